Context: an optimization exercise on an open-source flow, tuned for small area, a short achievable clock period and few clock cycles per item. The choices shown serve that exercise and are no tape-out recipe. RTL that was checked went through simulation tests only; none was proved equivalent to the original. Order is by start time. A run may have started before the one above it ended, and the first run may already hold edits. Some runs may be left out. An edit can pass the tests and still lose a function that they never use. Only the layout flow was run in runs 2 to 15, 19, 21, 22, 27 to 29, 31, 32 and 37; the RTL was not checked for function there. No driver is modelled on the clock port, so clocking that relies on it looks cheaper here than on a real chip. No activity file was given, so power comes from the tool's default toggle rates.

**flow/design.v**
```verilog
module Convolution(
        clk,
        rst_n,
        in_valid,
        weight_valid,
        In_IFM_1,
        In_IFM_2,
        In_IFM_3,
        In_IFM_4,
        In_IFM_5,
        In_IFM_6,
        In_IFM_7,
        In_IFM_8,
        In_IFM_9,
        In_Weight_1,
        In_Weight_2,
        In_Weight_3,
        In_Weight_4,
        In_Weight_5,
        In_Weight_6,
        In_Weight_7,
        In_Weight_8,
        In_Weight_9,
        out_valid, 
        Out_OFM
);
input clk, rst_n, in_valid, weight_valid;
input [7:0]In_IFM_1;
input [7:0]In_IFM_2;
input [7:0]In_IFM_3;
input [7:0]In_IFM_4;
input [7:0]In_IFM_5;
input [7:0]In_IFM_6;
input [7:0]In_IFM_7;
input [7:0]In_IFM_8;
input [7:0]In_IFM_9;
input [7:0]In_Weight_1;
input [7:0]In_Weight_2;
input [7:0]In_Weight_3;
input [7:0]In_Weight_4;
input [7:0]In_Weight_5;
input [7:0]In_Weight_6;
input [7:0]In_Weight_7;
input [7:0]In_Weight_8;
input [7:0]In_Weight_9;
output reg out_valid;
output reg [20:0] Out_OFM;
reg EXE;
reg [7:0]IFM_1;
reg [7:0]IFM_2;
reg [7:0]IFM_3;
reg [7:0]IFM_4;
reg [7:0]IFM_5;
reg [7:0]IFM_6;
reg [7:0]IFM_7;
reg [7:0]IFM_8;
reg [7:0]IFM_9;
reg [7:0]Weight_1;
reg [7:0]Weight_2;
reg [7:0]Weight_3;
reg [7:0]Weight_4;
reg [7:0]Weight_5;
reg [7:0]Weight_6;
reg [7:0]Weight_7;
reg [7:0]Weight_8;
reg [7:0]Weight_9;
always @(posedge clk or negedge rst_n) begin
    if (!rst_n) begin
        Weight_1 <= 0;
        Weight_2 <= 0;
        Weight_3 <= 0;
        Weight_4 <= 0;
        Weight_5 <= 0;
        Weight_6 <= 0;
        Weight_7 <= 0;
        Weight_8 <= 0;
        Weight_9 <= 0;
        IFM_1 <= 0;
        IFM_2 <= 0;
        IFM_3 <= 0;
        IFM_4 <= 0;
        IFM_5 <= 0;
        IFM_6 <= 0;
        IFM_7 <= 0;
        IFM_8 <= 0;
        IFM_9 <= 0;
    end 
	else begin
        if (weight_valid) begin
            Weight_1 <= In_Weight_1;
            Weight_2 <= In_Weight_2;
            Weight_3 <= In_Weight_3;
            Weight_4 <= In_Weight_4;
            Weight_5 <= In_Weight_5;
            Weight_6 <= In_Weight_6;
            Weight_7 <= In_Weight_7;
            Weight_8 <= In_Weight_8;
            Weight_9 <= In_Weight_9;
        end
        if (in_valid) begin
            IFM_1 <= In_IFM_1;
            IFM_2 <= In_IFM_2;
            IFM_3 <= In_IFM_3;
            IFM_4 <= In_IFM_4;
            IFM_5 <= In_IFM_5;
            IFM_6 <= In_IFM_6;
            IFM_7 <= In_IFM_7;
            IFM_8 <= In_IFM_8;
            IFM_9 <= In_IFM_9;
        end
    end
end
always@(posedge clk or negedge rst_n) begin
        if(!rst_n)
                EXE <= 0;
        else if(in_valid)
                EXE <= 1;
        else
                EXE <= 0;
end
always@(posedge clk or negedge rst_n) begin
        if(!rst_n)
                out_valid <= 0;
        else if(EXE)
                out_valid <= 1;
        else
                out_valid <= 0;
end
always@(posedge clk or negedge rst_n) begin
        if(!rst_n)
                Out_OFM <= 0;
        else if(EXE) begin
                Out_OFM <= IFM_1*Weight_1
                          +IFM_2*Weight_2
                          +IFM_3*Weight_3
                          +IFM_4*Weight_4
                          +IFM_5*Weight_5
                          +IFM_6*Weight_6
                          +IFM_7*Weight_7
                          +IFM_8*Weight_8
                          +IFM_9*Weight_9;
        end
        else 
                Out_OFM <= 0;
end
endmodule
```
**flow/run.sh**
```bash
#!/bin/bash
# synth_recipe.tcl (not shown) runs the flow's synth.tcl, then flattens the netlist and writes it again
# the make line also repeats each setting of config.mk as NAME=value (left out here)
make -C /OpenROAD-flow-scripts/flow DESIGN_CONFIG=/design/flow/config.mk WORK_HOME=/design/flow/orfs CLKGATE_MAP_FILE= SYNTH_SCRIPT=/design/flow/synth_recipe.tcl finish
```
**flow/config.mk**
```make
export PLATFORM = sky130hd
export DESIGN_NAME = Convolution
export DESIGN_NICKNAME = Convolution
export VERILOG_FILES = /design/flow/design.v
export SDC_FILE = /design/flow/constraint.sdc
export NUM_CORES = 8
export LEC_CHECK = 0
export CAP_MARGIN = 20
export CORE_MARGIN = 2
export CORE_UTILIZATION = 40
export SLEW_MARGIN = 20
```
**flow/constraint.sdc**
```tcl
create_clock -name core_clock -period 8.0 [get_ports {clk}]
set_input_delay 1.6000 -clock core_clock [delete_from_list [all_inputs] [get_ports {clk}]]
set_output_delay 1.6000 -clock core_clock [all_outputs]
set_load 0.01 [all_outputs]
```
==> results.py, run 1 <==
metrics = {
    "place": {
        "placer_congestion": 0.901,
        "postPlaceCellArea_sq_um": 29300,
        "hpwl_reported_at_the_end_of_detailed_placement_mm": 59.0,
        "buffer_ports.inserted": 169,
    },
    "detailed_routing": {
        "antenna_left": 0,
        "met3_wirelength_mm": 2.49,
        "drt_wirelength_mm": 68.2,
        "routed_via_density": 4.72,
        "detail_route.first_pass.iterations": 5,
        "top_routing_layer_in_use": "met4",
        "initialDrtViolationCount": 861,
        "routed_wire_length_per_instance_um": 19.1,
        "via_count": 16876,
        "drc_errors": 0,
        "metal_1_wl_mm": 30.5,
        "routed_length_on_met2_mm": 33.9,
    },
    "worst_setup_path": {
        "setup.worst_path.end_class": "register",
        "timing.rr.start": "IFM_4[5]",
        "cpPeakStageDelay_ns": 0.63,
        "cpMostUsedCell": "fa_1",
        "critical_path.startpoint_type": "register",
        "rr_endpoint": "Out_OFM[14]",
        "crit_end": "Out_OFM[14]",
        "crit_path_top_delay_cell": "fa_1",
        "cp_num_cells": 21,
        "cp.buffers_inverters": 4,
        "start_point_of_the_critical_path": "IFM_4[5]",
        "worstPathRequired_ns": 8.43,
        "timing.critical_path.max_delay_family": "adder cells",
        "cp_data_arrival_time_ns": 8.18,
        "cell_chain_critical_path": "and2_1, fa_1, fa_1, inv_1, fa_1, inv_1, fa_1, fa_1, fa_1, fa_1, inv_1, fa_1, inv_1, fa_1, fa_1, ha_1, a21o_1, o21bai_2, o31a_1, a221oi_2, mux2i_1",
        "timing.reg2reg.worst_path_depth": 21,
        "timing_worst_setup_path_type": "register to register",
        "crit_fanout": 9,
        "rrSetupSlack_ns": 0.25,
    },
    "sta": {
        "max_slew.worst_pin.slew_ns": 0.797,
        "setup_violations": 0,
        "setup_tns_ns": 0,
        "timing.final.crit_share_pct": 96.9,
        "clock_skew_ns": 0.0138,
        "final_max_slew_viol_count": 0,
        "timing.final.crit_period_ns": 7.75,
        "fin_worst_hold_slack_ns": 0.588,
        "timing.fmax_mhz": 129,
        "final-hold-violation-count": 0,
        "setup_repair_after_global_routing_missed_its_margin": "no",
        "slew_margin_rel_pct": 46.8,
    },
    "floorplan": {
        "design.portCount": 170,
        "die_y_um": 261,
        "die_w_um": 261,
        "fp-row-count": 94,
        "initial_core_util_pct": 40.3,
        "die_area_sq_um": 68200,
        "design.core.area_sq_um": 65600,
    },
    "global_route": {
        "globalRouteOverflowTotal": 0,
        "antenna_found_initial": 0,
        "grt_start_max_net_pins": 93,
        "overall_fraction_of_global_route_tracks_in_use_pct": 21.3,
        "first_global_vias": 19372,
        "first_pass_grt_wire_length_mm": 109,
    },
    "layout": {
        "number_of_flip_flops_in_the_largest_register": 21,
        "numnets_final": 3645,
        "layout.core_utilization_pct": 45.6,
        "drive_gt1_share_pct": 9.08,
        "area.growth.synth_to_final_pct": 13.2,
        "finalInstanceArea_sq_um": 29900,
        "max_flop_register": "Out_OFM",
    },
    "cts": {
        "worst_setup_hold_path_clk_slew_ns": 0.07,
        "cts_max_path_buffers": 2,
        "htree_num_levels": 4,
        "clock-root-buffer": "clkbuf_16",
        "clkLatencyLatePin_ns": 0.51,
        "cts.hold.buffers_added": 0,
        "cts_sinks": 167,
        "clock_tree_from_tritoncts": "built",
        "cts_buffers": 17,
    },
    "synthesis": {
        "netlist_instances": 2518,
        "netlist_top_cells_area": "fa_1 41%, dfrtp_1 16%, ha_1 12%",
        "yosysWarningCount": 1,
        "post_synthesis_mean_instance_area_sq_um": 10.5,
        "area_of_the_mapped_netlist_sq_um": 26500,
        "synth_cell_types": 44,
        "top_cell_type_s_share_of_synthesized_area_pct": 41.1,
        "yosys_register_bits": 167,
        "async_flop_share_pct": 100,
        "synth_enable_flop_cells": 0,
        "synth-seq-area-share_pct": 15.8,
        "post-synth-top-area-cell": "fa_1",
        "dominant_synthesized_flop_cell": "dfrtp_1",
    },
    "outcome": {
        "status": "complete, no violations",
    },
    "min_path": {
        "holdPathStages": 1,
        "worstHoldPathType": "register to register",
    },
    "flow_run": {
        "maxCapViolCount": 0,
    },
}
-- cells in the mapped netlist, drive strengths merged, types with 5 or more instances --
master	n
o21a	5
ha	258
dfrtp	167
inv	668
nand2b	7
o21ai	7
buf	9
mux2i	5
nor2	16
and2	388
nand2	205
fa	543
a21oi	12
a21o	6
mux2	144
clkbuf	37
-- metal layers --
| layer | vias up | track usage (%) |
|---|---|---|
| li1 | 7752 | - |
| met1 | 8751 | 28.5 |
| met2 | 302 | 36.1 |
| met3 | 71 | 3.18 |
| met4 | 0 | 5.82 |
| met5 | - | 0 |
-- worst min path at each step --
stage | to | slack [ns] | startpoint
after detailed placement | IFM_5[7] | 0.59 | IFM_5[7]
final | Weight_8[2] | 0.59 | Weight_8[2]
after global routing | Weight_8[2] | 0.61 | Weight_8[2]
after floorplan | out_valid | 0.45 | EXE
after global placement | IFM_5[7] | 0.57 | IFM_5[7]
after CTS | IFM_5[7] | 0.61 | IFM_5[7]
-- stage by stage --
stage / instances / setup WS, ns
floorplan: 2518 / 0.597
global placement: 3537 / 0.250
detailed placement: 3537 / 0.205
CTS: 3569 / 0.154
global route: 3573 / 0.000910
finish: 3574 / 0.246
-- cell families (layout without fill, tap and decap cells) --
kind of cell | count (synthesis) | count (layout) | synth area share (%)
adder cells (fa/ha/maj) | 801 | 801 | 53.3
buffers and inverters | 714 | 905 | 10.2
AND/OR/NAND/NOR | 632 | 632 | 12.8
flip-flops | 167 | 167 | 15.8
multiplexers | 149 | 149 | 6.32
AO/OA/AOI/OAI | 48 | 48 | 1.33
XOR/XNOR | 7 | 7 | 0.232
other | 0 | 1 | 0
-- layout make-up --
class | count | area, sq um
clock inverter | 11 | 123
antenna | 1 | 2.50
fill | 6151 | 35700
sequential | 167 | 4210
timing repair buffer | 205 | 1970
multi-input combinational | 1637 | 19600
tap | 864 | 1080
inverter | 668 | 2510
clock buffer | 21 | 460
-- cell usage in the layout, fill, tap and decap left out, types with 2 or more instances in the layout --
master,count
and2_1,388
nand2b_1,7
xnor2_1,4
dfrtp_1,146
clkbuf_8,2
o21a_1,4
mux2i_1,5
a21oi_1,10
clkbuf_1,2
clkbuf_16,17
a211oi_1,2
buf_4,37
nor3_1,3
clkdlybuf4s50_1,166
nor2_1,16
o211ai_1,2
inv_1,668
dfrtp_2,21
mux2_2,144
nor4_1,2
fa_1,543
ha_1,258
o21ai_0,7
a21oi_2,2
bufinv_16,2
clkinv_2,4
nand4_1,3
clkinv_4,3
a21o_1,6
and3_1,3
xor2_1,3
nand2_1,205
-- what timing repair did --
action,CTS,global route
buffers inserted,0,4
endpoints found under the hold margin,0,0
gates resized for setup,0,24
setup endpoints to repair,0,8
Testbench counts, summed over its fixed seeds: cycles 808, items 800.
Power of run 1 is not shown: default switching activity piles up to over one toggle a cycle in this logic, so the estimate is an artifact.
--- run 2: outline of the changes from run 1 ---
flow/design.v: 146 -> 2124 lines; modules unchanged: 0
  Convolution: edited, 146 -> 2118 lines, shown in part
  fa: new, 6 lines
==> module Convolution, changes in run 2, first 75 of 2261 lines <==
@@ -1,146 +1,2118 @@
-module Convolution(
-        clk,
-        rst_n,
-        in_valid,
-        weight_valid,
-        In_IFM_1,
-        In_IFM_2,
-        In_IFM_3,
-        In_IFM_4,
-        In_IFM_5,
-        In_IFM_6,
-        In_IFM_7,
-        In_IFM_8,
-        In_IFM_9,
-        In_Weight_1,
-        In_Weight_2,
-        In_Weight_3,
-        In_Weight_4,
-        In_Weight_5,
-        In_Weight_6,
-        In_Weight_7,
-        In_Weight_8,
-        In_Weight_9,
-        out_valid, 
-        Out_OFM
-);
+module Convolution(clk, rst_n, in_valid, weight_valid,
+  In_IFM_1, In_IFM_2, In_IFM_3, In_IFM_4, In_IFM_5, In_IFM_6, In_IFM_7, In_IFM_8, In_IFM_9,
+  In_Weight_1, In_Weight_2, In_Weight_3, In_Weight_4, In_Weight_5, In_Weight_6, In_Weight_7, In_Weight_8, In_Weight_9,
+  out_valid, Out_OFM);
 input clk, rst_n, in_valid, weight_valid;
-input [7:0]In_IFM_1;
-input [7:0]In_IFM_2;
-input [7:0]In_IFM_3;
-input [7:0]In_IFM_4;
-input [7:0]In_IFM_5;
-input [7:0]In_IFM_6;
-input [7:0]In_IFM_7;
-input [7:0]In_IFM_8;
-input [7:0]In_IFM_9;
-input [7:0]In_Weight_1;
-input [7:0]In_Weight_2;
-input [7:0]In_Weight_3;
-input [7:0]In_Weight_4;
-input [7:0]In_Weight_5;
-input [7:0]In_Weight_6;
-input [7:0]In_Weight_7;
-input [7:0]In_Weight_8;
-input [7:0]In_Weight_9;
-output reg out_valid;
-output reg [20:0] Out_OFM;
-reg EXE;
-reg [7:0]IFM_1;
-reg [7:0]IFM_2;
-reg [7:0]IFM_3;
-reg [7:0]IFM_4;
-reg [7:0]IFM_5;
-reg [7:0]IFM_6;
-reg [7:0]IFM_7;
-reg [7:0]IFM_8;
-reg [7:0]IFM_9;
-reg [7:0]Weight_1;
-reg [7:0]Weight_2;
-reg [7:0]Weight_3;
-reg [7:0]Weight_4;
-reg [7:0]Weight_5;
-reg [7:0]Weight_6;
-reg [7:0]Weight_7;
-reg [7:0]Weight_8;
-reg [7:0]Weight_9;
-always @(posedge clk or negedge rst_n) begin
-    if (!rst_n) begin
-        Weight_1 <= 0;
-        Weight_2 <= 0;
==> module fa as of run 2 <==
module fa(a, b, c, s, co);
input a, b, c;
output s, co;
assign s = a ^ b ^ c;
assign co = (a & b) | (a & c) | (b & c);
endmodule
--- a/flow/config.mk
+++ b/flow/config.mk
@@ -11 +11,2 @@
 export SLEW_MARGIN = 20
+export SYNTH_HIERARCHICAL = 1
==> results.py, run 2 <==
metrics = {
    "synthesis": {
        "area_of_the_mapped_netlist_sq_um": 22400,
        "synth_cell_types": 40,
        "synth-seq-area-share_pct": 35.1,
        "synth.cells.most_frequent": "586 x nand2_1, 549 x fa_1, 279 x dfxtp_1",
        "post_synthesis_mean_instance_area_sq_um": 12.9,
        "post-synth-top-area-cell": "fa_1",
        "top_count_cell_post_synth": "nand2_1",
        "top_cell_type_s_share_of_synthesized_area_pct": 49.1,
        "yosys_register_bits": 355,
        "dominant_synthesized_flop_cell": "dfxtp_1",
        "netlist_instances": 1740,
        "synth_enable_flop_cells": 72,
        "yosysWarningCount": 7,
        "netlist_top_cells_area": "fa_1 49%, dfxtp_1 25%, nand2_1 9.8%",
        "async_flop_share_pct": 1.13,
    },
    "global_route": {
        "first_global_vias": 15072,
        "overall_fraction_of_global_route_tracks_in_use_pct": 24.3,
        "antenna_found_initial": 0,
        "first_pass_grt_wire_length_mm": 99.0,
        "globalRouteOverflowTotal": 0,
        "grt_start_max_net_pins": 73,
    },
    "sta": {
        "slew_margin_rel_pct": 45.5,
        "timing.fmax_mhz": 317,
        "clock_skew_ns": 0.0355,
        "setup_violations": 0,
        "timing.final.crit_period_ns": 3.16,
        "setup_tns_ns": 0,
        "final-hold-violation-count": 0,
        "timing.final.crit_share_pct": 39.5,
        "max_slew.worst_pin.slew_ns": 0.818,
        "fin_worst_hold_slack_ns": 0.326,
        "final_max_slew_viol_count": 0,
        "setup_repair_after_global_routing_missed_its_margin": "no",
    },
    "detailed_routing": {
        "initialDrtViolationCount": 1106,
        "routed_wire_length_per_instance_um": 25.4,
        "via_count": 13186,
        "antenna_left": 0,
        "routed_via_density": 5.09,
        "detail_route.first_pass.iterations": 5,
        "drc_errors": 0,
        "drt_wirelength_mm": 65.8,
    },
    "worst_setup_path": {
        "worstPathRequired_ns": 8.46,
        "timing.critical_path.max_delay_family": "adder cells",
        "cp.buffers_inverters": 0,
        "timing_worst_setup_path_type": "register to register",
        "crit_fanout": 7,
        "setup.worst_path.end_class": "register",
        "cp_data_arrival_time_ns": 3.62,
        "cpMostUsedCell": "fa_1",
        "critical_path.startpoint_type": "register",
        "cell_chain_critical_path": "fa_1, fa_1, ha_1, nand2_1, o31a_4, o2111ai_1, or3b_1",
        "cpPeakStageDelay_ns": 0.57,
        "crit_path_top_delay_cell": "fa_1",
    },
    "layout": {
        "drive_gt1_share_pct": 4.29,
        "number_of_flip_flops_in_the_largest_register": 20,
        "antennaDiodeCount": 0,
        "commonest_non_fill_non_tap_cell_in_the_layout": "nand2_1",
        "multi_input_comb_area_sq_um": 14000,
        "max_flop_register": "ofm",
        "area.growth.synth_to_final_pct": 15.6,
        "layout.filler_cells": 4816,
        "numnets_final": 2522,
        "highest_count_cells_in_the_layout_ignoring_fill_and_taps": "586 x nand2_1, 549 x fa_1, 279 x dfxtp_1",
        "layout.area.seq_sq_um": 7850,
    },
    "min_path": {
        "worstHoldPathType": "register to register",
    },
    "floorplan": {
        "fp-row-count": 86,
        "die_area_sq_um": 57900,
        "design.core.area_sq_um": 55200,
        "design.portCount": 170,
        "initial_core_util_pct": 40.6,
        "die_y_um": 241,
        "die_w_um": 241,
    },
    "cts": {
        "cts_max_path_buffers": 3,
        "cts_buffers": 42,
        "cts_sinks": 355,
        "clock_tree_from_tritoncts": "built",
        "clkLatencyLatePin_ns": 0.59,
        "cts-resized-gates": 0,
        "post-cts-setup-buffer-count": 0,
        "clock-root-buffer": "clkbuf_16",
        "cts.hold.buffers_added": 0,
        "worst_setup_hold_path_clk_slew_ns": 0.06,
        "htree_num_levels": 2,
    },
    "outcome": {
        "status": "complete, no violations",
    },
    "power_and_ir_drop": {
        "worst_vdd_ir_mv": 0.346,
        "pwr_density_cell_nw_per_um2": 436,
        "static-leakage-power_nw": 9.11,
        "totalPowerFinal_w": 0.0113,
    },
    "place": {
        "buffer_ports.inserted": 168,
        "hpwl_reported_at_the_end_of_detailed_placement_mm": 55.4,
        "placer_congestion": 0.945,
    },
    "flow_run": {
        "maxCapViolCount": 0,
    },
}
run 2: stage by stage:
stage	util [%]	cell area (sq um)	std cells	worst slack, ns
2_1_floorplan	-	22400	1745	5.24
6_report	46.9	25900	2589	4.84
4_1_cts	46.9	25900	2589	4.82
3_3_place_gp	44.3	24500	2514	4.85
3_5_place_dp	44.3	24500	2514	4.83
5_1_grt	46.9	25900	2589	4.76
run 2: worst paths after layout:
check,slack [ns],startpoint,to,depth (start not counted)
setup / recovery,4.84,r1222,ofm[14],7
hold / removal,0.33,r869,r1205,0
hold reg to reg,0.33,r869,r1205,0
setup reg to reg,4.84,r1222,ofm[14],7
min in group asynchronous,1.22,rst_n,vld[2],1
max in group asynchronous,6.62,rst_n,vld[1],1
run 2: layout make-up:
type	instances	area share, %
inverter	7	0.102
timing repair buffer	168	6.50
tap	748	3.62
clock buffer	56	4.57
multi-input combinational	1236	54.0
sequential	355	30.3
clock inverter	19	0.870
run 2: kinds of logic (layout without fill, tap and decap cells):
logic type | count (synthesis) | in the layout | share of synthesized area, %
simple gates | 610 | 610 | 10.4
fa+ha+maj | 564 | 564 | 49.9
flops | 355 | 355 | 35.1
buf+inv | 154 | 250 | 2.60
compound gates | 40 | 40 | 1.36
xor+xnor | 14 | 14 | 0.548
other cells | 2 | 7 | 0.0335
mux | 1 | 1 | 0.0447
run 2: worst register-to-register path, cell delays in order, from the launching register on:
cell	delay, ns
dfxtp_1	0.32
fa_1	0.57
fa_1	0.42
ha_1	0.52
nand2_1	0.15
o31a_4	0.46
o2111ai_1	0.24
or3b_1	0.36
run 2: Yosys stat by module, one instance, submodules excluded:
module       cells inside  copies in the design
Convolution          1191                     1
fa                      1                   549
run 2: power by group:
group          switching (W)  internal, W  total (W)
logic                0.00352      0.00276    0.00628
registers           0.000451      0.00258    0.00303
clock network       0.000792      0.00117    0.00196
run 2: routing by layer:
metal  up-vias  GRT usage (%)  part of all wire (%)
li1       5402              -                     -
met3       122           3.77                   6.8
met1      7039           31.5                    38
met5         -              0                     0
met4         0           10.5                   4.9
met2       623           40.9                    50
==> run 3, diff against run 2 <==
--- a/flow/config.mk
+++ b/flow/config.mk
@@ -7,2 +7,3 @@
 export LEC_CHECK = 0
+export ABC_CLOCK_PERIOD_IN_PS = 2000
 export CAP_MARGIN = 20
@@ -10,2 +11,4 @@
 export CORE_UTILIZATION = 40
+export CTS_BUF_LIST = sky130_fd_sc_hd__clkbuf_4 sky130_fd_sc_hd__clkbuf_8
+export SETUP_SLACK_MARGIN = 5
 export SLEW_MARGIN = 20
==> results.py, run 3 <==
metrics = {
    "outcome": {
        "status": "complete, no violations",
    },
    "power_and_ir_drop": {
        "totalPowerFinal_w": 0.0114,
        "worst_vdd_ir_mv": 0.375,
        "static-leakage-power_nw": 9.33,
        "pwr_density_cell_nw_per_um2": 435,
    },
    "sta": {
        "timing.fmax_mhz": 337,
        "setup_violations": 0,
        "max_slew.worst_pin.slew_ns": 0.649,
        "timing.final.crit_share_pct": 37.1,
        "final_max_slew_viol_count": 0,
        "setup_ws_ns": 5.03,
        "clock_skew_ns": 0.0365,
        "fin_worst_hold_slack_ns": 0.324,
        "setup_tns_ns": 0,
        "final-hold-violation-count": 0,
        "timing.final.crit_period_ns": 2.97,
        "setup_repair_after_global_routing_missed_its_margin": "yes",
        "slew_margin_rel_pct": 56.7,
    },
    "synthesis": {
        "synth.cells.most_frequent": "586 x nand2_1, 549 x fa_1, 279 x dfxtp_1",
        "synth_cell_types": 40,
        "area_of_the_mapped_netlist_sq_um": 22400,
        "yosysWarningCount": 7,
        "post-synth-top-area-cell": "fa_1",
        "netlist_instances": 1740,
        "post_synthesis_mean_instance_area_sq_um": 12.9,
        "top_cell_type_s_share_of_synthesized_area_pct": 49.1,
        "top_count_cell_post_synth": "nand2_1",
        "dominant_synthesized_flop_cell": "dfxtp_1",
        "synth-seq-area-share_pct": 35.1,
        "yosys_register_bits": 355,
        "netlist_top_cells_area": "fa_1 49%, dfxtp_1 25%, nand2_1 9.8%",
        "async_flop_share_pct": 1.13,
        "synth_enable_flop_cells": 72,
    },
    "cts": {
        "clock_tree_from_tritoncts": "built",
        "cts_buffers": 67,
        "cts_sinks": 355,
        "htree_num_levels": 3,
        "cts_max_path_buffers": 3,
        "worst_setup_hold_path_clk_slew_ns": 0.06,
        "clkLatencyLatePin_ns": 0.66,
        "clock-root-buffer": "clkbuf_8",
    },
    "worst_setup_path": {
        "cpMostUsedCell": "fa_1",
        "cp.buffers_inverters": 0,
        "timing.critical_path.max_delay_family": "adder cells",
        "crit_path_top_delay_cell": "edfxtp_1",
        "cpPeakStageDelay_ns": 0.60,
        "worstPathRequired_ns": 8.52,
        "cell_chain_critical_path": "nand2_1, fa_1, fa_1, fa_1, fa_1",
        "timing_worst_setup_path_type": "register to register",
        "critical_path.startpoint_type": "register",
        "setup.worst_path.end_class": "register",
        "cp_data_arrival_time_ns": 3.50,
        "crit_fanout": 8,
    },
    "global_route": {
        "first_pass_grt_wire_length_mm": 99.5,
        "use_met3_pct": 3.84,
        "overall_fraction_of_global_route_tracks_in_use_pct": 24.5,
        "grt_start_max_net_pins": 73,
        "use_met1_pct": 31.4,
        "grt_most_used_layer": "met2",
        "use_met2_pct": 40.9,
        "globalRouteOverflowTotal": 0,
        "antenna_found_initial": 0,
        "first_global_vias": 15249,
    },
    "floorplan": {
        "design.portCount": 170,
        "fp-row-count": 86,
        "die_w_um": 241,
        "design.core.area_sq_um": 55200,
        "die_area_sq_um": 57900,
        "die_y_um": 241,
        "initial_core_util_pct": 40.6,
    },
    "layout": {
        "layout.core_utilization_pct": 47.4,
        "highest_count_cells_in_the_layout_ignoring_fill_and_taps": "586 x nand2_1, 549 x fa_1, 271 x dfxtp_1",
        "numnets_final": 2566,
        "area.growth.synth_to_final_pct": 17.0,
        "drive_gt1_share_pct": 8.56,
        "commonest_non_fill_non_tap_cell_in_the_layout": "nand2_1",
        "number_of_flip_flops_in_the_largest_register": 20,
        "max_flop_register": "ofm",
        "antennaDiodeCount": 0,
    },
    "place": {
        "hpwl_reported_at_the_end_of_detailed_placement_mm": 55.4,
        "placer_congestion": 0.945,
        "pre_cts_slack_ns": 4.83,
        "buffer_ports.inserted": 168,
    },
    "detailed_routing": {
        "antenna_left": 0,
        "drc_errors": 0,
        "detail_route.first_pass.iterations": 5,
        "routed_wire_length_per_instance_um": 24.9,
        "initialDrtViolationCount": 1052,
        "via_count": 13493,
        "drt_wirelength_mm": 66.1,
        "routed_via_density": 5.09,
    },
    "flow_run": {
        "maxCapViolCount": 0,
    },
    "min_path": {
        "worstHoldPathType": "register to register",
    },
}
==> run 3: cell counts after synthesis <==
Identical to the previous run, type by type.
==> run 3: kinds of logic (layout without fill, tap and decap cells) <==
group | after synthesis | after routing | synth area share [%]
and+or+nand+nor | 610 | 610 | 10.4
adders and majority gates | 564 | 564 | 49.9
DFF | 355 | 355 | 35.1
buffers and inverters | 154 | 314 | 2.60
AOI/OAI and AO/OA | 40 | 40 | 1.36
xor gates and xnor gates | 14 | 14 | 0.548
other | 2 | 7 | 0.0335
muxes | 1 | 1 | 0.0447
==> run 3: final timing paths <==
| kind | start | endpoint | slack, ns | depth (start not counted) |
|---|---|---|---|---|
| setup / recovery | w1[4] | r979 | 5.03 | 5 |
| setup reg to reg | w1[4] | r979 | 5.03 | 5 |
| min in group asynchronous | rst_n | vld[3] | 1.17 | 1 |
| hold / removal | r870 | r1206 | 0.32 | 0 |
| hold reg to reg | r870 | r1206 | 0.32 | 0 |
| max in group asynchronous | rst_n | vld[0] | 6.67 | 1 |
==> run 3: where the power goes <==
part,leakage [nW],switching [W],internal [W]
sequential,3.10,0.000435,0.00258
combinational,5.48,0.00363,0.00286
clock,0.750,0.000811,0.00109
==> run 3: area by class of cell <==
| type | count | area (sq um) |
|---|---|---|
| clock buffers | 98 | 1220 |
| clock inverters | 22 | 208 |
| fillers | 4812 | 29000 |
| inverters | 7 | 26.3 |
| multi-input cells | 1236 | 14000 |
| flip-flops and latches | 355 | 7860 |
| well taps | 748 | 936 |
| repair buffers | 187 | 1910 |
==> run 3: repair_timing <==
action                                  in CTS  in global routing
hold buffers                                 0                  0
endpoints found under the setup margin      29                 21
cloned                                       0                  0
pin swaps                                    0                  1
setup buffers                                5                 13
resized for setup                           27                 11
==> run 3: metal layers <==
layer	share of wire, %	vias to the layer above
met5	0	-
met1	38	7159
met2	50	698
met4	5.0	0
li1	-	5503
met3	7.4	133
==> run 3: stage by stage <==
stage	area, sq um	std cells
floorplan	22400	1745
global placement	24500	2514
detailed placement	24500	2514
CTS	25900	2639
global route	26200	2653
finish	26200	2653
==> run 3: Yosys stat by module, one instance, submodules excluded <==
| module | cells | flip-flops and latches |
|---|---|---|
| Convolution | 1191 | 355 |
| fa | 1 | 0 |
==> run 3: worst reg2reg max path, stage by stage, from the launching register on <==
cell	delay, ns
edfxtp_1	0.60
nand2_1	0.16
fa_1	0.53
fa_1	0.60
fa_1	0.46
fa_1	0.48
==> run 4, diff against run 3 <==
--- a/flow/config.mk
+++ b/flow/config.mk
@@ -10,4 +10,5 @@
 export CORE_MARGIN = 2
-export CORE_UTILIZATION = 40
+export CORE_UTILIZATION = 60
 export CTS_BUF_LIST = sky130_fd_sc_hd__clkbuf_4 sky130_fd_sc_hd__clkbuf_8
+export PLACE_DENSITY = 0.7
 export SETUP_SLACK_MARGIN = 5
==> results.py, run 4 <==
metrics = {
    "cts": {
        "htree_num_levels": 2,
        "cts_max_path_buffers": 3,
        "clock-root-buffer": "clkbuf_8",
        "cts_buffers": 59,
        "worst_setup_hold_path_clk_slew_ns": 0.06,
        "clkLatencyLatePin_ns": 0.68,
        "cts_sinks": 355,
        "clock_tree_from_tritoncts": "built",
    },
    "sta": {
        "timing.final.crit_period_ns": 2.92,
        "slew_margin_rel_pct": 26.5,
        "clock_skew_ns": 0.0298,
        "setup_repair_after_global_routing_missed_its_margin": "yes",
        "setup_violations": 0,
        "timing.fmax_mhz": 342,
        "timing.final.crit_share_pct": 36.5,
        "final-hold-violation-count": 0,
        "setup_tns_ns": 0,
        "max_slew.worst_pin.slew_ns": 1.10,
        "final_max_slew_viol_count": 0,
    },
    "flow_run": {
        "maxCapViolCount": 0,
    },
    "detailed_routing": {
        "drt_wirelength_mm": 60.6,
        "routed_wire_length_per_instance_um": 25.8,
        "routed_via_density": 5.78,
        "antenna_left": 0,
        "detail_route.first_pass.iterations": 5,
        "initialDrtViolationCount": 1151,
        "via_count": 13563,
        "drc_errors": 0,
    },
    "global_route": {
        "globalRouteOverflowTotal": 0,
        "use_met1_pct": 44.6,
        "use_met2_pct": 55.1,
        "first_pass_grt_wire_length_mm": 93.9,
        "overall_fraction_of_global_route_tracks_in_use_pct": 34.1,
        "antenna_found_initial": 0,
        "grt_most_used_layer": "met2",
        "first_global_vias": 15305,
        "grt_start_max_net_pins": 73,
        "use_met3_pct": 6.16,
    },
    "power_and_ir_drop": {
        "pwr_density_cell_nw_per_um2": 433,
        "static-leakage-power_nw": 9.15,
        "worst_vdd_ir_mv": 0.401,
    },
    "floorplan": {
        "design.portCount": 170,
        "die_y_um": 197,
        "fp-row-count": 70,
        "die_area_sq_um": 38900,
        "initial_core_util_pct": 61.0,
        "die_w_um": 197,
        "design.core.area_sq_um": 36700,
    },
    "worst_setup_path": {
        "setup.worst_path.end_class": "register",
        "crit_path_top_delay_cell": "edfxtp_1",
        "cp_data_arrival_time_ns": 3.44,
        "cpPeakStageDelay_ns": 0.64,
        "crit_fanout": 8,
        "timing_worst_setup_path_type": "register to register",
        "cpMostUsedCell": "fa_1",
        "worstPathRequired_ns": 8.52,
        "cell_chain_critical_path": "nand2_1, fa_1, fa_1, fa_1, fa_1",
        "rrSetupSlack_ns": 5.08,
        "critical_path.startpoint_type": "register",
    },
    "layout": {
        "highest_count_cells_in_the_layout_ignoring_fill_and_taps": "586 x nand2_1, 549 x fa_1, 279 x dfxtp_1",
        "max_flop_register": "ofm",
        "commonest_non_fill_non_tap_cell_in_the_layout": "nand2_1",
        "number_of_flip_flops_in_the_largest_register": 20,
        "numnets_final": 2542,
        "layout.cells.non_filler": 2348,
        "drive_gt1_share_pct": 6.65,
        "area.growth.synth_to_final_pct": 13.6,
        "antennaDiodeCount": 0,
        "finalInstanceArea_sq_um": 25400,
    },
    "synthesis": {
        "netlist_instances": 1740,
        "async_flop_share_pct": 1.13,
        "synth_cell_types": 40,
        "synth-seq-area-share_pct": 35.1,
        "synth_enable_flop_cells": 72,
        "post-synth-top-area-cell": "fa_1",
        "synth.cells.most_frequent": "586 x nand2_1, 549 x fa_1, 279 x dfxtp_1",
        "area_of_the_mapped_netlist_sq_um": 22400,
        "netlist_top_cells_area": "fa_1 49%, dfxtp_1 25%, nand2_1 9.8%",
        "post_synthesis_mean_instance_area_sq_um": 12.9,
        "yosysWarningCount": 7,
        "yosys_register_bits": 355,
        "dominant_synthesized_flop_cell": "dfxtp_1",
        "top_count_cell_post_synth": "nand2_1",
        "top_cell_type_s_share_of_synthesized_area_pct": 49.1,
    },
    "min_path": {
        "worstHoldPathType": "register to register",
    },
    "place": {
        "placer_congestion": 0.954,
        "buffer_ports.inserted": 168,
        "hpwl_reported_at_the_end_of_detailed_placement_mm": 51.1,
        "placed_cells_incl_taps": 2234,
        "postPlaceCellArea_sq_um": 24100,
    },
    "outcome": {
        "status": "complete, no violations",
    },
}
## run 4: cell counts after synthesis
No cell type changed its count.
## run 4: worst paths after layout
kind                          end  startpoint  depth (start not counted)
min                         r1206        r870                          0
max in group asynchronous  vld[3]       rst_n                          1
min reg2reg                 r1206        r870                          0
max                          r974       w3[3]                          5
max reg2reg                  r974       w3[3]                          5
min in group asynchronous  vld[1]       rst_n                          1
## run 4: cells by family (layout without fill, tap and decap cells)
family	after synthesis	in the layout	share of synthesized area [%]
mux	1	1	0.0447
flops	355	355	35.1
other cells	2	7	0.0335
fa+ha+maj	564	564	49.9
buf+inv	154	289	2.60
simple gates	610	610	10.4
xor+xnor	14	14	0.548
compound gates	40	40	1.36
## run 4: what timing repair did
action                     CTS  global route
gates cloned                 0             0
setup endpoints to repair   22             4
hold buffers                 0             0
buffers inserted             0             3
resized for setup           22             5
hold endpoints to repair     0             0
## run 4: power by group
part | leakage, nW | internal [W] | switching [W]
registers | 3.10 | 0.00258 | 0.000441
clock network | 0.686 | 0.000964 | 0.000754
logic | 5.36 | 0.00282 | 0.00347
## run 4: layer usage
layer / part of all wire (%) / vias to the layer above / routed length, um
met2: 48 / 854 / 29000
met3: 10 / 181 / 6200
met1: 36 / 7073 / 21600
met4: 6.3 / 0 / 3790
li1: - / 5455 / -
met5: 0 / - / 0
## run 4: layout make-up
| cell class | instances | area (sq um) |
|---|---|---|
| Tap cell | 468 | 586 |
| Clock buffer | 94 | 1140 |
| Multi-Input combinational cell | 1236 | 14000 |
| Timing Repair Buffer | 171 | 1690 |
| Inverter | 7 | 26.3 |
| Clock inverter | 17 | 136 |
| Sequential cell | 355 | 7850 |
| Fill cell | 2598 | 11300 |
## run 4: worst max-delay path, delay by kind of cell (launching register included)
kind,cells,cell delay (ns)
adder cells (fa/ha/maj),4,1.96
AND/OR/NAND/NOR,1,0.16
flip-flops,1,0.64
## run 4: Yosys stat by module (local to each module, per instance)
| module | times used | flops+latches | area [sq um] |
|---|---|---|---|
| fa | 549 | 0 | 20.0 |
| Convolution | 1 | 355 | 11400 |
## run 4: through the flow
step | power (W) | worst slack, ns | hold slack (ns) | utilization (%)
detailed placement | 0.00929 | 4.97 | 0.315 | 65.7
global placement | 0.00909 | 4.98 | 0.310 | 65.7
floorplan | 0.00691 | 5.24 | 0.310 | -
finish | 0.0110 | 5.08 | 0.326 | 69.3
CTS | 0.0110 | 5.03 | 0.329 | 69.1
global route | 0.0120 | 4.94 | 0.335 | 69.3
==> run 5, diff against run 4 <==
==> flow/flow/run.sh (new file) <==
#!/bin/bash
# Own flow: the standard ORFS flow (standard synthesis, same steps), with
#  - port buffers of a plain small buffer cell (every input and output port still gets one),
#  - a tighter setup-slack target for the resizer's timing repair.
# Each tool's full output goes to flow_*.log in this folder; ORFS's own per-step logs stay
# under orfs/logs/.
set -euo pipefail
MARGIN=$(cat flow/margin.txt 2>/dev/null || echo 5.4)
export BUFFER_PORTS_ARGS="-buffer_cell sky130_fd_sc_hd__buf_1"
bash standard.sh SETUP_SLACK_MARGIN=$MARGIN finish > flow_orfs.log 2>&1
==> flow/flow/margin.txt (new file) <==
5.4
==> flow/standard.sh (new file) <==
#!/bin/bash
# synth_recipe.tcl (not shown) runs the flow's synth.tcl, then flattens the netlist and writes it again
# the make line also repeats each setting of config.mk as NAME=value (left out here)
make -C /OpenROAD-flow-scripts/flow DESIGN_CONFIG=/design/flow/config.mk WORK_HOME=/design/flow/orfs CLKGATE_MAP_FILE= SYNTH_SCRIPT=/design/flow/synth_recipe.tcl "${@:-finish}"
--- a/flow/config.mk
+++ b/flow/config.mk
@@ -11,5 +11,3 @@
 export CORE_UTILIZATION = 60
-export CTS_BUF_LIST = sky130_fd_sc_hd__clkbuf_4 sky130_fd_sc_hd__clkbuf_8
 export PLACE_DENSITY = 0.7
-export SETUP_SLACK_MARGIN = 5
 export SLEW_MARGIN = 20
removed: flow/run.sh
==> results.py, run 5 <==
metrics = {
    "worst_setup_path": {
        "crit_fanout": 6,
        "setup.worst_path.end_class": "register",
        "worstPathRequired_ns": 8.43,
        "critical_path.startpoint_type": "register",
        "rrSetupSlack_ns": 5.21,
        "timing.rr.start": "r1237",
        "crit_end": "ofm[16]",
        "cp_data_arrival_time_ns": 3.22,
        "timing_worst_setup_path_type": "register to register",
        "rr_endpoint": "ofm[16]",
        "timing.reg2reg.worst_path_depth": 9,
        "start_point_of_the_critical_path": "r1237",
    },
    "detailed_routing": {
        "routed_via_density": 5.83,
        "antenna_left": 0,
        "drt_wirelength_mm": 65.2,
        "drc_errors": 0,
        "routed_wire_length_per_instance_um": 26.8,
        "detail_route.first_pass.iterations": 8,
        "via_count": 14209,
        "initialDrtViolationCount": 1405,
    },
    "synthesis": {
        "netlist_top_cells_area": "fa_1 49%, dfxtp_1 25%, nand2_1 9.8%",
        "area_of_the_mapped_netlist_sq_um": 22400,
        "synth_enable_flop_cells": 72,
        "top_cell_type_s_share_of_synthesized_area_pct": 49.1,
        "dominant_synthesized_flop_cell": "dfxtp_1",
        "yosys_register_bits": 355,
        "synth.cells.most_frequent": "586 x nand2_1, 549 x fa_1, 279 x dfxtp_1",
        "netlist_instances": 1740,
        "top_count_cell_post_synth": "nand2_1",
        "synth-seq-area-share_pct": 35.1,
        "post-synth-top-area-cell": "fa_1",
        "yosysWarningCount": 7,
        "post_synthesis_mean_instance_area_sq_um": 12.9,
        "async_flop_share_pct": 1.13,
        "synth_cell_types": 40,
    },
    "sta": {
        "clock_skew_ns": 0.0161,
        "setup_repair_after_global_routing_missed_its_margin": "yes",
        "timing.final.crit_period_ns": 2.79,
        "slew_margin_rel_pct": 28.9,
        "setup_violations": 0,
        "setup_tns_ns": 0,
        "timing.final.crit_share_pct": 34.9,
        "timing.fmax_mhz": 358,
        "max_slew.worst_pin.slew_ns": 1.07,
        "final_max_slew_viol_count": 0,
        "final-hold-violation-count": 0,
    },
    "global_route": {
        "globalRouteOverflowTotal": 0,
        "first_pass_grt_wire_length_mm": 96.5,
        "grt_start_max_net_pins": 73,
        "overall_fraction_of_global_route_tracks_in_use_pct": 35.3,
        "antenna_found_initial": 0,
        "first_global_vias": 15862,
    },
    "floorplan": {
        "design.portCount": 170,
        "die_w_um": 197,
        "die_y_um": 197,
        "design.core.area_sq_um": 36700,
        "die_area_sq_um": 38900,
        "initial_core_util_pct": 61.0,
        "fp-row-count": 70,
    },
    "place": {
        "hpwl_reported_at_the_end_of_detailed_placement_mm": 50.1,
        "buffer_ports.inserted": 168,
        "placer_congestion": 0.944,
        "placed_cells_incl_taps": 2235,
    },
    "layout": {
        "max_flop_register": "ofm",
        "commonest_non_fill_non_tap_cell_in_the_layout": "nand2_1",
        "antennaDiodeCount": 0,
        "number_of_flip_flops_in_the_largest_register": 20,
        "drive_gt1_share_pct": 32.2,
        "layout.cells.non_filler": 2436,
        "highest_count_cells_in_the_layout_ignoring_fill_and_taps": "541 x nand2_1, 295 x fa_1, 254 x fa_2",
        "area.growth.synth_to_final_pct": 22.4,
        "numnets_final": 2651,
    },
    "cts": {
        "clock-root-buffer": "clkbuf_16",
        "worst_setup_hold_path_clk_slew_ns": 0.06,
        "cts.hold.buffers_added": 0,
        "cts_buffers": 39,
        "htree_num_levels": 2,
        "cts_sinks": 355,
        "clock_tree_from_tritoncts": "built",
        "cts_max_path_buffers": 3,
        "clkLatencyLatePin_ns": 0.56,
    },
    "min_path": {
        "worstHoldPathType": "register to register",
    },
    "power_and_ir_drop": {
        "pwr_density_cell_nw_per_um2": 463,
        "worst_vdd_ir_mv": 0.485,
        "static-leakage-power_nw": 9.65,
    },
    "outcome": {
        "status": "complete, no violations",
    },
    "flow_run": {
        "maxCapViolCount": 0,
    },
}
-- run 5: cell counts after synthesis --
No cell type changed its count.
-- run 5: cell families (layout without fill, tap and decap cells) --
logic type | after synthesis | after routing | synth area share, %
adders and majority gates | 564 | 564 | 49.9
other | 2 | 7 | 0.0335
AOI/OAI and AO/OA | 40 | 40 | 1.36
muxes | 1 | 1 | 0.0447
and+or+nand+nor | 610 | 610 | 10.4
DFF | 355 | 355 | 35.1
xor gates and xnor gates | 14 | 14 | 0.548
buffers and inverters | 154 | 377 | 2.60
-- run 5: area by class of cell --
class | instances | area, sq um
clock buffers | 57 | 1170
clock inverters | 13 | 130
fillers | 2282 | 9310
inverters | 7 | 26.3
multi-input cells | 1236 | 15000
flip-flops and latches | 355 | 8000
well taps | 468 | 586
repair buffers | 300 | 2480
-- run 5: modules after synthesis, one instance, submodules excluded --
| module | times used | cells | flip-flops and latches |
|---|---|---|---|
| fa | 549 | 1 | 0 |
| Convolution | 1 | 1191 | 355 |
-- run 5: critical path: stages, from the launching register on --
cell and delay, ns:
dfxtp_2 0.32, fa_1 0.52, fa_1 0.48, ha_4 0.31, o21ai_0 0.33, a21oi_4 0.08, buf_4 0.15, nand2_1 0.05
nor3_1 0.05, a2111oi_2 0.36
-- run 5: per-stage QoR --
step	utilization, %	cell area, sq um	power [W]	hold slack (ns)	setup slack [ns]
5_1_grt	74.6	27400	0.0135	0.333	5.16
4_1_cts	72.5	26600	0.0119	0.325	5.28
3_3_place_gp	63.0	23100	0.00915	0.311	4.92
6_report	74.6	27400	0.0127	0.325	5.21
2_1_floorplan	-	22500	0.00708	0.310	5.40
3_5_place_dp	63.0	23100	0.00934	0.312	4.90
-- run 5: per-layer routing --
| layer | up-vias | share of wire [%] | track usage [%] |
|---|---|---|---|
| met2 | 995 | 48 | 56.5 |
| met3 | 209 | 10 | 7.05 |
| li1 | 5668 | - | - |
| met4 | 0 | 7.2 | 20.4 |
| met5 | - | 0 | 0 |
| met1 | 7337 | 34 | 45.6 |
-- run 5: where the power goes --
| part | total, W | switching (W) | leakage (nW) | internal, W |
|---|---|---|---|---|
| sequential | 0.00298 | 0.000393 | 3.11 | 0.00258 |
| combinational | 0.00787 | 0.00418 | 5.92 | 0.00368 |
| clock | 0.00184 | 0.000758 | 0.633 | 0.00108 |
-- run 5: how the worst min path moves through the flow --
stage / cells after the start / endpoint / slack [ns] / from
detailed placement: 0 / r1207 / 0.31 / r871
floorplan: 0 / r1205 / 0.31 / r869
finish: 0 / r1207 / 0.33 / r871
global route: 0 / r1206 / 0.33 / r870
CTS: 0 / r1207 / 0.33 / r871
global placement: 0 / r1206 / 0.31 / r870
-- run 5: repair_timing --
item,in CTS,in global routing
pin swaps,98,138
buffers inserted,114,17
resized for setup,307,211
endpoints found under the setup margin,96,84
## Run 6: large edit since run 5, in outline
flow/design.v: 2124 -> 2099 lines; modules unchanged: 1
  Convolution: edited, 2118 -> 2069 lines, shown in part
  cpa: new, 24 lines
==> module Convolution as of run 6, first 83 of 2069 lines <==
module Convolution(clk, rst_n, in_valid, weight_valid,
  In_IFM_1, In_IFM_2, In_IFM_3, In_IFM_4, In_IFM_5, In_IFM_6, In_IFM_7, In_IFM_8, In_IFM_9,
  In_Weight_1, In_Weight_2, In_Weight_3, In_Weight_4, In_Weight_5, In_Weight_6, In_Weight_7, In_Weight_8, In_Weight_9,
  out_valid, Out_OFM);
input clk, rst_n, in_valid, weight_valid;
input [7:0] In_IFM_1;
input [7:0] In_IFM_2;
input [7:0] In_IFM_3;
input [7:0] In_IFM_4;
input [7:0] In_IFM_5;
input [7:0] In_IFM_6;
input [7:0] In_IFM_7;
input [7:0] In_IFM_8;
input [7:0] In_IFM_9;
input [7:0] In_Weight_1;
input [7:0] In_Weight_2;
input [7:0] In_Weight_3;
input [7:0] In_Weight_4;
input [7:0] In_Weight_5;
input [7:0] In_Weight_6;
input [7:0] In_Weight_7;
input [7:0] In_Weight_8;
input [7:0] In_Weight_9;
output out_valid;
output [20:0] Out_OFM;
reg [7:0] x1, w1;
reg [7:0] x2, w2;
reg [7:0] x3, w3;
reg [7:0] x4, w4;
reg [7:0] x5, w5;
reg [7:0] x6, w6;
reg [7:0] x7, w7;
reg [7:0] x8, w8;
reg [7:0] x9, w9;
always @(posedge clk) begin
  x1 <= In_IFM_1;
  x2 <= In_IFM_2;
  x3 <= In_IFM_3;
  x4 <= In_IFM_4;
  x5 <= In_IFM_5;
  x6 <= In_IFM_6;
  x7 <= In_IFM_7;
  x8 <= In_IFM_8;
  x9 <= In_IFM_9;
  if (weight_valid) begin
    w1 <= In_Weight_1;
    w2 <= In_Weight_2;
    w3 <= In_Weight_3;
    w4 <= In_Weight_4;
    w5 <= In_Weight_5;
    w6 <= In_Weight_6;
    w7 <= In_Weight_7;
    w8 <= In_Weight_8;
    w9 <= In_Weight_9;
  end
end
reg [3:0] vld;
always @(posedge clk or negedge rst_n)
  if (!rst_n) vld <= 4'd0;
  else vld <= {vld[2:0], in_valid};
assign out_valid = vld[3];
reg k1_907;
reg k1_908;
reg k1_909;
reg k1_910;
reg k1_911;
reg k1_912;
reg k1_913;
reg k1_914;
reg k1_915;
reg k1_916;
reg k1_917;
reg k1_918;
reg k1_919;
reg k1_920;
reg k1_921;
reg k1_922;
reg k1_923;
reg k1_924;
reg k1_925;
reg k1_926;
reg k1_927;
reg k1_928;
==> module cpa as of run 6 <==
module cpa(a, b, s);
parameter N = 16;
input [N-1:0] a, b;
output [N-1:0] s;
localparam LV = $clog2(N);
wire [(LV+1)*N-1:0] g, p;
assign g[N-1:0] = ~a & ~b;
assign p[N-1:0] = a ^ b;
genvar l, i;
generate
  for (l = 0; l < LV; l = l + 1) begin : lvl
    for (i = 0; i < N; i = i + 1) begin : bt
      if (i >= (1 << l)) begin : op
        assign g[(l+1)*N+i] = g[l*N+i] | (p[l*N+i] & g[l*N+i-(1<<l)]);
        assign p[(l+1)*N+i] = p[l*N+i] & p[l*N+i-(1<<l)];
      end else begin : pass
        assign g[(l+1)*N+i] = g[l*N+i];
        assign p[(l+1)*N+i] = p[l*N+i];
      end
    end
  end
endgenerate
assign s = p[N-1:0] ^ {g[LV*N+N-2:LV*N], 1'b0};
endmodule
removed: flow/flow/run.sh
removed: flow/flow/margin.txt
removed: flow/standard.sh
==> flow/run.sh (new file) <==
#!/bin/bash
# synth_recipe.tcl (not shown) runs the flow's synth.tcl, then flattens the netlist and writes it again
# the make line also repeats each setting of config.mk as NAME=value (left out here)
make -C /OpenROAD-flow-scripts/flow DESIGN_CONFIG=/design/flow/config.mk WORK_HOME=/design/flow/orfs CLKGATE_MAP_FILE= SYNTH_SCRIPT=/design/flow/synth_recipe.tcl finish
--- a/flow/config.mk
+++ b/flow/config.mk
@@ -12,2 +12,3 @@
 export PLACE_DENSITY = 0.7
+export SETUP_SLACK_MARGIN = 5
 export SLEW_MARGIN = 20
==> results.py, run 6 <==
metrics = {
    "floorplan": {
        "design.core.area_sq_um": 37500,
        "initial_core_util_pct": 60.8,
        "fp-row-count": 71,
        "die_y_um": 199,
        "design.portCount": 170,
        "die_w_um": 199,
        "die_area_sq_um": 39500,
    },
    "worst_setup_path": {
        "rrSetupSlack_ns": 5.03,
        "cp_data_arrival_time_ns": 3.39,
        "cell_chain_critical_path": "nand2_1, fa_1, fa_1, fa_1, fa_1",
        "rr_endpoint": "k1_948",
        "critical_path.startpoint_type": "register",
        "setup.worst_path.end_class": "register",
        "timing.rr.start": "w2[6]",
        "start_point_of_the_critical_path": "w2[6]",
        "cpMostUsedCell": "fa_1",
        "worstPathRequired_ns": 8.42,
        "cpPeakStageDelay_ns": 0.63,
        "timing.reg2reg.worst_path_depth": 5,
        "timing_worst_setup_path_type": "register to register",
        "crit_fanout": 8,
        "crit_path_top_delay_cell": "fa_1",
    },
    "min_path": {
        "hold_path_startpoint": "k1_907",
        "min_delay_worst_endpoint": "k2_1223",
        "holdPathStages": 0,
        "worstHoldPathType": "register to register",
    },
    "power_and_ir_drop": {
        "worst_vdd_ir_mv": 0.413,
        "static-leakage-power_nw": 9.11,
        "pwr_density_cell_nw_per_um2": 412,
    },
    "synthesis": {
        "top_cell_type_s_share_of_synthesized_area_pct": 49.0,
        "synth-seq-area-share_pct": 31.6,
        "synth_compound_area_share_pct": 0.731,
        "yosys_register_bits": 323,
        "largest_family_of_logic_cells_by_synthesized_area": "adder cells",
        "synth_enable_flop_cells": 72,
        "post_synth_fa_ha_maj_area_fraction_pct": 49.6,
        "yosysWarningCount": 7,
        "synth_cell_types": 34,
        "area_of_the_mapped_netlist_sq_um": 22800,
        "share_of_synthesized_cell_area_in_and_or_nand_and_nor_gates_pct": 9.98,
        "fraction_of_synthesized_cell_area_in_xor_and_xnor_cells_pct": 0.385,
        "synth.mux.area_fraction_pct": 0,
        "async_flop_share_pct": 1.24,
        "post-synth-top-area-cell": "fa_1",
        "dominant_synthesized_flop_cell": "dfxtp_1",
        "synth.cells.most_frequent": "570 x nand2_1, 557 x fa_1, 247 x dfxtp_1",
        "post_synthesis_mean_instance_area_sq_um": 13.4,
        "netlist_top_cells_area": "fa_1 49%, dfxtp_1 22%, edfxtp_1 9.5%",
        "netlist_instances": 1694,
        "top_count_cell_post_synth": "nand2_1",
    },
    "layout": {
        "layout.filler_cells": 2774,
        "area.growth.synth_to_final_pct": 10.1,
        "highest_count_cells_in_the_layout_ignoring_fill_and_taps": "570 x nand2_1, 551 x fa_1, 233 x dfxtp_1",
        "commonest_non_fill_non_tap_cell_in_the_layout": "nand2_1",
        "number_of_flip_flops_in_the_largest_register": 20,
        "layout.area.seq_sq_um": 7220,
        "antennaDiodeCount": 0,
        "drive_gt1_share_pct": 6.22,
        "layout.core_utilization_pct": 66.9,
        "finalInstanceArea_sq_um": 25100,
        "max_flop_register": "ofm",
        "multi_input_comb_area_sq_um": 13900,
        "numnets_final": 2508,
    },
    "cts": {
        "cts_max_path_buffers": 3,
        "worst_setup_hold_path_clk_slew_ns": 0.06,
        "clock_tree_from_tritoncts": "built",
        "clkLatencyLatePin_ns": 0.56,
        "htree_num_levels": 2,
        "cts_sinks": 323,
        "cts.hold.buffers_added": 0,
        "cts_buffers": 36,
        "clock-root-buffer": "clkbuf_16",
    },
    "sta": {
        "final_max_slew_viol_count": 0,
        "clock_skew_ns": 0.0251,
        "setup_tns_ns": 0,
        "setup_violations": 0,
        "timing.final.crit_share_pct": 37.2,
        "timing.final.crit_period_ns": 2.97,
        "setup_ws_ns": 5.03,
        "final-hold-violation-count": 0,
        "slew_margin_rel_pct": 51.1,
        "max_slew.worst_pin.slew_ns": 0.734,
        "setup_repair_after_global_routing_missed_its_margin": "yes",
        "timing.fmax_mhz": 336,
    },
    "global_route": {
        "grt_start_max_net_pins": 52,
        "overall_fraction_of_global_route_tracks_in_use_pct": 31.1,
        "globalRouteOverflowTotal": 0,
        "antenna_found_initial": 0,
        "first_pass_grt_wire_length_mm": 86.7,
        "first_global_vias": 14379,
    },
    "detailed_routing": {
        "detail_route.first_pass.iterations": 6,
        "drc_errors": 0,
        "routed_via_density": 5.53,
        "via_count": 12872,
        "antenna_left": 0,
        "drt_wirelength_mm": 56.2,
        "initialDrtViolationCount": 1286,
        "routed_wire_length_per_instance_um": 24.1,
    },
    "place": {
        "postPlaceCellArea_sq_um": 23500,
        "placer_congestion": 0.933,
        "pre_cts_slack_ns": 4.97,
        "hpwl_reported_at_the_end_of_detailed_placement_mm": 47.9,
        "buffer_ports.inserted": 168,
    },
    "flow_run": {
        "maxCapViolCount": 0,
    },
    "outcome": {
        "status": "complete, no violations",
    },
}
## run 6: cell families after synthesis
| family | Yosys count |
|---|---|
| AO/OA/AOI/OAI | 22 |
| XOR/XNOR | 10 |
| adder cells (fa/ha/maj) | 568 |
| buffers and inverters | 177 |
| flip-flops | 323 |
| other | 2 |
| AND/OR/NAND/NOR | 592 |
## run 6: worst max-delay path, delay by kind of cell (launching register included)
kind,cells,cell delay (ns)
flops,1,0.56
fa+ha+maj,4,2.14
simple gates,1,0.13
## run 6: repair_timing
action | in CTS | in global routing
buffers inserted | 6 | 19
setup endpoints to repair | 15 | 28
gates resized for setup | 14 | 27
cloned | 0 | 0
pin swaps | 0 | 1
## run 6: routing by layer
layer	global-route usage [%]	up-vias	routed length (um)
met4	17.1	0	3540
met3	5.32	142	5500
met2	50.9	815	27800
met5	0	-	0
li1	-	5241	-
met1	40.1	6674	19300
## run 6: power by group
part | switching (W) | internal (W)
registers | 0.000349 | 0.00235
logic | 0.00311 | 0.00281
clock network | 0.000686 | 0.00103
## run 6: modules after synthesis, one instance, submodules excluded, excerpt
| module | area (sq um) | cells | flip-flops and latches |
|---|---|---|---|
| fa | 20.0 | 1 | 0 |
| Convolution | 11100 | 1054 | 323 |
## run 6: final cells by class
class | instances | share of cell area [%]
Multi-Input combinational cell | 1205 | 55.3
Tap cell | 511 | 2.55
Clock buffer | 47 | 4.08
Timing Repair Buffer | 194 | 8.03
Sequential cell | 323 | 28.8
Inverter | 32 | 0.479
Clock inverter | 16 | 0.748
## run 6: per-stage QoR
stage,total power [W],std cells,hold slack (ns)
floorplan,0.00648,1705,0.310
global placement,0.00855,2240,0.314
detailed placement,0.00880,2240,0.315
CTS,0.0105,2309,0.328
global route,0.0113,2328,0.341
finish,0.0103,2328,0.326
## run 6: how the worst max path moves through the flow
stage | end | slack, ns | cells after the start
4_1_cts | Out_OFM[11] | 5.00 | 1
2_1_floorplan | k2_1236 | 5.27 | 5
3_3_place_gp | k1_948 | 4.98 | 5
3_5_place_dp | k1_948 | 4.97 | 5
6_report | k1_948 | 5.03 | 5
5_1_grt | k1_961 | 4.97 | 5
==> run 7: too many edits to list; what changed since run 6 <==
flow/design.v: 2099 -> 2135 lines; modules unchanged: 2
  Convolution: edited, 2069 -> 2105 lines, shown in part
==> module Convolution, changes in run 7, first 81 of 1928 lines <==
@@ -61,2 +61,30 @@
 assign out_valid = vld[3];
+reg k1_879;
+reg k1_880;
+reg k1_881;
+reg k1_882;
+reg k1_883;
+reg k1_884;
+reg k1_885;
+reg k1_886;
+reg k1_887;
+reg k1_888;
+reg k1_889;
+reg k1_890;
+reg k1_891;
+reg k1_892;
+reg k1_893;
+reg k1_894;
+reg k1_895;
+reg k1_896;
+reg k1_897;
+reg k1_898;
+reg k1_899;
+reg k1_900;
+reg k1_901;
+reg k1_902;
+reg k1_903;
+reg k1_904;
+reg k1_905;
+reg k1_906;
 reg k1_907;
@@ -171,20 +199,2 @@
 reg k1_1016;
-reg k1_1017;
-reg k1_1018;
-reg k1_1019;
-reg k1_1020;
-reg k1_1021;
-reg k1_1022;
-reg k1_1023;
-reg k1_1024;
-reg k1_1025;
-reg k1_1026;
-reg k1_1027;
-reg k1_1028;
-reg k1_1029;
-reg k1_1030;
-reg k2_1223;
-reg k2_1224;
-reg k2_1225;
-reg k2_1226;
 reg k2_1227;
@@ -216,2 +226,11 @@
 reg k2_1253;
+reg k2_1254;
+reg k2_1255;
+reg k2_1256;
+reg k2_1257;
+reg k2_1258;
+reg k2_1259;
+reg k2_1260;
+reg k2_1261;
+reg k2_1262;
 wire pp1_0_0 = ~(x1[0] & w1[0]);
@@ -903,675 +922,675 @@
 wire s111, c112;
-fa u_s111(.a(s103), .b(s105), .c(s107), .s(s111), .co(c112));
+fa u_s111(.a(pp1_0_4), .b(pp1_1_3), .c(pp1_2_2), .s(s111), .co(c112));
 wire s113, c114;
-fa u_s113(.a(pp1_0_4), .b(pp1_1_3), .c(pp1_2_2), .s(s113), .co(c114));
+fa u_s113(.a(pp1_3_1), .b(pp1_4_0), .c(pp2_0_4), .s(s113), .co(c114));
 wire s115, c116;
-fa u_s115(.a(pp1_3_1), .b(pp1_4_0), .c(pp2_0_4), .s(s115), .co(c116));
+fa u_s115(.a(pp2_1_3), .b(pp2_2_2), .c(pp2_3_1), .s(s115), .co(c116));
 wire s117, c118;
-fa u_s117(.a(pp2_1_3), .b(pp2_2_2), .c(pp2_3_1), .s(s117), .co(c118));
+fa u_s117(.a(pp2_4_0), .b(pp3_0_4), .c(pp3_1_3), .s(s117), .co(c118));
 wire s119, c120;
-fa u_s119(.a(pp2_4_0), .b(pp3_0_4), .c(pp3_1_3), .s(s119), .co(c120));
+fa u_s119(.a(pp3_2_2), .b(pp3_3_1), .c(pp3_4_0), .s(s119), .co(c120));
 wire s121, c122;
==> results.py, run 7 <==
metrics = {
    "layout": {
        "numnets_final": 2512,
        "number_of_flip_flops_in_the_largest_register": 20,
        "antennaDiodeCount": 0,
        "layout.core_utilization_pct": 66.5,
        "drive_gt1_share_pct": 4.27,
        "highest_count_cells_in_the_layout_ignoring_fill_and_taps": "571 x nand2_1, 556 x fa_1, 265 x dfxtp_1",
        "area.growth.synth_to_final_pct": 8.67,
        "max_flop_register": "ofm",
        "commonest_non_fill_non_tap_cell_in_the_layout": "nand2_1",
    },
    "synthesis": {
        "synth.cells.most_frequent": "571 x nand2_1, 556 x fa_1, 266 x dfxtp_1",
        "async_flop_share_pct": 1.17,
        "synth.mux.area_fraction_pct": 0,
        "top_cell_type_s_share_of_synthesized_area_pct": 48.1,
        "synth-seq-area-share_pct": 32.8,
        "post_synth_fa_ha_maj_area_fraction_pct": 48.7,
        "dominant_synthesized_flop_cell": "dfxtp_1",
        "yosys_register_bits": 342,
        "netlist_top_cells_area": "fa_1 48%, dfxtp_1 23%, edfxtp_1 9.3%",
        "synth_cell_types": 28,
        "post_synthesis_mean_instance_area_sq_um": 13.5,
        "largest_family_of_logic_cells_by_synthesized_area": "adder cells",
        "netlist_instances": 1718,
        "synth_enable_flop_cells": 72,
        "yosysWarningCount": 7,
        "share_of_synthesized_cell_area_in_and_or_nand_and_nor_gates_pct": 9.70,
        "top_count_cell_post_synth": "nand2_1",
        "fraction_of_synthesized_cell_area_in_xor_and_xnor_cells_pct": 0.454,
        "synth_compound_area_share_pct": 0.778,
        "area_of_the_mapped_netlist_sq_um": 23200,
        "post-synth-top-area-cell": "fa_1",
    },
    "power_and_ir_drop": {
        "clock_power_share_pct": 16.3,
        "pwr_density_cell_nw_per_um2": 430,
        "power.switching_fraction_pct": 40.7,
        "static-leakage-power_nw": 9.10,
        "power.net_switching_w": 0.00440,
        "cellInternalPower_w": 0.00641,
        "pwr-share-comb_pct": 56.8,
        "power_frac_seq_pct": 26.9,
        "worst_vdd_ir_mv": 0.527,
    },
    "worst_setup_path": {
        "crit_fanout": 8,
        "setup.worst_path.end_class": "register",
        "cpMostUsedCell": "fa_1",
        "worstPathRequired_ns": 8.44,
        "cp_data_arrival_time_ns": 3.35,
        "cpPeakStageDelay_ns": 0.57,
        "timing_worst_setup_path_type": "register to register",
        "crit_path_top_delay_cell": "edfxtp_1",
        "critical_path.startpoint_type": "register",
        "cell_chain_critical_path": "nand2_1, fa_1, fa_1, fa_1, fa_1",
    },
    "cts": {
        "worst_setup_hold_path_clk_slew_ns": 0.06,
        "cts.hold.buffers_added": 0,
        "htree_num_levels": 2,
        "clkLatencyLatePin_ns": 0.56,
        "clock-root-buffer": "clkbuf_16",
        "clock_tree_from_tritoncts": "built",
        "cts_sinks": 342,
        "cts_max_path_buffers": 3,
        "cts_buffers": 38,
    },
    "global_route": {
        "antenna_found_initial": 0,
        "overall_fraction_of_global_route_tracks_in_use_pct": 31.2,
        "globalRouteOverflowTotal": 0,
        "first_pass_grt_wire_length_mm": 89.7,
        "first_global_vias": 14617,
        "grt_start_max_net_pins": 51,
    },
    "sta": {
        "setup_violations": 0,
        "slew_margin_rel_pct": 51.3,
        "final-hold-violation-count": 0,
        "timing.fmax_mhz": 343,
        "timing.final.crit_period_ns": 2.92,
        "final_max_slew_viol_count": 0,
        "timing.final.crit_share_pct": 36.5,
        "setup_repair_after_global_routing_missed_its_margin": "no",
        "clock_skew_ns": 0.0105,
        "max_slew.worst_pin.slew_ns": 0.730,
        "setup_tns_ns": 0,
    },
    "detailed_routing": {
        "antenna_left": 0,
        "routed_wire_length_per_instance_um": 24.7,
        "via_count": 12868,
        "detail_route.first_pass.iterations": 7,
        "initialDrtViolationCount": 1165,
        "routed_via_density": 5.51,
        "drc_errors": 0,
        "drt_wirelength_mm": 57.7,
    },
    "floorplan": {
        "die_area_sq_um": 40200,
        "fp-row-count": 71,
        "die_y_um": 200,
        "initial_core_util_pct": 61.2,
        "design.portCount": 170,
        "design.core.area_sq_um": 37800,
        "die_w_um": 200,
    },
    "place": {
        "placer_congestion": 0.889,
        "hpwl_reported_at_the_end_of_detailed_placement_mm": 48.9,
        "buffer_ports.inserted": 168,
    },
    "flow_run": {
        "maxCapViolCount": 0,
    },
    "outcome": {
        "status": "complete, no violations",
    },
    "min_path": {
        "worstHoldPathType": "register to register",
    },
}
## run 7: area by class of cell
class | instances | area [sq um]
fill | 2762 | 12700
clock buffer | 56 | 1160
clock inverter | 13 | 108
sequential | 342 | 7590
multi-input combinational | 1209 | 13900
timing repair buffer | 172 | 1690
tap | 511 | 639
inverter | 33 | 124
## run 7: path summary, 6_finish.rpt
check	endpoint	start	depth (start not counted)	slack [ns]
worst max-delay path	k1_915	w1[5]	5	5.08
worst min-delay path	k2_1228	k1_880	0	0.33
worst max register to register	k1_915	w1[5]	5	5.08
worst min register to register	k2_1228	k1_880	0	0.33
max in group asynchronous	vld[3]	rst_n	1	6.59
min in group asynchronous	vld[0]	rst_n	1	1.24
## run 7: cell families (layout without fill, tap and decap cells)
group,Yosys count,count (layout)
adder cells (fa/ha/maj),568,568
AO/OA/AOI/OAI,27,27
AND/OR/NAND/NOR,589,589
flip-flops,342,342
other,2,13
buffers and inverters,178,274
XOR/XNOR,12,12
## run 7: stage by stage
step / area (sq um) / total power [W] / cells / setup slack (ns) / hold slack (ns)
6_report: 25200 / 0.0108 / 2336 / 5.08 / 0.329
5_1_grt: 25200 / 0.0118 / 2336 / 5.00 / 0.343
4_1_cts: 25100 / 0.0110 / 2333 / 5.00 / 0.333
3_5_place_dp: 23900 / 0.00921 / 2264 / 4.92 / 0.315
3_3_place_gp: 23900 / 0.00900 / 2264 / 4.97 / 0.317
2_1_floorplan: 23200 / 0.00674 / 1729 / 5.32 / 0.310
## run 7: modules after synthesis (local to each module, per instance), a selection
module / cells inside / times used
Convolution: 1072 / 1
fa: 1 / 555
## run 7: routing by layer
layer | global-route usage, % | vias up | part of all wire (%)
met4 | 15.2 | 0 | 5.5
met1 | 41.0 | 6725 | 36
met3 | 5.19 | 129 | 9.1
met5 | 0 | - | 0
li1 | - | 5287 | -
met2 | 51.3 | 727 | 49
## run 7: critical path, delay by kind of cell (launching register included)
| kind | cells | cell delay (ns) |
|---|---|---|
| adder cells (fa/ha/maj) | 4 | 2.08 |
| flip-flops | 1 | 0.57 |
| AND/OR/NAND/NOR | 1 | 0.15 |
## run 7: power by group through the flow
stage	registers, W	clock network [W]	logic, W
floorplan	0.00277	0	0.00397
global placement	0.00292	0	0.00608
detailed placement	0.00294	0	0.00627
CTS	0.00291	0.00180	0.00629
global route	0.00297	0.00186	0.00695
finish	0.00291	0.00176	0.00614
## run 7: repair_timing
action	CTS	global route
endpoints found under the setup margin	20	4
setup buffers	0	3
gates cloned	0	0
resized for setup	20	2
pin swaps	0	0
==> run 8, diff against run 7 <==
==> flow/flow/run.sh (new file) <==
#!/bin/bash
# Own flow: the standard ORFS flow (standard synthesis, same steps), with
#  - port buffers of a plain small buffer cell (every input and output port still gets one),
#  - a tighter setup-slack target for the resizer's timing repair.
# Each tool's full output goes to flow_*.log in this folder; ORFS's own per-step logs stay
# under orfs/logs/.
set -euo pipefail
MARGIN=$(cat flow/margin.txt 2>/dev/null || echo 5.4)
export BUFFER_PORTS_ARGS="-buffer_cell sky130_fd_sc_hd__buf_1"
bash standard.sh SETUP_SLACK_MARGIN=$MARGIN finish > flow_orfs.log 2>&1
==> flow/flow/margin.txt (new file) <==
5.2
==> flow/standard.sh (new file) <==
#!/bin/bash
# synth_recipe.tcl (not shown) runs the flow's synth.tcl, then flattens the netlist and writes it again
# the make line also repeats each setting of config.mk as NAME=value (left out here)
make -C /OpenROAD-flow-scripts/flow DESIGN_CONFIG=/design/flow/config.mk WORK_HOME=/design/flow/orfs CLKGATE_MAP_FILE= SYNTH_SCRIPT=/design/flow/synth_recipe.tcl "${@:-finish}"
--- a/flow/config.mk
+++ b/flow/config.mk
@@ -12,3 +12,2 @@
 export PLACE_DENSITY = 0.7
-export SETUP_SLACK_MARGIN = 5
 export SLEW_MARGIN = 20
removed: flow/run.sh
==> results.py, run 8 <==
metrics = {
    "worst_setup_path": {
        "timing.reg2reg.worst_path_depth": 5,
        "cp.buffers_inverters": 0,
        "timing.rr.start": "k1_916",
        "timing.critical_path.max_delay_family": "adder cells",
        "critical_path.startpoint_type": "register",
        "cp_data_arrival_time_ns": 3.27,
        "rrSetupSlack_ns": 5.16,
        "cpMostUsedCell": "fa_1",
        "worstPathRequired_ns": 8.43,
        "cpPeakStageDelay_ns": 0.52,
        "timing_worst_setup_path_type": "register to register",
        "cell_chain_critical_path": "fa_2, fa_1, fa_1, fa_1, fa_1",
        "rr_endpoint": "k2_1238",
        "setup.worst_path.end_class": "register",
        "crit_path_top_delay_cell": "fa_1",
        "crit_fanout": 1,
    },
    "min_path": {
        "hold_path_startpoint": "k1_880",
        "worstHoldPathType": "register to register",
        "min_delay_worst_endpoint": "k2_1228",
        "holdPathStages": 0,
    },
    "power_and_ir_drop": {
        "worst_vdd_ir_mv": 0.511,
        "static-leakage-power_nw": 9.21,
        "pwr_density_cell_nw_per_um2": 425,
    },
    "synthesis": {
        "share_of_synthesized_cell_area_in_and_or_nand_and_nor_gates_pct": 9.70,
        "top_cell_type_s_share_of_synthesized_area_pct": 48.1,
        "top_count_cell_post_synth": "nand2_1",
        "synth_compound_area_share_pct": 0.778,
        "synth.mux.area_fraction_pct": 0,
        "post_synth_fa_ha_maj_area_fraction_pct": 48.7,
        "fraction_of_synthesized_cell_area_in_xor_and_xnor_cells_pct": 0.454,
        "netlist_instances": 1718,
        "netlist_top_cells_area": "fa_1 48%, dfxtp_1 23%, edfxtp_1 9.3%",
        "largest_family_of_logic_cells_by_synthesized_area": "adder cells",
        "synth-seq-area-share_pct": 32.8,
        "synth.cells.most_frequent": "571 x nand2_1, 556 x fa_1, 266 x dfxtp_1",
        "dominant_synthesized_flop_cell": "dfxtp_1",
        "async_flop_share_pct": 1.17,
        "area_of_the_mapped_netlist_sq_um": 23200,
        "synth_cell_types": 28,
        "synth_enable_flop_cells": 72,
        "post-synth-top-area-cell": "fa_1",
        "yosys_register_bits": 342,
        "yosysWarningCount": 7,
        "post_synthesis_mean_instance_area_sq_um": 13.5,
    },
    "cts": {
        "htree_num_levels": 2,
        "clkLatencyLatePin_ns": 0.57,
        "clock_tree_from_tritoncts": "built",
        "cts_sinks": 342,
        "cts_buffers": 38,
        "clock-root-buffer": "clkbuf_16",
        "cts_max_path_buffers": 3,
        "worst_setup_hold_path_clk_slew_ns": 0.06,
    },
    "sta": {
        "setup_repair_after_global_routing_missed_its_margin": "yes",
        "max_slew.worst_pin.slew_ns": 0.807,
        "setup_tns_ns": 0,
        "fin_worst_hold_slack_ns": 0.325,
        "setup_ws_ns": 5.16,
        "timing.final.crit_share_pct": 35.5,
        "timing.fmax_mhz": 352,
        "setup_violations": 0,
        "timing.final.crit_period_ns": 2.84,
        "final_max_slew_viol_count": 0,
        "final-hold-violation-count": 0,
        "slew_margin_rel_pct": 46.2,
        "clock_skew_ns": 0.0149,
    },
    "floorplan": {
        "design.portCount": 170,
        "fp-row-count": 71,
        "initial_core_util_pct": 61.2,
        "die_w_um": 200,
        "design.core.area_sq_um": 37800,
        "die_y_um": 200,
        "die_area_sq_um": 40200,
    },
    "layout": {
        "drive_gt1_share_pct": 14.2,
        "numnets_final": 2593,
        "commonest_non_fill_non_tap_cell_in_the_layout": "nand2_1",
        "area.growth.synth_to_final_pct": 10.5,
        "highest_count_cells_in_the_layout_ignoring_fill_and_taps": "569 x nand2_1, 512 x fa_1, 195 x dfxtp_1",
        "number_of_flip_flops_in_the_largest_register": 20,
        "layout.core_utilization_pct": 67.6,
        "max_flop_register": "ofm",
        "antennaDiodeCount": 0,
    },
    "place": {
        "hpwl_reported_at_the_end_of_detailed_placement_mm": 49.1,
        "pre_cts_slack_ns": 5.02,
        "buffer_ports.inserted": 168,
        "placer_congestion": 0.992,
    },
    "global_route": {
        "antenna_found_initial": 0,
        "overall_fraction_of_global_route_tracks_in_use_pct": 31.5,
        "globalRouteOverflowTotal": 0,
        "grt_start_max_net_pins": 73,
        "first_global_vias": 14995,
        "first_pass_grt_wire_length_mm": 90.8,
    },
    "detailed_routing": {
        "drt_wirelength_mm": 59.8,
        "drc_errors": 0,
        "routed_via_density": 5.54,
        "routed_wire_length_per_instance_um": 24.7,
        "detail_route.first_pass.iterations": 7,
        "via_count": 13390,
        "antenna_left": 0,
        "initialDrtViolationCount": 1222,
    },
    "outcome": {
        "status": "complete, no violations",
    },
    "flow_run": {
        "maxCapViolCount": 0,
    },
}
## run 8: worst max path at each step
stage / start / endpoint / slack [ns] / depth (start not counted)
floorplan: k1_961 / k2_1249 / 5.32 / 5
global placement: weight_valid / w3[0] / 5.06 / 1
detailed placement: weight_valid / w2[0] / 5.02 / 1
CTS: x9[5] / k1_1001 / 5.19 / 5
global route: k1_916 / k2_1238 / 5.15 / 5
finish: k1_916 / k2_1238 / 5.16 / 5
## run 8: cell type report
cell class / instances / area (sq um)
Multi-Input combinational cell: 1209 / 14000
Inverter: 33 / 124
Timing Repair Buffer: 253 / 1890
Tap cell: 511 / 639
Sequential cell: 342 / 7680
Fill cell: 2762 / 12300
Clock buffer: 52 / 1100
Clock inverter: 17 / 179
## run 8: cells by family after synthesis
group | Yosys count
AND/OR/NAND/NOR | 589
XOR/XNOR | 12
AO/OA/AOI/OAI | 27
flip-flops | 342
other | 2
adder cells (fa/ha/maj) | 568
buffers and inverters | 178
## run 8: worst reg2reg max path: stages (launching register included)
cell and delay, ns:
dfxtp_2 0.35, fa_2 0.41, fa_1 0.52, fa_1 0.44, fa_1 0.52, fa_1 0.46
## run 8: through the flow
step | instance area (sq um) | total power [W] | instances
3_5_place_dp | 22800 | 0.00898 | 2263
3_3_place_gp | 22800 | 0.00875 | 2263
5_1_grt | 25600 | 0.0119 | 2417
2_1_floorplan | 23200 | 0.00674 | 1729
4_1_cts | 25100 | 0.0109 | 2391
6_report | 25600 | 0.0109 | 2417
## run 8: routing by layer
layer | global-route usage, % | wire length, um
met1 | 41.0 | 21100
met4 | 15.1 | 3400
met3 | 6.31 | 6140
met2 | 51.6 | 29100
met5 | 0 | 0
## run 8: repair_timing
item | in CTS | in global routing
hold buffers | 0 | 0
pin swaps | 0 | 19
resized for setup | 52 | 67
endpoints found under the setup margin | 61 | 59
setup buffers | 59 | 26
## run 8: where the power goes
group | switching, W | leakage (nW) | total [W] | internal [W]
registers | 0.000347 | 2.99 | 0.00285 | 0.00250
logic | 0.00334 | 5.59 | 0.00623 | 0.00289
clock network | 0.000733 | 0.633 | 0.00180 | 0.00106
## run 8: Yosys stat by module, one instance, submodules excluded, excerpt
module | cells inside | area [sq um]
Convolution | 1072 | 11400
fa | 1 | 20.0
==> run 9, diff against run 8 <==
==> flow/flow/margin.txt (replaced) <==
5.0
==> results.py, run 9 <==
metrics = {
    "outcome": {
        "status": "complete, no violations",
    },
    "cts": {
        "worst_setup_hold_path_clk_slew_ns": 0.06,
        "cts_sinks": 342,
        "clock-root-buffer": "clkbuf_16",
        "clock_tree_from_tritoncts": "built",
        "clkLatencyLatePin_ns": 0.57,
        "cts_buffers": 38,
        "cts.hold.buffers_added": 0,
        "cts_max_path_buffers": 3,
        "htree_num_levels": 2,
    },
    "place": {
        "buffer_ports.inserted": 168,
        "postPlaceCellArea_sq_um": 22800,
        "pre_cts_slack_ns": 5.02,
        "placer_congestion": 0.992,
        "hpwl_reported_at_the_end_of_detailed_placement_mm": 49.1,
    },
    "detailed_routing": {
        "routed_via_density": 5.53,
        "routed_wire_length_per_instance_um": 24.8,
        "antenna_left": 0,
        "via_count": 12907,
        "detail_route.first_pass.iterations": 6,
        "drt_wirelength_mm": 57.8,
        "drc_errors": 0,
        "initialDrtViolationCount": 1260,
    },
    "sta": {
        "final_max_slew_viol_count": 0,
        "setup_tns_ns": 0,
        "timing.fmax_mhz": 337,
        "setup_ws_ns": 5.03,
        "slew_margin_rel_pct": 46.8,
        "timing.final.crit_share_pct": 37.1,
        "setup_violations": 0,
        "max_slew.worst_pin.slew_ns": 0.798,
        "timing.final.crit_period_ns": 2.97,
        "final-hold-violation-count": 0,
        "clock_skew_ns": 0.0169,
        "setup_repair_after_global_routing_missed_its_margin": "no",
    },
    "synthesis": {
        "top_cell_type_s_share_of_synthesized_area_pct": 48.1,
        "post-synth-top-area-cell": "fa_1",
        "synth.cells.most_frequent": "571 x nand2_1, 556 x fa_1, 266 x dfxtp_1",
        "netlist_top_cells_area": "fa_1 48%, dfxtp_1 23%, edfxtp_1 9.3%",
        "synth_enable_flop_cells": 72,
        "area_of_the_mapped_netlist_sq_um": 23200,
        "netlist_instances": 1718,
        "synth-seq-area-share_pct": 32.8,
        "yosys_register_bits": 342,
        "post_synthesis_mean_instance_area_sq_um": 13.5,
        "synth_cell_types": 28,
        "dominant_synthesized_flop_cell": "dfxtp_1",
        "top_count_cell_post_synth": "nand2_1",
        "async_flop_share_pct": 1.17,
        "yosysWarningCount": 7,
    },
    "layout": {
        "highest_count_cells_in_the_layout_ignoring_fill_and_taps": "571 x nand2_1, 556 x fa_1, 263 x dfxtp_1",
        "max_flop_register": "ofm",
        "numnets_final": 2512,
        "number_of_flip_flops_in_the_largest_register": 20,
        "area.growth.synth_to_final_pct": 4.53,
        "commonest_non_fill_non_tap_cell_in_the_layout": "nand2_1",
        "antennaDiodeCount": 0,
        "layout.filler_cells": 2935,
        "finalInstanceArea_sq_um": 24200,
        "drive_gt1_share_pct": 4.16,
    },
    "floorplan": {
        "initial_core_util_pct": 61.2,
        "design.portCount": 170,
        "die_w_um": 200,
        "die_area_sq_um": 40200,
        "fp-row-count": 71,
        "die_y_um": 200,
        "design.core.area_sq_um": 37800,
    },
    "global_route": {
        "globalRouteOverflowTotal": 0,
        "first_global_vias": 14494,
        "antenna_found_initial": 0,
        "grt_start_max_net_pins": 73,
        "first_pass_grt_wire_length_mm": 89.3,
        "overall_fraction_of_global_route_tracks_in_use_pct": 31.0,
    },
    "power_and_ir_drop": {
        "cellInternalPower_w": 0.00629,
        "pwr_density_cell_nw_per_um2": 440,
        "totalPowerFinal_w": 0.0106,
        "pwr-share-comb_pct": 55.9,
        "worst_vdd_ir_mv": 0.520,
        "power.net_switching_w": 0.00435,
        "power.switching_fraction_pct": 40.9,
        "power_frac_seq_pct": 27.3,
        "static-leakage-power_nw": 8.63,
        "clock_power_share_pct": 16.8,
    },
    "worst_setup_path": {
        "timing.rr.start": "w1[5]",
        "rrSetupSlack_ns": 5.03,
        "crit_fanout": 8,
        "setup.worst_path.end_class": "register",
        "rr_endpoint": "k1_915",
        "start_point_of_the_critical_path": "w1[5]",
        "worstPathRequired_ns": 8.44,
        "timing.reg2reg.worst_path_depth": 5,
        "cp_data_arrival_time_ns": 3.40,
        "crit_end": "k1_915",
        "critical_path.startpoint_type": "register",
        "timing_worst_setup_path_type": "register to register",
    },
    "min_path": {
        "worstHoldPathType": "register to register",
        "holdPathStages": 0,
    },
    "flow_run": {
        "maxCapViolCount": 0,
    },
}
==> run 9: cell counts after synthesis <==
Identical to the previous run, type by type.
==> run 9: power by group through the flow <==
stage / Sequential, W / Clock [W] / Combinational, W
floorplan: 0.00277 / 0 / 0.00397
global placement: 0.00292 / 0 / 0.00583
detailed placement: 0.00293 / 0 / 0.00605
CTS: 0.00290 / 0.00183 / 0.00610
global route: 0.00296 / 0.00190 / 0.00682
finish: 0.00290 / 0.00179 / 0.00595
==> run 9: what timing repair did <==
| item | in CTS | in global routing |
|---|---|---|
| endpoints found under the setup margin | 0 | 9 |
| setup buffers | 0 | 4 |
| gates resized for setup | 0 | 3 |
==> run 9: logic make-up (layout without fill, tap and decap cells) <==
group	after synthesis	after routing	synth area share [%]
flops	342	342	32.8
simple gates	589	589	9.70
compound gates	27	27	0.778
xor+xnor	12	12	0.454
other cells	2	13	0.0324
fa+ha+maj	568	568	48.7
buf+inv	178	274	7.57
==> run 9: worst min-delay path by stage <==
stage / from / end / slack (ns)
4_1_cts: k1_880 / k2_1228 / 0.33
3_5_place_dp: k1_880 / k2_1228 / 0.31
5_1_grt: k1_880 / k2_1228 / 0.33
6_report: k1_880 / k2_1228 / 0.33
3_3_place_gp: k1_880 / k2_1228 / 0.31
2_1_floorplan: k1_879 / k2_1227 / 0.31
==> run 9: metal layers <==
layer	routed length (um)	global-route usage [%]	up-vias
li1	-	-	5300
met1	20700	40.8	6692
met2	28300	50.6	779
met3	5920	6.22	136
met4	2910	14.2	0
met5	0	0	-
==> run 9: worst max-delay path: stages, from the launching register on <==
cell and delay (ns):
edfxtp_1 0.57, nand2_1 0.14, fa_1 0.53, fa_1 0.56, fa_1 0.55, fa_1 0.49
==> run 9: Yosys stat by module (local to each module, per instance), a selection <==
module,cell area (sq um),cells inside
Convolution,11400,1072
fa,20.0,1
==> run 9: area by class of cell <==
cell class	count	area, sq um	area share (%)
Clock buffer	52	1100	4.53
Tap cell	511	639	2.64
Clock inverter	17	179	0.739
Sequential cell	342	7590	31.4
Inverter	33	124	0.512
Timing Repair Buffer	172	718	2.97
Multi-Input combinational cell	1209	13900	57.3
==> run 9: through the flow <==
stage          hold slack, ns  instances  util, %
3_3_place_gp            0.312       2263     60.4
4_1_cts                 0.326       2332     63.7
6_report                0.325       2336     64.0
3_5_place_dp            0.312       2263     60.4
2_1_floorplan           0.310       1729        -
5_1_grt                 0.329       2336     64.0
==> run 10, diff against run 9 <==
--- a/flow/design.v
+++ b/flow/design.v
@@ -34,2 +34,20 @@
 reg [7:0] x9, w9;
+wire [7:0] wn1;
+wsel #(.N(8)) u_wsel1(.s(weight_valid), .a(In_Weight_1), .b(w1), .y(wn1));
+wire [7:0] wn2;
+wsel #(.N(8)) u_wsel2(.s(weight_valid), .a(In_Weight_2), .b(w2), .y(wn2));
+wire [7:0] wn3;
+wsel #(.N(8)) u_wsel3(.s(weight_valid), .a(In_Weight_3), .b(w3), .y(wn3));
+wire [7:0] wn4;
+wsel #(.N(8)) u_wsel4(.s(weight_valid), .a(In_Weight_4), .b(w4), .y(wn4));
+wire [7:0] wn5;
+wsel #(.N(8)) u_wsel5(.s(weight_valid), .a(In_Weight_5), .b(w5), .y(wn5));
+wire [7:0] wn6;
+wsel #(.N(8)) u_wsel6(.s(weight_valid), .a(In_Weight_6), .b(w6), .y(wn6));
+wire [7:0] wn7;
+wsel #(.N(8)) u_wsel7(.s(weight_valid), .a(In_Weight_7), .b(w7), .y(wn7));
+wire [7:0] wn8;
+wsel #(.N(8)) u_wsel8(.s(weight_valid), .a(In_Weight_8), .b(w8), .y(wn8));
+wire [7:0] wn9;
+wsel #(.N(8)) u_wsel9(.s(weight_valid), .a(In_Weight_9), .b(w9), .y(wn9));
 always @(posedge clk) begin
@@ -44,13 +62,11 @@
   x9 <= In_IFM_9;
-  if (weight_valid) begin
-    w1 <= In_Weight_1;
-    w2 <= In_Weight_2;
-    w3 <= In_Weight_3;
-    w4 <= In_Weight_4;
-    w5 <= In_Weight_5;
-    w6 <= In_Weight_6;
-    w7 <= In_Weight_7;
-    w8 <= In_Weight_8;
-    w9 <= In_Weight_9;
-  end
+  w1 <= wn1;
+  w2 <= wn2;
+  w3 <= wn3;
+  w4 <= wn4;
+  w5 <= wn5;
+  w6 <= wn6;
+  w7 <= wn7;
+  w8 <= wn8;
+  w9 <= wn9;
 end
@@ -2111,2 +2127,9 @@
 endmodule
+module wsel(s, a, b, y);
+parameter N = 8;
+input s;
+input [N-1:0] a, b;
+output [N-1:0] y;
+assign y = s ? a : b;
+endmodule
 module cpa(a, b, s);
==> flow/flow/margin.txt (replaced) <==
5.2
==> results.py, run 10 <==
metrics = {
    "layout": {
        "commonest_non_fill_non_tap_cell_in_the_layout": "nand2_1",
        "layout.cells.non_filler": 2408,
        "finalInstanceArea_sq_um": 24700,
        "numnets_final": 2581,
        "drive_gt1_share_pct": 16.2,
        "area.growth.synth_to_final_pct": 4.59,
        "number_of_flip_flops_in_the_largest_register": 20,
        "antennaDiodeCount": 0,
        "max_flop_register": "ofm",
        "highest_count_cells_in_the_layout_ignoring_fill_and_taps": "571 x nand2_1, 537 x fa_1, 196 x dfxtp_1",
    },
    "place": {
        "pre_cts_slack_ns": 4.60,
        "postPlaceCellArea_sq_um": 23200,
        "buffer_ports.inserted": 168,
        "placer_congestion": 0.952,
        "hpwl_reported_at_the_end_of_detailed_placement_mm": 50.0,
        "placed_cells_incl_taps": 2343,
    },
    "power_and_ir_drop": {
        "pwr_density_cell_nw_per_um2": 441,
        "static-leakage-power_nw": 9.00,
        "totalPowerFinal_w": 0.0109,
        "worst_vdd_ir_mv": 0.617,
    },
    "sta": {
        "clock_skew_ns": 0.0167,
        "timing.final.crit_period_ns": 2.79,
        "setup_tns_ns": 0,
        "slew_margin_rel_pct": 58.5,
        "final-hold-violation-count": 0,
        "timing.final.crit_share_pct": 34.9,
        "setup_violations": 0,
        "max_slew.worst_pin.slew_ns": 0.622,
        "timing.fmax_mhz": 358,
        "setup_ws_ns": 5.21,
        "setup_repair_after_global_routing_missed_its_margin": "yes",
        "final_max_slew_viol_count": 0,
    },
    "global_route": {
        "first_global_vias": 15092,
        "overall_fraction_of_global_route_tracks_in_use_pct": 31.5,
        "grt_start_max_net_pins": 45,
        "antenna_found_initial": 0,
        "first_pass_grt_wire_length_mm": 93.3,
        "globalRouteOverflowTotal": 0,
    },
    "worst_setup_path": {
        "cp.buffers_inverters": 0,
        "cell_chain_critical_path": "fa_2, fa_1, fa_1, fa_1, fa_1",
        "cpPeakStageDelay_ns": 0.51,
        "setup.worst_path.end_class": "register",
        "worstPathRequired_ns": 8.43,
        "cp_data_arrival_time_ns": 3.22,
        "crit_path_top_delay_cell": "fa_1",
        "timing_worst_setup_path_type": "register to register",
        "crit_fanout": 1,
        "timing.critical_path.max_delay_family": "adder cells",
        "cpMostUsedCell": "fa_1",
        "critical_path.startpoint_type": "register",
    },
    "synthesis": {
        "yosys_register_bits": 342,
        "top_count_cell_post_synth": "nand2_1",
        "synth.cells.most_frequent": "571 x nand2_1, 556 x fa_1, 338 x dfxtp_1",
        "dominant_synthesized_flop_cell": "dfxtp_1",
        "top_cell_type_s_share_of_synthesized_area_pct": 47.1,
        "synth-seq-area-share_pct": 29.1,
        "synth_cell_types": 28,
        "synth_enable_flop_cells": 0,
        "post-synth-top-area-cell": "fa_1",
        "async_flop_share_pct": 1.17,
        "post_synthesis_mean_instance_area_sq_um": 13.1,
        "netlist_instances": 1799,
        "netlist_top_cells_area": "fa_1 47%, dfxtp_1 29%, nand2_1 9.1%",
        "area_of_the_mapped_netlist_sq_um": 23600,
        "yosysWarningCount": 7,
    },
    "floorplan": {
        "initial_core_util_pct": 61.0,
        "design.portCount": 170,
        "fp-row-count": 72,
        "die_w_um": 202,
        "design.core.area_sq_um": 38700,
        "die_y_um": 202,
        "die_area_sq_um": 41000,
    },
    "flow_run": {
        "maxCapViolCount": 0,
    },
    "cts": {
        "cts_max_path_buffers": 3,
        "clock-root-buffer": "clkbuf_16",
        "cts_sinks": 342,
        "clock_tree_from_tritoncts": "built",
        "htree_num_levels": 2,
        "cts.hold.buffers_added": 0,
        "clkLatencyLatePin_ns": 0.57,
        "worst_setup_hold_path_clk_slew_ns": 0.06,
        "cts_buffers": 38,
        "post-cts-setup-buffer-count": 0,
    },
    "detailed_routing": {
        "via_count": 13498,
        "top_routing_layer_in_use": "met4",
        "routed_via_density": 5.61,
        "drc_errors": 0,
        "antenna_left": 0,
        "routed_length_on_met2_mm": 28.0,
        "met3_wirelength_mm": 5.69,
        "routed_wire_length_per_instance_um": 24.8,
        "initialDrtViolationCount": 1317,
        "drt_wirelength_mm": 59.7,
        "metal_1_wl_mm": 22.2,
        "detail_route.first_pass.iterations": 5,
    },
    "min_path": {
        "worstHoldPathType": "register to register",
    },
    "outcome": {
        "status": "complete, no violations",
    },
}
## run 10: area by class of cell
class / count / area [sq um]
Clock buffer: 49 / 1040
Clock inverter: 16 / 139
Fill cell: 3019 / 14000
Inverter: 33 / 124
Multi-Input combinational cell: 1281 / 15000
Sequential cell: 342 / 7100
Tap cell: 518 / 648
Timing Repair Buffer: 169 / 646
## run 10: what timing repair did
item,in CTS,in global routing
endpoints found under the setup margin,58,94
pin swaps,1,3
resized for setup,124,65
## run 10: per-stage QoR
step	hold WS [ns]	util, %
CTS	0.327	63.4
finish	0.326	63.8
global route	0.331	63.8
global placement	0.314	59.9
detailed placement	0.313	59.9
floorplan	0.310	-
## run 10: worst reg2reg max path, cell delays in order, from the launching register on
cell and delay [ns]:
dfxtp_2 0.34, fa_2 0.39, fa_1 0.51, fa_1 0.44, fa_1 0.51, fa_1 0.47
## run 10: per-layer routing
metal	vias up	global-route usage, %
li1	5504	-
met1	7035	42.3
met2	808	49.0
met3	151	5.76
met4	0	18.0
met5	-	0
## run 10: kinds of logic (layout without fill, tap and decap cells)
group	Yosys count	after routing	share of synthesized area [%]
other cells	2	13	0.0318
flops	342	342	29.1
simple gates	589	589	9.51
compound gates	27	27	0.763
buf+inv	187	267	7.85
xor+xnor	12	12	0.445
fa+ha+maj	568	568	47.8
mux	72	72	4.58
## run 10: power by group
part           switching, W  leakage (nW)  internal, W  total, W
Combinational       0.00339          5.52      0.00289   0.00629
Sequential         0.000453          2.90      0.00246   0.00292
Clock              0.000732         0.578     0.000956   0.00169
## run 10: path summary, 6_finish.rpt
kind | from | end | slack (ns) | cells past startpoint
setup / recovery | k1_916 | k2_1238 | 5.21 | 5
min in group asynchronous | rst_n | vld[3] | 0.85 | 1
hold / removal | k1_880 | k2_1228 | 0.33 | 0
max in group asynchronous | rst_n | vld[1] | 6.97 | 1
setup reg to reg | k1_916 | k2_1238 | 5.21 | 5
hold reg to reg | k1_880 | k2_1228 | 0.33 | 0
## run 10: Yosys stat by module (local to each module, per instance), excerpt
module | area, sq um | cells inside | flip-flops and latches | times used
fa | 20.0 | 1 | 0 | 555
Convolution | 10700 | 1072 | 342 | 1
==> run 11, diff against run 10 <==
==> flow/flow/margin.txt (replaced) <==
5.5
==> results.py, run 11 <==
metrics = {
    "layout": {
        "number_of_flip_flops_in_the_largest_register": 20,
        "drive_gt1_share_pct": 45.2,
        "commonest_non_fill_non_tap_cell_in_the_layout": "nand2_1",
        "numnets_final": 2749,
        "max_flop_register": "ofm",
        "finalInstanceArea_sq_um": 28400,
        "antennaDiodeCount": 0,
        "area.growth.synth_to_final_pct": 20.0,
        "highest_count_cells_in_the_layout_ignoring_fill_and_taps": "470 x nand2_1, 337 x fa_2, 219 x fa_1",
    },
    "synthesis": {
        "post-synth-top-area-cell": "fa_1",
        "fraction_of_synthesized_cell_area_in_xor_and_xnor_cells_pct": 0.445,
        "post_synthesis_mean_instance_area_sq_um": 13.1,
        "netlist_instances": 1799,
        "synth_cell_types": 28,
        "yosys_register_bits": 342,
        "async_flop_share_pct": 1.17,
        "netlist_top_cells_area": "fa_1 47%, dfxtp_1 29%, nand2_1 9.1%",
        "yosysWarningCount": 7,
        "area_of_the_mapped_netlist_sq_um": 23600,
        "largest_family_of_logic_cells_by_synthesized_area": "adder cells",
        "post_synth_fa_ha_maj_area_fraction_pct": 47.8,
        "dominant_synthesized_flop_cell": "dfxtp_1",
        "synth_compound_area_share_pct": 0.763,
        "synth-seq-area-share_pct": 29.1,
        "top_count_cell_post_synth": "nand2_1",
        "share_of_synthesized_cell_area_in_and_or_nand_and_nor_gates_pct": 9.51,
        "synth.mux.area_fraction_pct": 4.58,
        "synth.cells.most_frequent": "571 x nand2_1, 556 x fa_1, 338 x dfxtp_1",
        "top_cell_type_s_share_of_synthesized_area_pct": 47.1,
        "synth_enable_flop_cells": 0,
    },
    "power_and_ir_drop": {
        "static-leakage-power_nw": 10.4,
        "worst_vdd_ir_mv": 0.590,
        "pwr_density_cell_nw_per_um2": 428,
    },
    "global_route": {
        "grt_start_max_net_pins": 47,
        "overall_fraction_of_global_route_tracks_in_use_pct": 33.4,
        "antenna_found_initial": 0,
        "first_global_vias": 15784,
        "first_pass_grt_wire_length_mm": 97.9,
        "globalRouteOverflowTotal": 0,
    },
    "cts": {
        "clock-root-buffer": "clkbuf_16",
        "cts_buffers": 38,
        "clkLatencyLatePin_ns": 0.58,
        "cts_max_path_buffers": 3,
        "htree_num_levels": 2,
        "clock_tree_from_tritoncts": "built",
        "worst_setup_hold_path_clk_slew_ns": 0.06,
        "cts.hold.buffers_added": 0,
        "cts_sinks": 342,
    },
    "floorplan": {
        "design.portCount": 170,
        "die_area_sq_um": 41000,
        "die_w_um": 202,
        "design.core.area_sq_um": 38700,
        "initial_core_util_pct": 61.0,
        "die_y_um": 202,
        "fp-row-count": 72,
    },
    "worst_setup_path": {
        "critical_path.startpoint_type": "register",
        "cp_num_cells": 6,
        "timing_worst_setup_path_type": "register to register",
        "cpMostUsedCell": "fa_2",
        "timing.critical_path.max_delay_family": "adder cells",
        "crit_path_top_delay_cell": "fa_2",
        "cp_data_arrival_time_ns": 3.23,
        "cell_chain_critical_path": "clkbuf_4, nand2_1, fa_2, fa_2, fa_2, fa_2",
        "setup.worst_path.end_class": "register",
        "crit_fanout": 6,
        "cpPeakStageDelay_ns": 0.56,
        "cp.buffers_inverters": 1,
        "timing.reg2reg.worst_path_depth": 6,
        "worstPathRequired_ns": 8.44,
    },
    "place": {
        "buffer_ports.inserted": 168,
        "hpwl_reported_at_the_end_of_detailed_placement_mm": 50.0,
        "postPlaceCellArea_sq_um": 23300,
        "placer_congestion": 0.985,
        "pre_cts_slack_ns": 4.59,
    },
    "sta": {
        "final_max_slew_viol_count": 0,
        "setup_violations": 0,
        "timing.final.crit_share_pct": 34.9,
        "timing.fmax_mhz": 358,
        "setup_ws_ns": 5.21,
        "final-hold-violation-count": 0,
        "setup_tns_ns": 0,
        "timing.final.crit_period_ns": 2.79,
        "setup_repair_after_global_routing_missed_its_margin": "yes",
        "max_slew.worst_pin.slew_ns": 0.578,
        "slew_margin_rel_pct": 61.4,
        "clock_skew_ns": 0.0409,
    },
    "detailed_routing": {
        "routed_via_density": 5.83,
        "via_count": 15027,
        "initialDrtViolationCount": 1626,
        "routed_wire_length_per_instance_um": 28.0,
        "antenna_left": 0,
        "drc_errors": 0,
        "detail_route.first_pass.iterations": 7,
        "drt_wirelength_mm": 72.2,
    },
    "outcome": {
        "status": "complete, no violations",
    },
    "min_path": {
        "holdPathStages": 0,
        "worstHoldPathType": "register to register",
    },
    "flow_run": {
        "maxCapViolCount": 0,
    },
}
==> run 11: cell types whose count changed in the layout (fill, tap and decap cells not counted), moves of 46 or more <==
| cell | delta |
|---|---|
| dfxtp_2 | -103 |
| fa_1 | -318 |
| buf_4 | +82 |
| buf_6 | +46 |
| nand2_1 | -101 |
| dfxtp_4 | +118 |
| nand2_2 | +66 |
| fa_2 | +318 |
==> run 11: worst paths after layout <==
path / start / slack (ns) / end
min reg2reg: k1_880 / 0.33 / k2_1228
max reg2reg: w2[4] / 5.21 / k1_995
max in group asynchronous: rst_n / 6.95 / vld[3]
min in group asynchronous: rst_n / 0.86 / vld[0]
min: k1_880 / 0.33 / k2_1228
max: w2[4] / 5.21 / k1_995
==> run 11: final cells by class <==
| cell class | instances | area, sq um |
|---|---|---|
| Clock buffer | 58 | 1170 |
| Clock inverter | 9 | 151 |
| Fill cell | 2442 | 10400 |
| Inverter | 33 | 124 |
| Multi-Input combinational cell | 1281 | 16300 |
| Sequential cell | 342 | 7420 |
| Tap cell | 518 | 648 |
| Timing Repair Buffer | 337 | 2590 |
==> run 11: through the flow <==
stage	hold WS (ns)	instances	util [%]	power, W
2_1_floorplan	0.310	1810	-	0.00710
3_3_place_gp	0.315	2343	60.2	0.00916
3_5_place_dp	0.315	2343	60.2	0.00942
4_1_cts	0.334	2459	67.5	0.0118
5_1_grt	0.341	2578	73.2	0.0130
6_report	0.329	2578	73.2	0.0121
==> run 11: repair_timing <==
item	4_1_cts	5_1_grt
setup buffers	49	119
endpoints found under the setup margin	179	113
resized for setup	495	373
pin swaps	80	199
==> run 11: layer usage <==
metal	vias up	part of all wire, %	global-route usage [%]
li1	5856	-	-
met1	7728	34	43.9
met2	1152	47	52.2
met3	291	12	7.11
met4	0	7.3	18.8
met5	-	0	0
==> run 11: logic make-up after synthesis <==
logic type	after synthesis
other	2
AO/OA/AOI/OAI	27
XOR/XNOR	12
buffers and inverters	187
flip-flops	342
multiplexers	72
AND/OR/NAND/NOR	589
adder cells (fa/ha/maj)	568
==> run 11: Yosys stat by module (local to each module, per instance), excerpt <==
module / cells inside / flops+latches / cell area, sq um
Convolution: 1072 / 342 / 10700
fa: 1 / 0 / 20.0
==> run 11: power breakdown <==
group          internal (W)  switching, W  total, W
Combinational       0.00353       0.00379   0.00733
Sequential          0.00246      0.000467   0.00293
Clock               0.00114      0.000736   0.00187
==> run 11: worst register-to-register path, cell delays in order (launching register included) <==
cell,delay [ns]
dfxtp_4,0.40
clkbuf_4,0.23
nand2_1,0.10
fa_2,0.47
fa_2,0.46
fa_2,0.56
fa_2,0.43
==> run 12, diff against run 11 <==
==> flow/flow/run.sh (replaced) <==
#!/bin/bash
# Own flow: the standard ORFS flow (standard synthesis, same steps and scripts), with
#  - port buffers of a plain small buffer cell (every input and output port still gets one),
#  - a tighter setup-slack target for the resizer's timing repair (flow/margin.txt),
#  - optionally (flow/post_cts.tcl) a step after clock-tree synthesis that sizes down cells
#    that are faster than needed, keeping the same setup-slack target.
# Each tool's full output goes to flow_orfs.log in this folder; ORFS's per-step logs stay
# under orfs/logs/.
set -euo pipefail
MARGIN=$(cat flow/margin.txt 2>/dev/null || echo 5.0)
export BUFFER_PORTS_ARGS="-buffer_cell sky130_fd_sc_hd__buf_1"
if [[ -f flow/post_cts.tcl ]]; then
  export POST_CTS_TCL=$PWD/flow/post_cts.tcl
fi
export OWN_MARGIN=$MARGIN
bash standard.sh SETUP_SLACK_MARGIN=$MARGIN finish > flow_orfs.log 2>&1
==> flow/flow/margin.txt (replaced) <==
5.2
--- a/flow/config.mk
+++ b/flow/config.mk
@@ -11,2 +11,4 @@
 export CORE_UTILIZATION = 60
+export CTS_CLUSTER_DIAMETER = 100
+export CTS_CLUSTER_SIZE = 30
 export PLACE_DENSITY = 0.7
==> results.py, run 12 <==
metrics = {
    "outcome": {
        "status": "complete, no violations",
    },
    "synthesis": {
        "top_count_cell_post_synth": "nand2_1",
        "yosysWarningCount": 7,
        "post-synth-top-area-cell": "fa_1",
        "top_cell_type_s_share_of_synthesized_area_pct": 47.1,
        "share_of_synthesized_cell_area_in_and_or_nand_and_nor_gates_pct": 9.51,
        "synth-seq-area-share_pct": 29.1,
        "post_synth_fa_ha_maj_area_fraction_pct": 47.8,
        "post_synthesis_mean_instance_area_sq_um": 13.1,
        "area_of_the_mapped_netlist_sq_um": 23600,
        "synth_cell_types": 28,
        "netlist_top_cells_area": "fa_1 47%, dfxtp_1 29%, nand2_1 9.1%",
        "dominant_synthesized_flop_cell": "dfxtp_1",
        "synth.mux.area_fraction_pct": 4.58,
        "netlist_instances": 1799,
        "synth.cells.most_frequent": "571 x nand2_1, 556 x fa_1, 338 x dfxtp_1",
        "yosys_register_bits": 342,
        "async_flop_share_pct": 1.17,
        "synth_enable_flop_cells": 0,
        "largest_family_of_logic_cells_by_synthesized_area": "adder cells",
        "synth_compound_area_share_pct": 0.763,
        "fraction_of_synthesized_cell_area_in_xor_and_xnor_cells_pct": 0.445,
    },
    "power_and_ir_drop": {
        "pwr_density_cell_nw_per_um2": 423,
        "worst_vdd_ir_mv": 0.660,
        "static-leakage-power_nw": 8.66,
    },
    "floorplan": {
        "fp-row-count": 72,
        "die_y_um": 202,
        "design.core.area_sq_um": 38700,
        "initial_core_util_pct": 61.0,
        "die_w_um": 202,
        "die_area_sq_um": 41000,
        "design.portCount": 170,
    },
    "detailed_routing": {
        "antenna_left": 0,
        "routed_wire_length_per_instance_um": 24.7,
        "initialDrtViolationCount": 1313,
        "detail_route.first_pass.iterations": 5,
        "via_count": 13267,
        "routed_via_density": 5.61,
        "drt_wirelength_mm": 58.5,
        "drc_errors": 0,
    },
    "layout": {
        "max_flop_register": "ofm",
        "highest_count_cells_in_the_layout_ignoring_fill_and_taps": "571 x nand2_1, 540 x fa_1, 196 x dfxtp_1",
        "drive_gt1_share_pct": 14.3,
        "multi_input_comb_area_sq_um": 15000,
        "area.growth.synth_to_final_pct": 1.68,
        "number_of_flip_flops_in_the_largest_register": 20,
        "finalInstanceArea_sq_um": 24000,
        "commonest_non_fill_non_tap_cell_in_the_layout": "nand2_1",
        "antennaDiodeCount": 0,
        "layout.core_utilization_pct": 62.0,
        "numnets_final": 2559,
        "layout.area.seq_sq_um": 7130,
        "layout.filler_cells": 3078,
        "layout.cells.non_filler": 2365,
    },
    "worst_setup_path": {
        "timing.rr.start": "k1_916",
        "rr_endpoint": "k2_1238",
        "cpPeakStageDelay_ns": 0.51,
        "setup.worst_path.end_class": "register",
        "worstPathRequired_ns": 8.40,
        "cell_chain_critical_path": "fa_2, fa_1, fa_1, fa_1, fa_1",
        "critical_path.startpoint_type": "register",
        "timing_worst_setup_path_type": "register to register",
        "rrSetupSlack_ns": 5.17,
        "cp_data_arrival_time_ns": 3.23,
        "crit_fanout": 1,
        "crit_path_top_delay_cell": "fa_1",
        "timing.reg2reg.worst_path_depth": 5,
        "cpMostUsedCell": "fa_1",
    },
    "global_route": {
        "first_global_vias": 14819,
        "grt_start_max_net_pins": 45,
        "use_met3_pct": 4.79,
        "grt_most_used_layer": "met2",
        "overall_fraction_of_global_route_tracks_in_use_pct": 30.8,
        "use_met2_pct": 48.8,
        "use_met1_pct": 42.5,
        "antenna_found_initial": 0,
        "first_pass_grt_wire_length_mm": 91.8,
        "globalRouteOverflowTotal": 0,
    },
    "cts": {
        "clock_tree_from_tritoncts": "built",
        "clkLatencyLatePin_ns": 0.55,
        "worst_setup_hold_path_clk_slew_ns": 0.12,
        "cts_sinks": 342,
    },
    "sta": {
        "setup_violations": 0,
        "clock_skew_ns": 0.0232,
        "timing.final.crit_period_ns": 2.83,
        "slew_margin_rel_pct": 58.3,
        "timing.fmax_mhz": 353,
        "timing.final.crit_share_pct": 35.4,
        "fin_worst_hold_slack_ns": 0.342,
        "setup_tns_ns": 0,
        "setup_repair_after_global_routing_missed_its_margin": "yes",
        "final_max_slew_viol_count": 0,
        "final-hold-violation-count": 0,
        "max_slew.worst_pin.slew_ns": 0.626,
    },
    "flow_run": {
        "maxCapViolCount": 0,
    },
    "place": {
        "postPlaceCellArea_sq_um": 23200,
        "placed_cells_incl_taps": 2343,
        "hpwl_reported_at_the_end_of_detailed_placement_mm": 50.0,
        "placer_congestion": 0.952,
        "buffer_ports.inserted": 168,
    },
    "min_path": {
        "hold_path_startpoint": "k1_880",
        "min_delay_worst_endpoint": "k2_1228",
        "holdPathStages": 0,
        "worstHoldPathType": "register to register",
    },
}
## run 12: metrics by stage
stage / power (W) / setup WS [ns]
2_1_floorplan: 0.00697 / 5.32
3_3_place_gp: 0.00901 / 4.64
3_5_place_dp: 0.00923 / 4.60
5_1_grt: 0.0112 / 5.14
6_report: 0.0102 / 5.17
## run 12: cells by family after synthesis
group	after synthesis
simple gates	589
xor+xnor	12
flops	342
fa+ha+maj	568
compound gates	27
mux	72
other cells	2
buf+inv	187
## run 12: how the worst max path moves through the flow
stage                 start  depth (start not counted)       to  slack [ns]
2_1_floorplan        k1_961                          5  k2_1249        5.32
3_3_place_gp   weight_valid                          3    w8[0]        4.64
3_5_place_dp   weight_valid                          3    w7[1]        4.60
5_1_grt              k1_916                          5  k2_1238        5.14
6_report             k1_916                          5  k2_1238        5.17
## run 12: cell type report
cell class                 instances  share of cell area (%)
tap                              518                    2.70
multi-input combinational       1281                    62.4
clock inverter                     5                   0.234
sequential                       342                    29.7
clock buffer                      17                    1.77
inverter                          33                   0.516
timing repair buffer             169                    2.69
## run 12: Yosys stat by module, one instance, submodules excluded, excerpt
module	flip-flops and latches	copies in the design	cell area, sq um	cells
Convolution	342	1	10700	1072
fa	0	555	20.0	1
## run 12: worst max-delay path: cells and delay by family (launching register included)
| kind | cells | cell delay [ns] |
|---|---|---|
| adder cells (fa/ha/maj) | 5 | 2.32 |
| flip-flops | 1 | 0.36 |
## run 12: where the power goes
part | switching (W) | total (W) | leakage, nW | internal [W]
combinational | 0.00339 | 0.00628 | 5.52 | 0.00289
sequential | 0.000452 | 0.00291 | 2.90 | 0.00246
clock | 0.000575 | 0.000977 | 0.234 | 0.000401
## run 12: routing by layer
metal  part of all wire [%]  up-vias
li1                       -     5426
met1                     38     6959
met2                     47      744
met3                    8.9      138
met4                    5.9        0
met5                      0        -
==> run 13, diff against run 12 <==
==> flow/flow/post_cts.tcl (new file) <==
# After clock-tree synthesis and its timing repair: size down cells on paths with more
# setup slack than the target, then legalise the placement again.
estimate_parasitics -placement
repair_timing -recover_power 100 -setup_margin $::env(OWN_MARGIN) -verbose
detailed_placement
check_placement -verbose
--- a/flow/config.mk
+++ b/flow/config.mk
@@ -11,4 +11,2 @@
 export CORE_UTILIZATION = 60
-export CTS_CLUSTER_DIAMETER = 100
-export CTS_CLUSTER_SIZE = 30
 export PLACE_DENSITY = 0.7
==> results.py, run 13 <==
metrics = {
    "synthesis": {
        "post-synth-top-area-cell": "fa_1",
        "synth_cell_types": 28,
        "post_synthesis_mean_instance_area_sq_um": 13.1,
        "synth-seq-area-share_pct": 29.1,
        "dominant_synthesized_flop_cell": "dfxtp_1",
        "yosysWarningCount": 7,
        "netlist_instances": 1799,
        "synth.cells.most_frequent": "571 x nand2_1, 556 x fa_1, 338 x dfxtp_1",
        "top_count_cell_post_synth": "nand2_1",
        "top_cell_type_s_share_of_synthesized_area_pct": 47.1,
        "yosys_register_bits": 342,
        "async_flop_share_pct": 1.17,
        "netlist_top_cells_area": "fa_1 47%, dfxtp_1 29%, nand2_1 9.1%",
        "area_of_the_mapped_netlist_sq_um": 23600,
        "synth_enable_flop_cells": 0,
    },
    "sta": {
        "timing.final.crit_share_pct": 35.1,
        "max_slew.worst_pin.slew_ns": 0.767,
        "setup_repair_after_global_routing_missed_its_margin": "yes",
        "final-hold-violation-count": 0,
        "slew_margin_rel_pct": 48.9,
        "setup_tns_ns": 0,
        "setup_violations": 0,
        "timing.final.crit_period_ns": 2.81,
        "fin_worst_hold_slack_ns": 0.326,
        "clock_skew_ns": 0.0189,
        "timing.fmax_mhz": 356,
        "final_max_slew_viol_count": 0,
    },
    "min_path": {
        "hold_path_startpoint": "k1_880",
        "min_delay_worst_endpoint": "k2_1228",
        "holdPathStages": 0,
        "worstHoldPathType": "register to register",
    },
    "layout": {
        "max_flop_register": "ofm",
        "drive_gt1_share_pct": 13.2,
        "area.growth.synth_to_final_pct": 3.51,
        "finalInstanceArea_sq_um": 24500,
        "layout.core_utilization_pct": 63.1,
        "number_of_flip_flops_in_the_largest_register": 20,
        "commonest_non_fill_non_tap_cell_in_the_layout": "nand2_1",
        "layout.filler_cells": 3104,
        "antennaDiodeCount": 0,
        "numnets_final": 2581,
        "highest_count_cells_in_the_layout_ignoring_fill_and_taps": "571 x nand2_1, 534 x fa_1, 196 x dfxtp_1",
    },
    "detailed_routing": {
        "detail_route.first_pass.iterations": 7,
        "antenna_left": 0,
        "drt_wirelength_mm": 59.8,
        "routed_wire_length_per_instance_um": 24.9,
        "initialDrtViolationCount": 1140,
        "routed_via_density": 5.63,
        "drc_errors": 0,
        "via_count": 13549,
    },
    "place": {
        "postPlaceCellArea_sq_um": 23200,
        "placer_congestion": 0.952,
        "hpwl_reported_at_the_end_of_detailed_placement_mm": 50.0,
        "buffer_ports.inserted": 168,
    },
    "floorplan": {
        "initial_core_util_pct": 61.0,
        "die_area_sq_um": 41000,
        "design.core.area_sq_um": 38700,
        "die_w_um": 202,
        "fp-row-count": 72,
        "die_y_um": 202,
        "design.portCount": 170,
    },
    "worst_setup_path": {
        "start_point_of_the_critical_path": "k1_916",
        "critical_path.startpoint_type": "register",
        "rr_endpoint": "k2_1238",
        "timing.reg2reg.worst_path_depth": 5,
        "crit_path_top_delay_cell": "fa_1",
        "timing.rr.start": "k1_916",
        "cp.buffers_inverters": 0,
        "setup.worst_path.end_class": "register",
        "cell_chain_critical_path": "fa_2, fa_1, fa_1, fa_1, fa_1",
        "cp_data_arrival_time_ns": 3.23,
        "rrSetupSlack_ns": 5.19,
        "cpMostUsedCell": "fa_1",
        "cpPeakStageDelay_ns": 0.51,
        "timing_worst_setup_path_type": "register to register",
        "crit_fanout": 1,
        "timing.critical_path.max_delay_family": "adder cells",
        "worstPathRequired_ns": 8.42,
    },
    "power_and_ir_drop": {
        "worst_vdd_ir_mv": 0.614,
        "static-leakage-power_nw": 8.71,
        "pwr_density_cell_nw_per_um2": 443,
    },
    "cts": {
        "clkLatencyLatePin_ns": 0.57,
        "cts_sinks": 342,
        "worst_setup_hold_path_clk_slew_ns": 0.06,
        "clock_tree_from_tritoncts": "built",
    },
    "flow_run": {
        "maxCapViolCount": 0,
    },
    "global_route": {
        "overall_fraction_of_global_route_tracks_in_use_pct": 31.6,
        "first_pass_grt_wire_length_mm": 93.6,
        "globalRouteOverflowTotal": 0,
        "grt_start_max_net_pins": 45,
        "first_global_vias": 15154,
        "antenna_found_initial": 0,
    },
    "outcome": {
        "status": "complete, no violations",
    },
}
-- run 13: cell counts after synthesis --
Identical to the previous run, type by type.
-- run 13: how the worst max path moves through the flow --
stage / to / slack, ns / cells after the start
6_report: k2_1238 / 5.19 / 5
5_1_grt: ofm[17] / 5.13 / 9
3_5_place_dp: w7[1] / 4.60 / 3
3_3_place_gp: w8[0] / 4.64 / 3
2_1_floorplan: k2_1249 / 5.32 / 5
-- run 13: layout make-up --
class / instances / area (sq um) / share of cell area, %
multi-input combinational: 1281 / 14700 / 60.2
sequential: 342 / 7120 / 29.1
clock buffer: 49 / 1040 / 4.26
tap: 518 / 648 / 2.65
timing repair buffer: 169 / 643 / 2.63
clock inverter: 16 / 139 / 0.568
inverter: 33 / 124 / 0.507
-- run 13: logic make-up (layout without fill, tap and decap cells) --
group	count (synthesis)	after routing	share of synthesized area (%)
AOI/OAI and AO/OA	27	27	0.763
xor gates and xnor gates	12	12	0.445
DFF	342	342	29.1
other	2	13	0.0318
adders and majority gates	568	568	47.8
and+or+nand+nor	589	589	9.51
muxes	72	72	4.58
buffers and inverters	187	267	7.85
-- run 13: metrics by stage --
step / setup WS, ns / total power, W / instances
floorplan: 5.32 / 0.00697 / 1810
global placement: 4.64 / 0.00901 / 2343
detailed placement: 4.60 / 0.00923 / 2343
global route: 5.13 / 0.0119 / 2408
finish: 5.19 / 0.0108 / 2408
-- run 13: where the power goes --
group	switching [W]	total (W)	internal, W
clock network	0.000732	0.00169	0.000956
logic	0.00337	0.00622	0.00285
registers	0.000450	0.00291	0.00246
-- run 13: per-layer routing --
metal	GRT usage, %	up-vias	part of all wire, %
met5	0	-	0
met4	18.2	0	6.5
met3	5.76	159	9.3
met2	48.9	810	47
met1	42.5	7074	38
li1	-	5506	-
-- run 13: modules after synthesis (local to each module, per instance), a selection --
module | cell area [sq um] | flip-flops and latches
Convolution | 10700 | 342
fa | 20.0 | 0
-- run 13: worst reg2reg max path, stage by stage, from the launching register on --
cell and delay [ns]:
dfxtp_1 0.34, fa_2 0.40, fa_1 0.51, fa_1 0.44, fa_1 0.51, fa_1 0.47
==> run 14, diff against run 13 <==
--- a/flow/config.mk
+++ b/flow/config.mk
@@ -11,2 +11,4 @@
 export CORE_UTILIZATION = 60
+export CTS_CLUSTER_DIAMETER = 100
+export CTS_CLUSTER_SIZE = 30
 export PLACE_DENSITY = 0.7
==> results.py, run 14 <==
metrics = {
    "outcome": {
        "status": "complete, no violations",
    },
    "synthesis": {
        "netlist_instances": 1799,
        "synth_cell_types": 28,
        "synth-seq-area-share_pct": 29.1,
        "area_of_the_mapped_netlist_sq_um": 23600,
        "top_cell_type_s_share_of_synthesized_area_pct": 47.1,
        "yosys_register_bits": 342,
        "post_synthesis_mean_instance_area_sq_um": 13.1,
        "synth_enable_flop_cells": 0,
        "yosysWarningCount": 7,
        "async_flop_share_pct": 1.17,
        "netlist_top_cells_area": "fa_1 47%, dfxtp_1 29%, nand2_1 9.1%",
        "dominant_synthesized_flop_cell": "dfxtp_1",
        "synth.cells.most_frequent": "571 x nand2_1, 556 x fa_1, 338 x dfxtp_1",
        "top_count_cell_post_synth": "nand2_1",
        "post-synth-top-area-cell": "fa_1",
    },
    "worst_setup_path": {
        "timing_worst_setup_path_type": "register to register",
        "cp_data_arrival_time_ns": 3.22,
        "setup.worst_path.end_class": "register",
        "crit_fanout": 1,
        "critical_path.startpoint_type": "register",
        "worstPathRequired_ns": 8.39,
    },
    "global_route": {
        "antenna_found_initial": 0,
        "grt_start_max_net_pins": 45,
        "overall_fraction_of_global_route_tracks_in_use_pct": 30.9,
        "globalRouteOverflowTotal": 0,
        "first_global_vias": 14853,
        "first_pass_grt_wire_length_mm": 92.1,
    },
    "layout": {
        "layout.area.seq_sq_um": 7110,
        "area.growth.synth_to_final_pct": 0.466,
        "antennaDiodeCount": 0,
        "commonest_non_fill_non_tap_cell_in_the_layout": "nand2_1",
        "drive_gt1_share_pct": 11.3,
        "max_flop_register": "ofm",
        "layout.cells.non_filler": 2365,
        "layout.filler_cells": 3159,
        "finalInstanceArea_sq_um": 23700,
        "numnets_final": 2559,
        "multi_input_comb_area_sq_um": 14700,
        "number_of_flip_flops_in_the_largest_register": 20,
        "highest_count_cells_in_the_layout_ignoring_fill_and_taps": "571 x nand2_1, 539 x fa_1, 196 x dfxtp_1",
    },
    "detailed_routing": {
        "drc_errors": 0,
        "antenna_left": 0,
        "routed_wire_length_per_instance_um": 24.8,
        "detail_route.first_pass.iterations": 7,
        "initialDrtViolationCount": 1213,
        "drt_wirelength_mm": 58.7,
        "routed_via_density": 5.64,
        "via_count": 13333,
    },
    "sta": {
        "setup_tns_ns": 0,
        "timing.final.crit_share_pct": 35.4,
        "setup_repair_after_global_routing_missed_its_margin": "yes",
        "timing.fmax_mhz": 353,
        "max_slew.worst_pin.slew_ns": 0.785,
        "timing.final.crit_period_ns": 2.83,
        "fin_worst_hold_slack_ns": 0.342,
        "clock_skew_ns": 0.0263,
        "slew_margin_rel_pct": 47.7,
        "final-hold-violation-count": 0,
        "setup_violations": 0,
        "final_max_slew_viol_count": 0,
    },
    "power_and_ir_drop": {
        "pwr_density_cell_nw_per_um2": 427,
        "totalPowerFinal_w": 0.0101,
        "worst_vdd_ir_mv": 0.662,
        "static-leakage-power_nw": 8.36,
    },
    "floorplan": {
        "fp-row-count": 72,
        "initial_core_util_pct": 61.0,
        "die_w_um": 202,
        "die_y_um": 202,
        "die_area_sq_um": 41000,
        "design.core.area_sq_um": 38700,
        "design.portCount": 170,
    },
    "place": {
        "postPlaceCellArea_sq_um": 23200,
        "buffer_ports.inserted": 168,
        "hpwl_reported_at_the_end_of_detailed_placement_mm": 50.0,
        "placer_congestion": 0.952,
        "placed_cells_incl_taps": 2343,
    },
    "cts": {
        "clock_tree_from_tritoncts": "built",
        "clkLatencyLatePin_ns": 0.55,
        "worst_setup_hold_path_clk_slew_ns": 0.12,
        "cts_sinks": 342,
    },
    "min_path": {
        "worstHoldPathType": "register to register",
    },
    "flow_run": {
        "maxCapViolCount": 0,
    },
}
==> run 14: logic make-up after synthesis <==
kind of cell	after synthesis	share of synthesized area, %
multiplexers	72	4.58
other	2	0.0318
AND/OR/NAND/NOR	589	9.51
AO/OA/AOI/OAI	27	0.763
buffers and inverters	187	7.85
adder cells (fa/ha/maj)	568	47.8
flip-flops	342	29.1
XOR/XNOR	12	0.445
==> run 14: modules after synthesis, one instance, submodules excluded, excerpt <==
module / cell area [sq um] / copies in the design / flops+latches / cells
Convolution: 10700 / 1 / 342 / 1072
fa: 20.0 / 555 / 0 / 1
==> run 14: per-layer routing <==
layer / wire [um] / GRT usage [%]
met5: 0 / 0
met4: 3360 / 13.9
met3: 5110 / 4.76
met1: 22500 / 42.8
met2: 27700 / 48.9
==> run 14: critical path, cell delays in order, from the launching register on <==
cell     delay (ns)
dfxtp_2        0.36
fa_2           0.39
fa_1           0.50
fa_1           0.44
fa_1           0.51
fa_1           0.48
==> run 14: worst paths after layout <==
kind,start,end,slack [ns],cells past startpoint
setup / recovery,k1_916,k2_1238,5.17,5
hold / removal,k1_880,k2_1228,0.34,0
min in group asynchronous,rst_n,vld[0],0.87,1
hold reg to reg,k1_880,k2_1228,0.34,0
setup reg to reg,k1_916,k2_1238,5.17,5
max in group asynchronous,rst_n,vld[3],6.95,1
==> run 14: layout make-up <==
type / instances / share of cell area, %
clock inverters: 5 / 0.237
flip-flops and latches: 342 / 29.9
clock buffers: 17 / 1.79
repair buffers: 169 / 2.71
multi-input cells: 1281 / 62.1
inverters: 33 / 0.522
well taps: 518 / 2.73
==> run 14: stage by stage <==
step,utilization [%],worst slack (ns)
6_report,61.3,5.17
5_1_grt,61.3,5.14
3_5_place_dp,59.9,4.60
3_3_place_gp,59.9,4.64
2_1_floorplan,-,5.32
==> run 14: where the power goes <==
part	switching [W]	leakage (nW)	internal, W
sequential	0.000450	2.90	0.00246
clock	0.000579	0.234	0.000401
combinational	0.00338	5.23	0.00286
==> run 15, diff against run 14 <==
--- a/flow/config.mk
+++ b/flow/config.mk
@@ -11,3 +11,3 @@
 export CORE_UTILIZATION = 60
-export CTS_CLUSTER_DIAMETER = 100
+export CTS_CLUSTER_DIAMETER = 50
 export CTS_CLUSTER_SIZE = 30
==> results.py, run 15 <==
metrics = {
    "flow_run": {
        "maxCapViolCount": 0,
    },
    "place": {
        "buffer_ports.inserted": 168,
        "hpwl_reported_at_the_end_of_detailed_placement_mm": 50.0,
        "placer_congestion": 0.952,
        "pre_cts_slack_ns": 4.60,
    },
    "synthesis": {
        "synth.cells.most_frequent": "571 x nand2_1, 556 x fa_1, 338 x dfxtp_1",
        "yosys_register_bits": 342,
        "async_flop_share_pct": 1.17,
        "top_cell_type_s_share_of_synthesized_area_pct": 47.1,
        "area_of_the_mapped_netlist_sq_um": 23600,
        "dominant_synthesized_flop_cell": "dfxtp_1",
        "top_count_cell_post_synth": "nand2_1",
        "netlist_top_cells_area": "fa_1 47%, dfxtp_1 29%, nand2_1 9.1%",
        "post_synthesis_mean_instance_area_sq_um": 13.1,
        "synth_cell_types": 28,
        "synth_enable_flop_cells": 0,
        "netlist_instances": 1799,
        "post-synth-top-area-cell": "fa_1",
        "synth-seq-area-share_pct": 29.1,
        "yosysWarningCount": 7,
    },
    "power_and_ir_drop": {
        "pwr_density_cell_nw_per_um2": 443,
        "static-leakage-power_nw": 8.75,
        "pwr-share-comb_pct": 57.3,
        "clock_power_share_pct": 16.0,
        "power.net_switching_w": 0.00467,
        "cellInternalPower_w": 0.00622,
        "power_frac_seq_pct": 26.7,
        "worst_vdd_ir_mv": 0.672,
        "power.switching_fraction_pct": 42.9,
    },
    "min_path": {
        "holdPathStages": 0,
        "worstHoldPathType": "register to register",
    },
    "worst_setup_path": {
        "cpPeakStageDelay_ns": 0.51,
        "start_point_of_the_critical_path": "k1_916",
        "crit_path_top_delay_cell": "fa_1",
        "cp_data_arrival_time_ns": 3.25,
        "critical_path.startpoint_type": "register",
        "rr_endpoint": "k2_1238",
        "cell_chain_critical_path": "fa_2, fa_1, fa_1, fa_1, fa_1",
        "rrSetupSlack_ns": 5.17,
        "timing.rr.start": "k1_916",
        "cpMostUsedCell": "fa_1",
        "crit_end": "k2_1238",
        "crit_fanout": 1,
        "timing.reg2reg.worst_path_depth": 5,
        "worstPathRequired_ns": 8.42,
        "setup.worst_path.end_class": "register",
        "timing_worst_setup_path_type": "register to register",
    },
    "sta": {
        "setup_ws_ns": 5.17,
        "timing.final.crit_period_ns": 2.83,
        "clock_skew_ns": 0.0330,
        "slew_margin_rel_pct": 48.8,
        "setup_repair_after_global_routing_missed_its_margin": "yes",
        "final_max_slew_viol_count": 0,
        "max_slew.worst_pin.slew_ns": 0.768,
        "setup_violations": 0,
        "final-hold-violation-count": 0,
        "timing.fmax_mhz": 354,
        "setup_tns_ns": 0,
        "timing.final.crit_share_pct": 35.3,
        "fin_worst_hold_slack_ns": 0.333,
    },
    "cts": {
        "clkLatencyLatePin_ns": 0.58,
        "clock_tree_from_tritoncts": "built",
        "cts_sinks": 342,
        "worst_setup_hold_path_clk_slew_ns": 0.08,
    },
    "global_route": {
        "grt_start_max_net_pins": 45,
        "globalRouteOverflowTotal": 0,
        "grt_most_used_layer": "met2",
        "use_met1_pct": 42.6,
        "use_met3_pct": 6.72,
        "use_met2_pct": 48.5,
        "overall_fraction_of_global_route_tracks_in_use_pct": 31.7,
        "first_pass_grt_wire_length_mm": 93.9,
        "first_global_vias": 15146,
        "antenna_found_initial": 0,
    },
    "layout": {
        "max_flop_register": "ofm",
        "layout.core_utilization_pct": 63.5,
        "numnets_final": 2578,
        "area.growth.synth_to_final_pct": 4.19,
        "highest_count_cells_in_the_layout_ignoring_fill_and_taps": "571 x nand2_1, 526 x fa_1, 196 x dfxtp_1",
        "multi_input_comb_area_sq_um": 14800,
        "antennaDiodeCount": 0,
        "drive_gt1_share_pct": 13.7,
        "number_of_flip_flops_in_the_largest_register": 20,
        "layout.filler_cells": 3059,
        "layout.area.seq_sq_um": 7210,
        "commonest_non_fill_non_tap_cell_in_the_layout": "nand2_1",
    },
    "detailed_routing": {
        "via_count": 13539,
        "drc_errors": 0,
        "routed_via_density": 5.63,
        "drt_wirelength_mm": 59.9,
        "routed_wire_length_per_instance_um": 24.9,
        "antenna_left": 0,
        "initialDrtViolationCount": 1146,
        "detail_route.first_pass.iterations": 6,
    },
    "floorplan": {
        "fp-row-count": 72,
        "initial_core_util_pct": 61.0,
        "design.portCount": 170,
        "design.core.area_sq_um": 38700,
        "die_area_sq_um": 41000,
        "die_y_um": 202,
        "die_w_um": 202,
    },
    "outcome": {
        "status": "complete, no violations",
    },
}
[run 15: cell count changes in the layout (fill, tap and decap cells not counted), sizes merged]
cell / change
clkbuf: +22
inv: +10
clkinv: +9
[run 15: stage by stage]
stage | area [sq um] | total power, W | instances
global placement | 23200 | 0.00901 | 2343
finish | 24600 | 0.0109 | 2406
floorplan | 23700 | 0.00697 | 1810
detailed placement | 23200 | 0.00923 | 2343
global route | 24600 | 0.0120 | 2406
[run 15: final cells by class]
type / count / area share, %
timing repair buffer: 169 / 2.61
multi-input combinational: 1281 / 59.9
clock inverter: 24 / 1.23
tap: 518 / 2.63
sequential: 342 / 29.3
inverter: 33 / 0.503
clock buffer: 39 / 3.79
[run 15: kinds of logic after synthesis]
logic type | share of synthesized area (%)
buffers and inverters | 7.85
AOI/OAI and AO/OA | 0.763
and+or+nand+nor | 9.51
xor gates and xnor gates | 0.445
muxes | 4.58
DFF | 29.1
adders and majority gates | 47.8
other | 0.0318
[run 15: per-module statistics from Yosys, one instance, submodules excluded, a selection]
module,cells,area [sq um]
fa,1,20.0
Convolution,1072,10700
[run 15: per-layer routing]
metal	wire, um	vias up
met5	0	-
met4	4200	0
met3	5780	170
met2	27700	773
met1	22200	7072
li1	-	5524
[run 15: worst min-delay path by stage]
stage	from	end	slack, ns
2_1_floorplan	k1_879	k2_1227	0.31
3_3_place_gp	k1_880	k2_1228	0.31
3_5_place_dp	k1_879	k2_1227	0.31
5_1_grt	k1_880	k2_1228	0.34
6_report	k1_880	k2_1228	0.33
[run 15: power by group through the flow]
| stage | combinational [W] | sequential [W] | clock (W) |
|---|---|---|---|
| floorplan | 0.00423 | 0.00274 | 0 |
| global placement | 0.00609 | 0.00291 | 0 |
| detailed placement | 0.00630 | 0.00293 | 0 |
| global route | 0.00716 | 0.00297 | 0.00184 |
| finish | 0.00625 | 0.00291 | 0.00174 |
[run 15: critical path: cells and delay by family (launching register included)]
kind / cells / cell delay (ns)
adders and majority gates: 5 / 2.34
DFF: 1 / 0.34
==> run 16, diff against run 15 <==
--- a/flow/design.v
+++ b/flow/design.v
@@ -2116,3 +2116,3 @@
 wire [12:0] hi;
-cpa #(.N(13)) u_cpa(.a(fa_a), .b(fa_b), .s(hi));
+cpa #(.N(13), .LV(4)) u_cpa(.a(fa_a), .b(fa_b), .s(hi));
 reg [19:0] ofm;
@@ -2138,3 +2138,3 @@
 output [N-1:0] s;
-localparam LV = $clog2(N);
+parameter LV = 4;   
 wire [(LV+1)*N-1:0] g, p;
==> flow/flow/run.sh (replaced) <==
#!/bin/bash
# Own flow: the standard ORFS flow (standard synthesis, same steps), with
#  - port buffers of a plain small buffer cell (every input and output port still gets one),
#  - a tighter setup-slack target for the resizer's timing repair.
# Each tool's full output goes to flow_*.log in this folder; ORFS's own per-step logs stay
# under orfs/logs/.
set -euo pipefail
MARGIN=$(cat flow/margin.txt 2>/dev/null || echo 5.4)
export BUFFER_PORTS_ARGS="-buffer_cell sky130_fd_sc_hd__buf_1"
bash standard.sh SETUP_SLACK_MARGIN=$MARGIN finish > flow_orfs.log 2>&1
--- a/flow/config.mk
+++ b/flow/config.mk
@@ -11,4 +11,2 @@
 export CORE_UTILIZATION = 60
-export CTS_CLUSTER_DIAMETER = 50
-export CTS_CLUSTER_SIZE = 30
 export PLACE_DENSITY = 0.7
removed: flow/flow/post_cts.tcl
==> results.py, run 16 <==
metrics = {
    "layout": {
        "numnets_final": 2581,
        "area.growth.synth_to_final_pct": 4.59,
        "commonest_non_fill_non_tap_cell_in_the_layout": "nand2_1",
        "highest_count_cells_in_the_layout_ignoring_fill_and_taps": "571 x nand2_1, 537 x fa_1, 196 x dfxtp_1",
        "max_flop_register": "ofm",
        "antennaDiodeCount": 0,
        "number_of_flip_flops_in_the_largest_register": 20,
        "drive_gt1_share_pct": 16.2,
    },
    "floorplan": {
        "die_area_sq_um": 41000,
        "design.portCount": 170,
        "die_w_um": 202,
        "die_y_um": 202,
        "initial_core_util_pct": 61.0,
        "design.core.area_sq_um": 38700,
        "fp-row-count": 72,
    },
    "synthesis": {
        "synth_enable_flop_cells": 0,
        "netlist_instances": 1799,
        "async_flop_share_pct": 1.17,
        "top_count_cell_post_synth": "nand2_1",
        "synth-seq-area-share_pct": 29.1,
        "netlist_top_cells_area": "fa_1 47%, dfxtp_1 29%, nand2_1 9.1%",
        "yosys_register_bits": 342,
        "dominant_synthesized_flop_cell": "dfxtp_1",
        "synth.cells.most_frequent": "571 x nand2_1, 556 x fa_1, 338 x dfxtp_1",
        "yosysWarningCount": 7,
        "top_cell_type_s_share_of_synthesized_area_pct": 47.1,
        "post-synth-top-area-cell": "fa_1",
        "synth_cell_types": 28,
        "area_of_the_mapped_netlist_sq_um": 23600,
        "post_synthesis_mean_instance_area_sq_um": 13.1,
    },
    "global_route": {
        "use_met3_pct": 5.76,
        "use_met2_pct": 49.0,
        "grt_start_max_net_pins": 45,
        "globalRouteOverflowTotal": 0,
        "overall_fraction_of_global_route_tracks_in_use_pct": 31.5,
        "grt_most_used_layer": "met2",
        "use_met1_pct": 42.3,
        "first_global_vias": 15092,
        "first_pass_grt_wire_length_mm": 93.3,
        "antenna_found_initial": 0,
    },
    "detailed_routing": {
        "drc_errors": 0,
        "routed_via_density": 5.61,
        "detail_route.first_pass.iterations": 5,
        "initialDrtViolationCount": 1317,
        "antenna_left": 0,
        "routed_wire_length_per_instance_um": 24.8,
        "via_count": 13498,
        "drt_wirelength_mm": 59.7,
    },
    "worst_setup_path": {
        "crit_end": "k2_1238",
        "worstPathRequired_ns": 8.43,
        "setup.worst_path.end_class": "register",
        "critical_path.startpoint_type": "register",
        "rr_endpoint": "k2_1238",
        "cpPeakStageDelay_ns": 0.51,
        "cpMostUsedCell": "fa_1",
        "timing_worst_setup_path_type": "register to register",
        "rrSetupSlack_ns": 5.21,
        "crit_fanout": 1,
        "cp_data_arrival_time_ns": 3.22,
        "timing.rr.start": "k1_916",
        "timing.reg2reg.worst_path_depth": 5,
        "crit_path_top_delay_cell": "fa_1",
        "start_point_of_the_critical_path": "k1_916",
        "cell_chain_critical_path": "fa_2, fa_1, fa_1, fa_1, fa_1",
    },
    "sta": {
        "setup_ws_ns": 5.21,
        "max_slew.worst_pin.slew_ns": 0.622,
        "setup_tns_ns": 0,
        "slew_margin_rel_pct": 58.5,
        "timing.final.crit_period_ns": 2.79,
        "final-hold-violation-count": 0,
        "timing.final.crit_share_pct": 34.9,
        "final_max_slew_viol_count": 0,
        "clock_skew_ns": 0.0167,
        "setup_violations": 0,
        "timing.fmax_mhz": 358,
        "fin_worst_hold_slack_ns": 0.326,
        "setup_repair_after_global_routing_missed_its_margin": "yes",
    },
    "cts": {
        "cts_sinks": 342,
        "clock-root-buffer": "clkbuf_16",
        "clkLatencyLatePin_ns": 0.57,
        "htree_num_levels": 2,
        "cts_buffers": 38,
        "worst_setup_hold_path_clk_slew_ns": 0.06,
        "cts.hold.buffers_added": 0,
        "cts_max_path_buffers": 3,
        "post-cts-setup-buffer-count": 0,
        "clock_tree_from_tritoncts": "built",
    },
    "place": {
        "buffer_ports.inserted": 168,
        "hpwl_reported_at_the_end_of_detailed_placement_mm": 50.0,
        "placer_congestion": 0.952,
        "pre_cts_slack_ns": 4.60,
    },
    "power_and_ir_drop": {
        "static-leakage-power_nw": 9.00,
        "worst_vdd_ir_mv": 0.617,
        "pwr_density_cell_nw_per_um2": 441,
    },
    "min_path": {
        "worstHoldPathType": "register to register",
    },
    "outcome": {
        "status": "complete, no violations",
    },
    "flow_run": {
        "maxCapViolCount": 0,
    },
}
==> run 16: changes by cell type in the layout (fill, tap and decap cells not counted), moves of 6 or more <==
cell      change
mux2_4       +70
mux2_1       -58
dfxtp_2      +43
dfxtp_4      -43
mux2_2       -12
fa_1         +11
fa_2         -11
clkinv_8      -6
==> run 16: per-layer routing <==
layer | part of all wire [%] | routed length (um)
met3 | 9.5 | 5690
met1 | 37 | 22200
met2 | 47 | 28000
met4 | 6.4 | 3790
met5 | 0 | 0
==> run 16: kinds of logic after synthesis <==
group / after synthesis / share of synthesized area, %
simple gates: 589 / 9.51
fa+ha+maj: 568 / 47.8
flops: 342 / 29.1
buf+inv: 187 / 7.85
mux: 72 / 4.58
compound gates: 27 / 0.763
xor+xnor: 12 / 0.445
other cells: 2 / 0.0318
==> run 16: where the power goes <==
part	internal (W)	switching (W)	total [W]	leakage, nW
Clock	0.000956	0.000732	0.00169	0.578
Sequential	0.00246	0.000453	0.00292	2.90
Combinational	0.00289	0.00339	0.00629	5.52
==> run 16: Yosys stat by module (local to each module, per instance), excerpt <==
module | times used | flops+latches | cells | area (sq um)
Convolution | 1 | 342 | 1072 | 10700
fa | 555 | 0 | 1 | 20.0
==> run 16: layout make-up <==
type                            count  area, sq um
Sequential cell                   342         7100
Inverter                           33          124
Fill cell                        3019        14000
Tap cell                          518          648
Clock inverter                     16          139
Clock buffer                       49         1040
Multi-Input combinational cell   1281        15000
Timing Repair Buffer              169          646
==> run 16: worst min path at each step <==
stage                     startpoint  endpoint  slack (ns)  depth (start not counted)
final                         k1_880   k2_1228        0.33                          0
after global routing          k1_880   k2_1228        0.33                          0
after CTS                     k1_879   k2_1227        0.33                          0
after detailed placement      k1_879   k2_1227        0.31                          0
after global placement        k1_880   k2_1228        0.31                          0
after floorplan               k1_879   k2_1227        0.31                          0
==> run 16: critical path: cells and delay by family, from the launching register on <==
family / cells / cell delay (ns)
DFF: 1 / 0.34
adders and majority gates: 5 / 2.31
==> run 16: timing repair <==
item | 4_1_cts | 5_1_grt
pin swaps | 1 | 3
endpoints found under the setup margin | 58 | 94
resized for setup | 124 | 65
==> run 16: stage by stage <==
step	instance area, sq um	power (W)	instances	utilization [%]
global placement	23200	0.00901	2343	59.9
CTS	24600	0.0110	2408	63.4
floorplan	23700	0.00697	1810	-
detailed placement	23200	0.00923	2343	59.9
global route	24700	0.0120	2408	63.8
finish	24700	0.0109	2408	63.8
Testbench counts for the RTL of run 16, summed over its fixed seeds: cycles 824, items 800.
==> run 17, diff against run 16 <==
==> flow/flow/run.sh (replaced) <==
#!/bin/bash
# Own flow: the standard ORFS flow (standard synthesis, same steps and scripts), with
#  - port buffers of a plain small buffer cell (every input and output port still gets one),
#  - a tighter setup-slack target for the resizer's timing repair (flow/margin.txt),
#  - optionally (flow/post_cts.tcl) a step after clock-tree synthesis that sizes down cells
#    that are faster than needed, keeping the same setup-slack target.
# Each tool's full output goes to flow_orfs.log in this folder; ORFS's per-step logs stay
# under orfs/logs/.
set -euo pipefail
MARGIN=$(cat flow/margin.txt 2>/dev/null || echo 5.0)
export BUFFER_PORTS_ARGS="-buffer_cell sky130_fd_sc_hd__buf_1"
if [[ -f flow/post_cts.tcl ]]; then
  export POST_CTS_TCL=$PWD/flow/post_cts.tcl
fi
export OWN_MARGIN=$MARGIN
bash standard.sh SETUP_SLACK_MARGIN=$MARGIN finish > flow_orfs.log 2>&1
==> flow/flow/post_cts.tcl (new file) <==
# After clock-tree synthesis and its timing repair: size down cells on paths with more
# setup slack than the target, then legalise the placement again.
estimate_parasitics -placement
repair_timing -recover_power 100 -setup_margin $::env(OWN_MARGIN) -verbose
detailed_placement
check_placement -verbose
--- a/flow/config.mk
+++ b/flow/config.mk
@@ -11,2 +11,4 @@
 export CORE_UTILIZATION = 60
+export CTS_CLUSTER_DIAMETER = 75
+export CTS_CLUSTER_SIZE = 30
 export PLACE_DENSITY = 0.7
==> results.py, run 17 <==
metrics = {
    "synthesis": {
        "synth_enable_flop_cells": 0,
        "post-synth-top-area-cell": "fa_1",
        "synth.cells.most_frequent": "571 x nand2_1, 556 x fa_1, 338 x dfxtp_1",
        "async_flop_share_pct": 1.17,
        "netlist_top_cells_area": "fa_1 47%, dfxtp_1 29%, nand2_1 9.1%",
        "yosys_register_bits": 342,
        "dominant_synthesized_flop_cell": "dfxtp_1",
        "yosysWarningCount": 7,
        "synth_cell_types": 28,
        "area_of_the_mapped_netlist_sq_um": 23600,
        "netlist_instances": 1799,
        "synth-seq-area-share_pct": 29.1,
        "post_synthesis_mean_instance_area_sq_um": 13.1,
        "top_cell_type_s_share_of_synthesized_area_pct": 47.1,
        "top_count_cell_post_synth": "nand2_1",
    },
    "detailed_routing": {
        "routed_wire_length_per_instance_um": 24.7,
        "detail_route.first_pass.iterations": 5,
        "drc_errors": 0,
        "drt_wirelength_mm": 58.9,
        "routed_via_density": 5.61,
        "via_count": 13354,
        "initialDrtViolationCount": 1158,
        "antenna_left": 0,
    },
    "layout": {
        "commonest_non_fill_non_tap_cell_in_the_layout": "nand2_1",
        "highest_count_cells_in_the_layout_ignoring_fill_and_taps": "571 x nand2_1, 537 x fa_1, 195 x dfxtp_1",
        "max_flop_register": "ofm",
        "number_of_flip_flops_in_the_largest_register": 20,
        "numnets_final": 2566,
        "antennaDiodeCount": 0,
        "drive_gt1_share_pct": 12.0,
        "area.growth.synth_to_final_pct": 1.82,
    },
    "floorplan": {
        "design.portCount": 170,
        "fp-row-count": 72,
        "die_w_um": 202,
        "initial_core_util_pct": 61.0,
        "design.core.area_sq_um": 38700,
        "die_y_um": 202,
        "die_area_sq_um": 41000,
    },
    "sta": {
        "slew_margin_rel_pct": 48.2,
        "final-hold-violation-count": 0,
        "setup_tns_ns": 0,
        "timing.final.crit_period_ns": 2.79,
        "setup_repair_after_global_routing_missed_its_margin": "yes",
        "timing.fmax_mhz": 358,
        "timing.final.crit_share_pct": 34.9,
        "setup_violations": 0,
        "fin_worst_hold_slack_ns": 0.336,
        "clock_skew_ns": 0.0328,
        "max_slew.worst_pin.slew_ns": 0.777,
        "final_max_slew_viol_count": 0,
    },
    "power_and_ir_drop": {
        "static-leakage-power_nw": 8.51,
        "worst_vdd_ir_mv": 0.667,
        "pwr_density_cell_nw_per_um2": 432,
    },
    "place": {
        "hpwl_reported_at_the_end_of_detailed_placement_mm": 50.0,
        "placer_congestion": 0.952,
        "buffer_ports.inserted": 168,
    },
    "worst_setup_path": {
        "timing.reg2reg.worst_path_depth": 5,
        "cp_data_arrival_time_ns": 3.22,
        "critical_path.startpoint_type": "register",
        "crit_fanout": 1,
        "timing_worst_setup_path_type": "register to register",
        "setup.worst_path.end_class": "register",
        "worstPathRequired_ns": 8.42,
    },
    "flow_run": {
        "maxCapViolCount": 0,
    },
    "min_path": {
        "worstHoldPathType": "register to register",
        "holdPathStages": 0,
    },
    "outcome": {
        "status": "complete, no violations",
    },
    "global_route": {
        "grt_start_max_net_pins": 45,
        "globalRouteOverflowTotal": 0,
        "first_pass_grt_wire_length_mm": 92.4,
        "antenna_found_initial": 0,
        "first_global_vias": 14921,
        "overall_fraction_of_global_route_tracks_in_use_pct": 31.0,
    },
    "cts": {
        "clock_tree_from_tritoncts": "built",
        "worst_setup_hold_path_clk_slew_ns": 0.09,
        "cts_sinks": 342,
        "clkLatencyLatePin_ns": 0.58,
    },
}
[run 17: area by class of cell]
type	instances	area [sq um]
flip-flops and latches	342	7140
well taps	518	648
clock inverters	14	188
clock buffers	25	583
repair buffers	169	643
fillers	3140	14700
inverters	33	124
multi-input cells	1281	14700
[run 17: power breakdown]
part	internal (W)	leakage [nW]	switching [W]
Sequential	0.00246	2.91	0.000449
Clock	0.000601	0.378	0.000685
Combinational	0.00283	5.22	0.00336
Total	0.00589	8.51	0.00449
[run 17: metrics by stage]
step           worst slack, ns  util [%]  total power, W  area [sq um]  instances
6_report                  5.21      62.1          0.0104         24100       2382
2_1_floorplan             5.32         -         0.00697         23700       1810
3_3_place_gp              4.64      59.9         0.00901         23200       2343
5_1_grt                   5.14      62.1          0.0115         24100       2382
3_5_place_dp              4.60      59.9         0.00923         23200       2343
[run 17: logic make-up after synthesis]
| kind of cell | share of synthesized area [%] |
|---|---|
| other cells | 0.0318 |
| mux | 4.58 |
| fa+ha+maj | 47.8 |
| flops | 29.1 |
| compound gates | 0.763 |
| xor+xnor | 0.445 |
| simple gates | 9.51 |
| buf+inv | 7.85 |
[run 17: per-module statistics from Yosys, one instance, submodules excluded, excerpt]
module	times used	cells inside	cell area, sq um
Convolution	1	1072	10700
fa	555	1	20.0
[run 17: critical path, stage by stage, from the launching register on]
cell	delay (ns)
dfxtp_2	0.35
fa_2	0.39
fa_1	0.50
fa_1	0.44
fa_1	0.51
fa_1	0.48
[run 17: path summary, 6_finish.rpt]
path                             start  endpoint  slack (ns)
worst max-delay path            k1_916   k2_1238        5.21
worst min-delay path            k1_879   k2_1227        0.34
worst max register to register  k1_916   k2_1238        5.21
worst min register to register  k1_879   k2_1227        0.34
max in group asynchronous        rst_n    vld[0]        6.96
min in group asynchronous        rst_n    vld[3]        0.85
[run 17: layer usage]
metal | share of wire, % | routed length, um | GRT usage [%]
met2 | 47 | 27600 | 48.8
met3 | 9.2 | 5450 | 5.40
met5 | 0 | 0 | 0
met1 | 38 | 22300 | 42.3
met4 | 6.2 | 3650 | 15.0
==> run 18, diff against run 17 <==
--- a/flow/config.mk
+++ b/flow/config.mk
@@ -11,4 +11,4 @@
 export CORE_UTILIZATION = 60
-export CTS_CLUSTER_DIAMETER = 75
-export CTS_CLUSTER_SIZE = 30
+export CTS_CLUSTER_DIAMETER = 100
+export CTS_CLUSTER_SIZE = 20
 export PLACE_DENSITY = 0.7
==> results.py, run 18 <==
metrics = {
    "outcome": {
        "status": "complete, no violations",
    },
    "sta": {
        "setup_repair_after_global_routing_missed_its_margin": "yes",
        "max_slew.worst_pin.slew_ns": 0.772,
        "timing.final.crit_share_pct": 35.3,
        "setup_tns_ns": 0,
        "timing.final.crit_period_ns": 2.82,
        "slew_margin_rel_pct": 48.6,
        "final_max_slew_viol_count": 0,
        "final-hold-violation-count": 0,
        "clock_skew_ns": 0.0269,
        "setup_violations": 0,
        "timing.fmax_mhz": 354,
    },
    "synthesis": {
        "area_of_the_mapped_netlist_sq_um": 23600,
        "async_flop_share_pct": 1.17,
        "top_cell_type_s_share_of_synthesized_area_pct": 47.1,
        "netlist_top_cells_area": "fa_1 47%, dfxtp_1 29%, nand2_1 9.1%",
        "synth-seq-area-share_pct": 29.1,
        "synth.cells.most_frequent": "571 x nand2_1, 556 x fa_1, 338 x dfxtp_1",
        "post-synth-top-area-cell": "fa_1",
        "top_count_cell_post_synth": "nand2_1",
        "synth_enable_flop_cells": 0,
        "synth_cell_types": 28,
        "dominant_synthesized_flop_cell": "dfxtp_1",
        "post_synthesis_mean_instance_area_sq_um": 13.1,
        "yosysWarningCount": 7,
        "yosys_register_bits": 342,
        "netlist_instances": 1799,
    },
    "global_route": {
        "use_met3_pct": 5.90,
        "first_pass_grt_wire_length_mm": 92.6,
        "globalRouteOverflowTotal": 0,
        "antenna_found_initial": 0,
        "use_met1_pct": 42.2,
        "overall_fraction_of_global_route_tracks_in_use_pct": 31.1,
        "grt_start_max_net_pins": 45,
        "use_met2_pct": 48.6,
        "first_global_vias": 14986,
        "grt_most_used_layer": "met2",
    },
    "worst_setup_path": {
        "worstPathRequired_ns": 8.41,
        "crit_fanout": 1,
        "cpMostUsedCell": "fa_1",
        "cp_data_arrival_time_ns": 3.23,
        "crit_path_top_delay_cell": "fa_1",
        "cell_chain_critical_path": "fa_2, fa_1, fa_1, fa_1, fa_1",
        "cp.buffers_inverters": 0,
        "timing_worst_setup_path_type": "register to register",
        "timing.critical_path.max_delay_family": "adder cells",
        "cpPeakStageDelay_ns": 0.51,
        "setup.worst_path.end_class": "register",
        "critical_path.startpoint_type": "register",
    },
    "layout": {
        "highest_count_cells_in_the_layout_ignoring_fill_and_taps": "571 x nand2_1, 537 x fa_1, 195 x dfxtp_1",
        "number_of_flip_flops_in_the_largest_register": 20,
        "layout.cells.non_filler": 2367,
        "commonest_non_fill_non_tap_cell_in_the_layout": "nand2_1",
        "area.growth.synth_to_final_pct": 0.879,
        "max_flop_register": "ofm",
        "antennaDiodeCount": 0,
        "finalInstanceArea_sq_um": 23800,
        "numnets_final": 2564,
        "layout.core_utilization_pct": 61.5,
        "layout.filler_cells": 3156,
        "drive_gt1_share_pct": 11.3,
    },
    "cts": {
        "clock_tree_from_tritoncts": "built",
        "clkLatencyLatePin_ns": 0.57,
        "cts_sinks": 342,
        "worst_setup_hold_path_clk_slew_ns": 0.09,
    },
    "flow_run": {
        "maxCapViolCount": 0,
    },
    "detailed_routing": {
        "drc_errors": 0,
        "routed_via_density": 5.63,
        "via_count": 13328,
        "antenna_left": 0,
        "detail_route.first_pass.iterations": 5,
        "initialDrtViolationCount": 1145,
        "drt_wirelength_mm": 58.9,
        "routed_wire_length_per_instance_um": 24.9,
    },
    "floorplan": {
        "initial_core_util_pct": 61.0,
        "fp-row-count": 72,
        "design.portCount": 170,
        "die_y_um": 202,
        "die_area_sq_um": 41000,
        "design.core.area_sq_um": 38700,
        "die_w_um": 202,
    },
    "power_and_ir_drop": {
        "worst_vdd_ir_mv": 0.661,
        "pwr_density_cell_nw_per_um2": 427,
        "totalPowerFinal_w": 0.0102,
        "static-leakage-power_nw": 8.40,
    },
    "min_path": {
        "worstHoldPathType": "register to register",
    },
    "place": {
        "hpwl_reported_at_the_end_of_detailed_placement_mm": 50.0,
        "buffer_ports.inserted": 168,
        "postPlaceCellArea_sq_um": 23200,
        "placer_congestion": 0.952,
        "placed_cells_incl_taps": 2343,
    },
}
## run 18: area by class of cell
class	count	area, sq um	share of cell area [%]
Multi-Input combinational cell	1281	14700	61.8
Sequential cell	342	7130	29.9
Tap cell	518	648	2.72
Timing Repair Buffer	169	643	2.70
Clock buffer	22	529	2.22
Inverter	33	124	0.520
Clock inverter	2	28.8	0.121
## run 18: stage by stage
| stage | hold WS [ns] | setup WS [ns] |
|---|---|---|
| 2_1_floorplan | 0.310 | 5.32 |
| 3_3_place_gp | 0.314 | 4.64 |
| 3_5_place_dp | 0.313 | 4.60 |
| 5_1_grt | 0.336 | 5.14 |
| 6_report | 0.330 | 5.18 |
## run 18: where the power goes
group	switching, W	total [W]	internal, W	leakage, nW
Sequential	0.000450	0.00291	0.00246	2.90
Clock	0.000594	0.00107	0.000479	0.274
Combinational	0.00336	0.00620	0.00284	5.23
Total	0.00440	0.0102	0.00578	8.40
## run 18: path summary, 6_finish.rpt
kind	start	endpoint	slack, ns	depth (start not counted)
max	k1_916	k2_1238	5.18	5
min in group asynchronous	rst_n	vld[0]	0.86	1
max in group asynchronous	rst_n	vld[3]	6.96	1
max reg2reg	k1_916	k2_1238	5.18	5
min reg2reg	k1_879	k2_1227	0.33	0
min	k1_879	k2_1227	0.33	0
## run 18: logic make-up after synthesis
| logic type | Yosys count | share of synthesized area, % |
|---|---|---|
| AO/OA/AOI/OAI | 27 | 0.763 |
| other | 2 | 0.0318 |
| AND/OR/NAND/NOR | 589 | 9.51 |
| multiplexers | 72 | 4.58 |
| adder cells (fa/ha/maj) | 568 | 47.8 |
| XOR/XNOR | 12 | 0.445 |
| flip-flops | 342 | 29.1 |
| buffers and inverters | 187 | 7.85 |
## run 18: per-module statistics from Yosys (local to each module, per instance), excerpt
| module | cells inside | flip-flops and latches |
|---|---|---|
| fa | 1 | 0 |
| Convolution | 1072 | 342 |
## run 18: per-layer routing
layer  vias to the layer above  wire length (um)
met5                         -                 0
met4                         0              3900
met3                       164              5560
met2                       774             27100
met1                      6944             22400
li1                       5446                 -
==> run 19, diff against run 18 <==
--- a/flow/design.v
+++ b/flow/design.v
@@ -2136,5 +2136,5 @@
 parameter N = 16;
+parameter LV = 4;   
 input [N-1:0] a, b;
 output [N-1:0] s;
-parameter LV = 4;   
 wire [(LV+1)*N-1:0] g, p;
@@ -2146,5 +2146,5 @@
     for (i = 0; i < N; i = i + 1) begin : bt
-      if (i >= (1 << l)) begin : op
-        assign g[(l+1)*N+i] = g[l*N+i] | (p[l*N+i] & g[l*N+i-(1<<l)]);
-        assign p[(l+1)*N+i] = p[l*N+i] & p[l*N+i-(1<<l)];
+      if ((i >> l) % 2 == 1) begin : op
+        assign g[(l+1)*N+i] = g[l*N+i] | (p[l*N+i] & g[l*N+((i>>l)<<l)-1]);
+        assign p[(l+1)*N+i] = p[l*N+i] & p[l*N+((i>>l)<<l)-1];
       end else begin : pass
==> results.py, run 19 <==
metrics = {
    "synthesis": {
        "top_count_cell_post_synth": "nand2_1",
        "top_cell_type_s_share_of_synthesized_area_pct": 47.5,
        "synth_enable_flop_cells": 0,
        "post_synthesis_mean_instance_area_sq_um": 13.2,
        "post-synth-top-area-cell": "fa_1",
        "yosys_register_bits": 342,
        "dominant_synthesized_flop_cell": "dfxtp_1",
        "area_of_the_mapped_netlist_sq_um": 23500,
        "netlist_top_cells_area": "fa_1 48%, dfxtp_1 29%, nand2_1 9.1%",
        "async_flop_share_pct": 1.17,
        "synth-seq-area-share_pct": 29.2,
        "synth.cells.most_frequent": "571 x nand2_1, 559 x fa_1, 338 x dfxtp_1",
        "synth_cell_types": 26,
        "netlist_instances": 1783,
        "yosysWarningCount": 7,
    },
    "sta": {
        "fin_worst_hold_slack_ns": 0.333,
        "timing.final.crit_period_ns": 2.82,
        "setup_repair_after_global_routing_missed_its_margin": "yes",
        "setup_tns_ns": 0,
        "slew_margin_rel_pct": 53.5,
        "clock_skew_ns": 0.0137,
        "setup_ws_ns": 5.18,
        "max_slew.worst_pin.slew_ns": 0.698,
        "timing.fmax_mhz": 355,
        "final-hold-violation-count": 0,
        "setup_violations": 0,
        "final_max_slew_viol_count": 0,
        "timing.final.crit_share_pct": 35.3,
    },
    "detailed_routing": {
        "drt_wirelength_mm": 56.8,
        "routed_via_density": 5.56,
        "routed_wire_length_per_instance_um": 24.1,
        "initialDrtViolationCount": 1129,
        "drc_errors": 0,
        "antenna_left": 0,
        "via_count": 13110,
        "detail_route.first_pass.iterations": 7,
    },
    "layout": {
        "commonest_non_fill_non_tap_cell_in_the_layout": "nand2_1",
        "multi_input_comb_area_sq_um": 14700,
        "drive_gt1_share_pct": 11.3,
        "number_of_flip_flops_in_the_largest_register": 20,
        "layout.filler_cells": 3060,
        "layout.area.seq_sq_um": 7120,
        "max_flop_register": "ofm",
        "numnets_final": 2552,
        "antennaDiodeCount": 0,
        "highest_count_cells_in_the_layout_ignoring_fill_and_taps": "571 x nand2_1, 547 x fa_1, 193 x dfxtp_1",
        "area.growth.synth_to_final_pct": 0.983,
    },
    "worst_setup_path": {
        "crit_fanout": 1,
        "timing_worst_setup_path_type": "register to register",
        "rrSetupSlack_ns": 5.18,
        "setup.worst_path.end_class": "register",
        "critical_path.startpoint_type": "register",
        "cp_data_arrival_time_ns": 3.24,
        "worstPathRequired_ns": 8.42,
        "rr_endpoint": "k2_1238",
        "timing.rr.start": "k1_916",
        "timing.reg2reg.worst_path_depth": 5,
    },
    "floorplan": {
        "die_y_um": 202,
        "die_w_um": 202,
        "design.portCount": 170,
        "design.core.area_sq_um": 38700,
        "initial_core_util_pct": 60.8,
        "fp-row-count": 72,
        "die_area_sq_um": 40800,
    },
    "outcome": {
        "status": "complete, no violations",
    },
    "power_and_ir_drop": {
        "pwr_density_cell_nw_per_um2": 415,
        "static-leakage-power_nw": 8.42,
        "totalPowerFinal_w": 0.00986,
        "worst_vdd_ir_mv": 0.443,
    },
    "global_route": {
        "use_met2_pct": 48.7,
        "use_met1_pct": 38.6,
        "grt_start_max_net_pins": 48,
        "first_pass_grt_wire_length_mm": 89.0,
        "grt_most_used_layer": "met2",
        "overall_fraction_of_global_route_tracks_in_use_pct": 30.0,
        "globalRouteOverflowTotal": 0,
        "antenna_found_initial": 0,
        "first_global_vias": 15003,
        "use_met3_pct": 4.47,
    },
    "cts": {
        "clkLatencyLatePin_ns": 0.55,
        "worst_setup_hold_path_clk_slew_ns": 0.08,
        "clock_tree_from_tritoncts": "built",
        "cts_sinks": 342,
    },
    "min_path": {
        "worstHoldPathType": "register to register",
        "min_delay_worst_endpoint": "k2_1227",
        "hold_path_startpoint": "k1_879",
        "holdPathStages": 0,
    },
    "place": {
        "pre_cts_slack_ns": 4.61,
        "hpwl_reported_at_the_end_of_detailed_placement_mm": 48.2,
        "placer_congestion": 0.911,
        "buffer_ports.inserted": 168,
    },
    "flow_run": {
        "maxCapViolCount": 0,
    },
}
==> run 19: critical path, cell delays in order, from the launching register on <==
cell     delay, ns
dfxtp_1       0.35
fa_1          0.43
fa_1          0.51
fa_1          0.44
fa_1          0.53
fa_1          0.43
==> run 19: cell families (layout without fill, tap and decap cells) <==
logic type      after synthesis  count (layout)  synth area share [%]
flops                       342             342                  29.2
buf+inv                     189             234                  7.91
other cells                   2              13                0.0319
compound gates               13              13                 0.425
xor+xnor                      7               7                 0.260
fa+ha+maj                   570             570                  48.1
mux                          73              73                  4.63
simple gates                587             587                  9.48
==> run 19: routing by layer <==
layer	routed length, um	vias to the layer above
met4	4380	0
met2	27300	824
li1	-	5376
met1	19800	6741
met5	0	-
met3	5300	169
==> run 19: Yosys stat by module, one instance, submodules excluded, a selection <==
module / copies in the design / flops+latches / cells / area (sq um)
fa: 555 / 0 / 1 / 20.0
Convolution: 1 / 342 / 1072 / 10700
==> run 19: report_power, final <==
group / leakage, nW / switching (W) / internal [W] / total (W)
sequential: 2.90 / 0.000463 / 0.00246 / 0.00292
clock: 0.272 / 0.000582 / 0.000481 / 0.00106
combinational: 5.24 / 0.00314 / 0.00274 / 0.00587
==> run 19: worst max-delay path by stage <==
stage,cells after the start,from,end
5_1_grt,10,k2_1245,ofm[16]
3_5_place_dp,3,weight_valid,w8[0]
3_3_place_gp,3,weight_valid,w9[0]
2_1_floorplan,11,k2_1234,ofm[16]
6_report,5,k1_916,k2_1238
==> run 19: layout make-up <==
class                           instances  share of cell area [%]
Clock buffer                           25                    2.27
Clock inverter                          3                  0.0894
Inverter                               35                   0.552
Multi-Input combinational cell       1263                    61.6
Sequential cell                       342                    30.0
Tap cell                              518                    2.73
Timing Repair Buffer                  171                    2.80
==> run 19: per-stage QoR <==
step | utilization [%] | instance area (sq um) | cells
5_1_grt | 61.4 | 23800 | 2357
2_1_floorplan | - | 23600 | 1794
3_3_place_gp | 59.8 | 23100 | 2327
3_5_place_dp | 59.8 | 23100 | 2327
6_report | 61.4 | 23800 | 2357
==> run 20, diff against run 19 <==
--- a/flow/design.v
+++ b/flow/design.v
@@ -2136,5 +2136,5 @@
 parameter N = 16;
-parameter LV = 4;   
 input [N-1:0] a, b;
 output [N-1:0] s;
+parameter LV = 4;   
 wire [(LV+1)*N-1:0] g, p;
@@ -2146,5 +2146,5 @@
     for (i = 0; i < N; i = i + 1) begin : bt
-      if ((i >> l) % 2 == 1) begin : op
-        assign g[(l+1)*N+i] = g[l*N+i] | (p[l*N+i] & g[l*N+((i>>l)<<l)-1]);
-        assign p[(l+1)*N+i] = p[l*N+i] & p[l*N+((i>>l)<<l)-1];
+      if (i >= (1 << l)) begin : op
+        assign g[(l+1)*N+i] = g[l*N+i] | (p[l*N+i] & g[l*N+i-(1<<l)]);
+        assign p[(l+1)*N+i] = p[l*N+i] & p[l*N+i-(1<<l)];
       end else begin : pass
--- a/flow/config.mk
+++ b/flow/config.mk
@@ -10,6 +10,6 @@
 export CORE_MARGIN = 2
-export CORE_UTILIZATION = 60
+export CORE_UTILIZATION = 70
 export CTS_CLUSTER_DIAMETER = 100
 export CTS_CLUSTER_SIZE = 20
-export PLACE_DENSITY = 0.7
+export PLACE_DENSITY = 0.8
 export SLEW_MARGIN = 20
==> results.py, run 20 <==
metrics = {
    "worst_setup_path": {
        "crit_fanout": 1,
        "critical_path.startpoint_type": "register",
        "crit_path_top_delay_cell": "fa_1",
        "timing_worst_setup_path_type": "register to register",
        "timing.critical_path.max_delay_family": "adder cells",
        "rr_endpoint": "k2_1238",
        "cp.buffers_inverters": 0,
        "cpPeakStageDelay_ns": 0.51,
        "worstPathRequired_ns": 8.39,
        "cp_data_arrival_time_ns": 3.20,
        "timing.rr.start": "k1_916",
        "timing.reg2reg.worst_path_depth": 5,
        "cell_chain_critical_path": "fa_2, fa_1, fa_1, fa_1, fa_1",
        "rrSetupSlack_ns": 5.20,
        "setup.worst_path.end_class": "register",
        "cpMostUsedCell": "fa_1",
    },
    "min_path": {
        "min_delay_worst_endpoint": "k2_1228",
        "worstHoldPathType": "register to register",
        "holdPathStages": 0,
        "hold_path_startpoint": "k1_880",
    },
    "floorplan": {
        "initial_core_util_pct": 70.8,
        "design.portCount": 170,
        "design.core.area_sq_um": 33400,
        "die_w_um": 188,
        "die_y_um": 188,
        "die_area_sq_um": 35200,
        "fp-row-count": 67,
    },
    "power_and_ir_drop": {
        "worst_vdd_ir_mv": 0.506,
        "totalPowerFinal_w": 0.0102,
        "pwr_density_cell_nw_per_um2": 429,
        "static-leakage-power_nw": 8.41,
    },
    "synthesis": {
        "netlist_instances": 1799,
        "async_flop_share_pct": 1.17,
        "post_synthesis_mean_instance_area_sq_um": 13.1,
        "synth_cell_types": 28,
        "area_of_the_mapped_netlist_sq_um": 23600,
        "synth-seq-area-share_pct": 29.1,
        "synth_enable_flop_cells": 0,
        "netlist_top_cells_area": "fa_1 47%, dfxtp_1 29%, nand2_1 9.1%",
        "top_cell_type_s_share_of_synthesized_area_pct": 47.1,
        "yosys_register_bits": 342,
        "synth.cells.most_frequent": "571 x nand2_1, 556 x fa_1, 338 x dfxtp_1",
        "top_count_cell_post_synth": "nand2_1",
        "yosysWarningCount": 7,
        "post-synth-top-area-cell": "fa_1",
        "dominant_synthesized_flop_cell": "dfxtp_1",
    },
    "detailed_routing": {
        "detail_route.first_pass.iterations": 6,
        "routed_via_density": 5.93,
        "drc_errors": 0,
        "initialDrtViolationCount": 1295,
        "antenna_left": 0,
        "routed_wire_length_per_instance_um": 25.5,
        "via_count": 13635,
        "drt_wirelength_mm": 58.6,
    },
    "sta": {
        "clock_skew_ns": 0.0338,
        "final_max_slew_viol_count": 0,
        "setup_repair_after_global_routing_missed_its_margin": "yes",
        "timing.final.crit_share_pct": 35.0,
        "final-hold-violation-count": 0,
        "setup_tns_ns": 0,
        "timing.final.crit_period_ns": 2.80,
        "setup_violations": 0,
        "timing.fmax_mhz": 357,
        "fin_worst_hold_slack_ns": 0.330,
        "slew_margin_rel_pct": 58.9,
        "max_slew.worst_pin.slew_ns": 0.616,
    },
    "place": {
        "placer_congestion": 1.03,
        "hpwl_reported_at_the_end_of_detailed_placement_mm": 49.0,
        "buffer_ports.inserted": 168,
    },
    "layout": {
        "layout.area.seq_sq_um": 7130,
        "multi_input_comb_area_sq_um": 14700,
        "commonest_non_fill_non_tap_cell_in_the_layout": "nand2_1",
        "highest_count_cells_in_the_layout_ignoring_fill_and_taps": "571 x nand2_1, 534 x fa_1, 196 x dfxtp_1",
        "area.growth.synth_to_final_pct": 0.588,
        "antennaDiodeCount": 0,
        "layout.filler_cells": 2320,
        "numnets_final": 2564,
        "max_flop_register": "ofm",
        "number_of_flip_flops_in_the_largest_register": 20,
        "drive_gt1_share_pct": 11.2,
    },
    "cts": {
        "worst_setup_hold_path_clk_slew_ns": 0.09,
        "cts_sinks": 342,
        "clock_tree_from_tritoncts": "built",
        "clkLatencyLatePin_ns": 0.55,
    },
    "global_route": {
        "globalRouteOverflowTotal": 0,
        "first_global_vias": 15471,
        "antenna_found_initial": 0,
        "overall_fraction_of_global_route_tracks_in_use_pct": 36.1,
        "first_pass_grt_wire_length_mm": 92.6,
        "grt_start_max_net_pins": 51,
    },
    "outcome": {
        "status": "complete, no violations",
    },
    "flow_run": {
        "maxCapViolCount": 0,
    },
}
## run 20: cell types whose count changed after synthesis, sizes merged, moves of 3 or more
cell and delta:
nor4 +4, a21oi +5, o21ai +4, xnor2 +6
fa -3, a211oi +4
## run 20: worst max path at each step
stage	depth (start not counted)	startpoint	slack, ns	to
2_1_floorplan	5	k1_961	5.32	k2_1249
3_3_place_gp	3	weight_valid	4.69	w1[1]
3_5_place_dp	3	weight_valid	4.60	w1[6]
5_1_grt	9	k2_1234	5.15	ofm[17]
6_report	5	k1_916	5.20	k2_1238
## run 20: layout make-up
type	count	area share (%)
clock buffer	23	2.24
clock inverter	2	0.195
inverter	33	0.521
multi-input combinational	1281	62.0
sequential	342	30.0
tap	448	2.36
timing repair buffer	169	2.71
## run 20: metal layers
layer	wire length (um)	part of all wire (%)	global-route usage, %
met1	20600	35	48.9
met2	26500	45	55.1
met3	7010	12	7.73
met4	4500	7.7	20.7
met5	0	0	0
## run 20: worst reg2reg max path: stages (launching register included)
cell     delay, ns
dfxtp_2       0.35
fa_2          0.39
fa_1          0.50
fa_1          0.43
fa_1          0.51
fa_1          0.47
## run 20: cells by family (layout without fill, tap and decap cells)
| kind of cell | count (synthesis) | in the layout | synth area share (%) |
|---|---|---|---|
| buf+inv | 187 | 227 | 7.85 |
| other cells | 2 | 13 | 0.0318 |
| compound gates | 27 | 27 | 0.763 |
| simple gates | 589 | 589 | 9.51 |
| flops | 342 | 342 | 29.1 |
| xor+xnor | 12 | 12 | 0.445 |
| mux | 72 | 72 | 4.58 |
| fa+ha+maj | 568 | 568 | 47.8 |
## run 20: per-module statistics from Yosys (local to each module, per instance), excerpt
| module | copies in the design | flip-flops and latches |
|---|---|---|
| Convolution | 1 | 342 |
| fa | 555 | 0 |
## run 20: through the flow
| step | setup slack, ns | utilization [%] | instances | instance area, sq um |
|---|---|---|---|---|
| 2_1_floorplan | 5.32 | - | 1810 | 23700 |
| 5_1_grt | 5.15 | 71.2 | 2298 | 23800 |
| 3_5_place_dp | 4.60 | 69.3 | 2273 | 23100 |
| 3_3_place_gp | 4.69 | 69.3 | 2273 | 23100 |
| 6_report | 5.20 | 71.2 | 2298 | 23800 |
## run 20: power by group
group | internal [W] | leakage (nW) | switching (W)
logic | 0.00285 | 5.23 | 0.00336
clock network | 0.000508 | 0.282 | 0.000571
registers | 0.00246 | 2.90 | 0.000441
total | 0.00582 | 8.41 | 0.00437
Testbench counts for the RTL of run 20, summed over its fixed seeds: cycles 824, items 800.
--- run 21: outline of the changes from run 20 ---
flow/design.v: 2158 -> 2310 lines; modules unchanged: 2
  Convolution: edited, 2121 -> 2273 lines, shown in part
  cpa: edited, 24 -> 24 lines
==> module Convolution, changes in run 21, first 126 of 2262 lines <==
@@ -72,7 +72,85 @@
 end
-reg [3:0] vld;
+reg [4:0] vld;
 always @(posedge clk or negedge rst_n)
-  if (!rst_n) vld <= 4'd0;
-  else vld <= {vld[2:0], in_valid};
-assign out_valid = vld[3];
+  if (!rst_n) vld <= 5'd0;
+  else vld <= {vld[3:0], in_valid};
+assign out_valid = vld[4];
+reg k1_801;
+reg k1_802;
+reg k1_803;
+reg k1_804;
+reg k1_805;
+reg k1_806;
+reg k1_807;
+reg k1_808;
+reg k1_809;
+reg k1_810;
+reg k1_811;
+reg k1_812;
+reg k1_813;
+reg k1_814;
+reg k1_815;
+reg k1_816;
+reg k1_817;
+reg k1_818;
+reg k1_819;
+reg k1_820;
+reg k1_821;
+reg k1_822;
+reg k1_823;
+reg k1_824;
+reg k1_825;
+reg k1_826;
+reg k1_827;
+reg k1_828;
+reg k1_829;
+reg k1_830;
+reg k1_831;
+reg k1_832;
+reg k1_833;
+reg k1_834;
+reg k1_835;
+reg k1_836;
+reg k1_837;
+reg k1_838;
+reg k1_839;
+reg k1_840;
+reg k1_841;
+reg k1_842;
+reg k1_843;
+reg k1_844;
+reg k1_845;
+reg k1_846;
+reg k1_847;
+reg k1_848;
+reg k1_849;
+reg k1_850;
+reg k1_851;
+reg k1_852;
+reg k1_853;
+reg k1_854;
+reg k1_855;
+reg k1_856;
+reg k1_857;
+reg k1_858;
+reg k1_859;
+reg k1_860;
+reg k1_861;
+reg k1_862;
+reg k1_863;
+reg k1_864;
+reg k1_865;
+reg k1_866;
+reg k1_867;
+reg k1_868;
+reg k1_869;
+reg k1_870;
+reg k1_871;
+reg k1_872;
+reg k1_873;
+reg k1_874;
+reg k1_875;
+reg k1_876;
+reg k1_877;
+reg k1_878;
 reg k1_879;
@@ -175,54 +253,2 @@
 reg k1_976;
-reg k1_977;
-reg k1_978;
-reg k1_979;
-reg k1_980;
-reg k1_981;
-reg k1_982;
-reg k1_983;
-reg k1_984;
-reg k1_985;
-reg k1_986;
-reg k1_987;
-reg k1_988;
-reg k1_989;
-reg k1_990;
-reg k1_991;
-reg k1_992;
-reg k1_993;
-reg k1_994;
-reg k1_995;
-reg k1_996;
-reg k1_997;
-reg k1_998;
-reg k1_999;
-reg k1_1000;
-reg k1_1001;
-reg k1_1002;
-reg k1_1003;
-reg k1_1004;
-reg k1_1005;
-reg k1_1006;
-reg k1_1007;
-reg k1_1008;
-reg k1_1009;
-reg k1_1010;
==> module cpa as of run 21 <==
module cpa(a, b, s);
parameter N = 16;
parameter LV = 4;   
input [N-1:0] a, b;
output [N-1:0] s;
wire [(LV+1)*N-1:0] g, p;
assign g[N-1:0] = {a[N-1:1] & b[N-1:1], a[0] | b[0]};   
assign p[N-1:0] = a ^ b;
genvar l, i;
generate
  for (l = 0; l < LV; l = l + 1) begin : lvl
    for (i = 0; i < N; i = i + 1) begin : bt
      if ((i >> l) % 2 == 1) begin : op
        assign g[(l+1)*N+i] = g[l*N+i] | (p[l*N+i] & g[l*N+((i>>l)<<l)-1]);
        assign p[(l+1)*N+i] = p[l*N+i] & p[l*N+((i>>l)<<l)-1];
      end else begin : pass
        assign g[(l+1)*N+i] = g[l*N+i];
        assign p[(l+1)*N+i] = p[l*N+i];
      end
    end
  end
endgenerate
assign s = ~(p[N-1:0] ^ {g[LV*N+N-2:LV*N], 1'b1});
endmodule
==> flow/flow/margin.txt (replaced) <==
5.4
--- a/flow/config.mk
+++ b/flow/config.mk
@@ -10,6 +10,6 @@
 export CORE_MARGIN = 2
-export CORE_UTILIZATION = 70
+export CORE_UTILIZATION = 60
 export CTS_CLUSTER_DIAMETER = 100
 export CTS_CLUSTER_SIZE = 20
-export PLACE_DENSITY = 0.8
+export PLACE_DENSITY = 0.7
 export SLEW_MARGIN = 20
==> results.py, run 21 <==
metrics = {
    "synthesis": {
        "dominant_synthesized_flop_cell": "dfxtp_1",
        "top_count_cell_post_synth": "nand2_1",
        "yosys_register_bits": 418,
        "post-synth-top-area-cell": "fa_1",
        "post_synthesis_mean_instance_area_sq_um": 13.6,
        "synth_enable_flop_cells": 0,
        "synth-seq-area-share_pct": 33.5,
        "netlist_instances": 1841,
        "synth.cells.most_frequent": "570 x nand2_1, 560 x fa_1, 413 x dfxtp_1",
        "top_cell_type_s_share_of_synthesized_area_pct": 44.8,
        "area_of_the_mapped_netlist_sq_um": 25000,
        "synth_cell_types": 29,
        "netlist_top_cells_area": "fa_1 45%, dfxtp_1 33%, nand2_1 8.6%",
        "yosysWarningCount": 7,
        "async_flop_share_pct": 1.20,
    },
    "worst_setup_path": {
        "cell_chain_critical_path": "clkbuf_2",
        "worstPathRequired_ns": 6.40,
        "timing.critical_path.max_delay_family": "flip-flops",
        "cpPeakStageDelay_ns": 0.36,
        "cp_data_arrival_time_ns": 1.04,
        "timing_worst_setup_path_type": "register to output pin",
        "cp.buffers_inverters": 1,
        "crit_fanout": 1,
        "critical_path.startpoint_type": "register",
        "setup.worst_path.end_class": "output pin",
        "crit_path_top_delay_cell": "dfrtp_1",
    },
    "floorplan": {
        "design.core.area_sq_um": 41000,
        "die_y_um": 208,
        "fp-row-count": 74,
        "die_w_um": 208,
        "initial_core_util_pct": 61.0,
        "design.portCount": 170,
        "die_area_sq_um": 43400,
    },
    "layout": {
        "number_of_flip_flops_in_the_largest_register": 20,
        "area.growth.synth_to_final_pct": 0.460,
        "layout.cells.non_filler": 2432,
        "numnets_final": 2614,
        "layout.filler_cells": 3256,
        "drive_gt1_share_pct": 4.79,
        "max_flop_register": "ofm",
        "commonest_non_fill_non_tap_cell_in_the_layout": "nand2_1",
        "highest_count_cells_in_the_layout_ignoring_fill_and_taps": "570 x nand2_1, 560 x fa_1, 396 x dfxtp_1",
        "antennaDiodeCount": 0,
    },
    "sta": {
        "setup_tns_ns": 0,
        "final_max_slew_viol_count": 0,
        "timing.final.crit_period_ns": 2.64,
        "clock_skew_ns": 0.0215,
        "setup_violations": 0,
        "setup_repair_after_global_routing_missed_its_margin": "yes",
        "timing.final.crit_share_pct": 33.0,
        "final-hold-violation-count": 0,
        "timing.fmax_mhz": 378,
    },
    "detailed_routing": {
        "via_count": 13589,
        "antenna_left": 0,
        "routed_wire_length_per_instance_um": 25.0,
        "routed_via_density": 5.59,
        "drc_errors": 0,
        "detail_route.first_pass.iterations": 6,
        "initialDrtViolationCount": 1232,
        "drt_wirelength_mm": 60.7,
    },
    "global_route": {
        "first_global_vias": 15035,
        "overall_fraction_of_global_route_tracks_in_use_pct": 29.8,
        "antenna_found_initial": 1,
        "first_pass_grt_wire_length_mm": 93.6,
        "globalRouteOverflowTotal": 0,
        "grt_start_max_net_pins": 45,
    },
    "power_and_ir_drop": {
        "pwr_density_cell_nw_per_um2": 391,
        "static-leakage-power_nw": 9.07,
        "worst_vdd_ir_mv": 0.299,
    },
    "place": {
        "buffer_ports.inserted": 168,
        "placed_cells_incl_taps": 2401,
        "placer_congestion": 0.961,
        "hpwl_reported_at_the_end_of_detailed_placement_mm": 50.6,
    },
    "cts": {
        "cts_sinks": 418,
        "clock_tree_from_tritoncts": "built",
        "clkLatencyLatePin_ns": 0.56,
        "worst_setup_hold_path_clk_slew_ns": 0.08,
    },
    "outcome": {
        "status": "complete, no violations",
    },
    "flow_run": {
        "maxCapViolCount": 0,
    },
    "min_path": {
        "worstHoldPathType": "register to register",
    },
}
-- run 21: final cells by class --
type	count	area [sq um]	share of cell area, %
Multi-Input combinational cell	1264	14600	58.2
Sequential cell	418	8410	33.5
Timing Repair Buffer	169	697	2.77
Tap cell	532	666	2.65
Clock buffer	29	651	2.59
Inverter	18	67.6	0.269
Clock inverter	2	25.0	0.0995
-- run 21: final timing paths --
kind                          from        end  slack, ns  cells after the start
setup / recovery            vld[4]  out_valid       5.36                      1
hold / removal             k2_1240    k3_1337       0.33                      0
setup reg to reg             w2[2]     k1_837       5.46                      4
hold reg to reg            k2_1240    k3_1337       0.33                      0
max in group asynchronous    rst_n     vld[3]       6.91                      1
min in group asynchronous    rst_n     vld[1]       0.88                      1
-- run 21: cell families (layout without fill, tap and decap cells) --
| group | after synthesis | count (layout) | synth area share [%] |
|---|---|---|---|
| XOR/XNOR | 7 | 7 | 0.245 |
| AND/OR/NAND/NOR | 589 | 589 | 9.03 |
| adder cells (fa/ha/maj) | 570 | 570 | 45.3 |
| buffers and inverters | 172 | 218 | 7.18 |
| flip-flops | 418 | 418 | 33.5 |
| other | 2 | 15 | 0.0300 |
| AO/OA/AOI/OAI | 11 | 11 | 0.345 |
| multiplexers | 72 | 72 | 4.32 |
-- run 21: routing by layer --
layer	vias up	wire length, um	GRT usage [%]
met5	-	0	0
met4	0	3120	11.9
met3	130	5450	4.59
met2	758	28400	46.9
met1	7123	23700	42.1
li1	5578	-	-
-- run 21: metrics by stage --
stage               utilization, %  total power, W  hold WS (ns)  instance area (sq um)  worst slack [ns]
floorplan                        -         0.00675         0.310                  25100              5.68
global placement              60.1         0.00841         0.315                  24600              4.64
detailed placement            60.1         0.00862         0.312                  24600              4.61
global route                  61.3          0.0108         0.338                  25100              5.31
finish                        61.3         0.00983         0.332                  25100              5.36
-- run 21: power by group --
group	internal, W	switching (W)	total [W]
clock	0.000577	0.000687	0.00126
combinational	0.00238	0.00273	0.00511
sequential	0.00294	0.000516	0.00346
-- run 21: modules after synthesis (local to each module, per instance), a selection --
module       times used  area [sq um]
Convolution           1         12200
fa                  556          20.0
==> run 22, diff against run 21 <==
--- a/flow/design.v
+++ b/flow/design.v
@@ -72,7 +72,7 @@
 end
-reg [4:0] vld;
+reg [3:0] vld;
 always @(posedge clk or negedge rst_n)
-  if (!rst_n) vld <= 5'd0;
-  else vld <= {vld[3:0], in_valid};
-assign out_valid = vld[4];
+  if (!rst_n) vld <= 4'd0;
+  else vld <= {vld[2:0], in_valid};
+assign out_valid = vld[3];
 reg k1_801;
@@ -253,10 +253,2 @@
 reg k1_976;
-reg k2_1239;
-reg k2_1240;
-reg k2_1241;
-reg k2_1242;
-reg k2_1243;
-reg k2_1244;
-reg k2_1245;
-reg k2_1246;
 reg k2_1247;
@@ -300,28 +292,7 @@
 reg k2_1285;
-reg k3_1336;
-reg k3_1337;
-reg k3_1338;
-reg k3_1339;
-reg k3_1340;
-reg k3_1341;
-reg k3_1342;
-reg k3_1343;
-reg k3_1344;
-reg k3_1345;
-reg k3_1346;
-reg k3_1347;
-reg k3_1348;
-reg k3_1349;
-reg k3_1350;
-reg k3_1351;
-reg k3_1352;
-reg k3_1353;
-reg k3_1354;
-reg k3_1355;
-reg k3_1356;
-reg k3_1357;
-reg k3_1358;
-reg k3_1359;
-reg k3_1360;
-reg k3_1361;
+reg k2_1286;
+reg k2_1287;
+reg k2_1288;
+reg k2_1289;
+reg k2_1290;
 wire pp1_0_0 = ~(x1[0] & w1[0]);
@@ -1787,229 +1758,233 @@
 wire s1061, c1062;
-fa u_s1061(.a(k1_870), .b(k1_871), .c(k1_872), .s(s1061), .co(c1062));
+fa u_s1061(.a(c1034), .b(s1057), .c(c1036), .s(s1061), .co(c1062));
 wire s1063, c1064;
-fa u_s1063(.a(k1_873), .b(k1_874), .c(k1_875), .s(s1063), .co(c1064));
+fa u_s1063(.a(k1_870), .b(k1_871), .c(k1_872), .s(s1063), .co(c1064));
 wire s1065, c1066;
-fa u_s1065(.a(k1_876), .b(k1_877), .c(k1_878), .s(s1065), .co(c1066));
+fa u_s1065(.a(k1_873), .b(k1_874), .c(k1_875), .s(s1065), .co(c1066));
 wire s1067, c1068;
-fa u_s1067(.a(k1_879), .b(k1_880), .c(k1_881), .s(s1067), .co(c1068));
+fa u_s1067(.a(k1_876), .b(k1_877), .c(k1_878), .s(s1067), .co(c1068));
 wire s1069, c1070;
-fa u_s1069(.a(k1_882), .b(k1_883), .c(k1_884), .s(s1069), .co(c1070));
+fa u_s1069(.a(k1_879), .b(k1_880), .c(k1_881), .s(s1069), .co(c1070));
 wire s1071, c1072;
-fa u_s1071(.a(k1_885), .b(k1_886), .c(k1_887), .s(s1071), .co(c1072));
+fa u_s1071(.a(k1_882), .b(k1_883), .c(k1_884), .s(s1071), .co(c1072));
 wire s1073, c1074;
-fa u_s1073(.a(k1_888), .b(c1038), .c(c1040), .s(s1073), .co(c1074));
+fa u_s1073(.a(k1_885), .b(k1_886), .c(k1_887), .s(s1073), .co(c1074));
 wire s1075, c1076;
-fa u_s1075(.a(c1042), .b(c1044), .c(c1046), .s(s1075), .co(c1076));
+fa u_s1075(.a(k1_888), .b(c1038), .c(c1040), .s(s1075), .co(c1076));
 wire s1077, c1078;
-fa u_s1077(.a(c1048), .b(s1061), .c(s1063), .s(s1077), .co(c1078));
+fa u_s1077(.a(c1042), .b(c1044), .c(c1046), .s(s1077), .co(c1078));
 wire s1079, c1080;
-fa u_s1079(.a(s1065), .b(s1067), .c(s1069), .s(s1079), .co(c1080));
+fa u_s1079(.a(c1048), .b(s1063), .c(s1065), .s(s1079), .co(c1080));
 wire s1081, c1082;
-fa u_s1081(.a(s1071), .b(c1050), .c(c1052), .s(s1081), .co(c1082));
+fa u_s1081(.a(s1067), .b(s1069), .c(s1071), .s(s1081), .co(c1082));
 wire s1083, c1084;
-fa u_s1083(.a(s1073), .b(c1054), .c(s1075), .s(s1083), .co(c1084));
+fa u_s1083(.a(s1073), .b(c1050), .c(c1052), .s(s1083), .co(c1084));
 wire s1085, c1086;
-fa u_s1085(.a(s1077), .b(s1079), .c(c1056), .s(s1085), .co(c1086));
+fa u_s1085(.a(s1075), .b(c1054), .c(s1077), .s(s1085), .co(c1086));
 wire s1087, c1088;
-fa u_s1087(.a(s1081), .b(c1058), .c(s1083), .s(s1087), .co(c1088));
+fa u_s1087(.a(s1079), .b(s1081), .c(c1056), .s(s1087), .co(c1088));
 wire s1089, c1090;
-fa u_s1089(.a(k1_889), .b(k1_890), .c(k1_891), .s(s1089), .co(c1090));
+fa u_s1089(.a(s1083), .b(c1058), .c(s1085), .s(s1089), .co(c1090));
 wire s1091, c1092;
-fa u_s1091(.a(k1_892), .b(k1_893), .c(k1_894), .s(s1091), .co(c1092));
+fa u_s1091(.a(k1_889), .b(k1_890), .c(k1_891), .s(s1091), .co(c1092));
 wire s1093, c1094;
-fa u_s1093(.a(k1_895), .b(k1_896), .c(k1_897), .s(s1093), .co(c1094));
+fa u_s1093(.a(k1_892), .b(k1_893), .c(k1_894), .s(s1093), .co(c1094));
 wire s1095, c1096;
-fa u_s1095(.a(k1_898), .b(k1_899), .c(k1_900), .s(s1095), .co(c1096));
+fa u_s1095(.a(k1_895), .b(k1_896), .c(k1_897), .s(s1095), .co(c1096));
 wire s1097, c1098;
-fa u_s1097(.a(k1_901), .b(k1_902), .c(k1_903), .s(s1097), .co(c1098));
+fa u_s1097(.a(k1_898), .b(k1_899), .c(k1_900), .s(s1097), .co(c1098));
 wire s1099, c1100;
-fa u_s1099(.a(k1_904), .b(k1_905), .c(k1_906), .s(s1099), .co(c1100));
+fa u_s1099(.a(k1_901), .b(k1_902), .c(k1_903), .s(s1099), .co(c1100));
 wire s1101, c1102;
-fa u_s1101(.a(k1_907), .b(k1_908), .c(c1062), .s(s1101), .co(c1102));
+fa u_s1101(.a(k1_904), .b(k1_905), .c(k1_906), .s(s1101), .co(c1102));
 wire s1103, c1104;
-fa u_s1103(.a(c1064), .b(c1066), .c(c1068), .s(s1103), .co(c1104));
+fa u_s1103(.a(k1_907), .b(k1_908), .c(c1064), .s(s1103), .co(c1104));
 wire s1105, c1106;
-fa u_s1105(.a(c1070), .b(c1072), .c(s1089), .s(s1105), .co(c1106));
+fa u_s1105(.a(c1066), .b(c1068), .c(c1070), .s(s1105), .co(c1106));
 wire s1107, c1108;
-fa u_s1107(.a(s1091), .b(s1093), .c(s1095), .s(s1107), .co(c1108));
+fa u_s1107(.a(c1072), .b(c1074), .c(s1091), .s(s1107), .co(c1108));
 wire s1109, c1110;
-fa u_s1109(.a(s1097), .b(s1099), .c(c1074), .s(s1109), .co(c1110));
+fa u_s1109(.a(s1093), .b(s1095), .c(s1097), .s(s1109), .co(c1110));
 wire s1111, c1112;
-fa u_s1111(.a(s1101), .b(c1076), .c(c1078), .s(s1111), .co(c1112));
+fa u_s1111(.a(s1099), .b(s1101), .c(c1076), .s(s1111), .co(c1112));
 wire s1113, c1114;
-fa u_s1113(.a(c1080), .b(s1103), .c(s1105), .s(s1113), .co(c1114));
+fa u_s1113(.a(s1103), .b(c1078), .c(c1080), .s(s1113), .co(c1114));
 wire s1115, c1116;
-fa u_s1115(.a(s1107), .b(s1109), .c(c1082), .s(s1115), .co(c1116));
+fa u_s1115(.a(c1082), .b(s1105), .c(s1107), .s(s1115), .co(c1116));
 wire s1117, c1118;
-fa u_s1117(.a(c1084), .b(s1111), .c(s1113), .s(s1117), .co(c1118));
+fa u_s1117(.a(s1109), .b(s1111), .c(c1084), .s(s1117), .co(c1118));
 wire s1119, c1120;
-fa u_s1119(.a(k1_909), .b(k1_910), .c(k1_911), .s(s1119), .co(c1120));
+fa u_s1119(.a(c1086), .b(s1113), .c(s1115), .s(s1119), .co(c1120));
 wire s1121, c1122;
-fa u_s1121(.a(k1_912), .b(k1_913), .c(k1_914), .s(s1121), .co(c1122));
+fa u_s1121(.a(k1_909), .b(k1_910), .c(k1_911), .s(s1121), .co(c1122));
 wire s1123, c1124;
-fa u_s1123(.a(k1_915), .b(k1_916), .c(k1_917), .s(s1123), .co(c1124));
+fa u_s1123(.a(k1_912), .b(k1_913), .c(k1_914), .s(s1123), .co(c1124));
 wire s1125, c1126;
-fa u_s1125(.a(k1_918), .b(k1_919), .c(k1_920), .s(s1125), .co(c1126));
+fa u_s1125(.a(k1_915), .b(k1_916), .c(k1_917), .s(s1125), .co(c1126));
 wire s1127, c1128;
-fa u_s1127(.a(k1_921), .b(k1_922), .c(k1_923), .s(s1127), .co(c1128));
+fa u_s1127(.a(k1_918), .b(k1_919), .c(k1_920), .s(s1127), .co(c1128));
 wire s1129, c1130;
-fa u_s1129(.a(k1_924), .b(k1_925), .c(c1090), .s(s1129), .co(c1130));
+fa u_s1129(.a(k1_921), .b(k1_922), .c(k1_923), .s(s1129), .co(c1130));
 wire s1131, c1132;
-fa u_s1131(.a(c1092), .b(c1094), .c(c1096), .s(s1131), .co(c1132));
+fa u_s1131(.a(k1_924), .b(k1_925), .c(c1092), .s(s1131), .co(c1132));
 wire s1133, c1134;
-fa u_s1133(.a(c1098), .b(c1100), .c(s1119), .s(s1133), .co(c1134));
+fa u_s1133(.a(c1094), .b(c1096), .c(c1098), .s(s1133), .co(c1134));
 wire s1135, c1136;
-fa u_s1135(.a(s1121), .b(s1123), .c(s1125), .s(s1135), .co(c1136));
+fa u_s1135(.a(c1100), .b(c1102), .c(s1121), .s(s1135), .co(c1136));
 wire s1137, c1138;
-fa u_s1137(.a(s1127), .b(c1102), .c(s1129), .s(s1137), .co(c1138));
+fa u_s1137(.a(s1123), .b(s1125), .c(s1127), .s(s1137), .co(c1138));
 wire s1139, c1140;
-fa u_s1139(.a(c1104), .b(c1106), .c(c1108), .s(s1139), .co(c1140));
+fa u_s1139(.a(s1129), .b(c1104), .c(s1131), .s(s1139), .co(c1140));
 wire s1141, c1142;
-fa u_s1141(.a(s1131), .b(s1133), .c(s1135), .s(s1141), .co(c1142));
+fa u_s1141(.a(c1106), .b(c1108), .c(c1110), .s(s1141), .co(c1142));
 wire s1143, c1144;
-fa u_s1143(.a(c1110), .b(s1137), .c(c1112), .s(s1143), .co(c1144));
+fa u_s1143(.a(s1133), .b(s1135), .c(s1137), .s(s1143), .co(c1144));
 wire s1145, c1146;
-fa u_s1145(.a(c1114), .b(s1139), .c(s1141), .s(s1145), .co(c1146));
+fa u_s1145(.a(c1112), .b(s1139), .c(c1114), .s(s1145), .co(c1146));
 wire s1147, c1148;
-fa u_s1147(.a(k1_926), .b(k1_927), .c(k1_928), .s(s1147), .co(c1148));
+fa u_s1147(.a(c1116), .b(s1141), .c(s1143), .s(s1147), .co(c1148));
 wire s1149, c1150;
-fa u_s1149(.a(k1_929), .b(k1_930), .c(k1_931), .s(s1149), .co(c1150));
+fa u_s1149(.a(k1_926), .b(k1_927), .c(k1_928), .s(s1149), .co(c1150));
 wire s1151, c1152;
-fa u_s1151(.a(k1_932), .b(k1_933), .c(k1_934), .s(s1151), .co(c1152));
+fa u_s1151(.a(k1_929), .b(k1_930), .c(k1_931), .s(s1151), .co(c1152));
 wire s1153, c1154;
-fa u_s1153(.a(k1_935), .b(k1_936), .c(k1_937), .s(s1153), .co(c1154));
+fa u_s1153(.a(k1_932), .b(k1_933), .c(k1_934), .s(s1153), .co(c1154));
 wire s1155, c1156;
-fa u_s1155(.a(k1_938), .b(k1_939), .c(k1_940), .s(s1155), .co(c1156));
+fa u_s1155(.a(k1_935), .b(k1_936), .c(k1_937), .s(s1155), .co(c1156));
 wire s1157, c1158;
-fa u_s1157(.a(k1_941), .b(c1120), .c(c1122), .s(s1157), .co(c1158));
+fa u_s1157(.a(k1_938), .b(k1_939), .c(k1_940), .s(s1157), .co(c1158));
 wire s1159, c1160;
-fa u_s1159(.a(c1124), .b(c1126), .c(c1128), .s(s1159), .co(c1160));
+fa u_s1159(.a(k1_941), .b(c1122), .c(c1124), .s(s1159), .co(c1160));
 wire s1161, c1162;
-fa u_s1161(.a(s1147), .b(s1149), .c(s1151), .s(s1161), .co(c1162));
+fa u_s1161(.a(c1126), .b(c1128), .c(c1130), .s(s1161), .co(c1162));
 wire s1163, c1164;
-fa u_s1163(.a(s1153), .b(s1155), .c(c1130), .s(s1163), .co(c1164));
+fa u_s1163(.a(s1149), .b(s1151), .c(s1153), .s(s1163), .co(c1164));
 wire s1165, c1166;
-fa u_s1165(.a(c1132), .b(c1134), .c(s1157), .s(s1165), .co(c1166));
+fa u_s1165(.a(s1155), .b(s1157), .c(c1132), .s(s1165), .co(c1166));
 wire s1167, c1168;
-fa u_s1167(.a(c1136), .b(s1159), .c(s1161), .s(s1167), .co(c1168));
+fa u_s1167(.a(c1134), .b(c1136), .c(s1159), .s(s1167), .co(c1168));
 wire s1169, c1170;
-fa u_s1169(.a(c1138), .b(s1163), .c(c1140), .s(s1169), .co(c1170));
+fa u_s1169(.a(c1138), .b(s1161), .c(s1163), .s(s1169), .co(c1170));
 wire s1171, c1172;
-fa u_s1171(.a(c1142), .b(s1165), .c(s1167), .s(s1171), .co(c1172));
+fa u_s1171(.a(c1140), .b(s1165), .c(c1142), .s(s1171), .co(c1172));
 wire s1173, c1174;
-fa u_s1173(.a(k1_942), .b(k1_943), .c(k1_944), .s(s1173), .co(c1174));
+fa u_s1173(.a(c1144), .b(s1167), .c(s1169), .s(s1173), .co(c1174));
 wire s1175, c1176;
-fa u_s1175(.a(k1_945), .b(k1_946), .c(k1_947), .s(s1175), .co(c1176));
+fa u_s1175(.a(k1_942), .b(k1_943), .c(k1_944), .s(s1175), .co(c1176));
 wire s1177, c1178;
-fa u_s1177(.a(k1_948), .b(k1_949), .c(k1_950), .s(s1177), .co(c1178));
+fa u_s1177(.a(k1_945), .b(k1_946), .c(k1_947), .s(s1177), .co(c1178));
 wire s1179, c1180;
-fa u_s1179(.a(k1_951), .b(k1_952), .c(k1_953), .s(s1179), .co(c1180));
+fa u_s1179(.a(k1_948), .b(k1_949), .c(k1_950), .s(s1179), .co(c1180));
 wire s1181, c1182;
-fa u_s1181(.a(c1148), .b(c1150), .c(c1152), .s(s1181), .co(c1182));
+fa u_s1181(.a(k1_951), .b(k1_952), .c(k1_953), .s(s1181), .co(c1182));
 wire s1183, c1184;
-fa u_s1183(.a(c1154), .b(c1156), .c(s1173), .s(s1183), .co(c1184));
+fa u_s1183(.a(c1150), .b(c1152), .c(c1154), .s(s1183), .co(c1184));
 wire s1185, c1186;
-fa u_s1185(.a(s1175), .b(s1177), .c(s1179), .s(s1185), .co(c1186));
+fa u_s1185(.a(c1156), .b(c1158), .c(s1175), .s(s1185), .co(c1186));
 wire s1187, c1188;
-fa u_s1187(.a(c1158), .b(c1160), .c(c1162), .s(s1187), .co(c1188));
+fa u_s1187(.a(s1177), .b(s1179), .c(s1181), .s(s1187), .co(c1188));
 wire s1189, c1190;
-fa u_s1189(.a(s1181), .b(s1183), .c(s1185), .s(s1189), .co(c1190));
+fa u_s1189(.a(c1160), .b(c1162), .c(c1164), .s(s1189), .co(c1190));
 wire s1191, c1192;
-fa u_s1191(.a(c1164), .b(c1166), .c(s1187), .s(s1191), .co(c1192));
+fa u_s1191(.a(s1183), .b(s1185), .c(s1187), .s(s1191), .co(c1192));
 wire s1193, c1194;
-fa u_s1193(.a(k1_954), .b(k1_955), .c(k1_956), .s(s1193), .co(c1194));
+fa u_s1193(.a(c1166), .b(c1168), .c(s1189), .s(s1193), .co(c1194));
 wire s1195, c1196;
-fa u_s1195(.a(k1_957), .b(k1_958), .c(k1_959), .s(s1195), .co(c1196));
+fa u_s1195(.a(c1170), .b(s1191), .c(c1172), .s(s1195), .co(c1196));
 wire s1197, c1198;
-fa u_s1197(.a(k1_960), .b(k1_961), .c(k1_962), .s(s1197), .co(c1198));
+fa u_s1197(.a(k1_954), .b(k1_955), .c(k1_956), .s(s1197), .co(c1198));
 wire s1199, c1200;
-fa u_s1199(.a(c1174), .b(c1176), .c(c1178), .s(s1199), .co(c1200));
+fa u_s1199(.a(k1_957), .b(k1_958), .c(k1_959), .s(s1199), .co(c1200));
 wire s1201, c1202;
-fa u_s1201(.a(c1180), .b(s1193), .c(s1195), .s(s1201), .co(c1202));
+fa u_s1201(.a(k1_960), .b(k1_961), .c(k1_962), .s(s1201), .co(c1202));
 wire s1203, c1204;
-fa u_s1203(.a(s1197), .b(c1182), .c(c1184), .s(s1203), .co(c1204));
+fa u_s1203(.a(c1176), .b(c1178), .c(c1180), .s(s1203), .co(c1204));
 wire s1205, c1206;
-fa u_s1205(.a(c1186), .b(s1199), .c(s1201), .s(s1205), .co(c1206));
+fa u_s1205(.a(c1182), .b(s1197), .c(s1199), .s(s1205), .co(c1206));
 wire s1207, c1208;
-fa u_s1207(.a(c1188), .b(s1203), .c(c1190), .s(s1207), .co(c1208));
+fa u_s1207(.a(s1201), .b(c1184), .c(c1186), .s(s1207), .co(c1208));
 wire s1209, c1210;
-fa u_s1209(.a(k1_963), .b(k1_964), .c(k1_965), .s(s1209), .co(c1210));
+fa u_s1209(.a(c1188), .b(s1203), .c(s1205), .s(s1209), .co(c1210));
 wire s1211, c1212;
-fa u_s1211(.a(k1_966), .b(k1_967), .c(k1_968), .s(s1211), .co(c1212));
+fa u_s1211(.a(c1190), .b(s1207), .c(c1192), .s(s1211), .co(c1212));
 wire s1213, c1214;
-fa u_s1213(.a(k1_969), .b(k1_970), .c(c1194), .s(s1213), .co(c1214));
+fa u_s1213(.a(k1_963), .b(k1_964), .c(k1_965), .s(s1213), .co(c1214));
 wire s1215, c1216;
-fa u_s1215(.a(c1196), .b(c1198), .c(s1209), .s(s1215), .co(c1216));
+fa u_s1215(.a(k1_966), .b(k1_967), .c(k1_968), .s(s1215), .co(c1216));
 wire s1217, c1218;
-fa u_s1217(.a(s1211), .b(s1213), .c(c1200), .s(s1217), .co(c1218));
+fa u_s1217(.a(k1_969), .b(k1_970), .c(c1198), .s(s1217), .co(c1218));
 wire s1219, c1220;
-fa u_s1219(.a(c1202), .b(s1215), .c(c1204), .s(s1219), .co(c1220));
+fa u_s1219(.a(c1200), .b(c1202), .c(s1213), .s(s1219), .co(c1220));
 wire s1221, c1222;
-fa u_s1221(.a(k1_971), .b(k1_972), .c(k1_973), .s(s1221), .co(c1222));
+fa u_s1221(.a(s1215), .b(s1217), .c(c1204), .s(s1221), .co(c1222));
 wire s1223, c1224;
-fa u_s1223(.a(k1_974), .b(c1210), .c(c1212), .s(s1223), .co(c1224));
+fa u_s1223(.a(c1206), .b(s1219), .c(c1208), .s(s1223), .co(c1224));
 wire s1225, c1226;
-fa u_s1225(.a(s1221), .b(c1214), .c(c1216), .s(s1225), .co(c1226));
+fa u_s1225(.a(s1221), .b(c1210), .c(s1223), .s(s1225), .co(c1226));
 wire s1227, c1228;
-fa u_s1227(.a(s1223), .b(c1218), .c(s1225), .s(s1227), .co(c1228));
+fa u_s1227(.a(k1_971), .b(k1_972), .c(k1_973), .s(s1227), .co(c1228));
 wire s1229, c1230;
-fa u_s1229(.a(k1_975), .b(k1_976), .c(c1222), .s(s1229), .co(c1230));
+fa u_s1229(.a(k1_974), .b(c1214), .c(c1216), .s(s1229), .co(c1230));
 wire s1231, c1232;
-fa u_s1231(.a(c1224), .b(s1229), .c(c1226), .s(s1231), .co(c1232));
+fa u_s1231(.a(s1227), .b(c1218), .c(c1220), .s(s1231), .co(c1232));
 wire s1233, c1234;
-fa u_s1233(.a(1'b1), .b(k1_802), .c(k1_803), .s(s1233), .co(c1234));
+fa u_s1233(.a(s1229), .b(c1222), .c(s1231), .s(s1233), .co(c1234));
 wire s1235, c1236;
-fa u_s1235(.a(1'b1), .b(c1234), .c(s979), .s(s1235), .co(c1236));
+fa u_s1235(.a(k1_975), .b(k1_976), .c(c1228), .s(s1235), .co(c1236));
 wire s1237, c1238;
-fa u_s1237(.a(c980), .b(s985), .c(c1236), .s(s1237), .co(c1238));
-wire s1286, c1287;
-fa u_s1286(.a(k2_1245), .b(k2_1246), .c(k2_1247), .s(s1286), .co(c1287));
-wire s1288, c1289;
-fa u_s1288(.a(k2_1248), .b(k2_1249), .c(k2_1250), .s(s1288), .co(c1289));
-wire s1290, c1291;
-fa u_s1290(.a(k2_1251), .b(c1287), .c(s1288), .s(s1290), .co(c1291));
-wire s1292, c1293;
-fa u_s1292(.a(k2_1252), .b(k2_1253), .c(k2_1254), .s(s1292), .co(c1293));
-wire s1294, c1295;
-fa u_s1294(.a(c1289), .b(s1292), .c(c1291), .s(s1294), .co(c1295));
-wire s1296, c1297;
-fa u_s1296(.a(k2_1255), .b(k2_1256), .c(k2_1257), .s(s1296), .co(c1297));
-wire s1298, c1299;
-fa u_s1298(.a(k2_1258), .b(c1293), .c(s1296), .s(s1298), .co(c1299));
-wire s1300, c1301;
-fa u_s1300(.a(k2_1259), .b(k2_1260), .c(k2_1261), .s(s1300), .co(c1301));
-wire s1302, c1303;
-fa u_s1302(.a(k2_1262), .b(c1297), .c(s1300), .s(s1302), .co(c1303));
-wire s1304, c1305;
-fa u_s1304(.a(k2_1263), .b(k2_1264), .c(k2_1265), .s(s1304), .co(c1305));
-wire s1306, c1307;
-fa u_s1306(.a(k2_1266), .b(c1301), .c(s1304), .s(s1306), .co(c1307));
-wire s1308, c1309;
-fa u_s1308(.a(k2_1267), .b(k2_1268), .c(k2_1269), .s(s1308), .co(c1309));
-wire s1310, c1311;
-fa u_s1310(.a(k2_1270), .b(k2_1271), .c(c1305), .s(s1310), .co(c1311));
-wire s1312, c1313;
-fa u_s1312(.a(s1308), .b(s1310), .c(c1307), .s(s1312), .co(c1313));
-wire s1314, c1315;
-fa u_s1314(.a(k2_1272), .b(k2_1273), .c(k2_1274), .s(s1314), .co(c1315));
-wire s1316, c1317;
-fa u_s1316(.a(c1309), .b(s1314), .c(c1311), .s(s1316), .co(c1317));
-wire s1318, c1319;
-fa u_s1318(.a(k2_1275), .b(k2_1276), .c(k2_1277), .s(s1318), .co(c1319));
-wire s1320, c1321;
-fa u_s1320(.a(k2_1278), .b(c1315), .c(s1318), .s(s1320), .co(c1321));
-wire s1322, c1323;
-fa u_s1322(.a(k2_1279), .b(k2_1280), .c(c1319), .s(s1322), .co(c1323));
-wire s1324, c1325;
-fa u_s1324(.a(k2_1281), .b(k2_1282), .c(c1323), .s(s1324), .co(c1325));
-wire s1326, c1327;
-fa u_s1326(.a(k2_1283), .b(k2_1284), .c(c1325), .s(s1326), .co(c1327));
-wire s1328, c1329;
-fa u_s1328(.a(1'b1), .b(k2_1243), .c(k2_1285), .s(s1328), .co(c1329));
-wire s1330, c1331;
-fa u_s1330(.a(1'b1), .b(k2_1244), .c(c1329), .s(s1330), .co(c1331));
-wire s1332, c1333;
-fa u_s1332(.a(1'b1), .b(s1286), .c(c1331), .s(s1332), .co(c1333));
-wire s1334, c1335;
-fa u_s1334(.a(1'b1), .b(s1290), .c(c1333), .s(s1334), .co(c1335));
+fa u_s1237(.a(c1230), .b(s1235), .c(c1232), .s(s1237), .co(c1238));
+wire s1239, c1240;
+fa u_s1239(.a(1'b1), .b(k1_802), .c(k1_803), .s(s1239), .co(c1240));
+wire s1241, c1242;
+fa u_s1241(.a(1'b1), .b(c1240), .c(s979), .s(s1241), .co(c1242));
+wire s1243, c1244;
+fa u_s1243(.a(c980), .b(s985), .c(c1242), .s(s1243), .co(c1244));
+wire s1245, c1246;
+fa u_s1245(.a(1'b1), .b(s997), .c(c1244), .s(s1245), .co(c1246));
+wire s1291, c1292;
+fa u_s1291(.a(1'b1), .b(k2_1252), .c(k2_1290), .s(s1291), .co(c1292));
+wire s1293, c1294;
+fa u_s1293(.a(k2_1253), .b(k2_1254), .c(k2_1255), .s(s1293), .co(c1294));
+wire s1295, c1296;
+fa u_s1295(.a(1'b1), .b(k2_1256), .c(k2_1257), .s(s1295), .co(c1296));
+wire s1297, c1298;
+fa u_s1297(.a(k2_1258), .b(k2_1259), .c(k2_1260), .s(s1297), .co(c1298));
+wire s1299, c1300;
+fa u_s1299(.a(k2_1262), .b(k2_1263), .c(k2_1264), .s(s1299), .co(c1300));
+wire s1301, c1302;
+fa u_s1301(.a(k2_1266), .b(k2_1267), .c(k2_1268), .s(s1301), .co(c1302));
+wire s1303, c1304;
+fa u_s1303(.a(k2_1270), .b(k2_1271), .c(k2_1272), .s(s1303), .co(c1304));
+wire s1305, c1306;
+fa u_s1305(.a(k2_1274), .b(k2_1275), .c(k2_1276), .s(s1305), .co(c1306));
+wire s1307, c1308;
+fa u_s1307(.a(k2_1277), .b(k2_1278), .c(k2_1279), .s(s1307), .co(c1308));
+wire s1309, c1310;
+fa u_s1309(.a(1'b1), .b(k2_1281), .c(k2_1282), .s(s1309), .co(c1310));
+wire s1311, c1312;
+fa u_s1311(.a(k2_1283), .b(k2_1284), .c(k2_1285), .s(s1311), .co(c1312));
+wire s1313, c1314;
+fa u_s1313(.a(1'b1), .b(k2_1286), .c(k2_1287), .s(s1313), .co(c1314));
+wire s1315, c1316;
+fa u_s1315(.a(1'b1), .b(k2_1288), .c(k2_1289), .s(s1315), .co(c1316));
+wire s1317, c1318;
+fa u_s1317(.a(1'b1), .b(k2_1261), .c(c1296), .s(s1317), .co(c1318));
+wire s1319, c1320;
+fa u_s1319(.a(k2_1265), .b(c1298), .c(s1299), .s(s1319), .co(c1320));
+wire s1321, c1322;
+fa u_s1321(.a(k2_1269), .b(c1300), .c(s1301), .s(s1321), .co(c1322));
+wire s1323, c1324;
+fa u_s1323(.a(k2_1273), .b(c1302), .c(s1303), .s(s1323), .co(c1324));
+wire s1325, c1326;
+fa u_s1325(.a(1'b1), .b(c1304), .c(s1305), .s(s1325), .co(c1326));
+wire s1327, c1328;
+fa u_s1327(.a(k2_1280), .b(c1306), .c(s1307), .s(s1327), .co(c1328));
+wire s1329, c1330;
+fa u_s1329(.a(1'b1), .b(c1308), .c(s1309), .s(s1329), .co(c1330));
+wire s1331, c1332;
+fa u_s1331(.a(1'b1), .b(c1310), .c(s1311), .s(s1331), .co(c1332));
+wire s1333, c1334;
+fa u_s1333(.a(1'b1), .b(c1312), .c(s1313), .s(s1333), .co(c1334));
+wire s1335, c1336;
+fa u_s1335(.a(1'b1), .b(c1314), .c(s1315), .s(s1335), .co(c1336));
 always @(posedge clk) begin
@@ -2191,82 +2166,53 @@
   k1_976 <= c800;
-  k2_1239 <= k1_801;
-  k2_1240 <= s1233;
-  k2_1241 <= s1235;
-  k2_1242 <= s1237;
-  k2_1243 <= s997;
-  k2_1244 <= s1015;
-  k2_1245 <= s1033;
-  k2_1246 <= c1016;
-  k2_1247 <= s1035;
-  k2_1248 <= c1034;
-  k2_1249 <= s1057;
-  k2_1250 <= c1036;
-  k2_1251 <= s1059;
-  k2_1252 <= c1060;
-  k2_1253 <= s1085;
-  k2_1254 <= s1087;
-  k2_1255 <= c1086;
-  k2_1256 <= s1115;
-  k2_1257 <= c1088;
-  k2_1258 <= s1117;
-  k2_1259 <= c1116;
-  k2_1260 <= s1143;
-  k2_1261 <= c1118;
-  k2_1262 <= s1145;
-  k2_1263 <= c1144;
-  k2_1264 <= s1169;
-  k2_1265 <= c1146;
-  k2_1266 <= s1171;
-  k2_1267 <= c1168;
-  k2_1268 <= s1189;
-  k2_1269 <= c1170;
-  k2_1270 <= s1191;
-  k2_1271 <= c1172;
-  k2_1272 <= s1205;
-  k2_1273 <= c1192;
-  k2_1274 <= s1207;
-  k2_1275 <= s1217;
-  k2_1276 <= c1206;
-  k2_1277 <= s1219;
-  k2_1278 <= c1208;
-  k2_1279 <= c1220;
-  k2_1280 <= s1227;
-  k2_1281 <= c1228;
-  k2_1282 <= s1231;
-  k2_1283 <= c1230;
-  k2_1284 <= c1232;
-  k2_1285 <= c1238;
-  k3_1336 <= k2_1239;
-  k3_1337 <= k2_1240;
-  k3_1338 <= k2_1241;
-  k3_1339 <= k2_1242;
-  k3_1340 <= s1328;
-  k3_1341 <= s1330;
-  k3_1342 <= s1332;
-  k3_1343 <= s1334;
-  k3_1344 <= s1294;
-  k3_1345 <= s1298;
-  k3_1346 <= c1295;
-  k3_1347 <= c1299;
-  k3_1348 <= s1302;
-  k3_1349 <= c1303;
-  k3_1350 <= s1306;
-  k3_1351 <= s1312;
-  k3_1352 <= s1316;
-  k3_1353 <= c1313;
-  k3_1354 <= s1320;
-  k3_1355 <= c1317;
-  k3_1356 <= s1322;
-  k3_1357 <= c1321;
-  k3_1358 <= s1324;
-  k3_1359 <= s1326;
-  k3_1360 <= c1327;
-  k3_1361 <= c1335;
+  k2_1247 <= k1_801;
+  k2_1248 <= s1239;
+  k2_1249 <= s1241;
+  k2_1250 <= s1243;
+  k2_1251 <= s1245;
+  k2_1252 <= s1015;
+  k2_1253 <= s1033;
+  k2_1254 <= c1016;
+  k2_1255 <= s1035;
+  k2_1256 <= s1059;
+  k2_1257 <= s1061;
+  k2_1258 <= c1060;
+  k2_1259 <= s1087;
+  k2_1260 <= s1089;
+  k2_1261 <= c1062;
+  k2_1262 <= c1088;
+  k2_1263 <= s1117;
+  k2_1264 <= c1090;
+  k2_1265 <= s1119;
+  k2_1266 <= c1118;
+  k2_1267 <= s1145;
+  k2_1268 <= c1120;
+  k2_1269 <= s1147;
+  k2_1270 <= c1146;
+  k2_1271 <= s1171;
+  k2_1272 <= c1148;
+  k2_1273 <= s1173;
+  k2_1274 <= s1193;
+  k2_1275 <= c1174;
+  k2_1276 <= s1195;
+  k2_1277 <= s1209;
+  k2_1278 <= c1194;
+  k2_1279 <= s1211;
+  k2_1280 <= c1196;
+  k2_1281 <= c1212;
+  k2_1282 <= s1225;
+  k2_1283 <= c1224;
+  k2_1284 <= s1233;
+  k2_1285 <= c1226;
+  k2_1286 <= c1234;
+  k2_1287 <= s1237;
+  k2_1288 <= c1236;
+  k2_1289 <= c1238;
+  k2_1290 <= c1246;
 end
-wire [11:0] fa_a = {1'b1,k3_1360,k3_1359,k3_1358,k3_1356,k3_1354,k3_1352,k3_1351,k3_1349,k3_1347,k3_1345,k3_1344};
-wire [11:0] fa_b = {1'b1,1'b1,1'b1,1'b1,k3_1357,k3_1355,k3_1353,1'b1,k3_1350,k3_1348,k3_1346,k3_1361};
-wire [11:0] hi;
-cpa #(.N(12), .LV(4)) u_cpa(.a(fa_a), .b(fa_b), .s(hi));
+wire [13:0] fa_a = {1'b1,c1316,s1335,s1333,s1331,s1329,s1327,s1325,s1323,s1321,s1319,s1297,c1294,c1292};
+wire [13:0] fa_b = {1'b1,c1336,c1334,c1332,c1330,c1328,c1326,c1324,c1322,c1320,c1318,s1317,s1295,s1293};
+wire [13:0] hi;
+cpa #(.N(14), .LV(4)) u_cpa(.a(fa_a), .b(fa_b), .s(hi));
 reg [19:0] ofm;
-always @(posedge clk) ofm <= {hi, ~{k3_1343,k3_1342,k3_1341,k3_1340,k3_1339,k3_1338,k3_1337,k3_1336}};
+always @(posedge clk) ofm <= {hi, ~{s1291,k2_1251,k2_1250,k2_1249,k2_1248,k2_1247}};
 assign Out_OFM = {1'd0, ofm};
==> flow/flow/margin.txt (replaced) <==
5.3
==> results.py, run 22 <==
metrics = {
    "outcome": {
        "status": "complete, no violations",
    },
    "power_and_ir_drop": {
        "static-leakage-power_nw": 8.84,
        "clock_power_share_pct": 10.9,
        "worst_vdd_ir_mv": 0.373,
        "pwr_density_cell_nw_per_um2": 446,
        "power.switching_fraction_pct": 41.3,
        "power_frac_seq_pct": 29.5,
        "pwr-share-comb_pct": 59.6,
        "cellInternalPower_w": 0.00647,
        "power.net_switching_w": 0.00456,
    },
    "worst_setup_path": {
        "rrSetupSlack_ns": 5.10,
        "start_point_of_the_critical_path": "k2_1272",
        "worstPathRequired_ns": 8.46,
        "critical_path.startpoint_type": "register",
        "timing_worst_setup_path_type": "register to register",
        "setup.worst_path.end_class": "register",
        "rr_endpoint": "ofm[15]",
        "timing.reg2reg.worst_path_depth": 10,
        "cp_data_arrival_time_ns": 3.36,
        "timing.rr.start": "k2_1272",
        "crit_fanout": 3,
    },
    "synthesis": {
        "synth.cells.most_frequent": "573 x nand2_1, 562 x fa_1, 384 x dfxtp_1",
        "post-synth-top-area-cell": "fa_1",
        "top_count_cell_post_synth": "nand2_1",
        "dominant_synthesized_flop_cell": "dfxtp_1",
        "area_of_the_mapped_netlist_sq_um": 24600,
        "yosysWarningCount": 7,
        "netlist_top_cells_area": "fa_1 46%, dfxtp_1 31%, nand2_1 8.8%",
        "yosys_register_bits": 388,
        "async_flop_share_pct": 1.03,
        "post_synthesis_mean_instance_area_sq_um": 13.4,
        "synth_enable_flop_cells": 0,
        "synth_cell_types": 32,
        "netlist_instances": 1830,
        "synth-seq-area-share_pct": 31.7,
        "top_cell_type_s_share_of_synthesized_area_pct": 45.8,
    },
    "sta": {
        "setup_tns_ns": 0,
        "max_slew.worst_pin.slew_ns": 0.594,
        "clock_skew_ns": 0.0201,
        "final-hold-violation-count": 0,
        "timing.final.crit_period_ns": 2.90,
        "setup_repair_after_global_routing_missed_its_margin": "yes",
        "timing.fmax_mhz": 345,
        "slew_margin_rel_pct": 60.4,
        "setup_violations": 0,
        "timing.final.crit_share_pct": 36.2,
        "fin_worst_hold_slack_ns": 0.353,
        "final_max_slew_viol_count": 0,
    },
    "detailed_routing": {
        "antenna_left": 0,
        "drc_errors": 0,
        "drt_wirelength_mm": 58.6,
        "via_count": 13559,
        "detail_route.first_pass.iterations": 5,
        "routed_wire_length_per_instance_um": 24.1,
        "routed_via_density": 5.58,
        "initialDrtViolationCount": 1178,
    },
    "floorplan": {
        "die_y_um": 206,
        "initial_core_util_pct": 60.4,
        "design.core.area_sq_um": 40600,
        "design.portCount": 170,
        "fp-row-count": 74,
        "die_w_um": 206,
        "die_area_sq_um": 42600,
    },
    "layout": {
        "max_flop_register": "ofm",
        "antennaDiodeCount": 0,
        "highest_count_cells_in_the_layout_ignoring_fill_and_taps": "572 x nand2_1, 550 x fa_1, 381 x dfxtp_1",
        "drive_gt1_share_pct": 4.64,
        "numnets_final": 2615,
        "area.growth.synth_to_final_pct": 0.785,
        "commonest_non_fill_non_tap_cell_in_the_layout": "nand2_1",
        "number_of_flip_flops_in_the_largest_register": 20,
    },
    "global_route": {
        "first_global_vias": 15097,
        "antenna_found_initial": 0,
        "first_pass_grt_wire_length_mm": 91.5,
        "grt_start_max_net_pins": 45,
        "overall_fraction_of_global_route_tracks_in_use_pct": 30.1,
        "globalRouteOverflowTotal": 0,
    },
    "flow_run": {
        "maxCapViolCount": 0,
    },
    "place": {
        "hpwl_reported_at_the_end_of_detailed_placement_mm": 49.1,
        "placer_congestion": 0.894,
        "buffer_ports.inserted": 168,
    },
    "min_path": {
        "holdPathStages": 0,
        "hold_path_startpoint": "k1_801",
        "min_delay_worst_endpoint": "k2_1247",
        "worstHoldPathType": "register to register",
    },
    "cts": {
        "worst_setup_hold_path_clk_slew_ns": 0.08,
        "clock_tree_from_tritoncts": "built",
        "cts_sinks": 388,
        "clkLatencyLatePin_ns": 0.57,
    },
}
==> run 22: logic make-up (layout without fill, tap and decap cells) <==
kind of cell,Yosys count,in the layout,synth area share (%)
buffers and inverters,173,224,7.34
xor gates and xnor gates,7,7,0.250
AOI/OAI and AO/OA,19,19,0.540
DFF,388,388,31.7
muxes,72,72,4.40
other,2,17,0.0306
adders and majority gates,574,574,46.4
and+or+nand+nor,595,595,9.30
==> run 22: worst max path at each step <==
stage	endpoint	slack (ns)	depth (start not counted)
after floorplan	ofm[15]	5.23	10
after global placement	w8[0]	4.63	3
after detailed placement	w7[0]	4.57	3
after global routing	ofm[14]	5.02	9
final	ofm[15]	5.10	10
==> run 22: critical path: stages, from the launching register on <==
cell	delay, ns
dfxtp_2	0.33
fa_1	0.56
fa_1	0.47
ha_4	0.32
o211ai_1	0.08
a21o_2	0.26
nand2_2	0.08
a21o_1	0.16
a21oi_2	0.07
fa_2	0.34
xor2_1	0.14
==> run 22: through the flow <==
| step | std cells | setup WS (ns) | total power, W | util, % | area [sq um] |
|---|---|---|---|---|---|
| floorplan | 1845 | 5.23 | 0.00745 | - | 24600 |
| global placement | 2391 | 4.63 | 0.00933 | 59.5 | 24200 |
| detailed placement | 2391 | 4.57 | 0.00950 | 59.5 | 24200 |
| global route | 2428 | 5.02 | 0.0121 | 60.9 | 24700 |
| finish | 2428 | 5.10 | 0.0110 | 60.9 | 24700 |
==> run 22: routing by layer <==
layer | vias up | wire length (um) | track usage, %
met5 | - | 0 | 0
met4 | 0 | 4580 | 17.8
met3 | 168 | 4960 | 4.04
met2 | 793 | 28200 | 49.0
met1 | 7029 | 20800 | 38.9
li1 | 5569 | - | -
==> run 22: area by class of cell <==
class | count | area, sq um
clock inverter | 2 | 37.5
tap | 532 | 666
sequential | 388 | 7790
timing repair buffer | 178 | 737
inverter | 18 | 67.6
clock buffer | 26 | 597
fill | 3215 | 15900
multi-input combinational | 1284 | 14900
==> run 22: power groups by stage <==
stage | Sequential [W] | Combinational, W | Clock (W)
2_1_floorplan | 0.00306 | 0.00438 | 0
3_3_place_gp | 0.00328 | 0.00605 | 0
3_5_place_dp | 0.00329 | 0.00620 | 0
5_1_grt | 0.00332 | 0.00753 | 0.00129
6_report | 0.00325 | 0.00657 | 0.00120
==> run 22: modules after synthesis, one instance, submodules excluded, excerpt <==
module       cells  cell area, sq um  copies in the design  flip-flops and latches
Convolution   1117             11600                     1                     388
fa               1              20.0                   558                       0
==> run 23: too many edits to list; what changed since run 22 <==
flow/design.v: 2256 -> 2158 lines; modules unchanged: 3
  Convolution: edited, 2219 -> 2121 lines, shown in part
==> module Convolution, changes in run 23, first 134 of 2215 lines <==
@@ -77,80 +77,2 @@
 assign out_valid = vld[3];
-reg k1_801;
-reg k1_802;
-reg k1_803;
-reg k1_804;
-reg k1_805;
-reg k1_806;
-reg k1_807;
-reg k1_808;
-reg k1_809;
-reg k1_810;
-reg k1_811;
-reg k1_812;
-reg k1_813;
-reg k1_814;
-reg k1_815;
-reg k1_816;
-reg k1_817;
-reg k1_818;
-reg k1_819;
-reg k1_820;
-reg k1_821;
-reg k1_822;
-reg k1_823;
-reg k1_824;
-reg k1_825;
-reg k1_826;
-reg k1_827;
-reg k1_828;
-reg k1_829;
-reg k1_830;
-reg k1_831;
-reg k1_832;
-reg k1_833;
-reg k1_834;
-reg k1_835;
-reg k1_836;
-reg k1_837;
-reg k1_838;
-reg k1_839;
-reg k1_840;
-reg k1_841;
-reg k1_842;
-reg k1_843;
-reg k1_844;
-reg k1_845;
-reg k1_846;
-reg k1_847;
-reg k1_848;
-reg k1_849;
-reg k1_850;
-reg k1_851;
-reg k1_852;
-reg k1_853;
-reg k1_854;
-reg k1_855;
-reg k1_856;
-reg k1_857;
-reg k1_858;
-reg k1_859;
-reg k1_860;
-reg k1_861;
-reg k1_862;
-reg k1_863;
-reg k1_864;
-reg k1_865;
-reg k1_866;
-reg k1_867;
-reg k1_868;
-reg k1_869;
-reg k1_870;
-reg k1_871;
-reg k1_872;
-reg k1_873;
-reg k1_874;
-reg k1_875;
-reg k1_876;
-reg k1_877;
-reg k1_878;
 reg k1_879;
@@ -253,2 +175,62 @@
 reg k1_976;
+reg k1_977;
+reg k1_978;
+reg k1_979;
+reg k1_980;
+reg k1_981;
+reg k1_982;
+reg k1_983;
+reg k1_984;
+reg k1_985;
+reg k1_986;
+reg k1_987;
+reg k1_988;
+reg k1_989;
+reg k1_990;
+reg k1_991;
+reg k1_992;
+reg k1_993;
+reg k1_994;
+reg k1_995;
+reg k1_996;
+reg k1_997;
+reg k1_998;
+reg k1_999;
+reg k1_1000;
+reg k1_1001;
+reg k1_1002;
+reg k1_1003;
+reg k1_1004;
+reg k1_1005;
+reg k1_1006;
+reg k1_1007;
+reg k1_1008;
+reg k1_1009;
+reg k1_1010;
+reg k1_1011;
+reg k1_1012;
+reg k1_1013;
+reg k1_1014;
+reg k1_1015;
+reg k1_1016;
+reg k2_1227;
+reg k2_1228;
+reg k2_1229;
+reg k2_1230;
+reg k2_1231;
+reg k2_1232;
+reg k2_1233;
+reg k2_1234;
+reg k2_1235;
+reg k2_1236;
+reg k2_1237;
==> flow/flow/margin.txt (replaced) <==
5.2
==> results.py, run 23 <==
metrics = {
    "outcome": {
        "status": "complete, no violations",
    },
    "sta": {
        "timing.final.crit_period_ns": 2.78,
        "slew_margin_rel_pct": 53.7,
        "final-hold-violation-count": 0,
        "setup_violations": 0,
        "clock_skew_ns": 0.0344,
        "max_slew.worst_pin.slew_ns": 0.695,
        "final_max_slew_viol_count": 0,
        "setup_tns_ns": 0,
        "timing.fmax_mhz": 360,
        "fin_worst_hold_slack_ns": 0.339,
        "setup_repair_after_global_routing_missed_its_margin": "yes",
        "timing.final.crit_share_pct": 34.7,
    },
    "synthesis": {
        "post_synth_fa_ha_maj_area_fraction_pct": 48.2,
        "synth_enable_flop_cells": 0,
        "synth_cell_types": 31,
        "area_of_the_mapped_netlist_sq_um": 23500,
        "async_flop_share_pct": 1.17,
        "share_of_synthesized_cell_area_in_and_or_nand_and_nor_gates_pct": 9.53,
        "synth-seq-area-share_pct": 29.2,
        "synth_compound_area_share_pct": 0.458,
        "largest_family_of_logic_cells_by_synthesized_area": "adder cells",
        "netlist_top_cells_area": "fa_1 48%, dfxtp_1 29%, nand2_1 9.1%",
        "top_count_cell_post_synth": "nand2_1",
        "yosysWarningCount": 7,
        "dominant_synthesized_flop_cell": "dfxtp_1",
        "top_cell_type_s_share_of_synthesized_area_pct": 47.6,
        "fraction_of_synthesized_cell_area_in_xor_and_xnor_cells_pct": 0.261,
        "post-synth-top-area-cell": "fa_1",
        "synth.cells.most_frequent": "572 x nand2_1, 559 x fa_1, 338 x dfxtp_1",
        "synth.mux.area_fraction_pct": 4.65,
        "yosys_register_bits": 342,
        "post_synthesis_mean_instance_area_sq_um": 13.3,
        "netlist_instances": 1765,
    },
    "floorplan": {
        "design.core.area_sq_um": 38600,
        "initial_core_util_pct": 60.8,
        "die_area_sq_um": 40800,
        "design.portCount": 170,
        "die_y_um": 202,
        "fp-row-count": 72,
        "die_w_um": 202,
    },
    "worst_setup_path": {
        "cpPeakStageDelay_ns": 0.52,
        "timing.reg2reg.worst_path_depth": 5,
        "crit_fanout": 1,
        "setup.worst_path.end_class": "register",
        "crit_path_top_delay_cell": "fa_1",
        "timing.critical_path.max_delay_family": "adder cells",
        "crit_end": "k2_1238",
        "timing_worst_setup_path_type": "register to register",
        "critical_path.startpoint_type": "register",
        "cp_num_cells": 5,
        "rr_endpoint": "k2_1238",
        "cpMostUsedCell": "fa_1",
        "cp.buffers_inverters": 0,
        "rrSetupSlack_ns": 5.22,
        "timing.rr.start": "k1_916",
        "start_point_of_the_critical_path": "k1_916",
        "cell_chain_critical_path": "fa_1, fa_1, fa_1, fa_1, fa_1",
        "cp_data_arrival_time_ns": 3.22,
        "worstPathRequired_ns": 8.45,
    },
    "layout": {
        "area.growth.synth_to_final_pct": 1.10,
        "drive_gt1_share_pct": 11.5,
        "finalInstanceArea_sq_um": 23800,
        "antennaDiodeCount": 0,
        "layout.filler_cells": 3027,
        "numnets_final": 2535,
        "max_flop_register": "ofm",
        "layout.cells.non_filler": 2339,
        "number_of_flip_flops_in_the_largest_register": 20,
        "highest_count_cells_in_the_layout_ignoring_fill_and_taps": "572 x nand2_1, 549 x fa_1, 194 x dfxtp_1",
        "commonest_non_fill_non_tap_cell_in_the_layout": "nand2_1",
    },
    "detailed_routing": {
        "initialDrtViolationCount": 1113,
        "via_count": 13138,
        "antenna_left": 0,
        "drc_errors": 0,
        "routed_via_density": 5.62,
        "detail_route.first_pass.iterations": 6,
        "routed_wire_length_per_instance_um": 24.7,
        "drt_wirelength_mm": 57.7,
    },
    "global_route": {
        "first_global_vias": 14829,
        "globalRouteOverflowTotal": 0,
        "antenna_found_initial": 0,
        "overall_fraction_of_global_route_tracks_in_use_pct": 30.3,
        "first_pass_grt_wire_length_mm": 90.2,
        "grt_start_max_net_pins": 49,
    },
    "power_and_ir_drop": {
        "cellInternalPower_w": 0.00572,
        "power_frac_seq_pct": 29.5,
        "pwr_density_cell_nw_per_um2": 418,
        "static-leakage-power_nw": 8.32,
        "clock_power_share_pct": 10.9,
        "pwr-share-comb_pct": 59.6,
        "worst_vdd_ir_mv": 0.347,
        "power.net_switching_w": 0.00421,
        "power.switching_fraction_pct": 42.4,
    },
    "place": {
        "hpwl_reported_at_the_end_of_detailed_placement_mm": 48.3,
        "placer_congestion": 0.912,
        "postPlaceCellArea_sq_um": 23100,
        "buffer_ports.inserted": 168,
        "placed_cells_incl_taps": 2309,
    },
    "cts": {
        "cts_sinks": 342,
        "worst_setup_hold_path_clk_slew_ns": 0.09,
        "clock_tree_from_tritoncts": "built",
        "clkLatencyLatePin_ns": 0.57,
    },
    "flow_run": {
        "maxCapViolCount": 0,
    },
    "min_path": {
        "worstHoldPathType": "register to register",
        "holdPathStages": 0,
    },
}
==> run 23: cell types whose count changed after synthesis, moves of 2 or more <==
cell / before / now
nor3_1: 3 / 0
fa_1: 562 / 559
a21o_1: 3 / 1
o211ai_1: 2 / 0
dfxtp_1: 384 / 338
xnor2_1: 3 / 5
a21oi_1: 5 / 2
xor2_1: 4 / 2
a21o_2: 2 / 0
a21oi_2: 0 / 2
==> run 23: cell families (layout without fill, tap and decap cells) <==
group | Yosys count | count (layout)
simple gates | 587 | 587
mux | 73 | 73
xor+xnor | 7 | 7
other cells | 2 | 13
fa+ha+maj | 570 | 570
buf+inv | 171 | 216
compound gates | 13 | 13
flops | 342 | 342
==> run 23: layout make-up <==
class	count	area, sq um	area share (%)
Clock buffer	24	547	2.30
Sequential cell	342	7110	29.9
Inverter	17	63.8	0.269
Multi-Input combinational cell	1263	14700	61.8
Timing Repair Buffer	172	666	2.80
Tap cell	518	648	2.73
Clock inverter	3	26.3	0.111
==> run 23: Yosys stat by module, one instance, submodules excluded, a selection <==
module	copies in the design	cells inside	area, sq um	flip-flops and latches
fa	555	1	20.0	0
Convolution	1	1072	10700	342
==> run 23: worst min path at each step <==
stage                     startpoint       to  slack (ns)
after floorplan               k1_879  k2_1227        0.31
after global placement        k1_880  k2_1228        0.31
after detailed placement      k1_879  k2_1227        0.32
after global routing          k1_879  k2_1227        0.33
final                         k1_879  k2_1227        0.34
==> run 23: routing by layer <==
metal  global-route usage [%]  vias to the layer above  wire length (um)
li1                         -                     5342                 -
met1                     38.7                     6865             20300
met2                     50.9                      789             28800
met3                     4.32                      142              5110
met4                     15.4                        0              3510
met5                        0                        -                 0
==> run 23: worst register-to-register path: stages, from the launching register on <==
cell     delay, ns
dfxtp_1       0.35
fa_1          0.44
fa_1          0.52
fa_1          0.45
fa_1          0.52
fa_1          0.40
==> run 23: power groups by stage <==
stage	Clock, W	Combinational, W	Sequential, W
6_report	0.00108	0.00591	0.00293
5_1_grt	0.00117	0.00676	0.00298
3_5_place_dp	0	0.00582	0.00295
3_3_place_gp	0	0.00563	0.00293
2_1_floorplan	0	0.00403	0.00274
==> run 23: through the flow <==
step | util [%] | total power, W | setup WS, ns
2_1_floorplan | - | 0.00677 | 5.32
3_3_place_gp | 59.8 | 0.00855 | 4.65
3_5_place_dp | 59.8 | 0.00877 | 4.62
5_1_grt | 61.5 | 0.0109 | 5.13
6_report | 61.5 | 0.00993 | 5.22
Testbench counts for the RTL of run 23, summed over its fixed seeds: cycles 824, items 800.
==> run 24, diff against run 23 <==
==> flow/flow/margin.txt (replaced) <==
5.3
==> results.py, run 24 <==
metrics = {
    "cts": {
        "clkLatencyLatePin_ns": 0.57,
        "clock_tree_from_tritoncts": "built",
        "cts_sinks": 342,
        "worst_setup_hold_path_clk_slew_ns": 0.09,
    },
    "min_path": {
        "hold_path_startpoint": "k1_880",
        "worstHoldPathType": "register to register",
    },
    "synthesis": {
        "netlist_instances": 1765,
        "synth_cell_types": 31,
        "netlist_top_cells_area": "fa_1 48%, dfxtp_1 29%, nand2_1 9.1%",
        "async_flop_share_pct": 1.17,
        "dominant_synthesized_flop_cell": "dfxtp_1",
        "synth.mux.area_fraction_pct": 4.65,
        "share_of_synthesized_cell_area_in_and_or_nand_and_nor_gates_pct": 9.53,
        "top_count_cell_post_synth": "nand2_1",
        "yosysWarningCount": 7,
        "yosys_register_bits": 342,
        "post_synthesis_mean_instance_area_sq_um": 13.3,
        "fraction_of_synthesized_cell_area_in_xor_and_xnor_cells_pct": 0.261,
        "synth_compound_area_share_pct": 0.458,
        "synth.cells.most_frequent": "572 x nand2_1, 559 x fa_1, 338 x dfxtp_1",
        "top_cell_type_s_share_of_synthesized_area_pct": 47.6,
        "largest_family_of_logic_cells_by_synthesized_area": "adder cells",
        "synth_enable_flop_cells": 0,
        "area_of_the_mapped_netlist_sq_um": 23500,
        "synth-seq-area-share_pct": 29.2,
        "post-synth-top-area-cell": "fa_1",
        "post_synth_fa_ha_maj_area_fraction_pct": 48.2,
    },
    "place": {
        "pre_cts_slack_ns": 4.62,
        "hpwl_reported_at_the_end_of_detailed_placement_mm": 48.3,
        "buffer_ports.inserted": 168,
        "placed_cells_incl_taps": 2309,
        "placer_congestion": 0.912,
    },
    "layout": {
        "numnets_final": 2541,
        "number_of_flip_flops_in_the_largest_register": 20,
        "max_flop_register": "ofm",
        "highest_count_cells_in_the_layout_ignoring_fill_and_taps": "572 x nand2_1, 498 x fa_1, 190 x dfxtp_1",
        "layout.cells.non_filler": 2345,
        "layout.core_utilization_pct": 62.6,
        "antennaDiodeCount": 0,
        "area.growth.synth_to_final_pct": 2.98,
        "layout.filler_cells": 2944,
        "drive_gt1_share_pct": 15.0,
        "commonest_non_fill_non_tap_cell_in_the_layout": "nand2_1",
    },
    "floorplan": {
        "die_y_um": 202,
        "die_w_um": 202,
        "fp-row-count": 72,
        "design.core.area_sq_um": 38600,
        "die_area_sq_um": 40800,
        "design.portCount": 170,
        "initial_core_util_pct": 60.8,
    },
    "global_route": {
        "first_pass_grt_wire_length_mm": 90.3,
        "grt_start_max_net_pins": 49,
        "antenna_found_initial": 0,
        "first_global_vias": 14836,
        "globalRouteOverflowTotal": 0,
        "overall_fraction_of_global_route_tracks_in_use_pct": 30.3,
    },
    "power_and_ir_drop": {
        "pwr_density_cell_nw_per_um2": 418,
        "static-leakage-power_nw": 8.38,
        "power.net_switching_w": 0.00426,
        "clock_power_share_pct": 10.7,
        "pwr-share-comb_pct": 60.4,
        "worst_vdd_ir_mv": 0.376,
        "power_frac_seq_pct": 28.9,
        "cellInternalPower_w": 0.00585,
        "power.switching_fraction_pct": 42.1,
    },
    "worst_setup_path": {
        "cp_data_arrival_time_ns": 3.22,
        "rrSetupSlack_ns": 5.23,
        "setup.worst_path.end_class": "register",
        "timing.rr.start": "k1_916",
        "start_point_of_the_critical_path": "k1_916",
        "timing_worst_setup_path_type": "register to register",
        "critical_path.startpoint_type": "register",
        "worstPathRequired_ns": 8.45,
        "crit_fanout": 1,
    },
    "sta": {
        "timing.fmax_mhz": 361,
        "fin_worst_hold_slack_ns": 0.339,
        "setup_violations": 0,
        "slew_margin_rel_pct": 58.6,
        "setup_repair_after_global_routing_missed_its_margin": "yes",
        "final-hold-violation-count": 0,
        "clock_skew_ns": 0.0317,
        "setup_tns_ns": 0,
        "timing.final.crit_period_ns": 2.77,
        "timing.final.crit_share_pct": 34.7,
        "setup_ws_ns": 5.23,
        "final_max_slew_viol_count": 0,
        "max_slew.worst_pin.slew_ns": 0.622,
    },
    "detailed_routing": {
        "drc_errors": 0,
        "routed_via_density": 5.63,
        "detail_route.first_pass.iterations": 6,
        "routed_wire_length_per_instance_um": 24.7,
        "drt_wirelength_mm": 58.0,
        "via_count": 13198,
        "initialDrtViolationCount": 1152,
        "antenna_left": 0,
    },
    "flow_run": {
        "maxCapViolCount": 0,
    },
    "outcome": {
        "status": "complete, no violations",
    },
}
run 24: final timing paths:
path                            endpoint  cells past startpoint
worst max-delay path             k2_1238                      5
worst min-delay path             k2_1228                      0
worst max register to register   k2_1238                      5
worst min register to register   k2_1228                      0
max in group asynchronous         vld[2]                      1
min in group asynchronous         vld[0]                      1
run 24: power groups by stage:
stage	sequential (W)	combinational [W]	clock, W
detailed placement	0.00295	0.00582	0
global placement	0.00293	0.00563	0
floorplan	0.00274	0.00403	0
global route	0.00298	0.00694	0.00117
finish	0.00292	0.00610	0.00108
run 24: cell families (layout without fill, tap and decap cells):
| family | count (synthesis) | after routing |
|---|---|---|
| other | 2 | 13 |
| and+or+nand+nor | 587 | 587 |
| muxes | 73 | 73 |
| adders and majority gates | 570 | 570 |
| buffers and inverters | 171 | 222 |
| xor gates and xnor gates | 7 | 7 |
| AOI/OAI and AO/OA | 13 | 13 |
| DFF | 342 | 342 |
run 24: cell type report:
type | count | area (sq um) | area share [%]
inverters | 17 | 63.8 | 0.264
repair buffers | 178 | 733 | 3.03
clock buffers | 24 | 547 | 2.26
clock inverters | 3 | 26.3 | 0.109
well taps | 518 | 648 | 2.68
multi-input cells | 1263 | 14800 | 61.2
flip-flops and latches | 342 | 7360 | 30.4
run 24: worst max-delay path: stages (launching register included):
cell and delay [ns]:
dfxtp_2 0.35, fa_2 0.38, fa_1 0.51, fa_1 0.45, fa_2 0.55, fa_2 0.42
run 24: routing by layer:
layer	vias up	routed length [um]	track usage (%)	part of all wire, %
met3	159	5050	4.31	8.7
met4	0	3650	14.9	6.3
met2	774	28900	51.2	50
li1	5357	-	-	-
met5	-	0	0	0
met1	6908	20400	38.7	35
run 24: modules after synthesis (local to each module, per instance), excerpt:
| module | flip-flops and latches | copies in the design |
|---|---|---|
| Convolution | 342 | 1 |
| fa | 0 | 555 |
run 24: metrics by stage:
stage | total power [W] | instance area, sq um
detailed placement | 0.00877 | 23100
floorplan | 0.00677 | 23500
global placement | 0.00855 | 23100
finish | 0.0101 | 24200
global route | 0.0111 | 24200
==> run 25, diff against run 24 <==
==> flow/flow/margin.txt (replaced) <==
5.1
==> results.py, run 25 <==
metrics = {
    "outcome": {
        "status": "complete, no violations",
    },
    "detailed_routing": {
        "drc_errors": 0,
        "drt_wirelength_mm": 57.5,
        "detail_route.first_pass.iterations": 8,
        "antenna_left": 0,
        "routed_via_density": 5.64,
        "initialDrtViolationCount": 1212,
        "routed_wire_length_per_instance_um": 24.6,
        "via_count": 13183,
    },
    "layout": {
        "commonest_non_fill_non_tap_cell_in_the_layout": "nand2_1",
        "multi_input_comb_area_sq_um": 14600,
        "layout.area.seq_sq_um": 6990,
        "layout.filler_cells": 3058,
        "number_of_flip_flops_in_the_largest_register": 20,
        "layout.cells.non_filler": 2337,
        "max_flop_register": "ofm",
        "numnets_final": 2533,
        "highest_count_cells_in_the_layout_ignoring_fill_and_taps": "572 x nand2_1, 558 x fa_1, 240 x dfxtp_1",
        "antennaDiodeCount": 0,
        "drive_gt1_share_pct": 8.14,
        "area.growth.synth_to_final_pct": 0.277,
    },
    "floorplan": {
        "fp-row-count": 72,
        "die_area_sq_um": 40800,
        "design.core.area_sq_um": 38600,
        "initial_core_util_pct": 60.8,
        "design.portCount": 170,
        "die_w_um": 202,
        "die_y_um": 202,
    },
    "synthesis": {
        "top_count_cell_post_synth": "nand2_1",
        "netlist_instances": 1765,
        "dominant_synthesized_flop_cell": "dfxtp_1",
        "largest_family_of_logic_cells_by_synthesized_area": "adder cells",
        "synth_compound_area_share_pct": 0.458,
        "fraction_of_synthesized_cell_area_in_xor_and_xnor_cells_pct": 0.261,
        "post-synth-top-area-cell": "fa_1",
        "synth.mux.area_fraction_pct": 4.65,
        "share_of_synthesized_cell_area_in_and_or_nand_and_nor_gates_pct": 9.53,
        "top_cell_type_s_share_of_synthesized_area_pct": 47.6,
        "netlist_top_cells_area": "fa_1 48%, dfxtp_1 29%, nand2_1 9.1%",
        "synth-seq-area-share_pct": 29.2,
        "synth.cells.most_frequent": "572 x nand2_1, 559 x fa_1, 338 x dfxtp_1",
        "async_flop_share_pct": 1.17,
        "synth_enable_flop_cells": 0,
        "yosys_register_bits": 342,
        "synth_cell_types": 31,
        "post_synthesis_mean_instance_area_sq_um": 13.3,
        "post_synth_fa_ha_maj_area_fraction_pct": 48.2,
        "area_of_the_mapped_netlist_sq_um": 23500,
        "yosysWarningCount": 7,
    },
    "worst_setup_path": {
        "setup.worst_path.end_class": "register",
        "worstPathRequired_ns": 8.45,
        "cp_data_arrival_time_ns": 3.34,
        "crit_fanout": 9,
        "timing_worst_setup_path_type": "register to register",
        "critical_path.startpoint_type": "register",
    },
    "place": {
        "placed_cells_incl_taps": 2309,
        "placer_congestion": 0.912,
        "buffer_ports.inserted": 168,
        "hpwl_reported_at_the_end_of_detailed_placement_mm": 48.3,
    },
    "sta": {
        "slew_margin_rel_pct": 54.1,
        "timing.final.crit_share_pct": 36.1,
        "timing.final.crit_period_ns": 2.89,
        "timing.fmax_mhz": 346,
        "setup_violations": 0,
        "final_max_slew_viol_count": 0,
        "setup_repair_after_global_routing_missed_its_margin": "no",
        "final-hold-violation-count": 0,
        "clock_skew_ns": 0.0350,
        "setup_tns_ns": 0,
        "max_slew.worst_pin.slew_ns": 0.689,
    },
    "power_and_ir_drop": {
        "worst_vdd_ir_mv": 0.347,
        "static-leakage-power_nw": 8.30,
        "pwr_density_cell_nw_per_um2": 417,
    },
    "min_path": {
        "worstHoldPathType": "register to register",
    },
    "global_route": {
        "grt_start_max_net_pins": 49,
        "overall_fraction_of_global_route_tracks_in_use_pct": 30.1,
        "antenna_found_initial": 0,
        "globalRouteOverflowTotal": 0,
        "first_global_vias": 14752,
        "first_pass_grt_wire_length_mm": 89.9,
    },
    "flow_run": {
        "maxCapViolCount": 0,
    },
    "cts": {
        "clkLatencyLatePin_ns": 0.57,
        "cts_sinks": 342,
        "worst_setup_hold_path_clk_slew_ns": 0.08,
        "clock_tree_from_tritoncts": "built",
    },
}
-- run 25: cell counts after synthesis --
No cell type changed its count.
-- run 25: worst paths after layout --
| path | slack, ns | cells past startpoint | end | from |
|---|---|---|---|---|
| worst max register to register | 5.11 | 5 | k1_944 | w4[4] |
| worst max-delay path | 5.11 | 5 | k1_944 | w4[4] |
| worst min register to register | 0.34 | 0 | k2_1228 | k1_880 |
| worst min-delay path | 0.34 | 0 | k2_1228 | k1_880 |
| max in group asynchronous | 7.00 | 1 | vld[2] | rst_n |
| min in group asynchronous | 0.84 | 1 | vld[0] | rst_n |
-- run 25: power by group --
part	internal, W	switching (W)	total [W]
combinational	0.00270	0.00311	0.00582
clock	0.000489	0.000596	0.00109
sequential	0.00246	0.000469	0.00293
total	0.00565	0.00418	0.00983
-- run 25: logic make-up after synthesis --
kind of cell               after synthesis
AOI/OAI and AO/OA                       13
xor gates and xnor gates                 7
adders and majority gates              570
buffers and inverters                  171
DFF                                    342
muxes                                   73
other                                    2
and+or+nand+nor                        587
-- run 25: critical path, stage by stage (launching register included) --
cell and delay [ns]:
dfxtp_1 0.62, nand2_1 0.16, fa_1 0.54, fa_1 0.51
fa_1 0.49, fa_1 0.47
-- run 25: layout make-up --
class / instances / share of cell area [%]
clock inverters: 3 / 0.112
flip-flops and latches: 342 / 29.7
repair buffers: 170 / 2.76
multi-input cells: 1263 / 62.1
inverters: 17 / 0.271
well taps: 518 / 2.75
clock buffers: 24 / 2.32
-- run 25: modules after synthesis, one instance, submodules excluded, excerpt --
module	cells	area (sq um)	copies in the design	flip-flops and latches
fa	1	20.0	555	0
Convolution	1072	10700	1	342
-- run 25: metrics by stage --
stage                     area, sq um  hold slack (ns)  util, %  power, W  worst slack (ns)
after detailed placement        23100            0.317     59.8   0.00877              4.62
after global routing            23600            0.331     61.0    0.0108              5.09
after global placement          23100            0.311     59.8   0.00855              4.65
after floorplan                 23500            0.310        -   0.00677              5.32
final                           23600            0.339     61.0   0.00983              5.11
-- run 25: per-layer routing --
layer	GRT usage [%]	routed length [um]
met5	0	0
met4	15.0	3590
met3	4.26	5210
met2	50.9	28600
met1	38.5	20100
==> run 26, diff against run 25 <==
--- a/flow/design.v
+++ b/flow/design.v
@@ -2116,3 +2116,98 @@
 wire [12:0] hi;
-cpa #(.N(13), .LV(4)) u_cpa(.a(fa_a), .b(fa_b), .s(hi));
+wire cg0, cp0;
+skm_g u_cg0(.a(fa_a[0]), .b(fa_b[0]), .y(cg0));
+skm_x u_cp0(.a(fa_a[0]), .b(fa_b[0]), .y(cp0));
+wire cg1, cp1;
+skm_g u_cg1(.a(fa_a[1]), .b(fa_b[1]), .y(cg1));
+skm_x u_cp1(.a(fa_a[1]), .b(fa_b[1]), .y(cp1));
+wire cg2, cp2;
+skm_g u_cg2(.a(fa_a[2]), .b(fa_b[2]), .y(cg2));
+skm_x u_cp2(.a(fa_a[2]), .b(fa_b[2]), .y(cp2));
+wire cg3, cp3;
+skm_g u_cg3(.a(fa_a[3]), .b(fa_b[3]), .y(cg3));
+skm_x u_cp3(.a(fa_a[3]), .b(fa_b[3]), .y(cp3));
+wire cg4, cp4;
+skm_g u_cg4(.a(fa_a[4]), .b(fa_b[4]), .y(cg4));
+skm_x u_cp4(.a(fa_a[4]), .b(fa_b[4]), .y(cp4));
+wire cg5, cp5;
+skm_g u_cg5(.a(fa_a[5]), .b(fa_b[5]), .y(cg5));
+skm_x u_cp5(.a(fa_a[5]), .b(fa_b[5]), .y(cp5));
+wire cg6, cp6;
+skm_g u_cg6(.a(fa_a[6]), .b(fa_b[6]), .y(cg6));
+skm_x u_cp6(.a(fa_a[6]), .b(fa_b[6]), .y(cp6));
+wire cg7, cp7;
+skm_g u_cg7(.a(fa_a[7]), .b(fa_b[7]), .y(cg7));
+skm_x u_cp7(.a(fa_a[7]), .b(fa_b[7]), .y(cp7));
+wire cg8, cp8;
+skm_g u_cg8(.a(fa_a[8]), .b(fa_b[8]), .y(cg8));
+skm_x u_cp8(.a(fa_a[8]), .b(fa_b[8]), .y(cp8));
+wire cg9, cp9;
+skm_g u_cg9(.a(fa_a[9]), .b(fa_b[9]), .y(cg9));
+skm_x u_cp9(.a(fa_a[9]), .b(fa_b[9]), .y(cp9));
+wire cg10, cp10;
+skm_g u_cg10(.a(fa_a[10]), .b(fa_b[10]), .y(cg10));
+skm_x u_cp10(.a(fa_a[10]), .b(fa_b[10]), .y(cp10));
+wire cg11, cp11;
+skm_g u_cg11(.a(fa_a[11]), .b(fa_b[11]), .y(cg11));
+skm_x u_cp11(.a(fa_a[11]), .b(fa_b[11]), .y(cp11));
+wire cg12, cp12;
+skm_g u_cg12(.a(fa_a[12]), .b(fa_b[12]), .y(cg12));
+skm_x u_cp12(.a(fa_a[12]), .b(fa_b[12]), .y(cp12));
+wire pg0_1, pp0_1;
+skm_o11110 u_pg0_1(.gi(cg1), .pi(cp1), .gj(cg0), .pj(cp0), .go(pg0_1), .po(pp0_1));
+wire pg0_3, pp0_3;
+skm_o11110 u_pg0_3(.gi(cg3), .pi(cp3), .gj(cg2), .pj(cp2), .go(pg0_3), .po(pp0_3));
+wire pg0_5, pp0_5;
+skm_o11110 u_pg0_5(.gi(cg5), .pi(cp5), .gj(cg4), .pj(cp4), .go(pg0_5), .po(pp0_5));
+wire pg0_7, pp0_7;
+skm_o11110 u_pg0_7(.gi(cg7), .pi(cp7), .gj(cg6), .pj(cp6), .go(pg0_7), .po(pp0_7));
+wire pg0_9, pp0_9;
+skm_o11110 u_pg0_9(.gi(cg9), .pi(cp9), .gj(cg8), .pj(cp8), .go(pg0_9), .po(pp0_9));
+wire pg0_11, pp0_11;
+skm_o11110 u_pg0_11(.gi(cg11), .pi(cp11), .gj(cg10), .pj(cp10), .go(pg0_11), .po(pp0_11));
+wire pg1_2, pp1_2;
+skm_o11090 u_pg1_2(.gi(cg2), .pi(cp2), .gj(pg0_1), .pj(pg0_1), .go(pg1_2), .po(pp1_2));
+wire pg1_3, pp1_3;
+skm_o00001 u_pg1_3(.gi(pg0_3), .pi(pp0_3), .gj(pg0_1), .pj(pp0_1), .go(pg1_3), .po(pp1_3));
+wire pg1_6, pp1_6;
+skm_o11000 u_pg1_6(.gi(cg6), .pi(cp6), .gj(pg0_5), .pj(pp0_5), .go(pg1_6), .po(pp1_6));
+wire pg1_7, pp1_7;
+skm_o00001 u_pg1_7(.gi(pg0_7), .pi(pp0_7), .gj(pg0_5), .pj(pp0_5), .go(pg1_7), .po(pp1_7));
+wire pg1_10, pp1_10;
+skm_o11000 u_pg1_10(.gi(cg10), .pi(cp10), .gj(pg0_9), .pj(pp0_9), .go(pg1_10), .po(pp1_10));
+wire pg1_11, pp1_11;
+skm_o00001 u_pg1_11(.gi(pg0_11), .pi(pp0_11), .gj(pg0_9), .pj(pp0_9), .go(pg1_11), .po(pp1_11));
+wire pg2_4, pp2_4;
+skm_o11190 u_pg2_4(.gi(cg4), .pi(cp4), .gj(pg1_3), .pj(pg1_3), .go(pg2_4), .po(pp2_4));
+wire pg2_5, pp2_5;
+skm_o00191 u_pg2_5(.gi(pg0_5), .pi(pp0_5), .gj(pg1_3), .pj(pg1_3), .go(pg2_5), .po(pp2_5));
+wire pg2_6, pp2_6;
+skm_o00191 u_pg2_6(.gi(pg1_6), .pi(pp1_6), .gj(pg1_3), .pj(pg1_3), .go(pg2_6), .po(pp2_6));
+wire pg2_7, pp2_7;
+skm_o11110 u_pg2_7(.gi(pg1_7), .pi(pp1_7), .gj(pg1_3), .pj(pp1_3), .go(pg2_7), .po(pp2_7));
+wire pg2_12, pp2_12;
+skm_o11110 u_pg2_12(.gi(cg12), .pi(cp12), .gj(pg1_11), .pj(pp1_11), .go(pg2_12), .po(pp2_12));
+wire pg3_8, pp3_8;
+skm_o11090 u_pg3_8(.gi(cg8), .pi(cp8), .gj(pg2_7), .pj(pg2_7), .go(pg3_8), .po(pp3_8));
+wire pg3_9, pp3_9;
+skm_o00091 u_pg3_9(.gi(pg0_9), .pi(pp0_9), .gj(pg2_7), .pj(pg2_7), .go(pg3_9), .po(pp3_9));
+wire pg3_10, pp3_10;
+skm_o00091 u_pg3_10(.gi(pg1_10), .pi(pp1_10), .gj(pg2_7), .pj(pg2_7), .go(pg3_10), .po(pp3_10));
+wire pg3_11, pp3_11;
+skm_o11090 u_pg3_11(.gi(pg1_11), .pi(pp1_11), .gj(pg2_7), .pj(pg2_7), .go(pg3_11), .po(pp3_11));
+wire pg3_12, pp3_12;
+skm_o00091 u_pg3_12(.gi(pg2_12), .pi(pp2_12), .gj(pg2_7), .pj(pg2_7), .go(pg3_12), .po(pp3_12));
+assign hi[0] = cp0;
+skm_s1 u_sum1(.p(cp1), .c(cg0), .s(hi[1]));
+skm_s0 u_sum2(.p(cp2), .c(pg0_1), .s(hi[2]));
+skm_s0 u_sum3(.p(cp3), .c(pg1_2), .s(hi[3]));
+skm_s1 u_sum4(.p(cp4), .c(pg1_3), .s(hi[4]));
+skm_s0 u_sum5(.p(cp5), .c(pg2_4), .s(hi[5]));
+skm_s1 u_sum6(.p(cp6), .c(pg2_5), .s(hi[6]));
+skm_s1 u_sum7(.p(cp7), .c(pg2_6), .s(hi[7]));
+skm_s0 u_sum8(.p(cp8), .c(pg2_7), .s(hi[8]));
+skm_s0 u_sum9(.p(cp9), .c(pg3_8), .s(hi[9]));
+skm_s1 u_sum10(.p(cp10), .c(pg3_9), .s(hi[10]));
+skm_s1 u_sum11(.p(cp11), .c(pg3_10), .s(hi[11]));
+skm_s0 u_sum12(.p(cp12), .c(pg3_11), .s(hi[12]));
 reg [19:0] ofm;
@@ -2127,2 +2222,64 @@
 endmodule
+module skm_g(a, b, y);
+input a, b;
+output y;
+assign y = ~(a | b);
+endmodule
+module skm_x(a, b, y);
+input a, b;
+output y;
+assign y = a ^ b;
+endmodule
+module skm_o00001(gi, pi, gj, pj, go, po);
+input gi, pi, gj, pj;
+output go, po;
+assign go = (~gi | (~pi & ~gj));
+assign po = (~pi & ~pj);
+endmodule
+module skm_o00091(gi, pi, gj, pj, go, po);
+input gi, pi, gj, pj;
+output go, po;
+assign go = (~gi | (~pi & ~gj));
+assign po = 1'b0;
+endmodule
+module skm_o00191(gi, pi, gj, pj, go, po);
+input gi, pi, gj, pj;
+output go, po;
+assign go = (~gi | (~pi & gj));
+assign po = 1'b0;
+endmodule
+module skm_o11000(gi, pi, gj, pj, go, po);
+input gi, pi, gj, pj;
+output go, po;
+assign go = ~(gi | (pi & ~gj));
+assign po = ~(pi & ~pj);
+endmodule
+module skm_o11090(gi, pi, gj, pj, go, po);
+input gi, pi, gj, pj;
+output go, po;
+assign go = ~(gi | (pi & ~gj));
+assign po = 1'b0;
+endmodule
+module skm_o11110(gi, pi, gj, pj, go, po);
+input gi, pi, gj, pj;
+output go, po;
+assign go = ~(gi | (pi & gj));
+assign po = ~(pi & pj);
+endmodule
+module skm_o11190(gi, pi, gj, pj, go, po);
+input gi, pi, gj, pj;
+output go, po;
+assign go = ~(gi | (pi & gj));
+assign po = 1'b0;
+endmodule
+module skm_s0(p, c, s);
+input p, c;
+output s;
+assign s = ~(p ^ c);
+endmodule
+module skm_s1(p, c, s);
+input p, c;
+output s;
+assign s = p ^ c;
+endmodule
 module wsel(s, a, b, y);
@@ -2134,25 +2291 @@
 endmodule
-module cpa(a, b, s);
-parameter N = 16;
-parameter LV = 4;   
-input [N-1:0] a, b;
-output [N-1:0] s;
-wire [(LV+1)*N-1:0] g, p;
-assign g[N-1:0] = {a[N-1:1] & b[N-1:1], a[0] | b[0]};   
-assign p[N-1:0] = a ^ b;
-genvar l, i;
-generate
-  for (l = 0; l < LV; l = l + 1) begin : lvl
-    for (i = 0; i < N; i = i + 1) begin : bt
-      if ((i >> l) % 2 == 1) begin : op
-        assign g[(l+1)*N+i] = g[l*N+i] | (p[l*N+i] & g[l*N+((i>>l)<<l)-1]);
-        assign p[(l+1)*N+i] = p[l*N+i] & p[l*N+((i>>l)<<l)-1];
-      end else begin : pass
-        assign g[(l+1)*N+i] = g[l*N+i];
-        assign p[(l+1)*N+i] = p[l*N+i];
-      end
-    end
-  end
-endgenerate
-assign s = ~(p[N-1:0] ^ {g[LV*N+N-2:LV*N], 1'b1});
-endmodule
==> flow/flow/margin.txt (replaced) <==
5.2
==> results.py, run 26 <==
metrics = {
    "outcome": {
        "status": "complete, no violations",
    },
    "worst_setup_path": {
        "crit_path_top_delay_cell": "fa_1",
        "cpPeakStageDelay_ns": 0.53,
        "critical_path.startpoint_type": "register",
        "cp.buffers_inverters": 0,
        "crit_fanout": 1,
        "setup.worst_path.end_class": "register",
        "cpMostUsedCell": "fa_1",
        "cell_chain_critical_path": "fa_2, fa_1, fa_1, fa_1, fa_1",
        "worstPathRequired_ns": 8.43,
        "timing.critical_path.max_delay_family": "adder cells",
        "timing_worst_setup_path_type": "register to register",
        "cp_data_arrival_time_ns": 3.20,
    },
    "min_path": {
        "worstHoldPathType": "register to register",
    },
    "place": {
        "buffer_ports.inserted": 168,
        "placer_congestion": 0.951,
        "hpwl_reported_at_the_end_of_detailed_placement_mm": 49.0,
    },
    "detailed_routing": {
        "routed_via_density": 5.60,
        "drc_errors": 0,
        "initialDrtViolationCount": 1100,
        "drt_wirelength_mm": 58.4,
        "routed_wire_length_per_instance_um": 24.8,
        "via_count": 13168,
        "detail_route.first_pass.iterations": 5,
        "antenna_left": 0,
    },
    "sta": {
        "max_slew.worst_pin.slew_ns": 0.545,
        "setup_repair_after_global_routing_missed_its_margin": "yes",
        "final_max_slew_viol_count": 0,
        "final-hold-violation-count": 0,
        "timing.final.crit_share_pct": 34.6,
        "clock_skew_ns": 0.0214,
        "setup_violations": 0,
        "setup_tns_ns": 0,
        "slew_margin_rel_pct": 63.6,
        "timing.fmax_mhz": 361,
        "timing.final.crit_period_ns": 2.77,
        "fin_worst_hold_slack_ns": 0.334,
    },
    "cts": {
        "clock_tree_from_tritoncts": "built",
        "cts_sinks": 342,
        "worst_setup_hold_path_clk_slew_ns": 0.09,
        "clkLatencyLatePin_ns": 0.56,
    },
    "floorplan": {
        "die_y_um": 202,
        "initial_core_util_pct": 60.8,
        "design.core.area_sq_um": 38600,
        "fp-row-count": 72,
        "design.portCount": 170,
        "die_area_sq_um": 40700,
        "die_w_um": 202,
    },
    "global_route": {
        "first_global_vias": 14934,
        "antenna_found_initial": 0,
        "globalRouteOverflowTotal": 0,
        "first_pass_grt_wire_length_mm": 91.5,
        "overall_fraction_of_global_route_tracks_in_use_pct": 30.8,
        "grt_start_max_net_pins": 43,
    },
    "layout": {
        "drive_gt1_share_pct": 11.4,
        "layout.area.seq_sq_um": 7100,
        "layout.filler_cells": 3043,
        "max_flop_register": "ofm",
        "area.growth.synth_to_final_pct": 0.837,
        "multi_input_comb_area_sq_um": 14600,
        "commonest_non_fill_non_tap_cell_in_the_layout": "nand2_1",
        "highest_count_cells_in_the_layout_ignoring_fill_and_taps": "574 x nand2_1, 540 x fa_1, 196 x dfxtp_1",
        "number_of_flip_flops_in_the_largest_register": 20,
        "antennaDiodeCount": 0,
        "numnets_final": 2535,
    },
    "power_and_ir_drop": {
        "static-leakage-power_nw": 8.26,
        "worst_vdd_ir_mv": 0.330,
        "pwr_density_cell_nw_per_um2": 415,
    },
    "synthesis": {
        "netlist_instances": 1781,
        "area_of_the_mapped_netlist_sq_um": 23500,
        "yosysWarningCount": 7,
        "post_synthesis_mean_instance_area_sq_um": 13.2,
    },
    "flow_run": {
        "maxCapViolCount": 0,
    },
}
==> run 26: area by class of cell <==
type / instances / area share [%]
flip-flops and latches: 342 / 30.0
well taps: 518 / 2.74
inverters: 14 / 0.222
repair buffers: 170 / 2.83
clock buffers: 23 / 2.25
multi-input cells: 1283 / 61.8
clock inverters: 3 / 0.137
==> run 26: worst paths after layout <==
path                       startpoint      end  slack, ns  cells past startpoint
min                            k1_879  k2_1227       0.33                      0
max in group asynchronous       rst_n   vld[3]       6.97                      1
min reg2reg                    k1_879  k2_1227       0.33                      0
max reg2reg                    k1_916  k2_1238       5.23                      5
min in group asynchronous       rst_n   vld[2]       0.86                      1
max                            k1_916  k2_1238       5.23                      5
==> run 26: stage by stage <==
step / power (W) / area [sq um] / setup WS, ns / instances / util (%)
finish: 0.00984 / 23700 / 5.23 / 2353 / 61.3
global route: 0.0109 / 23700 / 5.19 / 2353 / 61.3
detailed placement: 0.00888 / 23100 / 4.59 / 2326 / 59.8
global placement: 0.00860 / 23100 / 4.63 / 2326 / 59.8
floorplan: 0.00691 / 23500 / 5.32 / 1793 / -
==> run 26: where the power goes <==
part / internal (W) / leakage (nW) / switching (W)
Clock: 0.000480 / 0.273 / 0.000593
Combinational: 0.00270 / 5.08 / 0.00315
Sequential: 0.00246 / 2.90 / 0.000451
==> run 26: per-layer routing <==
metal  track usage [%]  vias up  share of wire, %
met3              3.93      140               8.8
met2              48.7      802                47
met1              42.1     6846                38
li1                  -     5380                 -
met5                 0        -                 0
met4              16.8        0               6.4
Testbench counts for the RTL of run 26, summed over its fixed seeds: cycles 824, items 800.
==> run 27: too many edits to list; what changed since run 26 <==
flow/design.v: 2291 -> 2464 lines; modules unchanged: 12
  Convolution: edited, 2216 -> 2384 lines, shown in part
  skm_t: new, 5 lines
  skm_o00111: new, 6 lines
  removed: skm_o11090
==> module Convolution, changes in run 27, first 134 of 2405 lines <==
@@ -77,2 +77,80 @@
 assign out_valid = vld[3];
+reg k1_801;
+reg k1_802;
+reg k1_803;
+reg k1_804;
+reg k1_805;
+reg k1_806;
+reg k1_807;
+reg k1_808;
+reg k1_809;
+reg k1_810;
+reg k1_811;
+reg k1_812;
+reg k1_813;
+reg k1_814;
+reg k1_815;
+reg k1_816;
+reg k1_817;
+reg k1_818;
+reg k1_819;
+reg k1_820;
+reg k1_821;
+reg k1_822;
+reg k1_823;
+reg k1_824;
+reg k1_825;
+reg k1_826;
+reg k1_827;
+reg k1_828;
+reg k1_829;
+reg k1_830;
+reg k1_831;
+reg k1_832;
+reg k1_833;
+reg k1_834;
+reg k1_835;
+reg k1_836;
+reg k1_837;
+reg k1_838;
+reg k1_839;
+reg k1_840;
+reg k1_841;
+reg k1_842;
+reg k1_843;
+reg k1_844;
+reg k1_845;
+reg k1_846;
+reg k1_847;
+reg k1_848;
+reg k1_849;
+reg k1_850;
+reg k1_851;
+reg k1_852;
+reg k1_853;
+reg k1_854;
+reg k1_855;
+reg k1_856;
+reg k1_857;
+reg k1_858;
+reg k1_859;
+reg k1_860;
+reg k1_861;
+reg k1_862;
+reg k1_863;
+reg k1_864;
+reg k1_865;
+reg k1_866;
+reg k1_867;
+reg k1_868;
+reg k1_869;
+reg k1_870;
+reg k1_871;
+reg k1_872;
+reg k1_873;
+reg k1_874;
+reg k1_875;
+reg k1_876;
+reg k1_877;
+reg k1_878;
 reg k1_879;
@@ -175,62 +253,2 @@
 reg k1_976;
-reg k1_977;
-reg k1_978;
-reg k1_979;
-reg k1_980;
-reg k1_981;
-reg k1_982;
-reg k1_983;
-reg k1_984;
-reg k1_985;
-reg k1_986;
-reg k1_987;
-reg k1_988;
-reg k1_989;
-reg k1_990;
-reg k1_991;
-reg k1_992;
-reg k1_993;
-reg k1_994;
-reg k1_995;
-reg k1_996;
-reg k1_997;
-reg k1_998;
-reg k1_999;
-reg k1_1000;
-reg k1_1001;
-reg k1_1002;
-reg k1_1003;
-reg k1_1004;
-reg k1_1005;
-reg k1_1006;
-reg k1_1007;
-reg k1_1008;
-reg k1_1009;
-reg k1_1010;
-reg k1_1011;
-reg k1_1012;
-reg k1_1013;
-reg k1_1014;
-reg k1_1015;
-reg k1_1016;
-reg k2_1227;
-reg k2_1228;
-reg k2_1229;
-reg k2_1230;
-reg k2_1231;
-reg k2_1232;
-reg k2_1233;
-reg k2_1234;
-reg k2_1235;
-reg k2_1236;
-reg k2_1237;
==> module skm_t as of run 27 <==
module skm_t(a, b, y);
input a, b;
output y;
assign y = ~(a & b);
endmodule
==> module skm_o00111 as of run 27 <==
module skm_o00111(gi, pi, gj, pj, go, po);
input gi, pi, gj, pj;
output go, po;
assign go = (~gi | (~pi & gj));
assign po = (~pi & pj);
endmodule
==> flow/flow/margin.txt (replaced) <==
5.35
==> results.py, run 27 <==
metrics = {
    "place": {
        "hpwl_reported_at_the_end_of_detailed_placement_mm": 53.2,
        "placer_congestion": 0.971,
        "buffer_ports.inserted": 168,
    },
    "worst_setup_path": {
        "setup.worst_path.end_class": "register",
        "worstPathRequired_ns": 8.45,
        "cpMostUsedCell": "a21oi_2",
        "cp.buffers_inverters": 10,
        "crit_fanout": 3,
        "timing_worst_setup_path_type": "register to register",
        "cpPeakStageDelay_ns": 0.56,
        "timing.critical_path.max_delay_family": "compound AO/OA/AOI/OAI gates",
        "critical_path.startpoint_type": "register",
        "crit_path_top_delay_cell": "fa_1",
        "cp_data_arrival_time_ns": 4.42,
    },
    "cts": {
        "cts_sinks": 388,
        "clkLatencyLatePin_ns": 0.58,
        "worst_setup_hold_path_clk_slew_ns": 0.09,
        "clock_tree_from_tritoncts": "built",
    },
    "synthesis": {
        "area_of_the_mapped_netlist_sq_um": 24900,
        "post_synthesis_mean_instance_area_sq_um": 13.1,
        "yosysWarningCount": 10,
        "netlist_instances": 1906,
    },
    "layout": {
        "numnets_final": 2693,
        "layout.core_utilization_pct": 61.8,
        "layout.filler_cells": 3274,
        "drive_gt1_share_pct": 8.29,
        "area.growth.synth_to_final_pct": 1.57,
        "max_flop_register": "ofm",
        "commonest_non_fill_non_tap_cell_in_the_layout": "nand2_1",
        "number_of_flip_flops_in_the_largest_register": 20,
        "antennaDiodeCount": 0,
        "highest_count_cells_in_the_layout_ignoring_fill_and_taps": "583 x nand2_1, 532 x fa_1, 376 x dfxtp_1",
    },
    "global_route": {
        "grt_start_max_net_pins": 43,
        "globalRouteOverflowTotal": 0,
        "overall_fraction_of_global_route_tracks_in_use_pct": 31.5,
        "first_pass_grt_wire_length_mm": 99.8,
        "first_global_vias": 15987,
        "antenna_found_initial": 1,
    },
    "sta": {
        "setup_repair_after_global_routing_missed_its_margin": "yes",
        "timing.final.crit_period_ns": 3.97,
        "fin_worst_hold_slack_ns": 0.333,
        "timing.fmax_mhz": 252,
        "slew_margin_rel_pct": 56.0,
        "final_max_slew_viol_count": 0,
        "clock_skew_ns": 0.0238,
        "setup_violations": 0,
        "timing.final.crit_share_pct": 49.6,
        "max_slew.worst_pin.slew_ns": 0.654,
        "final-hold-violation-count": 0,
        "setup_tns_ns": 0,
    },
    "floorplan": {
        "fp-row-count": 74,
        "design.core.area_sq_um": 40900,
        "initial_core_util_pct": 60.8,
        "die_area_sq_um": 43100,
        "die_y_um": 208,
        "design.portCount": 170,
        "die_w_um": 208,
    },
    "detailed_routing": {
        "initialDrtViolationCount": 1355,
        "detail_route.first_pass.iterations": 5,
        "routed_via_density": 5.63,
        "via_count": 14206,
        "routed_wire_length_per_instance_um": 25.5,
        "drc_errors": 0,
        "drt_wirelength_mm": 64.3,
        "antenna_left": 0,
    },
    "outcome": {
        "status": "complete, no violations",
    },
    "min_path": {
        "worstHoldPathType": "register to register",
    },
    "flow_run": {
        "maxCapViolCount": 0,
    },
}
run 27: through the flow:
| stage | worst slack, ns | std cells | cell area, sq um |
|---|---|---|---|
| after floorplan | 4.44 | 1923 | 25000 |
| after global placement | 3.95 | 2470 | 24500 |
| after detailed placement | 3.92 | 2470 | 24500 |
| after global routing | 3.65 | 2522 | 25300 |
| final | 4.03 | 2522 | 25300 |
run 27: worst paths after layout:
check | startpoint | end | slack, ns | cells past startpoint
max | k2_1256 | ofm[19] | 4.03 | 28
min | k1_801 | k2_1247 | 0.33 | 0
max reg2reg | k2_1256 | ofm[19] | 4.03 | 28
min reg2reg | k1_801 | k2_1247 | 0.33 | 0
max in group asynchronous | rst_n | vld[1] | 6.99 | 1
min in group asynchronous | rst_n | vld[2] | 0.84 | 1
run 27: layer usage:
| layer | up-vias | routed length, um | GRT usage (%) | share of wire [%] |
|---|---|---|---|---|
| met4 | 0 | 3800 | 14.4 | 5.9 |
| met2 | 845 | 28900 | 47.9 | 45 |
| li1 | 5808 | - | - | - |
| met5 | - | 0 | 0 | 0 |
| met1 | 7397 | 25100 | 44.1 | 39 |
| met3 | 156 | 6560 | 6.96 | 10 |
run 27: final cells by class:
class	count	area (sq um)	share of cell area (%)
multi-input cells	1345	15100	59.9
flip-flops and latches	388	7800	30.9
repair buffers	193	872	3.45
well taps	532	666	2.63
clock buffers	25	583	2.31
inverters	36	135	0.535
clock inverters	3	90.1	0.356
Power of run 27 is not shown: the default activity estimate is doubtful for this run.
==> run 28, diff against run 27 <==
--- a/flow/design.v
+++ b/flow/design.v
@@ -253,2 +253,10 @@
 reg k1_976;
+reg k2_1239;
+reg k2_1240;
+reg k2_1241;
+reg k2_1242;
+reg k2_1243;
+reg k2_1244;
+reg k2_1245;
+reg k2_1246;
 reg k2_1247;
@@ -292,7 +300,2 @@
 reg k2_1285;
-reg k2_1286;
-reg k2_1287;
-reg k2_1288;
-reg k2_1289;
-reg k2_1290;
 wire pp1_0_0 = ~(x1[0] & w1[0]);
@@ -1758,233 +1761,231 @@
 wire s1061, c1062;
-fa u_s1061(.a(c1034), .b(s1057), .c(c1036), .s(s1061), .co(c1062));
+fa u_s1061(.a(k1_870), .b(k1_871), .c(k1_872), .s(s1061), .co(c1062));
 wire s1063, c1064;
-fa u_s1063(.a(k1_870), .b(k1_871), .c(k1_872), .s(s1063), .co(c1064));
+fa u_s1063(.a(k1_873), .b(k1_874), .c(k1_875), .s(s1063), .co(c1064));
 wire s1065, c1066;
-fa u_s1065(.a(k1_873), .b(k1_874), .c(k1_875), .s(s1065), .co(c1066));
+fa u_s1065(.a(k1_876), .b(k1_877), .c(k1_878), .s(s1065), .co(c1066));
 wire s1067, c1068;
-fa u_s1067(.a(k1_876), .b(k1_877), .c(k1_878), .s(s1067), .co(c1068));
+fa u_s1067(.a(k1_879), .b(k1_880), .c(k1_881), .s(s1067), .co(c1068));
 wire s1069, c1070;
-fa u_s1069(.a(k1_879), .b(k1_880), .c(k1_881), .s(s1069), .co(c1070));
+fa u_s1069(.a(k1_882), .b(k1_883), .c(k1_884), .s(s1069), .co(c1070));
 wire s1071, c1072;
-fa u_s1071(.a(k1_882), .b(k1_883), .c(k1_884), .s(s1071), .co(c1072));
+fa u_s1071(.a(k1_885), .b(k1_886), .c(k1_887), .s(s1071), .co(c1072));
 wire s1073, c1074;
-fa u_s1073(.a(k1_885), .b(k1_886), .c(k1_887), .s(s1073), .co(c1074));
+fa u_s1073(.a(k1_888), .b(c1038), .c(c1040), .s(s1073), .co(c1074));
 wire s1075, c1076;
-fa u_s1075(.a(k1_888), .b(c1038), .c(c1040), .s(s1075), .co(c1076));
+fa u_s1075(.a(c1042), .b(c1044), .c(c1046), .s(s1075), .co(c1076));
 wire s1077, c1078;
-fa u_s1077(.a(c1042), .b(c1044), .c(c1046), .s(s1077), .co(c1078));
+fa u_s1077(.a(c1048), .b(s1061), .c(s1063), .s(s1077), .co(c1078));
 wire s1079, c1080;
-fa u_s1079(.a(c1048), .b(s1063), .c(s1065), .s(s1079), .co(c1080));
+fa u_s1079(.a(s1065), .b(s1067), .c(s1069), .s(s1079), .co(c1080));
 wire s1081, c1082;
-fa u_s1081(.a(s1067), .b(s1069), .c(s1071), .s(s1081), .co(c1082));
+fa u_s1081(.a(s1071), .b(c1050), .c(c1052), .s(s1081), .co(c1082));
 wire s1083, c1084;
-fa u_s1083(.a(s1073), .b(c1050), .c(c1052), .s(s1083), .co(c1084));
+fa u_s1083(.a(s1073), .b(c1054), .c(s1075), .s(s1083), .co(c1084));
 wire s1085, c1086;
-fa u_s1085(.a(s1075), .b(c1054), .c(s1077), .s(s1085), .co(c1086));
+fa u_s1085(.a(s1077), .b(s1079), .c(c1056), .s(s1085), .co(c1086));
 wire s1087, c1088;
-fa u_s1087(.a(s1079), .b(s1081), .c(c1056), .s(s1087), .co(c1088));
+fa u_s1087(.a(s1081), .b(c1058), .c(s1083), .s(s1087), .co(c1088));
 wire s1089, c1090;
-fa u_s1089(.a(s1083), .b(c1058), .c(s1085), .s(s1089), .co(c1090));
+fa u_s1089(.a(k1_889), .b(k1_890), .c(k1_891), .s(s1089), .co(c1090));
 wire s1091, c1092;
-fa u_s1091(.a(k1_889), .b(k1_890), .c(k1_891), .s(s1091), .co(c1092));
+fa u_s1091(.a(k1_892), .b(k1_893), .c(k1_894), .s(s1091), .co(c1092));
 wire s1093, c1094;
-fa u_s1093(.a(k1_892), .b(k1_893), .c(k1_894), .s(s1093), .co(c1094));
+fa u_s1093(.a(k1_895), .b(k1_896), .c(k1_897), .s(s1093), .co(c1094));
 wire s1095, c1096;
-fa u_s1095(.a(k1_895), .b(k1_896), .c(k1_897), .s(s1095), .co(c1096));
+fa u_s1095(.a(k1_898), .b(k1_899), .c(k1_900), .s(s1095), .co(c1096));
 wire s1097, c1098;
-fa u_s1097(.a(k1_898), .b(k1_899), .c(k1_900), .s(s1097), .co(c1098));
+fa u_s1097(.a(k1_901), .b(k1_902), .c(k1_903), .s(s1097), .co(c1098));
 wire s1099, c1100;
-fa u_s1099(.a(k1_901), .b(k1_902), .c(k1_903), .s(s1099), .co(c1100));
+fa u_s1099(.a(k1_904), .b(k1_905), .c(k1_906), .s(s1099), .co(c1100));
 wire s1101, c1102;
-fa u_s1101(.a(k1_904), .b(k1_905), .c(k1_906), .s(s1101), .co(c1102));
+fa u_s1101(.a(k1_907), .b(k1_908), .c(c1062), .s(s1101), .co(c1102));
 wire s1103, c1104;
-fa u_s1103(.a(k1_907), .b(k1_908), .c(c1064), .s(s1103), .co(c1104));
+fa u_s1103(.a(c1064), .b(c1066), .c(c1068), .s(s1103), .co(c1104));
 wire s1105, c1106;
-fa u_s1105(.a(c1066), .b(c1068), .c(c1070), .s(s1105), .co(c1106));
+fa u_s1105(.a(c1070), .b(c1072), .c(s1089), .s(s1105), .co(c1106));
 wire s1107, c1108;
-fa u_s1107(.a(c1072), .b(c1074), .c(s1091), .s(s1107), .co(c1108));
+fa u_s1107(.a(s1091), .b(s1093), .c(s1095), .s(s1107), .co(c1108));
 wire s1109, c1110;
-fa u_s1109(.a(s1093), .b(s1095), .c(s1097), .s(s1109), .co(c1110));
+fa u_s1109(.a(s1097), .b(s1099), .c(c1074), .s(s1109), .co(c1110));
 wire s1111, c1112;
-fa u_s1111(.a(s1099), .b(s1101), .c(c1076), .s(s1111), .co(c1112));
+fa u_s1111(.a(s1101), .b(c1076), .c(c1078), .s(s1111), .co(c1112));
 wire s1113, c1114;
-fa u_s1113(.a(s1103), .b(c1078), .c(c1080), .s(s1113), .co(c1114));
+fa u_s1113(.a(c1080), .b(s1103), .c(s1105), .s(s1113), .co(c1114));
 wire s1115, c1116;
-fa u_s1115(.a(c1082), .b(s1105), .c(s1107), .s(s1115), .co(c1116));
+fa u_s1115(.a(s1107), .b(s1109), .c(c1082), .s(s1115), .co(c1116));
 wire s1117, c1118;
-fa u_s1117(.a(s1109), .b(s1111), .c(c1084), .s(s1117), .co(c1118));
+fa u_s1117(.a(c1084), .b(s1111), .c(s1113), .s(s1117), .co(c1118));
 wire s1119, c1120;
-fa u_s1119(.a(c1086), .b(s1113), .c(s1115), .s(s1119), .co(c1120));
+fa u_s1119(.a(k1_909), .b(k1_910), .c(k1_911), .s(s1119), .co(c1120));
 wire s1121, c1122;
-fa u_s1121(.a(k1_909), .b(k1_910), .c(k1_911), .s(s1121), .co(c1122));
+fa u_s1121(.a(k1_912), .b(k1_913), .c(k1_914), .s(s1121), .co(c1122));
 wire s1123, c1124;
-fa u_s1123(.a(k1_912), .b(k1_913), .c(k1_914), .s(s1123), .co(c1124));
+fa u_s1123(.a(k1_915), .b(k1_916), .c(k1_917), .s(s1123), .co(c1124));
 wire s1125, c1126;
-fa u_s1125(.a(k1_915), .b(k1_916), .c(k1_917), .s(s1125), .co(c1126));
+fa u_s1125(.a(k1_918), .b(k1_919), .c(k1_920), .s(s1125), .co(c1126));
 wire s1127, c1128;
-fa u_s1127(.a(k1_918), .b(k1_919), .c(k1_920), .s(s1127), .co(c1128));
+fa u_s1127(.a(k1_921), .b(k1_922), .c(k1_923), .s(s1127), .co(c1128));
 wire s1129, c1130;
-fa u_s1129(.a(k1_921), .b(k1_922), .c(k1_923), .s(s1129), .co(c1130));
+fa u_s1129(.a(k1_924), .b(k1_925), .c(c1090), .s(s1129), .co(c1130));
 wire s1131, c1132;
-fa u_s1131(.a(k1_924), .b(k1_925), .c(c1092), .s(s1131), .co(c1132));
+fa u_s1131(.a(c1092), .b(c1094), .c(c1096), .s(s1131), .co(c1132));
 wire s1133, c1134;
-fa u_s1133(.a(c1094), .b(c1096), .c(c1098), .s(s1133), .co(c1134));
+fa u_s1133(.a(c1098), .b(c1100), .c(s1119), .s(s1133), .co(c1134));
 wire s1135, c1136;
-fa u_s1135(.a(c1100), .b(c1102), .c(s1121), .s(s1135), .co(c1136));
+fa u_s1135(.a(s1121), .b(s1123), .c(s1125), .s(s1135), .co(c1136));
 wire s1137, c1138;
-fa u_s1137(.a(s1123), .b(s1125), .c(s1127), .s(s1137), .co(c1138));
+fa u_s1137(.a(s1127), .b(c1102), .c(s1129), .s(s1137), .co(c1138));
 wire s1139, c1140;
-fa u_s1139(.a(s1129), .b(c1104), .c(s1131), .s(s1139), .co(c1140));
+fa u_s1139(.a(c1104), .b(c1106), .c(c1108), .s(s1139), .co(c1140));
 wire s1141, c1142;
-fa u_s1141(.a(c1106), .b(c1108), .c(c1110), .s(s1141), .co(c1142));
+fa u_s1141(.a(s1131), .b(s1133), .c(s1135), .s(s1141), .co(c1142));
 wire s1143, c1144;
-fa u_s1143(.a(s1133), .b(s1135), .c(s1137), .s(s1143), .co(c1144));
+fa u_s1143(.a(c1110), .b(s1137), .c(c1112), .s(s1143), .co(c1144));
 wire s1145, c1146;
-fa u_s1145(.a(c1112), .b(s1139), .c(c1114), .s(s1145), .co(c1146));
+fa u_s1145(.a(c1114), .b(s1139), .c(s1141), .s(s1145), .co(c1146));
 wire s1147, c1148;
-fa u_s1147(.a(c1116), .b(s1141), .c(s1143), .s(s1147), .co(c1148));
+fa u_s1147(.a(k1_926), .b(k1_927), .c(k1_928), .s(s1147), .co(c1148));
 wire s1149, c1150;
-fa u_s1149(.a(k1_926), .b(k1_927), .c(k1_928), .s(s1149), .co(c1150));
+fa u_s1149(.a(k1_929), .b(k1_930), .c(k1_931), .s(s1149), .co(c1150));
 wire s1151, c1152;
-fa u_s1151(.a(k1_929), .b(k1_930), .c(k1_931), .s(s1151), .co(c1152));
+fa u_s1151(.a(k1_932), .b(k1_933), .c(k1_934), .s(s1151), .co(c1152));
 wire s1153, c1154;
-fa u_s1153(.a(k1_932), .b(k1_933), .c(k1_934), .s(s1153), .co(c1154));
+fa u_s1153(.a(k1_935), .b(k1_936), .c(k1_937), .s(s1153), .co(c1154));
 wire s1155, c1156;
-fa u_s1155(.a(k1_935), .b(k1_936), .c(k1_937), .s(s1155), .co(c1156));
+fa u_s1155(.a(k1_938), .b(k1_939), .c(k1_940), .s(s1155), .co(c1156));
 wire s1157, c1158;
-fa u_s1157(.a(k1_938), .b(k1_939), .c(k1_940), .s(s1157), .co(c1158));
+fa u_s1157(.a(k1_941), .b(c1120), .c(c1122), .s(s1157), .co(c1158));
 wire s1159, c1160;
-fa u_s1159(.a(k1_941), .b(c1122), .c(c1124), .s(s1159), .co(c1160));
+fa u_s1159(.a(c1124), .b(c1126), .c(c1128), .s(s1159), .co(c1160));
 wire s1161, c1162;
-fa u_s1161(.a(c1126), .b(c1128), .c(c1130), .s(s1161), .co(c1162));
+fa u_s1161(.a(s1147), .b(s1149), .c(s1151), .s(s1161), .co(c1162));
 wire s1163, c1164;
-fa u_s1163(.a(s1149), .b(s1151), .c(s1153), .s(s1163), .co(c1164));
+fa u_s1163(.a(s1153), .b(s1155), .c(c1130), .s(s1163), .co(c1164));
 wire s1165, c1166;
-fa u_s1165(.a(s1155), .b(s1157), .c(c1132), .s(s1165), .co(c1166));
+fa u_s1165(.a(c1132), .b(c1134), .c(s1157), .s(s1165), .co(c1166));
 wire s1167, c1168;
-fa u_s1167(.a(c1134), .b(c1136), .c(s1159), .s(s1167), .co(c1168));
+fa u_s1167(.a(c1136), .b(s1159), .c(s1161), .s(s1167), .co(c1168));
 wire s1169, c1170;
-fa u_s1169(.a(c1138), .b(s1161), .c(s1163), .s(s1169), .co(c1170));
+fa u_s1169(.a(c1138), .b(s1163), .c(c1140), .s(s1169), .co(c1170));
 wire s1171, c1172;
-fa u_s1171(.a(c1140), .b(s1165), .c(c1142), .s(s1171), .co(c1172));
+fa u_s1171(.a(c1142), .b(s1165), .c(s1167), .s(s1171), .co(c1172));
 wire s1173, c1174;
-fa u_s1173(.a(c1144), .b(s1167), .c(s1169), .s(s1173), .co(c1174));
+fa u_s1173(.a(k1_942), .b(k1_943), .c(k1_944), .s(s1173), .co(c1174));
 wire s1175, c1176;
-fa u_s1175(.a(k1_942), .b(k1_943), .c(k1_944), .s(s1175), .co(c1176));
+fa u_s1175(.a(k1_945), .b(k1_946), .c(k1_947), .s(s1175), .co(c1176));
 wire s1177, c1178;
-fa u_s1177(.a(k1_945), .b(k1_946), .c(k1_947), .s(s1177), .co(c1178));
+fa u_s1177(.a(k1_948), .b(k1_949), .c(k1_950), .s(s1177), .co(c1178));
 wire s1179, c1180;
-fa u_s1179(.a(k1_948), .b(k1_949), .c(k1_950), .s(s1179), .co(c1180));
+fa u_s1179(.a(k1_951), .b(k1_952), .c(k1_953), .s(s1179), .co(c1180));
 wire s1181, c1182;
-fa u_s1181(.a(k1_951), .b(k1_952), .c(k1_953), .s(s1181), .co(c1182));
+fa u_s1181(.a(c1148), .b(c1150), .c(c1152), .s(s1181), .co(c1182));
 wire s1183, c1184;
-fa u_s1183(.a(c1150), .b(c1152), .c(c1154), .s(s1183), .co(c1184));
+fa u_s1183(.a(c1154), .b(c1156), .c(s1173), .s(s1183), .co(c1184));
 wire s1185, c1186;
-fa u_s1185(.a(c1156), .b(c1158), .c(s1175), .s(s1185), .co(c1186));
+fa u_s1185(.a(s1175), .b(s1177), .c(s1179), .s(s1185), .co(c1186));
 wire s1187, c1188;
-fa u_s1187(.a(s1177), .b(s1179), .c(s1181), .s(s1187), .co(c1188));
+fa u_s1187(.a(c1158), .b(c1160), .c(c1162), .s(s1187), .co(c1188));
 wire s1189, c1190;
-fa u_s1189(.a(c1160), .b(c1162), .c(c1164), .s(s1189), .co(c1190));
+fa u_s1189(.a(s1181), .b(s1183), .c(s1185), .s(s1189), .co(c1190));
 wire s1191, c1192;
-fa u_s1191(.a(s1183), .b(s1185), .c(s1187), .s(s1191), .co(c1192));
+fa u_s1191(.a(c1164), .b(c1166), .c(s1187), .s(s1191), .co(c1192));
 wire s1193, c1194;
-fa u_s1193(.a(c1166), .b(c1168), .c(s1189), .s(s1193), .co(c1194));
+fa u_s1193(.a(k1_954), .b(k1_955), .c(k1_956), .s(s1193), .co(c1194));
 wire s1195, c1196;
-fa u_s1195(.a(c1170), .b(s1191), .c(c1172), .s(s1195), .co(c1196));
+fa u_s1195(.a(k1_957), .b(k1_958), .c(k1_959), .s(s1195), .co(c1196));
 wire s1197, c1198;
-fa u_s1197(.a(k1_954), .b(k1_955), .c(k1_956), .s(s1197), .co(c1198));
+fa u_s1197(.a(k1_960), .b(k1_961), .c(k1_962), .s(s1197), .co(c1198));
 wire s1199, c1200;
-fa u_s1199(.a(k1_957), .b(k1_958), .c(k1_959), .s(s1199), .co(c1200));
+fa u_s1199(.a(c1174), .b(c1176), .c(c1178), .s(s1199), .co(c1200));
 wire s1201, c1202;
-fa u_s1201(.a(k1_960), .b(k1_961), .c(k1_962), .s(s1201), .co(c1202));
+fa u_s1201(.a(c1180), .b(s1193), .c(s1195), .s(s1201), .co(c1202));
 wire s1203, c1204;
-fa u_s1203(.a(c1176), .b(c1178), .c(c1180), .s(s1203), .co(c1204));
+fa u_s1203(.a(s1197), .b(c1182), .c(c1184), .s(s1203), .co(c1204));
 wire s1205, c1206;
-fa u_s1205(.a(c1182), .b(s1197), .c(s1199), .s(s1205), .co(c1206));
+fa u_s1205(.a(c1186), .b(s1199), .c(s1201), .s(s1205), .co(c1206));
 wire s1207, c1208;
-fa u_s1207(.a(s1201), .b(c1184), .c(c1186), .s(s1207), .co(c1208));
+fa u_s1207(.a(c1188), .b(s1203), .c(c1190), .s(s1207), .co(c1208));
 wire s1209, c1210;
-fa u_s1209(.a(c1188), .b(s1203), .c(s1205), .s(s1209), .co(c1210));
+fa u_s1209(.a(k1_963), .b(k1_964), .c(k1_965), .s(s1209), .co(c1210));
 wire s1211, c1212;
-fa u_s1211(.a(c1190), .b(s1207), .c(c1192), .s(s1211), .co(c1212));
+fa u_s1211(.a(k1_966), .b(k1_967), .c(k1_968), .s(s1211), .co(c1212));
 wire s1213, c1214;
-fa u_s1213(.a(k1_963), .b(k1_964), .c(k1_965), .s(s1213), .co(c1214));
+fa u_s1213(.a(k1_969), .b(k1_970), .c(c1194), .s(s1213), .co(c1214));
 wire s1215, c1216;
-fa u_s1215(.a(k1_966), .b(k1_967), .c(k1_968), .s(s1215), .co(c1216));
+fa u_s1215(.a(c1196), .b(c1198), .c(s1209), .s(s1215), .co(c1216));
 wire s1217, c1218;
-fa u_s1217(.a(k1_969), .b(k1_970), .c(c1198), .s(s1217), .co(c1218));
+fa u_s1217(.a(s1211), .b(s1213), .c(c1200), .s(s1217), .co(c1218));
 wire s1219, c1220;
-fa u_s1219(.a(c1200), .b(c1202), .c(s1213), .s(s1219), .co(c1220));
+fa u_s1219(.a(c1202), .b(s1215), .c(c1204), .s(s1219), .co(c1220));
 wire s1221, c1222;
-fa u_s1221(.a(s1215), .b(s1217), .c(c1204), .s(s1221), .co(c1222));
+fa u_s1221(.a(k1_971), .b(k1_972), .c(k1_973), .s(s1221), .co(c1222));
 wire s1223, c1224;
-fa u_s1223(.a(c1206), .b(s1219), .c(c1208), .s(s1223), .co(c1224));
+fa u_s1223(.a(k1_974), .b(c1210), .c(c1212), .s(s1223), .co(c1224));
 wire s1225, c1226;
-fa u_s1225(.a(s1221), .b(c1210), .c(s1223), .s(s1225), .co(c1226));
+fa u_s1225(.a(s1221), .b(c1214), .c(c1216), .s(s1225), .co(c1226));
 wire s1227, c1228;
-fa u_s1227(.a(k1_971), .b(k1_972), .c(k1_973), .s(s1227), .co(c1228));
+fa u_s1227(.a(s1223), .b(c1218), .c(s1225), .s(s1227), .co(c1228));
 wire s1229, c1230;
-fa u_s1229(.a(k1_974), .b(c1214), .c(c1216), .s(s1229), .co(c1230));
+fa u_s1229(.a(k1_975), .b(k1_976), .c(c1222), .s(s1229), .co(c1230));
 wire s1231, c1232;
-fa u_s1231(.a(s1227), .b(c1218), .c(c1220), .s(s1231), .co(c1232));
+fa u_s1231(.a(c1224), .b(s1229), .c(c1226), .s(s1231), .co(c1232));
 wire s1233, c1234;
-fa u_s1233(.a(s1229), .b(c1222), .c(s1231), .s(s1233), .co(c1234));
+fa u_s1233(.a(1'b1), .b(k1_802), .c(k1_803), .s(s1233), .co(c1234));
 wire s1235, c1236;
-fa u_s1235(.a(k1_975), .b(k1_976), .c(c1228), .s(s1235), .co(c1236));
+fa u_s1235(.a(1'b1), .b(c1234), .c(s979), .s(s1235), .co(c1236));
 wire s1237, c1238;
-fa u_s1237(.a(c1230), .b(s1235), .c(c1232), .s(s1237), .co(c1238));
-wire s1239, c1240;
-fa u_s1239(.a(1'b1), .b(k1_802), .c(k1_803), .s(s1239), .co(c1240));
-wire s1241, c1242;
-fa u_s1241(.a(1'b1), .b(c1240), .c(s979), .s(s1241), .co(c1242));
-wire s1243, c1244;
-fa u_s1243(.a(c980), .b(s985), .c(c1242), .s(s1243), .co(c1244));
-wire s1245, c1246;
-fa u_s1245(.a(1'b1), .b(s997), .c(c1244), .s(s1245), .co(c1246));
-wire s1291, c1292;
-fa u_s1291(.a(1'b1), .b(k2_1252), .c(k2_1290), .s(s1291), .co(c1292));
-wire s1293, c1294;
-fa u_s1293(.a(k2_1253), .b(k2_1254), .c(k2_1255), .s(s1293), .co(c1294));
-wire s1295, c1296;
-fa u_s1295(.a(1'b1), .b(k2_1256), .c(k2_1257), .s(s1295), .co(c1296));
-wire s1297, c1298;
-fa u_s1297(.a(k2_1258), .b(k2_1259), .c(k2_1260), .s(s1297), .co(c1298));
-wire s1299, c1300;
-fa u_s1299(.a(k2_1262), .b(k2_1263), .c(k2_1264), .s(s1299), .co(c1300));
-wire s1301, c1302;
-fa u_s1301(.a(k2_1266), .b(k2_1267), .c(k2_1268), .s(s1301), .co(c1302));
-wire s1303, c1304;
-fa u_s1303(.a(k2_1270), .b(k2_1271), .c(k2_1272), .s(s1303), .co(c1304));
-wire s1305, c1306;
-fa u_s1305(.a(k2_1274), .b(k2_1275), .c(k2_1276), .s(s1305), .co(c1306));
-wire s1307, c1308;
-fa u_s1307(.a(k2_1277), .b(k2_1278), .c(k2_1279), .s(s1307), .co(c1308));
-wire s1309, c1310;
-fa u_s1309(.a(1'b1), .b(k2_1281), .c(k2_1282), .s(s1309), .co(c1310));
-wire s1311, c1312;
-fa u_s1311(.a(k2_1283), .b(k2_1284), .c(k2_1285), .s(s1311), .co(c1312));
-wire s1313, c1314;
-fa u_s1313(.a(1'b1), .b(k2_1286), .c(k2_1287), .s(s1313), .co(c1314));
-wire s1315, c1316;
-fa u_s1315(.a(1'b1), .b(k2_1288), .c(k2_1289), .s(s1315), .co(c1316));
-wire s1317, c1318;
-fa u_s1317(.a(1'b1), .b(k2_1261), .c(c1296), .s(s1317), .co(c1318));
-wire s1319, c1320;
-fa u_s1319(.a(k2_1265), .b(c1298), .c(s1299), .s(s1319), .co(c1320));
-wire s1321, c1322;
-fa u_s1321(.a(k2_1269), .b(c1300), .c(s1301), .s(s1321), .co(c1322));
-wire s1323, c1324;
-fa u_s1323(.a(k2_1273), .b(c1302), .c(s1303), .s(s1323), .co(c1324));
-wire s1325, c1326;
-fa u_s1325(.a(1'b1), .b(c1304), .c(s1305), .s(s1325), .co(c1326));
-wire s1327, c1328;
-fa u_s1327(.a(k2_1280), .b(c1306), .c(s1307), .s(s1327), .co(c1328));
-wire s1329, c1330;
-fa u_s1329(.a(1'b1), .b(c1308), .c(s1309), .s(s1329), .co(c1330));
-wire s1331, c1332;
-fa u_s1331(.a(1'b1), .b(c1310), .c(s1311), .s(s1331), .co(c1332));
-wire s1333, c1334;
-fa u_s1333(.a(1'b1), .b(c1312), .c(s1313), .s(s1333), .co(c1334));
-wire s1335, c1336;
-fa u_s1335(.a(1'b1), .b(c1314), .c(s1315), .s(s1335), .co(c1336));
+fa u_s1237(.a(c980), .b(s985), .c(c1236), .s(s1237), .co(c1238));
+wire s1286, c1287;
+fa u_s1286(.a(1'b1), .b(k2_1243), .c(k2_1285), .s(s1286), .co(c1287));
+wire s1288, c1289;
+fa u_s1288(.a(1'b1), .b(k2_1244), .c(c1287), .s(s1288), .co(c1289));
+wire s1290, c1291;
+fa u_s1290(.a(k2_1245), .b(k2_1246), .c(k2_1247), .s(s1290), .co(c1291));
+wire s1292, c1293;
+fa u_s1292(.a(k2_1248), .b(k2_1249), .c(k2_1250), .s(s1292), .co(c1293));
+wire s1294, c1295;
+fa u_s1294(.a(k2_1252), .b(k2_1253), .c(k2_1254), .s(s1294), .co(c1295));
+wire s1296, c1297;
+fa u_s1296(.a(k2_1255), .b(k2_1256), .c(k2_1257), .s(s1296), .co(c1297));
+wire s1298, c1299;
+fa u_s1298(.a(k2_1259), .b(k2_1260), .c(k2_1261), .s(s1298), .co(c1299));
+wire s1300, c1301;
+fa u_s1300(.a(k2_1263), .b(k2_1264), .c(k2_1265), .s(s1300), .co(c1301));
+wire s1302, c1303;
+fa u_s1302(.a(k2_1267), .b(k2_1268), .c(k2_1269), .s(s1302), .co(c1303));
+wire s1304, c1305;
+fa u_s1304(.a(1'b1), .b(k2_1270), .c(k2_1271), .s(s1304), .co(c1305));
+wire s1306, c1307;
+fa u_s1306(.a(k2_1272), .b(k2_1273), .c(k2_1274), .s(s1306), .co(c1307));
+wire s1308, c1309;
+fa u_s1308(.a(k2_1275), .b(k2_1276), .c(k2_1277), .s(s1308), .co(c1309));
+wire s1310, c1311;
+fa u_s1310(.a(1'b1), .b(k2_1279), .c(k2_1280), .s(s1310), .co(c1311));
+wire s1312, c1313;
+fa u_s1312(.a(1'b1), .b(k2_1281), .c(k2_1282), .s(s1312), .co(c1313));
+wire s1314, c1315;
+fa u_s1314(.a(1'b1), .b(k2_1283), .c(k2_1284), .s(s1314), .co(c1315));
+wire s1316, c1317;
+fa u_s1316(.a(1'b1), .b(k2_1251), .c(c1291), .s(s1316), .co(c1317));
+wire s1318, c1319;
+fa u_s1318(.a(1'b1), .b(c1293), .c(s1294), .s(s1318), .co(c1319));
+wire s1320, c1321;
+fa u_s1320(.a(k2_1258), .b(c1295), .c(s1296), .s(s1320), .co(c1321));
+wire s1322, c1323;
+fa u_s1322(.a(k2_1262), .b(c1297), .c(s1298), .s(s1322), .co(c1323));
+wire s1324, c1325;
+fa u_s1324(.a(k2_1266), .b(c1299), .c(s1300), .s(s1324), .co(c1325));
+wire s1326, c1327;
+fa u_s1326(.a(c1301), .b(s1304), .c(s1302), .s(s1326), .co(c1327));
+wire s1328, c1329;
+fa u_s1328(.a(c1305), .b(c1303), .c(s1306), .s(s1328), .co(c1329));
+wire s1330, c1331;
+fa u_s1330(.a(k2_1278), .b(c1307), .c(s1308), .s(s1330), .co(c1331));
+wire s1332, c1333;
+fa u_s1332(.a(1'b1), .b(c1309), .c(s1310), .s(s1332), .co(c1333));
+wire s1334, c1335;
+fa u_s1334(.a(1'b1), .b(c1311), .c(s1312), .s(s1334), .co(c1335));
+wire s1336, c1337;
+fa u_s1336(.a(1'b1), .b(c1313), .c(s1314), .s(s1336), .co(c1337));
 always @(posedge clk) begin
@@ -2166,49 +2167,52 @@
   k1_976 <= c800;
-  k2_1247 <= k1_801;
-  k2_1248 <= s1239;
-  k2_1249 <= s1241;
-  k2_1250 <= s1243;
-  k2_1251 <= s1245;
-  k2_1252 <= s1015;
-  k2_1253 <= s1033;
-  k2_1254 <= c1016;
-  k2_1255 <= s1035;
-  k2_1256 <= s1059;
-  k2_1257 <= s1061;
-  k2_1258 <= c1060;
-  k2_1259 <= s1087;
-  k2_1260 <= s1089;
-  k2_1261 <= c1062;
-  k2_1262 <= c1088;
-  k2_1263 <= s1117;
-  k2_1264 <= c1090;
-  k2_1265 <= s1119;
-  k2_1266 <= c1118;
-  k2_1267 <= s1145;
-  k2_1268 <= c1120;
-  k2_1269 <= s1147;
-  k2_1270 <= c1146;
-  k2_1271 <= s1171;
-  k2_1272 <= c1148;
-  k2_1273 <= s1173;
-  k2_1274 <= s1193;
-  k2_1275 <= c1174;
-  k2_1276 <= s1195;
-  k2_1277 <= s1209;
-  k2_1278 <= c1194;
-  k2_1279 <= s1211;
-  k2_1280 <= c1196;
-  k2_1281 <= c1212;
-  k2_1282 <= s1225;
-  k2_1283 <= c1224;
-  k2_1284 <= s1233;
-  k2_1285 <= c1226;
-  k2_1286 <= c1234;
-  k2_1287 <= s1237;
-  k2_1288 <= c1236;
-  k2_1289 <= c1238;
-  k2_1290 <= c1246;
+  k2_1239 <= k1_801;
+  k2_1240 <= s1233;
+  k2_1241 <= s1235;
+  k2_1242 <= s1237;
+  k2_1243 <= s997;
+  k2_1244 <= s1015;
+  k2_1245 <= s1033;
+  k2_1246 <= c1016;
+  k2_1247 <= s1035;
+  k2_1248 <= c1034;
+  k2_1249 <= s1057;
+  k2_1250 <= c1036;
+  k2_1251 <= s1059;
+  k2_1252 <= c1060;
+  k2_1253 <= s1085;
+  k2_1254 <= s1087;
+  k2_1255 <= c1086;
+  k2_1256 <= s1115;
+  k2_1257 <= c1088;
+  k2_1258 <= s1117;
+  k2_1259 <= c1116;
+  k2_1260 <= s1143;
+  k2_1261 <= c1118;
+  k2_1262 <= s1145;
+  k2_1263 <= c1144;
+  k2_1264 <= s1169;
+  k2_1265 <= c1146;
+  k2_1266 <= s1171;
+  k2_1267 <= c1168;
+  k2_1268 <= s1189;
+  k2_1269 <= c1170;
+  k2_1270 <= s1191;
+  k2_1271 <= c1172;
+  k2_1272 <= s1205;
+  k2_1273 <= c1192;
+  k2_1274 <= s1207;
+  k2_1275 <= s1217;
+  k2_1276 <= c1206;
+  k2_1277 <= s1219;
+  k2_1278 <= c1208;
+  k2_1279 <= c1220;
+  k2_1280 <= s1227;
+  k2_1281 <= c1228;
+  k2_1282 <= s1231;
+  k2_1283 <= c1230;
+  k2_1284 <= c1232;
+  k2_1285 <= c1238;
 end
-wire [13:0] fa_a = {1'b1,c1316,s1335,s1333,s1331,s1329,s1327,s1325,s1323,s1321,s1319,s1297,c1294,c1292};
-wire [13:0] fa_b = {1'b1,c1336,c1334,c1332,c1330,c1328,c1326,c1324,c1322,c1320,c1318,s1317,s1295,s1293};
+wire [13:0] fa_a = {1'b1,c1315,s1336,s1334,s1332,s1330,s1328,s1326,s1324,s1322,s1320,s1318,s1292,s1290};
+wire [13:0] fa_b = {1'b1,c1337,c1335,c1333,c1331,c1329,c1327,c1325,c1323,c1321,c1319,c1317,s1316,c1289};
 wire [13:0] hi;
@@ -2381,3 +2385,3 @@
 reg [19:0] ofm;
-always @(posedge clk) ofm <= {hi, ~{s1291,k2_1251,k2_1250,k2_1249,k2_1248,k2_1247}};
+always @(posedge clk) ofm <= {hi, ~{s1288,s1286,k2_1242,k2_1241,k2_1240,k2_1239}};
 assign Out_OFM = {1'd0, ofm};
==> results.py, run 28 <==
metrics = {
    "worst_setup_path": {
        "timing_worst_setup_path_type": "register to register",
        "crit_fanout": 3,
        "worstPathRequired_ns": 8.49,
        "critical_path.startpoint_type": "register",
        "cp_data_arrival_time_ns": 4.88,
        "setup.worst_path.end_class": "register",
    },
    "sta": {
        "max_slew.worst_pin.slew_ns": 0.577,
        "final_max_slew_viol_count": 0,
        "final-hold-violation-count": 0,
        "timing.final.crit_share_pct": 54.8,
        "setup_repair_after_global_routing_missed_its_margin": "yes",
        "timing.final.crit_period_ns": 4.38,
        "slew_margin_rel_pct": 61.5,
        "setup_violations": 0,
        "timing.fmax_mhz": 228,
        "clock_skew_ns": 0.0209,
        "setup_tns_ns": 0,
    },
    "floorplan": {
        "die_w_um": 208,
        "design.core.area_sq_um": 40900,
        "fp-row-count": 74,
        "die_y_um": 208,
        "die_area_sq_um": 43200,
        "initial_core_util_pct": 60.9,
        "design.portCount": 170,
    },
    "min_path": {
        "worstHoldPathType": "register to register",
    },
    "cts": {
        "cts_sinks": 391,
        "clkLatencyLatePin_ns": 0.57,
        "clock_tree_from_tritoncts": "built",
        "worst_setup_hold_path_clk_slew_ns": 0.09,
    },
    "place": {
        "placer_congestion": 0.979,
        "hpwl_reported_at_the_end_of_detailed_placement_mm": 53.1,
        "buffer_ports.inserted": 168,
    },
    "global_route": {
        "use_met2_pct": 47.0,
        "use_met3_pct": 6.10,
        "antenna_found_initial": 1,
        "first_global_vias": 15731,
        "globalRouteOverflowTotal": 0,
        "grt_start_max_net_pins": 41,
        "grt_most_used_layer": "met2",
        "use_met1_pct": 45.2,
        "first_pass_grt_wire_length_mm": 99.1,
        "overall_fraction_of_global_route_tracks_in_use_pct": 31.4,
    },
    "detailed_routing": {
        "routed_via_density": 5.62,
        "antenna_left": 0,
        "drt_wirelength_mm": 63.9,
        "initialDrtViolationCount": 1323,
        "routed_wire_length_per_instance_um": 25.4,
        "via_count": 14121,
        "drc_errors": 0,
        "detail_route.first_pass.iterations": 6,
    },
    "layout": {
        "highest_count_cells_in_the_layout_ignoring_fill_and_taps": "582 x nand2_1, 554 x fa_1, 381 x dfxtp_1",
        "layout.filler_cells": 3338,
        "commonest_non_fill_non_tap_cell_in_the_layout": "nand2_1",
        "numnets_final": 2687,
        "max_flop_register": "ofm",
        "number_of_flip_flops_in_the_largest_register": 20,
        "antennaDiodeCount": 0,
        "area.growth.synth_to_final_pct": 1.12,
        "drive_gt1_share_pct": 7.11,
    },
    "synthesis": {
        "netlist_instances": 1908,
        "area_of_the_mapped_netlist_sq_um": 24900,
        "yosysWarningCount": 10,
        "post_synthesis_mean_instance_area_sq_um": 13.1,
    },
    "outcome": {
        "status": "complete, no violations",
    },
    "flow_run": {
        "maxCapViolCount": 0,
    },
}
## run 28: area by class of cell
class / count / area (sq um) / area share, %
tap: 532 / 666 / 2.64
clock buffer: 24 / 579 / 2.30
sequential: 391 / 7860 / 31.2
inverter: 36 / 135 / 0.536
timing repair buffer: 187 / 838 / 3.33
multi-input combinational: 1343 / 15100 / 60.0
clock inverter: 1 / 11.3 / 0.0447
## run 28: routing by layer
metal	wire, um	part of all wire [%]
met1	25600	40
met2	28200	44
met3	6480	10
met4	3580	5.6
met5	0	0
## run 28: final timing paths
path,from,endpoint,depth (start not counted),slack [ns]
max,k2_1243,ofm[19],19,3.62
min,k1_801,k2_1239,0,0.33
max reg2reg,k2_1243,ofm[19],19,3.62
min reg2reg,k1_801,k2_1239,0,0.33
max in group asynchronous,rst_n,vld[3],1,6.99
min in group asynchronous,rst_n,vld[0],1,0.85
## run 28: critical path: stages (launching register included)
cell,delay [ns]
dfxtp_1,0.32
fa_1,0.40
fa_1,0.53
nand2_1,0.23
nand2_2,0.11
nand2b_4,0.15
nand2b_4,0.15
nand2b_4,0.16
nand2b_1,0.18
nand2b_1,0.19
nand2b_1,0.19
nand2b_1,0.23
nand2b_1,0.25
nand2b_1,0.25
nand2b_1,0.20
nand2b_1,0.19
nor2b_1,0.21
nand2b_1,0.10
o21ai_2,0.13
xor2_1,0.13
## run 28: metrics by stage
stage          instances  hold slack, ns  utilization (%)  cell area, sq um  setup slack, ns
2_1_floorplan       1924           0.310                -             25000             4.37
5_1_grt             2514           0.346             61.6             25200             3.36
3_5_place_dp        2471           0.313             60.0             24600             3.48
6_report            2514           0.331             61.6             25200             3.62
3_3_place_gp        2471           0.315             60.0             24600             3.50
Power of run 28 is not shown: the default activity estimate is doubtful for this run.
==> run 29, diff against run 28 <==
--- a/flow/design.v
+++ b/flow/design.v
@@ -2288,84 +2288,84 @@
 skm_t u_ct13(.a(fa_a[13]), .b(fa_b[13]), .y(ct13));
+wire pg0_13, pp0_13;
+skm_o11110 u_pg0_13(.gi(cg13), .pi(ct13), .gj(cg12), .pj(ct12), .go(pg0_13), .po(pp0_13));
+wire pg0_12, pp0_12;
+skm_o11110 u_pg0_12(.gi(cg12), .pi(ct12), .gj(cg11), .pj(ct11), .go(pg0_12), .po(pp0_12));
+wire pg0_11, pp0_11;
+skm_o11110 u_pg0_11(.gi(cg11), .pi(ct11), .gj(cg10), .pj(ct10), .go(pg0_11), .po(pp0_11));
+wire pg0_10, pp0_10;
+skm_o11110 u_pg0_10(.gi(cg10), .pi(ct10), .gj(cg9), .pj(ct9), .go(pg0_10), .po(pp0_10));
+wire pg0_9, pp0_9;
+skm_o11110 u_pg0_9(.gi(cg9), .pi(ct9), .gj(cg8), .pj(ct8), .go(pg0_9), .po(pp0_9));
+wire pg0_8, pp0_8;
+skm_o11110 u_pg0_8(.gi(cg8), .pi(ct8), .gj(cg7), .pj(ct7), .go(pg0_8), .po(pp0_8));
+wire pg0_7, pp0_7;
+skm_o11110 u_pg0_7(.gi(cg7), .pi(ct7), .gj(cg6), .pj(ct6), .go(pg0_7), .po(pp0_7));
+wire pg0_6, pp0_6;
+skm_o11110 u_pg0_6(.gi(cg6), .pi(ct6), .gj(cg5), .pj(ct5), .go(pg0_6), .po(pp0_6));
+wire pg0_5, pp0_5;
+skm_o11110 u_pg0_5(.gi(cg5), .pi(ct5), .gj(cg4), .pj(ct4), .go(pg0_5), .po(pp0_5));
+wire pg0_4, pp0_4;
+skm_o11110 u_pg0_4(.gi(cg4), .pi(ct4), .gj(cg3), .pj(ct3), .go(pg0_4), .po(pp0_4));
+wire pg0_3, pp0_3;
+skm_o11110 u_pg0_3(.gi(cg3), .pi(ct3), .gj(cg2), .pj(ct2), .go(pg0_3), .po(pp0_3));
+wire pg0_2, pp0_2;
+skm_o11110 u_pg0_2(.gi(cg2), .pi(ct2), .gj(cg1), .pj(ct1), .go(pg0_2), .po(pp0_2));
 wire pg0_1, pp0_1;
 skm_o11110 u_pg0_1(.gi(cg1), .pi(ct1), .gj(cg0), .pj(ct0), .go(pg0_1), .po(pp0_1));
-wire pg0_2, pp0_2;
-skm_o11000 u_pg0_2(.gi(cg2), .pi(ct2), .gj(pg0_1), .pj(pp0_1), .go(pg0_2), .po(pp0_2));
-wire pg0_3, pp0_3;
-skm_o11000 u_pg0_3(.gi(cg3), .pi(ct3), .gj(pg0_2), .pj(pp0_2), .go(pg0_3), .po(pp0_3));
-wire pg0_4, pp0_4;
-skm_o11000 u_pg0_4(.gi(cg4), .pi(ct4), .gj(pg0_3), .pj(pp0_3), .go(pg0_4), .po(pp0_4));
-wire pg0_5, pp0_5;
-skm_o11000 u_pg0_5(.gi(cg5), .pi(ct5), .gj(pg0_4), .pj(pp0_4), .go(pg0_5), .po(pp0_5));
-wire pg0_6, pp0_6;
-skm_o11000 u_pg0_6(.gi(cg6), .pi(ct6), .gj(pg0_5), .pj(pp0_5), .go(pg0_6), .po(pp0_6));
-wire pg0_7, pp0_7;
-skm_o11000 u_pg0_7(.gi(cg7), .pi(ct7), .gj(pg0_6), .pj(pp0_6), .go(pg0_7), .po(pp0_7));
-wire pg0_8, pp0_8;
-skm_o11000 u_pg0_8(.gi(cg8), .pi(ct8), .gj(pg0_7), .pj(pp0_7), .go(pg0_8), .po(pp0_8));
-wire pg0_9, pp0_9;
-skm_o11000 u_pg0_9(.gi(cg9), .pi(ct9), .gj(pg0_8), .pj(pp0_8), .go(pg0_9), .po(pp0_9));
-wire pg0_10, pp0_10;
-skm_o11000 u_pg0_10(.gi(cg10), .pi(ct10), .gj(pg0_9), .pj(pp0_9), .go(pg0_10), .po(pp0_10));
-wire pg0_11, pp0_11;
-skm_o11000 u_pg0_11(.gi(cg11), .pi(ct11), .gj(pg0_10), .pj(pp0_10), .go(pg0_11), .po(pp0_11));
-wire pg0_12, pp0_12;
-skm_o11000 u_pg0_12(.gi(cg12), .pi(ct12), .gj(pg0_11), .pj(pp0_11), .go(pg0_12), .po(pp0_12));
-wire pg0_13, pp0_13;
-skm_o11000 u_pg0_13(.gi(cg13), .pi(ct13), .gj(pg0_12), .pj(pp0_12), .go(pg0_13), .po(pp0_13));
-wire pg1_2, pp1_2;
-skm_o00111 u_pg1_2(.gi(pg0_2), .pi(pp0_2), .gj(cg0), .pj(ct0), .go(pg1_2), .po(pp1_2));
+wire pg1_13, pp1_13;
+skm_o00001 u_pg1_13(.gi(pg0_13), .pi(pp0_13), .gj(pg0_11), .pj(pp0_11), .go(pg1_13), .po(pp1_13));
+wire pg1_12, pp1_12;
+skm_o00001 u_pg1_12(.gi(pg0_12), .pi(pp0_12), .gj(pg0_10), .pj(pp0_10), .go(pg1_12), .po(pp1_12));
+wire pg1_11, pp1_11;
+skm_o00001 u_pg1_11(.gi(pg0_11), .pi(pp0_11), .gj(pg0_9), .pj(pp0_9), .go(pg1_11), .po(pp1_11));
+wire pg1_10, pp1_10;
+skm_o00001 u_pg1_10(.gi(pg0_10), .pi(pp0_10), .gj(pg0_8), .pj(pp0_8), .go(pg1_10), .po(pp1_10));
+wire pg1_9, pp1_9;
+skm_o00001 u_pg1_9(.gi(pg0_9), .pi(pp0_9), .gj(pg0_7), .pj(pp0_7), .go(pg1_9), .po(pp1_9));
+wire pg1_8, pp1_8;
+skm_o00001 u_pg1_8(.gi(pg0_8), .pi(pp0_8), .gj(pg0_6), .pj(pp0_6), .go(pg1_8), .po(pp1_8));
+wire pg1_7, pp1_7;
+skm_o00001 u_pg1_7(.gi(pg0_7), .pi(pp0_7), .gj(pg0_5), .pj(pp0_5), .go(pg1_7), .po(pp1_7));
+wire pg1_6, pp1_6;
+skm_o00001 u_pg1_6(.gi(pg0_6), .pi(pp0_6), .gj(pg0_4), .pj(pp0_4), .go(pg1_6), .po(pp1_6));
+wire pg1_5, pp1_5;
+skm_o00001 u_pg1_5(.gi(pg0_5), .pi(pp0_5), .gj(pg0_3), .pj(pp0_3), .go(pg1_5), .po(pp1_5));
+wire pg1_4, pp1_4;
+skm_o00001 u_pg1_4(.gi(pg0_4), .pi(pp0_4), .gj(pg0_2), .pj(pp0_2), .go(pg1_4), .po(pp1_4));
 wire pg1_3, pp1_3;
 skm_o00001 u_pg1_3(.gi(pg0_3), .pi(pp0_3), .gj(pg0_1), .pj(pp0_1), .go(pg1_3), .po(pp1_3));
-wire pg1_4, pp1_4;
-skm_o00111 u_pg1_4(.gi(pg0_4), .pi(pp0_4), .gj(pg1_2), .pj(pp1_2), .go(pg1_4), .po(pp1_4));
-wire pg1_5, pp1_5;
-skm_o00111 u_pg1_5(.gi(pg0_5), .pi(pp0_5), .gj(pg1_3), .pj(pp1_3), .go(pg1_5), .po(pp1_5));
-wire pg1_6, pp1_6;
-skm_o00111 u_pg1_6(.gi(pg0_6), .pi(pp0_6), .gj(pg1_4), .pj(pp1_4), .go(pg1_6), .po(pp1_6));
-wire pg1_7, pp1_7;
-skm_o00111 u_pg1_7(.gi(pg0_7), .pi(pp0_7), .gj(pg1_5), .pj(pp1_5), .go(pg1_7), .po(pp1_7));
-wire pg1_8, pp1_8;
-skm_o00111 u_pg1_8(.gi(pg0_8), .pi(pp0_8), .gj(pg1_6), .pj(pp1_6), .go(pg1_8), .po(pp1_8));
-wire pg1_9, pp1_9;
-skm_o00111 u_pg1_9(.gi(pg0_9), .pi(pp0_9), .gj(pg1_7), .pj(pp1_7), .go(pg1_9), .po(pp1_9));
-wire pg1_10, pp1_10;
-skm_o00111 u_pg1_10(.gi(pg0_10), .pi(pp0_10), .gj(pg1_8), .pj(pp1_8), .go(pg1_10), .po(pp1_10));
-wire pg1_11, pp1_11;
-skm_o00111 u_pg1_11(.gi(pg0_11), .pi(pp0_11), .gj(pg1_9), .pj(pp1_9), .go(pg1_11), .po(pp1_11));
-wire pg1_12, pp1_12;
-skm_o00111 u_pg1_12(.gi(pg0_12), .pi(pp0_12), .gj(pg1_10), .pj(pp1_10), .go(pg1_12), .po(pp1_12));
-wire pg1_13, pp1_13;
-skm_o00111 u_pg1_13(.gi(pg0_13), .pi(pp0_13), .gj(pg1_11), .pj(pp1_11), .go(pg1_13), .po(pp1_13));
-wire pg2_4, pp2_4;
-skm_o11110 u_pg2_4(.gi(pg1_4), .pi(pp1_4), .gj(cg0), .pj(ct0), .go(pg2_4), .po(pp2_4));
-wire pg2_5, pp2_5;
-skm_o11000 u_pg2_5(.gi(pg1_5), .pi(pp1_5), .gj(pg0_1), .pj(pp0_1), .go(pg2_5), .po(pp2_5));
-wire pg2_6, pp2_6;
-skm_o11190 u_pg2_6(.gi(pg1_6), .pi(pp1_6), .gj(pg1_2), .pj(pg1_2), .go(pg2_6), .po(pp2_6));
+wire pg1_2, pp1_2;
+skm_o00111 u_pg1_2(.gi(pg0_2), .pi(pp0_2), .gj(cg0), .pj(ct0), .go(pg1_2), .po(pp1_2));
+wire pg2_13, pp2_13;
+skm_o11110 u_pg2_13(.gi(pg1_13), .pi(pp1_13), .gj(pg1_9), .pj(pp1_9), .go(pg2_13), .po(pp2_13));
+wire pg2_12, pp2_12;
+skm_o11110 u_pg2_12(.gi(pg1_12), .pi(pp1_12), .gj(pg1_8), .pj(pp1_8), .go(pg2_12), .po(pp2_12));
+wire pg2_11, pp2_11;
+skm_o11110 u_pg2_11(.gi(pg1_11), .pi(pp1_11), .gj(pg1_7), .pj(pp1_7), .go(pg2_11), .po(pp2_11));
+wire pg2_10, pp2_10;
+skm_o11110 u_pg2_10(.gi(pg1_10), .pi(pp1_10), .gj(pg1_6), .pj(pp1_6), .go(pg2_10), .po(pp2_10));
+wire pg2_9, pp2_9;
+skm_o11110 u_pg2_9(.gi(pg1_9), .pi(pp1_9), .gj(pg1_5), .pj(pp1_5), .go(pg2_9), .po(pp2_9));
+wire pg2_8, pp2_8;
+skm_o11110 u_pg2_8(.gi(pg1_8), .pi(pp1_8), .gj(pg1_4), .pj(pp1_4), .go(pg2_8), .po(pp2_8));
 wire pg2_7, pp2_7;
 skm_o11190 u_pg2_7(.gi(pg1_7), .pi(pp1_7), .gj(pg1_3), .pj(pg1_3), .go(pg2_7), .po(pp2_7));
-wire pg2_8, pp2_8;
-skm_o11000 u_pg2_8(.gi(pg1_8), .pi(pp1_8), .gj(pg2_4), .pj(pp2_4), .go(pg2_8), .po(pp2_8));
-wire pg2_9, pp2_9;
-skm_o11000 u_pg2_9(.gi(pg1_9), .pi(pp1_9), .gj(pg2_5), .pj(pp2_5), .go(pg2_9), .po(pp2_9));
-wire pg2_10, pp2_10;
-skm_o11000 u_pg2_10(.gi(pg1_10), .pi(pp1_10), .gj(pg2_6), .pj(None), .go(pg2_10), .po(pp2_10));
-wire pg2_11, pp2_11;
-skm_o11000 u_pg2_11(.gi(pg1_11), .pi(pp1_11), .gj(pg2_7), .pj(None), .go(pg2_11), .po(pp2_11));
-wire pg2_12, pp2_12;
-skm_o11000 u_pg2_12(.gi(pg1_12), .pi(pp1_12), .gj(pg2_8), .pj(pp2_8), .go(pg2_12), .po(pp2_12));
-wire pg2_13, pp2_13;
-skm_o11000 u_pg2_13(.gi(pg1_13), .pi(pp1_13), .gj(pg2_9), .pj(pp2_9), .go(pg2_13), .po(pp2_13));
-wire pg3_8, pp3_8;
-skm_o00191 u_pg3_8(.gi(pg2_8), .pi(pp2_8), .gj(cg0), .pj(cg0), .go(pg3_8), .po(pp3_8));
-wire pg3_9, pp3_9;
-skm_o00091 u_pg3_9(.gi(pg2_9), .pi(pp2_9), .gj(pg0_1), .pj(pg0_1), .go(pg3_9), .po(pp3_9));
-wire pg3_10, pp3_10;
-skm_o00191 u_pg3_10(.gi(pg2_10), .pi(pp2_10), .gj(pg1_2), .pj(pg1_2), .go(pg3_10), .po(pp3_10));
-wire pg3_11, pp3_11;
-skm_o00191 u_pg3_11(.gi(pg2_11), .pi(pp2_11), .gj(pg1_3), .pj(pg1_3), .go(pg3_11), .po(pp3_11));
-wire pg3_12, pp3_12;
-skm_o00091 u_pg3_12(.gi(pg2_12), .pi(pp2_12), .gj(pg2_4), .pj(pg2_4), .go(pg3_12), .po(pp3_12));
+wire pg2_6, pp2_6;
+skm_o11190 u_pg2_6(.gi(pg1_6), .pi(pp1_6), .gj(pg1_2), .pj(pg1_2), .go(pg2_6), .po(pp2_6));
+wire pg2_5, pp2_5;
+skm_o11000 u_pg2_5(.gi(pg1_5), .pi(pp1_5), .gj(pg0_1), .pj(pp0_1), .go(pg2_5), .po(pp2_5));
+wire pg2_4, pp2_4;
+skm_o11110 u_pg2_4(.gi(pg1_4), .pi(pp1_4), .gj(cg0), .pj(ct0), .go(pg2_4), .po(pp2_4));
 wire pg3_13, pp3_13;
 skm_o00091 u_pg3_13(.gi(pg2_13), .pi(pp2_13), .gj(pg2_5), .pj(pg2_5), .go(pg3_13), .po(pp3_13));
+wire pg3_12, pp3_12;
+skm_o00091 u_pg3_12(.gi(pg2_12), .pi(pp2_12), .gj(pg2_4), .pj(pg2_4), .go(pg3_12), .po(pp3_12));
+wire pg3_11, pp3_11;
+skm_o00191 u_pg3_11(.gi(pg2_11), .pi(pp2_11), .gj(pg1_3), .pj(pg1_3), .go(pg3_11), .po(pp3_11));
+wire pg3_10, pp3_10;
+skm_o00191 u_pg3_10(.gi(pg2_10), .pi(pp2_10), .gj(pg1_2), .pj(pg1_2), .go(pg3_10), .po(pp3_10));
+wire pg3_9, pp3_9;
+skm_o00091 u_pg3_9(.gi(pg2_9), .pi(pp2_9), .gj(pg0_1), .pj(pg0_1), .go(pg3_9), .po(pp3_9));
+wire pg3_8, pp3_8;
+skm_o00191 u_pg3_8(.gi(pg2_8), .pi(pp2_8), .gj(cg0), .pj(cg0), .go(pg3_8), .po(pp3_8));
 assign hi[0] = cp0;
==> results.py, run 29 <==
metrics = {
    "detailed_routing": {
        "antenna_left": 0,
        "detail_route.first_pass.iterations": 6,
        "initialDrtViolationCount": 1169,
        "drc_errors": 0,
        "routed_wire_length_per_instance_um": 25.0,
        "via_count": 13708,
        "routed_via_density": 5.56,
        "drt_wirelength_mm": 61.5,
    },
    "floorplan": {
        "die_y_um": 207,
        "initial_core_util_pct": 60.7,
        "die_w_um": 207,
        "design.portCount": 170,
        "fp-row-count": 74,
        "die_area_sq_um": 42900,
        "design.core.area_sq_um": 40700,
    },
    "worst_setup_path": {
        "crit_fanout": 1,
        "timing_worst_setup_path_type": "register to output pin",
        "setup.worst_path.end_class": "output pin",
        "crit_path_top_delay_cell": "dfrtp_1",
        "timing.critical_path.max_delay_family": "flip-flops",
        "cp_data_arrival_time_ns": 1.04,
        "timing.reg2reg.worst_path_depth": 4,
        "worstPathRequired_ns": 6.40,
        "timing.rr.start": "x5[2]",
        "start_point_of_the_critical_path": "vld[3]",
        "cell_chain_critical_path": "clkbuf_2",
        "cpPeakStageDelay_ns": 0.38,
        "cp.buffers_inverters": 1,
        "critical_path.startpoint_type": "register",
        "rrSetupSlack_ns": 5.37,
        "rr_endpoint": "k1_814",
    },
    "layout": {
        "layout.filler_cells": 3245,
        "highest_count_cells_in_the_layout_ignoring_fill_and_taps": "597 x nand2_1, 557 x fa_1, 387 x dfxtp_1",
        "area.growth.synth_to_final_pct": -0.0100,
        "antennaDiodeCount": 0,
        "multi_input_comb_area_sq_um": 14900,
        "drive_gt1_share_pct": 4.14,
        "commonest_non_fill_non_tap_cell_in_the_layout": "nand2_1",
        "numnets_final": 2637,
        "max_flop_register": "ofm",
        "number_of_flip_flops_in_the_largest_register": 20,
        "layout.area.seq_sq_um": 7850,
        "layout.core_utilization_pct": 60.7,
    },
    "sta": {
        "slew_margin_rel_pct": 65.5,
        "setup_repair_after_global_routing_missed_its_margin": "yes",
        "max_slew.worst_pin.slew_ns": 0.517,
        "timing.final.crit_share_pct": 33.1,
        "clock_skew_ns": 0.0292,
        "timing.final.crit_period_ns": 2.64,
        "setup_tns_ns": 0,
        "final-hold-violation-count": 0,
        "setup_violations": 0,
        "final_max_slew_viol_count": 0,
        "timing.fmax_mhz": 378,
    },
    "place": {
        "placer_congestion": 0.958,
        "hpwl_reported_at_the_end_of_detailed_placement_mm": 52.0,
        "buffer_ports.inserted": 168,
    },
    "flow_run": {
        "maxCapViolCount": 0,
    },
    "synthesis": {
        "area_of_the_mapped_netlist_sq_um": 24700,
        "yosysWarningCount": 7,
        "post_synthesis_mean_instance_area_sq_um": 13.2,
        "netlist_instances": 1877,
    },
    "global_route": {
        "globalRouteOverflowTotal": 0,
        "grt_start_max_net_pins": 45,
        "overall_fraction_of_global_route_tracks_in_use_pct": 30.3,
        "first_pass_grt_wire_length_mm": 94.4,
        "antenna_found_initial": 0,
        "first_global_vias": 15260,
    },
    "min_path": {
        "worstHoldPathType": "register to register",
        "min_delay_worst_endpoint": "k2_1239",
        "hold_path_startpoint": "k1_801",
        "holdPathStages": 0,
    },
    "cts": {
        "clock_tree_from_tritoncts": "built",
        "clkLatencyLatePin_ns": 0.57,
        "worst_setup_hold_path_clk_slew_ns": 0.08,
        "cts_sinks": 391,
    },
    "power_and_ir_drop": {
        "pwr_density_cell_nw_per_um2": 449,
        "static-leakage-power_nw": 8.83,
        "worst_vdd_ir_mv": 0.373,
    },
    "outcome": {
        "status": "complete, no violations",
    },
}
==> run 29: final cells by class <==
| class | instances | share of cell area (%) |
|---|---|---|
| clock buffer | 25 | 2.36 |
| clock inverter | 2 | 0.0506 |
| inverter | 11 | 0.167 |
| multi-input combinational | 1335 | 60.3 |
| sequential | 391 | 31.7 |
| tap | 532 | 2.69 |
| timing repair buffer | 170 | 2.75 |
==> run 29: power breakdown <==
group          switching (W)  internal, W  total (W)
sequential          0.000494      0.00276    0.00325
combinational        0.00377      0.00293    0.00670
clock               0.000641     0.000518    0.00116
total                0.00491      0.00621     0.0111
==> run 29: worst max path at each step <==
stage / cells past startpoint / slack [ns] / endpoint
finish: 1 / 5.36 / out_valid
global placement: 3 / 4.66 / w1[4]
floorplan: 4 / 5.68 / k2_1262
global route: 8 / 5.26 / ofm[18]
detailed placement: 3 / 4.62 / w1[1]
==> run 29: metal layers <==
layer	track usage, %	part of all wire, %
met5	0	0
met4	13.9	5.9
met3	8.96	12
met2	45.4	44
met1	41.2	38
==> run 29: metrics by stage <==
step	instances	setup WS [ns]	total power [W]	area [sq um]	hold WS (ns)
global placement	2438	4.66	0.00990	24400	0.317
finish	2466	5.36	0.0111	24700	0.333
detailed placement	2438	4.62	0.0101	24400	0.319
floorplan	1891	5.68	0.00793	24800	0.310
global route	2466	5.26	0.0122	24700	0.347
==> run 30, diff against run 29 <==
--- a/flow/design.v
+++ b/flow/design.v
@@ -253,10 +253,2 @@
 reg k1_976;
-reg k2_1239;
-reg k2_1240;
-reg k2_1241;
-reg k2_1242;
-reg k2_1243;
-reg k2_1244;
-reg k2_1245;
-reg k2_1246;
 reg k2_1247;
@@ -300,2 +292,7 @@
 reg k2_1285;
+reg k2_1286;
+reg k2_1287;
+reg k2_1288;
+reg k2_1289;
+reg k2_1290;
 wire pp1_0_0 = ~(x1[0] & w1[0]);
@@ -1761,231 +1758,233 @@
 wire s1061, c1062;
-fa u_s1061(.a(k1_870), .b(k1_871), .c(k1_872), .s(s1061), .co(c1062));
+fa u_s1061(.a(c1034), .b(s1057), .c(c1036), .s(s1061), .co(c1062));
 wire s1063, c1064;
-fa u_s1063(.a(k1_873), .b(k1_874), .c(k1_875), .s(s1063), .co(c1064));
+fa u_s1063(.a(k1_870), .b(k1_871), .c(k1_872), .s(s1063), .co(c1064));
 wire s1065, c1066;
-fa u_s1065(.a(k1_876), .b(k1_877), .c(k1_878), .s(s1065), .co(c1066));
+fa u_s1065(.a(k1_873), .b(k1_874), .c(k1_875), .s(s1065), .co(c1066));
 wire s1067, c1068;
-fa u_s1067(.a(k1_879), .b(k1_880), .c(k1_881), .s(s1067), .co(c1068));
+fa u_s1067(.a(k1_876), .b(k1_877), .c(k1_878), .s(s1067), .co(c1068));
 wire s1069, c1070;
-fa u_s1069(.a(k1_882), .b(k1_883), .c(k1_884), .s(s1069), .co(c1070));
+fa u_s1069(.a(k1_879), .b(k1_880), .c(k1_881), .s(s1069), .co(c1070));
 wire s1071, c1072;
-fa u_s1071(.a(k1_885), .b(k1_886), .c(k1_887), .s(s1071), .co(c1072));
+fa u_s1071(.a(k1_882), .b(k1_883), .c(k1_884), .s(s1071), .co(c1072));
 wire s1073, c1074;
-fa u_s1073(.a(k1_888), .b(c1038), .c(c1040), .s(s1073), .co(c1074));
+fa u_s1073(.a(k1_885), .b(k1_886), .c(k1_887), .s(s1073), .co(c1074));
 wire s1075, c1076;
-fa u_s1075(.a(c1042), .b(c1044), .c(c1046), .s(s1075), .co(c1076));
+fa u_s1075(.a(k1_888), .b(c1038), .c(c1040), .s(s1075), .co(c1076));
 wire s1077, c1078;
-fa u_s1077(.a(c1048), .b(s1061), .c(s1063), .s(s1077), .co(c1078));
+fa u_s1077(.a(c1042), .b(c1044), .c(c1046), .s(s1077), .co(c1078));
 wire s1079, c1080;
-fa u_s1079(.a(s1065), .b(s1067), .c(s1069), .s(s1079), .co(c1080));
+fa u_s1079(.a(c1048), .b(s1063), .c(s1065), .s(s1079), .co(c1080));
 wire s1081, c1082;
-fa u_s1081(.a(s1071), .b(c1050), .c(c1052), .s(s1081), .co(c1082));
+fa u_s1081(.a(s1067), .b(s1069), .c(s1071), .s(s1081), .co(c1082));
 wire s1083, c1084;
-fa u_s1083(.a(s1073), .b(c1054), .c(s1075), .s(s1083), .co(c1084));
+fa u_s1083(.a(s1073), .b(c1050), .c(c1052), .s(s1083), .co(c1084));
 wire s1085, c1086;
-fa u_s1085(.a(s1077), .b(s1079), .c(c1056), .s(s1085), .co(c1086));
+fa u_s1085(.a(s1075), .b(c1054), .c(s1077), .s(s1085), .co(c1086));
 wire s1087, c1088;
-fa u_s1087(.a(s1081), .b(c1058), .c(s1083), .s(s1087), .co(c1088));
+fa u_s1087(.a(s1079), .b(s1081), .c(c1056), .s(s1087), .co(c1088));
 wire s1089, c1090;
-fa u_s1089(.a(k1_889), .b(k1_890), .c(k1_891), .s(s1089), .co(c1090));
+fa u_s1089(.a(s1083), .b(c1058), .c(s1085), .s(s1089), .co(c1090));
 wire s1091, c1092;
-fa u_s1091(.a(k1_892), .b(k1_893), .c(k1_894), .s(s1091), .co(c1092));
+fa u_s1091(.a(k1_889), .b(k1_890), .c(k1_891), .s(s1091), .co(c1092));
 wire s1093, c1094;
-fa u_s1093(.a(k1_895), .b(k1_896), .c(k1_897), .s(s1093), .co(c1094));
+fa u_s1093(.a(k1_892), .b(k1_893), .c(k1_894), .s(s1093), .co(c1094));
 wire s1095, c1096;
-fa u_s1095(.a(k1_898), .b(k1_899), .c(k1_900), .s(s1095), .co(c1096));
+fa u_s1095(.a(k1_895), .b(k1_896), .c(k1_897), .s(s1095), .co(c1096));
 wire s1097, c1098;
-fa u_s1097(.a(k1_901), .b(k1_902), .c(k1_903), .s(s1097), .co(c1098));
+fa u_s1097(.a(k1_898), .b(k1_899), .c(k1_900), .s(s1097), .co(c1098));
 wire s1099, c1100;
-fa u_s1099(.a(k1_904), .b(k1_905), .c(k1_906), .s(s1099), .co(c1100));
+fa u_s1099(.a(k1_901), .b(k1_902), .c(k1_903), .s(s1099), .co(c1100));
 wire s1101, c1102;
-fa u_s1101(.a(k1_907), .b(k1_908), .c(c1062), .s(s1101), .co(c1102));
+fa u_s1101(.a(k1_904), .b(k1_905), .c(k1_906), .s(s1101), .co(c1102));
 wire s1103, c1104;
-fa u_s1103(.a(c1064), .b(c1066), .c(c1068), .s(s1103), .co(c1104));
+fa u_s1103(.a(k1_907), .b(k1_908), .c(c1064), .s(s1103), .co(c1104));
 wire s1105, c1106;
-fa u_s1105(.a(c1070), .b(c1072), .c(s1089), .s(s1105), .co(c1106));
+fa u_s1105(.a(c1066), .b(c1068), .c(c1070), .s(s1105), .co(c1106));
 wire s1107, c1108;
-fa u_s1107(.a(s1091), .b(s1093), .c(s1095), .s(s1107), .co(c1108));
+fa u_s1107(.a(c1072), .b(c1074), .c(s1091), .s(s1107), .co(c1108));
 wire s1109, c1110;
-fa u_s1109(.a(s1097), .b(s1099), .c(c1074), .s(s1109), .co(c1110));
+fa u_s1109(.a(s1093), .b(s1095), .c(s1097), .s(s1109), .co(c1110));
 wire s1111, c1112;
-fa u_s1111(.a(s1101), .b(c1076), .c(c1078), .s(s1111), .co(c1112));
+fa u_s1111(.a(s1099), .b(s1101), .c(c1076), .s(s1111), .co(c1112));
 wire s1113, c1114;
-fa u_s1113(.a(c1080), .b(s1103), .c(s1105), .s(s1113), .co(c1114));
+fa u_s1113(.a(s1103), .b(c1078), .c(c1080), .s(s1113), .co(c1114));
 wire s1115, c1116;
-fa u_s1115(.a(s1107), .b(s1109), .c(c1082), .s(s1115), .co(c1116));
+fa u_s1115(.a(c1082), .b(s1105), .c(s1107), .s(s1115), .co(c1116));
 wire s1117, c1118;
-fa u_s1117(.a(c1084), .b(s1111), .c(s1113), .s(s1117), .co(c1118));
+fa u_s1117(.a(s1109), .b(s1111), .c(c1084), .s(s1117), .co(c1118));
 wire s1119, c1120;
-fa u_s1119(.a(k1_909), .b(k1_910), .c(k1_911), .s(s1119), .co(c1120));
+fa u_s1119(.a(c1086), .b(s1113), .c(s1115), .s(s1119), .co(c1120));
 wire s1121, c1122;
-fa u_s1121(.a(k1_912), .b(k1_913), .c(k1_914), .s(s1121), .co(c1122));
+fa u_s1121(.a(k1_909), .b(k1_910), .c(k1_911), .s(s1121), .co(c1122));
 wire s1123, c1124;
-fa u_s1123(.a(k1_915), .b(k1_916), .c(k1_917), .s(s1123), .co(c1124));
+fa u_s1123(.a(k1_912), .b(k1_913), .c(k1_914), .s(s1123), .co(c1124));
 wire s1125, c1126;
-fa u_s1125(.a(k1_918), .b(k1_919), .c(k1_920), .s(s1125), .co(c1126));
+fa u_s1125(.a(k1_915), .b(k1_916), .c(k1_917), .s(s1125), .co(c1126));
 wire s1127, c1128;
-fa u_s1127(.a(k1_921), .b(k1_922), .c(k1_923), .s(s1127), .co(c1128));
+fa u_s1127(.a(k1_918), .b(k1_919), .c(k1_920), .s(s1127), .co(c1128));
 wire s1129, c1130;
-fa u_s1129(.a(k1_924), .b(k1_925), .c(c1090), .s(s1129), .co(c1130));
+fa u_s1129(.a(k1_921), .b(k1_922), .c(k1_923), .s(s1129), .co(c1130));
 wire s1131, c1132;
-fa u_s1131(.a(c1092), .b(c1094), .c(c1096), .s(s1131), .co(c1132));
+fa u_s1131(.a(k1_924), .b(k1_925), .c(c1092), .s(s1131), .co(c1132));
 wire s1133, c1134;
-fa u_s1133(.a(c1098), .b(c1100), .c(s1119), .s(s1133), .co(c1134));
+fa u_s1133(.a(c1094), .b(c1096), .c(c1098), .s(s1133), .co(c1134));
 wire s1135, c1136;
-fa u_s1135(.a(s1121), .b(s1123), .c(s1125), .s(s1135), .co(c1136));
+fa u_s1135(.a(c1100), .b(c1102), .c(s1121), .s(s1135), .co(c1136));
 wire s1137, c1138;
-fa u_s1137(.a(s1127), .b(c1102), .c(s1129), .s(s1137), .co(c1138));
+fa u_s1137(.a(s1123), .b(s1125), .c(s1127), .s(s1137), .co(c1138));
 wire s1139, c1140;
-fa u_s1139(.a(c1104), .b(c1106), .c(c1108), .s(s1139), .co(c1140));
+fa u_s1139(.a(s1129), .b(c1104), .c(s1131), .s(s1139), .co(c1140));
 wire s1141, c1142;
-fa u_s1141(.a(s1131), .b(s1133), .c(s1135), .s(s1141), .co(c1142));
+fa u_s1141(.a(c1106), .b(c1108), .c(c1110), .s(s1141), .co(c1142));
 wire s1143, c1144;
-fa u_s1143(.a(c1110), .b(s1137), .c(c1112), .s(s1143), .co(c1144));
+fa u_s1143(.a(s1133), .b(s1135), .c(s1137), .s(s1143), .co(c1144));
 wire s1145, c1146;
-fa u_s1145(.a(c1114), .b(s1139), .c(s1141), .s(s1145), .co(c1146));
+fa u_s1145(.a(c1112), .b(s1139), .c(c1114), .s(s1145), .co(c1146));
 wire s1147, c1148;
-fa u_s1147(.a(k1_926), .b(k1_927), .c(k1_928), .s(s1147), .co(c1148));
+fa u_s1147(.a(c1116), .b(s1141), .c(s1143), .s(s1147), .co(c1148));
 wire s1149, c1150;
-fa u_s1149(.a(k1_929), .b(k1_930), .c(k1_931), .s(s1149), .co(c1150));
+fa u_s1149(.a(k1_926), .b(k1_927), .c(k1_928), .s(s1149), .co(c1150));
 wire s1151, c1152;
-fa u_s1151(.a(k1_932), .b(k1_933), .c(k1_934), .s(s1151), .co(c1152));
+fa u_s1151(.a(k1_929), .b(k1_930), .c(k1_931), .s(s1151), .co(c1152));
 wire s1153, c1154;
-fa u_s1153(.a(k1_935), .b(k1_936), .c(k1_937), .s(s1153), .co(c1154));
+fa u_s1153(.a(k1_932), .b(k1_933), .c(k1_934), .s(s1153), .co(c1154));
 wire s1155, c1156;
-fa u_s1155(.a(k1_938), .b(k1_939), .c(k1_940), .s(s1155), .co(c1156));
+fa u_s1155(.a(k1_935), .b(k1_936), .c(k1_937), .s(s1155), .co(c1156));
 wire s1157, c1158;
-fa u_s1157(.a(k1_941), .b(c1120), .c(c1122), .s(s1157), .co(c1158));
+fa u_s1157(.a(k1_938), .b(k1_939), .c(k1_940), .s(s1157), .co(c1158));
 wire s1159, c1160;
-fa u_s1159(.a(c1124), .b(c1126), .c(c1128), .s(s1159), .co(c1160));
+fa u_s1159(.a(k1_941), .b(c1122), .c(c1124), .s(s1159), .co(c1160));
 wire s1161, c1162;
-fa u_s1161(.a(s1147), .b(s1149), .c(s1151), .s(s1161), .co(c1162));
+fa u_s1161(.a(c1126), .b(c1128), .c(c1130), .s(s1161), .co(c1162));
 wire s1163, c1164;
-fa u_s1163(.a(s1153), .b(s1155), .c(c1130), .s(s1163), .co(c1164));
+fa u_s1163(.a(s1149), .b(s1151), .c(s1153), .s(s1163), .co(c1164));
 wire s1165, c1166;
-fa u_s1165(.a(c1132), .b(c1134), .c(s1157), .s(s1165), .co(c1166));
+fa u_s1165(.a(s1155), .b(s1157), .c(c1132), .s(s1165), .co(c1166));
 wire s1167, c1168;
-fa u_s1167(.a(c1136), .b(s1159), .c(s1161), .s(s1167), .co(c1168));
+fa u_s1167(.a(c1134), .b(c1136), .c(s1159), .s(s1167), .co(c1168));
 wire s1169, c1170;
-fa u_s1169(.a(c1138), .b(s1163), .c(c1140), .s(s1169), .co(c1170));
+fa u_s1169(.a(c1138), .b(s1161), .c(s1163), .s(s1169), .co(c1170));
 wire s1171, c1172;
-fa u_s1171(.a(c1142), .b(s1165), .c(s1167), .s(s1171), .co(c1172));
+fa u_s1171(.a(c1140), .b(s1165), .c(c1142), .s(s1171), .co(c1172));
 wire s1173, c1174;
-fa u_s1173(.a(k1_942), .b(k1_943), .c(k1_944), .s(s1173), .co(c1174));
+fa u_s1173(.a(c1144), .b(s1167), .c(s1169), .s(s1173), .co(c1174));
 wire s1175, c1176;
-fa u_s1175(.a(k1_945), .b(k1_946), .c(k1_947), .s(s1175), .co(c1176));
+fa u_s1175(.a(k1_942), .b(k1_943), .c(k1_944), .s(s1175), .co(c1176));
 wire s1177, c1178;
-fa u_s1177(.a(k1_948), .b(k1_949), .c(k1_950), .s(s1177), .co(c1178));
+fa u_s1177(.a(k1_945), .b(k1_946), .c(k1_947), .s(s1177), .co(c1178));
 wire s1179, c1180;
-fa u_s1179(.a(k1_951), .b(k1_952), .c(k1_953), .s(s1179), .co(c1180));
+fa u_s1179(.a(k1_948), .b(k1_949), .c(k1_950), .s(s1179), .co(c1180));
 wire s1181, c1182;
-fa u_s1181(.a(c1148), .b(c1150), .c(c1152), .s(s1181), .co(c1182));
+fa u_s1181(.a(k1_951), .b(k1_952), .c(k1_953), .s(s1181), .co(c1182));
 wire s1183, c1184;
-fa u_s1183(.a(c1154), .b(c1156), .c(s1173), .s(s1183), .co(c1184));
+fa u_s1183(.a(c1150), .b(c1152), .c(c1154), .s(s1183), .co(c1184));
 wire s1185, c1186;
-fa u_s1185(.a(s1175), .b(s1177), .c(s1179), .s(s1185), .co(c1186));
+fa u_s1185(.a(c1156), .b(c1158), .c(s1175), .s(s1185), .co(c1186));
 wire s1187, c1188;
-fa u_s1187(.a(c1158), .b(c1160), .c(c1162), .s(s1187), .co(c1188));
+fa u_s1187(.a(s1177), .b(s1179), .c(s1181), .s(s1187), .co(c1188));
 wire s1189, c1190;
-fa u_s1189(.a(s1181), .b(s1183), .c(s1185), .s(s1189), .co(c1190));
+fa u_s1189(.a(c1160), .b(c1162), .c(c1164), .s(s1189), .co(c1190));
 wire s1191, c1192;
-fa u_s1191(.a(c1164), .b(c1166), .c(s1187), .s(s1191), .co(c1192));
+fa u_s1191(.a(s1183), .b(s1185), .c(s1187), .s(s1191), .co(c1192));
 wire s1193, c1194;
-fa u_s1193(.a(k1_954), .b(k1_955), .c(k1_956), .s(s1193), .co(c1194));
+fa u_s1193(.a(c1166), .b(c1168), .c(s1189), .s(s1193), .co(c1194));
 wire s1195, c1196;
-fa u_s1195(.a(k1_957), .b(k1_958), .c(k1_959), .s(s1195), .co(c1196));
+fa u_s1195(.a(c1170), .b(s1191), .c(c1172), .s(s1195), .co(c1196));
 wire s1197, c1198;
-fa u_s1197(.a(k1_960), .b(k1_961), .c(k1_962), .s(s1197), .co(c1198));
+fa u_s1197(.a(k1_954), .b(k1_955), .c(k1_956), .s(s1197), .co(c1198));
 wire s1199, c1200;
-fa u_s1199(.a(c1174), .b(c1176), .c(c1178), .s(s1199), .co(c1200));
+fa u_s1199(.a(k1_957), .b(k1_958), .c(k1_959), .s(s1199), .co(c1200));
 wire s1201, c1202;
-fa u_s1201(.a(c1180), .b(s1193), .c(s1195), .s(s1201), .co(c1202));
+fa u_s1201(.a(k1_960), .b(k1_961), .c(k1_962), .s(s1201), .co(c1202));
 wire s1203, c1204;
-fa u_s1203(.a(s1197), .b(c1182), .c(c1184), .s(s1203), .co(c1204));
+fa u_s1203(.a(c1176), .b(c1178), .c(c1180), .s(s1203), .co(c1204));
 wire s1205, c1206;
-fa u_s1205(.a(c1186), .b(s1199), .c(s1201), .s(s1205), .co(c1206));
+fa u_s1205(.a(c1182), .b(s1197), .c(s1199), .s(s1205), .co(c1206));
 wire s1207, c1208;
-fa u_s1207(.a(c1188), .b(s1203), .c(c1190), .s(s1207), .co(c1208));
+fa u_s1207(.a(s1201), .b(c1184), .c(c1186), .s(s1207), .co(c1208));
 wire s1209, c1210;
-fa u_s1209(.a(k1_963), .b(k1_964), .c(k1_965), .s(s1209), .co(c1210));
+fa u_s1209(.a(c1188), .b(s1203), .c(s1205), .s(s1209), .co(c1210));
 wire s1211, c1212;
-fa u_s1211(.a(k1_966), .b(k1_967), .c(k1_968), .s(s1211), .co(c1212));
+fa u_s1211(.a(c1190), .b(s1207), .c(c1192), .s(s1211), .co(c1212));
 wire s1213, c1214;
-fa u_s1213(.a(k1_969), .b(k1_970), .c(c1194), .s(s1213), .co(c1214));
+fa u_s1213(.a(k1_963), .b(k1_964), .c(k1_965), .s(s1213), .co(c1214));
 wire s1215, c1216;
-fa u_s1215(.a(c1196), .b(c1198), .c(s1209), .s(s1215), .co(c1216));
+fa u_s1215(.a(k1_966), .b(k1_967), .c(k1_968), .s(s1215), .co(c1216));
 wire s1217, c1218;
-fa u_s1217(.a(s1211), .b(s1213), .c(c1200), .s(s1217), .co(c1218));
+fa u_s1217(.a(k1_969), .b(k1_970), .c(c1198), .s(s1217), .co(c1218));
 wire s1219, c1220;
-fa u_s1219(.a(c1202), .b(s1215), .c(c1204), .s(s1219), .co(c1220));
+fa u_s1219(.a(c1200), .b(c1202), .c(s1213), .s(s1219), .co(c1220));
 wire s1221, c1222;
-fa u_s1221(.a(k1_971), .b(k1_972), .c(k1_973), .s(s1221), .co(c1222));
+fa u_s1221(.a(s1215), .b(s1217), .c(c1204), .s(s1221), .co(c1222));
 wire s1223, c1224;
-fa u_s1223(.a(k1_974), .b(c1210), .c(c1212), .s(s1223), .co(c1224));
+fa u_s1223(.a(c1206), .b(s1219), .c(c1208), .s(s1223), .co(c1224));
 wire s1225, c1226;
-fa u_s1225(.a(s1221), .b(c1214), .c(c1216), .s(s1225), .co(c1226));
+fa u_s1225(.a(s1221), .b(c1210), .c(s1223), .s(s1225), .co(c1226));
 wire s1227, c1228;
-fa u_s1227(.a(s1223), .b(c1218), .c(s1225), .s(s1227), .co(c1228));
+fa u_s1227(.a(k1_971), .b(k1_972), .c(k1_973), .s(s1227), .co(c1228));
 wire s1229, c1230;
-fa u_s1229(.a(k1_975), .b(k1_976), .c(c1222), .s(s1229), .co(c1230));
+fa u_s1229(.a(k1_974), .b(c1214), .c(c1216), .s(s1229), .co(c1230));
 wire s1231, c1232;
-fa u_s1231(.a(c1224), .b(s1229), .c(c1226), .s(s1231), .co(c1232));
+fa u_s1231(.a(s1227), .b(c1218), .c(c1220), .s(s1231), .co(c1232));
 wire s1233, c1234;
-fa u_s1233(.a(1'b1), .b(k1_802), .c(k1_803), .s(s1233), .co(c1234));
+fa u_s1233(.a(s1229), .b(c1222), .c(s1231), .s(s1233), .co(c1234));
 wire s1235, c1236;
-fa u_s1235(.a(1'b1), .b(c1234), .c(s979), .s(s1235), .co(c1236));
+fa u_s1235(.a(k1_975), .b(k1_976), .c(c1228), .s(s1235), .co(c1236));
 wire s1237, c1238;
-fa u_s1237(.a(c980), .b(s985), .c(c1236), .s(s1237), .co(c1238));
-wire s1286, c1287;
-fa u_s1286(.a(1'b1), .b(k2_1243), .c(k2_1285), .s(s1286), .co(c1287));
-wire s1288, c1289;
-fa u_s1288(.a(1'b1), .b(k2_1244), .c(c1287), .s(s1288), .co(c1289));
-wire s1290, c1291;
-fa u_s1290(.a(k2_1245), .b(k2_1246), .c(k2_1247), .s(s1290), .co(c1291));
-wire s1292, c1293;
-fa u_s1292(.a(k2_1248), .b(k2_1249), .c(k2_1250), .s(s1292), .co(c1293));
-wire s1294, c1295;
-fa u_s1294(.a(k2_1252), .b(k2_1253), .c(k2_1254), .s(s1294), .co(c1295));
-wire s1296, c1297;
-fa u_s1296(.a(k2_1255), .b(k2_1256), .c(k2_1257), .s(s1296), .co(c1297));
-wire s1298, c1299;
-fa u_s1298(.a(k2_1259), .b(k2_1260), .c(k2_1261), .s(s1298), .co(c1299));
-wire s1300, c1301;
-fa u_s1300(.a(k2_1263), .b(k2_1264), .c(k2_1265), .s(s1300), .co(c1301));
-wire s1302, c1303;
-fa u_s1302(.a(k2_1267), .b(k2_1268), .c(k2_1269), .s(s1302), .co(c1303));
-wire s1304, c1305;
-fa u_s1304(.a(1'b1), .b(k2_1270), .c(k2_1271), .s(s1304), .co(c1305));
-wire s1306, c1307;
-fa u_s1306(.a(k2_1272), .b(k2_1273), .c(k2_1274), .s(s1306), .co(c1307));
-wire s1308, c1309;
-fa u_s1308(.a(k2_1275), .b(k2_1276), .c(k2_1277), .s(s1308), .co(c1309));
-wire s1310, c1311;
-fa u_s1310(.a(1'b1), .b(k2_1279), .c(k2_1280), .s(s1310), .co(c1311));
-wire s1312, c1313;
-fa u_s1312(.a(1'b1), .b(k2_1281), .c(k2_1282), .s(s1312), .co(c1313));
-wire s1314, c1315;
-fa u_s1314(.a(1'b1), .b(k2_1283), .c(k2_1284), .s(s1314), .co(c1315));
-wire s1316, c1317;
-fa u_s1316(.a(1'b1), .b(k2_1251), .c(c1291), .s(s1316), .co(c1317));
-wire s1318, c1319;
-fa u_s1318(.a(1'b1), .b(c1293), .c(s1294), .s(s1318), .co(c1319));
-wire s1320, c1321;
-fa u_s1320(.a(k2_1258), .b(c1295), .c(s1296), .s(s1320), .co(c1321));
-wire s1322, c1323;
-fa u_s1322(.a(k2_1262), .b(c1297), .c(s1298), .s(s1322), .co(c1323));
-wire s1324, c1325;
-fa u_s1324(.a(k2_1266), .b(c1299), .c(s1300), .s(s1324), .co(c1325));
-wire s1326, c1327;
-fa u_s1326(.a(c1301), .b(s1304), .c(s1302), .s(s1326), .co(c1327));
-wire s1328, c1329;
-fa u_s1328(.a(c1305), .b(c1303), .c(s1306), .s(s1328), .co(c1329));
-wire s1330, c1331;
-fa u_s1330(.a(k2_1278), .b(c1307), .c(s1308), .s(s1330), .co(c1331));
-wire s1332, c1333;
-fa u_s1332(.a(1'b1), .b(c1309), .c(s1310), .s(s1332), .co(c1333));
-wire s1334, c1335;
-fa u_s1334(.a(1'b1), .b(c1311), .c(s1312), .s(s1334), .co(c1335));
-wire s1336, c1337;
-fa u_s1336(.a(1'b1), .b(c1313), .c(s1314), .s(s1336), .co(c1337));
+fa u_s1237(.a(c1230), .b(s1235), .c(c1232), .s(s1237), .co(c1238));
+wire s1239, c1240;
+fa u_s1239(.a(1'b1), .b(k1_802), .c(k1_803), .s(s1239), .co(c1240));
+wire s1241, c1242;
+fa u_s1241(.a(1'b1), .b(c1240), .c(s979), .s(s1241), .co(c1242));
+wire s1243, c1244;
+fa u_s1243(.a(c980), .b(s985), .c(c1242), .s(s1243), .co(c1244));
+wire s1245, c1246;
+fa u_s1245(.a(1'b1), .b(s997), .c(c1244), .s(s1245), .co(c1246));
+wire s1291, c1292;
+fa u_s1291(.a(1'b1), .b(k2_1252), .c(k2_1290), .s(s1291), .co(c1292));
+wire s1293, c1294;
+fa u_s1293(.a(k2_1253), .b(k2_1254), .c(k2_1255), .s(s1293), .co(c1294));
+wire s1295, c1296;
+fa u_s1295(.a(1'b1), .b(k2_1256), .c(k2_1257), .s(s1295), .co(c1296));
+wire s1297, c1298;
+fa u_s1297(.a(k2_1258), .b(k2_1259), .c(k2_1260), .s(s1297), .co(c1298));
+wire s1299, c1300;
+fa u_s1299(.a(k2_1262), .b(k2_1263), .c(k2_1264), .s(s1299), .co(c1300));
+wire s1301, c1302;
+fa u_s1301(.a(k2_1266), .b(k2_1267), .c(k2_1268), .s(s1301), .co(c1302));
+wire s1303, c1304;
+fa u_s1303(.a(k2_1270), .b(k2_1271), .c(k2_1272), .s(s1303), .co(c1304));
+wire s1305, c1306;
+fa u_s1305(.a(k2_1274), .b(k2_1275), .c(k2_1276), .s(s1305), .co(c1306));
+wire s1307, c1308;
+fa u_s1307(.a(k2_1277), .b(k2_1278), .c(k2_1279), .s(s1307), .co(c1308));
+wire s1309, c1310;
+fa u_s1309(.a(1'b1), .b(k2_1281), .c(k2_1282), .s(s1309), .co(c1310));
+wire s1311, c1312;
+fa u_s1311(.a(k2_1283), .b(k2_1284), .c(k2_1285), .s(s1311), .co(c1312));
+wire s1313, c1314;
+fa u_s1313(.a(1'b1), .b(k2_1286), .c(k2_1287), .s(s1313), .co(c1314));
+wire s1315, c1316;
+fa u_s1315(.a(1'b1), .b(k2_1288), .c(k2_1289), .s(s1315), .co(c1316));
+wire s1317, c1318;
+fa u_s1317(.a(1'b1), .b(k2_1261), .c(c1296), .s(s1317), .co(c1318));
+wire s1319, c1320;
+fa u_s1319(.a(k2_1265), .b(c1298), .c(s1299), .s(s1319), .co(c1320));
+wire s1321, c1322;
+fa u_s1321(.a(k2_1269), .b(c1300), .c(s1301), .s(s1321), .co(c1322));
+wire s1323, c1324;
+fa u_s1323(.a(k2_1273), .b(c1302), .c(s1303), .s(s1323), .co(c1324));
+wire s1325, c1326;
+fa u_s1325(.a(1'b1), .b(c1304), .c(s1305), .s(s1325), .co(c1326));
+wire s1327, c1328;
+fa u_s1327(.a(k2_1280), .b(c1306), .c(s1307), .s(s1327), .co(c1328));
+wire s1329, c1330;
+fa u_s1329(.a(1'b1), .b(c1308), .c(s1309), .s(s1329), .co(c1330));
+wire s1331, c1332;
+fa u_s1331(.a(1'b1), .b(c1310), .c(s1311), .s(s1331), .co(c1332));
+wire s1333, c1334;
+fa u_s1333(.a(1'b1), .b(c1312), .c(s1313), .s(s1333), .co(c1334));
+wire s1335, c1336;
+fa u_s1335(.a(1'b1), .b(c1314), .c(s1315), .s(s1335), .co(c1336));
 always @(posedge clk) begin
@@ -2167,52 +2166,49 @@
   k1_976 <= c800;
-  k2_1239 <= k1_801;
-  k2_1240 <= s1233;
-  k2_1241 <= s1235;
-  k2_1242 <= s1237;
-  k2_1243 <= s997;
-  k2_1244 <= s1015;
-  k2_1245 <= s1033;
-  k2_1246 <= c1016;
-  k2_1247 <= s1035;
-  k2_1248 <= c1034;
-  k2_1249 <= s1057;
-  k2_1250 <= c1036;
-  k2_1251 <= s1059;
-  k2_1252 <= c1060;
-  k2_1253 <= s1085;
-  k2_1254 <= s1087;
-  k2_1255 <= c1086;
-  k2_1256 <= s1115;
-  k2_1257 <= c1088;
-  k2_1258 <= s1117;
-  k2_1259 <= c1116;
-  k2_1260 <= s1143;
-  k2_1261 <= c1118;
-  k2_1262 <= s1145;
-  k2_1263 <= c1144;
-  k2_1264 <= s1169;
-  k2_1265 <= c1146;
-  k2_1266 <= s1171;
-  k2_1267 <= c1168;
-  k2_1268 <= s1189;
-  k2_1269 <= c1170;
-  k2_1270 <= s1191;
-  k2_1271 <= c1172;
-  k2_1272 <= s1205;
-  k2_1273 <= c1192;
-  k2_1274 <= s1207;
-  k2_1275 <= s1217;
-  k2_1276 <= c1206;
-  k2_1277 <= s1219;
-  k2_1278 <= c1208;
-  k2_1279 <= c1220;
-  k2_1280 <= s1227;
-  k2_1281 <= c1228;
-  k2_1282 <= s1231;
-  k2_1283 <= c1230;
-  k2_1284 <= c1232;
-  k2_1285 <= c1238;
+  k2_1247 <= k1_801;
+  k2_1248 <= s1239;
+  k2_1249 <= s1241;
+  k2_1250 <= s1243;
+  k2_1251 <= s1245;
+  k2_1252 <= s1015;
+  k2_1253 <= s1033;
+  k2_1254 <= c1016;
+  k2_1255 <= s1035;
+  k2_1256 <= s1059;
+  k2_1257 <= s1061;
+  k2_1258 <= c1060;
+  k2_1259 <= s1087;
+  k2_1260 <= s1089;
+  k2_1261 <= c1062;
+  k2_1262 <= c1088;
+  k2_1263 <= s1117;
+  k2_1264 <= c1090;
+  k2_1265 <= s1119;
+  k2_1266 <= c1118;
+  k2_1267 <= s1145;
+  k2_1268 <= c1120;
+  k2_1269 <= s1147;
+  k2_1270 <= c1146;
+  k2_1271 <= s1171;
+  k2_1272 <= c1148;
+  k2_1273 <= s1173;
+  k2_1274 <= s1193;
+  k2_1275 <= c1174;
+  k2_1276 <= s1195;
+  k2_1277 <= s1209;
+  k2_1278 <= c1194;
+  k2_1279 <= s1211;
+  k2_1280 <= c1196;
+  k2_1281 <= c1212;
+  k2_1282 <= s1225;
+  k2_1283 <= c1224;
+  k2_1284 <= s1233;
+  k2_1285 <= c1226;
+  k2_1286 <= c1234;
+  k2_1287 <= s1237;
+  k2_1288 <= c1236;
+  k2_1289 <= c1238;
+  k2_1290 <= c1246;
 end
-wire [13:0] fa_a = {1'b1,c1315,s1336,s1334,s1332,s1330,s1328,s1326,s1324,s1322,s1320,s1318,s1292,s1290};
-wire [13:0] fa_b = {1'b1,c1337,c1335,c1333,c1331,c1329,c1327,c1325,c1323,c1321,c1319,c1317,s1316,c1289};
+wire [13:0] fa_a = {1'b1,c1316,s1335,s1333,s1331,s1329,s1327,s1325,s1323,s1321,s1319,s1297,c1294,c1292};
+wire [13:0] fa_b = {1'b1,c1336,c1334,c1332,c1330,c1328,c1326,c1324,c1322,c1320,c1318,s1317,s1295,s1293};
 wire [13:0] hi;
@@ -2385,3 +2381,3 @@
 reg [19:0] ofm;
-always @(posedge clk) ofm <= {hi, ~{s1288,s1286,k2_1242,k2_1241,k2_1240,k2_1239}};
+always @(posedge clk) ofm <= {hi, ~{s1291,k2_1251,k2_1250,k2_1249,k2_1248,k2_1247}};
 assign Out_OFM = {1'd0, ofm};
==> flow/flow/margin.txt (replaced) <==
5.4
==> results.py, run 30 <==
metrics = {
    "outcome": {
        "status": "complete, no violations",
    },
    "worst_setup_path": {
        "start_point_of_the_critical_path": "vld[3]",
        "cp_num_cells": 1,
        "timing_worst_setup_path_type": "register to output pin",
        "crit_fanout": 1,
        "cp_data_arrival_time_ns": 1.03,
        "worstPathRequired_ns": 6.40,
        "cp.buffers_inverters": 1,
        "setup.worst_path.end_class": "output pin",
        "cell_chain_critical_path": "clkbuf_2",
        "timing.rr.start": "k1_825",
        "timing.reg2reg.worst_path_depth": 5,
        "cpPeakStageDelay_ns": 0.36,
        "critical_path.startpoint_type": "register",
        "timing.critical_path.max_delay_family": "flip-flops",
        "crit_path_top_delay_cell": "dfrtp_1",
    },
    "synthesis": {
        "netlist_instances": 1875,
        "yosysWarningCount": 7,
        "area_of_the_mapped_netlist_sq_um": 24700,
        "post_synthesis_mean_instance_area_sq_um": 13.2,
    },
    "global_route": {
        "antenna_found_initial": 2,
        "overall_fraction_of_global_route_tracks_in_use_pct": 31.2,
        "globalRouteOverflowTotal": 0,
        "first_global_vias": 15500,
        "grt_start_max_net_pins": 49,
        "first_pass_grt_wire_length_mm": 94.7,
    },
    "layout": {
        "numnets_final": 2636,
        "layout.core_utilization_pct": 60.9,
        "antennaDiodeCount": 0,
        "layout.filler_cells": 3250,
        "highest_count_cells_in_the_layout_ignoring_fill_and_taps": "597 x nand2_1, 537 x fa_1, 369 x dfxtp_1",
        "area.growth.synth_to_final_pct": 0.385,
        "number_of_flip_flops_in_the_largest_register": 20,
        "max_flop_register": "ofm",
        "drive_gt1_share_pct": 6.05,
        "commonest_non_fill_non_tap_cell_in_the_layout": "nand2_1",
    },
    "min_path": {
        "hold_path_startpoint": "k1_801",
        "worstHoldPathType": "register to register",
        "holdPathStages": 0,
    },
    "sta": {
        "setup_tns_ns": 0,
        "setup_violations": 0,
        "setup_repair_after_global_routing_missed_its_margin": "yes",
        "final-hold-violation-count": 0,
        "clock_skew_ns": 0.0176,
        "timing.final.crit_share_pct": 32.9,
        "fin_worst_hold_slack_ns": 0.346,
        "timing.final.crit_period_ns": 2.63,
        "final_max_slew_viol_count": 0,
        "max_slew.worst_pin.slew_ns": 0.626,
        "slew_margin_rel_pct": 58.3,
        "timing.fmax_mhz": 380,
    },
    "floorplan": {
        "design.core.area_sq_um": 40700,
        "die_y_um": 207,
        "design.portCount": 170,
        "fp-row-count": 74,
        "die_area_sq_um": 42800,
        "die_w_um": 207,
        "initial_core_util_pct": 60.6,
    },
    "detailed_routing": {
        "via_count": 13834,
        "routed_via_density": 5.61,
        "drt_wirelength_mm": 61.4,
        "drc_errors": 0,
        "antenna_left": 0,
        "routed_wire_length_per_instance_um": 24.9,
        "initialDrtViolationCount": 1260,
        "detail_route.first_pass.iterations": 6,
    },
    "cts": {
        "cts_sinks": 388,
        "clock_tree_from_tritoncts": "built",
        "clkLatencyLatePin_ns": 0.57,
        "worst_setup_hold_path_clk_slew_ns": 0.09,
    },
    "place": {
        "hpwl_reported_at_the_end_of_detailed_placement_mm": 51.7,
        "buffer_ports.inserted": 168,
        "placer_congestion": 0.942,
    },
    "power_and_ir_drop": {
        "static-leakage-power_nw": 8.83,
        "worst_vdd_ir_mv": 0.297,
        "pwr_density_cell_nw_per_um2": 453,
    },
    "flow_run": {
        "maxCapViolCount": 0,
    },
}
## run 30: metrics by stage
stage                     setup slack, ns  instances  area, sq um  power, W
after global routing                 5.29       2465        24800    0.0124
after global placement               4.67       2437        24300   0.00993
after detailed placement             4.58       2437        24300    0.0102
final                                5.37       2465        24800    0.0112
after floorplan                      5.43       1890        24800   0.00797
## run 30: path summary, 6_finish.rpt
check                            endpoint  slack, ns
worst min register to register    k2_1247       0.35
worst min-delay path              k2_1247       0.35
worst max register to register    k2_1257       5.37
worst max-delay path            out_valid       5.37
min in group asynchronous          vld[2]       0.85
max in group asynchronous          vld[1]       6.97
## run 30: cell type report
cell class	instances	area (sq um)	area share [%]
inverters	11	41.3	0.167
multi-input cells	1337	15000	60.4
clock buffers	26	587	2.37
flip-flops and latches	388	7810	31.5
clock inverters	2	13.8	0.0555
repair buffers	169	711	2.87
well taps	532	666	2.68
## run 30: where the power goes
group	switching (W)	internal, W
Combinational	0.00377	0.00307
Clock	0.000637	0.000521
Sequential	0.000489	0.00275
Total	0.00490	0.00634
## run 30: routing by layer
metal	GRT usage (%)	wire, um
met1	41.8	23200
met2	46.8	27100
met4	15.7	3980
met5	1.50	99
met3	9.34	6990
Testbench counts for the RTL of run 30, summed over its fixed seeds: cycles 824, items 800.
## Run 31: large edit since run 30, in outline
flow/design.v: 2464 -> 2450 lines; modules unchanged: 13
  Convolution: edited, 2384 -> 2370 lines, shown in part
  skm_o11090: new, 6 lines
  removed: skm_o11000
==> module Convolution, changes in run 31, first 48 of 569 lines <==
@@ -253,12 +253,2 @@
 reg k1_976;
-reg k2_1247;
-reg k2_1248;
-reg k2_1249;
-reg k2_1250;
-reg k2_1251;
-reg k2_1252;
-reg k2_1253;
-reg k2_1254;
-reg k2_1255;
-reg k2_1256;
 reg k2_1257;
@@ -297,2 +287,7 @@
 reg k2_1290;
+reg k2_1291;
+reg k2_1292;
+reg k2_1293;
+reg k2_1294;
+reg k2_1295;
 wire pp1_0_0 = ~(x1[0] & w1[0]);
@@ -1734,257 +1729,267 @@
 wire s1037, c1038;
-fa u_s1037(.a(k1_852), .b(k1_853), .c(k1_854), .s(s1037), .co(c1038));
+fa u_s1037(.a(s1033), .b(c1016), .c(s1035), .s(s1037), .co(c1038));
 wire s1039, c1040;
-fa u_s1039(.a(k1_855), .b(k1_856), .c(k1_857), .s(s1039), .co(c1040));
+fa u_s1039(.a(k1_852), .b(k1_853), .c(k1_854), .s(s1039), .co(c1040));
 wire s1041, c1042;
-fa u_s1041(.a(k1_858), .b(k1_859), .c(k1_860), .s(s1041), .co(c1042));
+fa u_s1041(.a(k1_855), .b(k1_856), .c(k1_857), .s(s1041), .co(c1042));
 wire s1043, c1044;
-fa u_s1043(.a(k1_861), .b(k1_862), .c(k1_863), .s(s1043), .co(c1044));
+fa u_s1043(.a(k1_858), .b(k1_859), .c(k1_860), .s(s1043), .co(c1044));
 wire s1045, c1046;
-fa u_s1045(.a(k1_864), .b(k1_865), .c(k1_866), .s(s1045), .co(c1046));
+fa u_s1045(.a(k1_861), .b(k1_862), .c(k1_863), .s(s1045), .co(c1046));
 wire s1047, c1048;
-fa u_s1047(.a(k1_867), .b(k1_868), .c(k1_869), .s(s1047), .co(c1048));
+fa u_s1047(.a(k1_864), .b(k1_865), .c(k1_866), .s(s1047), .co(c1048));
 wire s1049, c1050;
-fa u_s1049(.a(c1018), .b(c1020), .c(c1022), .s(s1049), .co(c1050));
+fa u_s1049(.a(k1_867), .b(k1_868), .c(k1_869), .s(s1049), .co(c1050));
 wire s1051, c1052;
-fa u_s1051(.a(c1024), .b(s1037), .c(s1039), .s(s1051), .co(c1052));
+fa u_s1051(.a(c1018), .b(c1020), .c(c1022), .s(s1051), .co(c1052));
 wire s1053, c1054;
-fa u_s1053(.a(s1041), .b(s1043), .c(s1045), .s(s1053), .co(c1054));
==> module skm_o11090 as of run 31 <==
module skm_o11090(gi, pi, gj, pj, go, po);
input gi, pi, gj, pj;
output go, po;
assign go = ~(gi | (pi & ~gj));
assign po = 1'b0;
endmodule
==> flow/flow/margin.txt (replaced) <==
5.35
==> results.py, run 31 <==
metrics = {
    "worst_setup_path": {
        "crit_fanout": 1,
        "rr_endpoint": "k2_1278",
        "cpMostUsedCell": "fa_2",
        "timing.rr.start": "k1_909",
        "crit_path_top_delay_cell": "fa_1",
        "setup.worst_path.end_class": "register",
        "cell_chain_critical_path": "fa_1, fa_2, fa_1, fa_2, fa_2",
        "cpPeakStageDelay_ns": 0.58,
        "timing.reg2reg.worst_path_depth": 5,
        "cp_data_arrival_time_ns": 3.30,
        "timing_worst_setup_path_type": "register to register",
        "rrSetupSlack_ns": 5.21,
        "critical_path.startpoint_type": "register",
        "worstPathRequired_ns": 8.51,
    },
    "global_route": {
        "use_met1_pct": 43.8,
        "globalRouteOverflowTotal": 0,
        "antenna_found_initial": 2,
        "first_global_vias": 14851,
        "first_pass_grt_wire_length_mm": 93.0,
        "use_met3_pct": 5.43,
        "use_met2_pct": 46.7,
        "grt_most_used_layer": "met2",
        "grt_start_max_net_pins": 49,
        "overall_fraction_of_global_route_tracks_in_use_pct": 30.7,
    },
    "detailed_routing": {
        "via_count": 13790,
        "drc_errors": 0,
        "drt_wirelength_mm": 61.2,
        "detail_route.first_pass.iterations": 5,
        "antenna_left": 0,
        "initialDrtViolationCount": 1317,
        "routed_via_density": 5.61,
        "routed_wire_length_per_instance_um": 24.9,
    },
    "layout": {
        "layout.filler_cells": 3282,
        "numnets_final": 2635,
        "max_flop_register": "ofm",
        "number_of_flip_flops_in_the_largest_register": 20,
        "antennaDiodeCount": 0,
        "highest_count_cells_in_the_layout_ignoring_fill_and_taps": "594 x nand2_1, 508 x fa_1, 367 x dfxtp_1",
        "area.growth.synth_to_final_pct": 0.726,
        "commonest_non_fill_non_tap_cell_in_the_layout": "nand2_1",
        "drive_gt1_share_pct": 7.63,
    },
    "place": {
        "buffer_ports.inserted": 168,
        "placer_congestion": 0.976,
        "hpwl_reported_at_the_end_of_detailed_placement_mm": 51.5,
    },
    "sta": {
        "max_slew.worst_pin.slew_ns": 0.600,
        "setup_violations": 0,
        "setup_tns_ns": 0,
        "final-hold-violation-count": 0,
        "timing.fmax_mhz": 359,
        "timing.final.crit_share_pct": 34.8,
        "setup_repair_after_global_routing_missed_its_margin": "yes",
        "timing.final.crit_period_ns": 2.79,
        "final_max_slew_viol_count": 0,
        "clock_skew_ns": 0.0136,
        "slew_margin_rel_pct": 60.0,
    },
    "floorplan": {
        "design.core.area_sq_um": 40600,
        "die_y_um": 207,
        "design.portCount": 170,
        "die_w_um": 207,
        "fp-row-count": 74,
        "die_area_sq_um": 42700,
        "initial_core_util_pct": 60.6,
    },
    "flow_run": {
        "maxCapViolCount": 0,
    },
    "min_path": {
        "hold_path_startpoint": "k1_801",
        "holdPathStages": 0,
        "min_delay_worst_endpoint": "k2_1257",
        "worstHoldPathType": "register to register",
    },
    "synthesis": {
        "yosysWarningCount": 7,
        "post_synthesis_mean_instance_area_sq_um": 13.2,
        "area_of_the_mapped_netlist_sq_um": 24600,
        "netlist_instances": 1865,
    },
    "cts": {
        "cts_sinks": 383,
        "clkLatencyLatePin_ns": 0.57,
        "worst_setup_hold_path_clk_slew_ns": 0.08,
        "clock_tree_from_tritoncts": "built",
    },
    "outcome": {
        "status": "complete, no violations",
    },
}
## run 31: cell type report
cell class	instances	area (sq um)	area share (%)
Clock buffer	25	593	2.39
Clock inverter	2	18.8	0.0756
Inverter	12	45.0	0.182
Multi-Input combinational cell	1335	15100	60.9
Sequential cell	383	7700	31.0
Tap cell	532	666	2.68
Timing Repair Buffer	169	674	2.72
## run 31: per-layer routing
| metal | share of wire [%] | wire length [um] |
|---|---|---|
| met1 | 40 | 24400 |
| met2 | 45 | 27500 |
| met3 | 9.3 | 5690 |
| met4 | 5.8 | 3540 |
| met5 | 0.039 | 24 |
## run 31: how the worst max path moves through the flow
stage                  from      end  slack (ns)  cells after the start
6_report             k1_909  k2_1278        5.21                      5
5_1_grt              k1_830  k2_1263        5.17                      5
3_5_place_dp   weight_valid    w2[2]        4.58                      3
3_3_place_gp   weight_valid    w1[5]        4.64                      3
2_1_floorplan        k1_926  k2_1284        5.32                      5
## run 31: worst max-delay path, delay by kind of cell, from the launching register on
kind / cells / cell delay, ns
DFF: 1 / 0.33
adders and majority gates: 5 / 2.41
## run 31: through the flow
step / instance area, sq um / worst slack (ns) / hold slack (ns) / utilization, % / std cells
after floorplan: 24800 / 5.32 / 0.310 / - / 1884
after global placement: 24300 / 4.64 / 0.315 / 59.9 / 2431
after detailed placement: 24300 / 4.58 / 0.316 / 59.9 / 2431
after global routing: 24800 / 5.17 / 0.358 / 61.1 / 2458
final: 24800 / 5.21 / 0.330 / 61.1 / 2458
Power of run 31 is not shown: the default activity estimate is doubtful for this run.
==> run 32: too many edits to list; what changed since run 31 <==
flow/design.v: 2450 -> 2438 lines; modules unchanged: 14
  Convolution: edited, 2370 -> 2352 lines, shown in part
  skm_o11000: new, 6 lines
==> module Convolution, changes in run 32, first 48 of 656 lines <==
@@ -253,2 +253,12 @@
 reg k1_976;
+reg k2_1247;
+reg k2_1248;
+reg k2_1249;
+reg k2_1250;
+reg k2_1251;
+reg k2_1252;
+reg k2_1253;
+reg k2_1254;
+reg k2_1255;
+reg k2_1256;
 reg k2_1257;
@@ -287,7 +297,2 @@
 reg k2_1290;
-reg k2_1291;
-reg k2_1292;
-reg k2_1293;
-reg k2_1294;
-reg k2_1295;
 wire pp1_0_0 = ~(x1[0] & w1[0]);
@@ -1729,267 +1734,257 @@
 wire s1037, c1038;
-fa u_s1037(.a(s1033), .b(c1016), .c(s1035), .s(s1037), .co(c1038));
+fa u_s1037(.a(k1_852), .b(k1_853), .c(k1_854), .s(s1037), .co(c1038));
 wire s1039, c1040;
-fa u_s1039(.a(k1_852), .b(k1_853), .c(k1_854), .s(s1039), .co(c1040));
+fa u_s1039(.a(k1_855), .b(k1_856), .c(k1_857), .s(s1039), .co(c1040));
 wire s1041, c1042;
-fa u_s1041(.a(k1_855), .b(k1_856), .c(k1_857), .s(s1041), .co(c1042));
+fa u_s1041(.a(k1_858), .b(k1_859), .c(k1_860), .s(s1041), .co(c1042));
 wire s1043, c1044;
-fa u_s1043(.a(k1_858), .b(k1_859), .c(k1_860), .s(s1043), .co(c1044));
+fa u_s1043(.a(k1_861), .b(k1_862), .c(k1_863), .s(s1043), .co(c1044));
 wire s1045, c1046;
-fa u_s1045(.a(k1_861), .b(k1_862), .c(k1_863), .s(s1045), .co(c1046));
+fa u_s1045(.a(k1_864), .b(k1_865), .c(k1_866), .s(s1045), .co(c1046));
 wire s1047, c1048;
-fa u_s1047(.a(k1_864), .b(k1_865), .c(k1_866), .s(s1047), .co(c1048));
+fa u_s1047(.a(k1_867), .b(k1_868), .c(k1_869), .s(s1047), .co(c1048));
 wire s1049, c1050;
-fa u_s1049(.a(k1_867), .b(k1_868), .c(k1_869), .s(s1049), .co(c1050));
+fa u_s1049(.a(c1018), .b(c1020), .c(c1022), .s(s1049), .co(c1050));
 wire s1051, c1052;
-fa u_s1051(.a(c1018), .b(c1020), .c(c1022), .s(s1051), .co(c1052));
+fa u_s1051(.a(c1024), .b(s1037), .c(s1039), .s(s1051), .co(c1052));
 wire s1053, c1054;
-fa u_s1053(.a(c1024), .b(s1039), .c(s1041), .s(s1053), .co(c1054));
==> module skm_o11000 as of run 32 <==
module skm_o11000(gi, pi, gj, pj, go, po);
input gi, pi, gj, pj;
output go, po;
assign go = ~(gi | (pi & ~gj));
assign po = ~(pi & ~pj);
endmodule
==> results.py, run 32 <==
metrics = {
    "outcome": {
        "status": "complete, no violations",
    },
    "place": {
        "buffer_ports.inserted": 168,
        "hpwl_reported_at_the_end_of_detailed_placement_mm": 49.4,
        "placed_cells_incl_taps": 2409,
        "placer_congestion": 0.945,
    },
    "global_route": {
        "first_global_vias": 15492,
        "globalRouteOverflowTotal": 0,
        "overall_fraction_of_global_route_tracks_in_use_pct": 30.1,
        "grt_start_max_net_pins": 48,
        "antenna_found_initial": 0,
        "first_pass_grt_wire_length_mm": 91.9,
    },
    "worst_setup_path": {
        "worstPathRequired_ns": 6.40,
        "critical_path.startpoint_type": "register",
        "setup.worst_path.end_class": "output pin",
        "cp.buffers_inverters": 1,
        "timing.critical_path.max_delay_family": "flip-flops",
        "cp_data_arrival_time_ns": 1.05,
        "crit_path_top_delay_cell": "dfrtp_1",
        "crit_fanout": 1,
        "timing.rr.start": "k1_806",
        "timing.reg2reg.worst_path_depth": 5,
        "cell_chain_critical_path": "clkbuf_2",
        "rr_endpoint": "k2_1251",
        "rrSetupSlack_ns": 5.40,
        "timing_worst_setup_path_type": "register to output pin",
        "cpPeakStageDelay_ns": 0.36,
    },
    "cts": {
        "worst_setup_hold_path_clk_slew_ns": 0.09,
        "cts_sinks": 388,
        "clock_tree_from_tritoncts": "built",
        "clkLatencyLatePin_ns": 0.57,
    },
    "layout": {
        "highest_count_cells_in_the_layout_ignoring_fill_and_taps": "587 x nand2_1, 537 x fa_1, 375 x dfxtp_1",
        "antennaDiodeCount": 0,
        "layout.cells.non_filler": 2438,
        "drive_gt1_share_pct": 5.93,
        "layout.filler_cells": 3218,
        "multi_input_comb_area_sq_um": 14800,
        "number_of_flip_flops_in_the_largest_register": 20,
        "numnets_final": 2609,
        "max_flop_register": "ofm",
        "commonest_non_fill_non_tap_cell_in_the_layout": "nand2_1",
        "layout.area.seq_sq_um": 7800,
        "area.growth.synth_to_final_pct": 0.652,
    },
    "power_and_ir_drop": {
        "cellInternalPower_w": 0.00639,
        "power.switching_fraction_pct": 42.6,
        "power.net_switching_w": 0.00474,
        "clock_power_share_pct": 10.5,
        "static-leakage-power_nw": 8.81,
        "pwr-share-comb_pct": 60.2,
        "power_frac_seq_pct": 29.3,
        "worst_vdd_ir_mv": 0.534,
        "pwr_density_cell_nw_per_um2": 450,
    },
    "sta": {
        "timing.final.crit_share_pct": 33.2,
        "slew_margin_rel_pct": 62.2,
        "timing.final.crit_period_ns": 2.65,
        "setup_violations": 0,
        "final_max_slew_viol_count": 0,
        "max_slew.worst_pin.slew_ns": 0.567,
        "clock_skew_ns": 0.0184,
        "setup_tns_ns": 0,
        "final-hold-violation-count": 0,
        "timing.fmax_mhz": 377,
        "setup_repair_after_global_routing_missed_its_margin": "yes",
    },
    "floorplan": {
        "die_w_um": 206,
        "design.portCount": 170,
        "die_y_um": 206,
        "initial_core_util_pct": 60.4,
        "design.core.area_sq_um": 40600,
        "fp-row-count": 74,
        "die_area_sq_um": 42500,
    },
    "detailed_routing": {
        "antenna_left": 0,
        "drc_errors": 0,
        "routed_via_density": 5.54,
        "initialDrtViolationCount": 1155,
        "routed_wire_length_per_instance_um": 24.0,
        "detail_route.first_pass.iterations": 5,
        "via_count": 13504,
        "drt_wirelength_mm": 58.5,
    },
    "min_path": {
        "min_delay_worst_endpoint": "k2_1247",
        "worstHoldPathType": "register to register",
        "holdPathStages": 0,
        "hold_path_startpoint": "k1_801",
    },
    "flow_run": {
        "maxCapViolCount": 0,
    },
    "synthesis": {
        "area_of_the_mapped_netlist_sq_um": 24500,
        "yosysWarningCount": 7,
        "post_synthesis_mean_instance_area_sq_um": 13.3,
        "netlist_instances": 1847,
    },
}
run 32: layer usage:
layer	wire length (um)	vias up	GRT usage, %
met1	20500	6995	38.3
met3	4920	163	3.91
met2	28500	760	49.2
met4	4530	0	19.2
li1	-	5586	-
met5	0	-	0
run 32: final cells by class:
class                           count  share of cell area (%)
Multi-Input combinational cell   1307                    60.1
Sequential cell                   388                    31.6
Timing Repair Buffer              170                    3.02
Tap cell                          532                    2.69
Clock buffer                       25                    2.36
Inverter                           13                   0.197
Clock inverter                      3                   0.101
run 32: power groups by stage:
stage	logic, W	clock network [W]	registers (W)
after global placement	0.00625	0	0.00327
after global routing	0.00762	0.00127	0.00332
final	0.00670	0.00116	0.00326
after floorplan	0.00459	0	0.00307
after detailed placement	0.00653	0	0.00329
run 32: worst max path at each step:
stage / endpoint / cells past startpoint / startpoint
finish: out_valid / 1 / vld[3]
global route: out_valid / 1 / vld[3]
detailed placement: w8[3] / 3 / weight_valid
global placement: w9[2] / 3 / weight_valid
floorplan: k2_1282 / 5 / k1_926
run 32: per-stage QoR:
step	hold slack [ns]	util, %	setup slack [ns]	total power (W)	cell area, sq um
detailed placement	0.323	59.5	4.60	0.00982	24200
global placement	0.313	59.5	4.66	0.00952	24200
global route	0.353	60.8	5.28	0.0122	24700
floorplan	0.310	-	5.39	0.00765	24600
finish	0.341	60.8	5.35	0.0111	24700
==> run 33, diff against run 32 <==
==> flow/design.v: back to that of run 30 <==
--- a/flow/config.mk
+++ b/flow/config.mk
@@ -10,6 +10,6 @@
 export CORE_MARGIN = 2
-export CORE_UTILIZATION = 60
+export CORE_UTILIZATION = 70
 export CTS_CLUSTER_DIAMETER = 100
 export CTS_CLUSTER_SIZE = 20
-export PLACE_DENSITY = 0.7
+export PLACE_DENSITY = 0.8
 export SLEW_MARGIN = 20
==> results.py, run 33 <==
metrics = {
    "sta": {
        "setup_ws_ns": 5.35,
        "clock_skew_ns": 0.0372,
        "timing.fmax_mhz": 378,
        "setup_repair_after_global_routing_missed_its_margin": "yes",
        "slew_margin_rel_pct": 58.7,
        "max_slew.worst_pin.slew_ns": 0.620,
        "setup_violations": 0,
        "timing.final.crit_share_pct": 33.1,
        "final_max_slew_viol_count": 0,
        "final-hold-violation-count": 0,
        "timing.final.crit_period_ns": 2.65,
        "setup_tns_ns": 0,
    },
    "worst_setup_path": {
        "timing.critical_path.max_delay_family": "flip-flops",
        "rr_endpoint": "k1_851",
        "timing.rr.start": "x6[1]",
        "worstPathRequired_ns": 6.40,
        "timing_worst_setup_path_type": "register to output pin",
        "setup.worst_path.end_class": "output pin",
        "cell_chain_critical_path": "clkbuf_2",
        "timing.reg2reg.worst_path_depth": 4,
        "crit_path_top_delay_cell": "dfrtp_1",
        "critical_path.startpoint_type": "register",
        "crit_fanout": 1,
        "cp_data_arrival_time_ns": 1.05,
        "cp.buffers_inverters": 1,
        "rrSetupSlack_ns": 5.37,
        "cpPeakStageDelay_ns": 0.37,
    },
    "synthesis": {
        "netlist_instances": 1875,
        "area_of_the_mapped_netlist_sq_um": 24700,
        "yosysWarningCount": 7,
        "post_synthesis_mean_instance_area_sq_um": 13.2,
    },
    "min_path": {
        "holdPathStages": 0,
        "worstHoldPathType": "register to register",
        "hold_path_startpoint": "k1_801",
        "min_delay_worst_endpoint": "k2_1247",
    },
    "layout": {
        "layout.filler_cells": 2369,
        "numnets_final": 2636,
        "area.growth.synth_to_final_pct": -0.218,
        "multi_input_comb_area_sq_um": 15000,
        "drive_gt1_share_pct": 5.02,
        "commonest_non_fill_non_tap_cell_in_the_layout": "nand2_1",
        "highest_count_cells_in_the_layout_ignoring_fill_and_taps": "597 x nand2_1, 536 x fa_1, 381 x dfxtp_1",
        "layout.area.seq_sq_um": 7790,
        "number_of_flip_flops_in_the_largest_register": 20,
        "max_flop_register": "ofm",
    },
    "detailed_routing": {
        "routed_wire_length_per_instance_um": 25.8,
        "via_count": 14251,
        "metal_1_wl_mm": 22.6,
        "met3_wirelength_mm": 6.63,
        "detail_route.first_pass.iterations": 6,
        "routed_via_density": 5.97,
        "top_routing_layer_in_use": "met4",
        "antenna_left": 0,
        "drc_errors": 0,
        "drt_wirelength_mm": 61.7,
        "routed_length_on_met2_mm": 27.9,
        "initialDrtViolationCount": 1607,
    },
    "place": {
        "hpwl_reported_at_the_end_of_detailed_placement_mm": 51.2,
        "placer_congestion": 0.965,
        "buffer_ports.inserted": 168,
        "pre_cts_slack_ns": 4.60,
    },
    "flow_run": {
        "maxCapViolCount": 0,
    },
    "outcome": {
        "status": "complete, no violations",
    },
    "global_route": {
        "first_global_vias": 15586,
        "overall_fraction_of_global_route_tracks_in_use_pct": 36.4,
        "globalRouteOverflowTotal": 0,
        "antenna_found_initial": 0,
        "grt_start_max_net_pins": 49,
        "first_pass_grt_wire_length_mm": 94.6,
    },
    "floorplan": {
        "fp-row-count": 68,
        "die_w_um": 192,
        "die_y_um": 192,
        "die_area_sq_um": 36800,
        "design.core.area_sq_um": 34600,
        "design.portCount": 170,
        "initial_core_util_pct": 71.3,
    },
    "cts": {
        "clkLatencyLatePin_ns": 0.58,
        "worst_setup_hold_path_clk_slew_ns": 0.08,
        "clock_tree_from_tritoncts": "built",
        "cts_sinks": 388,
    },
}
## run 33: metrics by stage
stage / std cells / area, sq um / hold WS, ns / utilization [%]
after floorplan: 1890 / 24800 / 0.310 / -
after global placement: 2360 / 24200 / 0.319 / 70.0
after global routing: 2388 / 24600 / 0.351 / 71.2
final: 2389 / 24600 / 0.332 / 71.2
after detailed placement: 2360 / 24200 / 0.318 / 70.0
## run 33: worst max-delay path by stage
stage / startpoint / endpoint / slack, ns / cells past startpoint
2_1_floorplan: k1_926 / k2_1282 / 5.39 / 5
3_5_place_dp: weight_valid / w2[0] / 4.60 / 3
6_report: vld[3] / out_valid / 5.35 / 1
3_3_place_gp: weight_valid / w1[6] / 4.64 / 3
5_1_grt: vld[3] / out_valid / 5.31 / 1
## run 33: final cells by class
class / count / area share [%]
Inverter: 11 / 0.168
Sequential cell: 388 / 31.6
Clock buffer: 24 / 2.35
Tap cell: 455 / 2.31
Multi-Input combinational cell: 1337 / 60.7
Clock inverter: 4 / 0.112
Antenna cell: 1 / 0.0102
Timing Repair Buffer: 169 / 2.69
## run 33: routing by layer
metal | track usage (%) | vias up
li1 | - | 5688
met1 | 50.1 | 7338
met2 | 55.1 | 1022
met3 | 6.83 | 203
met4 | 21.2 | 0
met5 | 0 | -
Testbench counts for the RTL of run 33, summed over its fixed seeds: cycles 824, items 800.
Power of run 33 is not shown: the default activity estimate is doubtful for this run.
==> run 34, diff against run 33 <==
--- a/flow/config.mk
+++ b/flow/config.mk
@@ -10,6 +10,6 @@
 export CORE_MARGIN = 2
-export CORE_UTILIZATION = 70
+export CORE_UTILIZATION = 60
 export CTS_CLUSTER_DIAMETER = 100
 export CTS_CLUSTER_SIZE = 20
-export PLACE_DENSITY = 0.8
+export PLACE_DENSITY = 0.7
 export SLEW_MARGIN = 20
==> results.py, run 34 <==
metrics = {
    "cts": {
        "clock_tree_from_tritoncts": "built",
        "clkLatencyLatePin_ns": 0.57,
        "cts_sinks": 388,
        "worst_setup_hold_path_clk_slew_ns": 0.08,
    },
    "sta": {
        "timing.final.crit_period_ns": 2.64,
        "timing.fmax_mhz": 379,
        "final_max_slew_viol_count": 0,
        "setup_tns_ns": 0,
        "clock_skew_ns": 0.0202,
        "timing.final.crit_share_pct": 32.9,
        "setup_repair_after_global_routing_missed_its_margin": "yes",
        "setup_violations": 0,
        "final-hold-violation-count": 0,
        "max_slew.worst_pin.slew_ns": 0.511,
        "slew_margin_rel_pct": 65.9,
    },
    "worst_setup_path": {
        "rrSetupSlack_ns": 5.37,
        "critical_path.startpoint_type": "register",
        "cell_chain_critical_path": "clkbuf_2",
        "cpPeakStageDelay_ns": 0.36,
        "cp_data_arrival_time_ns": 1.04,
        "start_point_of_the_critical_path": "vld[3]",
        "timing_worst_setup_path_type": "register to output pin",
        "cp.buffers_inverters": 1,
        "worstPathRequired_ns": 6.40,
        "crit_fanout": 1,
        "timing.critical_path.max_delay_family": "flip-flops",
        "setup.worst_path.end_class": "output pin",
        "rr_endpoint": "k2_1257",
        "crit_end": "out_valid",
        "timing.rr.start": "k1_825",
        "timing.reg2reg.worst_path_depth": 5,
        "crit_path_top_delay_cell": "dfrtp_1",
        "cp_num_cells": 1,
    },
    "floorplan": {
        "initial_core_util_pct": 60.6,
        "die_w_um": 207,
        "die_y_um": 207,
        "fp-row-count": 74,
        "die_area_sq_um": 42800,
        "design.portCount": 170,
        "design.core.area_sq_um": 40700,
    },
    "global_route": {
        "grt_start_max_net_pins": 49,
        "first_pass_grt_wire_length_mm": 94.6,
        "antenna_found_initial": 1,
        "first_global_vias": 15196,
        "overall_fraction_of_global_route_tracks_in_use_pct": 31.0,
        "globalRouteOverflowTotal": 0,
    },
    "detailed_routing": {
        "drt_wirelength_mm": 61.3,
        "routed_wire_length_per_instance_um": 24.9,
        "drc_errors": 0,
        "via_count": 13849,
        "antenna_left": 0,
        "detail_route.first_pass.iterations": 6,
        "routed_via_density": 5.62,
        "initialDrtViolationCount": 1421,
    },
    "layout": {
        "numnets_final": 2637,
        "commonest_non_fill_non_tap_cell_in_the_layout": "nand2_1",
        "max_flop_register": "ofm",
        "layout.core_utilization_pct": 60.7,
        "number_of_flip_flops_in_the_largest_register": 20,
        "layout.filler_cells": 3290,
        "area.growth.synth_to_final_pct": 0.152,
        "drive_gt1_share_pct": 4.92,
        "antennaDiodeCount": 0,
        "highest_count_cells_in_the_layout_ignoring_fill_and_taps": "597 x nand2_1, 542 x fa_1, 383 x dfxtp_1",
    },
    "power_and_ir_drop": {
        "pwr_density_cell_nw_per_um2": 454,
        "worst_vdd_ir_mv": 0.357,
        "static-leakage-power_nw": 8.83,
    },
    "place": {
        "buffer_ports.inserted": 168,
        "hpwl_reported_at_the_end_of_detailed_placement_mm": 51.8,
        "placer_congestion": 0.962,
    },
    "outcome": {
        "status": "complete, no violations",
    },
    "synthesis": {
        "area_of_the_mapped_netlist_sq_um": 24700,
        "yosysWarningCount": 7,
        "post_synthesis_mean_instance_area_sq_um": 13.2,
        "netlist_instances": 1875,
    },
    "min_path": {
        "worstHoldPathType": "register to register",
    },
    "flow_run": {
        "maxCapViolCount": 0,
    },
}
==> run 34: per-stage QoR <==
step	power, W	setup WS, ns	hold WS [ns]	area (sq um)	cells
2_1_floorplan	0.00796	5.39	0.310	24800	1890
3_3_place_gp	0.00996	4.67	0.315	24300	2437
3_5_place_dp	0.0102	4.63	0.318	24300	2437
5_1_grt	0.0124	5.30	0.341	24700	2464
6_report	0.0112	5.36	0.335	24700	2464
==> run 34: worst min-delay path by stage <==
stage,startpoint,endpoint,slack [ns],depth (start not counted)
3_3_place_gp,k1_801,k2_1247,0.32,0
2_1_floorplan,k1_801,k2_1247,0.31,0
6_report,k1_801,k2_1247,0.33,0
3_5_place_dp,k1_801,k2_1247,0.32,0
5_1_grt,k1_801,k2_1247,0.34,0
==> run 34: final cells by class <==
| class | instances | area, sq um | area share (%) |
|---|---|---|---|
| clock buffer | 25 | 583 | 2.36 |
| sequential | 388 | 7790 | 31.5 |
| timing repair buffer | 170 | 688 | 2.78 |
| inverter | 11 | 41.3 | 0.167 |
| clock inverter | 1 | 16.3 | 0.0658 |
| multi-input combinational | 1337 | 15000 | 60.4 |
| tap | 532 | 666 | 2.69 |
==> run 34: routing by layer <==
metal	track usage, %	wire (um)	vias to the layer above	share of wire, %
li1	-	-	5689	-
met1	43.2	23500	7167	38
met2	47.1	27400	856	45
met3	7.57	6980	137	11
met4	13.0	3430	0	5.6
met5	0	0	-	0
==> run 34: where the power goes <==
| group | switching [W] | total [W] | internal, W | leakage (nW) |
|---|---|---|---|---|
| sequential | 0.000486 | 0.00323 | 0.00274 | 3.27 |
| combinational | 0.00377 | 0.00683 | 0.00306 | 5.26 |
| clock | 0.000640 | 0.00116 | 0.000519 | 0.293 |
==> run 35, diff against run 34 <==
--- a/flow/config.mk
+++ b/flow/config.mk
@@ -11,4 +11,4 @@
 export CORE_UTILIZATION = 60
-export CTS_CLUSTER_DIAMETER = 100
-export CTS_CLUSTER_SIZE = 20
+export CTS_CLUSTER_DIAMETER = 75
+export CTS_CLUSTER_SIZE = 30
 export PLACE_DENSITY = 0.7
==> results.py, run 35 <==
metrics = {
    "worst_setup_path": {
        "crit_path_top_delay_cell": "dfrtp_1",
        "setup.worst_path.end_class": "output pin",
        "cp.buffers_inverters": 1,
        "timing_worst_setup_path_type": "register to output pin",
        "cp_data_arrival_time_ns": 1.06,
        "worstPathRequired_ns": 6.40,
        "crit_fanout": 1,
        "critical_path.startpoint_type": "register",
        "timing.critical_path.max_delay_family": "flip-flops",
        "cpPeakStageDelay_ns": 0.36,
        "cell_chain_critical_path": "clkbuf_2",
    },
    "global_route": {
        "first_global_vias": 15245,
        "overall_fraction_of_global_route_tracks_in_use_pct": 31.2,
        "first_pass_grt_wire_length_mm": 95.4,
        "antenna_found_initial": 1,
        "globalRouteOverflowTotal": 0,
        "grt_start_max_net_pins": 49,
    },
    "layout": {
        "layout.filler_cells": 3226,
        "max_flop_register": "ofm",
        "drive_gt1_share_pct": 6.66,
        "number_of_flip_flops_in_the_largest_register": 20,
        "commonest_non_fill_non_tap_cell_in_the_layout": "nand2_1",
        "layout.core_utilization_pct": 61.9,
        "area.growth.synth_to_final_pct": 2.10,
        "numnets_final": 2640,
        "highest_count_cells_in_the_layout_ignoring_fill_and_taps": "597 x nand2_1, 542 x fa_1, 373 x dfxtp_1",
        "layout.cells.non_filler": 2486,
    },
    "place": {
        "hpwl_reported_at_the_end_of_detailed_placement_mm": 51.8,
        "placed_cells_incl_taps": 2437,
        "placer_congestion": 0.962,
        "pre_cts_slack_ns": 4.63,
        "buffer_ports.inserted": 168,
    },
    "floorplan": {
        "die_area_sq_um": 42800,
        "design.portCount": 170,
        "die_y_um": 207,
        "initial_core_util_pct": 60.6,
        "die_w_um": 207,
        "fp-row-count": 74,
        "design.core.area_sq_um": 40700,
    },
    "sta": {
        "final-hold-violation-count": 0,
        "setup_ws_ns": 5.34,
        "timing.final.crit_share_pct": 33.2,
        "max_slew.worst_pin.slew_ns": 0.519,
        "setup_repair_after_global_routing_missed_its_margin": "yes",
        "clock_skew_ns": 0.0293,
        "slew_margin_rel_pct": 65.4,
        "timing.final.crit_period_ns": 2.66,
        "final_max_slew_viol_count": 0,
        "setup_violations": 0,
        "setup_tns_ns": 0,
        "timing.fmax_mhz": 376,
    },
    "cts": {
        "clock_tree_from_tritoncts": "built",
        "clkLatencyLatePin_ns": 0.59,
        "cts_sinks": 388,
        "worst_setup_hold_path_clk_slew_ns": 0.08,
    },
    "detailed_routing": {
        "routed_via_density": 5.58,
        "initialDrtViolationCount": 1346,
        "detail_route.first_pass.iterations": 5,
        "drc_errors": 0,
        "drt_wirelength_mm": 61.6,
        "routed_wire_length_per_instance_um": 24.8,
        "antenna_left": 0,
        "via_count": 13878,
    },
    "flow_run": {
        "maxCapViolCount": 0,
    },
    "synthesis": {
        "area_of_the_mapped_netlist_sq_um": 24700,
        "post_synthesis_mean_instance_area_sq_um": 13.2,
        "yosysWarningCount": 7,
        "netlist_instances": 1875,
    },
    "min_path": {
        "worstHoldPathType": "register to register",
    },
    "power_and_ir_drop": {
        "static-leakage-power_nw": 9.03,
        "worst_vdd_ir_mv": 0.371,
        "pwr_density_cell_nw_per_um2": 462,
    },
    "outcome": {
        "status": "complete, no violations",
    },
}
[run 35: cell count changes in the layout (fill, tap and decap cells not counted), sizes merged]
cell / change
buf: +17
clkbuf: -13
clkinv: +7
diode: +1
inv: +10
[run 35: final timing paths]
check,startpoint,end,slack [ns],cells after the start
min in group asynchronous,rst_n,vld[3],0.82,1
setup reg to reg,k1_942,k2_1282,5.38,5
setup / recovery,vld[3],out_valid,5.34,1
hold / removal,k1_801,k2_1247,0.33,0
max in group asynchronous,rst_n,vld[0],7.01,1
hold reg to reg,k1_801,k2_1247,0.33,0
[run 35: final cells by class]
| type | instances | area (sq um) | area share (%) |
|---|---|---|---|
| Timing Repair Buffer | 170 | 752 | 2.98 |
| Multi-Input combinational cell | 1337 | 15000 | 59.3 |
| Antenna cell | 1 | 2.50 | 0.00992 |
| Tap cell | 532 | 666 | 2.64 |
| Clock inverter | 18 | 298 | 1.18 |
| Inverter | 11 | 41.3 | 0.164 |
| Clock buffer | 29 | 703 | 2.79 |
| Sequential cell | 388 | 7800 | 30.9 |
[run 35: power by group]
group	leakage (nW)	total (W)	internal [W]	switching, W
Combinational	5.28	0.00689	0.00309	0.00379
Clock	0.479	0.00153	0.000706	0.000819
Sequential	3.27	0.00324	0.00275	0.000492
[run 35: metal layers]
| layer | up-vias | track usage [%] | routed length [um] |
|---|---|---|---|
| met3 | 138 | 7.02 | 6410 |
| li1 | 5716 | - | - |
| met5 | - | 0 | 0 |
| met1 | 7200 | 44.1 | 24100 |
| met4 | 0 | 13.4 | 3430 |
| met2 | 824 | 47.2 | 27600 |
[run 35: through the flow]
stage / hold slack (ns) / instance area (sq um) / power [W]
final: 0.334 / 25200 / 0.0117
after global placement: 0.315 / 24300 / 0.00996
after detailed placement: 0.318 / 24300 / 0.0102
after floorplan: 0.310 / 24800 / 0.00796
after global routing: 0.340 / 25200 / 0.0128
==> run 36, diff against run 35 <==
--- a/flow/config.mk
+++ b/flow/config.mk
@@ -10,6 +10,6 @@
 export CORE_MARGIN = 2
-export CORE_UTILIZATION = 60
-export CTS_CLUSTER_DIAMETER = 75
-export CTS_CLUSTER_SIZE = 30
-export PLACE_DENSITY = 0.7
+export CORE_UTILIZATION = 55
+export CTS_CLUSTER_DIAMETER = 100
+export CTS_CLUSTER_SIZE = 20
+export PLACE_DENSITY = 0.6
 export SLEW_MARGIN = 20
==> results.py, run 36 <==
metrics = {
    "layout": {
        "layout.area.seq_sq_um": 7790,
        "numnets_final": 2637,
        "area.growth.synth_to_final_pct": 0.522,
        "max_flop_register": "ofm",
        "antennaDiodeCount": 0,
        "highest_count_cells_in_the_layout_ignoring_fill_and_taps": "597 x nand2_1, 540 x fa_1, 381 x dfxtp_1",
        "layout.filler_cells": 3826,
        "drive_gt1_share_pct": 5.59,
        "multi_input_comb_area_sq_um": 15000,
        "number_of_flip_flops_in_the_largest_register": 20,
        "commonest_non_fill_non_tap_cell_in_the_layout": "nand2_1",
    },
    "detailed_routing": {
        "drc_errors": 0,
        "via_count": 13624,
        "routed_wire_length_per_instance_um": 25.3,
        "drt_wirelength_mm": 63.8,
        "initialDrtViolationCount": 1216,
        "antenna_left": 0,
        "detail_route.first_pass.iterations": 5,
        "routed_via_density": 5.40,
    },
    "sta": {
        "setup_tns_ns": 0,
        "final_max_slew_viol_count": 0,
        "timing.final.crit_share_pct": 33.0,
        "slew_margin_rel_pct": 61.5,
        "final-hold-violation-count": 0,
        "setup_violations": 0,
        "setup_repair_after_global_routing_missed_its_margin": "yes",
        "max_slew.worst_pin.slew_ns": 0.577,
        "timing.fmax_mhz": 378,
        "timing.final.crit_period_ns": 2.64,
        "clock_skew_ns": 0.0144,
    },
    "floorplan": {
        "initial_core_util_pct": 55.7,
        "die_area_sq_um": 46600,
        "die_y_um": 216,
        "die_w_um": 216,
        "fp-row-count": 77,
        "design.portCount": 170,
        "design.core.area_sq_um": 44300,
    },
    "cts": {
        "clock_tree_from_tritoncts": "built",
        "cts_sinks": 388,
        "worst_setup_hold_path_clk_slew_ns": 0.08,
        "clkLatencyLatePin_ns": 0.57,
    },
    "min_path": {
        "worstHoldPathType": "register to register",
        "min_delay_worst_endpoint": "k2_1247",
        "holdPathStages": 0,
        "hold_path_startpoint": "k1_801",
    },
    "worst_setup_path": {
        "cell_chain_critical_path": "clkbuf_2",
        "timing.rr.start": "k1_825",
        "rr_endpoint": "k2_1257",
        "crit_fanout": 1,
        "timing.reg2reg.worst_path_depth": 5,
        "critical_path.startpoint_type": "register",
        "cp_data_arrival_time_ns": 1.04,
        "worstPathRequired_ns": 6.40,
        "crit_path_top_delay_cell": "dfrtp_1",
        "timing.critical_path.max_delay_family": "flip-flops",
        "cpPeakStageDelay_ns": 0.36,
        "start_point_of_the_critical_path": "vld[3]",
        "timing_worst_setup_path_type": "register to output pin",
        "setup.worst_path.end_class": "output pin",
        "cp.buffers_inverters": 1,
        "rrSetupSlack_ns": 5.38,
    },
    "global_route": {
        "overall_fraction_of_global_route_tracks_in_use_pct": 29.0,
        "use_met2_pct": 45.3,
        "grt_start_max_net_pins": 46,
        "first_global_vias": 15402,
        "use_met1_pct": 41.6,
        "globalRouteOverflowTotal": 0,
        "first_pass_grt_wire_length_mm": 97.8,
        "use_met3_pct": 3.85,
        "grt_most_used_layer": "met2",
        "antenna_found_initial": 1,
    },
    "place": {
        "hpwl_reported_at_the_end_of_detailed_placement_mm": 54.3,
        "placer_congestion": 0.947,
        "buffer_ports.inserted": 168,
    },
    "outcome": {
        "status": "complete, no violations",
    },
    "synthesis": {
        "post_synthesis_mean_instance_area_sq_um": 13.2,
        "area_of_the_mapped_netlist_sq_um": 24700,
        "yosysWarningCount": 7,
        "netlist_instances": 1875,
    },
    "flow_run": {
        "maxCapViolCount": 0,
    },
}
run 36: cell types whose count changed in the layout (fill, tap and decap cells not counted), moves of 4 or more:
cell       before  now
buf_6          11    2
clkbuf_2        2   19
dfxtp_2        11    3
buf_2          10    2
mux2_2          4    9
mux2_1         66   61
dfxtp_1       373  381
inv_8           5    0
clkinv_8        5    0
clkbuf_16      27   23
run 36: per-stage QoR:
stage | hold WS, ns | util [%] | setup WS, ns | cell area (sq um) | std cells
2_1_floorplan | 0.310 | - | 5.39 | 24800 | 1890
3_3_place_gp | 0.314 | 55.1 | 4.63 | 24400 | 2497
3_5_place_dp | 0.318 | 55.1 | 4.57 | 24400 | 2497
5_1_grt | 0.348 | 56.0 | 5.31 | 24800 | 2524
6_report | 0.333 | 56.0 | 5.36 | 24800 | 2524
run 36: worst register-to-register path: cells and delay by family, from the launching register on:
kind | cells | cell delay (ns)
flip-flops | 1 | 0.33
adder cells (fa/ha/maj) | 5 | 2.17
run 36: layer usage:
metal | vias to the layer above | routed length, um
li1 | 5691 | -
met1 | 7186 | 26900
met2 | 638 | 29100
met3 | 109 | 4470
met4 | 0 | 3290
met5 | - | 0
run 36: worst max path at each step:
stage | to | depth (start not counted)
3_5_place_dp | w2[1] | 3
2_1_floorplan | k2_1282 | 5
6_report | out_valid | 1
3_3_place_gp | w1[3] | 3
5_1_grt | out_valid | 1
run 36: layout make-up:
type / instances / share of cell area, %
Multi-Input combinational cell: 1337 / 60.3
Sequential cell: 388 / 31.4
Tap cell: 592 / 2.98
Timing Repair Buffer: 170 / 2.80
Clock buffer: 24 / 2.33
Inverter: 11 / 0.166
Clock inverter: 2 / 0.0655
Power of run 36 is not shown: the default activity estimate is doubtful for this run.
==> run 37, diff against run 36 <==
--- a/flow/design.v
+++ b/flow/design.v
@@ -1936,5 +1936,7 @@
 wire s1239, c1240;
-fa u_s1239(.a(1'b1), .b(k1_802), .c(k1_803), .s(s1239), .co(c1240));
+has u_s1239(.a(k1_802), .b(k1_803), .y(s1239));
+hac u_c1240(.a(k1_802), .b(k1_803), .y(c1240));
 wire s1241, c1242;
-fa u_s1241(.a(1'b1), .b(c1240), .c(s979), .s(s1241), .co(c1242));
+has u_s1241(.a(c1240), .b(s979), .y(s1241));
+hac u_c1242(.a(c1240), .b(s979), .y(c1242));
 wire s1243, c1244;
@@ -1942,5 +1944,7 @@
 wire s1245, c1246;
-fa u_s1245(.a(1'b1), .b(s997), .c(c1244), .s(s1245), .co(c1246));
+has u_s1245(.a(s997), .b(c1244), .y(s1245));
+hac u_c1246(.a(s997), .b(c1244), .y(c1246));
 wire s1291, c1292;
-fa u_s1291(.a(1'b1), .b(k2_1252), .c(k2_1290), .s(s1291), .co(c1292));
+has u_s1291(.a(k2_1252), .b(k2_1290), .y(s1291));
+hac u_c1292(.a(k2_1252), .b(k2_1290), .y(c1292));
 wire s1293, c1294;
@@ -1948,3 +1952,4 @@
 wire s1295, c1296;
-fa u_s1295(.a(1'b1), .b(k2_1256), .c(k2_1257), .s(s1295), .co(c1296));
+has u_s1295(.a(k2_1256), .b(k2_1257), .y(s1295));
+hac u_c1296(.a(k2_1256), .b(k2_1257), .y(c1296));
 wire s1297, c1298;
@@ -1962,3 +1967,4 @@
 wire s1309, c1310;
-fa u_s1309(.a(1'b1), .b(k2_1281), .c(k2_1282), .s(s1309), .co(c1310));
+has u_s1309(.a(k2_1281), .b(k2_1282), .y(s1309));
+hac u_c1310(.a(k2_1281), .b(k2_1282), .y(c1310));
 wire s1311, c1312;
@@ -1966,7 +1972,10 @@
 wire s1313, c1314;
-fa u_s1313(.a(1'b1), .b(k2_1286), .c(k2_1287), .s(s1313), .co(c1314));
+has u_s1313(.a(k2_1286), .b(k2_1287), .y(s1313));
+hac u_c1314(.a(k2_1286), .b(k2_1287), .y(c1314));
 wire s1315, c1316;
-fa u_s1315(.a(1'b1), .b(k2_1288), .c(k2_1289), .s(s1315), .co(c1316));
+has u_s1315(.a(k2_1288), .b(k2_1289), .y(s1315));
+hac u_c1316(.a(k2_1288), .b(k2_1289), .y(c1316));
 wire s1317, c1318;
-fa u_s1317(.a(1'b1), .b(k2_1261), .c(c1296), .s(s1317), .co(c1318));
+has u_s1317(.a(k2_1261), .b(c1296), .y(s1317));
+hac u_c1318(.a(k2_1261), .b(c1296), .y(c1318));
 wire s1319, c1320;
@@ -1978,3 +1987,4 @@
 wire s1325, c1326;
-fa u_s1325(.a(1'b1), .b(c1304), .c(s1305), .s(s1325), .co(c1326));
+has u_s1325(.a(c1304), .b(s1305), .y(s1325));
+hac u_c1326(.a(c1304), .b(s1305), .y(c1326));
 wire s1327, c1328;
@@ -1982,9 +1992,13 @@
 wire s1329, c1330;
-fa u_s1329(.a(1'b1), .b(c1308), .c(s1309), .s(s1329), .co(c1330));
+has u_s1329(.a(s1309), .b(c1308), .y(s1329));
+hac u_c1330(.a(s1309), .b(c1308), .y(c1330));
 wire s1331, c1332;
-fa u_s1331(.a(1'b1), .b(c1310), .c(s1311), .s(s1331), .co(c1332));
+has u_s1331(.a(c1310), .b(s1311), .y(s1331));
+hac u_c1332(.a(c1310), .b(s1311), .y(c1332));
 wire s1333, c1334;
-fa u_s1333(.a(1'b1), .b(c1312), .c(s1313), .s(s1333), .co(c1334));
+has u_s1333(.a(s1313), .b(c1312), .y(s1333));
+hac u_c1334(.a(s1313), .b(c1312), .y(c1334));
 wire s1335, c1336;
-fa u_s1335(.a(1'b1), .b(c1314), .c(s1315), .s(s1335), .co(c1336));
+has u_s1335(.a(c1314), .b(s1315), .y(s1335));
+hac u_c1336(.a(c1314), .b(s1315), .y(c1336));
 always @(posedge clk) begin
@@ -2211,4 +2225,4 @@
 end
-wire [13:0] fa_a = {1'b1,c1316,s1335,s1333,s1331,s1329,s1327,s1325,s1323,s1321,s1319,s1297,c1294,c1292};
-wire [13:0] fa_b = {1'b1,c1336,c1334,c1332,c1330,c1328,c1326,c1324,c1322,c1320,c1318,s1317,s1295,s1293};
+wire [13:0] fa_a = {1'b1,c1316,s1335,s1333,s1331,s1329,s1327,s1325,s1323,s1321,s1319,s1297,s1295,c1292};
+wire [13:0] fa_b = {1'b1,c1336,c1334,c1332,c1330,c1328,c1326,c1324,c1322,c1320,c1318,s1317,c1294,s1293};
 wire [13:0] hi;
@@ -2390,2 +2404,12 @@
 endmodule
+module has(a, b, y);
+input a, b;
+output y;
+assign y = ~(a ^ b);
+endmodule
+module hac(a, b, y);
+input a, b;
+output y;
+assign y = a | b;
+endmodule
 module skm_g(a, b, y);
--- a/flow/config.mk
+++ b/flow/config.mk
@@ -10,6 +10,6 @@
 export CORE_MARGIN = 2
-export CORE_UTILIZATION = 55
+export CORE_UTILIZATION = 60
 export CTS_CLUSTER_DIAMETER = 100
 export CTS_CLUSTER_SIZE = 20
-export PLACE_DENSITY = 0.6
+export PLACE_DENSITY = 0.7
 export SLEW_MARGIN = 20
==> results.py, run 37 <==
metrics = {
    "sta": {
        "final-hold-violation-count": 0,
        "slew_margin_rel_pct": 62.9,
        "clock_skew_ns": 0.0135,
        "timing.fmax_mhz": 379,
        "fin_worst_hold_slack_ns": 0.334,
        "final_max_slew_viol_count": 0,
        "setup_violations": 0,
        "max_slew.worst_pin.slew_ns": 0.550,
        "timing.final.crit_share_pct": 33.0,
        "setup_tns_ns": 0,
        "setup_ws_ns": 5.36,
        "setup_repair_after_global_routing_missed_its_margin": "yes",
        "timing.final.crit_period_ns": 2.64,
    },
    "place": {
        "placer_congestion": 0.949,
        "buffer_ports.inserted": 168,
        "hpwl_reported_at_the_end_of_detailed_placement_mm": 52.2,
        "pre_cts_slack_ns": 4.59,
    },
    "detailed_routing": {
        "antenna_left": 0,
        "detail_route.first_pass.iterations": 5,
        "drt_wirelength_mm": 62.4,
        "drc_errors": 0,
        "via_count": 13966,
        "routed_wire_length_per_instance_um": 25.3,
        "routed_via_density": 5.66,
        "initialDrtViolationCount": 1188,
    },
    "worst_setup_path": {
        "timing_worst_setup_path_type": "register to output pin",
        "timing.rr.start": "k1_831",
        "crit_path_top_delay_cell": "dfrtp_1",
        "start_point_of_the_critical_path": "vld[3]",
        "crit_end": "out_valid",
        "worstPathRequired_ns": 6.40,
        "cp_data_arrival_time_ns": 1.04,
        "cp.buffers_inverters": 1,
        "rrSetupSlack_ns": 5.37,
        "timing.critical_path.max_delay_family": "flip-flops",
        "cell_chain_critical_path": "clkbuf_2",
        "cp_num_cells": 1,
        "timing.reg2reg.worst_path_depth": 5,
        "crit_fanout": 1,
        "rr_endpoint": "k2_1257",
        "setup.worst_path.end_class": "output pin",
        "critical_path.startpoint_type": "register",
        "cpPeakStageDelay_ns": 0.36,
    },
    "global_route": {
        "antenna_found_initial": 1,
        "globalRouteOverflowTotal": 0,
        "grt_start_max_net_pins": 40,
        "first_pass_grt_wire_length_mm": 96.3,
        "first_global_vias": 15480,
        "overall_fraction_of_global_route_tracks_in_use_pct": 31.6,
    },
    "layout": {
        "antennaDiodeCount": 0,
        "number_of_flip_flops_in_the_largest_register": 20,
        "layout.core_utilization_pct": 60.7,
        "layout.filler_cells": 3236,
        "area.growth.synth_to_final_pct": 0.137,
        "commonest_non_fill_non_tap_cell_in_the_layout": "nand2_1",
        "drive_gt1_share_pct": 6.41,
        "numnets_final": 2624,
        "max_flop_register": "ofm",
        "highest_count_cells_in_the_layout_ignoring_fill_and_taps": "597 x nand2_1, 528 x fa_1, 378 x dfxtp_1",
    },
    "cts": {
        "clkLatencyLatePin_ns": 0.56,
        "worst_setup_hold_path_clk_slew_ns": 0.08,
        "clock_tree_from_tritoncts": "built",
        "cts_sinks": 388,
    },
    "floorplan": {
        "die_w_um": 207,
        "die_area_sq_um": 42700,
        "design.portCount": 170,
        "initial_core_util_pct": 60.6,
        "die_y_um": 207,
        "fp-row-count": 74,
        "design.core.area_sq_um": 40600,
    },
    "synthesis": {
        "netlist_instances": 1889,
        "yosysWarningCount": 7,
        "post_synthesis_mean_instance_area_sq_um": 13.0,
        "area_of_the_mapped_netlist_sq_um": 24600,
    },
    "outcome": {
        "status": "complete, no violations",
    },
    "power_and_ir_drop": {
        "pwr_density_cell_nw_per_um2": 446,
        "static-leakage-power_nw": 8.75,
        "worst_vdd_ir_mv": 0.332,
    },
    "min_path": {
        "worstHoldPathType": "register to register",
    },
    "flow_run": {
        "maxCapViolCount": 0,
    },
}
## run 37: cell types whose count changed in the layout (fill, tap and decap cells not counted), moves of 3 or more
cell     delta
conb_1     -14
dfxtp_1     -3
dfxtp_2     +3
fa_1       -12
mux2_1     -14
mux2_2     +11
mux2_4      +3
or2_1      +14
xnor2_1    +14
## run 37: per-stage QoR
step	area [sq um]	std cells	power, W
global route	24700	2467	0.0121
finish	24700	2467	0.0110
global placement	24200	2437	0.00967
floorplan	24600	1890	0.00776
detailed placement	24200	2437	0.00996
## run 37: metal layers
layer / wire length [um] / global-route usage (%) / vias to the layer above
li1: - / - / 5718
met1: 24700 / 44.5 / 7295
met2: 27500 / 47.4 / 813
met3: 6510 / 7.22 / 140
met4: 3700 / 14.1 / 0
met5: 0 / 0 / -
## run 37: worst min path at each step
stage | end | cells past startpoint | slack, ns | startpoint
finish | k2_1247 | 0 | 0.33 | k1_801
global route | k2_1247 | 0 | 0.35 | k1_801
detailed placement | k2_1247 | 0 | 0.31 | k1_801
global placement | k2_1247 | 0 | 0.32 | k1_801
floorplan | k2_1247 | 0 | 0.31 | k1_801
## run 37: area by class of cell
class / instances / area [sq um] / share of cell area [%]
Multi-Input combinational cell: 1337 / 14800 / 60.2
Sequential cell: 388 / 7790 / 31.6
Timing Repair Buffer: 171 / 701 / 2.84
Tap cell: 532 / 666 / 2.70
Clock buffer: 26 / 597 / 2.42
Inverter: 11 / 41.3 / 0.167
Clock inverter: 2 / 13.8 / 0.0558
## run 37: report_power, final
| group | leakage (nW) | internal (W) | switching (W) |
|---|---|---|---|
| Sequential | 3.27 | 0.00273 | 0.000497 |
| Combinational | 5.17 | 0.00297 | 0.00364 |
| Clock | 0.301 | 0.000529 | 0.000638 |
| Total | 8.75 | 0.00623 | 0.00477 |
==> run 38, diff against run 37 <==
==> flow/design.v: back to that of run 30 <==
--- a/flow/config.mk
+++ b/flow/config.mk
@@ -11,4 +11,5 @@
 export CORE_UTILIZATION = 60
+export CTS_BUF_LIST = sky130_fd_sc_hd__clkbuf_4 sky130_fd_sc_hd__clkbuf_8
 export CTS_CLUSTER_DIAMETER = 100
-export CTS_CLUSTER_SIZE = 20
+export CTS_CLUSTER_SIZE = 15
 export PLACE_DENSITY = 0.7
==> results.py, run 38 <==
metrics = {
    "power_and_ir_drop": {
        "static-leakage-power_nw": 8.77,
        "worst_vdd_ir_mv": 0.374,
        "pwr_density_cell_nw_per_um2": 448,
    },
    "layout": {
        "layout.filler_cells": 3289,
        "numnets_final": 2643,
        "drive_gt1_share_pct": 5.93,
        "highest_count_cells_in_the_layout_ignoring_fill_and_taps": "597 x nand2_1, 540 x fa_1, 374 x dfxtp_1",
        "antennaDiodeCount": 0,
        "finalInstanceArea_sq_um": 24600,
        "max_flop_register": "ofm",
        "commonest_non_fill_non_tap_cell_in_the_layout": "nand2_1",
        "number_of_flip_flops_in_the_largest_register": 20,
        "area.growth.synth_to_final_pct": -0.269,
    },
    "synthesis": {
        "area_of_the_mapped_netlist_sq_um": 24700,
        "post_synthesis_mean_instance_area_sq_um": 13.2,
        "netlist_instances": 1875,
        "yosysWarningCount": 7,
    },
    "global_route": {
        "overall_fraction_of_global_route_tracks_in_use_pct": 30.9,
        "globalRouteOverflowTotal": 0,
        "first_global_vias": 15229,
        "antenna_found_initial": 1,
        "grt_start_max_net_pins": 49,
        "first_pass_grt_wire_length_mm": 94.4,
    },
    "place": {
        "placer_congestion": 0.962,
        "buffer_ports.inserted": 168,
        "postPlaceCellArea_sq_um": 24300,
        "hpwl_reported_at_the_end_of_detailed_placement_mm": 51.8,
    },
    "worst_setup_path": {
        "timing_worst_setup_path_type": "register to output pin",
        "critical_path.startpoint_type": "register",
        "worstPathRequired_ns": 6.40,
        "crit_path_top_delay_cell": "dfrtp_1",
        "cp_data_arrival_time_ns": 1.14,
        "start_point_of_the_critical_path": "vld[3]",
        "cp.buffers_inverters": 1,
        "timing.reg2reg.worst_path_depth": 5,
        "setup.worst_path.end_class": "output pin",
        "cpPeakStageDelay_ns": 0.37,
        "cp_num_cells": 1,
        "cell_chain_critical_path": "clkbuf_2",
        "rrSetupSlack_ns": 5.37,
        "timing.rr.start": "k1_830",
        "timing.critical_path.max_delay_family": "flip-flops",
        "crit_fanout": 1,
        "rr_endpoint": "k2_1257",
    },
    "outcome": {
        "status": "complete, no violations",
    },
    "sta": {
        "slew_margin_rel_pct": 64.4,
        "setup_repair_after_global_routing_missed_its_margin": "yes",
        "final-hold-violation-count": 0,
        "max_slew.worst_pin.slew_ns": 0.533,
        "setup_tns_ns": 0,
        "timing.final.crit_share_pct": 34.2,
        "timing.fmax_mhz": 366,
        "clock_skew_ns": 0.0321,
        "final_max_slew_viol_count": 0,
        "setup_violations": 0,
        "timing.final.crit_period_ns": 2.74,
    },
    "cts": {
        "clock_tree_from_tritoncts": "built",
        "clkLatencyLatePin_ns": 0.66,
        "worst_setup_hold_path_clk_slew_ns": 0.10,
        "cts_sinks": 388,
    },
    "detailed_routing": {
        "detail_route.first_pass.iterations": 8,
        "met3_wirelength_mm": 6.36,
        "routed_wire_length_per_instance_um": 24.8,
        "antenna_left": 0,
        "top_routing_layer_in_use": "met4",
        "routed_via_density": 5.60,
        "drt_wirelength_mm": 61.2,
        "initialDrtViolationCount": 1384,
        "metal_1_wl_mm": 24.2,
        "via_count": 13833,
        "drc_errors": 0,
        "routed_length_on_met2_mm": 27.0,
    },
    "min_path": {
        "hold_path_startpoint": "k1_801",
        "min_delay_worst_endpoint": "k2_1247",
        "holdPathStages": 0,
        "worstHoldPathType": "register to register",
    },
    "flow_run": {
        "maxCapViolCount": 0,
    },
    "floorplan": {
        "initial_core_util_pct": 60.6,
        "die_w_um": 207,
        "die_area_sq_um": 42800,
        "die_y_um": 207,
        "design.core.area_sq_um": 40700,
        "design.portCount": 170,
        "fp-row-count": 74,
    },
}
[run 38: how the worst max path moves through the flow]
stage and endpoint:
6_report out_valid, 5_1_grt out_valid, 3_5_place_dp w1[5], 3_3_place_gp w1[2], 2_1_floorplan k2_1282
[run 38: metrics by stage]
step                      power, W  cells  hold WS [ns]  setup slack (ns)  utilization (%)
after detailed placement    0.0102   2437         0.318              4.63             59.7
final                       0.0110   2470         0.338              5.26             60.5
after floorplan            0.00796   1890         0.310              5.39                -
after global routing        0.0122   2470         0.346              5.20             60.5
after global placement     0.00996   2437         0.315              4.67             59.7
[run 38: power breakdown]
group	total (W)	internal (W)	switching, W	leakage (nW)
combinational	0.00684	0.00307	0.00377	5.27
clock	0.000961	0.000340	0.000621	0.220
sequential	0.00324	0.00275	0.000488	3.27
total	0.0110	0.00616	0.00488	8.77
[run 38: metal layers]
metal / vias up / global-route usage (%)
met2: 792 / 46.2
met1: 7221 / 44.0
met3: 131 / 6.80
li1: 5689 / -
met4: 0 / 13.6
met5: - / 0
[run 38: cell type report]
cell class	count	area, sq um	area share [%]
sequential	388	7800	31.7
inverter	11	41.3	0.168
clock buffer	31	420	1.71
tap	532	666	2.70
timing repair buffer	170	739	3.00
clock inverter	1	7.51	0.0305
multi-input combinational	1337	15000	60.7
Testbench counts for the RTL of run 38, summed over its fixed seeds: cycles 824, items 800.

port drivers added, routing unchanged:
How much do the figures lean on ideal ports? The routed layouts below were timed once more, with nothing changed but the port constraints. Step 1 (the two cells are an assumption about what drives the block):
set clk [get_ports {clk}]
set_driving_cell -lib_cell sky130_fd_sc_hd__clkbuf_16 $clk
set_driving_cell -lib_cell sky130_fd_sc_hd__buf_2 [delete_from_list [all_inputs] $clk]
Step 2 moves the port delays by t, midway between the first and last clock arrival at a register: inputs arrive t later, outputs are due t later. That takes back most of the time a late clock gives input paths. Slacks: ideal / step 1 / step 2; pairs: ideal / step 1.
| run | shift t [ns] | setup slack, ns | worst setup path at the end |
|---|---|---|---|
| run 1 | 0.562 | 0.246 / 0.246 / 0.246 | register to register |
| run 2 | 0.625 | 4.842 / 4.842 / 4.842 | register to register |
| run 3 | 0.701 | 5.029 / 5.029 / 5.029 | register to register |
| run 4 | 0.719 | 5.079 / 5.070 / 5.079 | register to register |
| run 5 | 0.610 | 5.210 / 5.210 / 5.046 | input to register |
| run 6 | 0.598 | 5.027 / 5.027 / 5.008 | input to register |
| run 7 | 0.608 | 5.082 / 5.082 / 4.923 | input to register |
| run 8 | 0.615 | 5.160 / 5.160 / 5.160 | register to register |
| run 9 | 0.615 | 5.033 / 5.033 / 5.033 | register to register |
| run 10 | 0.621 | 5.205 / 5.205 / 4.806 | input to register |
| run 11 | 0.615 | 5.208 / 5.208 / 4.925 | input to register |
| run 12 | 0.589 | 5.169 / 5.169 / 4.805 | input to register |
| run 13 | 0.619 | 5.189 / 5.189 / 4.767 | input to register |
| run 14 | 0.589 | 5.170 / 5.170 / 4.757 | input to register |
| run 15 | 0.623 | 5.174 / 5.174 / 4.779 | input to register |
| run 16 | 0.621 | 5.205 / 5.205 / 4.806 | input to register |
| run 17 | 0.619 | 5.207 / 5.207 / 4.752 | input to register |
| run 18 | 0.612 | 5.179 / 5.179 / 4.777 | input to register |
| run 19 | 0.601 | 5.180 / 5.180 / 4.793 | input to register |
| run 20 | 0.588 | 5.198 / 5.198 / 4.730 | input to register |
| run 21 | 0.610 | 5.357 / 5.301 / 5.012 | input to register |
| run 22 | 0.609 | 5.103 / 5.103 / 5.100 | input to register |
| run 23 | 0.607 | 5.222 / 5.222 / 4.793 | input to register |
| run 24 | 0.607 | 5.227 / 5.227 / 4.843 | input to register |
| run 25 | 0.608 | 5.110 / 5.110 / 4.781 | input to register |
| run 26 | 0.607 | 5.229 / 5.229 / 5.105 | input to register |
| run 27 | 0.619 | 4.028 / 4.028 / 4.028 | register to register |
| run 28 | 0.619 | 3.617 / 3.617 / 3.617 | register to register |
| run 29 | 0.613 | 5.355 / 5.298 / 5.285 | input to register |
| run 30 | 0.611 | 5.367 / 5.314 / 4.829 | input to register |
| run 31 | 0.615 | 5.213 / 5.213 / 4.752 | input to register |
| run 32 | 0.618 | 5.347 / 5.291 / 5.003 | input to register |
| run 33 | 0.617 | 5.353 / 5.298 / 4.776 | input to register |
| run 34 | 0.609 | 5.365 / 5.314 / 5.310 | input to register |
| run 35 | 0.633 | 5.343 / 5.290 / 5.315 | input to register |
| run 36 | 0.621 | 5.357 / 5.299 / 5.261 | input to register |
| run 37 | 0.607 | 5.362 / 5.307 / 4.987 | input to register |
| run 38 | 0.696 | 5.265 / 5.213 / 5.308 | input to register |
After both steps setup and hold are still met in every run listed. The setup slack of run 33, which loses most, moves by -0.055 ns with the drivers and by -0.577 ns with both steps.
